Background: an optimization exercise with open tools, aiming at small area and a short achievable clock period. Do not read the settings as production practice.
At most, simulation tests tie the RTL to the original design; equivalence was not proved.
The runs stand in the order in which they began. Some may have run side by side, so a run need not build on the results above it, and the first need not be the original design.
Some runs may be left out. An edit can pass the tests and still lose a function that they never use.
No functional check of the RTL was part of runs 3 to 7, 10 to 13, 19 to 22, 26 to 33, 35, 40 and 41.
In runs 7 to 35 and 37 to 41 the design's own scripts or RTL, not TritonCTS, make the clock network.
The flow treats the clock pin as an ideal source. Dropping or thinning the clock tree relies on that and would not hold on a real chip.
Power is estimated from default activity; no workload was simulated.

## flow/config.mk

```make
export PLATFORM = sky130hd
export DESIGN_NAME = fifo_module
export DESIGN_NICKNAME = fifo_module
export VERILOG_FILES = /design/flow/design.v
export SDC_FILE = /design/flow/constraint.sdc
export NUM_CORES = 4
export LEC_CHECK = 0
export CAP_MARGIN = 20
export CORE_MARGIN = 2
export CORE_UTILIZATION = 40
export SLEW_MARGIN = 20
```

## flow/constraint.sdc

```tcl
create_clock -name core_clock -period 4.0 [get_ports {clk}]
set_input_delay 0.8000 -clock core_clock [delete_from_list [all_inputs] [get_ports {clk}]]
set_output_delay 0.8000 -clock core_clock [all_outputs]
set_load 0.01 [all_outputs]
```

## flow/design.v

```verilog
module fifo_module #(
    parameter WIDTH = 8,
    parameter DEPTH = 16,
    parameter ADDR_WIDTH = 4
) (
    input clk,
    input rst,
    input [WIDTH-1:0] data_in,
    input write_enable,
    input read_enable,
    output reg [WIDTH-1:0] data_out,
    output wire full,
    output wire empty
);
reg [WIDTH-1:0] fifo_mem [0:DEPTH-1];
reg [ADDR_WIDTH-1:0] write_ptr;
reg [ADDR_WIDTH-1:0] read_ptr;
reg[ADDR_WIDTH:0] count;
always @(posedge clk ) begin
    if(rst) begin
        write_ptr <=0;
    end
    else if (write_enable && !full) begin
        fifo_mem[write_ptr]<=data_in;
        write_ptr <= write_ptr +1;
    end
end
always @(posedge clk) begin
    if(rst) begin
        read_ptr <=0;
    end
    else if (read_enable && !empty) begin
        data_out <= fifo_mem[read_ptr];
        read_ptr <= read_ptr +1;
    end
end
always @(posedge clk ) begin
    if(rst) begin 
        count<=0;
    end
    else begin
        case({write_enable && !full, read_enable && !empty})
        2'b10: count <= count+1;
        2'b01: count <= count-1;
        default: count <= count;
        endcase
    end
end
assign full = (count == DEPTH);
assign empty = (count == 0);
endmodule
```

## flow/run.sh

```bash
#!/bin/bash
# synth_recipe.tcl (not shown) runs the flow's synth.tcl, then flattens the netlist and writes it again
# the make line also repeats each setting of config.mk as NAME=value (left out here)
make -C /OpenROAD-flow-scripts/flow DESIGN_CONFIG=/design/flow/config.mk WORK_HOME=/design/flow/orfs CLKGATE_MAP_FILE= SYNTH_SCRIPT=/design/flow/synth_recipe.tcl finish
```

==> key figures, run 1 <==
Logic synthesis
  • Average size of a mapped cell: 18.4 um^2
  • Sequential share of the synthesized area: 73.6%
  • Yosys reg bits: 149
  • Ys Warns: 1
  • Net Count, Synth: 342
  • Unique masters post-synth: 33
  • Cell Area, Synth: around 6000 um^2
  • Gate Count Post-Synth: 320

CTS
  • CTS tree: done
  • Clock slew at reported path FFs: around 60 ps
  • Worst-case clock buffer depth: 2
  • Clock Latency Late Sink: between 400 and 500 ps
  • Post-CTS Setup Inserts: 0
  • H-Tree Depth: 4
  • Hold_buf cts: 0
  • Post-CTS sizing: 0
  • CTS root buf: clkbuf_16
  • TritonCTS buffer count: 17
  • Clk sinks: 149

Pwr
  • Pwr per Cell Area: roughly 600 nW/um^2
  • LEAKAGE: 2.31 nW
  • Maximum vdd drop: 294 uV

Die
  • Die Y: 125 um
  • Die width: between 100 and 150 um
  • Die Area: about 16,000 um^2
  • Std cell rows: 44
  • I/O pins: 22
  • Initial Util: 40.8%
  • Core area: ~14,000 um^2

Routing
  • Via count: 2,925
  • DR pass1 iterations: 5
  • Drt initial violations: 309
  • Final WL: roughly 11,000 um
  • ANT nets after route: 0
  • Wirelength per Cell: about 20 um
  • Via-per-instance ratio: approximately 5.3
  • DRC viols: 0

Setup path
  • WS Path Type: flop to flop
  • WP data required: 4310 ps
  • Crit. End Element: flop
  • R2R setup slack: about 810 ps
  • CP startpoint kind: flop
  • CP max FO: 7
  • CP arrival: 3490 ps
  • Crit path from: count[0]
  • FF-to-FF Start: count[0]

Timing
  • Fin. max-slew vios: 0
  • Final Skew: approximately 8 ps
  • Tcrit/Tclk final: 79.7%
  • Max Fclk: 314 MHz
  • Hold Slack: roughly 550 ps
  • Slew @ Worst Pin: 958 ps
  • Final period demand of the worst path: 3190 ps
  • RSZ-0062 raised after global routing: no
  • Max_slew headroom: a little over a third
  • Final hold violation count: 0
  • Setup_tns: 0 ps
  • Endpoints failing setup: 0

Layout
  • Final nets: ~380
  • Layout area overhead: 18.3%
  • Commonest non-fill, non-tap cell in the layout: edfxtp_1
  • Share of cells above drive strength 1: 20.6%
  • Antenna cells: 0
  • Commonest cells after routing, fill and taps aside: 136 x edfxtp_1, 40 x nor2_1, 32 x mux4_2, 21 x clkdlybuf4s50_1, 17 x clkbuf_16

Global route
  • GR Overflow Total: 0
  • Initial antenna violation count: 0
  • First-pass GRT wire length: ~18,000 um
  • Gr usage total: approximately 16%
  • Vias in the first global route: 3,098
  • Largest net degree at the start of global routing: 33

Outcome
  • Outcome: timing/DRC/antenna clean

Min path
  • Hold Path Origin: count[2]
  • Min-delay worst type: flop to flop

Placement
  • IO buf count: 21
  • Gpl congestion: 0.720
  • Post-DP HPWL: approximately 7300 um

Job
  • MaxCap Viol Count: 0
-- cells by family (layout without fill, tap and decap cells) --
family / Yosys count / in the layout / share of synthesized area (%)
fa+ha+maj: 10 / 10 / 2.25
mux: 37 / 37 / 13.1
compound gates: 26 / 26 / 3.24
buf+inv: 24 / 77 / 1.76
simple gates: 67 / 67 / 5.00
flops: 149 / 149 / 73.6
xor+xnor: 7 / 7 / 1.04
-- critical path, cell delays in order (launching register included) --
cell	delay, ps
dfxtp_1	340
or4_1	680
o21a_1	330
inv_1	90
ha_1	270
inv_1	110
fa_1	400
nand2b_1	160
a21oi_1	160
mux2i_1	210
mux2_2	340
-- synthesized netlist by cell type, drive strengths merged --
cell type	instances	area (um^2)
edfxtp	136	4080
nor2	40	150
mux4	32	721
a22oi	16	120
nand2	14	52.6
dfxtp	13	260
ha	9	113
buf	8	43.8
clkbuf	8	30.0
inv	8	30.0
xor2	6	52.6
a21oi	4	20.0
mux2i	3	30.0
nor2b	3	18.8
o211ai	3	27.5
mux2	2	22.5
nand2b	2	12.5
or3	2	12.5
a21o	1	7.51
and2	1	6.26
and3	1	6.26
fa	1	20.0
nand4	1	12.5
nor4	1	6.26
nor4bb	1	10.0
o21a	1	7.51
o21ai	1	8.76
or4	1	7.51
xnor2	1	8.76
-- through the flow --
stage	instances	util [%]	setup slack, ps	total power, mW	instance area (um^2)
2_1_floorplan	320	-	1070	2.45	5900
3_3_place_gp	526	44.3	761	2.67	6410
3_5_place_dp	526	44.3	664	2.68	6410
4_1_cts	557	48.2	793	4.23	6980
5_1_grt	557	48.2	596	4.38	6980
6_report	557	48.2	813	4.18	6980
-- flip-flops by register name, summed over array words and instances (netlist names) --
name,count
fifo_mem,128
read_ptr,4
write_ptr,4
count,5
data_out,8
-- cell type report --
type                            instances  area [um^2]
Inverter                                8         30.0
Sequential cell                       149         4350
Clock buffer                           19          433
Fill cell                            1216         7500
Tap cell                              184          230
Clock inverter                         12          136
Timing Repair Buffer                   38          350
Multi-Input combinational cell        147         1450
-- power breakdown --
group          switching, mW  internal [mW]
Sequential            0.0952           1.78
Combinational          0.350          0.403
Clock                  0.581          0.965
-- layer usage --
metal	track usage [%]	vias up	wire, um
met3	4.88	13	639
li1	-	1338	-
met2	23.8	67	5490
met5	0	-	0
met4	5.62	0	148
met1	22.1	1507	5050
-- final timing paths --
check | endpoint | depth (start not counted)
setup reg to reg | count[4] | 10
hold reg to reg | count[2] | 2
setup / recovery | count[4] | 10
hold / removal | count[2] | 2
==> inputs of run 2 (changes only) <==
==> flow/design.v (replaced) <==
module fifo_module #(
    parameter WIDTH = 8,
    parameter DEPTH = 16,
    parameter ADDR_WIDTH = 4
) (
    input clk,
    input rst,
    input [WIDTH-1:0] data_in,
    input write_enable,
    input read_enable,
    output reg [WIDTH-1:0] data_out,
    output wire full,
    output wire empty
);
reg [WIDTH-1:0] mem [0:DEPTH-1];
reg [ADDR_WIDTH:0] head;
assign empty = head[ADDR_WIDTH];
assign full  = ~head[ADDR_WIDTH] & (&head[ADDR_WIDTH-1:0]);
wire do_write = write_enable & ~full;
wire do_read  = read_enable & ~empty;
integer i;
always @(posedge clk) begin
    if (do_write) begin
        mem[0] <= data_in;
        for (i = 1; i < DEPTH; i = i + 1)
            mem[i] <= mem[i-1];
    end
end
always @(posedge clk) begin
    if (do_read && !rst)
        data_out <= mem[head[ADDR_WIDTH-1:0]];
end
always @(posedge clk) begin
    if (rst)
        head <= {(ADDR_WIDTH+1){1'b1}};
    else if (do_write && !do_read)
        head <= head + 1'b1;
    else if (do_read && !do_write)
        head <= head - 1'b1;
end
endmodule
==> run 2 against run 1 <==
  * Clock power fell by 5%
  * Final cell count increased by 1.4%
  * Synthesized area shrank 3.2%
  * Sequential power is 19% higher
  * Critical path depth fell by 7
  * Wire length shrank 2.4%
  * Utilization fell by 0.46 points
  * Sequential share of layout area is 0.67 points higher
  * Non-clock buffer count shrank 11
  * Via count grew 6.3%
  * Power up 17%
  * Final area is 4.7% lower
  * Critical path type is now flop to output pin
==> key figures, run 2 <==
Outcome
  • Outcome: timing/DRC/antenna clean (unchanged)

CTS
  • CTS tree: done (unchanged)
  • TritonCTS buffer count: 17 (unchanged)
  • Post-CTS Setup Inserts: 0 (unchanged)
  • Post-CTS sizing: 0 (unchanged)
  • Clock Latency Late Sink: 420 ps (about the same)
  • H-Tree Depth: 4 (unchanged)
  • Clk sinks: 141 (was 149)
  • Clock slew at reported path FFs: 50 ps (was 60 ps)
  • Worst-case clock buffer depth: 2 (unchanged)
  • Hold_buf cts: 0 (unchanged)
  • CTS root buf: clkbuf_16 (unchanged)

Job
  • MaxCap Viol Count: 0 (unchanged)

Timing
  • Tcrit/Tclk final: 73.6% (was 79.7%)
  • Final period demand of the worst path: 2940 ps (was 3190 ps)
  • Max_slew headroom: 35.6% (was 35.9%)
  • Endpoints failing setup: 0 (unchanged)
  • Slew @ Worst Pin: 962 ps (was 958 ps)
  • Hold Slack: 439 ps (was 553 ps)
  • Final setup margin: 1060 ps (was 813 ps)
  • Max Fclk: 340 MHz (was 314 MHz)
  • RSZ-0062 raised after global routing: no (unchanged)
  • Final Skew: 8.51 ps (was 7.97 ps)
  • Final hold violation count: 0 (unchanged)
  • Fin. max-slew vios: 0 (unchanged)

Setup path
  • Worst path max stage delay: 800 ps (was 680 ps)
  • Crit. End Element: output pin (was flop)
  • WP data required: 3200 ps (was 4310 ps)
  • Max stage delay cell, worst path: dfxtp_2 (was or4_1)
  • CP cell instances: nand2_4 > nor3_4 > clkdlybuf4s50_1 (was or4_1 > o21a_1 > inv_1 > ha_1 > inv_1 > fa_1 > nand2b_1 > a21oi_1 > mux2i_1 > mux2_2)
  • CP startpoint kind: flop (unchanged)
  • CP max FO: 39 (was 7)
  • CP arrival: 2140 ps (was 3490 ps)
  • WS Path Type: flop to output pin (was flop to flop)

Global route
  • Vias in the first global route: 3,022 (was 3,098)
  • First-pass GRT wire length: 17,200 um (was 18,100 um)
  • Largest net degree at the start of global routing: 129 (was 33)
  • Gr usage total: 15.8% (was 15.9%)
  • Initial antenna violation count: 0 (unchanged)
  • GR Overflow Total: 0 (unchanged)

Logic synthesis
  • Yosys top cell area share: 71.5% (was 69.2%)
  • Top FF cell, synth: edfxtp_1 (unchanged)
  • Mux contribution to synthesized area: 6.37% (was 13.1%)
  • Async SR Flop Fraction: 0% (unchanged)
  • EDFF count, synth: 136 (unchanged)
  • Compound-cell area share of the yosys netlist: 8.98% (was 3.24%)
  • Area contributors post-synth: edfxtp_1 71%, mux2_2 4.5%, a22oi_1 2.4% (was edfxtp_1 69%, mux4_2 12%, dfxtp_1 4.4%)
  • Yosys reg bits: 141 (was 149)
  • Unique masters post-synth: 52 (was 33)
  • Synth top cells by count: 136 x edfxtp_1, 23 x mux2_2, 18 x a22oi_1 (was 136 x edfxtp_1, 40 x nor2_1, 32 x mux4_2)
  • Post-synthesis adder-cell area fraction: 1.23% (was 2.25%)
  • Post-synth top area cell: edfxtp_1 (unchanged)
  • Largest family of logic cells by synthesized area: compound AO/OA/AOI/OAI gates (was multiplexers)
  • Synth Area in Simple Gates: 7.03% (was 5.00%)
  • Synth Area in XOR/XNOR: 0.460% (was 1.04%)
  • Most common cell in the netlist: edfxtp_1 (unchanged)
  • Cell Area, Synth: 5710 um^2 (was 5900 um^2)
  • Ys Warns: 2 (was 1)
  • Sequential share of the synthesized area: 73.2% (was 73.6%)
  • Average size of a mapped cell: 16.4 um^2 (was 18.4 um^2)
  • Gate Count Post-Synth: 348 (was 320)
  • Net Count, Synth: 365 (was 342)

Pwr
  • Power Total: 4.90 mW (was 4.18 mW)
  • Pwr per Cell Area: 737 nW/um^2 (was 598 nW/um^2)
  • Sequential cell fraction of total power: 45.6% (was 45.0%)
  • Comb pwr share: 24.5% (was 18.0%)
  • Switching share of power: 29.7% (was 24.6%)
  • P_int: 3.45 mW (was 3.15 mW)
  • LEAKAGE: 2.27 nW (was 2.31 nW)
  • Clock power share: 29.9% (was 37.0%)
  • Maximum vdd drop: 297 uV (was 294 uV)
  • P_sw: 1.46 mW (was 1.03 mW)

Routing
  • Wirelength per Cell: 19.6 um (was 20.3 um)
  • DRC viols: 0 (unchanged)
  • ANT nets after route: 0 (unchanged)
  • Top layer in use: met4 (unchanged)
  • Metal3 WL: 504 um (was 639 um)
  • Final WL: 11,100 um (was 11,300 um)
  • Via count: 3,110 (was 2,925)
  • DR pass1 iterations: 5 (unchanged)
  • Metal-1 WL: 5270 um (was 5050 um)
  • Met2 wire length: 4990 um (was 5490 um)
  • Via-per-instance ratio: 5.50 (was 5.25)
  • Drt initial violations: 317 (was 309)

Placement
  • Post-DP HPWL: 6360 um (was 7280 um)
  • DP Worst Slack: 1110 ps (was 664 ps)
  • IO buf count: 21 (unchanged)
  • Gpl congestion: 0.783 (was 0.720)

Layout
  • Layout area overhead: 16.4% (was 18.3%)
  • Top reg by flops: mem (was fifo_mem)
  • Commonest cells after routing, fill and taps aside: 136 x edfxtp_1, 23 x mux2_2, 21 x clkdlybuf4s50_1, 18 x a22oi_1, 17 x clkbuf_16 (was 136 x edfxtp_1, 40 x nor2_1, 32 x mux4_2, 21 x clkdlybuf4s50_1, 17 x clkbuf_16)
  • Antenna cells: 0 (unchanged)
  • Max FFs per register: 128 (unchanged)
  • Largest registers: mem x128, data_out x8, head x5 (was fifo_mem x128, data_out x8, count x5)
  • Final nets: 390 (was 383)
  • Commonest non-fill, non-tap cell in the layout: edfxtp_1 (unchanged)
  • Share of cells above drive strength 1: 18.4% (was 20.6%)

Min path
  • Min-delay worst type: flop to flop (unchanged)

Die
  • Initial Util: 41.0% (was 40.8%)
  • Std cell rows: 43 (was 44)
  • I/O pins: 22 (unchanged)
  • Die width: 124 um (was 125 um)
  • Core area: 13,900 um^2 (was 14,500 um^2)
  • Die Y: 124 um (was 125 um)
  • Die Area: 15,300 um^2 (was 15,700 um^2)
==> run 2: cell count changes in the layout (fill, tap and decap cells not counted), sizes merged, moves of 6 or more <==
cell | before | now
nand3 | 0 | 11
mux4 | 32 | 0
dfxtp | 13 | 5
mux2i | 3 | 9
nor2 | 40 | 16
nor2b | 3 | 12
o21ai | 1 | 9
buf | 17 | 6
mux2 | 2 | 24
a31oi | 0 | 7
==> run 2: power groups by stage <==
stage,Sequential [mW],Clock [mW],Combinational [mW]
after global routing,2.28,1.55,1.32
final,2.23,1.47,1.20
after floorplan,2.15,0,1.01
after CTS,2.24,1.50,1.21
after global placement,2.25,0,1.19
after detailed placement,2.26,0,1.21
==> run 2: path summary, 6_finish.rpt <==
path | slack [ps] | end | depth (start not counted) | from
worst max-delay path | 1060 | full | 3 | head[3]
worst min-delay path | 440 | mem[11][2] | 0 | mem[10][2]
worst max register to register | 1400 | head[4] | 10 | head[3]
worst min register to register | 440 | mem[11][2] | 0 | mem[10][2]
==> run 2: area by class of cell <==
cell class / instances / area [um^2]
Timing Repair Buffer: 27 / 268
Multi-Input combinational cell: 182 / 1420
Clock inverter: 10 / 98.8
Sequential cell: 141 / 4190
Fill cell: 1165 / 7280
Clock buffer: 21 / 440
Tap cell: 180 / 225
Inverter: 4 / 15.0
==> run 2: critical path: cells and delay by family, from the launching register on <==
kind	cells	cell delay, ps
flip-flops	1	800
AND/OR/NAND/NOR	2	330
buffers and inverters	1	580
==> run 2: cell families after synthesis <==
| logic type | after synthesis |
|---|---|
| DFF | 141 |
| adders and majority gates | 5 |
| AOI/OAI and AO/OA | 68 |
| buffers and inverters | 25 |
| xor gates and xnor gates | 3 |
| muxes | 33 |
| and+or+nand+nor | 73 |
==> run 2: per-stage QoR <==
step / cells / utilization [%] / instance area, um^2 / setup TNS, ps
floorplan: 348 / - / 5780 / -611
global placement: 534 / 43.9 / 6110 / 0
detailed placement: 534 / 43.9 / 6110 / 0
CTS: 565 / 47.7 / 6650 / 0
global route: 565 / 47.7 / 6650 / 0
finish: 565 / 47.7 / 6650 / 0
==> run 2: routing by layer <==
layer / vias to the layer above / track usage, %
met4: 0 / 8.45
li1: 1441 / -
met2: 93 / 22.1
met5: - / 0
met3: 22 / 4.29
met1: 1554 / 22.4
==> inputs of run 3 (changes only) <==
==> flow/design.v (replaced) <==
module fifo_module #(
    parameter WIDTH = 8,
    parameter DEPTH = 16,
    parameter ADDR_WIDTH = 4
) (
    input clk,
    input rst,
    input [WIDTH-1:0] data_in,
    input write_enable,
    input read_enable,
    output reg [WIDTH-1:0] data_out,
    output reg full,
    output reg empty
);
reg [WIDTH-1:0] mem [0:DEPTH-1];
reg [ADDR_WIDTH-1:0] head;
wire do_write = write_enable & ~full;
wire do_read  = read_enable & ~empty;
wire up = do_write & ~do_read;
wire dn = do_read & ~do_write;
wire [ADDR_WIDTH-1:0] head_inc = head + 1'b1;
wire [ADDR_WIDTH-1:0] head_dec = head - 1'b1;
wire head_lo = (head == 0);
wire head_hi = (head == DEPTH-2);
integer i;
always @(posedge clk) begin
    if (do_write) begin
        mem[0] <= data_in;
        for (i = 1; i < DEPTH; i = i + 1)
            mem[i] <= mem[i-1];
    end
end
always @(posedge clk) begin
    if (do_read && !rst)
        data_out <= mem[head];
end
always @(posedge clk) begin
    if (rst) begin
        head  <= {ADDR_WIDTH{1'b1}};
        empty <= 1'b1;
        full  <= 1'b0;
    end else begin
        if (up)
            head <= head_inc;
        else if (dn)
            head <= head_dec;
        if (empty)
            empty <= ~write_enable;
        else if (dn && head_lo)
            empty <= 1'b1;
        if (full)
            full <= ~read_enable;
        else if (up && head_hi)
            full <= 1'b1;
    end
end
endmodule
==> run 3 against run 2 <==
  * Worst hold slack better by 8.8 ps
  * Sequential power shrank 16%
  * Synthesized area shrank 2.2%
  * Maximum frequency grew 17%
  * Count of clock-buffer cells in the layout down 4
  * Die area is 2.2% lower
  * Largest cell class unchanged
  * Largest power group unchanged
  * Sequential share of layout area grew 0.67 points
  * Still clean on timing, DRC and antenna
  * Clock power up about 10%
==> key figures, run 3 <==
Die
  • Die Y: 122 um (was 124 um)
  • Die width: 122 um (was 124 um)
  • I/O pins: 22 (unchanged)
  • Initial Util: 40.6% (was 41.0%)
  • Std cell rows: 43 (unchanged)
  • Core area: 13,800 um^2 (was 13,900 um^2)
  • Die Area: 14,900 um^2 (was 15,300 um^2)

Logic synthesis
  • Top FF cell, synth: edfxtp_1 (unchanged)
  • Largest family of logic cells by synthesized area: compound AO/OA/AOI/OAI gates (unchanged)
  • Compound-cell area share of the yosys netlist: 11.1% (was 8.98%)
  • Most common cell in the netlist: edfxtp_1 (unchanged)
  • EDFF count, synth: 136 (unchanged)
  • Mux contribution to synthesized area: 1.97% (was 6.37%)
  • Ys Warns: 2 (unchanged)
  • Yosys reg bits: 142 (was 141)
  • Unique masters post-synth: 39 (was 52)
  • Average size of a mapped cell: 15.5 um^2 (was 16.4 um^2)
  • Post-synth top area cell: edfxtp_1 (unchanged)
  • Async SR Flop Fraction: 0% (unchanged)
  • Net Count, Synth: 380 (was 365)
  • Sequential share of the synthesized area: 75.3% (was 73.2%)
  • Yosys top cell area share: 73.1% (was 71.5%)
  • Synth Area in Simple Gates: 6.94% (was 7.03%)
  • Area contributors post-synth: edfxtp_1 73%, dfxtp_1 2.2%, a22oi_1 2.2% (was edfxtp_1 71%, mux2_2 4.5%, a22oi_1 2.4%)
  • Synth Area in XOR/XNOR: 0.470% (was 0.460%)
  • Gate Count Post-Synth: 361 (was 348)
  • Post-synthesis adder-cell area fraction: 1.57% (was 1.23%)
  • Synth top cells by count: 136 x edfxtp_1, 22 x nand2_1, 18 x a21oi_1 (was 136 x edfxtp_1, 23 x mux2_2, 18 x a22oi_1)
  • Cell Area, Synth: 5590 um^2 (was 5710 um^2)

CTS
  • Post-CTS sizing: 0 (unchanged)
  • Hold_buf cts: 0 (unchanged)
  • CTS tree: done (unchanged)
  • Post-CTS Setup Inserts: 0 (unchanged)
  • Clock slew at reported path FFs: 60 ps (was 50 ps)
  • CTS root buf: clkbuf_16 (unchanged)
  • Worst-case clock buffer depth: 2 (unchanged)
  • Clock Latency Late Sink: 420 ps (about the same)
  • TritonCTS buffer count: 17 (unchanged)
  • H-Tree Depth: 4 (unchanged)
  • Clk sinks: 142 (was 141)

Routing
  • DR pass1 iterations: 5 (unchanged)
  • DRC viols: 0 (unchanged)
  • Drt initial violations: 230 (was 317)
  • Via count: 3,224 (was 3,110)
  • ANT nets after route: 0 (unchanged)
  • Wirelength per Cell: 19.1 um (was 19.6 um)
  • Via-per-instance ratio: 5.56 (was 5.50)
  • Final WL: 11,100 um (about the same)

Timing
  • Final period demand of the worst path: 2510 ps (was 2940 ps)
  • Endpoints failing setup: 0 (unchanged)
  • Slew @ Worst Pin: 816 ps (was 962 ps)
  • Fin. max-slew vios: 0 (unchanged)
  • Final Skew: 7.37 ps (was 8.51 ps)
  • Final hold violation count: 0 (unchanged)
  • Max Fclk: 398 MHz (was 340 MHz)
  • Hold Slack: 448 ps (was 439 ps)
  • RSZ-0062 raised after global routing: no (unchanged)
  • Tcrit/Tclk final: 62.8% (was 73.6%)
  • Max_slew headroom: 45.4% (was 35.6%)
  • Final setup margin: 1490 ps (was 1060 ps)

Setup path
  • WS Path Type: flop to flop (was flop to output pin)
  • Worst path max stage delay: 450 ps (was 800 ps)
  • CP startpoint kind: flop (unchanged)
  • Max stage delay cell, worst path: dfxtp_1 (was dfxtp_2)
  • FF-to-FF Start: head[0] (was head[3])
  • Crit-path leading delay family: compound AO/OA/AOI/OAI gates (was flip-flops)
  • CP cell instances: inv_1 > ha_1 > buf_4 > a22o_1 > a211o_1 > a311oi_1 > a21oi_1 (was nand2_4 > nor3_4 > clkdlybuf4s50_1)
  • Reg2Reg Capture Point: data_out[7] (was head[4])
  • R2R setup slack: 1490 ps (was 1400 ps)
  • Reg2Reg Depth: 7 (was 10)
  • CP max FO: 19 (was 39)
  • WP data required: 4140 ps (was 3200 ps)
  • Crit. End Element: flop (was output pin)
  • Worst path bufs/invs: 2 (was 1)
  • CP arrival: 2650 ps (was 2140 ps)

Global route
  • First-pass GRT wire length: 17,700 um (was 17,200 um)
  • Initial antenna violation count: 0 (unchanged)
  • Vias in the first global route: 3,134 (was 3,022)
  • Largest net degree at the start of global routing: 129 (unchanged)
  • GR Overflow Total: 0 (unchanged)
  • Gr usage total: 15.9% (was 15.8%)

Placement
  • Gpl congestion: 0.770 (was 0.783)
  • IO buf count: 21 (unchanged)
  • Post-DP HPWL: 6550 um (was 6360 um)
  • Placed inst area: 6000 um^2 (was 6110 um^2)
  • DP Worst Slack: 1360 ps (was 1110 ps)
  • Cells after DPL: 548 (was 534)

Layout
  • Commonest non-fill, non-tap cell in the layout: edfxtp_1 (unchanged)
  • Layout area overhead: 18.3% (was 16.4%)
  • Final nets: 406 (was 390)
  • Max FFs per register: 128 (unchanged)
  • Share of cells above drive strength 1: 11.3% (was 18.4%)
  • Antenna cells: 0 (unchanged)
  • Final std cell area, no fill: 6610 um^2 (was 6650 um^2)
  • Filler cells: 1,224 (was 1,165)
  • Commonest cells after routing, fill and taps aside: 136 x edfxtp_1, 22 x nand2_1, 21 x clkdlybuf4s50_1, 18 x a21oi_1 (was 136 x edfxtp_1, 23 x mux2_2, 21 x clkdlybuf4s50_1, 18 x a22oi_1, 17 x clkbuf_16)
  • Top reg by flops: mem (unchanged)
  • Largest registers: mem x128, data_out x8, head x4 (was mem x128, data_out x8, head x5)
  • Final Non-Filler Cells: 580 (was 565)

Pwr
  • LEAKAGE: 2.28 nW (was 2.27 nW)
  • Pwr per Cell Area: 605 nW/um^2 (was 737 nW/um^2)
  • Maximum vdd drop: 314 uV (was 297 uV)

Job
  • MaxCap Viol Count: 0 (unchanged)

Min path
  • Min-delay worst type: flop to flop (unchanged)
  • Hold Path Origin: mem[3][2] (was mem[10][2])
  • Hold endpoint: mem[4][2] (was mem[11][2])
  • Hold path cells: 0 (unchanged)

Outcome
  • Outcome: timing/DRC/antenna clean (unchanged)
-- run 3: power by group --
part / internal [mW] / switching (mW) / total [mW]
combinational: 0.182 / 0.317 / 0.499
sequential: 1.80 / 0.0783 / 1.88
clock: 0.990 / 0.632 / 1.62
-- run 3: through the flow --
step           TNS [ps]  total power, mW  util [%]
3_5_place_dp          0             2.41      43.6
2_1_floorplan     -55.9             2.23         -
5_1_grt               0             4.14      48.0
3_3_place_gp          0             2.40      43.6
4_1_cts               0             4.03      48.0
6_report              0             4.00      48.0
-- run 3: worst register-to-register path: stages, from the launching register on --
cell	delay (ps)
dfxtp_1	450
inv_1	130
ha_1	440
buf_4	340
a22o_1	210
a211o_1	220
a311oi_1	320
a21oi_1	110
-- run 3: area by class of cell --
type | count | area [um^2] | share of cell area (%)
clock buffers | 17 | 425 | 6.44
well taps | 180 | 225 | 3.41
inverters | 6 | 26.3 | 0.398
multi-input cells | 190 | 1240 | 18.8
flip-flops and latches | 142 | 4200 | 63.6
clock inverters | 15 | 186 | 2.82
repair buffers | 30 | 303 | 4.58
-- run 3: worst max-delay path by stage --
| stage | start | endpoint | depth (start not counted) |
|---|---|---|---|
| global placement | write_enable | head[3] | 8 |
| global route | head[0] | data_out[7] | 7 |
| CTS | head[0] | data_out[7] | 7 |
| finish | head[0] | data_out[7] | 7 |
| detailed placement | write_enable | head[3] | 8 |
| floorplan | write_enable | head[3] | 7 |
-- run 3: cells by family after synthesis --
logic type,count (synthesis)
and+or+nand+nor,79
adders and majority gates,7
buffers and inverters,29
xor gates and xnor gates,3
AOI/OAI and AO/OA,90
DFF,142
muxes,11
-- run 3: metal layers --
layer,vias to the layer above,track usage [%],wire [um]
met5,-,0,0
met2,99,23.8,5250
met1,1627,22.3,5150
li1,1485,-,-
met3,13,3.75,509
met4,0,6.61,193
==> inputs of run 4 (changes only) <==
--- a/flow/config.mk
+++ b/flow/config.mk
@@ -9,3 +9,4 @@
 export CORE_MARGIN = 2
 export CORE_UTILIZATION = 40
+export SETUP_SLACK_MARGIN = 2.4
 export SLEW_MARGIN = 20
==> run 4 against run 3 <==
  * Non-clock buffer count is 33 higher
  * Wire length increased by 10%
  * Via count grew 5.7%
  * Critical path type unchanged
  * Largest cell class unchanged
==> key figures, run 4 <==
Layout
  • Commonest non-fill, non-tap cell in the layout: edfxtp_1 (unchanged)
  • Share of cells above drive strength 1: 26.3% (was 11.3%)
  • Max FFs per register: 128 (unchanged)
  • Top reg by flops: mem (unchanged)
  • Antenna cells: 0 (unchanged)
  • Final Util: 51.2% (was 48.0%)
  • Layout area overhead: 26.4% (was 18.3%)
  • Final nets: 439 (was 406)
  • Commonest cells after routing, fill and taps aside: 136 x edfxtp_1, 24 x buf_4, 19 x nand2_1, 19 x clkbuf_16, 18 x a21oi_1 (was 136 x edfxtp_1, 22 x nand2_1, 21 x clkdlybuf4s50_1, 18 x a21oi_1)
  • Largest registers: mem x128, data_out x8, head x4 (unchanged)

Routing
  • Via-per-instance ratio: 5.56 (about the same)
  • Wirelength per Cell: 19.9 um (was 19.1 um)
  • DRC viols: 0 (unchanged)
  • Metal-1 WL: 5360 um (was 5150 um)
  • Drt initial violations: 328 (was 230)
  • Via count: 3,407 (was 3,224)
  • ANT nets after route: 0 (unchanged)
  • Top layer in use: met5 (was met4)
  • Metal3 WL: 752 um (was 509 um)
  • Met2 wire length: 5910 um (was 5250 um)
  • DR pass1 iterations: 5 (unchanged)
  • Final WL: 12,200 um (was 11,100 um)

Logic synthesis
  • Average size of a mapped cell: 15.5 um^2 (unchanged)
  • Gate Count Post-Synth: 361 (unchanged)
  • Async SR Flop Fraction: 0% (unchanged)
  • Cell Area, Synth: 5590 um^2 (unchanged)
  • Yosys top cell area share: 73.1% (unchanged)
  • Yosys reg bits: 142 (unchanged)
  • Most common cell in the netlist: edfxtp_1 (unchanged)
  • Net Count, Synth: 380 (unchanged)
  • EDFF count, synth: 136 (unchanged)
  • Area contributors post-synth: edfxtp_1 73%, dfxtp_1 2.2%, a22oi_1 2.2% (unchanged)
  • Synth top cells by count: 136 x edfxtp_1, 22 x nand2_1, 18 x a21oi_1 (unchanged)
  • Ys Warns: 2 (unchanged)
  • Top FF cell, synth: edfxtp_1 (unchanged)
  • Unique masters post-synth: 39 (unchanged)
  • Sequential share of the synthesized area: 75.3% (unchanged)
  • Post-synth top area cell: edfxtp_1 (unchanged)

Pwr
  • P_sw: 1.03 mW (about the same)
  • Maximum vdd drop: 336 uV (was 314 uV)
  • Comb pwr share: 17.7% (was 12.5%)
  • LEAKAGE: 2.50 nW (was 2.28 nW)
  • Sequential cell fraction of total power: 47.2% (was 47.0%)
  • Pwr per Cell Area: 564 nW/um^2 (was 605 nW/um^2)
  • Power Total: 3.98 mW (was 4.00 mW)
  • Clock power share: 35.1% (was 40.5%)
  • Switching share of power: 25.9% (was 25.7%)
  • P_int: 2.95 mW (was 2.98 mW)

Die
  • Initial Util: 40.6% (unchanged)
  • I/O pins: 22 (unchanged)
  • Die width: 122 um (unchanged)
  • Std cell rows: 43 (unchanged)
  • Die Y: 122 um (unchanged)
  • Die Area: 14,900 um^2 (unchanged)
  • Core area: 13,800 um^2 (unchanged)

Setup path
  • FF-to-FF Start: head[1] (was head[0])
  • Crit path from: head[1] (was head[0])
  • CP startpoint kind: flop (unchanged)
  • CP arrival: 1980 ps (was 2650 ps)
  • WP data required: 4150 ps (was 4140 ps)
  • Worst path max stage delay: 370 ps (was 450 ps)
  • CP cell instances: inv_4 > buf_12 > ha_4 > buf_6 > a21oi_1 > a211oi_1 > a211oi_1 > a31oi_1 (was inv_1 > ha_1 > buf_4 > a22o_1 > a211o_1 > a311oi_1 > a21oi_1)
  • Max stage delay cell, worst path: dfxtp_4 (was dfxtp_1)
  • Crit. End Element: flop (unchanged)
  • WS Path Type: flop to flop (unchanged)
  • CP max FO: 10 (was 19)
  • CP most frequent cell: a211oi_1

CTS
  • TritonCTS buffer count: 17 (unchanged)
  • H-Tree Depth: 4 (unchanged)
  • CTS tree: done (unchanged)
  • Clk sinks: 142 (unchanged)
  • Clock slew at reported path FFs: 60 ps (about the same)
  • CTS root buf: clkbuf_16 (unchanged)
  • Hold_buf cts: 0 (unchanged)
  • Clock Latency Late Sink: 420 ps (about the same)
  • Worst-case clock buffer depth: 2 (unchanged)

Timing
  • Final period demand of the worst path: 1830 ps (was 2510 ps)
  • RSZ-0062 raised after global routing: yes (was no)
  • Fin. max-slew vios: 0 (unchanged)
  • Max Fclk: 545 MHz (was 398 MHz)
  • Slew @ Worst Pin: 482 ps (was 816 ps)
  • Final Skew: 8.31 ps (was 7.37 ps)
  • Endpoints failing setup: 0 (unchanged)
  • Final hold violation count: 0 (unchanged)
  • Tcrit/Tclk final: 45.9% (was 62.8%)
  • Max_slew headroom: 67.7% (was 45.4%)
  • Final setup margin: 2170 ps (was 1490 ps)

Global route
  • First-pass GRT wire length: 18,900 um (was 17,700 um)
  • Largest net degree at the start of global routing: 129 (unchanged)
  • Vias in the first global route: 3,389 (was 3,134)
  • Initial antenna violation count: 1 (was 0)
  • GR Overflow Total: 0 (unchanged)
  • Gr usage total: 17.2% (was 15.9%)

Placement
  • Gpl congestion: 0.798 (was 0.770)
  • DP Worst Slack: 1350 ps (was 1360 ps)
  • Post-DP HPWL: 6000 um (was 6550 um)
  • IO buf count: 21 (unchanged)

Min path
  • Hold Path Origin: mem[11][1] (was mem[3][2])
  • Min-delay worst type: flop to flop (unchanged)

Outcome
  • Outcome: timing/DRC/antenna clean (unchanged)

Job
  • MaxCap Viol Count: 0 (unchanged)
-- run 4: per-stage QoR --
stage	area (um^2)	hold WS, ps	TNS (ps)	instances
2_1_floorplan	5610	426	-55.7	361
3_3_place_gp	5970	430	0	545
3_5_place_dp	5970	433	0	545
4_1_cts	6890	446	0	606
5_1_grt	7060	451	0	613
6_report	7060	444	0	613
-- run 4: cells by family after synthesis --
kind of cell             Yosys count  synth area share, %
AND/OR/NAND/NOR                   79                 6.94
multiplexers                      11                 1.97
XOR/XNOR                           3                0.471
adder cells (fa/ha/maj)            7                 1.57
flip-flops                       142                 75.3
buffers and inverters             29                 2.67
AO/OA/AOI/OAI                     90                 11.1
-- run 4: cell type report --
class | instances | area, um^2
inverters | 6 | 31.3
repair buffers | 63 | 683
multi-input cells | 190 | 1390
flip-flops and latches | 142 | 4220
fillers | 1189 | 6720
well taps | 180 | 225
clock inverters | 12 | 77.6
clock buffers | 20 | 437
-- run 4: path summary, 6_finish.rpt --
check           endpoint  slack (ps)  depth (start not counted)
max reg2reg  data_out[2]        2170                          8
min reg2reg   mem[12][1]         440                          0
min           mem[12][1]         440                          0
max          data_out[2]        2170                          8
-- run 4: timing repair --
item / 4_1_cts / 5_1_grt
setup endpoints to repair: 160 / 129
hold endpoints to repair: 0 / 0
setup buffers: 29 / 5
resized for setup: 94 / 17
cloned: 0 / 2
pin swaps: 20 / 9
-- run 4: critical path, delay by kind of cell (launching register included) --
family / cells / cell delay [ps]
AO/OA/AOI/OAI: 4 / 690
adder cells (fa/ha/maj): 1 / 180
buffers and inverters: 3 / 330
flip-flops: 1 / 370
-- run 4: power by group through the flow --
stage	Sequential (mW)	Clock (mW)	Combinational, mW
2_1_floorplan	1.88	0	0.355
3_3_place_gp	1.90	0	0.494
3_5_place_dp	1.90	0	0.492
4_1_cts	1.88	1.41	0.632
5_1_grt	1.89	1.48	0.755
6_report	1.88	1.40	0.704
-- run 4: routing by layer --
| layer | global-route usage [%] | up-vias |
|---|---|---|
| li1 | - | 1548 |
| met1 | 24.0 | 1710 |
| met2 | 25.9 | 126 |
| met3 | 4.63 | 21 |
| met4 | 6.61 | 2 |
| met5 | 0 | - |
==> inputs of run 5 (changes only) <==
--- a/flow/config.mk
+++ b/flow/config.mk
@@ -9,4 +9,7 @@
 export CORE_MARGIN = 2
 export CORE_UTILIZATION = 40
-export SETUP_SLACK_MARGIN = 2.4
+export CTS_BUF_LIST = sky130_fd_sc_hd__clkbuf_8
+export CTS_CLUSTER_DIAMETER = 60
+export CTS_CLUSTER_SIZE = 24
+export SETUP_SLACK_MARGIN = 2.2
 export SLEW_MARGIN = 20
==> run 5 against run 4 <==
  * Maximum frequency grew 0.12%
  * Final cell count is 1.6% lower
  * Worst hold slack improved by 8.6 ps
  * Critical path type unchanged
  * Clock skew decreased by 0.89 ps
  * Still clean
  * Wire length shrank 2.3%
  * Synthesized area stayed put
  * Sequential power is essentially flat
  * Register-to-register slack about the same
  * First-iteration DRC count fell by 8.5%
  * Combinational power fell by 11%
  * Setup slack gained 2.2 ps
==> key figures, run 5 <==
Setup path
  • WS Path Type: flop to flop (unchanged)
  • Worst path max stage delay: 400 ps (was 370 ps)
  • Worst path bufs/invs: 2 (was 3)
  • Crit-path leading delay family: compound AO/OA/AOI/OAI gates (unchanged)
  • CP cell instances: inv_4 > ha_4 > buf_4 > a22o_1 > a211o_1 > a311oi_2 > a21oi_1 (was inv_4 > buf_12 > ha_4 > buf_6 > a21oi_1 > a211oi_1 > a211oi_1 > a31oi_1)
  • Crit. End Element: flop (unchanged)
  • CP arrival: 2010 ps (was 1980 ps)
  • CP startpoint kind: flop (unchanged)
  • CP max FO: 5 (was 10)
  • Max stage delay cell, worst path: dfxtp_4 (unchanged)
  • WP data required: 4180 ps (was 4150 ps)

Global route
  • Vias in the first global route: 3,383 (was 3,389)
  • First-pass GRT wire length: 18,800 um (was 18,900 um)
  • Largest net degree at the start of global routing: 129 (unchanged)
  • Initial antenna violation count: 0 (was 1)
  • Gr usage total: 17.1% (was 17.2%)
  • GR Overflow Total: 0 (unchanged)

Timing
  • RSZ-0062 raised after global routing: yes (unchanged)
  • Max Fclk: 546 MHz (was 545 MHz)
  • Final period demand of the worst path: 1830 ps (about the same)
  • Hold Slack: 453 ps (was 444 ps)
  • Final Skew: 7.42 ps (was 8.31 ps)
  • Fin. max-slew vios: 0 (unchanged)
  • Slew @ Worst Pin: 663 ps (was 482 ps)
  • Endpoints failing setup: 0 (unchanged)
  • Final hold violation count: 0 (unchanged)
  • Max_slew headroom: 55.8% (was 67.7%)
  • Tcrit/Tclk final: 45.8% (was 45.9%)

Routing
  • DRC viols: 0 (unchanged)
  • Via count: 3,283 (was 3,407)
  • ANT nets after route: 0 (unchanged)
  • DR pass1 iterations: 5 (unchanged)
  • Via-per-instance ratio: 5.44 (was 5.56)
  • Final WL: 12,000 um (was 12,200 um)
  • Wirelength per Cell: 19.8 um (was 19.9 um)
  • Drt initial violations: 300 (was 328)

Layout
  • Antenna cells: 0 (unchanged)
  • Max FFs per register: 128 (unchanged)
  • Largest registers: mem x128, data_out x8, head x4 (unchanged)
  • Share of cells above drive strength 1: 27.7% (was 26.3%)
  • Top reg by flops: mem (unchanged)
  • Commonest cells after routing, fill and taps aside: 136 x edfxtp_1, 20 x nand2_1, 20 x buf_4, 18 x a21oi_1, 17 x clkbuf_8 (was 136 x edfxtp_1, 24 x buf_4, 19 x nand2_1, 19 x clkbuf_16, 18 x a21oi_1)
  • Final std cell area, no fill: 6860 um^2 (was 7060 um^2)
  • Final nets: 429 (was 439)
  • Layout area overhead: 22.8% (was 26.4%)
  • Final Util: 49.8% (was 51.2%)
  • Commonest non-fill, non-tap cell in the layout: edfxtp_1 (unchanged)
  • Filler cells: 1,189 (unchanged)

Logic synthesis
  • Average size of a mapped cell: 15.5 um^2 (unchanged)
  • Sequential share of the synthesized area: 75.3% (unchanged)
  • Top FF cell, synth: edfxtp_1 (unchanged)
  • Cell Area, Synth: 5590 um^2 (unchanged)
  • Synth top cells by count: 136 x edfxtp_1, 22 x nand2_1, 18 x a21oi_1 (unchanged)
  • Async SR Flop Fraction: 0% (unchanged)
  • Yosys reg bits: 142 (unchanged)
  • Most common cell in the netlist: edfxtp_1 (unchanged)
  • Area contributors post-synth: edfxtp_1 73%, dfxtp_1 2.2%, a22oi_1 2.2% (unchanged)
  • Gate Count Post-Synth: 361 (unchanged)
  • Unique masters post-synth: 39 (unchanged)
  • Net Count, Synth: 380 (unchanged)
  • Post-synth top area cell: edfxtp_1 (unchanged)
  • Ys Warns: 2 (unchanged)
  • EDFF count, synth: 136 (unchanged)
  • Yosys top cell area share: 73.1% (unchanged)

CTS
  • TritonCTS buffer count: 17 (unchanged)
  • CTS tree: done (unchanged)
  • Hold_buf cts: 0 (unchanged)
  • Clock Latency Late Sink: 440 ps (was 420 ps)
  • CTS root buf: clkbuf_8 (was clkbuf_16)
  • Clock slew at reported path FFs: 80 ps (was 60 ps)
  • H-Tree Depth: 4 (unchanged)
  • Worst-case clock buffer depth: 2 (unchanged)
  • Clk sinks: 142 (unchanged)

Min path
  • Min-delay worst type: flop to flop (unchanged)

Pwr
  • Pwr per Cell Area: 546 nW/um^2 (was 564 nW/um^2)
  • LEAKAGE: 2.38 nW (was 2.50 nW)
  • Power Total: 3.75 mW (was 3.98 mW)
  • Maximum vdd drop: 341 uV (was 336 uV)

Placement
  • Placed inst area: 5990 um^2 (was 5970 um^2)
  • Gpl congestion: 0.813 (was 0.798)
  • IO buf count: 21 (unchanged)
  • Post-DP HPWL: 6510 um (was 6000 um)

Die
  • Std cell rows: 43 (unchanged)
  • Initial Util: 40.6% (unchanged)
  • Die Area: 14,900 um^2 (unchanged)
  • Die width: 122 um (unchanged)
  • I/O pins: 22 (unchanged)
  • Core area: 13,800 um^2 (unchanged)
  • Die Y: 122 um (unchanged)

Outcome
  • Outcome: timing/DRC/antenna clean (unchanged)

Job
  • MaxCap Viol Count: 0 (unchanged)
-- run 5: cell count changes in the layout (fill, tap and decap cells not counted), sizes merged, moves of 2 or more --
cell      change
buf          -10
clkinv        -5
clkbuf        -6
clkinvlp      +2
bufinv        +3
inv           +3
-- run 5: area by class of cell --
cell class                 count  area [um^2]  area share (%)
tap                          180          225            3.28
clock buffer                  17          234            3.41
clock inverter                15          196            2.86
inverter                       6         31.3           0.456
sequential                   142         4220            61.5
multi-input combinational    191         1460            21.3
timing repair buffer          52          487            7.10
-- run 5: power by group --
part | internal [mW] | leakage (nW) | switching, mW
clock | 0.677 | 0.219 | 0.545
sequential | 1.80 | 1.37 | 0.0914
combinational | 0.267 | 0.794 | 0.361
total | 2.75 | 2.38 | 0.998
-- run 5: worst paths after layout --
check / start / to / slack, ps / cells after the start
max: head[0] / data_out[7] / 2170 / 7
min: mem[1][0] / mem[2][0] / 450 / 0
max reg2reg: head[0] / data_out[7] / 2170 / 7
min reg2reg: mem[1][0] / mem[2][0] / 450 / 0
-- run 5: timing repair --
item / in CTS / in global routing
pin swaps: 13 / 15
cloned: 2 / 0
setup endpoints to repair: 157 / 121
gates resized for setup: 85 / 30
setup buffers: 19 / 2
-- run 5: routing by layer --
layer  track usage [%]  wire (um)
met5                 0          0
met4              7.40        192
met1              23.5       5480
met3              3.84        569
met2              26.3       5710
-- run 5: metrics by stage --
stage                     instances  setup TNS [ps]  worst slack [ps]
after floorplan                 361           -55.7             -55.7
after global placement          548               0              1380
after detailed placement        548               0              1350
after CTS                       601               0              2150
after global routing            603               0              2080
final                           603               0              2170
-- run 5: cells by family (layout without fill, tap and decap cells) --
group	count (synthesis)	in the layout	synth area share (%)
buf+inv	29	90	2.67
compound gates	90	90	11.1
mux	11	11	1.97
fa+ha+maj	7	7	1.57
simple gates	79	80	6.94
xor+xnor	3	3	0.471
flops	142	142	75.3
==> inputs of run 6 (changes only) <==
==> flow/flow/run.sh (new file) <==
#!/bin/bash
# Standard layout, with port buffers of a chosen cell and a clock tree without dummy loads.
set -euo pipefail
export BUFFER_PORTS_ARGS="-buffer_cell sky130_fd_sc_hd__buf_2"
export CTS_ARGS="-sink_clustering_enable -repair_clock_nets -dont_use_dummy_load -buf_list sky130_fd_sc_hd__clkbuf_8 -sink_clustering_size 24 -sink_clustering_max_diameter 60"
bash standard.sh > standard.log 2>&1
==> flow/standard.sh (new file) <==
#!/bin/bash
# synth_recipe.tcl (not shown) runs the flow's synth.tcl, then flattens the netlist and writes it again
# the make line also repeats each setting of config.mk as NAME=value (left out here)
make -C /OpenROAD-flow-scripts/flow DESIGN_CONFIG=/design/flow/config.mk WORK_HOME=/design/flow/orfs CLKGATE_MAP_FILE= SYNTH_SCRIPT=/design/flow/synth_recipe.tcl "${@:-finish}"
removed: flow/run.sh
==> run 6 against run 5 <==
  * Die area stayed put
  * Register-to-register slack hardly changed
  * Wire length is 2.4% lower
  * Sequential share of layout area is 4.7 points higher
  * Maximum frequency is 0.18% lower
  * Largest cell class unchanged
  * Critical endpoint is now data_out[1]
  * Final cell count is 3.6% lower
==> key figures, run 6 <==
Setup path
  • CP startpoint kind: flop (unchanged)
  • Reg2Reg Capture Point: data_out[1] (was data_out[7])
  • Max stage delay cell, worst path: dfxtp_4 (unchanged)
  • R2R setup slack: 2160 ps (was 2170 ps)
  • CP cell instances: inv_6 > ha_4 > buf_6 > a22o_1 > a211o_1 > a311oi_2 > a21oi_1 (was inv_4 > ha_4 > buf_4 > a22o_1 > a211o_1 > a311oi_2 > a21oi_1)
  • Crit. End Element: flop (unchanged)
  • CP arrival: 2020 ps (was 2010 ps)
  • CP max FO: 6 (was 5)
  • WS Path Type: flop to flop (unchanged)
  • WP data required: 4190 ps (was 4180 ps)
  • FF-to-FF Start: head[1] (was head[0])
  • Worst path max stage delay: 420 ps (was 400 ps)
  • Reg2Reg Depth: 7 (unchanged)

Layout
  • Largest registers: mem x128, data_out x8, head x4 (unchanged)
  • Top reg by flops: mem (unchanged)
  • Final nets: 422 (was 429)
  • Antenna cells: 0 (unchanged)
  • Filler cells: 1,230 (was 1,189)
  • Commonest cells after routing, fill and taps aside: 136 x edfxtp_1, 22 x buf_2, 20 x nand2_1, 18 x a21oi_1 (was 136 x edfxtp_1, 20 x nand2_1, 20 x buf_4, 18 x a21oi_1, 17 x clkbuf_8)
  • Layout area overhead: 14.0% (was 22.8%)
  • Commonest non-fill, non-tap cell in the layout: edfxtp_1 (unchanged)
  • Share of cells above drive strength 1: 21.7% (was 27.7%)
  • Sequential Area: 4220 um^2 (about the same)
  • Max FFs per register: 128 (unchanged)
  • Final Non-Filler Cells: 581 (was 603)
  • Multi-input logic area: 1330 um^2 (was 1460 um^2)

Die
  • Die Y: 122 um (unchanged)
  • Die width: 122 um (unchanged)
  • Std cell rows: 43 (unchanged)
  • Core area: 13,800 um^2 (unchanged)
  • Initial Util: 40.6% (unchanged)
  • Die Area: 14,900 um^2 (unchanged)
  • I/O pins: 22 (unchanged)

Routing
  • Final WL: 11,700 um (was 12,000 um)
  • Wirelength per Cell: 20.1 um (was 19.8 um)
  • Metal-1 WL: 5220 um (was 5480 um)
  • Top layer in use: met4 (unchanged)
  • DRC viols: 0 (unchanged)
  • Metal3 WL: 672 um (was 569 um)
  • Drt initial violations: 306 (was 300)
  • Met2 wire length: 5430 um (was 5710 um)
  • DR pass1 iterations: 5 (unchanged)
  • ANT nets after route: 0 (unchanged)
  • Via count: 3,264 (was 3,283)
  • Via-per-instance ratio: 5.62 (was 5.44)

Placement
  • Gpl congestion: 0.770 (was 0.813)
  • DP Worst Slack: 1570 ps (was 1350 ps)
  • Post-DP HPWL: 6620 um (was 6510 um)
  • IO buf count: 21 (unchanged)
  • Cells after DPL: 546 (was 548)

Job
  • MaxCap Viol Count: 0 (unchanged)

Logic synthesis
  • Gate Count Post-Synth: 361 (unchanged)
  • Cell Area, Synth: 5590 um^2 (unchanged)
  • EDFF count, synth: 136 (unchanged)
  • Synth Area in Simple Gates: 6.94% (unchanged)
  • Post-synthesis adder-cell area fraction: 1.57% (unchanged)
  • Most common cell in the netlist: edfxtp_1 (unchanged)
  • Post-synth top area cell: edfxtp_1 (unchanged)
  • Ys Warns: 2 (unchanged)
  • Yosys top cell area share: 73.1% (unchanged)
  • Synth top cells by count: 136 x edfxtp_1, 22 x nand2_1, 18 x a21oi_1 (unchanged)
  • Sequential share of the synthesized area: 75.3% (unchanged)
  • Synth Area in XOR/XNOR: 0.470% (unchanged)
  • Yosys reg bits: 142 (unchanged)
  • Top FF cell, synth: edfxtp_1 (unchanged)
  • Area contributors post-synth: edfxtp_1 73%, dfxtp_1 2.2%, a22oi_1 2.2% (unchanged)
  • Unique masters post-synth: 39 (unchanged)
  • Compound-cell area share of the yosys netlist: 11.1% (unchanged)
  • Net Count, Synth: 380 (unchanged)
  • Average size of a mapped cell: 15.5 um^2 (unchanged)
  • Largest family of logic cells by synthesized area: compound AO/OA/AOI/OAI gates (unchanged)
  • Async SR Flop Fraction: 0% (unchanged)
  • Mux contribution to synthesized area: 1.97% (unchanged)

Pwr
  • Pwr per Cell Area: 514 nW/um^2 (was 546 nW/um^2)
  • Maximum vdd drop: 229 uV (was 341 uV)
  • Power Total: 3.28 mW (was 3.75 mW)
  • LEAKAGE: 2.20 nW (was 2.38 nW)

Timing
  • Max Fclk: 545 MHz (was 546 MHz)
  • Fin. max-slew vios: 0 (unchanged)
  • Final hold violation count: 0 (unchanged)
  • Hold Slack: 447 ps (was 453 ps)
  • Final period demand of the worst path: 1840 ps (was 1830 ps)
  • Tcrit/Tclk final: 45.9% (was 45.8%)
  • Final setup margin: 2160 ps (was 2170 ps)
  • Endpoints failing setup: 0 (unchanged)
  • Final Skew: 12.3 ps (was 7.42 ps)
  • RSZ-0062 raised after global routing: yes (unchanged)
  • Max_slew headroom: 40.8% (was 55.8%)
  • Slew @ Worst Pin: 885 ps (was 663 ps)
  • Setup_tns: 0 ps (unchanged)

CTS
  • TritonCTS buffer count: 17 (unchanged)
  • Worst-case clock buffer depth: 2 (unchanged)
  • CTS tree: done (unchanged)
  • Clock Latency Late Sink: 440 ps (about the same)
  • CTS root buf: clkbuf_8 (unchanged)
  • Clock slew at reported path FFs: 70 ps (was 80 ps)
  • Hold_buf cts: 0 (unchanged)
  • H-Tree Depth: 4 (unchanged)
  • Clk sinks: 142 (unchanged)

Min path
  • Hold endpoint: mem[8][6] (was mem[2][0])
  • Hold Path Origin: mem[7][6] (was mem[1][0])
  • Min-delay worst type: flop to flop (unchanged)
  • Hold path cells: 0 (unchanged)

Outcome
  • Outcome: timing/DRC/antenna clean (unchanged)

Global route
  • GR Overflow Total: 0 (unchanged)
  • Initial antenna violation count: 0 (unchanged)
  • First-pass GRT wire length: 18,000 um (was 18,800 um)
  • Largest net degree at the start of global routing: 129 (unchanged)
  • Gr usage total: 16.6% (was 17.1%)
  • Vias in the first global route: 3,200 (was 3,383)
run 6: changes by cell type in the layout (fill, tap and decap cells not counted), sizes merged:
cell	change
dlygate4sd2	-1
buf	+5
clkinv	-6
clkdlybuf4s50	-9
bufinv	-4
clkinvlp	-2
inv	-3
bufbuf	-1
nand2	-1
run 6: stage by stage:
stage | area [um^2] | utilization (%)
global placement | 5870 | 42.6
finish | 6370 | 46.2
global route | 6370 | 46.2
CTS | 6310 | 45.8
detailed placement | 5870 | 42.6
floorplan | 5600 | -
run 6: kinds of logic after synthesis:
group,Yosys count
DFF,142
AOI/OAI and AO/OA,90
and+or+nand+nor,79
buffers and inverters,29
muxes,11
adders and majority gates,7
xor gates and xnor gates,3
run 6: what timing repair did:
item                       4_1_cts  5_1_grt
buffers inserted                15        3
resized for setup               25        9
setup endpoints to repair       17       18
pin swaps                       10        6
run 6: worst max-delay path by stage:
stage / from / end / cells after the start
6_report: head[1] / data_out[1] / 7
5_1_grt: head[1] / data_out[4] / 7
4_1_cts: data_out[7] / data_out[7] / 1
3_5_place_dp: head[0] / data_out[6] / 5
3_3_place_gp: head[0] / data_out[6] / 5
2_1_floorplan: write_enable / head[3] / 7
run 6: per-layer routing:
metal | track usage (%) | vias to the layer above
li1 | - | 1499
met1 | 22.6 | 1621
met2 | 25.1 | 115
met3 | 4.45 | 29
met4 | 7.61 | 0
met5 | 0 | -
run 6: critical path, delay by kind of cell, from the launching register on:
| kind | cells | cell delay (ps) |
|---|---|---|
| buf+inv | 2 | 180 |
| fa+ha+maj | 1 | 200 |
| compound gates | 4 | 800 |
| flops | 1 | 420 |
run 6: cell type report:
cell class                 count  area share (%)
clock buffer                  17            3.67
inverter                       6           0.491
tap                          180            3.54
multi-input combinational    190            20.8
sequential                   142            66.3
timing repair buffer          46            5.17
run 6: report_power, final:
group          internal, mW  switching (mW)
combinational         0.232           0.329
sequential             1.81          0.0933
clock                 0.373           0.442
==> inputs of run 7 (changes only) <==
==> flow/design.v (replaced) <==
module fifo_module #(
    parameter WIDTH = 8,
    parameter DEPTH = 16,
    parameter ADDR_WIDTH = 4
) (
    input clk,
    input rst,
    input [WIDTH-1:0] data_in,
    input write_enable,
    input read_enable,
    output reg [WIDTH-1:0] data_out,
    output reg full,
    output reg empty
);
reg [WIDTH-1:0] mem [0:DEPTH-1];
reg [ADDR_WIDTH-1:0] head;
wire [ADDR_WIDTH-1:0] head_d;
wire empty_d, full_d, mem_en, dout_en;
fm_ctrl u_ctrl (
    .we(write_enable), .re(read_enable), .rst(rst),
    .head(head), .empty(empty), .full(full),
    .head_d(head_d), .empty_d(empty_d), .full_d(full_d),
    .mem_en(mem_en), .dout_en(dout_en)
);
always @(posedge clk) begin
    head  <= head_d;
    empty <= empty_d;
    full  <= full_d;
end
integer i;
always @(posedge clk) begin
    if (mem_en) begin
        mem[0] <= data_in;
        for (i = 1; i < DEPTH; i = i + 1)
            mem[i] <= mem[i-1];
    end
end
wire [3:0] hn;
wire [3:0] nlo, nhi;
wire [DEPTH-1:0] sel;
genvar k, b;
generate
    for (k = 0; k < 4; k = k + 1) begin : g_inv
        fm_inv u_inv (.a(head[k]), .y(hn[k]));
    end
    for (k = 0; k < 4; k = k + 1) begin : g_pre
        fm_nand2 u_lo (.a(k[0] ? head[0] : hn[0]), .b(k[1] ? head[1] : hn[1]), .y(nlo[k]));
        fm_nand2 u_hi (.a(k[0] ? head[2] : hn[2]), .b(k[1] ? head[3] : hn[3]), .y(nhi[k]));
    end
    for (k = 0; k < DEPTH; k = k + 1) begin : g_sel
        fm_nor2 u_sel (.a(nlo[k % 4]), .b(nhi[k / 4]), .y(sel[k]));
    end
endgenerate
wire [WIDTH-1:0] oldest;
generate
    for (b = 0; b < WIDTH; b = b + 1) begin : g_rd
        wire [7:0] t;
        wire [1:0] z;
        for (k = 0; k < 8; k = k + 1) begin : g_t
            fm_a22oi u_t (.a1(sel[2*k]), .a2(mem[2*k][b]), .b1(sel[2*k+1]), .b2(mem[2*k+1][b]), .y(t[k]));
        end
        fm_nand4 u_z0 (.a(t[0]), .b(t[1]), .c(t[2]), .d(t[3]), .y(z[0]));
        fm_nand4 u_z1 (.a(t[4]), .b(t[5]), .c(t[6]), .d(t[7]), .y(z[1]));
        fm_or2 u_o (.a(z[0]), .b(z[1]), .y(oldest[b]));
    end
endgenerate
always @(posedge clk) begin
    if (dout_en)
        data_out <= oldest;
end
endmodule
module fm_ctrl (
    input we, input re, input rst,
    input [3:0] head, input empty, input full,
    output [3:0] head_d, output empty_d, output full_d,
    output mem_en, output dout_en
);
wire w  = we & ~full;
wire r  = re & ~empty;
wire up = w & ~r;
wire dn = r & ~w;
assign head_d  = rst ? 4'hf : up ? head + 1'b1 : dn ? head - 1'b1 : head;
assign empty_d = rst | (empty ? ~we : (head == 4'd0) & re & ~we);
assign full_d  = ~rst & (full ? ~re : (head == 4'd14) & we & ~re);
assign mem_en  = w;
assign dout_en = r & ~rst;
endmodule
module fm_inv (input a, output y);
assign y = ~a;
endmodule
module fm_nand2 (input a, input b, output y);
assign y = ~(a & b);
endmodule
module fm_nor2 (input a, input b, output y);
assign y = ~(a | b);
endmodule
module fm_or2 (input a, input b, output y);
assign y = a | b;
endmodule
module fm_nand4 (input a, input b, input c, input d, output y);
assign y = ~(a & b & c & d);
endmodule
module fm_a22oi (input a1, input a2, input b1, input b2, output y);
assign y = ~((a1 & a2) | (b1 & b2));
endmodule
==> flow/flow/run.sh (replaced) <==
#!/bin/bash
# The standard layout, with three changes: port buffers of a fixed small
# cell, every cell downsized after floorplanning (the repair steps size up
# what needs it), and a clock tree built by hand in place of the tool's.
set -euo pipefail
FLOW_DIR=$(cd "$(dirname "${BASH_SOURCE[0]}")" && pwd)
export BUFFER_PORTS_ARGS="-buffer_cell sky130_fd_sc_hd__buf_2"
export POST_FLOORPLAN_TCL=$FLOW_DIR/downsize.tcl
export PRE_CTS_TCL=$FLOW_DIR/cts_pre.tcl
bash standard.sh > standard.log 2>&1
==> flow/flow/cts_pre.tcl (new file) <==
# Build the clock tree by hand (see manual_cts.tcl) and skip the tool's own.
source [file join [file dirname [info script]] manual_cts.tcl]
fm_manual_cts 4 sky130_fd_sc_hd__clkbuf_16
proc clock_tree_synthesis {args} { puts "clock_tree_synthesis skipped: tree built by hand" }
==> flow/flow/downsize.tcl (new file) <==
# Give every cell its smallest drive strength; the later repair steps size up
# only what timing, slew and load need.
proc fm_downsize {} {
  set n 0
  foreach inst [get_cells *] {
    set cell [get_name [get_lib_cells -of_objects $inst]]
    if {![regexp {^(sky130_fd_sc_hd__[a-z0-9]+)_([0-9]+)$} $cell -> base drive]} { continue }
    set best $cell
    set best_area [get_property [get_lib_cells */$cell] area]
    foreach lc [get_lib_cells */${base}_*] {
      set name [get_name $lc]
      if {![regexp "^${base}_\[0-9\]+\$" $name]} { continue }
      if {[get_property $lc dont_use]} { continue }
      set a [get_property $lc area]
      if {$a < $best_area} { set best $name; set best_area $a }
    }
    if {$best ne $cell} {
      replace_cell $inst [get_lib_cells */$best]
      incr n
    }
  }
  puts "fm_downsize: $n cells downsized"
}
fm_downsize
==> flow/flow/manual_cts.tcl (new file) <==
# Clock tree built by hand: the clock port drives NBUF clock buffers, each
# driving the flip-flops of one region of the placement.
proc fm_split {pts k axis} {
  # split pts (list of {iterm x y}) into k groups of near-equal size,
  # alternating the sort axis
  if {$k <= 1} { return [list $pts] }
  set s [lsort -integer -index $axis $pts]
  set n [llength $s]
  set k1 [expr {$k / 2}]
  set n1 [expr {($n * $k1) / $k}]
  set nax [expr {$axis == 1 ? 2 : 1}]
  return [concat [fm_split [lrange $s 0 [expr {$n1 - 1}]] $k1 $nax] \
                 [fm_split [lrange $s $n1 end] [expr {$k - $k1}] $nax]]
}

proc fm_manual_cts {nbuf bufcell} {
  set block [ord::get_db_block]
  set clk [$block findNet clk]
  set pts {}
  foreach it [$clk getITerms] {
    set box [[$it getInst] getBBox]
    lappend pts [list $it [expr {([$box xMin] + [$box xMax]) / 2}] [expr {([$box yMin] + [$box yMax]) / 2}]]
  }
  set groups [fm_split $pts $nbuf 1]
  set master [[ord::get_db] findMaster $bufcell]
  set i 0
  foreach g $groups {
    set sx 0; set sy 0
    foreach p $g { incr sx [lindex $p 1]; incr sy [lindex $p 2] }
    set cx [expr {$sx / [llength $g]}]
    set cy [expr {$sy / [llength $g]}]
    set inst [odb::dbInst_create $block $master "clkbuf_fm_$i"]
    set net [odb::dbNet_create $block "clknet_fm_$i"]
    $net setSigType CLOCK
    foreach p $g {
      set it [lindex $p 0]
      $it disconnect
      $it connect $net
    }
    [$inst findITerm A] connect $clk
    [$inst findITerm X] connect $net
    $inst setLocation [expr {$cx - [$master getWidth] / 2}] [expr {$cy - [$master getHeight] / 2}]
    $inst setPlacementStatus PLACED
    puts "fm_manual_cts: clkbuf_fm_$i drives [llength $g] sinks"
    incr i
  }
  set_propagated_clock [all_clocks]
}
==> flow/config.mk (replaced) <==
export PLATFORM = sky130hd
export DESIGN_NAME = fifo_module
export DESIGN_NICKNAME = fifo_module
export VERILOG_FILES = /design/flow/design.v
export SDC_FILE = /design/flow/constraint.sdc
export NUM_CORES = 4
export LEC_CHECK = 0
export CAP_MARGIN = 20
export CORE_MARGIN = 2
export CORE_UTILIZATION = 60
export SETUP_SLACK_MARGIN = 2.4
export SLEW_MARGIN = 20
export SYNTH_HIERARCHICAL = 1
export SYNTH_MINIMUM_KEEP_SIZE = 0
==> run 7 against run 6 <==
  * Worst hold slack improved by 16 ps
  * Largest cell class unchanged
  * Final cell count is 23% lower
  * Largest power group unchanged
  * Critical endpoint is now head[0]
  * Via count is 15% lower
  * Utilization is 26 points higher
  * Critical path depth is 2 lower
  * Synthesized area is 1.3% lower
  * Register-to-register slack better by 250 ps
  * Synthesized cell count fell by 19%
==> key figures, run 7 <==
Outcome
  • Outcome: timing/DRC/antenna clean (unchanged)

Setup path
  • Worst path bufs/invs: 1 (was 2)
  • Reg2Reg Depth: 6 (was 7)
  • CP arrival: 1780 ps (was 2020 ps)
  • Worst path max stage delay: 370 ps (was 420 ps)
  • CP Depth: 5 (was 7)
  • R2R setup slack: 2410 ps (was 2160 ps)
  • WP data required: 4090 ps (was 4190 ps)
  • Crit path from: read_enable (was head[1])
  • Max stage delay cell, worst path: or3_4 (was dfxtp_4)
  • Reg2Reg Capture Point: data_out[2] (was data_out[1])
  • CP startpoint kind: input port (was flop)
  • Crit-path leading delay family: simple AND/OR/NAND/NOR gates (was compound AO/OA/AOI/OAI gates)
  • FF-to-FF Start: head[0] (was head[1])
  • CP max FO: 6 (unchanged)
  • CP cell instances: buf_2 > nand2b_2 > and2_4 > or3_4 > a21o_1 (was inv_6 > ha_4 > buf_6 > a22o_1 > a211o_1 > a311oi_2 > a21oi_1)
  • Crit. End Element: flop (unchanged)
  • WS Path Type: input port to flop (was flop to flop)
  • Crit path to: head[0] (was data_out[1])

Layout
  • Layout area overhead: 14.7% (was 14.0%)
  • Max FFs per register: 128 (unchanged)
  • Commonest cells after routing, fill and taps aside: 136 x edfxtp_1, 34 x a22oi_1, 32 x a22oi_2, 20 x buf_2 (was 136 x edfxtp_1, 22 x buf_2, 20 x nand2_1, 18 x a21oi_1)
  • Final nets: 355 (was 422)
  • Top reg by flops: mem (unchanged)
  • Commonest non-fill, non-tap cell in the layout: edfxtp_1 (unchanged)
  • Antenna cells: 0 (unchanged)
  • Share of cells above drive strength 1: 35.3% (was 21.7%)
  • Largest registers: mem x128, data_out x8, head x4 (unchanged)

Logic synthesis
  • Synth top cells by count: 136 x edfxtp_1, 64 x a22oi_2, 20 x nor2_1 (was 136 x edfxtp_1, 22 x nand2_1, 18 x a21oi_1)
  • Post-synth top area cell: edfxtp_1 (unchanged)
  • Yosys reg bits: 142 (unchanged)
  • Net Count, Synth: 307 (was 380)
  • Ys Warns: 9 (was 2)
  • Gate Count Post-Synth: 291 (was 361)
  • Yosys top cell area share: 74.1% (was 73.1%)
  • Top FF cell, synth: edfxtp_1 (unchanged)
  • Unique masters post-synth: 26 (was 39)
  • Async SR Flop Fraction: 0% (unchanged)
  • Average size of a mapped cell: 18.9 um^2 (was 15.5 um^2)
  • Sequential share of the synthesized area: 76.3% (was 75.3%)
  • Most common cell in the netlist: edfxtp_1 (unchanged)
  • EDFF count, synth: 136 (unchanged)
  • Area contributors post-synth: edfxtp_1 74%, a22oi_2 15%, dfxtp_1 2.2% (was edfxtp_1 73%, dfxtp_1 2.2%, a22oi_1 2.2%)
  • Cell Area, Synth: 5510 um^2 (was 5590 um^2)

Global route
  • Gr usage total: 18.9% (was 16.6%)
  • Largest net degree at the start of global routing: 65 (was 129)
  • Vias in the first global route: 2,664 (was 3,200)
  • Initial antenna violation count: 0 (unchanged)
  • First-pass GRT wire length: 14,700 um (was 18,000 um)
  • GR Overflow Total: 0 (unchanged)

CTS
  • Clock Latency Late Sink: 180 ps (was 440 ps)
  • Clock slew at reported path FFs: 120 ps (was 70 ps)
  • Hold_buf cts: 0 (unchanged)

Pwr
  • LEAKAGE: 2.08 nW (was 2.20 nW)
  • Pwr per Cell Area: 421 nW/um^2 (was 514 nW/um^2)
  • Maximum vdd drop: 371 uV (was 229 uV)
  • Clock power share: 19.4% (was 24.9%)
  • Comb pwr share: 12.5% (was 17.1%)
  • P_int: 2.08 mW (was 2.41 mW)
  • P_sw: 0.581 mW (was 0.864 mW)
  • Power Total: 2.66 mW (was 3.28 mW)
  • Switching share of power: 21.8% (was 26.4%)
  • Sequential cell fraction of total power: 68.1% (was 58.0%)

Die
  • Die Y: 99.8 um (was 122 um)
  • Initial Util: 62.6% (was 40.6%)
  • Die Area: 9970 um^2 (was 14,900 um^2)
  • Die width: 99.8 um (was 122 um)
  • I/O pins: 22 (unchanged)
  • Core area: 8810 um^2 (was 13,800 um^2)
  • Std cell rows: 34 (was 43)

Routing
  • Drt initial violations: 183 (was 306)
  • DR pass1 iterations: 4 (was 5)
  • Wirelength per Cell: 21.9 um (was 20.1 um)
  • Final WL: 9730 um (was 11,700 um)
  • DRC viols: 0 (unchanged)
  • Via-per-instance ratio: 6.24 (was 5.62)
  • ANT nets after route: 0 (unchanged)
  • Via count: 2,778 (was 3,264)

Timing
  • Endpoints failing setup: 0 (unchanged)
  • Max Fclk: 590 MHz (was 545 MHz)
  • Final hold violation count: 0 (unchanged)
  • Final Skew: 10.3 ps (was 12.3 ps)
  • Max_slew headroom: 68.3% (was 40.8%)
  • Tcrit/Tclk final: 42.4% (was 45.9%)
  • Hold Slack: 463 ps (was 447 ps)
  • Final period demand of the worst path: 1700 ps (was 1840 ps)
  • RSZ-0062 raised after global routing: yes (unchanged)
  • Slew @ Worst Pin: 475 ps (was 885 ps)
  • Setup_tns: 0 ps (unchanged)
  • Fin. max-slew vios: 0 (unchanged)

Placement
  • IO buf count: 21 (unchanged)
  • Post-DP HPWL: 5750 um (was 6620 um)
  • Gpl congestion: 0.740 (was 0.770)

Min path
  • Min-delay worst type: flop to flop (unchanged)
  • Hold path cells: 0 (unchanged)

Job
  • MaxCap Viol Count: 0 (unchanged)
## run 7: repair_timing
item                                    in CTS  in global routing
cloned                                       6                  2
resized for setup                           57                 63
endpoints found under the setup margin     147                131
pin swaps                                    2                 21
buffers inserted                            10                  3
## run 7: power groups by stage
stage	registers, mW	clock network, mW	logic [mW]
finish	1.82	0.515	0.333
global route	1.83	0.585	0.358
CTS	1.80	0.537	0.275
detailed placement	1.84	0	0.201
global placement	1.83	0	0.196
floorplan	1.84	0	0.167
## run 7: kinds of logic after synthesis
family / synth area share (%)
AO/OA/AOI/OAI: 15.5
adder cells (fa/ha/maj): 0.908
buffers and inverters: 0.477
flip-flops: 76.3
multiplexers: 0.568
AND/OR/NAND/NOR: 6.31
## run 7: layer usage
layer / global-route usage, % / vias to the layer above / share of wire [%]
met5: 0 / - / 0
met4: 2.74 / 0 / 1.6
met3: 1.53 / 7 / 3.5
met2: 30.8 / 64 / 49
met1: 29.3 / 1415 / 46
li1: - / 1292 / -
## run 7: worst min-delay path by stage
stage | start | end
after floorplan | mem[10][0] | mem[11][0]
final | mem[1][4] | mem[2][4]
after detailed placement | mem[12][3] | mem[13][3]
after global routing | mem[12][0] | mem[13][0]
after CTS | mem[12][3] | mem[13][3]
after global placement | mem[12][2] | mem[13][2]
## run 7: modules after synthesis (local to each module, per instance)
module       cell area (um^2)  cells inside
fifo_module              4200           142
fm_ctrl                   251            33
fm_a22oi                 12.5             1
fm_nand4                 6.26             1
fm_or2                   6.26             1
fm_inv                   3.75             1
fm_nand2                 3.75             1
fm_nor2                  3.75             1
## run 7: per-stage QoR
stage               setup WS (ps)  instance area, um^2  utilization, %  std cells
floorplan                     485                 5510               -        291
global placement             1990                 5440            61.7        420
detailed placement           1940                 5440            61.7        420
CTS                          2330                 5960            67.6        440
global route                 2310                 6320            71.8        445
finish                       2300                 6320            71.8        445
## run 7: cell type report
class                           count  area [um^2]
Sequential cell                   142         4220
Fill cell                         548         2480
Multi-Input combinational cell    142         1330
Timing Repair Buffer               43          499
Tap cell                          108          135
Buffer                              4          100
Inverter                            6         32.5
==> inputs of run 8 (changes only) <==
==> flow/design.v (replaced) <==
module fifo_module #(
    parameter WIDTH = 8,
    parameter DEPTH = 16,
    parameter ADDR_WIDTH = 4
) (
    input clk,
    input rst,
    input [WIDTH-1:0] data_in,
    input write_enable,
    input read_enable,
    output reg [WIDTH-1:0] data_out,
    output reg full,
    output reg empty
);
reg [WIDTH-1:0] mem_n [0:DEPTH-1];    
reg [ADDR_WIDTH-1:0] head;
wire [ADDR_WIDTH-1:0] head_d;
wire empty_d, full_d, dout_en;
wire [DEPTH-1:0] mem_en;
fm_ctrl u_ctrl (
    .we(write_enable), .re(read_enable), .rst(rst),
    .head(head), .empty(empty), .full(full),
    .head_d(head_d), .empty_d(empty_d), .full_d(full_d),
    .dout_en(dout_en)
);
always @(posedge clk) begin
    head  <= head_d;
    empty <= empty_d;
    full  <= full_d;
end
wire [WIDTH-1:0] din_n;
genvar k, b;
generate
    for (b = 0; b < WIDTH; b = b + 1) begin : g_din
        fm_inv u_inv (.a(data_in[b]), .y(din_n[b]));
    end
    for (k = 0; k < DEPTH; k = k + 1) begin : g_wen
        fm_nor2b u_en (.a(full), .b_n(write_enable), .y(mem_en[k]));
    end
endgenerate
always @(posedge clk) begin
    if (mem_en[0])
        mem_n[0] <= din_n;
end
generate
    for (k = 1; k < DEPTH; k = k + 1) begin : g_shift
        always @(posedge clk) begin
            if (mem_en[k])
                mem_n[k] <= mem_n[k-1];
        end
    end
endgenerate
wire [3:0] hn;
wire [3:0] nlo, nhi;
wire [DEPTH-1:0] sel;
generate
    for (k = 0; k < 4; k = k + 1) begin : g_inv
        fm_inv u_inv (.a(head[k]), .y(hn[k]));
    end
    for (k = 0; k < 4; k = k + 1) begin : g_pre
        fm_nand2 u_lo (.a(k[0] ? head[0] : hn[0]), .b(k[1] ? head[1] : hn[1]), .y(nlo[k]));
        fm_nand2 u_hi (.a(k[0] ? head[2] : hn[2]), .b(k[1] ? head[3] : hn[3]), .y(nhi[k]));
    end
    for (k = 0; k < DEPTH; k = k + 1) begin : g_sel
        fm_nor2 u_sel (.a(nlo[k % 4]), .b(nhi[k / 4]), .y(sel[k]));
    end
endgenerate
wire [WIDTH-1:0] oldest, dout_d;
generate
    for (b = 0; b < WIDTH; b = b + 1) begin : g_rd
        wire [7:0] t;
        wire [1:0] z;
        for (k = 0; k < 8; k = k + 1) begin : g_t
            fm_a22oi u_t (.a1(sel[2*k]), .a2(mem_n[2*k][b]), .b1(sel[2*k+1]), .b2(mem_n[2*k+1][b]), .y(t[k]));
        end
        fm_nand4 u_z0 (.a(t[0]), .b(t[1]), .c(t[2]), .d(t[3]), .y(z[0]));
        fm_nand4 u_z1 (.a(t[4]), .b(t[5]), .c(t[6]), .d(t[7]), .y(z[1]));
        fm_nor2 u_o (.a(z[0]), .b(z[1]), .y(oldest[b]));
        fm_mux2 u_h (.a0(data_out[b]), .a1(oldest[b]), .s(dout_en), .y(dout_d[b]));
    end
endgenerate
always @(posedge clk) begin
    data_out <= dout_d;
end
endmodule
module fm_ctrl (
    input we, input re, input rst,
    input [3:0] head, input empty, input full,
    output [3:0] head_d, output empty_d, output full_d,
    output dout_en
);
wire [3:0] nx_a, nx_b, nx_c;
wire e_rd, f_wr;
fm_ctrl_pre u_pre (.head(head), .empty(empty), .full(full),
                   .nx_a(nx_a), .nx_b(nx_b), .nx_c(nx_c), .e_rd(e_rd), .f_wr(f_wr));
wire d00, d01, d10, d11, rst_n;
fm_nor2  u_d00 (.a(we), .b(re), .y(d00));
fm_nor2b u_d01 (.a(we), .b_n(re), .y(d01));
fm_nor2b u_d10 (.a(re), .b_n(we), .y(d10));
fm_and2  u_d11 (.a(we), .b(re), .y(d11));
fm_inv   u_rst (.a(rst), .y(rst_n));
genvar i;
generate
    for (i = 0; i < 4; i = i + 1) begin : g_h
        wire t0, t1;
        fm_a22oi u_t0 (.a1(d00), .a2(head[i]), .b1(d01), .b2(nx_b[i]), .y(t0));
        fm_a22oi u_t1 (.a1(d10), .a2(nx_a[i]), .b1(d11), .b2(nx_c[i]), .y(t1));
        fm_nand3 u_o (.a(t0), .b(t1), .c(rst_n), .y(head_d[i]));
    end
endgenerate
wire te, tf;
fm_a22oi u_te (.a1(d00), .a2(empty), .b1(d01), .b2(e_rd), .y(te));
fm_nand2 u_e (.a(te), .b(rst_n), .y(empty_d));
fm_a22oi u_tf (.a1(d00), .a2(full), .b1(d10), .b2(f_wr), .y(tf));
fm_nor2  u_f (.a(tf), .b(rst), .y(full_d));
fm_nor3 u_den (.a(rst), .b(empty), .c(~re), .y(dout_en));
endmodule
module fm_ctrl_pre (
    input [3:0] head, input empty, input full,
    output [3:0] nx_a, output [3:0] nx_b, output [3:0] nx_c,
    output e_rd, output f_wr
);
wire [3:0] inc = head + 1'b1;
wire [3:0] dec = head - 1'b1;
assign nx_a = inc | {4{full}};
assign nx_b = dec | {4{empty}};
assign nx_c = {head[3:1], head[0] & ~full} & {4{~empty}};
assign e_rd = empty | (head == 4'd0);
assign f_wr = full | (head == 4'd14);
endmodule
module fm_inv (input a, output y);
assign y = ~a;
endmodule
module fm_nand2 (input a, input b, output y);
assign y = ~(a & b);
endmodule
module fm_and2 (input a, input b, output y);
assign y = a & b;
endmodule
module fm_nor2 (input a, input b, output y);
assign y = ~(a | b);
endmodule
module fm_nor2b (input a, input b_n, output y);
assign y = ~a & b_n;
endmodule
module fm_nand3 (input a, input b, input c, output y);
assign y = ~(a & b & c);
endmodule
module fm_nor3 (input a, input b, input c, output y);
assign y = ~(a | b | c);
endmodule
module fm_nand4 (input a, input b, input c, input d, output y);
assign y = ~(a & b & c & d);
endmodule
module fm_a22oi (input a1, input a2, input b1, input b2, output y);
assign y = ~((a1 & a2) | (b1 & b2));
endmodule
module fm_mux2 (input a0, input a1, input s, output y);
assign y = s ? a1 : a0;
endmodule
--- a/flow/config.mk
+++ b/flow/config.mk
@@ -9,5 +9,5 @@
 export CORE_MARGIN = 2
 export CORE_UTILIZATION = 60
-export SETUP_SLACK_MARGIN = 2.4
+export SETUP_SLACK_MARGIN = 2.25
 export SLEW_MARGIN = 20
 export SYNTH_HIERARCHICAL = 1
==> run 8 against run 7 <==
  * Wire length rose by 13%
  * Final cell count rose by 12%
  * Flip-flop and latch count did not move
  * Global-route usage rose by 1.6 points
  * First-iteration DRC count rose by 14%
  * Via count rose by 8.1%
  * Clock power barely moved
  * Register-to-register slack got worse by 80 ps
  * Synthesized cell count rose by 17%
  * Final area fell by 4.8%
  * Largest power group unchanged
==> key figures, run 8 <==
Logic synthesis
  • Yosys reg bits: 142 (unchanged)
  • Unique masters post-synth: 23 (was 26)
  • Average size of a mapped cell: 17.4 um^2 (was 18.9 um^2)
  • Gate Count Post-Synth: 340 (was 291)
  • Area contributors post-synth: edfxtp_1 65%, a22oi_2 16%, dfxtp_1 4.7% (was edfxtp_1 74%, a22oi_2 15%, dfxtp_1 2.2%)
  • Top FF cell, synth: edfxtp_1 (unchanged)
  • Most common cell in the netlist: edfxtp_1 (unchanged)
  • Cell Area, Synth: 5930 um^2 (was 5510 um^2)
  • Post-synth top area cell: edfxtp_1 (unchanged)
  • Net Count, Synth: 355 (was 307)
  • EDFF count, synth: 128 (was 136)
  • Yosys top cell area share: 64.8% (was 74.1%)
  • Synth top cells by count: 128 x edfxtp_1, 74 x a22oi_2, 30 x nor2_1 (was 136 x edfxtp_1, 64 x a22oi_2, 20 x nor2_1)
  • Ys Warns: 9 (unchanged)
  • Sequential share of the synthesized area: 69.5% (was 76.3%)
  • Async SR Flop Fraction: 0% (unchanged)

Global route
  • Gr usage total: 20.5% (was 18.9%)
  • Largest net degree at the start of global routing: 37 (was 65)
  • Vias in the first global route: 2,824 (was 2,664)
  • First-pass GRT wire length: 16,300 um (was 14,700 um)
  • GR Overflow Total: 0 (unchanged)
  • Initial antenna violation count: 0 (unchanged)

Layout
  • Antenna cells: 0 (unchanged)
  • Commonest cells after routing, fill and taps aside: 128 x edfxtp_1, 73 x a22oi_1, 21 x buf_2, 17 x nand4_1, 16 x nor2_4 (was 136 x edfxtp_1, 34 x a22oi_1, 32 x a22oi_2, 20 x buf_2)
  • Filler cells: 717 (was 548)
  • Sequential Area: 4140 um^2 (was 4220 um^2)
  • Largest registers: mem_n x128, data_out x8, head x4 (was mem x128, data_out x8, head x4)
  • Final std cell area, no fill: 6010 um^2 (was 6320 um^2)
  • Final nets: 383 (was 355)
  • Max FFs per register: 128 (unchanged)
  • Multi-input logic area: 1420 um^2 (was 1330 um^2)
  • Top reg by flops: mem_n (was mem)
  • Share of cells above drive strength 1: 21.3% (was 35.3%)
  • Layout area overhead: 1.41% (was 14.7%)
  • Commonest non-fill, non-tap cell in the layout: edfxtp_1 (unchanged)

Timing
  • Max_slew headroom: 72.2% (was 68.3%)
  • RSZ-0062 raised after global routing: yes (unchanged)
  • Setup_tns: 0 ps (unchanged)
  • Final period demand of the worst path: 1770 ps (was 1700 ps)
  • Fin. max-slew vios: 0 (unchanged)
  • Max Fclk: 566 MHz (was 590 MHz)
  • Tcrit/Tclk final: 44.2% (was 42.4%)
  • Slew @ Worst Pin: 416 ps (was 475 ps)
  • Final hold violation count: 0 (unchanged)
  • Endpoints failing setup: 0 (unchanged)
  • Final Skew: 6.86 ps (was 10.3 ps)

Routing
  • ANT nets after route: 0 (unchanged)
  • Final WL: 11,000 um (was 9730 um)
  • Via-per-instance ratio: 6.02 (was 6.24)
  • Via count: 3,002 (was 2,778)
  • DR pass1 iterations: 4 (unchanged)
  • DRC viols: 0 (unchanged)
  • Wirelength per Cell: 22.1 um (was 21.9 um)
  • Drt initial violations: 209 (was 183)

Die
  • Die Y: 103 um (was 99.8 um)
  • Die Area: 10,700 um^2 (was 9970 um^2)
  • Initial Util: 61.2% (was 62.6%)
  • Die width: 103 um (was 99.8 um)
  • I/O pins: 22 (unchanged)
  • Core area: 9680 um^2 (was 8810 um^2)
  • Std cell rows: 36 (was 34)

Pwr
  • Clock power share: 19.3% (was 19.4%)
  • Sequential cell fraction of total power: 69.0% (was 68.1%)
  • Pwr per Cell Area: 446 nW/um^2 (was 421 nW/um^2)
  • Comb pwr share: 11.7% (was 12.5%)
  • Switching share of power: 22.6% (was 21.8%)
  • P_int: 2.07 mW (was 2.08 mW)
  • Maximum vdd drop: 290 uV (was 371 uV)
  • LEAKAGE: 2.05 nW (was 2.08 nW)
  • P_sw: 0.606 mW (was 0.581 mW)

Setup path
  • WP data required: 3840 ps (was 4090 ps)
  • CP max FO: 20 (was 6)
  • CP arrival: 1610 ps (was 1780 ps)
  • CP startpoint kind: input port (unchanged)
  • Worst path max stage delay: 470 ps (was 370 ps)
  • Crit. End Element: flop (unchanged)
  • Max stage delay cell, worst path: nor2b_2 (was or3_4)
  • CP cell instances: buf_2 > nor2b_2 (was buf_2 > nand2b_2 > and2_4 > or3_4 > a21o_1)
  • Crit-path leading delay family: simple AND/OR/NAND/NOR gates (unchanged)
  • Worst path bufs/invs: 1 (unchanged)
  • WS Path Type: input port to flop (unchanged)

CTS
  • Clock Latency Late Sink: 180 ps (about the same)
  • Hold_buf cts: 0 (unchanged)
  • Clock slew at reported path FFs: 120 ps (about the same)

Outcome
  • Outcome: timing/DRC/antenna clean (unchanged)

Placement
  • Gpl congestion: 0.783 (was 0.740)
  • IO buf count: 21 (unchanged)
  • Placed inst area: 5660 um^2 (was 5440 um^2)
  • Post-DP HPWL: 8210 um (was 5750 um)

Job
  • MaxCap Viol Count: 0 (unchanged)

Min path
  • Min-delay worst type: flop to flop (unchanged)
-- run 8: power groups by stage --
stage / clock network, mW / registers [mW] / logic [mW]
global route: 0.575 / 1.86 / 0.347
global placement: 0 / 1.88 / 0.277
floorplan: 0 / 1.88 / 0.241
finish: 0.518 / 1.85 / 0.314
CTS: 0.529 / 1.85 / 0.310
detailed placement: 0 / 1.88 / 0.281
-- run 8: cell type report --
class	instances	share of cell area (%)
flip-flops and latches	142	68.9
multi-input cells	181	23.6
repair buffers	23	2.06
well taps	133	2.77
inverters	16	0.999
plain buffers	4	1.66
-- run 8: metrics by stage --
| step | cells | util, % | power (mW) | worst slack (ps) | hold slack [ps] |
|---|---|---|---|---|---|
| 5_1_grt | 499 | 62.1 | 2.79 | 2190 | 475 |
| 6_report | 499 | 62.1 | 2.68 | 2230 | 462 |
| 3_5_place_dp | 494 | 58.4 | 2.16 | 1820 | 434 |
| 4_1_cts | 498 | 61.5 | 2.69 | 2190 | 457 |
| 3_3_place_gp | 494 | 58.4 | 2.15 | 1860 | 433 |
| 2_1_floorplan | 340 | - | 2.12 | 2250 | 446 |
-- run 8: path summary, 6_finish.rpt --
check / from / to / slack, ps / depth (start not counted)
worst min-delay path: mem_n[5][2] / mem_n[6][2] / 460 / 0
worst min register to register: mem_n[5][2] / mem_n[6][2] / 460 / 0
worst max-delay path: write_enable / mem_n[10][7] / 2230 / 2
worst max register to register: head[2] / data_out[4] / 2330 / 7
-- run 8: worst register-to-register path: stages (launching register included) --
cell	delay (ps)
dfxtp_4	420
inv_1	170
nand2_4	120
nor2_4	190
a22oi_1	150
nand4_1	160
nor2_1	70
mux2_1	280
-- run 8: metal layers --
metal | vias to the layer above | GRT usage [%] | part of all wire (%)
li1 | 1398 | - | -
met1 | 1492 | 30.1 | 43
met2 | 95 | 34.4 | 49
met3 | 17 | 1.08 | 4.5
met4 | 0 | 4.35 | 2.7
met5 | - | 0 | 0
-- run 8: kinds of logic after synthesis --
group,synth area share (%)
xor gates and xnor gates,0.295
AOI/OAI and AO/OA,16.2
buffers and inverters,1.20
DFF,69.5
adders and majority gates,0.633
and+or+nand+nor,9.98
muxes,2.19
-- run 8: what timing repair did --
item | in CTS | in global routing
pin swaps | 0 | 6
setup endpoints to repair | 138 | 137
gates resized for setup | 65 | 13
buffers inserted | 0 | 1
-- run 8: modules after synthesis (local to each module, per instance), a selection --
module       area, um^2  copies in the design  flops+latches  cells
fifo_module        4120                     1            142    142
fm_ctrl_pre         193                     1              0     27
fm_mux2            15.0                     8              0      1
fm_nor2b           13.8                    18              0      1
fm_a22oi           12.5                    74              0      1
fm_nor3            10.0                     1              0      1
fm_and2            6.26                     1              0      1
fm_nand4           6.26                    16              0      1
fm_nand3           5.00                     4              0      1
fm_ctrl            3.75                     1              0      1
fm_nor2            3.75                    26              0      1
fm_inv             3.75                    13              0      1
==> inputs of run 9 (changes only) <==
--- a/flow/config.mk
+++ b/flow/config.mk
@@ -9,5 +9,5 @@
 export CORE_MARGIN = 2
 export CORE_UTILIZATION = 60
-export SETUP_SLACK_MARGIN = 2.25
+export SETUP_SLACK_MARGIN = 2.45
 export SLEW_MARGIN = 20
 export SYNTH_HIERARCHICAL = 1
==> run 9 against run 8 <==
  * Synthesized cell count is the same
  * Final area grew 8.0%
  * Setup slack gained 120 ps
  * Critical path depth grew 5
  * Register-to-register slack gained 30 ps
  * Largest cell class unchanged
  * Largest power group unchanged
==> key figures, run 9 <==
Outcome
  • Outcome: timing/DRC/antenna clean (unchanged)

Routing
  • DRC viols: 0 (unchanged)
  • ANT nets after route: 0 (unchanged)
  • Via-per-instance ratio: 6.01 (was 6.02)
  • Drt initial violations: 207 (was 209)
  • Via count: 3,106 (was 3,002)
  • Final WL: 11,700 um (was 11,000 um)
  • DR pass1 iterations: 5 (was 4)
  • Wirelength per Cell: 22.6 um (was 22.1 um)

Global route
  • Largest net degree at the start of global routing: 37 (unchanged)
  • Initial antenna violation count: 0 (unchanged)
  • Gr usage total: 22.5% (was 20.5%)
  • GR Overflow Total: 0 (unchanged)
  • Vias in the first global route: 3,094 (was 2,824)
  • First-pass GRT wire length: 17,800 um (was 16,300 um)

Die
  • Std cell rows: 36 (unchanged)
  • Core area: 9680 um^2 (unchanged)
  • I/O pins: 22 (unchanged)
  • Die Area: 10,700 um^2 (unchanged)
  • Initial Util: 61.2% (unchanged)
  • Die width: 103 um (unchanged)
  • Die Y: 103 um (unchanged)

Layout
  • Max FFs per register: 128 (unchanged)
  • Commonest cells after routing, fill and taps aside: 128 x edfxtp_1, 50 x a22oi_1, 24 x a22oi_2, 20 x buf_2, 17 x nand4_1 (was 128 x edfxtp_1, 73 x a22oi_1, 21 x buf_2, 17 x nand4_1, 16 x nor2_4)
  • Share of cells above drive strength 1: 35.9% (was 21.3%)
  • Final nets: 401 (was 383)
  • Final std cell area, no fill: 6490 um^2 (was 6010 um^2)
  • Commonest non-fill, non-tap cell in the layout: edfxtp_1 (unchanged)
  • Largest registers: mem_n x128, data_out x8, head x4 (unchanged)
  • Final Util: 67.1% (was 62.1%)
  • Filler cells: 671 (was 717)
  • Layout area overhead: 9.49% (was 1.41%)
  • Final Non-Filler Cells: 517 (was 499)
  • Top reg by flops: mem_n (unchanged)
  • Antenna cells: 0 (unchanged)

Placement
  • Gpl congestion: 0.858 (was 0.783)
  • IO buf count: 21 (unchanged)
  • DP Worst Slack: 1810 ps (was 1820 ps)
  • Placed inst area: 5660 um^2 (unchanged)
  • Cells after DPL: 494 (unchanged)
  • Post-DP HPWL: 8150 um (was 8210 um)

Timing
  • Final Skew: 14.1 ps (was 6.86 ps)
  • Final setup margin: 2360 ps (was 2230 ps)
  • Final hold violation count: 0 (unchanged)
  • Final period demand of the worst path: 1640 ps (was 1770 ps)
  • Slew @ Worst Pin: 432 ps (was 416 ps)
  • Setup_tns: 0 ps (unchanged)
  • Fin. max-slew vios: 0 (unchanged)
  • Hold Slack: 453 ps (was 462 ps)
  • Endpoints failing setup: 0 (unchanged)
  • Max Fclk: 609 MHz (was 566 MHz)
  • Max_slew headroom: 71.1% (was 72.2%)
  • Tcrit/Tclk final: 41.1% (was 44.2%)
  • RSZ-0062 raised after global routing: yes (unchanged)

Pwr
  • Power Total: 2.78 mW (was 2.68 mW)
  • Maximum vdd drop: 294 uV (was 290 uV)
  • LEAKAGE: 2.24 nW (was 2.05 nW)
  • Pwr per Cell Area: 429 nW/um^2 (was 446 nW/um^2)

Logic synthesis
  • Post-synth top area cell: edfxtp_1 (unchanged)
  • Sequential share of the synthesized area: 69.5% (unchanged)
  • Cell Area, Synth: 5930 um^2 (unchanged)
  • Most common cell in the netlist: edfxtp_1 (unchanged)
  • Ys Warns: 9 (unchanged)
  • Area contributors post-synth: edfxtp_1 65%, a22oi_2 16%, dfxtp_1 4.7% (unchanged)
  • Unique masters post-synth: 23 (unchanged)
  • Top FF cell, synth: edfxtp_1 (unchanged)
  • Async SR Flop Fraction: 0% (unchanged)
  • Gate Count Post-Synth: 340 (unchanged)
  • Synth top cells by count: 128 x edfxtp_1, 74 x a22oi_2, 30 x nor2_1 (unchanged)
  • EDFF count, synth: 128 (unchanged)
  • Average size of a mapped cell: 17.4 um^2 (unchanged)
  • Net Count, Synth: 355 (unchanged)
  • Yosys top cell area share: 64.8% (unchanged)
  • Yosys reg bits: 142 (unchanged)

Setup path
  • WP data required: 4140 ps (was 3840 ps)
  • CP max FO: 5 (was 20)
  • WS Path Type: flop to flop (was input port to flop)
  • CP arrival: 1780 ps (was 1610 ps)
  • Crit. End Element: flop (unchanged)
  • CP startpoint kind: flop (was input port)

Job
  • MaxCap Viol Count: 0 (unchanged)

CTS
  • Clock slew at reported path FFs: 120 ps (about the same)
  • Clock Latency Late Sink: 180 ps (about the same)

Min path
  • Min-delay worst type: flop to flop (unchanged)
==> run 9: cell counts after synthesis <==
No cell type changed its count.
==> run 9: final cells by class <==
class                   count  area (um^2)  share of cell area (%)
plain buffers               4          100                    1.54
inverters                  16         70.1                    1.08
multi-input cells         181         1710                    26.3
flip-flops and latches    142         4150                    63.9
well taps                 133          166                    2.56
repair buffers             41          302                    4.64
==> run 9: worst max-delay path: stages, from the launching register on <==
cell and delay, ps:
dfxtp_4 470, inv_6 70, nand2_8 120, nor2_4 60, a22oi_1 340, nand4_1 230, nor2_1 160, mux2_4 150
==> run 9: cells by family (layout without fill, tap and decap cells) <==
logic type | Yosys count | in the layout | share of synthesized area [%]
AO/OA/AOI/OAI | 78 | 78 | 16.2
flip-flops | 142 | 142 | 69.5
adder cells (fa/ha/maj) | 3 | 3 | 0.633
buffers and inverters | 17 | 61 | 1.20
XOR/XNOR | 2 | 2 | 0.295
AND/OR/NAND/NOR | 89 | 89 | 9.98
multiplexers | 9 | 9 | 2.19
==> run 9: timing repair <==
action | 4_1_cts | 5_1_grt
pin swaps | 45 | 16
endpoints found under the setup margin | 144 | 71
endpoints found under the hold margin | 0 | 0
hold buffers | 0 | 0
gates cloned | 0 | 0
resized for setup | 134 | 15
buffers inserted | 17 | 2
==> run 9: power breakdown <==
| group | switching, mW | internal, mW |
|---|---|---|
| clock network | 0.329 | 0.188 |
| logic | 0.225 | 0.192 |
| registers | 0.0902 | 1.76 |
| total | 0.644 | 2.14 |
==> run 9: worst paths after layout <==
kind / from / endpoint / slack [ps] / depth (start not counted)
worst min register to register: mem_n[6][7] / mem_n[7][7] / 450 / 0
worst max register to register: head[1] / data_out[2] / 2360 / 7
worst max-delay path: head[1] / data_out[2] / 2360 / 7
worst min-delay path: mem_n[6][7] / mem_n[7][7] / 450 / 0
==> run 9: modules after synthesis, one instance, submodules excluded <==
module	cell area, um^2	flops+latches
fm_nor2	3.75	0
fm_ctrl_pre	193	0
fm_nand3	5.00	0
fifo_module	4120	142
fm_mux2	15.0	0
fm_ctrl	3.75	0
fm_nand4	6.26	0
fm_inv	3.75	0
fm_nor3	10.0	0
fm_a22oi	12.5	0
fm_nand2	3.75	0
fm_and2	6.26	0
fm_nor2b	13.8	0
==> run 9: per-layer routing <==
layer	routed length [um]	vias up	GRT usage, %
met5	0	-	0
met4	390	0	7.59
met3	598	25	1.08
met2	5650	99	37.2
met1	5030	1538	32.5
li1	-	1444	-
==> inputs of run 10 (changes only) <==
==> flow/design.v (replaced) <==
module fifo_module #(
    parameter WIDTH = 8,
    parameter DEPTH = 16,
    parameter ADDR_WIDTH = 4
) (
    input clk,
    input rst,
    input [WIDTH-1:0] data_in,
    input write_enable,
    input read_enable,
    output reg [WIDTH-1:0] data_out,
    output reg full,
    output reg empty
);
reg [WIDTH-1:0] mem_n [0:DEPTH-1];    
reg [3:0] lo_n, hi_n;                 
reg full_q, empty_q;                  
wire [3:0] lo_d, hi_d;
wire empty_d, full_d, dout_en;
wire [DEPTH-1:0] mem_en;
fm_ctrl u_ctrl (
    .we(write_enable), .re(read_enable), .rst(rst),
    .lo_n(lo_n), .hi_n(hi_n), .empty(empty_q), .full(full_q),
    .lo_d(lo_d), .hi_d(hi_d), .empty_d(empty_d), .full_d(full_d),
    .dout_en(dout_en)
);
always @(posedge clk) begin
    lo_n    <= lo_d;
    hi_n    <= hi_d;
    empty_q <= empty_d;
    full_q  <= full_d;
    empty   <= empty_d;
    full    <= full_d;
end
wire [WIDTH-1:0] din_n;
genvar k, b;
generate
    for (b = 0; b < WIDTH; b = b + 1) begin : g_din
        fm_inv u_inv (.a(data_in[b]), .y(din_n[b]));
    end
    for (k = 0; k < DEPTH; k = k + 1) begin : g_wen
        wire en_n;
        fm_nand2b u_en_n (.a_n(full_q), .b(write_enable), .y(en_n));
        fm_inv u_en (.a(en_n), .y(mem_en[k]));
    end
endgenerate
always @(posedge clk) begin
    if (mem_en[0])
        mem_n[0] <= din_n;
end
generate
    for (k = 1; k < DEPTH; k = k + 1) begin : g_shift
        always @(posedge clk) begin
            if (mem_en[k])
                mem_n[k] <= mem_n[k-1];
        end
    end
endgenerate
wire [DEPTH-1:0] sel;
generate
    for (k = 0; k < DEPTH; k = k + 1) begin : g_sel
        fm_nor2 u_sel (.a(lo_n[k % 4]), .b(hi_n[k / 4]), .y(sel[k]));
    end
endgenerate
wire [WIDTH-1:0] oldest, dout_d;
generate
    for (b = 0; b < WIDTH; b = b + 1) begin : g_rd
        wire [7:0] t;
        wire [1:0] z;
        for (k = 0; k < 8; k = k + 1) begin : g_t
            fm_a22oi u_t (.a1(sel[2*k]), .a2(mem_n[2*k][b]), .b1(sel[2*k+1]), .b2(mem_n[2*k+1][b]), .y(t[k]));
        end
        fm_nand4 u_z0 (.a(t[0]), .b(t[1]), .c(t[2]), .d(t[3]), .y(z[0]));
        fm_nand4 u_z1 (.a(t[4]), .b(t[5]), .c(t[6]), .d(t[7]), .y(z[1]));
        fm_nor2 u_o (.a(z[0]), .b(z[1]), .y(oldest[b]));
        fm_mux2 u_h (.a0(data_out[b]), .a1(oldest[b]), .s(dout_en), .y(dout_d[b]));
    end
endgenerate
always @(posedge clk) begin
    data_out <= dout_d;
end
endmodule
module fm_ctrl (
    input we, input re, input rst,
    input [3:0] lo_n, input [3:0] hi_n, input empty, input full,
    output [3:0] lo_d, output [3:0] hi_d, output empty_d, output full_d,
    output dout_en
);
wire up, dn, hold, rst_n;
fm_updn u_updn (.we(we), .re(re), .empty(empty), .full(full), .up(up), .dn(dn), .hold(hold));
fm_inv u_rst (.a(rst), .y(rst_n));
wire [3:0] hi_inc, hi_dec;
genvar i;
generate
    for (i = 0; i < 4; i = i + 1) begin : g_hi
        fm_mux2 u_inc (.a0(hi_n[(i + 3) % 4]), .a1(hi_n[i]), .s(lo_n[3]), .y(hi_inc[i]));
        fm_mux2 u_dec (.a0(hi_n[(i + 1) % 4]), .a1(hi_n[i]), .s(lo_n[0]), .y(hi_dec[i]));
    end
endgenerate
wire [7:0] cur = {hi_n, lo_n};
wire [7:0] inc = {hi_inc, lo_n[2:0], lo_n[3]};
wire [7:0] dec = {hi_dec, lo_n[0], lo_n[3:1]};
wire [7:0] nxt;
generate
    for (i = 0; i < 8; i = i + 1) begin : g_h
        wire t0, t1;
        fm_a22oi u_t0 (.a1(up), .a2(inc[i]), .b1(dn), .b2(dec[i]), .y(t0));
        fm_nand2 u_t1 (.a(hold), .b(cur[i]), .y(t1));
        if (i % 4 == 3) begin : g_r0
            fm_a21oi u_o (.a1(t0), .a2(t1), .b1(rst), .y(nxt[i]));
        end else begin : g_r1
            fm_nand3 u_o (.a(t0), .b(t1), .c(rst_n), .y(nxt[i]));
        end
    end
endgenerate
assign lo_d = nxt[3:0];
assign hi_d = nxt[7:4];
wire h0, h14;
fm_nor2 u_h0 (.a(lo_n[0]), .b(hi_n[0]), .y(h0));
fm_nor2 u_h14 (.a(lo_n[2]), .b(hi_n[3]), .y(h14));
wire te, tf;
fm_a22oi u_te (.a1(empty), .a2(hold), .b1(dn), .b2(h0), .y(te));
fm_nand2 u_e (.a(te), .b(rst_n), .y(empty_d));
fm_a22oi u_tf (.a1(full), .a2(hold), .b1(up), .b2(h14), .y(tf));
fm_nor2  u_f (.a(tf), .b(rst), .y(full_d));
fm_nor3 u_den (.a(rst), .b(empty), .c(~re), .y(dout_en));
endmodule
module fm_updn (input we, input re, input empty, input full,
                output up, output dn, output hold);
wire w = we & ~full;
wire r = re & ~empty;
assign up = w & ~r;
assign dn = r & ~w;
assign hold = ~(up | dn);
endmodule
module fm_inv (input a, output y);
assign y = ~a;
endmodule
module fm_nand2 (input a, input b, output y);
assign y = ~(a & b);
endmodule
module fm_and2 (input a, input b, output y);
assign y = a & b;
endmodule
module fm_nor2 (input a, input b, output y);
assign y = ~(a | b);
endmodule
module fm_nor2b (input a, input b_n, output y);
assign y = ~a & b_n;
endmodule
module fm_nand2b (input a_n, input b, output y);
assign y = ~(~a_n & b);
endmodule
module fm_nand3 (input a, input b, input c, output y);
assign y = ~(a & b & c);
endmodule
module fm_nor3 (input a, input b, input c, output y);
assign y = ~(a | b | c);
endmodule
module fm_a21oi (input a1, input a2, input b1, output y);
assign y = ~((a1 & a2) | b1);
endmodule
module fm_nand4 (input a, input b, input c, input d, output y);
assign y = ~(a & b & c & d);
endmodule
module fm_a22oi (input a1, input a2, input b1, input b2, output y);
assign y = ~((a1 & a2) | (b1 & b2));
endmodule
module fm_mux2 (input a0, input a1, input s, output y);
assign y = s ? a1 : a0;
endmodule
==> flow/flow/cts_pre.tcl (replaced) <==
# Build the clock tree by hand (see manual_cts.tcl) and skip the tool's own:
# the clock port drives four inverters, each driving two inverters that
# drive the flip-flops.
source [file join [file dirname [info script]] manual_cts.tcl]
fm_manual_cts2 {{4 sky130_fd_sc_hd__inv_4} {8 sky130_fd_sc_hd__inv_8}}
proc clock_tree_synthesis {args} { puts "clock_tree_synthesis skipped: tree built by hand" }
# The tool would clone each clock inverter next to every flip-flop it drives.
proc repair_clock_inverters {args} { puts "repair_clock_inverters skipped: tree built by hand" }
==> flow/flow/manual_cts.tcl (replaced) <==
# Clock tree built by hand. The flip-flops are split by placement into
# groups of near-equal size, each driven by one leaf cell; with two levels,
# the leaves are split the same way under the cells the clock port drives.
# With inverters, two levels keep the clock's polarity.
proc fm_split {pts k axis} {
  # split pts (list of {object x y}) into k groups of near-equal size,
  # cutting across the longer spread first
  if {$k <= 1} { return [list $pts] }
  set xs [lsort -integer [lmap p $pts {lindex $p 1}]]
  set ys [lsort -integer [lmap p $pts {lindex $p 2}]]
  set axis [expr {([lindex $xs end] - [lindex $xs 0]) >= ([lindex $ys end] - [lindex $ys 0]) ? 1 : 2}]
  set s [lsort -integer -index $axis $pts]
  set n [llength $s]
  set k1 [expr {$k / 2}]
  set n1 [expr {($n * $k1) / $k}]
  return [concat [fm_split [lrange $s 0 [expr {$n1 - 1}]] $k1 $axis] \
                 [fm_split [lrange $s $n1 end] [expr {$k - $k1}] $axis]]
}

proc fm_drive {block groups master prefix src} {
  # one cell of master per group, its input on net src, its output driving
  # the group; returns {inst x y} for each new cell
  set out {}
  set i 0
  foreach g $groups {
    set sx 0; set sy 0
    foreach p $g { incr sx [lindex $p 1]; incr sy [lindex $p 2] }
    set cx [expr {$sx / [llength $g]}]
    set cy [expr {$sy / [llength $g]}]
    set inst [odb::dbInst_create $block $master "${prefix}_$i"]
    set net [odb::dbNet_create $block "${prefix}_net_$i"]
    $net setSigType CLOCK
    foreach p $g {
      set it [lindex $p 0]
      $it disconnect
      $it connect $net
    }
    set in_pin [lindex [lmap m [[$inst getMaster] getMTerms] {expr {[$m getIoType] eq "INPUT" && [$m getSigType] eq "SIGNAL" ? [$m getName] : [continue]}}] 0]
    set out_pin [lindex [lmap m [[$inst getMaster] getMTerms] {expr {[$m getIoType] eq "OUTPUT" ? [$m getName] : [continue]}}] 0]
    [$inst findITerm $in_pin] connect $src
    [$inst findITerm $out_pin] connect $net
    $inst setLocation [expr {$cx - [$master getWidth] / 2}] [expr {$cy - [$master getHeight] / 2}]
    $inst setPlacementStatus PLACED
    puts "fm_manual_cts: ${prefix}_$i ([$master getName]) drives [llength $g] pins"
    lappend out [list [$inst findITerm $in_pin] $cx $cy]
    incr i
  }
  return $out
}

# levels: list of {count cell}, from the clock port down to the leaves
proc fm_manual_cts2 {levels} {
  set block [ord::get_db_block]
  set db [ord::get_db]
  set clk [$block findNet clk]
  set pts {}
  foreach it [$clk getITerms] {
    set box [[$it getInst] getBBox]
    lappend pts [list $it [expr {([$box xMin] + [$box xMax]) / 2}] [expr {([$box yMin] + [$box yMax]) / 2}]]
  }
  # build from the leaves up: each level's cells are the sinks of the one above
  set lv [llength $levels]
  for {set l [expr {$lv - 1}]} {$l >= 0} {incr l -1} {
    lassign [lindex $levels $l] n cell
    set groups [fm_split $pts $n 1]
    set pts [fm_drive $block $groups [$db findMaster $cell] "clk_l${l}" $clk]
  }
  set_propagated_clock [all_clocks]
}
--- a/flow/config.mk
+++ b/flow/config.mk
@@ -9,5 +9,5 @@
 export CORE_MARGIN = 2
 export CORE_UTILIZATION = 60
-export SETUP_SLACK_MARGIN = 2.45
+export SETUP_SLACK_MARGIN = 2.55
 export SLEW_MARGIN = 20
 export SYNTH_HIERARCHICAL = 1
==> run 10 against run 9 <==
  * Die area down 0.33%
  * Largest power group unchanged
  * Critical endpoint is now empty_q
  * Utilization down 3.1 points
  * Flip-flop and latch count up 4
  * Synthesized area down 0.34%
  * Still clean on timing, DRC and antenna
  * Final area down 4.7%
==> key figures, run 10 <==
CTS
  • Clock Latency Late Sink: 140 ps (was 180 ps)
  • Clock slew at reported path FFs: 90 ps (was 120 ps)
  • Hold_buf cts: 0 (unchanged)

Die
  • Initial Util: 61.0% (was 61.2%)
  • Die width: 103 um (about the same)
  • Core area: 9680 um^2 (unchanged)
  • Std cell rows: 36 (unchanged)
  • Die Y: 103 um (about the same)
  • Die Area: 10,700 um^2 (about the same)
  • I/O pins: 22 (unchanged)

Placement
  • IO buf count: 21 (unchanged)
  • Gpl congestion: 0.777 (was 0.858)
  • Placed inst area: 5750 um^2 (was 5660 um^2)
  • DP Worst Slack: 1990 ps (was 1810 ps)
  • Post-DP HPWL: 7490 um (was 8150 um)
  • Cells after DPL: 500 (was 494)

Pwr
  • Switching share of power: 28.0% (was 23.1%)
  • Power Total: 2.97 mW (was 2.78 mW)
  • Pwr per Cell Area: 481 nW/um^2 (was 429 nW/um^2)
  • P_int: 2.14 mW (about the same)
  • LEAKAGE: 2.13 nW (was 2.24 nW)
  • Comb pwr share: 14.6% (was 15.0%)
  • P_sw: 0.832 mW (was 0.644 mW)
  • Sequential cell fraction of total power: 66.1% (was 66.5%)
  • Clock power share: 19.3% (was 18.5%)
  • Maximum vdd drop: 249 uV (was 294 uV)

Layout
  • Final Util: 63.9% (was 67.1%)
  • Antenna cells: 0 (unchanged)
  • Filler cells: 724 (was 671)
  • Max FFs per register: 128 (unchanged)
  • Commonest cells after routing, fill and taps aside: 128 x edfxtp_1, 67 x a22oi_1, 18 x nand2b_1, 17 x buf_2, 16 x nand4_1 (was 128 x edfxtp_1, 50 x a22oi_1, 24 x a22oi_2, 20 x buf_2, 17 x nand4_1)
  • Top reg by flops: mem_n (unchanged)
  • Final nets: 399 (was 401)
  • Layout area overhead: 4.72% (was 9.49%)
  • Largest registers: mem_n x128, data_out x8 (was mem_n x128, data_out x8, head x4)
  • Share of cells above drive strength 1: 25.6% (was 35.9%)
  • Final std cell area, no fill: 6190 um^2 (was 6490 um^2)
  • Commonest non-fill, non-tap cell in the layout: edfxtp_1 (unchanged)
  • Final Non-Filler Cells: 516 (was 517)

Global route
  • Busiest layer in global routing: met2 (unchanged)
  • Largest net degree at the start of global routing: 20 (was 37)
  • First-pass GRT wire length: 16,200 um (was 17,800 um)
  • Gr usage total: 19.7% (was 22.5%)
  • Grt met1 use: 27.8% (was 32.5%)
  • Met2 layer usage reported by global route: 34.6% (was 37.2%)
  • GR Overflow Total: 0 (unchanged)
  • Initial antenna violation count: 0 (unchanged)
  • Vias in the first global route: 3,059 (was 3,094)
  • Global-route met3 utilization: 1.55% (was 1.08%)

Logic synthesis
  • Area contributors post-synth: edfxtp_1 65%, a22oi_2 16%, dfxtp_1 6.1% (was edfxtp_1 65%, a22oi_2 16%, dfxtp_1 4.7%)
  • Post-synth top area cell: edfxtp_1 (unchanged)
  • Ys Warns: 9 (unchanged)
  • Cell Area, Synth: 5910 um^2 (was 5930 um^2)
  • Gate Count Post-Synth: 345 (was 340)
  • Most common cell in the netlist: edfxtp_1 (unchanged)
  • Async SR Flop Fraction: 0% (unchanged)
  • Unique masters post-synth: 14 (was 23)
  • Average size of a mapped cell: 17.1 um^2 (was 17.4 um^2)
  • Top FF cell, synth: edfxtp_1 (unchanged)
  • Synth top cells by count: 128 x edfxtp_1, 74 x a22oi_2, 27 x nor2_1 (was 128 x edfxtp_1, 74 x a22oi_2, 30 x nor2_1)
  • Yosys top cell area share: 65.0% (was 64.8%)
  • Yosys reg bits: 146 (was 142)
  • Sequential share of the synthesized area: 71.1% (was 69.5%)
  • EDFF count, synth: 128 (unchanged)
  • Net Count, Synth: 359 (was 355)

Routing
  • Final WL: 10,400 um (was 11,700 um)
  • Via-per-instance ratio: 5.83 (was 6.01)
  • Drt initial violations: 190 (was 207)
  • DR pass1 iterations: 4 (was 5)
  • Via count: 3,010 (was 3,106)
  • Wirelength per Cell: 20.1 um (was 22.6 um)
  • ANT nets after route: 0 (unchanged)
  • DRC viols: 0 (unchanged)

Job
  • MaxCap Viol Count: 0 (unchanged)

Timing
  • Setup_tns: 0 ps (unchanged)
  • Max_slew headroom: 76.6% (was 71.1%)
  • Slew @ Worst Pin: 351 ps (was 432 ps)
  • Final hold violation count: 0 (unchanged)
  • Tcrit/Tclk final: 38.2% (was 41.1%)
  • Final setup margin: 2470 ps (was 2360 ps)
  • Max Fclk: 655 MHz (was 609 MHz)
  • Fin. max-slew vios: 0 (unchanged)
  • Hold Slack: 450 ps (was 453 ps)
  • Endpoints failing setup: 0 (unchanged)
  • Final period demand of the worst path: 1530 ps (was 1640 ps)
  • RSZ-0062 raised after global routing: yes (unchanged)
  • Final Skew: 11.5 ps (was 14.1 ps)

Min path
  • Min-delay worst type: flop to flop (unchanged)

Setup path
  • CP startpoint kind: input port (was flop)
  • Crit. End Element: flop (unchanged)
  • Worst path max stage delay: 240 ps (was 470 ps)
  • WS Path Type: input port to flop (was flop to flop)
  • WP data required: 4040 ps (was 4140 ps)
  • CP max FO: 18 (was 5)
  • CP arrival: 1560 ps (was 1780 ps)
  • CP cell instances: buf_12 > nor2b_4 > ha_4 > a22oi_2 > nand2_1 (was inv_6 > nand2_8 > nor2_4 > a22oi_1 > nand4_1 > nor2_1 > mux2_4)
  • Max stage delay cell, worst path: ha_4 (was dfxtp_4)

Outcome
  • Outcome: timing/DRC/antenna clean (unchanged)
[run 10: cell types whose count changed after synthesis, sizes merged, moves of 2 or more]
| cell | change |
|---|---|
| inv | +10 |
| nand3 | +2 |
| xnor2 | -2 |
| dfxtp | +4 |
| nand2b | +13 |
| nor2 | -3 |
| nor2b | -18 |
| a31o | -2 |
| a21o | -2 |
| mux2 | +8 |
| a21oi | +2 |
[run 10: cell families after synthesis]
logic type	after synthesis	share of synthesized area, %
flip-flops	146	71.1
AND/OR/NAND/NOR	79	6.77
multiplexers	16	4.06
adder cells (fa/ha/maj)	2	0.423
AO/OA/AOI/OAI	76	16.0
buffers and inverters	26	1.65
[run 10: area by class of cell]
type	count	area (um^2)	area share, %
multi-input cells	173	1380	22.3
flip-flops and latches	146	4240	68.4
well taps	133	166	2.69
repair buffers	26	188	3.03
inverters	38	220	3.56
[run 10: critical path: cells and delay by family]
kind	cells	cell delay, ps
adder cells (fa/ha/maj)	1	240
buffers and inverters	1	120
AND/OR/NAND/NOR	2	220
AO/OA/AOI/OAI	1	180
[run 10: worst paths after layout]
| kind | slack [ps] | end | depth (start not counted) | start |
|---|---|---|---|---|
| setup / recovery | 2470 | empty_q | 5 | write_enable |
| setup reg to reg | 2550 | data_out[2] | 5 | hi_n[2] |
| hold reg to reg | 450 | mem_n[12][5] | 0 | mem_n[11][5] |
| hold / removal | 450 | mem_n[12][5] | 0 | mem_n[11][5] |
[run 10: modules after synthesis (local to each module, per instance), excerpt]
module	area (um^2)	flip-flops and latches	times used
fifo_module	4200	146	1
fm_nand2	3.75	0	9
fm_a22oi	12.5	0	74
fm_mux2	15.0	0	16
fm_a21oi	8.76	0	2
fm_updn	50.0	0	1
fm_ctrl	3.75	0	1
fm_nor2	3.75	0	27
fm_inv	3.75	0	25
[run 10: layer usage]
metal  part of all wire (%)  wire length, um
met1                     43             4420
met2                     51             5330
met5                      0                0
met4                    1.6              162
met3                    4.3              444
[run 10: what timing repair did]
| action | 4_1_cts | 5_1_grt |
|---|---|---|
| hold endpoints to repair | 0 | 0 |
| pin swaps | 1 | 2 |
| buffers inserted | 3 | 1 |
| gates resized for setup | 63 | 31 |
| setup endpoints to repair | 149 | 87 |
[run 10: power groups by stage]
stage               Sequential (mW)  Clock, mW  Combinational [mW]
detailed placement             1.97          0               0.360
CTS                            1.96      0.599               0.417
global placement               1.96          0               0.353
global route                   1.99      0.655               0.478
floorplan                      1.98          0               0.325
finish                         1.97      0.575               0.433
==> inputs of run 11 (changes only) <==
--- a/flow/config.mk
+++ b/flow/config.mk
@@ -9,5 +9,5 @@
 export CORE_MARGIN = 2
 export CORE_UTILIZATION = 60
-export SETUP_SLACK_MARGIN = 2.55
+export SETUP_SLACK_MARGIN = 2.7
 export SLEW_MARGIN = 20
 export SYNTH_HIERARCHICAL = 1
==> run 11 against run 10 <==
  * Via count increased by 5.1%
  * Global-route usage increased by 0.48 points
  * Still clean
  * Combinational power increased by 29%
==> key figures, run 11 <==
Outcome
  • Outcome: timing/DRC/antenna clean (unchanged)

Logic synthesis
  • Post-synth top area cell: edfxtp_1 (unchanged)
  • Area contributors post-synth: edfxtp_1 65%, a22oi_2 16%, dfxtp_1 6.1% (unchanged)
  • Cell Area, Synth: 5910 um^2 (unchanged)
  • Sequential share of the synthesized area: 71.1% (unchanged)
  • Ys Warns: 9 (unchanged)
  • Async SR Flop Fraction: 0% (unchanged)
  • Unique masters post-synth: 14 (unchanged)
  • Top FF cell, synth: edfxtp_1 (unchanged)
  • Synth top cells by count: 128 x edfxtp_1, 74 x a22oi_2, 27 x nor2_1 (unchanged)
  • Gate Count Post-Synth: 345 (unchanged)
  • Most common cell in the netlist: edfxtp_1 (unchanged)
  • EDFF count, synth: 128 (unchanged)
  • Average size of a mapped cell: 17.1 um^2 (unchanged)
  • Net Count, Synth: 359 (unchanged)
  • Yosys top cell area share: 65.0% (unchanged)
  • Yosys reg bits: 146 (unchanged)

Layout
  • Commonest non-fill, non-tap cell in the layout: edfxtp_1 (unchanged)
  • Max FFs per register: 128 (unchanged)
  • Multi-input logic area: 1510 um^2 (was 1380 um^2)
  • Filler cells: 634 (was 724)
  • Largest registers: mem_n x128, data_out x8 (unchanged)
  • Sequential Area: 4240 um^2 (about the same)
  • Share of cells above drive strength 1: 35.9% (was 25.6%)
  • Top reg by flops: mem_n (unchanged)
  • Final nets: 417 (was 399)
  • Commonest cells after routing, fill and taps aside: 128 x edfxtp_1, 66 x a22oi_1, 16 x nand4_1, 16 x buf_6, 15 x inv_8 (was 128 x edfxtp_1, 67 x a22oi_1, 18 x nand2b_1, 17 x buf_2, 16 x nand4_1)
  • Antenna cells: 0 (unchanged)
  • Layout area overhead: 12.5% (was 4.72%)

Timing
  • Max_slew headroom: 76.9% (was 76.6%)
  • Fin. max-slew vios: 0 (unchanged)
  • Final hold violation count: 0 (unchanged)
  • Max Fclk: 632 MHz (was 655 MHz)
  • Tcrit/Tclk final: 39.5% (was 38.2%)
  • Final setup margin: 2420 ps (was 2470 ps)
  • Setup_tns: 0 ps (unchanged)
  • Slew @ Worst Pin: 346 ps (was 351 ps)
  • RSZ-0062 raised after global routing: yes (unchanged)
  • Final period demand of the worst path: 1580 ps (was 1530 ps)
  • Final Skew: 15.4 ps (was 11.5 ps)
  • Endpoints failing setup: 0 (unchanged)

Global route
  • Vias in the first global route: 3,081 (was 3,059)
  • First-pass GRT wire length: 16,500 um (was 16,200 um)
  • Largest net degree at the start of global routing: 20 (unchanged)
  • Gr usage total: 20.2% (was 19.7%)
  • GR Overflow Total: 0 (unchanged)
  • Initial antenna violation count: 0 (unchanged)

Routing
  • Via count: 3,163 (was 3,010)
  • Final WL: 11,000 um (was 10,400 um)
  • ANT nets after route: 0 (unchanged)
  • Via-per-instance ratio: 5.92 (was 5.83)
  • DR pass1 iterations: 4 (unchanged)
  • DRC viols: 0 (unchanged)
  • Wirelength per Cell: 20.6 um (was 20.1 um)
  • Drt initial violations: 139 (was 190)

Placement
  • Gpl congestion: 0.756 (was 0.777)
  • Post-DP HPWL: 7460 um (was 7490 um)
  • IO buf count: 21 (unchanged)
  • DP Worst Slack: 1990 ps (about the same)

Pwr
  • Clock power share: 18.7% (was 19.3%)
  • P_sw: 0.877 mW (was 0.832 mW)
  • Comb pwr share: 17.9% (was 14.6%)
  • P_int: 2.24 mW (was 2.14 mW)
  • Switching share of power: 28.1% (was 28.0%)
  • Sequential cell fraction of total power: 63.5% (was 66.1%)
  • LEAKAGE: 2.30 nW (was 2.13 nW)
  • Power Total: 3.12 mW (was 2.97 mW)
  • Pwr per Cell Area: 469 nW/um^2 (was 481 nW/um^2)
  • Maximum vdd drop: 271 uV (was 249 uV)

Setup path
  • FF-to-FF Start: lo_n[2] (was hi_n[2])
  • Reg2Reg Depth: 5 (unchanged)
  • CP max FO: 5 (was 18)
  • R2R setup slack: 2550 ps (about the same)
  • Crit. End Element: flop (unchanged)
  • CP arrival: 1620 ps (was 1560 ps)
  • WS Path Type: input port to flop (unchanged)
  • WP data required: 4040 ps (about the same)
  • Reg2Reg Capture Point: data_out[2] (unchanged)
  • CP startpoint kind: input port (unchanged)

Job
  • MaxCap Viol Count: 0 (unchanged)

Min path
  • Hold endpoint: mem_n[5][5] (was mem_n[12][5])
  • Hold path cells: 0 (unchanged)
  • Min-delay worst type: flop to flop (unchanged)
  • Hold Path Origin: mem_n[4][5] (was mem_n[11][5])

CTS
  • Clock Latency Late Sink: 140 ps (about the same)
  • Clock slew at reported path FFs: 100 ps (was 90 ps)
  • Hold_buf cts: 0 (unchanged)

Die
  • Die width: 103 um (unchanged)
  • Die Y: 103 um (unchanged)
  • Core area: 9680 um^2 (unchanged)
  • Die Area: 10,700 um^2 (unchanged)
  • Std cell rows: 36 (unchanged)
  • I/O pins: 22 (unchanged)
  • Initial Util: 61.0% (unchanged)
run 11: cell counts after synthesis:
No cell type changed its count.
run 11: logic make-up after synthesis:
logic type / Yosys count / synth area share (%)
DFF: 146 / 71.1
and+or+nand+nor: 79 / 6.77
adders and majority gates: 2 / 0.423
AOI/OAI and AO/OA: 76 / 16.0
buffers and inverters: 26 / 1.65
muxes: 16 / 4.06
run 11: critical path, stage by stage:
cell and delay, ps:
buf_16 110, nor2b_4 120, ha_4 180, buf_12 130, a22oi_2 190, a21oi_2 80
run 11: how the worst max path moves through the flow:
stage               depth (start not counted)         start          end
floorplan                                   2           rst  data_out[0]
global placement                            5  write_enable      empty_q
detailed placement                          5  write_enable      empty_q
CTS                                         5   read_enable  data_out[3]
global route                                6  write_enable      hi_n[1]
finish                                      6  write_enable      hi_n[3]
run 11: stage by stage:
stage          std cells  hold slack [ps]  cell area (um^2)  util (%)
3_3_place_gp         500              429              5750      59.3
6_report             534              451              6650      68.7
5_1_grt              534              463              6650      68.7
2_1_floorplan        345              446              5960         -
3_5_place_dp         500              435              5750      59.3
4_1_cts              516              450              6250      64.5
run 11: per-layer routing:
layer	track usage (%)	routed length (um)	up-vias
met5	0	0	-
met4	2.33	127	0
met3	1.34	442	9
met2	35.7	5740	81
met1	28.8	4680	1597
li1	-	-	1476
run 11: power groups by stage:
stage / registers [mW] / logic [mW] / clock network, mW
2_1_floorplan: 1.98 / 0.328 / 0
3_3_place_gp: 1.96 / 0.358 / 0
3_5_place_dp: 1.97 / 0.363 / 0
4_1_cts: 1.97 / 0.491 / 0.604
5_1_grt: 2.00 / 0.603 / 0.666
6_report: 1.98 / 0.557 / 0.582
run 11: Yosys stat by module (local to each module, per instance), excerpt:
module | flops+latches | cells
fm_a21oi | 0 | 1
fm_nand2 | 0 | 1
fifo_module | 146 | 146
fm_nand3 | 0 | 1
fm_nor2 | 0 | 1
fm_inv | 0 | 1
fm_nand4 | 0 | 1
fm_nand2b | 0 | 1
fm_updn | 0 | 6
run 11: final cells by class:
cell class                 count  share of cell area [%]
inverter                      38                    4.40
sequential                   146                    63.8
tap                          133                    2.50
timing repair buffer          44                    6.62
multi-input combinational    173                    22.7
run 11: what timing repair did:
item                                    4_1_cts  5_1_grt
resized for setup                            98       64
endpoints found under the setup margin      156      124
cloned                                        0        1
pin swaps                                     2        8
setup buffers                                 4       17
==> inputs of run 12 (changes only) <==
--- a/flow/design.v
+++ b/flow/design.v
@@ -17,11 +17,10 @@
 reg full_q, empty_q;                  
 wire [3:0] lo_d, hi_d;
-wire empty_d, full_d, dout_en;
+wire empty_d, full_d;
 wire [DEPTH-1:0] mem_en;
 fm_ctrl u_ctrl (
     .we(write_enable), .re(read_enable), .rst(rst),
     .lo_n(lo_n), .hi_n(hi_n), .empty(empty_q), .full(full_q),
-    .lo_d(lo_d), .hi_d(hi_d), .empty_d(empty_d), .full_d(full_d),
-    .dout_en(dout_en)
+    .lo_d(lo_d), .hi_d(hi_d), .empty_d(empty_d), .full_d(full_d)
 );
 always @(posedge clk) begin
@@ -74,5 +73,7 @@
         fm_nand4 u_z1 (.a(t[4]), .b(t[5]), .c(t[6]), .d(t[7]), .y(z[1]));
         fm_nor2 u_o (.a(z[0]), .b(z[1]), .y(oldest[b]));
-        fm_mux2 u_h (.a0(data_out[b]), .a1(oldest[b]), .s(dout_en), .y(dout_d[b]));
+        wire den;
+        fm_nor3b u_den (.a(rst), .b(empty_q), .c_n(read_enable), .y(den));
+        fm_mux2 u_h (.a0(data_out[b]), .a1(oldest[b]), .s(den), .y(dout_d[b]));
     end
 endgenerate
@@ -84,9 +85,13 @@
     input we, input re, input rst,
     input [3:0] lo_n, input [3:0] hi_n, input empty, input full,
-    output [3:0] lo_d, output [3:0] hi_d, output empty_d, output full_d,
-    output dout_en
+    output [3:0] lo_d, output [3:0] hi_d, output empty_d, output full_d
 );
-wire up, dn, hold, rst_n;
-fm_updn u_updn (.we(we), .re(re), .empty(empty), .full(full), .up(up), .dn(dn), .hold(hold));
+wire w, r, up, dn, up_n, dn_n, rst_n;
+fm_nor2b  u_w  (.a(full), .b_n(we), .y(w));
+fm_nor2b  u_r  (.a(empty), .b_n(re), .y(r));
+fm_nor2b  u_up (.a(r), .b_n(w), .y(up));
+fm_nor2b  u_dn (.a(w), .b_n(r), .y(dn));
+fm_nand2b u_upn (.a_n(r), .b(w), .y(up_n));
+fm_nand2b u_dnn (.a_n(w), .b(r), .y(dn_n));
 fm_inv u_rst (.a(rst), .y(rst_n));
 wire [3:0] hi_inc, hi_dec;
@@ -106,5 +111,5 @@
         wire t0, t1;
         fm_a22oi u_t0 (.a1(up), .a2(inc[i]), .b1(dn), .b2(dec[i]), .y(t0));
-        fm_nand2 u_t1 (.a(hold), .b(cur[i]), .y(t1));
+        fm_nand3 u_t1 (.a(up_n), .b(dn_n), .c(cur[i]), .y(t1));
         if (i % 4 == 3) begin : g_r0
             fm_a21oi u_o (.a1(t0), .a2(t1), .b1(rst), .y(nxt[i]));
@@ -120,17 +125,8 @@
 fm_nor2 u_h14 (.a(lo_n[2]), .b(hi_n[3]), .y(h14));
 wire te, tf;
-fm_a22oi u_te (.a1(empty), .a2(hold), .b1(dn), .b2(h0), .y(te));
+fm_a22oi u_te (.a1(empty), .a2(up_n), .b1(dn), .b2(h0), .y(te));
 fm_nand2 u_e (.a(te), .b(rst_n), .y(empty_d));
-fm_a22oi u_tf (.a1(full), .a2(hold), .b1(up), .b2(h14), .y(tf));
+fm_a22oi u_tf (.a1(full), .a2(dn_n), .b1(up), .b2(h14), .y(tf));
 fm_nor2  u_f (.a(tf), .b(rst), .y(full_d));
-fm_nor3 u_den (.a(rst), .b(empty), .c(~re), .y(dout_en));
-endmodule
-module fm_updn (input we, input re, input empty, input full,
-                output up, output dn, output hold);
-wire w = we & ~full;
-wire r = re & ~empty;
-assign up = w & ~r;
-assign dn = r & ~w;
-assign hold = ~(up | dn);
 endmodule
 module fm_inv (input a, output y);
@@ -155,9 +151,9 @@
 assign y = ~(a & b & c);
 endmodule
-module fm_nor3 (input a, input b, input c, output y);
-assign y = ~(a | b | c);
-endmodule
 module fm_a21oi (input a1, input a2, input b1, output y);
 assign y = ~((a1 & a2) | b1);
+endmodule
+module fm_nor3b (input a, input b, input c_n, output y);
+assign y = ~a & ~b & c_n;
 endmodule
 module fm_nand4 (input a, input b, input c, input d, output y);
--- a/flow/config.mk
+++ b/flow/config.mk
@@ -9,5 +9,5 @@
 export CORE_MARGIN = 2
 export CORE_UTILIZATION = 60
-export SETUP_SLACK_MARGIN = 2.7
+export SETUP_SLACK_MARGIN = 2.6
 export SLEW_MARGIN = 20
 export SYNTH_HIERARCHICAL = 1
==> run 12 against run 11 <==
  * Wire length increased by 9.3%
  * Sequential share of layout area shrank 0.76 points
  * First-iteration DRC count up 68%
  * Global-route usage rose by 1.4 points
  * Critical path depth is the same
  * Setup slack lost 61 ps
  * Clock skew down 2.9 ps
==> key figures, run 12 <==
Die
  • I/O pins: 22 (unchanged)
  • Die Area: 10,900 um^2 (was 10,700 um^2)
  • Die width: 104 um (was 103 um)
  • Initial Util: 61.6% (was 61.0%)
  • Core area: 9770 um^2 (was 9680 um^2)
  • Die Y: 104 um (was 103 um)
  • Std cell rows: 36 (unchanged)

Pwr
  • P_int: 2.20 mW (was 2.24 mW)
  • P_sw: 0.865 mW (was 0.877 mW)
  • Comb pwr share: 16.7% (was 17.9%)
  • Switching share of power: 28.2% (was 28.1%)
  • Maximum vdd drop: 228 uV (was 271 uV)
  • LEAKAGE: 2.34 nW (was 2.30 nW)
  • Clock power share: 18.9% (was 18.7%)
  • Pwr per Cell Area: 455 nW/um^2 (was 469 nW/um^2)
  • Sequential cell fraction of total power: 64.4% (was 63.5%)

Timing
  • Final setup margin: 2360 ps (was 2420 ps)
  • Setup_tns: 0 ps (unchanged)
  • Max_slew headroom: 76.2% (was 76.9%)
  • Final hold violation count: 0 (unchanged)
  • RSZ-0062 raised after global routing: yes (unchanged)
  • Tcrit/Tclk final: 41.1% (was 39.5%)
  • Max Fclk: 609 MHz (was 632 MHz)
  • Slew @ Worst Pin: 357 ps (was 346 ps)
  • Final period demand of the worst path: 1640 ps (was 1580 ps)
  • Hold Slack: 452 ps (was 451 ps)
  • Fin. max-slew vios: 0 (unchanged)
  • Final Skew: 12.5 ps (was 15.4 ps)
  • Endpoints failing setup: 0 (unchanged)

Routing
  • Via count: 3,280 (was 3,163)
  • ANT nets after route: 0 (unchanged)
  • DR pass1 iterations: 5 (was 4)
  • Final WL: 12,000 um (was 11,000 um)
  • Via-per-instance ratio: 6.02 (was 5.92)
  • DRC viols: 0 (unchanged)
  • Wirelength per Cell: 22.1 um (was 20.6 um)
  • Drt initial violations: 234 (was 139)

Logic synthesis
  • Cell Area, Synth: 6020 um^2 (was 5910 um^2)
  • Sequential share of the synthesized area: 69.8% (was 71.1%)
  • EDFF count, synth: 128 (unchanged)
  • Yosys top cell area share: 63.8% (was 65.0%)
  • Yosys reg bits: 146 (unchanged)
  • Average size of a mapped cell: 17.2 um^2 (was 17.1 um^2)
  • Top FF cell, synth: edfxtp_1 (unchanged)
  • Area contributors post-synth: edfxtp_1 64%, a22oi_2 15%, dfxtp_1 6.0% (was edfxtp_1 65%, a22oi_2 16%, dfxtp_1 6.1%)
  • Ys Warns: 9 (unchanged)
  • Gate Count Post-Synth: 351 (was 345)
  • Net Count, Synth: 363 (was 359)
  • Post-synth top area cell: edfxtp_1 (unchanged)
  • Unique masters post-synth: 13 (was 14)
  • Async SR Flop Fraction: 0% (unchanged)
  • Synth top cells by count: 128 x edfxtp_1, 74 x a22oi_2, 27 x nor2_1 (unchanged)
  • Most common cell in the netlist: edfxtp_1 (unchanged)

CTS
  • Hold_buf cts: 0 (unchanged)
  • Clock Latency Late Sink: 140 ps (about the same)
  • Clock slew at reported path FFs: 100 ps (about the same)

Setup path
  • WS Path Type: input port to flop (unchanged)
  • Crit path from: write_enable (unchanged)
  • CP startpoint kind: input port (unchanged)
  • CP max FO: 7 (was 5)
  • Reg2Reg Depth: 5 (unchanged)
  • R2R setup slack: 2530 ps (was 2550 ps)
  • FF-to-FF Start: hi_n[1] (was lo_n[2])
  • Crit. End Element: flop (unchanged)
  • CP arrival: 1710 ps (was 1620 ps)
  • Crit path to: hi_n[3] (unchanged)
  • Reg2Reg Capture Point: data_out[3] (was data_out[2])
  • WP data required: 4070 ps (was 4040 ps)

Layout
  • Antenna cells: 0 (unchanged)
  • Layout area overhead: 12.0% (was 12.5%)
  • Filler cells: 672 (was 634)
  • Top reg by flops: mem_n (unchanged)
  • Largest registers: mem_n x128, data_out x8 (unchanged)
  • Commonest non-fill, non-tap cell in the layout: edfxtp_1 (unchanged)
  • Final std cell area, no fill: 6750 um^2 (was 6650 um^2)
  • Final nets: 426 (was 417)
  • Max FFs per register: 128 (unchanged)
  • Share of cells above drive strength 1: 34.7% (was 35.9%)
  • Commonest cells after routing, fill and taps aside: 128 x edfxtp_1, 63 x a22oi_1, 17 x inv_4, 17 x buf_4 (was 128 x edfxtp_1, 66 x a22oi_1, 16 x nand4_1, 16 x buf_6, 15 x inv_8)
  • Final Non-Filler Cells: 545 (was 534)

Global route
  • Initial antenna violation count: 0 (unchanged)
  • Vias in the first global route: 3,331 (was 3,081)
  • Met2 layer usage reported by global route: 37.7% (was 35.7%)
  • Gr usage total: 21.5% (was 20.2%)
  • Grt met1 use: 29.5% (was 28.8%)
  • Largest net degree at the start of global routing: 20 (unchanged)
  • Busiest layer in global routing: met2 (unchanged)
  • GR Overflow Total: 0 (unchanged)
  • Global-route met3 utilization: 1.94% (was 1.34%)
  • First-pass GRT wire length: 18,400 um (was 16,500 um)

Placement
  • Post-DP HPWL: 7770 um (was 7460 um)
  • Cells after DPL: 505 (was 500)
  • Gpl congestion: 0.810 (was 0.756)
  • IO buf count: 21 (unchanged)
  • Placed inst area: 5790 um^2 (was 5750 um^2)
  • DP Worst Slack: 1640 ps (was 1990 ps)

Job
  • MaxCap Viol Count: 0 (unchanged)

Min path
  • Min-delay worst type: flop to flop (unchanged)

Outcome
  • Outcome: timing/DRC/antenna clean (unchanged)
==> run 12: changes by cell type after synthesis, sizes merged <==
cell | previous run | this run
nand2 | 9 | 1
inv | 26 | 25
nor3 | 1 | 0
ha | 2 | 0
nand3 | 6 | 14
nor2b | 2 | 4
nor3b | 0 | 8
==> run 12: cells by family after synthesis <==
group                  count (synthesis)  share of synthesized area [%]
AO/OA/AOI/OAI                         76                           15.7
buffers and inverters                 25                           1.56
AND/OR/NAND/NOR                       88                           9.01
multiplexers                          16                           3.99
flip-flops                           146                           69.8
==> run 12: power groups by stage <==
stage / logic [mW] / clock network, mW / registers (mW)
detailed placement: 0.338 / 0 / 1.97
global route: 0.552 / 0.654 / 1.99
floorplan: 0.304 / 0 / 2.00
finish: 0.513 / 0.580 / 1.97
global placement: 0.331 / 0 / 1.96
CTS: 0.447 / 0.598 / 1.96
==> run 12: modules after synthesis (local to each module, per instance), a selection <==
module / cells inside / copies in the design / area, um^2
fifo_module: 146 / 1 / 4200
fm_a21oi: 1 / 2 / 8.76
fm_a22oi: 1 / 74 / 12.5
fm_inv: 1 / 25 / 3.75
fm_mux2: 1 / 16 / 15.0
fm_nand3: 1 / 14 / 5.00
fm_nand4: 1 / 16 / 6.26
fm_nor2: 1 / 27 / 3.75
fm_nor2b: 1 / 4 / 13.8
fm_nor3b: 1 / 8 / 12.5
==> run 12: layout make-up <==
| type | instances | area [um^2] | share of cell area [%] |
|---|---|---|---|
| inverters | 37 | 241 | 3.58 |
| multi-input cells | 184 | 1600 | 23.7 |
| flip-flops and latches | 146 | 4250 | 63.0 |
| repair buffers | 45 | 488 | 7.23 |
| well taps | 133 | 166 | 2.47 |
==> run 12: worst max-delay path, cell delays in order <==
cell	delay, ps
buf_16	120
nor2b_4	140
buf_12	140
nor2b_4	240
a22oi_1	100
a21oi_1	170
==> run 12: worst min-delay path by stage <==
| stage | from | end | depth (start not counted) |
|---|---|---|---|
| global placement | mem_n[12][4] | mem_n[13][4] | 0 |
| floorplan | mem_n[10][0] | mem_n[11][0] | 0 |
| CTS | mem_n[6][4] | mem_n[7][4] | 0 |
| finish | mem_n[6][4] | mem_n[7][4] | 0 |
| detailed placement | mem_n[6][4] | mem_n[7][4] | 0 |
| global route | mem_n[5][3] | mem_n[6][3] | 0 |
==> run 12: metal layers <==
metal	part of all wire, %	vias to the layer above
met3	4.9	19
met5	0	-
met1	42	1641
met2	51	94
li1	-	1526
met4	1.7	0
==> run 12: stage by stage <==
step	total power, mW	utilization, %
2_1_floorplan	2.30	-
3_3_place_gp	2.30	59.2
3_5_place_dp	2.31	59.2
4_1_cts	3.01	66.8
5_1_grt	3.20	69.0
6_report	3.07	69.0
==> run 12: what timing repair did <==
action / 4_1_cts / 5_1_grt
resized for setup: 129 / 32
cloned: 5 / 2
setup endpoints to repair: 152 / 113
pin swaps: 8 / 7
setup buffers: 15 / 6
==> inputs of run 13 (changes only) <==
--- a/flow/config.mk
+++ b/flow/config.mk
@@ -9,5 +9,5 @@
 export CORE_MARGIN = 2
 export CORE_UTILIZATION = 60
-export SETUP_SLACK_MARGIN = 2.6
+export SETUP_SLACK_MARGIN = 2.5
 export SLEW_MARGIN = 20
 export SYNTH_HIERARCHICAL = 1
==> run 13 against run 12 <==
  * Synthesized cell count unchanged
  * Synthesized area unchanged
  * Global-route usage down 1.6 points
  * Critical path type unchanged
  * Wire length down 6.5%
  * Still clean
  * Clock power about the same
  * Die area unchanged
==> key figures, run 13 <==
Outcome
  • Outcome: timing/DRC/antenna clean (unchanged)

Timing
  • Setup_tns: 0 ps (unchanged)
  • Max_slew headroom: 71.6% (was 76.2%)
  • Max Fclk: 615 MHz (was 609 MHz)
  • Final hold violation count: 0 (unchanged)
  • Fin. max-slew vios: 0 (unchanged)
  • Tcrit/Tclk final: 40.7% (was 41.1%)
  • Slew @ Worst Pin: 426 ps (was 357 ps)
  • Endpoints failing setup: 0 (unchanged)
  • Final Skew: 21.9 ps (was 12.5 ps)
  • Final period demand of the worst path: 1630 ps (was 1640 ps)
  • RSZ-0062 raised after global routing: yes (unchanged)

Setup path
  • WS Path Type: input port to flop (unchanged)
  • Reg2Reg Depth: 5 (unchanged)
  • Max stage delay cell, worst path: a22oi_1 (was nor2b_4)
  • Crit path from: write_enable (unchanged)
  • CP max FO: 6 (was 7)
  • WP data required: 4040 ps (was 4070 ps)
  • CP arrival: 1670 ps (was 1710 ps)
  • Crit. End Element: flop (unchanged)
  • Worst path max stage delay: 160 ps (was 240 ps)
  • FF-to-FF Start: lo_n[3] (was hi_n[1])
  • CP cell instances: buf_12 > nor2b_4 > buf_12 > buf_6 > nor2b_4 > a22oi_1 > nand3_1 (was buf_16 > nor2b_4 > buf_12 > nor2b_4 > a22oi_1 > a21oi_1)
  • CP startpoint kind: input port (unchanged)

CTS
  • Clock slew at reported path FFs: 100 ps (about the same)
  • Hold_buf cts: 0 (unchanged)
  • Clock Latency Late Sink: 150 ps (was 140 ps)

Min path
  • Hold path cells: 0 (unchanged)
  • Min-delay worst type: flop to flop (unchanged)
  • Hold Path Origin: mem_n[13][7] (was mem_n[6][4])

Placement
  • Gpl congestion: 0.780 (was 0.810)
  • IO buf count: 21 (unchanged)
  • Post-DP HPWL: 7700 um (was 7770 um)

Logic synthesis
  • Yosys top cell area share: 63.8% (unchanged)
  • Gate Count Post-Synth: 351 (unchanged)
  • Most common cell in the netlist: edfxtp_1 (unchanged)
  • Top FF cell, synth: edfxtp_1 (unchanged)
  • Compound-cell area share of the yosys netlist: 15.7% (unchanged)
  • Area contributors post-synth: edfxtp_1 64%, a22oi_2 15%, dfxtp_1 6.0% (unchanged)
  • Unique masters post-synth: 13 (unchanged)
  • Synth Area in Simple Gates: 9.01% (unchanged)
  • Post-synthesis adder-cell area fraction: 0% (unchanged)
  • Yosys reg bits: 146 (unchanged)
  • Ys Warns: 9 (unchanged)
  • Sequential share of the synthesized area: 69.8% (unchanged)
  • Largest family of logic cells by synthesized area: compound AO/OA/AOI/OAI gates (unchanged)
  • Average size of a mapped cell: 17.2 um^2 (unchanged)
  • Post-synth top area cell: edfxtp_1 (unchanged)
  • Async SR Flop Fraction: 0% (unchanged)
  • EDFF count, synth: 128 (unchanged)
  • Synth top cells by count: 128 x edfxtp_1, 74 x a22oi_2, 27 x nor2_1 (unchanged)
  • Synth Area in XOR/XNOR: 0% (unchanged)
  • Net Count, Synth: 363 (unchanged)
  • Mux contribution to synthesized area: 3.99% (unchanged)
  • Cell Area, Synth: 6020 um^2 (unchanged)

Layout
  • Top reg by flops: mem_n (unchanged)
  • Filler cells: 721 (was 672)
  • Max FFs per register: 128 (unchanged)
  • Final Util: 65.8% (was 69.0%)
  • Largest registers: mem_n x128, data_out x8 (unchanged)
  • Commonest cells after routing, fill and taps aside: 128 x edfxtp_1, 69 x a22oi_1, 18 x buf_2, 16 x nand4_1, 16 x nor2_4 (was 128 x edfxtp_1, 63 x a22oi_1, 17 x inv_4, 17 x buf_4)
  • Antenna cells: 0 (unchanged)
  • Layout area overhead: 6.77% (was 12.0%)
  • Share of cells above drive strength 1: 27.6% (was 34.7%)
  • Final nets: 416 (was 426)
  • Commonest non-fill, non-tap cell in the layout: edfxtp_1 (unchanged)

Global route
  • First-pass GRT wire length: 17,300 um (was 18,400 um)
  • Vias in the first global route: 3,180 (was 3,331)
  • Gr usage total: 20.0% (was 21.5%)
  • Largest net degree at the start of global routing: 20 (unchanged)
  • Initial antenna violation count: 0 (unchanged)
  • GR Overflow Total: 0 (unchanged)

Pwr
  • Pwr per Cell Area: 459 nW/um^2 (was 455 nW/um^2)
  • LEAKAGE: 2.22 nW (was 2.34 nW)
  • Maximum vdd drop: 274 uV (was 228 uV)

Die
  • Initial Util: 61.6% (unchanged)
  • Die width: 104 um (unchanged)
  • Die Y: 104 um (unchanged)
  • Std cell rows: 36 (unchanged)
  • Core area: 9770 um^2 (unchanged)
  • I/O pins: 22 (unchanged)
  • Die Area: 10,900 um^2 (unchanged)

Routing
  • Top layer in use: met4 (unchanged)
  • DRC viols: 0 (unchanged)
  • Met2 wire length: 5690 um (was 6170 um)
  • Metal3 WL: 249 um (was 589 um)
  • Drt initial violations: 171 (was 234)
  • Via-per-instance ratio: 5.96 (was 6.02)
  • Final WL: 11,200 um (was 12,000 um)
  • Metal-1 WL: 5100 um (was 5050 um)
  • DR pass1 iterations: 4 (was 5)
  • Via count: 3,190 (was 3,280)
  • Wirelength per Cell: 21.0 um (was 22.1 um)
  • ANT nets after route: 0 (unchanged)

Job
  • MaxCap Viol Count: 0 (unchanged)
run 13: cell counts after synthesis:
No cell type changed its count.
run 13: repair_timing:
item	4_1_cts	5_1_grt
setup buffers	9	6
gates resized for setup	93	15
endpoints found under the setup margin	148	34
pin swaps	7	8
gates cloned	2	1
run 13: path summary, 6_finish.rpt:
kind | to | slack [ps]
hold reg to reg | mem_n[14][7] | 450
hold / removal | mem_n[14][7] | 450
setup reg to reg | data_out[6] | 2520
setup / recovery | hi_n[0] | 2370
run 13: cells by family after synthesis:
kind of cell    after synthesis
compound gates               76
flops                       146
simple gates                 88
mux                          16
buf+inv                      25
run 13: layer usage:
| layer | global-route usage, % | vias up |
|---|---|---|
| li1 | - | 1504 |
| met1 | 28.7 | 1623 |
| met2 | 34.8 | 50 |
| met3 | 1.19 | 13 |
| met4 | 3.19 | 0 |
| met5 | 0 | - |
run 13: worst max-delay path: cells and delay by family:
| family | cells | cell delay [ps] |
|---|---|---|
| buffers and inverters | 3 | 360 |
| AOI/OAI and AO/OA | 1 | 160 |
| and+or+nand+nor | 3 | 350 |
run 13: report_power, final:
| part | leakage (nW) | switching (mW) | internal (mW) | total (mW) |
|---|---|---|---|---|
| registers | 1.40 | 0.121 | 1.84 | 1.96 |
| clock network | 0.0663 | 0.487 | 0.0955 | 0.582 |
| logic | 0.760 | 0.226 | 0.185 | 0.411 |
run 13: Yosys stat by module (local to each module, per instance), excerpt:
module / cells / copies in the design / flops+latches
fm_nor2b: 1 / 4 / 0
fm_a22oi: 1 / 74 / 0
fm_a21oi: 1 / 2 / 0
fm_inv: 1 / 25 / 0
fifo_module: 146 / 1 / 146
fm_nand2b: 1 / 18 / 0
fm_mux2: 1 / 16 / 0
fm_nor3b: 1 / 8 / 0
fm_nand4: 1 / 16 / 0
fm_nor2: 1 / 27 / 0
fm_nand2: 1 / 1 / 0
fm_nand3: 1 / 14 / 0
run 13: layout make-up:
type | instances | area [um^2] | area share [%]
inverter | 37 | 216 | 3.37
sequential | 146 | 4230 | 65.7
multi-input combinational | 183 | 1520 | 23.6
timing repair buffer | 36 | 305 | 4.75
tap | 133 | 166 | 2.59
run 13: stage by stage:
| stage | hold slack [ps] | setup slack (ps) | area, um^2 | cells | power (mW) |
|---|---|---|---|---|---|
| after floorplan | 446 | 2420 | 6040 | 351 | 2.28 |
| after global placement | 428 | 1780 | 5790 | 505 | 2.29 |
| after detailed placement | 433 | 1660 | 5790 | 505 | 2.31 |
| after CTS | 454 | 2410 | 6300 | 528 | 2.94 |
| after global routing | 461 | 2350 | 6430 | 535 | 3.09 |
| final | 449 | 2370 | 6430 | 535 | 2.95 |
==> inputs of run 14 (changes only) <==
--- a/flow/design.v
+++ b/flow/design.v
@@ -17,10 +17,11 @@
 reg full_q, empty_q;                  
 wire [3:0] lo_d, hi_d;
-wire empty_d, full_d;
+wire empty_d, full_d, dout_en;
 wire [DEPTH-1:0] mem_en;
 fm_ctrl u_ctrl (
     .we(write_enable), .re(read_enable), .rst(rst),
     .lo_n(lo_n), .hi_n(hi_n), .empty(empty_q), .full(full_q),
-    .lo_d(lo_d), .hi_d(hi_d), .empty_d(empty_d), .full_d(full_d)
+    .lo_d(lo_d), .hi_d(hi_d), .empty_d(empty_d), .full_d(full_d),
+    .dout_en(dout_en)
 );
 always @(posedge clk) begin
@@ -39,7 +40,5 @@
     end
     for (k = 0; k < DEPTH; k = k + 1) begin : g_wen
-        wire en_n;
-        fm_nand2b u_en_n (.a_n(full_q), .b(write_enable), .y(en_n));
-        fm_inv u_en (.a(en_n), .y(mem_en[k]));
+        fm_nor2b u_en (.a(full_q), .b_n(write_enable), .y(mem_en[k]));
     end
 endgenerate
@@ -73,7 +72,5 @@
         fm_nand4 u_z1 (.a(t[4]), .b(t[5]), .c(t[6]), .d(t[7]), .y(z[1]));
         fm_nor2 u_o (.a(z[0]), .b(z[1]), .y(oldest[b]));
-        wire den;
-        fm_nor3b u_den (.a(rst), .b(empty_q), .c_n(read_enable), .y(den));
-        fm_mux2 u_h (.a0(data_out[b]), .a1(oldest[b]), .s(den), .y(dout_d[b]));
+        fm_mux2 u_h (.a0(data_out[b]), .a1(oldest[b]), .s(dout_en), .y(dout_d[b]));
     end
 endgenerate
@@ -85,13 +82,9 @@
     input we, input re, input rst,
     input [3:0] lo_n, input [3:0] hi_n, input empty, input full,
-    output [3:0] lo_d, output [3:0] hi_d, output empty_d, output full_d
+    output [3:0] lo_d, output [3:0] hi_d, output empty_d, output full_d,
+    output dout_en
 );
-wire w, r, up, dn, up_n, dn_n, rst_n;
-fm_nor2b  u_w  (.a(full), .b_n(we), .y(w));
-fm_nor2b  u_r  (.a(empty), .b_n(re), .y(r));
-fm_nor2b  u_up (.a(r), .b_n(w), .y(up));
-fm_nor2b  u_dn (.a(w), .b_n(r), .y(dn));
-fm_nand2b u_upn (.a_n(r), .b(w), .y(up_n));
-fm_nand2b u_dnn (.a_n(w), .b(r), .y(dn_n));
+wire up, dn, hold, rst_n;
+fm_updn u_updn (.we(we), .re(re), .empty(empty), .full(full), .up(up), .dn(dn), .hold(hold));
 fm_inv u_rst (.a(rst), .y(rst_n));
 wire [3:0] hi_inc, hi_dec;
@@ -111,5 +104,5 @@
         wire t0, t1;
         fm_a22oi u_t0 (.a1(up), .a2(inc[i]), .b1(dn), .b2(dec[i]), .y(t0));
-        fm_nand3 u_t1 (.a(up_n), .b(dn_n), .c(cur[i]), .y(t1));
+        fm_nand2 u_t1 (.a(hold), .b(cur[i]), .y(t1));
         if (i % 4 == 3) begin : g_r0
             fm_a21oi u_o (.a1(t0), .a2(t1), .b1(rst), .y(nxt[i]));
@@ -125,8 +118,17 @@
 fm_nor2 u_h14 (.a(lo_n[2]), .b(hi_n[3]), .y(h14));
 wire te, tf;
-fm_a22oi u_te (.a1(empty), .a2(up_n), .b1(dn), .b2(h0), .y(te));
+fm_a22oi u_te (.a1(empty), .a2(hold), .b1(dn), .b2(h0), .y(te));
 fm_nand2 u_e (.a(te), .b(rst_n), .y(empty_d));
-fm_a22oi u_tf (.a1(full), .a2(dn_n), .b1(up), .b2(h14), .y(tf));
+fm_a22oi u_tf (.a1(full), .a2(hold), .b1(up), .b2(h14), .y(tf));
 fm_nor2  u_f (.a(tf), .b(rst), .y(full_d));
+fm_nor3 u_den (.a(rst), .b(empty), .c(~re), .y(dout_en));
+endmodule
+module fm_updn (input we, input re, input empty, input full,
+                output up, output dn, output hold);
+wire w = we & ~full;
+wire r = re & ~empty;
+assign up = w & ~r;
+assign dn = r & ~w;
+assign hold = ~(up | dn);
 endmodule
 module fm_inv (input a, output y);
@@ -145,15 +147,12 @@
 assign y = ~a & b_n;
 endmodule
-module fm_nand2b (input a_n, input b, output y);
-assign y = ~(~a_n & b);
-endmodule
 module fm_nand3 (input a, input b, input c, output y);
 assign y = ~(a & b & c);
 endmodule
+module fm_nor3 (input a, input b, input c, output y);
+assign y = ~(a | b | c);
+endmodule
 module fm_a21oi (input a1, input a2, input b1, output y);
 assign y = ~((a1 & a2) | b1);
-endmodule
-module fm_nor3b (input a, input b, input c_n, output y);
-assign y = ~a & ~b & c_n;
 endmodule
 module fm_nand4 (input a, input b, input c, input d, output y);
==> flow/flow/cts_pre.tcl (replaced) <==
# Build the clock tree by hand (see manual_cts.tcl) and skip the tool's own.
source [file join [file dirname [info script]] manual_cts.tcl]
fm_manual_cts 4 sky130_fd_sc_hd__clkbuf_16
proc clock_tree_synthesis {args} { puts "clock_tree_synthesis skipped: tree built by hand" }
==> flow/flow/manual_cts.tcl (replaced) <==
# Clock tree built by hand: the clock port drives NBUF clock buffers, each
# driving the flip-flops of one region of the placement.
proc fm_split {pts k axis} {
  # split pts (list of {iterm x y}) into k groups of near-equal size,
  # alternating the sort axis
  if {$k <= 1} { return [list $pts] }
  set s [lsort -integer -index $axis $pts]
  set n [llength $s]
  set k1 [expr {$k / 2}]
  set n1 [expr {($n * $k1) / $k}]
  set nax [expr {$axis == 1 ? 2 : 1}]
  return [concat [fm_split [lrange $s 0 [expr {$n1 - 1}]] $k1 $nax] \
                 [fm_split [lrange $s $n1 end] [expr {$k - $k1}] $nax]]
}

proc fm_manual_cts {nbuf bufcell} {
  set block [ord::get_db_block]
  set clk [$block findNet clk]
  set pts {}
  foreach it [$clk getITerms] {
    set box [[$it getInst] getBBox]
    lappend pts [list $it [expr {([$box xMin] + [$box xMax]) / 2}] [expr {([$box yMin] + [$box yMax]) / 2}]]
  }
  set groups [fm_split $pts $nbuf 1]
  set master [[ord::get_db] findMaster $bufcell]
  set i 0
  foreach g $groups {
    set sx 0; set sy 0
    foreach p $g { incr sx [lindex $p 1]; incr sy [lindex $p 2] }
    set cx [expr {$sx / [llength $g]}]
    set cy [expr {$sy / [llength $g]}]
    set inst [odb::dbInst_create $block $master "clkbuf_fm_$i"]
    set net [odb::dbNet_create $block "clknet_fm_$i"]
    $net setSigType CLOCK
    foreach p $g {
      set it [lindex $p 0]
      $it disconnect
      $it connect $net
    }
    [$inst findITerm A] connect $clk
    [$inst findITerm X] connect $net
    $inst setLocation [expr {$cx - [$master getWidth] / 2}] [expr {$cy - [$master getHeight] / 2}]
    $inst setPlacementStatus PLACED
    puts "fm_manual_cts: clkbuf_fm_$i drives [llength $g] sinks"
    incr i
  }
  set_propagated_clock [all_clocks]
}
--- a/flow/config.mk
+++ b/flow/config.mk
@@ -9,5 +9,5 @@
 export CORE_MARGIN = 2
 export CORE_UTILIZATION = 60
-export SETUP_SLACK_MARGIN = 2.5
+export SETUP_SLACK_MARGIN = 2.45
 export SLEW_MARGIN = 20
 export SYNTH_HIERARCHICAL = 1
==> run 14 against run 13 <==
  * Sequential power hardly changed
  * Critical path depth is 6 lower
  * Wire length is 2.8% lower
  * Final cell count is 8.4% lower
  * Via count is 8.1% lower
  * Combinational power hardly changed
  * Sequential share of layout area is 4.0 points higher
  * Clock power is 9.1% lower
  * Maximum frequency is 6.7% higher
  * Clock skew is 10 ps lower
  * Global-route usage hardly changed
  * Worst hold slack better by 15 ps
  * Largest cell class unchanged
==> key figures, run 14 <==
Timing
  • Final hold violation count: 0 (unchanged)
  • Slew @ Worst Pin: 438 ps (was 426 ps)
  • Max_slew headroom: 70.6% (was 71.6%)
  • Endpoints failing setup: 0 (unchanged)
  • Final period demand of the worst path: 1530 ps (was 1630 ps)
  • Fin. max-slew vios: 0 (unchanged)
  • Final Skew: 11.8 ps (was 21.9 ps)
  • RSZ-0062 raised after global routing: yes (unchanged)
  • Setup_tns: 0 ps (unchanged)
  • Max Fclk: 656 MHz (was 615 MHz)
  • Tcrit/Tclk final: 38.1% (was 40.7%)

Logic synthesis
  • Gate Count Post-Synth: 329 (was 351)
  • Top FF cell, synth: edfxtp_1 (unchanged)
  • Area contributors post-synth: edfxtp_1 64%, a22oi_2 16%, dfxtp_1 6.0% (was edfxtp_1 64%, a22oi_2 15%, dfxtp_1 6.0%)
  • Yosys top cell area share: 64.4% (was 63.8%)
  • Unique masters post-synth: 15 (was 13)
  • Average size of a mapped cell: 18.1 um^2 (was 17.2 um^2)
  • Cell Area, Synth: 5970 um^2 (was 6020 um^2)
  • Ys Warns: 9 (unchanged)
  • Post-synth top area cell: edfxtp_1 (unchanged)
  • Yosys reg bits: 146 (unchanged)
  • EDFF count, synth: 128 (unchanged)
  • Net Count, Synth: 343 (was 363)
  • Synth top cells by count: 128 x edfxtp_1, 74 x a22oi_2, 27 x nor2_1 (unchanged)
  • Sequential share of the synthesized area: 70.4% (was 69.8%)
  • Async SR Flop Fraction: 0% (unchanged)
  • Most common cell in the netlist: edfxtp_1 (unchanged)

Setup path
  • WP data required: 3200 ps (was 4040 ps)
  • CP cell instances: buf_2 (was buf_12 > nor2b_4 > buf_12 > buf_6 > nor2b_4 > a22oi_1 > nand3_1)
  • WS Path Type: flop to output pin (was input port to flop)
  • R2R setup slack: 2490 ps (was 2520 ps)
  • Crit-path leading delay family: flip-flops (was buffers and inverters)
  • Worst path max stage delay: 390 ps (was 160 ps)
  • CP max FO: 2 (was 6)
  • Reg2Reg Capture Point: data_out[4] (was data_out[6])
  • CP startpoint kind: flop (was input port)
  • FF-to-FF Start: hi_n[0] (was lo_n[3])
  • CP arrival: 730 ps (was 1670 ps)
  • Max stage delay cell, worst path: dfxtp_1 (was a22oi_1)
  • Worst path bufs/invs: 1 (was 3)
  • Crit. End Element: output pin (was flop)
  • Reg2Reg Depth: 5 (unchanged)

Pwr
  • Sequential cell fraction of total power: 67.7% (was 66.4%)
  • Clock power share: 18.1% (was 19.7%)
  • Power Total: 2.91 mW (was 2.95 mW)
  • Switching share of power: 24.0% (was 28.2%)
  • Maximum vdd drop: 337 uV (was 274 uV)
  • LEAKAGE: 2.03 nW (was 2.22 nW)
  • Pwr per Cell Area: 480 nW/um^2 (was 459 nW/um^2)
  • P_int: 2.21 mW (was 2.12 mW)
  • P_sw: 0.700 mW (was 0.834 mW)
  • Comb pwr share: 14.1% (was 13.9%)

Layout
  • Commonest cells after routing, fill and taps aside: 128 x edfxtp_1, 74 x a22oi_1, 19 x buf_2, 16 x nand4_1, 16 x nor2b_2 (was 128 x edfxtp_1, 69 x a22oi_1, 18 x buf_2, 16 x nand4_1, 16 x nor2_4)
  • Layout area overhead: 1.59% (was 6.77%)
  • Share of cells above drive strength 1: 23.0% (was 27.6%)
  • Antenna cells: 0 (unchanged)
  • Top reg by flops: mem_n (unchanged)
  • Commonest non-fill, non-tap cell in the layout: edfxtp_1 (unchanged)
  • Max FFs per register: 128 (unchanged)
  • Final nets: 373 (was 416)
  • Largest registers: mem_n x128, data_out x8 (unchanged)

Global route
  • Grt met1 use: 28.9% (was 28.7%)
  • Vias in the first global route: 2,793 (was 3,180)
  • Gr usage total: 20.0% (about the same)
  • Largest net degree at the start of global routing: 38 (was 20)
  • Global-route met3 utilization: 1.38% (was 1.19%)
  • Busiest layer in global routing: met2 (unchanged)
  • GR Overflow Total: 0 (unchanged)
  • Initial antenna violation count: 0 (unchanged)
  • First-pass GRT wire length: 16,600 um (was 17,300 um)
  • Met2 layer usage reported by global route: 34.4% (was 34.8%)

Die
  • Die Y: 104 um (about the same)
  • I/O pins: 22 (unchanged)
  • Die width: 104 um (about the same)
  • Core area: 9730 um^2 (was 9770 um^2)
  • Std cell rows: 36 (unchanged)
  • Initial Util: 61.4% (was 61.6%)
  • Die Area: 10,800 um^2 (was 10,900 um^2)

Routing
  • DRC viols: 0 (unchanged)
  • Via count: 2,933 (was 3,190)
  • ANT nets after route: 0 (unchanged)
  • DR pass1 iterations: 5 (was 4)
  • Wirelength per Cell: 22.3 um (was 21.0 um)
  • Via-per-instance ratio: 5.99 (was 5.96)
  • Drt initial violations: 239 (was 171)
  • Final WL: 10,900 um (was 11,200 um)

Min path
  • Min-delay worst type: flop to flop (unchanged)
  • Hold Path Origin: mem_n[7][1] (was mem_n[13][7])
  • Hold endpoint: mem_n[8][1] (was mem_n[14][7])
  • Hold path cells: 0 (unchanged)

Placement
  • IO buf count: 21 (unchanged)
  • Gpl congestion: 0.773 (was 0.780)
  • Post-DP HPWL: 7950 um (was 7700 um)

Job
  • MaxCap Viol Count: 0 (unchanged)

Outcome
  • Outcome: timing/DRC/antenna clean (unchanged)

CTS
  • Clock Latency Late Sink: 180 ps (was 150 ps)
  • Clock slew at reported path FFs: 120 ps (was 100 ps)
## run 14: repair_timing
item	4_1_cts	5_1_grt
resized for setup	61	22
hold buffers	0	0
buffers inserted	2	0
pin swaps	0	1
setup endpoints to repair	147	40
## run 14: cells by family after synthesis
family / share of synthesized area, %
flip-flops: 70.4
AO/OA/AOI/OAI: 15.8
AND/OR/NAND/NOR: 8.72
buffers and inverters: 0.629
adder cells (fa/ha/maj): 0.419
multiplexers: 4.02
## run 14: how the worst max path moves through the flow
| stage | start | slack, ps | cells after the start | endpoint |
|---|---|---|---|---|
| global placement | write_enable | 1910 | 2 | mem_n[13][6] |
| floorplan | rst | 2340 | 2 | data_out[0] |
| global route | data_out[7] | 2440 | 1 | data_out[7] |
| CTS | empty_q | 2450 | 1 | empty |
| finish | data_out[7] | 2470 | 1 | data_out[7] |
| detailed placement | write_enable | 1830 | 2 | mem_n[12][2] |
## run 14: routing by layer
metal	part of all wire [%]	vias to the layer above
li1	-	1377
met1	43	1448
met2	51	91
met3	3.9	17
met4	2.1	0
met5	0	-
## run 14: cell type report
class                      instances  area [um^2]
sequential                       146         4230
fill                             761         3660
timing repair buffer              24          156
tap                              133          166
buffer                             4          100
multi-input combinational        173         1370
inverter                          10         40.0
## run 14: per-stage QoR
stage          hold WS (ps)  instance area [um^2]  cells  worst slack [ps]  utilization (%)
2_1_floorplan           446                  6000    329              2340                -
3_3_place_gp            436                  5690    484              1910             58.4
3_5_place_dp            436                  5690    484              1830             58.4
4_1_cts                 464                  5990    490              2450             61.5
5_1_grt                 480                  6070    490              2440             62.3
6_report                464                  6070    490              2470             62.3
## run 14: worst reg2reg max path: stages, from the launching register on
cell and delay [ps]:
dfxtp_2 520, nor2_4 110, a22oi_1 330, nand4_1 210
nor2_1 140, mux2_4 150
## run 14: modules after synthesis, one instance, submodules excluded, excerpt
module | area, um^2 | times used | flip-flops and latches | cells inside
fm_ctrl | 3.75 | 1 | 0 | 1
fm_inv | 3.75 | 9 | 0 | 1
fm_mux2 | 15.0 | 16 | 0 | 1
fm_nand2 | 3.75 | 9 | 0 | 1
fm_nand4 | 6.26 | 16 | 0 | 1
fm_nor2b | 13.8 | 16 | 0 | 1
fm_updn | 50.0 | 1 | 0 | 6
## run 14: power groups by stage
stage          sequential, mW  clock [mW]  combinational, mW
6_report                 1.97       0.529              0.412
4_1_cts                  1.97       0.542              0.379
5_1_grt                  1.99       0.590              0.447
2_1_floorplan            1.98           0              0.330
3_3_place_gp             1.99           0              0.349
3_5_place_dp             1.99           0              0.355
==> inputs of run 15 (changes only) <==
==> flow/flow/cts_pre.tcl (replaced) <==
# Build the clock tree by hand (see manual_cts.tcl) and skip the tool's own:
# the clock port drives four inverters, each driving one inverter that
# drive the flip-flops.
source [file join [file dirname [info script]] manual_cts.tcl]
fm_manual_cts2 {{4 sky130_fd_sc_hd__inv_4} {4 sky130_fd_sc_hd__inv_16}}
proc clock_tree_synthesis {args} { puts "clock_tree_synthesis skipped: tree built by hand" }
# The tool would clone each clock inverter next to every flip-flop it drives.
proc repair_clock_inverters {args} { puts "repair_clock_inverters skipped: tree built by hand" }
==> flow/flow/manual_cts.tcl: back to that of run 10 <==
==> run 15 against run 14 <==
  * Sequential share of layout area fell by 0.56 points
  * Maximum frequency decreased by 2.2%
  * Setup slack got worse by 35 ps
  * Global-route usage up 0.43 points
  * Wire length is 2.5% higher
  * Flip-flop and latch count stayed put
  * Register-to-register slack improved by 30 ps
  * Sequential power barely moved
  * Critical path depth grew 3
  * Still clean on timing, DRC and antenna
  * Synthesized area unchanged
  * Synthesized cell count did not move
==> key figures, run 15 <==
Layout
  • Top reg by flops: mem_n (unchanged)
  • Largest registers: mem_n x128, data_out x8 (unchanged)
  • Max FFs per register: 128 (unchanged)
  • Filler cells: 746 (was 761)
  • Commonest cells after routing, fill and taps aside: 128 x edfxtp_1, 72 x a22oi_1, 19 x buf_2, 16 x nand4_1, 13 x nor2_4 (was 128 x edfxtp_1, 74 x a22oi_1, 19 x buf_2, 16 x nand4_1, 16 x nor2b_2)
  • Share of cells above drive strength 1: 24.7% (was 23.0%)
  • Final Util: 62.8% (was 62.3%)
  • Layout area overhead: 2.35% (was 1.59%)
  • Antenna cells: 0 (unchanged)
  • Final nets: 377 (was 373)
  • Commonest non-fill, non-tap cell in the layout: edfxtp_1 (unchanged)

Timing
  • Final period demand of the worst path: 1560 ps (was 1530 ps)
  • Max Fclk: 641 MHz (was 656 MHz)
  • Final Skew: 9.76 ps (was 11.8 ps)
  • Slew @ Worst Pin: 432 ps (was 438 ps)
  • Max_slew headroom: 71.1% (was 70.6%)
  • Tcrit/Tclk final: 39.0% (was 38.1%)
  • Final setup margin: 2440 ps (was 2470 ps)
  • Endpoints failing setup: 0 (unchanged)
  • RSZ-0062 raised after global routing: yes (unchanged)
  • Setup_tns: 0 ps (unchanged)
  • Final hold violation count: 0 (unchanged)
  • Fin. max-slew vios: 0 (unchanged)

Logic synthesis
  • Synth Area in XOR/XNOR: 0% (unchanged)
  • Area contributors post-synth: edfxtp_1 64%, a22oi_2 16%, dfxtp_1 6.0% (unchanged)
  • Async SR Flop Fraction: 0% (unchanged)
  • Cell Area, Synth: 5970 um^2 (unchanged)
  • Most common cell in the netlist: edfxtp_1 (unchanged)
  • Post-synthesis adder-cell area fraction: 0.419% (unchanged)
  • Post-synth top area cell: edfxtp_1 (unchanged)
  • EDFF count, synth: 128 (unchanged)
  • Yosys reg bits: 146 (unchanged)
  • Mux contribution to synthesized area: 4.02% (unchanged)
  • Net Count, Synth: 343 (unchanged)
  • Ys Warns: 9 (unchanged)
  • Synth Area in Simple Gates: 8.72% (unchanged)
  • Sequential share of the synthesized area: 70.4% (unchanged)
  • Synth top cells by count: 128 x edfxtp_1, 74 x a22oi_2, 27 x nor2_1 (unchanged)
  • Yosys top cell area share: 64.4% (unchanged)
  • Gate Count Post-Synth: 329 (unchanged)
  • Compound-cell area share of the yosys netlist: 15.8% (unchanged)
  • Largest family of logic cells by synthesized area: compound AO/OA/AOI/OAI gates (unchanged)
  • Average size of a mapped cell: 18.1 um^2 (unchanged)
  • Top FF cell, synth: edfxtp_1 (unchanged)
  • Unique masters post-synth: 15 (unchanged)

Setup path
  • WP data required: 4040 ps (was 3200 ps)
  • CP max FO: 8 (was 2)
  • WS Path Type: input port to flop (was flop to output pin)
  • Crit. End Element: flop (was output pin)
  • CP startpoint kind: input port (was flop)
  • CP arrival: 1600 ps (was 730 ps)

Die
  • Die width: 104 um (unchanged)
  • Std cell rows: 36 (unchanged)
  • Die Y: 104 um (unchanged)
  • Initial Util: 61.4% (unchanged)
  • Die Area: 10,800 um^2 (unchanged)
  • I/O pins: 22 (unchanged)
  • Core area: 9730 um^2 (unchanged)

Global route
  • Gr usage total: 20.4% (was 20.0%)
  • Vias in the first global route: 2,866 (was 2,793)
  • GR Overflow Total: 0 (unchanged)
  • Initial antenna violation count: 0 (unchanged)
  • Largest net degree at the start of global routing: 38 (unchanged)
  • First-pass GRT wire length: 16,800 um (was 16,600 um)

Placement
  • Gpl congestion: 0.773 (unchanged)
  • IO buf count: 21 (unchanged)
  • Post-DP HPWL: 7950 um (unchanged)
  • DP Worst Slack: 1830 ps (unchanged)

Routing
  • Drt initial violations: 242 (was 239)
  • Final WL: 11,200 um (was 10,900 um)
  • Metal3 WL: 406 um (was 424 um)
  • Via-per-instance ratio: 6.02 (was 5.99)
  • ANT nets after route: 0 (unchanged)
  • Top layer in use: met4 (unchanged)
  • Via count: 2,973 (was 2,933)
  • Wirelength per Cell: 22.7 um (was 22.3 um)
  • Metal-1 WL: 4830 um (was 4700 um)
  • DR pass1 iterations: 5 (unchanged)
  • Met2 wire length: 5660 um (was 5570 um)
  • DRC viols: 0 (unchanged)

CTS
  • Hold_buf cts: 0 (unchanged)
  • Clock Latency Late Sink: 150 ps (was 180 ps)
  • Clock slew at reported path FFs: 100 ps (was 120 ps)

Outcome
  • Outcome: timing/DRC/antenna clean (unchanged)

Pwr
  • Maximum vdd drop: 271 uV (was 337 uV)
  • Pwr per Cell Area: 483 nW/um^2 (was 480 nW/um^2)
  • LEAKAGE: 2.07 nW (was 2.03 nW)

Min path
  • Min-delay worst type: flop to flop (unchanged)

Job
  • MaxCap Viol Count: 0 (unchanged)
run 15: timing repair:
action	CTS	global route
buffers inserted	2	0
gates cloned	0	0
resized for setup	63	27
setup endpoints to repair	147	45
pin swaps	1	1
run 15: cell families (layout without fill, tap and decap cells):
family | Yosys count | after routing
AO/OA/AOI/OAI | 76 | 76
adder cells (fa/ha/maj) | 2 | 2
buffers and inverters | 10 | 42
flip-flops | 146 | 146
multiplexers | 16 | 16
AND/OR/NAND/NOR | 79 | 79
run 15: final timing paths:
check | start | endpoint | slack [ps] | cells after the start
setup / recovery | rst | data_out[7] | 2440 | 4
hold reg to reg | mem_n[6][5] | mem_n[7][5] | 460 | 0
setup reg to reg | hi_n[0] | data_out[4] | 2520 | 5
hold / removal | mem_n[6][5] | mem_n[7][5] | 460 | 0
run 15: per-stage QoR:
step / cell area (um^2) / power [mW] / hold slack (ps) / instances
floorplan: 6000 / 2.31 / 446 / 329
global placement: 5690 / 2.34 / 436 / 484
detailed placement: 5690 / 2.34 / 436 / 484
CTS: 6000 / 2.92 / 456 / 494
global route: 6110 / 3.08 / 472 / 494
finish: 6110 / 2.95 / 457 / 494
run 15: critical path, cell delays in order:
cell and delay [ps]:
buf_4 140, nor3_4 160, buf_6 190, mux2_4 310
run 15: layer usage:
metal / up-vias / GRT usage [%]
li1: 1392 / -
met1: 1476 / 29.4
met2: 87 / 34.7
met3: 18 / 1.51
met4: 0 / 4.83
met5: - / 0
run 15: area by class of cell:
cell class	instances	area (um^2)	area share [%]
repair buffers	24	153	2.50
well taps	133	166	2.72
flip-flops and latches	146	4230	69.2
inverters	18	143	2.33
multi-input cells	173	1420	23.2
run 15: power by group:
part | switching [mW] | internal, mW | total (mW) | leakage (nW)
clock | 0.460 | 0.0940 | 0.554 | 0.0570
sequential | 0.137 | 1.84 | 1.97 | 1.40
combinational | 0.226 | 0.197 | 0.423 | 0.610
total | 0.823 | 2.13 | 2.95 | 2.07
run 15: modules after synthesis, one instance, submodules excluded, a selection:
module       area [um^2]  flops+latches  times used  cells
fifo_module         4200            146           1    146
fm_updn             50.0              0           1      6
fm_nor3             10.0              0           1      1
fm_a21oi            8.76              0           2      1
fm_nand3            5.00              0           6      1
fm_nor2             3.75              0          27      1
fm_inv              3.75              0           9      1
==> inputs of run 16 (changes only) <==
==> flow/flow/run.sh (replaced) <==
#!/bin/bash
# The standard layout, with four changes: port buffers of a fixed small
# cell, every cell downsized after floorplanning (the repair steps size up
# what needs it), a clock tree built by hand in place of the tool's, and
# a final downsizing of cells with slack to spare.
set -euo pipefail
FLOW_DIR=$(cd "$(dirname "${BASH_SOURCE[0]}")" && pwd)
export BUFFER_PORTS_ARGS="-buffer_cell sky130_fd_sc_hd__buf_2"
export POST_FLOORPLAN_TCL=$FLOW_DIR/downsize.tcl
export PRE_CTS_TCL=$FLOW_DIR/cts_pre.tcl
export PRE_GLOBAL_ROUTE_TCL=$FLOW_DIR/grt_pre.tcl
bash standard.sh > standard.log 2>&1
==> flow/flow/cts_pre.tcl (replaced) <==
# Build the clock tree by hand (see manual_cts.tcl) and skip the tool's own.
source [file join [file dirname [info script]] manual_cts.tcl]
fm_manual_cts 4 sky130_fd_sc_hd__clkbuf_16
proc clock_tree_synthesis {args} { puts "clock_tree_synthesis skipped: tree built by hand" }
==> flow/flow/grt_pre.tcl (new file) <==
# After the timing repair of global routing, downsize the cells whose paths
# have slack to spare, keeping the same setup margin the repair aimed for.
proc recover_power_helper { } {
  set args [list -recover_power 100 -verbose]
  if { [env_var_exists_and_non_empty SETUP_SLACK_MARGIN] } {
    lappend args -setup_margin $::env(SETUP_SLACK_MARGIN)
  }
  report_wns
  log_cmd repair_timing {*}$args
  report_wns
}
==> flow/flow/manual_cts.tcl (replaced) <==
# Clock tree built by hand: the clock port drives NBUF clock buffers, each
# driving the flip-flops of one region of the placement.
proc fm_split {pts k axis} {
  # split pts (list of {iterm x y}) into k groups of near-equal size,
  # alternating the sort axis
  if {$k <= 1} { return [list $pts] }
  set s [lsort -integer -index $axis $pts]
  set n [llength $s]
  set k1 [expr {$k / 2}]
  set n1 [expr {($n * $k1) / $k}]
  set nax [expr {$axis == 1 ? 2 : 1}]
  return [concat [fm_split [lrange $s 0 [expr {$n1 - 1}]] $k1 $nax] \
                 [fm_split [lrange $s $n1 end] [expr {$k - $k1}] $nax]]
}

proc fm_manual_cts {nbuf bufcell} {
  set block [ord::get_db_block]
  set clk [$block findNet clk]
  set pts {}
  foreach it [$clk getITerms] {
    set box [[$it getInst] getBBox]
    lappend pts [list $it [expr {([$box xMin] + [$box xMax]) / 2}] [expr {([$box yMin] + [$box yMax]) / 2}]]
  }
  set groups [fm_split $pts $nbuf 1]
  set master [[ord::get_db] findMaster $bufcell]
  set i 0
  foreach g $groups {
    set sx 0; set sy 0
    foreach p $g { incr sx [lindex $p 1]; incr sy [lindex $p 2] }
    set cx [expr {$sx / [llength $g]}]
    set cy [expr {$sy / [llength $g]}]
    set inst [odb::dbInst_create $block $master "clkbuf_fm_$i"]
    set net [odb::dbNet_create $block "clknet_fm_$i"]
    $net setSigType CLOCK
    foreach p $g {
      set it [lindex $p 0]
      $it disconnect
      $it connect $net
    }
    [$inst findITerm A] connect $clk
    [$inst findITerm X] connect $net
    $inst setLocation [expr {$cx - [$master getWidth] / 2}] [expr {$cy - [$master getHeight] / 2}]
    $inst setPlacementStatus PLACED
    puts "fm_manual_cts: clkbuf_fm_$i drives [llength $g] sinks"
    incr i
  }
  set_propagated_clock [all_clocks]
}
==> run 16 against run 15 <==
  * Final area decreased by 2.9%
  * Power fell by 3.2%
  * First-iteration DRC count shrank 3.7%
  * Combinational power decreased by 15%
  * Utilization decreased by 1.8 points
  * Maximum frequency decreased by 32%
  * Sequential power hardly changed
  * Sequential share of layout area rose by 2.0 points
  * Global-route usage down 0.43 points
  * Clock power decreased by 5.1%
  * Critical endpoint is now mem_n[3][2]
  * Largest power group unchanged
==> key figures, run 16 <==
Pwr
  • Pwr per Cell Area: 481 nW/um^2 (was 483 nW/um^2)
  • P_int: 2.17 mW (was 2.13 mW)
  • Maximum vdd drop: 365 uV (was 271 uV)
  • Switching share of power: 24.1% (was 27.9%)
  • P_sw: 0.688 mW (was 0.823 mW)
  • Clock power share: 18.4% (was 18.8%)
  • LEAKAGE: 1.95 nW (was 2.07 nW)
  • Sequential cell fraction of total power: 69.0% (was 66.9%)
  • Comb pwr share: 12.6% (was 14.3%)

Placement
  • Post-DP HPWL: 7950 um (unchanged)
  • IO buf count: 21 (unchanged)
  • Gpl congestion: 0.773 (unchanged)
  • DP Worst Slack: 1830 ps (unchanged)

Die
  • Die Y: 104 um (unchanged)
  • Die Area: 10,800 um^2 (unchanged)
  • Std cell rows: 36 (unchanged)
  • I/O pins: 22 (unchanged)
  • Core area: 9730 um^2 (unchanged)
  • Die width: 104 um (unchanged)
  • Initial Util: 61.4% (unchanged)

Logic synthesis
  • Cell Area, Synth: 5970 um^2 (unchanged)
  • Most common cell in the netlist: edfxtp_1 (unchanged)
  • Top FF cell, synth: edfxtp_1 (unchanged)
  • EDFF count, synth: 128 (unchanged)
  • Sequential share of the synthesized area: 70.4% (unchanged)
  • Post-synth top area cell: edfxtp_1 (unchanged)
  • Net Count, Synth: 343 (unchanged)
  • Yosys top cell area share: 64.4% (unchanged)
  • Unique masters post-synth: 15 (unchanged)
  • Gate Count Post-Synth: 329 (unchanged)
  • Synth Area in XOR/XNOR: 0% (unchanged)
  • Async SR Flop Fraction: 0% (unchanged)
  • Average size of a mapped cell: 18.1 um^2 (unchanged)
  • Largest family of logic cells by synthesized area: compound AO/OA/AOI/OAI gates (unchanged)
  • Mux contribution to synthesized area: 4.02% (unchanged)
  • Ys Warns: 9 (unchanged)
  • Synth top cells by count: 128 x edfxtp_1, 74 x a22oi_2, 27 x nor2_1 (unchanged)
  • Area contributors post-synth: edfxtp_1 64%, a22oi_2 16%, dfxtp_1 6.0% (unchanged)
  • Compound-cell area share of the yosys netlist: 15.8% (unchanged)
  • Synth Area in Simple Gates: 8.72% (unchanged)
  • Post-synthesis adder-cell area fraction: 0.419% (unchanged)
  • Yosys reg bits: 146 (unchanged)

Timing
  • Setup_tns: 0 ps (unchanged)
  • Final setup margin: 1700 ps (was 2440 ps)
  • Max Fclk: 435 MHz (was 641 MHz)
  • Max_slew headroom: 41.0% (was 71.1%)
  • Tcrit/Tclk final: 57.5% (was 39.0%)
  • Endpoints failing setup: 0 (unchanged)
  • Slew @ Worst Pin: 885 ps (was 432 ps)
  • Final Skew: 6.69 ps (was 9.76 ps)
  • Final period demand of the worst path: 2300 ps (was 1560 ps)
  • RSZ-0062 raised after global routing: yes (unchanged)
  • Fin. max-slew vios: 0 (unchanged)
  • Final hold violation count: 0 (unchanged)

Routing
  • Via-per-instance ratio: 5.97 (was 6.02)
  • ANT nets after route: 0 (unchanged)
  • Via count: 2,925 (was 2,973)
  • Wirelength per Cell: 22.2 um (was 22.7 um)
  • DR pass1 iterations: 5 (unchanged)
  • Final WL: 10,900 um (was 11,200 um)
  • DRC viols: 0 (unchanged)
  • Drt initial violations: 233 (was 242)

Layout
  • Largest registers: mem_n x128, data_out x8 (unchanged)
  • Max FFs per register: 128 (unchanged)
  • Sequential Area: 4230 um^2 (about the same)
  • Top reg by flops: mem_n (unchanged)
  • Multi-input logic area: 1280 um^2 (was 1420 um^2)
  • Filler cells: 780 (was 746)
  • Commonest non-fill, non-tap cell in the layout: edfxtp_1 (unchanged)
  • Antenna cells: 0 (unchanged)
  • Commonest cells after routing, fill and taps aside: 128 x edfxtp_1, 74 x a22oi_1, 17 x nor2b_1, 16 x nand4_1, 15 x mux2_1 (was 128 x edfxtp_1, 72 x a22oi_1, 19 x buf_2, 16 x nand4_1, 13 x nor2_4)
  • Final nets: 373 (was 377)
  • Layout area overhead: -0.587% (was 2.35%)
  • Share of cells above drive strength 1: 12.9% (was 24.7%)

CTS
  • Clock slew at reported path FFs: 120 ps (was 100 ps)
  • Clock Latency Late Sink: 180 ps (was 150 ps)

Global route
  • Largest net degree at the start of global routing: 38 (unchanged)
  • Initial antenna violation count: 0 (unchanged)
  • Vias in the first global route: 2,793 (was 2,866)
  • Gr usage total: 20.0% (was 20.4%)
  • GR Overflow Total: 0 (unchanged)
  • First-pass GRT wire length: 16,600 um (was 16,800 um)

Setup path
  • Crit. End Element: flop (unchanged)
  • WS Path Type: input port to flop (unchanged)
  • Worst path max stage delay: 670 ps (was 310 ps)
  • CP startpoint kind: input port (unchanged)
  • Crit-path leading delay family: simple AND/OR/NAND/NOR gates (was buffers and inverters)
  • Worst path bufs/invs: 1 (was 2)
  • CP cell instances: clkbuf_1 > nor2b_1 (was buf_4 > nor3_4 > buf_6 > mux2_4)
  • CP max FO: 18 (was 8)
  • CP arrival: 2120 ps (was 1600 ps)
  • WP data required: 3820 ps (was 4040 ps)
  • Max stage delay cell, worst path: nor2b_1 (was mux2_4)

Min path
  • Min-delay worst type: flop to flop (unchanged)

Job
  • MaxCap Viol Count: 0 (unchanged)

Outcome
  • Outcome: timing/DRC/antenna clean (unchanged)
run 16: timing repair:
item	CTS	global route
endpoints found under the setup margin	147	40
resized for setup	61	22
pin swaps	0	1
hold buffers	0	0
setup buffers	2	0
run 16: through the flow:
step | utilization (%) | instance area, um^2 | hold slack [ps] | cells | total power [mW]
6_report | 61.0 | 5940 | 463 | 490 | 2.86
5_1_grt | 61.0 | 5940 | 480 | 490 | 2.98
4_1_cts | 61.5 | 5990 | 464 | 490 | 2.89
3_5_place_dp | 58.4 | 5690 | 436 | 484 | 2.34
3_3_place_gp | 58.4 | 5690 | 436 | 484 | 2.34
2_1_floorplan | - | 6000 | 446 | 329 | 2.31
run 16: area by class of cell:
type	instances	area share [%]
Buffer	4	1.69
Tap cell	133	2.80
Timing Repair Buffer	24	2.04
Multi-Input combinational cell	173	21.6
Sequential cell	146	71.2
Inverter	10	0.675
run 16: path summary, 6_finish.rpt:
check | end | depth (start not counted) | slack, ps | from
min | mem_n[6][2] | 0 | 460 | mem_n[5][2]
min reg2reg | mem_n[6][2] | 0 | 460 | mem_n[5][2]
max | mem_n[3][2] | 2 | 1700 | write_enable
max reg2reg | mem_n[2][7] | 3 | 2390 | full_q
run 16: cell families (layout without fill, tap and decap cells):
family                   count (synthesis)  count (layout)
AND/OR/NAND/NOR                         79              79
adder cells (fa/ha/maj)                  2               2
multiplexers                            16              16
AO/OA/AOI/OAI                           76              76
flip-flops                             146             146
buffers and inverters                   10              38
run 16: power groups by stage:
| stage | clock network [mW] | logic [mW] | registers (mW) |
|---|---|---|---|
| 6_report | 0.526 | 0.361 | 1.97 |
| 5_1_grt | 0.590 | 0.396 | 1.99 |
| 4_1_cts | 0.542 | 0.379 | 1.97 |
| 3_5_place_dp | 0 | 0.355 | 1.99 |
| 3_3_place_gp | 0 | 0.349 | 1.99 |
| 2_1_floorplan | 0 | 0.330 | 1.98 |
run 16: per-layer routing:
layer	share of wire [%]	global-route usage, %	wire length (um)
met1	43	28.9	4670
met2	51	34.4	5520
met3	4.3	1.38	465
met4	1.9	3.67	210
met5	0	0	0
run 16: Yosys stat by module, one instance, submodules excluded, excerpt:
| module | copies in the design | area (um^2) | flops+latches | cells |
|---|---|---|---|---|
| fm_a21oi | 2 | 8.76 | 0 | 1 |
| fm_inv | 9 | 3.75 | 0 | 1 |
| fm_ctrl | 1 | 3.75 | 0 | 1 |
| fm_nand3 | 6 | 5.00 | 0 | 1 |
| fm_nand4 | 16 | 6.26 | 0 | 1 |
| fm_nor2b | 16 | 13.8 | 0 | 1 |
| fm_a22oi | 74 | 12.5 | 0 | 1 |
| fm_mux2 | 16 | 15.0 | 0 | 1 |
==> inputs of run 17 (changes only) <==
==> flow/flow/run.sh (replaced) <==
#!/bin/bash
# The standard layout, with three changes: port buffers of a fixed small
# cell, every cell downsized after floorplanning (the repair steps size up
# what needs it), and a clock tree built by hand in place of the tool's.
set -euo pipefail
FLOW_DIR=$(cd "$(dirname "${BASH_SOURCE[0]}")" && pwd)
export BUFFER_PORTS_ARGS="-buffer_cell sky130_fd_sc_hd__buf_2"
export POST_FLOORPLAN_TCL=$FLOW_DIR/downsize.tcl
export PRE_CTS_TCL=$FLOW_DIR/cts_pre.tcl
export SETUP_MOVE_SEQUENCE=unbuffer,sizeup,swap
bash standard.sh > standard.log 2>&1
==> flow/flow/cts_pre.tcl (replaced) <==
# Build the clock tree by hand (see manual_cts.tcl) and skip the tool's own:
# the clock port drives four inverters, each driving one inverter that
# drive the flip-flops.
source [file join [file dirname [info script]] manual_cts.tcl]
fm_manual_cts2 {{4 sky130_fd_sc_hd__inv_4} {4 sky130_fd_sc_hd__inv_16}}
proc clock_tree_synthesis {args} { puts "clock_tree_synthesis skipped: tree built by hand" }
# The tool would clone each clock inverter next to every flip-flop it drives.
proc repair_clock_inverters {args} { puts "repair_clock_inverters skipped: tree built by hand" }
==> flow/flow/manual_cts.tcl: back to that of run 10 <==
--- a/flow/config.mk
+++ b/flow/config.mk
@@ -9,5 +9,5 @@
 export CORE_MARGIN = 2
 export CORE_UTILIZATION = 60
-export SETUP_SLACK_MARGIN = 2.45
+export SETUP_SLACK_MARGIN = 2.5
 export SLEW_MARGIN = 20
 export SYNTH_HIERARCHICAL = 1
removed: flow/flow/grt_pre.tcl
==> run 17 against run 16 <==
  * Largest cell class unchanged
  * Still clean
  * Power up 3.3%
  * Maximum frequency is 35% higher
  * Critical path type is now flop to output pin
  * Utilization is 1.5 points higher
  * Setup slack improved by 600 ps
  * Wire length increased by 0.78%
  * Final area is 2.5% higher
  * Clock power is 5.3% higher
  * Clock skew rose by 2.7 ps
  * Combinational power is 15% higher
  * Sequential share of layout area is 1.5 points lower
  * Register-to-register slack better by 120 ps
  * Largest power group unchanged
==> key figures, run 17 <==
Routing
  • Drt initial violations: 234 (was 233)
  • Wirelength per Cell: 22.3 um (was 22.2 um)
  • DR pass1 iterations: 5 (unchanged)
  • Via-per-instance ratio: 6.06 (was 5.97)
  • DRC viols: 0 (unchanged)
  • Final WL: 10,900 um (about the same)
  • ANT nets after route: 0 (unchanged)
  • Via count: 2,982 (was 2,925)

Timing
  • Max Fclk: 588 MHz (was 435 MHz)
  • RSZ-0062 raised after global routing: yes (unchanged)
  • Final period demand of the worst path: 1700 ps (was 2300 ps)
  • Final Skew: 9.42 ps (was 6.69 ps)
  • Max_slew headroom: 71.5% (was 41.0%)
  • Final hold violation count: 0 (unchanged)
  • Slew @ Worst Pin: 426 ps (was 885 ps)
  • Fin. max-slew vios: 0 (unchanged)
  • Endpoints failing setup: 0 (unchanged)
  • Tcrit/Tclk final: 42.5% (was 57.5%)
  • Final setup margin: 2300 ps (was 1700 ps)
  • Hold Slack: 459 ps (was 463 ps)
  • Setup_tns: 0 ps (unchanged)

Global route
  • Busiest layer in global routing: met2 (unchanged)
  • Gr usage total: 20.4% (was 20.0%)
  • GR Overflow Total: 0 (unchanged)
  • Largest net degree at the start of global routing: 38 (unchanged)
  • Initial antenna violation count: 0 (unchanged)
  • Global-route met3 utilization: 1.32% (was 1.38%)
  • Vias in the first global route: 2,963 (was 2,793)
  • Met2 layer usage reported by global route: 35.1% (was 34.4%)
  • Grt met1 use: 29.0% (was 28.9%)
  • First-pass GRT wire length: 17,000 um (was 16,600 um)

Setup path
  • CP arrival: 900 ps (was 2120 ps)
  • Crit. End Element: output pin (was flop)
  • Max stage delay cell, worst path: dfxtp_4 (was nor2b_1)
  • R2R setup slack: 2510 ps (was 2390 ps)
  • CP startpoint kind: flop (was input port)
  • Worst path max stage delay: 600 ps (was 670 ps)
  • Worst path bufs/invs: 1 (unchanged)
  • CP max FO: 20 (was 18)
  • CP cell instances: buf_6 (was clkbuf_1 > nor2b_1)
  • Crit-path leading delay family: flip-flops (was simple AND/OR/NAND/NOR gates)
  • WS Path Type: flop to output pin (was input port to flop)
  • WP data required: 3200 ps (was 3820 ps)

Min path
  • Min-delay worst type: flop to flop (unchanged)

Layout
  • Final nets: 375 (was 373)
  • Top reg by flops: mem_n (unchanged)
  • Commonest non-fill, non-tap cell in the layout: edfxtp_1 (unchanged)
  • Share of cells above drive strength 1: 26.5% (was 12.9%)
  • Layout area overhead: 1.91% (was -0.587%)
  • Max FFs per register: 128 (unchanged)
  • Antenna cells: 0 (unchanged)
  • Largest registers: mem_n x128, data_out x8 (unchanged)
  • Commonest cells after routing, fill and taps aside: 128 x edfxtp_1, 67 x a22oi_1, 16 x nand4_1, 16 x nor2b_2, 16 x buf_2 (was 128 x edfxtp_1, 74 x a22oi_1, 17 x nor2b_1, 16 x nand4_1, 15 x mux2_1)

Pwr
  • Comb pwr share: 14.1% (was 12.6%)
  • LEAKAGE: 2.03 nW (was 1.95 nW)
  • Switching share of power: 27.8% (was 24.1%)
  • P_int: 2.13 mW (was 2.17 mW)
  • Maximum vdd drop: 323 uV (was 365 uV)
  • Pwr per Cell Area: 485 nW/um^2 (was 481 nW/um^2)
  • Sequential cell fraction of total power: 67.2% (was 69.0%)
  • P_sw: 0.820 mW (was 0.688 mW)
  • Clock power share: 18.8% (was 18.4%)

Outcome
  • Outcome: timing/DRC/antenna clean (unchanged)

Die
  • Die Area: 10,800 um^2 (unchanged)
  • Core area: 9730 um^2 (unchanged)
  • I/O pins: 22 (unchanged)
  • Die Y: 104 um (unchanged)
  • Initial Util: 61.4% (unchanged)
  • Die width: 104 um (unchanged)
  • Std cell rows: 36 (unchanged)

Logic synthesis
  • Unique masters post-synth: 15 (unchanged)
  • Cell Area, Synth: 5970 um^2 (unchanged)
  • Yosys reg bits: 146 (unchanged)
  • Async SR Flop Fraction: 0% (unchanged)
  • EDFF count, synth: 128 (unchanged)
  • Yosys top cell area share: 64.4% (unchanged)
  • Post-synth top area cell: edfxtp_1 (unchanged)
  • Gate Count Post-Synth: 329 (unchanged)
  • Average size of a mapped cell: 18.1 um^2 (unchanged)
  • Synth top cells by count: 128 x edfxtp_1, 74 x a22oi_2, 27 x nor2_1 (unchanged)
  • Area contributors post-synth: edfxtp_1 64%, a22oi_2 16%, dfxtp_1 6.0% (unchanged)
  • Net Count, Synth: 343 (unchanged)
  • Most common cell in the netlist: edfxtp_1 (unchanged)
  • Sequential share of the synthesized area: 70.4% (unchanged)
  • Top FF cell, synth: edfxtp_1 (unchanged)
  • Ys Warns: 9 (unchanged)

Job
  • MaxCap Viol Count: 0 (unchanged)

CTS
  • Clock slew at reported path FFs: 100 ps (was 120 ps)
  • Clock Latency Late Sink: 150 ps (was 180 ps)

Placement
  • Gpl congestion: 0.781 (was 0.773)
  • Post-DP HPWL: 7950 um (about the same)
  • IO buf count: 21 (unchanged)
  • DP Worst Slack: 1890 ps (was 1830 ps)
==> run 17: path summary, 6_finish.rpt <==
path,start,end,depth (start not counted)
max,full_q,full,1
min,mem_n[1][5],mem_n[2][5],0
max reg2reg,lo_n[0],data_out[3],5
min reg2reg,mem_n[1][5],mem_n[2][5],0
==> run 17: Yosys stat by module (local to each module, per instance), excerpt <==
module	flip-flops and latches	copies in the design	area (um^2)	cells
fifo_module	146	1	4200	146
fm_mux2	0	16	15.0	1
fm_nor2b	0	16	13.8	1
fm_a22oi	0	74	12.5	1
fm_nor3	0	1	10.0	1
fm_nor2	0	27	3.75	1
fm_inv	0	9	3.75	1
fm_ctrl	0	1	3.75	1
==> run 17: kinds of logic (layout without fill, tap and decap cells) <==
kind of cell / count (synthesis) / count (layout) / share of synthesized area [%]
fa+ha+maj: 2 / 2 / 0.419
simple gates: 79 / 79 / 8.72
flops: 146 / 146 / 70.4
buf+inv: 10 / 40 / 0.629
compound gates: 76 / 76 / 15.8
mux: 16 / 16 / 4.02
==> run 17: layout make-up <==
type	instances	area, um^2
fillers	732	3640
inverters	18	143
multi-input cells	173	1380
flip-flops and latches	146	4240
well taps	133	166
repair buffers	22	151
==> run 17: power by group through the flow <==
stage | registers (mW) | clock network [mW] | logic, mW
floorplan | 1.98 | 0 | 0.332
global placement | 1.99 | 0 | 0.347
detailed placement | 1.99 | 0 | 0.351
CTS | 1.98 | 0.574 | 0.403
global route | 2.01 | 0.626 | 0.455
finish | 1.98 | 0.554 | 0.416
==> run 17: per-stage QoR <==
| step | power (mW) | std cells | utilization (%) | cell area [um^2] |
|---|---|---|---|---|
| after floorplan | 2.32 | 329 | - | 6020 |
| after global placement | 2.34 | 484 | 58.4 | 5690 |
| after detailed placement | 2.34 | 484 | 58.4 | 5690 |
| after CTS | 2.95 | 492 | 61.6 | 6000 |
| after global routing | 3.09 | 492 | 62.5 | 6080 |
| final | 2.95 | 492 | 62.5 | 6080 |
==> run 17: what timing repair did <==
action                     4_1_cts  5_1_grt
cloned                           0        0
hold buffers                     0        0
setup endpoints to repair      147      152
buffers inserted                 0        0
pin swaps                        1        1
gates resized for setup         68       24
==> run 17: metal layers <==
| metal | up-vias | share of wire [%] |
|---|---|---|
| met5 | - | 0 |
| met3 | 18 | 4.1 |
| li1 | 1383 | - |
| met2 | 84 | 52 |
| met1 | 1497 | 42 |
| met4 | 0 | 2.6 |
==> run 17: worst reg2reg max path, delay by kind of cell, from the launching register on <==
family / cells / cell delay [ps]
mux: 1 / 250
simple gates: 3 / 560
flops: 1 / 430
compound gates: 1 / 150
==> inputs of run 18 (changes only) <==
--- a/flow/flow/run.sh
+++ b/flow/flow/run.sh
@@ -8,4 +8,3 @@
 export POST_FLOORPLAN_TCL=$FLOW_DIR/downsize.tcl
 export PRE_CTS_TCL=$FLOW_DIR/cts_pre.tcl
-export SETUP_MOVE_SEQUENCE=unbuffer,sizeup,swap
 bash standard.sh > standard.log 2>&1
==> run 18 against run 17 <==
  * Still clean
  * Sequential share of layout area shrank 0.79 points
  * Register-to-register slack is essentially flat
  * Power grew 0.62%
  * Combinational power grew 4%
  * Global-route usage grew 0.33 points
  * Sequential power is essentially flat
  * Final area grew 1.1%
  * Die area is the same
  * Setup slack gained 110 ps
  * Worst hold slack is essentially flat
  * Largest cell class unchanged
==> key figures, run 18 <==
Outcome
  • Outcome: timing/DRC/antenna clean (unchanged)

Timing
  • Fin. max-slew vios: 0 (unchanged)
  • Max_slew headroom: 71.9% (was 71.5%)
  • Final period demand of the worst path: 1590 ps (was 1700 ps)
  • RSZ-0062 raised after global routing: yes (unchanged)
  • Endpoints failing setup: 0 (unchanged)
  • Setup_tns: 0 ps (unchanged)
  • Final hold violation count: 0 (unchanged)
  • Max Fclk: 629 MHz (was 588 MHz)
  • Tcrit/Tclk final: 39.7% (was 42.5%)
  • Final Skew: 11.2 ps (was 9.42 ps)
  • Slew @ Worst Pin: 420 ps (was 426 ps)

Setup path
  • Reg2Reg Capture Point: data_out[3] (unchanged)
  • Max stage delay cell, worst path: a22oi_2 (was dfxtp_4)
  • CP max FO: 18 (was 20)
  • CP Depth: 5 (was 1)
  • Crit. End Element: flop (was output pin)
  • CP cell instances: buf_12 > nor2b_4 > ha_4 > a22oi_2 > nand3_1 (was buf_6)
  • FF-to-FF Start: lo_n[0] (unchanged)
  • CP startpoint kind: input port (was flop)
  • R2R setup slack: 2520 ps (was 2510 ps)
  • WS Path Type: input port to flop (was flop to output pin)
  • Reg2Reg Depth: 5 (unchanged)
  • WP data required: 4020 ps (was 3200 ps)
  • Worst path bufs/invs: 1 (unchanged)
  • Crit-path leading delay family: simple AND/OR/NAND/NOR gates (was flip-flops)
  • Crit path to: lo_n[1] (was full)
  • CP arrival: 1610 ps (was 900 ps)
  • Crit path from: write_enable (was full_q)
  • Worst path max stage delay: 220 ps (was 600 ps)

Logic synthesis
  • Post-synth top area cell: edfxtp_1 (unchanged)
  • Synth Area in Simple Gates: 8.72% (unchanged)
  • Unique masters post-synth: 15 (unchanged)
  • Sequential share of the synthesized area: 70.4% (unchanged)
  • Mux contribution to synthesized area: 4.02% (unchanged)
  • Cell Area, Synth: 5970 um^2 (unchanged)
  • EDFF count, synth: 128 (unchanged)
  • Yosys top cell area share: 64.4% (unchanged)
  • Post-synthesis adder-cell area fraction: 0.419% (unchanged)
  • Average size of a mapped cell: 18.1 um^2 (unchanged)
  • Compound-cell area share of the yosys netlist: 15.8% (unchanged)
  • Synth Area in XOR/XNOR: 0% (unchanged)
  • Ys Warns: 9 (unchanged)
  • Gate Count Post-Synth: 329 (unchanged)
  • Area contributors post-synth: edfxtp_1 64%, a22oi_2 16%, dfxtp_1 6.0% (unchanged)
  • Top FF cell, synth: edfxtp_1 (unchanged)
  • Net Count, Synth: 343 (unchanged)
  • Most common cell in the netlist: edfxtp_1 (unchanged)
  • Synth top cells by count: 128 x edfxtp_1, 74 x a22oi_2, 27 x nor2_1 (unchanged)
  • Largest family of logic cells by synthesized area: compound AO/OA/AOI/OAI gates (unchanged)
  • Async SR Flop Fraction: 0% (unchanged)
  • Yosys reg bits: 146 (unchanged)

Die
  • Std cell rows: 36 (unchanged)
  • Die width: 104 um (unchanged)
  • Initial Util: 61.4% (unchanged)
  • Die Y: 104 um (unchanged)
  • Core area: 9730 um^2 (unchanged)
  • I/O pins: 22 (unchanged)
  • Die Area: 10,800 um^2 (unchanged)

Global route
  • Initial antenna violation count: 0 (unchanged)
  • Gr usage total: 20.7% (was 20.4%)
  • Largest net degree at the start of global routing: 38 (unchanged)
  • First-pass GRT wire length: 17,300 um (was 17,000 um)
  • Vias in the first global route: 2,992 (was 2,963)
  • GR Overflow Total: 0 (unchanged)

Layout
  • Filler cells: 723 (was 732)
  • Top reg by flops: mem_n (unchanged)
  • Commonest non-fill, non-tap cell in the layout: edfxtp_1 (unchanged)
  • Final nets: 381 (was 375)
  • Layout area overhead: 3.02% (was 1.91%)
  • Share of cells above drive strength 1: 27.1% (was 26.5%)
  • Commonest cells after routing, fill and taps aside: 128 x edfxtp_1, 70 x a22oi_1, 19 x buf_2, 16 x nand4_1, 12 x nor2b_2 (was 128 x edfxtp_1, 67 x a22oi_1, 16 x nand4_1, 16 x nor2b_2, 16 x buf_2)
  • Antenna cells: 0 (unchanged)
  • Max FFs per register: 128 (unchanged)
  • Largest registers: mem_n x128, data_out x8 (unchanged)

Pwr
  • Power Total: 2.97 mW (was 2.95 mW)
  • Pwr per Cell Area: 483 nW/um^2 (was 485 nW/um^2)
  • LEAKAGE: 2.08 nW (was 2.03 nW)
  • Maximum vdd drop: 325 uV (was 323 uV)

Placement
  • Gpl congestion: 0.781 (unchanged)
  • Post-DP HPWL: 7950 um (unchanged)
  • IO buf count: 21 (unchanged)

Min path
  • Hold Path Origin: mem_n[1][5] (unchanged)
  • Min-delay worst type: flop to flop (unchanged)

Routing
  • DRC viols: 0 (unchanged)
  • Via-per-instance ratio: 6.05 (was 6.06)
  • Wirelength per Cell: 22.5 um (was 22.3 um)
  • Via count: 3,014 (was 2,982)
  • ANT nets after route: 0 (unchanged)
  • Drt initial violations: 220 (was 234)
  • Final WL: 11,200 um (was 10,900 um)
  • DR pass1 iterations: 4 (was 5)

CTS
  • Clock Latency Late Sink: 150 ps (about the same)
  • Clock slew at reported path FFs: 100 ps (about the same)

Job
  • MaxCap Viol Count: 0 (unchanged)
run 18: report_power, final:
group          switching (mW)  total, mW  internal, mW
registers               0.137       1.98          1.84
logic                   0.229      0.433         0.205
clock network           0.465      0.559        0.0944
total                   0.830       2.97          2.14
run 18: repair_timing:
item,4_1_cts,5_1_grt
buffers inserted,2,4
pin swaps,1,0
hold buffers,0,0
gates resized for setup,69,26
setup endpoints to repair,147,143
run 18: per-layer routing:
metal  share of wire [%]  track usage, %  vias to the layer above
met2                  51            35.6                       86
li1                    -               -                     1394
met5                   0               0                        -
met4                 3.3            5.69                        0
met3                 3.9            1.70                       24
met1                  42            28.8                     1510
run 18: area by class of cell:
type	count	area (um^2)	share of cell area, %
multi-input combinational	173	1410	22.9
sequential	146	4240	68.9
timing repair buffer	28	190	3.09
tap	133	166	2.71
inverter	18	145	2.36
run 18: stage by stage:
step           util, %  area, um^2  worst slack, ps  hold WS [ps]  cells
6_report          63.2        6150             2410           459    498
5_1_grt           63.2        6150             2410           468    498
4_1_cts           61.8        6020             2470           462    494
3_5_place_dp      58.4        5690             1890           435    484
3_3_place_gp      58.4        5690             1920           432    484
2_1_floorplan        -        6020             2340           446    329
run 18: worst reg2reg max path, delay by kind of cell, from the launching register on:
family | cells | cell delay [ps]
AOI/OAI and AO/OA | 1 | 150
DFF | 1 | 430
muxes | 1 | 250
and+or+nand+nor | 3 | 540
run 18: cells by family after synthesis:
logic type      count (synthesis)
mux                            16
compound gates                 76
buf+inv                        10
fa+ha+maj                       2
simple gates                   79
flops                         146
run 18: how the worst min path moves through the flow:
stage	depth (start not counted)	to
detailed placement	0	mem_n[10][5]
floorplan	0	mem_n[11][0]
global route	0	mem_n[10][5]
global placement	0	mem_n[10][2]
CTS	0	mem_n[10][5]
finish	0	mem_n[2][5]
run 18: per-module statistics from Yosys (local to each module, per instance):
module,flops+latches,copies in the design
fm_inv,0,9
fm_nand3,0,6
fm_updn,0,1
fm_nand2,0,9
fm_nor2,0,27
fifo_module,146,1
fm_a22oi,0,74
fm_nor3,0,1
fm_ctrl,0,1
fm_a21oi,0,2
fm_mux2,0,16
fm_nor2b,0,16
fm_nand4,0,16
==> inputs of run 19 (changes only) <==
--- a/flow/design.v
+++ b/flow/design.v
@@ -17,11 +17,10 @@
 reg full_q, empty_q;                  
 wire [3:0] lo_d, hi_d;
-wire empty_d, full_d, dout_en;
+wire empty_d, full_d;
 wire [DEPTH-1:0] mem_en;
 fm_ctrl u_ctrl (
     .we(write_enable), .re(read_enable), .rst(rst),
     .lo_n(lo_n), .hi_n(hi_n), .empty(empty_q), .full(full_q),
-    .lo_d(lo_d), .hi_d(hi_d), .empty_d(empty_d), .full_d(full_d),
-    .dout_en(dout_en)
+    .lo_d(lo_d), .hi_d(hi_d), .empty_d(empty_d), .full_d(full_d)
 );
 always @(posedge clk) begin
@@ -40,5 +39,7 @@
     end
     for (k = 0; k < DEPTH; k = k + 1) begin : g_wen
-        fm_nor2b u_en (.a(full_q), .b_n(write_enable), .y(mem_en[k]));
+        wire en_n;
+        fm_nand2b u_en_n (.a_n(full_q), .b(write_enable), .y(en_n));
+        fm_inv u_en (.a(en_n), .y(mem_en[k]));
     end
 endgenerate
@@ -61,4 +62,7 @@
     end
 endgenerate
+wire den, den_n;
+fm_nor3b u_den (.a(rst), .b(empty_q), .c_n(read_enable), .y(den));
+fm_or3b u_den_n (.a(rst), .b(empty_q), .c_n(read_enable), .y(den_n));
 wire [WIDTH-1:0] oldest, dout_d;
 generate
@@ -72,5 +76,8 @@
         fm_nand4 u_z1 (.a(t[4]), .b(t[5]), .c(t[6]), .d(t[7]), .y(z[1]));
         fm_nor2 u_o (.a(z[0]), .b(z[1]), .y(oldest[b]));
-        fm_mux2 u_h (.a0(data_out[b]), .a1(oldest[b]), .s(dout_en), .y(dout_d[b]));
+        wire n0, n1;
+        fm_nand2 u_n0 (.a(den), .b(oldest[b]), .y(n0));
+        fm_nand2 u_n1 (.a(den_n), .b(data_out[b]), .y(n1));
+        fm_nand2 u_d (.a(n0), .b(n1), .y(dout_d[b]));
     end
 endgenerate
@@ -82,9 +89,19 @@
     input we, input re, input rst,
     input [3:0] lo_n, input [3:0] hi_n, input empty, input full,
-    output [3:0] lo_d, output [3:0] hi_d, output empty_d, output full_d,
-    output dout_en
+    output [3:0] lo_d, output [3:0] hi_d, output empty_d, output full_d
 );
-wire up, dn, hold, rst_n;
-fm_updn u_updn (.we(we), .re(re), .empty(empty), .full(full), .up(up), .dn(dn), .hold(hold));
+wire w, r, rst_n;
+wire [2:0] up, dn, up_n, dn_n;
+fm_nor2b  u_w  (.a(full), .b_n(we), .y(w));
+fm_nor2b  u_r  (.a(empty), .b_n(re), .y(r));
+genvar g;
+generate
+    for (g = 0; g < 3; g = g + 1) begin : g_ud
+        fm_nor2b  u_up (.a(r), .b_n(w), .y(up[g]));
+        fm_nor2b  u_dn (.a(w), .b_n(r), .y(dn[g]));
+        fm_nand2b u_upn (.a_n(r), .b(w), .y(up_n[g]));
+        fm_nand2b u_dnn (.a_n(w), .b(r), .y(dn_n[g]));
+    end
+endgenerate
 fm_inv u_rst (.a(rst), .y(rst_n));
 wire [3:0] hi_inc, hi_dec;
@@ -103,6 +120,6 @@
     for (i = 0; i < 8; i = i + 1) begin : g_h
         wire t0, t1;
-        fm_a22oi u_t0 (.a1(up), .a2(inc[i]), .b1(dn), .b2(dec[i]), .y(t0));
-        fm_nand2 u_t1 (.a(hold), .b(cur[i]), .y(t1));
+        fm_a22oi u_t0 (.a1(up[i / 4]), .a2(inc[i]), .b1(dn[i / 4]), .b2(dec[i]), .y(t0));
+        fm_nand3 u_t1 (.a(up_n[i / 4]), .b(dn_n[i / 4]), .c(cur[i]), .y(t1));
         if (i % 4 == 3) begin : g_r0
             fm_a21oi u_o (.a1(t0), .a2(t1), .b1(rst), .y(nxt[i]));
@@ -118,17 +135,8 @@
 fm_nor2 u_h14 (.a(lo_n[2]), .b(hi_n[3]), .y(h14));
 wire te, tf;
-fm_a22oi u_te (.a1(empty), .a2(hold), .b1(dn), .b2(h0), .y(te));
+fm_a22oi u_te (.a1(empty), .a2(up_n[2]), .b1(dn[2]), .b2(h0), .y(te));
 fm_nand2 u_e (.a(te), .b(rst_n), .y(empty_d));
-fm_a22oi u_tf (.a1(full), .a2(hold), .b1(up), .b2(h14), .y(tf));
+fm_a22oi u_tf (.a1(full), .a2(dn_n[2]), .b1(up[2]), .b2(h14), .y(tf));
 fm_nor2  u_f (.a(tf), .b(rst), .y(full_d));
-fm_nor3 u_den (.a(rst), .b(empty), .c(~re), .y(dout_en));
-endmodule
-module fm_updn (input we, input re, input empty, input full,
-                output up, output dn, output hold);
-wire w = we & ~full;
-wire r = re & ~empty;
-assign up = w & ~r;
-assign dn = r & ~w;
-assign hold = ~(up | dn);
 endmodule
 module fm_inv (input a, output y);
@@ -147,12 +155,18 @@
 assign y = ~a & b_n;
 endmodule
+module fm_nand2b (input a_n, input b, output y);
+assign y = ~(~a_n & b);
+endmodule
 module fm_nand3 (input a, input b, input c, output y);
 assign y = ~(a & b & c);
 endmodule
-module fm_nor3 (input a, input b, input c, output y);
-assign y = ~(a | b | c);
-endmodule
 module fm_a21oi (input a1, input a2, input b1, output y);
 assign y = ~((a1 & a2) | b1);
+endmodule
+module fm_nor3b (input a, input b, input c_n, output y);
+assign y = ~a & ~b & c_n;
+endmodule
+module fm_or3b (input a, input b, input c_n, output y);
+assign y = a | b | ~c_n;
 endmodule
 module fm_nand4 (input a, input b, input c, input d, output y);
==> flow/flow/cts_pre.tcl (replaced) <==
# Build the clock tree by hand (see manual_cts.tcl) and skip the tool's own:
# the clock port drives four inverters, each driving two inverters that
# drive the flip-flops.
source [file join [file dirname [info script]] manual_cts.tcl]
fm_manual_cts2 {{4 sky130_fd_sc_hd__clkinv_2} {8 sky130_fd_sc_hd__clkinv_4}}
proc clock_tree_synthesis {args} { puts "clock_tree_synthesis skipped: tree built by hand" }
# The tool would clone each clock inverter next to every flip-flop it drives.
proc repair_clock_inverters {args} { puts "repair_clock_inverters skipped: tree built by hand" }
--- a/flow/config.mk
+++ b/flow/config.mk
@@ -9,5 +9,5 @@
 export CORE_MARGIN = 2
 export CORE_UTILIZATION = 60
-export SETUP_SLACK_MARGIN = 2.5
+export SETUP_SLACK_MARGIN = 2.45
 export SLEW_MARGIN = 20
 export SYNTH_HIERARCHICAL = 1
==> run 19 against run 18 <==
  * Clock skew grew 11 ps
  * Synthesized area increased by 0.42%
  * Utilization grew 0.18 points
  * Wire length shrank 1.7%
  * Largest power group unchanged
  * Combinational power is 15% lower
  * Via count up 7.2%
  * Sequential power is 3% lower
  * Power fell by 6.1%
  * Register-to-register slack is essentially flat
  * Setup slack better by 53 ps
  * Final area increased by 0.28%
==> key figures, run 19 <==
Setup path
  • CP max FO: 7 (was 18)
  • WP data required: 4120 ps (was 4020 ps)
  • WS Path Type: input port to flop (unchanged)
  • R2R setup slack: 2520 ps (about the same)
  • Reg2Reg Capture Point: data_out[5] (was data_out[3])
  • CP startpoint kind: input port (unchanged)
  • Crit. End Element: flop (unchanged)
  • Reg2Reg Depth: 6 (was 5)
  • CP arrival: 1650 ps (was 1610 ps)
  • FF-to-FF Start: hi_n[1] (was lo_n[0])

Pwr
  • Power Total: 2.79 mW (was 2.97 mW)
  • LEAKAGE: 2.19 nW (was 2.08 nW)
  • Maximum vdd drop: 255 uV (was 325 uV)
  • Pwr per Cell Area: 452 nW/um^2 (was 483 nW/um^2)

Logic synthesis
  • Unique masters post-synth: 14 (was 15)
  • EDFF count, synth: 128 (unchanged)
  • Ys Warns: 9 (unchanged)
  • Yosys reg bits: 146 (unchanged)
  • Async SR Flop Fraction: 0% (unchanged)
  • Net Count, Synth: 381 (was 343)
  • Most common cell in the netlist: edfxtp_1 (unchanged)
  • Sequential share of the synthesized area: 70.1% (was 70.4%)
  • Area contributors post-synth: edfxtp_1 64%, a22oi_2 15%, dfxtp_1 6.0% (was edfxtp_1 64%, a22oi_2 16%, dfxtp_1 6.0%)
  • Post-synth top area cell: edfxtp_1 (unchanged)
  • Gate Count Post-Synth: 369 (was 329)
  • Cell Area, Synth: 6000 um^2 (was 5970 um^2)
  • Synth top cells by count: 128 x edfxtp_1, 74 x a22oi_2, 27 x nor2_1 (unchanged)
  • Average size of a mapped cell: 16.2 um^2 (was 18.1 um^2)
  • Yosys top cell area share: 64.1% (was 64.4%)
  • Top FF cell, synth: edfxtp_1 (unchanged)

Layout
  • Final nets: 425 (was 381)
  • Layout area overhead: 2.88% (was 3.02%)
  • Filler cells: 736 (was 723)
  • Commonest non-fill, non-tap cell in the layout: edfxtp_1 (unchanged)
  • Max FFs per register: 128 (unchanged)
  • Share of cells above drive strength 1: 20.7% (was 27.1%)
  • Antenna cells: 0 (unchanged)
  • Largest registers: mem_n x128, data_out x8 (unchanged)
  • Top reg by flops: mem_n (unchanged)
  • Commonest cells after routing, fill and taps aside: 128 x edfxtp_1, 71 x a22oi_1, 25 x inv_1, 25 x nand2_1, 20 x nand2b_1 (was 128 x edfxtp_1, 70 x a22oi_1, 19 x buf_2, 16 x nand4_1, 12 x nor2b_2)

CTS
  • Clock slew at reported path FFs: 120 ps (was 100 ps)
  • Hold_buf cts: 0 (unchanged)
  • Clock Latency Late Sink: 230 ps (was 150 ps)

Die
  • Std cell rows: 36 (unchanged)
  • Core area: 9730 um^2 (unchanged)
  • Die Y: 104 um (about the same)
  • Die width: 104 um (about the same)
  • Initial Util: 61.6% (was 61.4%)
  • I/O pins: 22 (unchanged)
  • Die Area: 10,800 um^2 (about the same)

Timing
  • Endpoints failing setup: 0 (unchanged)
  • RSZ-0062 raised after global routing: yes (unchanged)
  • Final period demand of the worst path: 1540 ps (was 1590 ps)
  • Max Fclk: 651 MHz (was 629 MHz)
  • Setup_tns: 0 ps (unchanged)
  • Final hold violation count: 0 (unchanged)
  • Slew @ Worst Pin: 540 ps (was 420 ps)
  • Final Skew: 22.6 ps (was 11.2 ps)
  • Tcrit/Tclk final: 38.4% (was 39.7%)
  • Fin. max-slew vios: 0 (unchanged)
  • Max_slew headroom: 63.8% (was 71.9%)

Min path
  • Hold path cells: 0 (unchanged)
  • Min-delay worst type: flop to flop (unchanged)
  • Hold Path Origin: mem_n[0][2] (was mem_n[1][5])
  • Hold endpoint: mem_n[1][2] (was mem_n[2][5])

Global route
  • Gr usage total: 20.1% (was 20.7%)
  • Vias in the first global route: 3,160 (was 2,992)
  • First-pass GRT wire length: 17,300 um (about the same)
  • Largest net degree at the start of global routing: 20 (was 38)
  • Initial antenna violation count: 0 (unchanged)
  • GR Overflow Total: 0 (unchanged)

Placement
  • Post-DP HPWL: 7780 um (was 7950 um)
  • IO buf count: 21 (unchanged)
  • Gpl congestion: 0.831 (was 0.781)

Routing
  • ANT nets after route: 0 (unchanged)
  • Via count: 3,230 (was 3,014)
  • Final WL: 11,000 um (was 11,200 um)
  • DRC viols: 0 (unchanged)
  • Wirelength per Cell: 20.3 um (was 22.5 um)
  • Drt initial violations: 247 (was 220)
  • Via-per-instance ratio: 5.94 (was 6.05)
  • DR pass1 iterations: 5 (was 4)

Job
  • MaxCap Viol Count: 0 (unchanged)

Outcome
  • Outcome: timing/DRC/antenna clean (unchanged)
run 19: report_power, final:
part	internal (mW)	total, mW	switching [mW]
combinational	0.147	0.368	0.222
sequential	1.83	1.93	0.102
clock	0.0569	0.491	0.434
total	2.03	2.79	0.758
run 19: metrics by stage:
step | hold slack (ps) | area, um^2 | worst slack [ps] | util, % | cells
floorplan | 446 | 6000 | 2370 | - | 369
global placement | 421 | 5790 | 1720 | 59.6 | 523
detailed placement | 428 | 5790 | 1590 | 59.6 | 523
CTS | 445 | 5950 | 2330 | 61.2 | 538
global route | 459 | 6170 | 2400 | 63.4 | 544
finish | 441 | 6170 | 2460 | 63.4 | 544
run 19: area by class of cell:
type	count	area, um^2	share of cell area, %
inverters	37	184	2.98
multi-input cells	199	1360	22.0
flip-flops and latches	146	4240	68.7
well taps	133	166	2.70
repair buffers	29	226	3.67
run 19: worst max-delay path by stage:
stage                 start           to  cells past startpoint  slack (ps)
6_report       write_enable      hi_n[2]                      6        2460
5_1_grt             hi_n[3]  data_out[5]                      6        2400
4_1_cts                 rst  data_out[2]                      4        2330
3_5_place_dp   write_enable      lo_n[3]                      5        1590
2_1_floorplan  write_enable      lo_n[3]                      4        2370
3_3_place_gp   write_enable      lo_n[3]                      5        1720
run 19: logic make-up (layout without fill, tap and decap cells):
logic type      Yosys count  in the layout  synth area share (%)
flops                   146            146                  70.1
simple gates            114            115                  10.6
compound gates           76             76                  15.7
buf+inv                  25             66                  1.57
mux                       8              8                  2.00
run 19: critical path, stage by stage:
cell	delay (ps)
buf_16	100
nor2b_4	260
buf_6	140
nor2b_4	40
a22oi_1	210
nand3_1	100
run 19: timing repair:
| action | CTS | global route |
|---|---|---|
| setup endpoints to repair | 92 | 25 |
| buffers inserted | 3 | 5 |
| resized for setup | 20 | 44 |
| pin swaps | 1 | 1 |
| gates cloned | 0 | 1 |
run 19: modules after synthesis, one instance, submodules excluded, a selection:
| module | cells | times used |
|---|---|---|
| fm_nand2 | 1 | 25 |
| fm_nor2b | 1 | 8 |
| fm_a22oi | 1 | 74 |
| fm_mux2 | 1 | 8 |
| fm_or3b | 1 | 1 |
| fm_inv | 1 | 25 |
run 19: metal layers:
layer	share of wire, %	up-vias	GRT usage [%]
met5	0	-	0
met4	3.1	0	5.21
met3	4.4	24	1.38
met2	48	106	32.2
met1	45	1583	30.5
li1	-	1517	-
==> inputs of run 20 (changes only) <==
--- a/flow/config.mk
+++ b/flow/config.mk
@@ -9,5 +9,5 @@
 export CORE_MARGIN = 2
 export CORE_UTILIZATION = 60
-export SETUP_SLACK_MARGIN = 2.45
+export SETUP_SLACK_MARGIN = 2.55
 export SLEW_MARGIN = 20
 export SYNTH_HIERARCHICAL = 1
==> run 20 against run 19 <==
  * Setup slack gained 15 ps
  * Worst hold slack better by 7.0 ps
  * Synthesized cell count unchanged
  * Critical path type is now flop to output pin
  * Utilization up 1.7 points
  * Highest routed layer unchanged
==> key figures, run 20 <==
Outcome
  • Outcome: timing/DRC/antenna clean (unchanged)

Timing
  • Max_slew headroom: 74.4% (was 63.8%)
  • RSZ-0062 raised after global routing: yes (unchanged)
  • Final period demand of the worst path: 1520 ps (was 1540 ps)
  • Tcrit/Tclk final: 38.0% (was 38.4%)
  • Final setup margin: 2480 ps (was 2460 ps)
  • Final Skew: 25.0 ps (was 22.6 ps)
  • Endpoints failing setup: 0 (unchanged)
  • Max Fclk: 657 MHz (was 651 MHz)
  • Fin. max-slew vios: 0 (unchanged)
  • Slew @ Worst Pin: 383 ps (was 540 ps)
  • Final hold violation count: 0 (unchanged)
  • Setup_tns: 0 ps (unchanged)

Pwr
  • Clock power share: 17.3% (was 17.6%)
  • Sequential cell fraction of total power: 68.1% (was 69.2%)
  • LEAKAGE: 2.24 nW (was 2.19 nW)
  • Pwr per Cell Area: 450 nW/um^2 (was 452 nW/um^2)
  • Power Total: 2.85 mW (was 2.79 mW)
  • P_int: 2.08 mW (was 2.03 mW)
  • Switching share of power: 27.0% (was 27.2%)
  • P_sw: 0.770 mW (was 0.758 mW)
  • Comb pwr share: 14.6% (was 13.2%)
  • Maximum vdd drop: 275 uV (was 255 uV)

Logic synthesis
  • Average size of a mapped cell: 16.2 um^2 (unchanged)
  • Synth top cells by count: 128 x edfxtp_1, 74 x a22oi_2, 27 x nor2_1 (unchanged)
  • Gate Count Post-Synth: 369 (unchanged)
  • Post-synth top area cell: edfxtp_1 (unchanged)
  • Cell Area, Synth: 6000 um^2 (unchanged)
  • Yosys reg bits: 146 (unchanged)
  • Async SR Flop Fraction: 0% (unchanged)
  • Sequential share of the synthesized area: 70.1% (unchanged)
  • Unique masters post-synth: 14 (unchanged)
  • Ys Warns: 9 (unchanged)
  • Top FF cell, synth: edfxtp_1 (unchanged)
  • Net Count, Synth: 381 (unchanged)
  • Yosys top cell area share: 64.1% (unchanged)
  • Area contributors post-synth: edfxtp_1 64%, a22oi_2 15%, dfxtp_1 6.0% (unchanged)
  • Most common cell in the netlist: edfxtp_1 (unchanged)
  • EDFF count, synth: 128 (unchanged)

Die
  • Die Area: 10,800 um^2 (unchanged)
  • I/O pins: 22 (unchanged)
  • Die Y: 104 um (unchanged)
  • Std cell rows: 36 (unchanged)
  • Die width: 104 um (unchanged)
  • Initial Util: 61.6% (unchanged)
  • Core area: 9730 um^2 (unchanged)

CTS
  • Clock Latency Late Sink: 230 ps (about the same)
  • Clock slew at reported path FFs: 120 ps (about the same)

Setup path
  • Worst path max stage delay: 380 ps (was 260 ps)
  • Crit. End Element: output pin (was flop)
  • Crit-path leading delay family: flip-flops (was simple AND/OR/NAND/NOR gates)
  • Worst path bufs/invs: 1 (was 2)
  • CP max FO: 2 (was 7)
  • CP Depth: 1 (was 6)
  • WS Path Type: flop to output pin (was input port to flop)
  • Reg2Reg Depth: 6 (unchanged)
  • Max stage delay cell, worst path: dfxtp_4 (was nor2b_4)
  • WP data required: 3200 ps (was 4120 ps)
  • CP startpoint kind: flop (was input port)
  • CP cell instances: buf_6 (was buf_16 > nor2b_4 > buf_6 > nor2b_4 > a22oi_1 > nand3_1)
  • CP arrival: 720 ps (was 1650 ps)

Routing
  • ANT nets after route: 0 (unchanged)
  • Via count: 3,227 (was 3,230)
  • Via-per-instance ratio: 5.87 (was 5.94)
  • Drt initial violations: 224 (was 247)
  • Wirelength per Cell: 20.1 um (was 20.3 um)
  • Top layer in use: met4 (unchanged)
  • Metal-1 WL: 4830 um (was 4930 um)
  • DR pass1 iterations: 5 (unchanged)
  • Met2 wire length: 5480 um (was 5270 um)
  • Final WL: 11,000 um (about the same)
  • Metal3 WL: 537 um (was 487 um)
  • DRC viols: 0 (unchanged)

Placement
  • DP Worst Slack: 1600 ps (was 1590 ps)
  • Gpl congestion: 0.816 (was 0.831)
  • Post-DP HPWL: 7600 um (was 7780 um)
  • IO buf count: 21 (unchanged)

Layout
  • Largest registers: mem_n x128, data_out x8 (unchanged)
  • Top reg by flops: mem_n (unchanged)
  • Commonest cells after routing, fill and taps aside: 128 x edfxtp_1, 68 x a22oi_1, 25 x nand2_1, 24 x inv_1, 20 x nand2b_1 (was 128 x edfxtp_1, 71 x a22oi_1, 25 x inv_1, 25 x nand2_1, 20 x nand2b_1)
  • Max FFs per register: 128 (unchanged)
  • Final Util: 65.1% (was 63.4%)
  • Commonest non-fill, non-tap cell in the layout: edfxtp_1 (unchanged)
  • Layout area overhead: 5.72% (was 2.88%)
  • Share of cells above drive strength 1: 23.7% (was 20.7%)
  • Final nets: 431 (was 425)
  • Antenna cells: 0 (unchanged)

Min path
  • Min-delay worst type: flop to flop (unchanged)
  • Hold path cells: 2 (was 0)

Global route
  • GR Overflow Total: 0 (unchanged)
  • Gr usage total: 19.8% (was 20.1%)
  • Largest net degree at the start of global routing: 20 (unchanged)
  • First-pass GRT wire length: 16,900 um (was 17,300 um)
  • Vias in the first global route: 3,095 (was 3,160)
  • Initial antenna violation count: 0 (unchanged)

Job
  • MaxCap Viol Count: 0 (unchanged)
[run 20: changes by cell type in the layout (fill, tap and decap cells not counted), moves of 2 or more]
| cell | before | now |
|---|---|---|
| a21oi_1 | 0 | 2 |
| nor2_4 | 0 | 5 |
| buf_2 | 17 | 9 |
| nor2_1 | 13 | 11 |
| nor2_2 | 14 | 11 |
| buf_6 | 5 | 12 |
| buf_4 | 5 | 11 |
| dfxtp_1 | 3 | 0 |
| a22oi_1 | 71 | 68 |
| a21oi_2 | 2 | 0 |
| dfxtp_4 | 5 | 9 |
| a22oi_2 | 3 | 6 |
[run 20: stage by stage]
| step | hold WS (ps) | cell area, um^2 | cells |
|---|---|---|---|
| after floorplan | 446 | 6000 | 369 |
| after global placement | 424 | 5790 | 523 |
| after detailed placement | 425 | 5790 | 523 |
| after CTS | 452 | 6090 | 539 |
| after global routing | 468 | 6340 | 550 |
| final | 448 | 6340 | 550 |
[run 20: what timing repair did]
item	4_1_cts	5_1_grt
hold buffers	0	0
setup buffers	4	9
pin swaps	0	4
endpoints found under the hold margin	0	0
gates resized for setup	58	32
gates cloned	0	2
setup endpoints to repair	156	34
[run 20: kinds of logic (layout without fill, tap and decap cells)]
group           count (synthesis)  after routing  synth area share [%]
buf+inv                        25             72                  1.57
compound gates                 76             76                  15.7
simple gates                  114            115                  10.6
mux                             8              8                  2.00
flops                         146            146                  70.1
[run 20: worst paths after layout]
check,start,end,slack (ps)
max,full_q,full,2480
min reg2reg,data_out[6],data_out[6],450
min,data_out[6],data_out[6],450
max reg2reg,lo_n[2],data_out[3],2570
[run 20: final cells by class]
| type | count | area [um^2] |
|---|---|---|
| flip-flops and latches | 146 | 4250 |
| fillers | 737 | 3390 |
| multi-input cells | 199 | 1410 |
| repair buffers | 35 | 328 |
| inverters | 37 | 188 |
| well taps | 133 | 166 |
[run 20: tightest hold or removal path, delay by kind of cell, from the launching register on]
family | cells | cell delay (ps)
AND/OR/NAND/NOR | 2 | 90
flip-flops | 1 | 340
[run 20: per-layer routing]
layer  up-vias  global-route usage (%)
met5         -                       0
met4         0                    2.90
met3        16                    1.82
met2        87                    33.3
met1      1599                    29.3
li1       1525                       -
[run 20: Yosys stat by module, one instance, submodules excluded, excerpt]
module / cell area [um^2] / cells / flops+latches / copies in the design
fifo_module: 4200 / 146 / 146 / 1
fm_nor3b: 12.5 / 1 / 0 / 1
fm_or3b: 8.76 / 1 / 0 / 1
fm_a21oi: 8.76 / 1 / 0 / 2
fm_nand4: 6.26 / 1 / 0 / 16
fm_nand3: 5.00 / 1 / 0 / 14
fm_nor2: 3.75 / 1 / 0 / 27
[run 20: power groups by stage]
| stage | Combinational, mW | Clock (mW) | Sequential, mW |
|---|---|---|---|
| final | 0.417 | 0.494 | 1.94 |
| after global routing | 0.454 | 0.584 | 1.96 |
| after CTS | 0.367 | 0.513 | 1.94 |
| after detailed placement | 0.318 | 0 | 1.95 |
| after global placement | 0.312 | 0 | 1.95 |
| after floorplan | 0.267 | 0 | 1.95 |
==> inputs of run 21 (changes only) <==
--- a/flow/design.v
+++ b/flow/design.v
@@ -17,10 +17,11 @@
 reg full_q, empty_q;                  
 wire [3:0] lo_d, hi_d;
-wire empty_d, full_d;
+wire empty_d, full_d, empty_o_d, full_o_d;
 wire [DEPTH-1:0] mem_en;
 fm_ctrl u_ctrl (
     .we(write_enable), .re(read_enable), .rst(rst),
     .lo_n(lo_n), .hi_n(hi_n), .empty(empty_q), .full(full_q),
-    .lo_d(lo_d), .hi_d(hi_d), .empty_d(empty_d), .full_d(full_d)
+    .lo_d(lo_d), .hi_d(hi_d), .empty_d(empty_d), .full_d(full_d),
+    .empty_o_d(empty_o_d), .full_o_d(full_o_d)
 );
 always @(posedge clk) begin
@@ -29,6 +30,6 @@
     empty_q <= empty_d;
     full_q  <= full_d;
-    empty   <= empty_d;
-    full    <= full_d;
+    empty   <= empty_o_d;
+    full    <= full_o_d;
 end
 wire [WIDTH-1:0] din_n;
@@ -89,5 +90,6 @@
     input we, input re, input rst,
     input [3:0] lo_n, input [3:0] hi_n, input empty, input full,
-    output [3:0] lo_d, output [3:0] hi_d, output empty_d, output full_d
+    output [3:0] lo_d, output [3:0] hi_d, output empty_d, output full_d,
+    output empty_o_d, output full_o_d
 );
 wire w, r, rst_n;
@@ -137,6 +139,8 @@
 fm_a22oi u_te (.a1(empty), .a2(up_n[2]), .b1(dn[2]), .b2(h0), .y(te));
 fm_nand2 u_e (.a(te), .b(rst_n), .y(empty_d));
+fm_nand2 u_eo (.a(te), .b(rst_n), .y(empty_o_d));
 fm_a22oi u_tf (.a1(full), .a2(dn_n[2]), .b1(up[2]), .b2(h14), .y(tf));
 fm_nor2  u_f (.a(tf), .b(rst), .y(full_d));
+fm_nor2  u_fo (.a(tf), .b(rst), .y(full_o_d));
 endmodule
 module fm_inv (input a, output y);
==> run 21 against run 20 <==
  * Flip-flop and latch count is 2 higher
  * Still clean on timing, DRC and antenna
  * Setup slack better by 15 ps
  * Final cell count stayed put
  * Highest routed layer unchanged
  * Sequential power hardly changed
  * Largest power group unchanged
==> key figures, run 21 <==
Die
  • Core area: 9770 um^2 (was 9730 um^2)
  • I/O pins: 22 (unchanged)
  • Die Y: 104 um (about the same)
  • Initial Util: 61.8% (was 61.6%)
  • Std cell rows: 36 (unchanged)
  • Die Area: 10,900 um^2 (was 10,800 um^2)
  • Die width: 104 um (about the same)

Logic synthesis
  • Top FF cell, synth: edfxtp_1 (unchanged)
  • Synth top cells by count: 128 x edfxtp_1, 74 x a22oi_2, 28 x nor2_1 (was 128 x edfxtp_1, 74 x a22oi_2, 27 x nor2_1)
  • Async SR Flop Fraction: 0% (unchanged)
  • EDFF count, synth: 128 (unchanged)
  • Yosys reg bits: 148 (was 146)
  • Average size of a mapped cell: 16.2 um^2 (about the same)
  • Ys Warns: 9 (unchanged)
  • Most common cell in the netlist: edfxtp_1 (unchanged)
  • Post-synth top area cell: edfxtp_1 (unchanged)
  • Gate Count Post-Synth: 373 (was 369)
  • Sequential share of the synthesized area: 70.2% (was 70.1%)
  • Net Count, Synth: 385 (was 381)
  • Yosys top cell area share: 63.6% (was 64.1%)
  • Area contributors post-synth: edfxtp_1 64%, a22oi_2 15%, dfxtp_1 6.6% (was edfxtp_1 64%, a22oi_2 15%, dfxtp_1 6.0%)
  • Cell Area, Synth: 6040 um^2 (was 6000 um^2)
  • Unique masters post-synth: 14 (unchanged)

CTS
  • Clock slew at reported path FFs: 110 ps (was 120 ps)
  • Clock Latency Late Sink: 230 ps (about the same)

Layout
  • Max FFs per register: 128 (unchanged)
  • Final Non-Filler Cells: 550 (unchanged)
  • Antenna cells: 0 (unchanged)
  • Layout area overhead: 5.82% (was 5.72%)
  • Final Util: 65.4% (was 65.1%)
  • Commonest cells after routing, fill and taps aside: 128 x edfxtp_1, 62 x a22oi_1, 25 x nand2_1, 23 x inv_1, 17 x nand2b_1 (was 128 x edfxtp_1, 68 x a22oi_1, 25 x nand2_1, 24 x inv_1, 20 x nand2b_1)
  • Final nets: 431 (unchanged)
  • Largest registers: mem_n x128, data_out x8 (unchanged)
  • Share of cells above drive strength 1: 25.9% (was 23.7%)
  • Final std cell area, no fill: 6390 um^2 (was 6340 um^2)
  • Top reg by flops: mem_n (unchanged)
  • Commonest non-fill, non-tap cell in the layout: edfxtp_1 (unchanged)

Timing
  • Final Skew: 19.7 ps (was 25.0 ps)
  • Max_slew headroom: 75.1% (was 74.4%)
  • Slew @ Worst Pin: 373 ps (was 383 ps)
  • Max Fclk: 664 MHz (was 657 MHz)
  • RSZ-0062 raised after global routing: yes (unchanged)
  • Tcrit/Tclk final: 37.7% (was 38.0%)
  • Setup_tns: 0 ps (unchanged)
  • Hold Slack: 446 ps (was 448 ps)
  • Final setup margin: 2490 ps (was 2480 ps)
  • Endpoints failing setup: 0 (unchanged)
  • Fin. max-slew vios: 0 (unchanged)
  • Final period demand of the worst path: 1510 ps (was 1520 ps)
  • Final hold violation count: 0 (unchanged)

Routing
  • DRC viols: 0 (unchanged)
  • Drt initial violations: 246 (was 224)
  • DR pass1 iterations: 5 (unchanged)
  • Via count: 3,262 (was 3,227)
  • Final WL: 11,200 um (was 11,000 um)
  • Wirelength per Cell: 20.4 um (was 20.1 um)
  • Via-per-instance ratio: 5.93 (was 5.87)
  • ANT nets after route: 0 (unchanged)

Min path
  • Min-delay worst type: flop to flop (unchanged)

Placement
  • Cells after DPL: 527 (was 523)
  • DP Worst Slack: 1650 ps (was 1600 ps)
  • Placed inst area: 5840 um^2 (was 5790 um^2)
  • Gpl congestion: 0.793 (was 0.816)
  • Post-DP HPWL: 7880 um (was 7600 um)
  • IO buf count: 21 (unchanged)

Global route
  • Largest net degree at the start of global routing: 20 (unchanged)
  • Vias in the first global route: 3,391 (was 3,095)
  • Initial antenna violation count: 0 (unchanged)
  • Gr usage total: 20.7% (was 19.8%)
  • First-pass GRT wire length: 18,100 um (was 16,900 um)
  • GR Overflow Total: 0 (unchanged)

Setup path
  • Crit-path leading delay family: simple AND/OR/NAND/NOR gates (was flip-flops)
  • CP arrival: 1660 ps (was 720 ps)
  • Max stage delay cell, worst path: nor2b_4 (was dfxtp_4)
  • CP startpoint kind: input port (was flop)
  • Worst path bufs/invs: 1 (unchanged)
  • WS Path Type: input port to flop (was flop to output pin)
  • CP max FO: 6 (was 2)
  • CP most frequent cell: nor2b_4
  • Crit. End Element: flop (was output pin)
  • Worst path max stage delay: 260 ps (was 380 ps)
  • WP data required: 4160 ps (was 3200 ps)
  • CP cell instances: buf_12 > nor2b_4 > nor2b_4 > a22oi_2 > a21oi_2 (was buf_6)

Pwr
  • LEAKAGE: 2.25 nW (was 2.24 nW)
  • Pwr per Cell Area: 450 nW/um^2 (about the same)
  • Power Total: 2.88 mW (was 2.85 mW)
  • Maximum vdd drop: 318 uV (was 275 uV)

Outcome
  • Outcome: timing/DRC/antenna clean (unchanged)

Job
  • MaxCap Viol Count: 0 (unchanged)
==> run 21: changes by cell type after synthesis, sizes merged <==
cell	delta
dfxtp	+2
nand2	+1
nor2	+1
==> run 21: final timing paths <==
kind,startpoint,endpoint,slack [ps],cells past startpoint
setup reg to reg,lo_n[2],data_out[5],2590,6
setup / recovery,write_enable,lo_n[3],2490,5
hold / removal,mem_n[1][1],mem_n[2][1],450,0
hold reg to reg,mem_n[1][1],mem_n[2][1],450,0
==> run 21: cell families after synthesis <==
logic type | count (synthesis) | share of synthesized area, %
simple gates | 116 | 10.6
compound gates | 76 | 15.6
buf+inv | 25 | 1.55
flops | 148 | 70.2
mux | 8 | 1.99
==> run 21: report_power, final <==
group	switching, mW	leakage, nW	internal, mW
Combinational	0.226	0.785	0.185
Sequential	0.116	1.42	1.85
Clock	0.442	0.0486	0.0568
Total	0.784	2.25	2.10
==> run 21: modules after synthesis, one instance, submodules excluded, excerpt <==
module	area, um^2	copies in the design
fm_a22oi	12.5	74
fm_mux2	15.0	8
fm_nand3	5.00	14
fm_a21oi	8.76	2
fm_or3b	8.76	1
fm_nor2	3.75	28
fm_nand2b	6.26	22
fm_nor3b	12.5	1
fm_nand4	6.26	16
fm_inv	3.75	25
fifo_module	4240	1
fm_nor2b	13.8	8
fm_nand2	3.75	26
==> run 21: area by class of cell <==
| type | instances | area [um^2] |
|---|---|---|
| well taps | 133 | 166 |
| inverters | 37 | 184 |
| fillers | 721 | 3380 |
| multi-input cells | 202 | 1490 |
| flip-flops and latches | 148 | 4290 |
| repair buffers | 30 | 270 |
==> run 21: repair_timing <==
| item | in CTS | in global routing |
|---|---|---|
| setup buffers | 3 | 6 |
| resized for setup | 63 | 42 |
| cloned | 2 | 0 |
| pin swaps | 2 | 7 |
| hold buffers | 0 | 0 |
| setup endpoints to repair | 158 | 114 |
==> run 21: per-layer routing <==
metal,up-vias,GRT usage [%],routed length (um)
li1,1533,-,-
met1,1623,28.7,4600
met2,92,36.6,5840
met3,14,1.82,565
met4,0,3.57,210
met5,-,0,0
==> inputs of run 22 (changes only) <==
==> flow/flow/cts_pre.tcl (replaced) <==
# Build the clock tree by hand (see manual_cts.tcl) and skip the tool's own:
# the clock port drives four inverters, each driving one inverter that
# drive the flip-flops.
source [file join [file dirname [info script]] manual_cts.tcl]
fm_manual_cts2 {{4 sky130_fd_sc_hd__inv_4} {4 sky130_fd_sc_hd__inv_16}}
proc clock_tree_synthesis {args} { puts "clock_tree_synthesis skipped: tree built by hand" }
# The tool would clone each clock inverter next to every flip-flop it drives.
proc repair_clock_inverters {args} { puts "repair_clock_inverters skipped: tree built by hand" }
==> run 22 against run 21 <==
  * Power increased by 1.8%
  * Clock skew fell by 12 ps
  * Sequential power is essentially flat
  * Critical path depth unchanged
  * Clock power grew 12%
  * Register-to-register slack worse by 30 ps
  * Setup slack worse by 71 ps
  * Worst hold slack better by 9.7 ps
  * Global-route usage about the same
  * Final area rose by 0.39%
  * Synthesized cell count did not move
==> key figures, run 22 <==
Pwr
  • Pwr per Cell Area: 457 nW/um^2 (was 450 nW/um^2)
  • Power Total: 2.93 mW (was 2.88 mW)
  • LEAKAGE: 2.27 nW (was 2.25 nW)
  • Maximum vdd drop: 288 uV (was 318 uV)

Setup path
  • Crit. End Element: flop (unchanged)
  • WP data required: 4080 ps (was 4160 ps)
  • Reg2Reg Capture Point: data_out[5] (unchanged)
  • CP arrival: 1660 ps (about the same)
  • R2R setup slack: 2560 ps (was 2590 ps)
  • Reg2Reg Depth: 6 (unchanged)
  • FF-to-FF Start: hi_n[1] (was lo_n[2])
  • WS Path Type: input port to flop (unchanged)
  • Crit path from: write_enable (unchanged)
  • Crit path to: lo_n[3] (unchanged)
  • CP startpoint kind: input port (unchanged)
  • CP max FO: 7 (was 6)

Routing
  • Via-per-instance ratio: 6.05 (was 5.93)
  • DRC viols: 0 (unchanged)
  • Drt initial violations: 247 (was 246)
  • Via count: 3,323 (was 3,262)
  • DR pass1 iterations: 5 (unchanged)
  • Final WL: 11,400 um (was 11,200 um)
  • Wirelength per Cell: 20.7 um (was 20.4 um)
  • ANT nets after route: 0 (unchanged)

Logic synthesis
  • Ys Warns: 9 (unchanged)
  • Unique masters post-synth: 14 (unchanged)
  • Async SR Flop Fraction: 0% (unchanged)
  • Area contributors post-synth: edfxtp_1 64%, a22oi_2 15%, dfxtp_1 6.6% (unchanged)
  • Most common cell in the netlist: edfxtp_1 (unchanged)
  • Top FF cell, synth: edfxtp_1 (unchanged)
  • Sequential share of the synthesized area: 70.2% (unchanged)
  • Average size of a mapped cell: 16.2 um^2 (unchanged)
  • Net Count, Synth: 385 (unchanged)
  • Synth top cells by count: 128 x edfxtp_1, 74 x a22oi_2, 28 x nor2_1 (unchanged)
  • Cell Area, Synth: 6040 um^2 (unchanged)
  • Yosys reg bits: 148 (unchanged)
  • Post-synth top area cell: edfxtp_1 (unchanged)
  • Gate Count Post-Synth: 373 (unchanged)
  • Yosys top cell area share: 63.6% (unchanged)
  • EDFF count, synth: 128 (unchanged)

Job
  • MaxCap Viol Count: 0 (unchanged)

Die
  • Core area: 9770 um^2 (unchanged)
  • Die Area: 10,900 um^2 (unchanged)
  • Std cell rows: 36 (unchanged)
  • I/O pins: 22 (unchanged)
  • Die width: 104 um (unchanged)
  • Initial Util: 61.8% (unchanged)
  • Die Y: 104 um (unchanged)

Min path
  • Hold path cells: 2 (was 0)
  • Min-delay worst type: flop to flop (unchanged)

Placement
  • IO buf count: 21 (unchanged)
  • Post-DP HPWL: 7880 um (unchanged)
  • DP Worst Slack: 1650 ps (unchanged)
  • Gpl congestion: 0.793 (unchanged)

Outcome
  • Outcome: timing/DRC/antenna clean (unchanged)

CTS
  • Clock Latency Late Sink: 150 ps (was 230 ps)
  • Clock slew at reported path FFs: 110 ps (about the same)
  • Hold_buf cts: 0 (unchanged)

Layout
  • Antenna cells: 0 (unchanged)
  • Max FFs per register: 128 (unchanged)
  • Layout area overhead: 6.23% (was 5.82%)
  • Largest registers: mem_n x128, data_out x8 (unchanged)
  • Commonest non-fill, non-tap cell in the layout: edfxtp_1 (unchanged)
  • Share of cells above drive strength 1: 27.9% (was 25.9%)
  • Final Util: 65.7% (was 65.4%)
  • Top reg by flops: mem_n (unchanged)
  • Final nets: 430 (was 431)
  • Commonest cells after routing, fill and taps aside: 128 x edfxtp_1, 63 x a22oi_1, 23 x nand2_1, 18 x nand2b_1, 16 x nand4_1 (was 128 x edfxtp_1, 62 x a22oi_1, 25 x nand2_1, 23 x inv_1, 17 x nand2b_1)

Timing
  • Endpoints failing setup: 0 (unchanged)
  • Slew @ Worst Pin: 383 ps (was 373 ps)
  • Final Skew: 8.13 ps (was 19.7 ps)
  • Final hold violation count: 0 (unchanged)
  • Fin. max-slew vios: 0 (unchanged)
  • Setup_tns: 0 ps (unchanged)
  • RSZ-0062 raised after global routing: yes (unchanged)
  • Final period demand of the worst path: 1580 ps (was 1510 ps)
  • Max Fclk: 634 MHz (was 664 MHz)
  • Tcrit/Tclk final: 39.4% (was 37.7%)
  • Final setup margin: 2420 ps (was 2490 ps)
  • Max_slew headroom: 74.4% (was 75.1%)

Global route
  • Vias in the first global route: 3,326 (was 3,391)
  • GR Overflow Total: 0 (unchanged)
  • Largest net degree at the start of global routing: 38 (was 20)
  • Initial antenna violation count: 0 (unchanged)
  • First-pass GRT wire length: 18,000 um (was 18,100 um)
  • Gr usage total: 20.7% (about the same)
-- run 22: cells by family after synthesis --
group	share of synthesized area [%]
flops	70.2
mux	1.99
compound gates	15.6
simple gates	10.6
buf+inv	1.55
-- run 22: worst max-delay path, stage by stage --
cell     delay, ps
buf_12         100
nor2b_4        250
nor2b_4        250
a22oi_1        120
a21oi_1        130
-- run 22: how the worst min path moves through the flow --
stage / from / to
after floorplan: mem_n[10][0] / mem_n[11][0]
after global placement: data_out[5] / data_out[5]
after detailed placement: data_out[4] / data_out[4]
after CTS: data_out[0] / data_out[0]
after global routing: mem_n[3][7] / mem_n[4][7]
final: data_out[5] / data_out[5]
-- run 22: metrics by stage --
stage / hold slack (ps) / instances / instance area (um^2)
detailed placement: 431 / 527 / 5840
CTS: 452 / 543 / 6190
finish: 456 / 549 / 6420
global placement: 422 / 527 / 5840
global route: 468 / 549 / 6420
floorplan: 446 / 373 / 6050
-- run 22: layout make-up --
cell class	count	area [um^2]
Sequential cell	148	4280
Fill cell	716	3350
Multi-Input combinational cell	202	1470
Timing Repair Buffer	33	303
Inverter	33	199
Tap cell	133	166
-- run 22: what timing repair did --
action,in CTS,in global routing
resized for setup,64,42
setup endpoints to repair,149,34
pin swaps,5,16
gates cloned,3,0
buffers inserted,5,6
-- run 22: Yosys stat by module (local to each module, per instance), a selection --
module	flip-flops and latches	cells inside	times used	cell area, um^2
fifo_module	148	148	1	4240
fm_nand2b	0	1	22	6.26
fm_a21oi	0	1	2	8.76
fm_nor2	0	1	28	3.75
fm_nor2b	0	1	8	13.8
fm_nor3b	0	1	1	12.5
fm_mux2	0	1	8	15.0
fm_inv	0	1	25	3.75
fm_nand4	0	1	16	6.26
fm_nand2	0	1	26	3.75
-- run 22: layer usage --
layer  track usage, %  wire length (um)
met1             29.2              4750
met2             36.4              5900
met4             3.28               197
met3             1.50               527
met5                0                 0
-- run 22: report_power, final --
part | leakage [nW] | internal (mW) | switching [mW]
logic | 0.801 | 0.178 | 0.229
clock network | 0.0570 | 0.0947 | 0.464
registers | 1.42 | 1.85 | 0.114
total | 2.27 | 2.13 | 0.807
==> inputs of run 23 (changes only) <==
==> flow/design.v: back to that of run 14 <==
==> flow/flow/cts_pre.tcl (replaced) <==
# Build the clock tree by hand (see manual_cts.tcl) and skip the tool's own:
# the clock port drives four inverters, each driving two inverters that
# drive the flip-flops.
source [file join [file dirname [info script]] manual_cts.tcl]
fm_manual_cts2 {{4 sky130_fd_sc_hd__clkinv_2} {8 sky130_fd_sc_hd__clkinv_4}}
proc clock_tree_synthesis {args} { puts "clock_tree_synthesis skipped: tree built by hand" }
# The tool would clone each clock inverter next to every flip-flop it drives.
proc repair_clock_inverters {args} { puts "repair_clock_inverters skipped: tree built by hand" }
--- a/flow/config.mk
+++ b/flow/config.mk
@@ -9,5 +9,5 @@
 export CORE_MARGIN = 2
 export CORE_UTILIZATION = 60
-export SETUP_SLACK_MARGIN = 2.55
+export SETUP_SLACK_MARGIN = 2.45
 export SLEW_MARGIN = 20
 export SYNTH_HIERARCHICAL = 1
==> run 23 against run 22 <==
  * Still clean
  * Combinational power shrank 4%
  * Register-to-register slack lost 60 ps
  * First-iteration DRC count shrank 14%
  * Wire length shrank 2.2%
  * Clock skew grew 13 ps
  * Maximum frequency grew 3.8%
==> key figures, run 23 <==
Logic synthesis
  • Top FF cell, synth: edfxtp_1 (unchanged)
  • Sequential share of the synthesized area: 70.4% (was 70.2%)
  • Ys Warns: 9 (unchanged)
  • Cell Area, Synth: 5970 um^2 (was 6040 um^2)
  • Unique masters post-synth: 15 (was 14)
  • Async SR Flop Fraction: 0% (unchanged)
  • Net Count, Synth: 343 (was 385)
  • Synth top cells by count: 128 x edfxtp_1, 74 x a22oi_2, 27 x nor2_1 (was 128 x edfxtp_1, 74 x a22oi_2, 28 x nor2_1)
  • Yosys top cell area share: 64.4% (was 63.6%)
  • Average size of a mapped cell: 18.1 um^2 (was 16.2 um^2)
  • EDFF count, synth: 128 (unchanged)
  • Yosys reg bits: 146 (was 148)
  • Area contributors post-synth: edfxtp_1 64%, a22oi_2 16%, dfxtp_1 6.0% (was edfxtp_1 64%, a22oi_2 15%, dfxtp_1 6.6%)
  • Most common cell in the netlist: edfxtp_1 (unchanged)
  • Gate Count Post-Synth: 329 (was 373)
  • Post-synth top area cell: edfxtp_1 (unchanged)

Layout
  • Commonest non-fill, non-tap cell in the layout: edfxtp_1 (unchanged)
  • Largest registers: mem_n x128, data_out x8 (unchanged)
  • Commonest cells after routing, fill and taps aside: 128 x edfxtp_1, 72 x a22oi_1, 19 x buf_2, 16 x mux2_1, 16 x nand4_1 (was 128 x edfxtp_1, 63 x a22oi_1, 23 x nand2_1, 18 x nand2b_1, 16 x nand4_1)
  • Final nets: 381 (was 430)
  • Sequential Area: 4240 um^2 (was 4280 um^2)
  • Antenna cells: 0 (unchanged)
  • Multi-input logic area: 1370 um^2 (was 1470 um^2)
  • Layout area overhead: 1.49% (was 6.23%)
  • Max FFs per register: 128 (unchanged)
  • Filler cells: 756 (was 716)
  • Share of cells above drive strength 1: 24.4% (was 27.9%)
  • Final std cell area, no fill: 6060 um^2 (was 6420 um^2)
  • Top reg by flops: mem_n (unchanged)

Routing
  • DR pass1 iterations: 5 (unchanged)
  • DRC viols: 0 (unchanged)
  • Metal3 WL: 526 um (was 527 um)
  • Wirelength per Cell: 22.3 um (was 20.7 um)
  • Drt initial violations: 213 (was 247)
  • Final WL: 11,100 um (was 11,400 um)
  • Metal-1 WL: 4730 um (was 4750 um)
  • Via count: 2,985 (was 3,323)
  • Met2 wire length: 5620 um (was 5900 um)
  • Via-per-instance ratio: 5.99 (was 6.05)
  • ANT nets after route: 0 (unchanged)
  • Top layer in use: met4 (unchanged)

Timing
  • Fin. max-slew vios: 0 (unchanged)
  • Slew @ Worst Pin: 418 ps (was 383 ps)
  • Max Fclk: 658 MHz (was 634 MHz)
  • RSZ-0062 raised after global routing: yes (unchanged)
  • Max_slew headroom: 72.0% (was 74.4%)
  • Setup_tns: 0 ps (unchanged)
  • Endpoints failing setup: 0 (unchanged)
  • Final period demand of the worst path: 1520 ps (was 1580 ps)
  • Final Skew: 20.9 ps (was 8.13 ps)
  • Final hold violation count: 0 (unchanged)
  • Hold Slack: 455 ps (was 456 ps)
  • Tcrit/Tclk final: 38.0% (was 39.4%)

Setup path
  • WP data required: 4100 ps (was 4080 ps)
  • CP arrival: 1620 ps (was 1660 ps)
  • CP startpoint kind: input port (unchanged)
  • WS Path Type: input port to flop (unchanged)
  • Crit. End Element: flop (unchanged)
  • CP max FO: 18 (was 7)

Global route
  • Initial antenna violation count: 0 (unchanged)
  • Largest net degree at the start of global routing: 20 (was 38)
  • First-pass GRT wire length: 16,900 um (was 18,000 um)
  • Gr usage total: 20.5% (was 20.7%)
  • GR Overflow Total: 0 (unchanged)
  • Vias in the first global route: 2,890 (was 3,326)

CTS
  • Clock slew at reported path FFs: 110 ps (about the same)
  • Clock Latency Late Sink: 220 ps (was 150 ps)

Die
  • I/O pins: 22 (unchanged)
  • Std cell rows: 36 (unchanged)
  • Core area: 9730 um^2 (was 9770 um^2)
  • Initial Util: 61.4% (was 61.8%)
  • Die width: 104 um (about the same)
  • Die Y: 104 um (about the same)
  • Die Area: 10,800 um^2 (was 10,900 um^2)

Placement
  • IO buf count: 21 (unchanged)
  • Post-DP HPWL: 7950 um (was 7880 um)
  • Placed inst area: 5690 um^2 (was 5840 um^2)
  • Gpl congestion: 0.773 (was 0.793)

Pwr
  • Pwr per Cell Area: 471 nW/um^2 (was 457 nW/um^2)
  • LEAKAGE: 2.03 nW (was 2.27 nW)
  • Maximum vdd drop: 224 uV (was 288 uV)
  • Power Total: 2.86 mW (was 2.93 mW)

Outcome
  • Outcome: timing/DRC/antenna clean (unchanged)

Job
  • MaxCap Viol Count: 0 (unchanged)

Min path
  • Min-delay worst type: flop to flop (unchanged)
run 23: stage by stage:
stage	instances	worst slack, ps	util (%)
after floorplan	329	2340	-
after global placement	484	1910	58.4
after detailed placement	484	1830	58.4
after CTS	498	2440	61.6
after global routing	498	2450	62.3
final	498	2480	62.3
run 23: per-layer routing:
metal  vias to the layer above  track usage [%]
li1                       1398                -
met1                      1462             29.8
met2                       109             34.3
met3                        16             1.51
met4                         0             5.02
met5                         -                0
run 23: where the power goes:
part	total, mW	switching [mW]	internal [mW]
Combinational	0.391	0.221	0.170
Clock	0.487	0.430	0.0570
Sequential	1.98	0.135	1.84
Total	2.86	0.786	2.07
run 23: logic make-up after synthesis:
family	after synthesis	share of synthesized area (%)
and+or+nand+nor	79	8.72
muxes	16	4.02
adders and majority gates	2	0.419
DFF	146	70.4
buffers and inverters	10	0.629
AOI/OAI and AO/OA	76	15.8
run 23: final cells by class:
cell class,instances,area share (%)
Multi-Input combinational cell,173,22.7
Timing Repair Buffer,24,2.56
Inverter,22,2.11
Sequential cell,146,69.9
Tap cell,133,2.75
run 23: worst paths after layout:
check	start	cells past startpoint	slack [ps]	to
min	mem_n[7][1]	0	460	mem_n[8][1]
max reg2reg	hi_n[3]	5	2500	data_out[6]
max	write_enable	5	2480	empty_q
min reg2reg	mem_n[7][1]	0	460	mem_n[8][1]
run 23: what timing repair did:
item	CTS	global route
gates resized for setup	65	18
hold endpoints to repair	0	0
setup endpoints to repair	150	17
setup buffers	2	0
hold buffers	0	0
run 23: critical path, stage by stage:
cell and delay [ps]:
buf_8 150, nor2b_4 180, ha_4 230, a22oi_1 180, nand2_1 70
run 23: Yosys stat by module (local to each module, per instance):
module | cells inside | copies in the design | flip-flops and latches | area [um^2]
fm_a22oi | 1 | 74 | 0 | 12.5
fm_ctrl | 1 | 1 | 0 | 3.75
fm_nand4 | 1 | 16 | 0 | 6.26
fm_inv | 1 | 9 | 0 | 3.75
fm_nand2 | 1 | 9 | 0 | 3.75
fm_nor2b | 1 | 16 | 0 | 13.8
fm_updn | 6 | 1 | 0 | 50.0
fifo_module | 146 | 1 | 146 | 4200
fm_mux2 | 1 | 16 | 0 | 15.0
fm_a21oi | 1 | 2 | 0 | 8.76
fm_nor2 | 1 | 27 | 0 | 3.75
fm_nor3 | 1 | 1 | 0 | 10.0
fm_nand3 | 1 | 6 | 0 | 5.00
==> inputs of run 24 (changes only) <==
--- a/flow/config.mk
+++ b/flow/config.mk
@@ -8,5 +8,5 @@
 export CAP_MARGIN = 20
 export CORE_MARGIN = 2
-export CORE_UTILIZATION = 60
+export CORE_UTILIZATION = 70
 export SETUP_SLACK_MARGIN = 2.45
 export SLEW_MARGIN = 20
==> run 24 against run 23 <==
  * Utilization rose by 10 points
  * Critical endpoint is now mem_n[12][2]
  * Clock skew fell by 13 ps
  * Die area fell by 14%
  * Still clean
  * Setup slack improved by 1.0 ps
  * Critical path depth fell by 3
==> key figures, run 24 <==
Setup path
  • CP startpoint kind: input port (unchanged)
  • Crit. End Element: flop (unchanged)
  • Worst path max stage delay: 440 ps (was 230 ps)
  • CP cell instances: buf_6 > nor2b_2 (was buf_8 > nor2b_4 > ha_4 > a22oi_1 > nand2_1)
  • Reg2Reg Capture Point: data_out[2] (was data_out[6])
  • CP arrival: 1400 ps (was 1620 ps)
  • Max stage delay cell, worst path: nor2b_2 (was ha_4)
  • R2R setup slack: 2500 ps (about the same)
  • Worst path bufs/invs: 1 (unchanged)
  • WS Path Type: input port to flop (unchanged)
  • Crit-path leading delay family: simple AND/OR/NAND/NOR gates (unchanged)
  • CP max FO: 18 (unchanged)
  • Reg2Reg Depth: 5 (unchanged)
  • WP data required: 3880 ps (was 4100 ps)
  • FF-to-FF Start: hi_n[3] (unchanged)

Logic synthesis
  • Synth top cells by count: 128 x edfxtp_1, 74 x a22oi_2, 27 x nor2_1 (unchanged)
  • Yosys reg bits: 146 (unchanged)
  • Async SR Flop Fraction: 0% (unchanged)
  • Cell Area, Synth: 5970 um^2 (unchanged)
  • Most common cell in the netlist: edfxtp_1 (unchanged)
  • Unique masters post-synth: 15 (unchanged)
  • Gate Count Post-Synth: 329 (unchanged)
  • EDFF count, synth: 128 (unchanged)
  • Area contributors post-synth: edfxtp_1 64%, a22oi_2 16%, dfxtp_1 6.0% (unchanged)
  • Average size of a mapped cell: 18.1 um^2 (unchanged)
  • Sequential share of the synthesized area: 70.4% (unchanged)
  • Ys Warns: 9 (unchanged)
  • Top FF cell, synth: edfxtp_1 (unchanged)
  • Net Count, Synth: 343 (unchanged)
  • Yosys top cell area share: 64.4% (unchanged)
  • Post-synth top area cell: edfxtp_1 (unchanged)

Routing
  • Via-per-instance ratio: 6.38 (was 5.99)
  • DRC viols: 0 (unchanged)
  • Metal-1 WL: 4360 um (was 4730 um)
  • Met2 wire length: 5060 um (was 5620 um)
  • ANT nets after route: 0 (unchanged)
  • Final WL: 10,300 um (was 11,100 um)
  • Via count: 3,003 (was 2,985)
  • Wirelength per Cell: 22.0 um (was 22.3 um)
  • Top layer in use: met4 (unchanged)
  • DR pass1 iterations: 5 (unchanged)
  • Metal3 WL: 703 um (was 526 um)
  • Drt initial violations: 180 (was 213)

Die
  • Die Y: 96.4 um (was 104 um)
  • Initial Util: 72.3% (was 61.4%)
  • Die width: 96.4 um (was 104 um)
  • Std cell rows: 33 (was 36)
  • I/O pins: 22 (unchanged)
  • Die Area: 9280 um^2 (was 10,800 um^2)
  • Core area: 8260 um^2 (was 9730 um^2)

Placement
  • IO buf count: 21 (unchanged)
  • Post-DP HPWL: 7270 um (was 7950 um)
  • DP Worst Slack: 1690 ps (was 1830 ps)
  • Gpl congestion: 0.770 (was 0.773)

Pwr
  • LEAKAGE: 2.02 nW (was 2.03 nW)
  • Power Total: 2.84 mW (was 2.86 mW)
  • Pwr per Cell Area: 474 nW/um^2 (was 471 nW/um^2)
  • Maximum vdd drop: 329 uV (was 224 uV)

Global route
  • Largest net degree at the start of global routing: 20 (unchanged)
  • Gr usage total: 22.8% (was 20.5%)
  • GR Overflow Total: 0 (unchanged)
  • Vias in the first global route: 2,916 (was 2,890)
  • First-pass GRT wire length: 15,700 um (was 16,900 um)
  • Initial antenna violation count: 0 (unchanged)

Job
  • MaxCap Viol Count: 0 (unchanged)

CTS
  • Clock slew at reported path FFs: 110 ps (about the same)
  • Hold_buf cts: 0 (unchanged)
  • Clock Latency Late Sink: 220 ps (about the same)

Min path
  • Hold Path Origin: mem_n[2][2] (was mem_n[7][1])
  • Hold endpoint: mem_n[3][2] (was mem_n[8][1])
  • Min-delay worst type: flop to flop (unchanged)
  • Hold path cells: 0 (unchanged)

Timing
  • RSZ-0062 raised after global routing: yes (unchanged)
  • Max Fclk: 658 MHz (about the same)
  • Slew @ Worst Pin: 462 ps (was 418 ps)
  • Tcrit/Tclk final: 38.0% (about the same)
  • Max_slew headroom: 69.0% (was 72.0%)
  • Setup_tns: 0 ps (unchanged)
  • Final hold violation count: 0 (unchanged)
  • Final setup margin: 2480 ps (about the same)
  • Endpoints failing setup: 0 (unchanged)
  • Fin. max-slew vios: 0 (unchanged)
  • Final period demand of the worst path: 1520 ps (about the same)
  • Final Skew: 8.02 ps (was 20.9 ps)

Layout
  • Final nets: 382 (was 381)
  • Commonest non-fill, non-tap cell in the layout: edfxtp_1 (unchanged)
  • Top reg by flops: mem_n (unchanged)
  • Share of cells above drive strength 1: 24.3% (was 24.4%)
  • Antenna cells: 0 (unchanged)
  • Final Util: 72.7% (was 62.3%)
  • Max FFs per register: 128 (unchanged)
  • Layout area overhead: 0.587% (was 1.49%)
  • Filler cells: 537 (was 756)
  • Largest registers: mem_n x128, data_out x8 (unchanged)
  • Commonest cells after routing, fill and taps aside: 128 x edfxtp_1, 74 x a22oi_1, 19 x buf_2 (was 128 x edfxtp_1, 72 x a22oi_1, 19 x buf_2, 16 x mux2_1, 16 x nand4_1)

Outcome
  • Outcome: timing/DRC/antenna clean (unchanged)
## run 24: modules after synthesis, one instance, submodules excluded, excerpt
module	times used	cells	flip-flops and latches	cell area [um^2]
fifo_module	1	146	146	4200
fm_ctrl	1	1	0	3.75
fm_mux2	16	1	0	15.0
fm_nand4	16	1	0	6.26
fm_nor2b	16	1	0	13.8
fm_a22oi	74	1	0	12.5
fm_a21oi	2	1	0	8.76
fm_updn	1	6	0	50.0
fm_nand3	6	1	0	5.00
fm_nor2	27	1	0	3.75
fm_nor3	1	1	0	10.0
fm_nand2	9	1	0	3.75
## run 24: layout make-up
class | instances | area (um^2) | area share [%]
Sequential cell | 146 | 4240 | 70.6
Multi-Input combinational cell | 173 | 1350 | 22.4
Timing Repair Buffer | 25 | 164 | 2.73
Tap cell | 105 | 131 | 2.19
Inverter | 22 | 128 | 2.12
## run 24: where the power goes
| group | total [mW] | leakage (nW) | switching [mW] | internal, mW |
|---|---|---|---|---|
| clock network | 0.490 | 0.0486 | 0.433 | 0.0568 |
| logic | 0.387 | 0.576 | 0.222 | 0.164 |
| registers | 1.97 | 1.40 | 0.127 | 1.84 |
## run 24: what timing repair did
| item | in CTS | in global routing |
|---|---|---|
| pin swaps | 1 | 0 |
| gates resized for setup | 63 | 13 |
| buffers inserted | 3 | 1 |
| setup endpoints to repair | 148 | 23 |
## run 24: layer usage
metal	up-vias	GRT usage, %
li1	1396	-
met1	1464	32.7
met2	126	38.1
met3	17	2.74
met4	0	5.40
met5	-	0
## run 24: worst max path at each step
| stage | start | endpoint | cells after the start |
|---|---|---|---|
| 2_1_floorplan | rst | data_out[0] | 2 |
| 3_3_place_gp | rst | data_out[5] | 3 |
| 3_5_place_dp | rst | data_out[6] | 3 |
| 4_1_cts | lo_n[0] | data_out[3] | 5 |
| 5_1_grt | lo_n[0] | data_out[3] | 5 |
| 6_report | write_enable | mem_n[12][2] | 2 |
## run 24: cells by family (layout without fill, tap and decap cells)
family / Yosys count / after routing / share of synthesized area (%)
compound gates: 76 / 76 / 15.8
fa+ha+maj: 2 / 2 / 0.419
buf+inv: 10 / 47 / 0.629
flops: 146 / 146 / 70.4
mux: 16 / 16 / 4.02
simple gates: 79 / 79 / 8.72
## run 24: per-stage QoR
step	hold WS [ps]	area [um^2]	cells
floorplan	446	6000	329
global placement	428	5640	455
detailed placement	434	5640	455
CTS	458	5970	470
global route	462	6010	471
finish	457	6010	471
==> inputs of run 25 (changes only) <==
==> flow/flow/run.sh (replaced) <==
#!/bin/bash
# The standard layout, with four changes: port buffers of a fixed small
# cell, every cell downsized after floorplanning (the repair steps size up
# what needs it), a clock tree built by hand in place of the tool's, and an
# area recovery after the timing repair of global routing.
set -euo pipefail
FLOW_DIR=$(cd "$(dirname "${BASH_SOURCE[0]}")" && pwd)
export BUFFER_PORTS_ARGS="-buffer_cell sky130_fd_sc_hd__buf_2"
export POST_FLOORPLAN_TCL=$FLOW_DIR/downsize.tcl
export PRE_CTS_TCL=$FLOW_DIR/cts_pre.tcl
export PRE_GLOBAL_ROUTE_TCL=$FLOW_DIR/grt_pre.tcl
bash standard.sh > standard.log 2>&1
==> flow/flow/grt_pre.tcl (new file) <==
# After the timing repair of global routing, give back area: the step that
# would recover power runs the area recovery of recover.tcl instead.
source [file join [file dirname [info script]] recover.tcl]
proc recover_power_helper { } {
  fm_recover_area
}
==> flow/flow/recover.tcl (new file) <==
# Area recovery: try each cell at a smaller drive strength, biggest saving
# first, and keep the change when the worst setup slack stays at or above
# what it was and no max-slew or max-capacitance violation appears.
proc fm_family_sizes {cell} {
  # cells of the same function as cell, smallest area first
  if {![regexp {^(sky130_fd_sc_hd__[a-z0-9]+)_([0-9]+)$} $cell -> base drive]} { return {} }
  set sizes {}
  foreach lc [get_lib_cells */${base}_*] {
    set name [get_name $lc]
    if {![regexp "^${base}_\[0-9\]+\$" $name]} { continue }
    if {[get_property $lc dont_use]} { continue }
    lappend sizes [list $name [get_property $lc area]]
  }
  return [lsort -real -index 1 $sizes]
}

proc fm_recover_area {} {
  set target [expr {[sta::worst_slack -max] - 0.002}]
  set slew0 [sta::max_slew_violation_count]
  set cap0 [sta::max_capacitance_violation_count]
  set cands {}
  foreach inst [get_cells *] {
    set name [get_name $inst]
    # leave the hand-built clock tree alone
    if {[string match clk_l* $name]} { continue }
    set lc [get_lib_cells -quiet -of_objects $inst]
    if {$lc eq "" || $lc eq "NULL"} { continue }
    set cell [get_name $lc]
    set area [get_property $lc area]
    set smaller {}
    foreach s [fm_family_sizes $cell] {
      if {[lindex $s 1] < $area} { lappend smaller $s }
    }
    if {[llength $smaller] == 0} { continue }
    lappend cands [list $inst $cell [expr {$area - [lindex $smaller 0 1]}] $smaller]
  }
  set saved 0.0
  set n 0
  foreach c [lsort -real -decreasing -index 2 $cands] {
    lassign $c inst cell gain smaller
    set area [get_property [get_lib_cells */$cell] area]
    foreach s $smaller {
      replace_cell $inst [get_lib_cells */[lindex $s 0]]
      if {[sta::worst_slack -max] >= $target
          && [sta::max_slew_violation_count] <= $slew0
          && [sta::max_capacitance_violation_count] <= $cap0} {
        set saved [expr {$saved + $area - [lindex $s 1]}]
        incr n
        break
      }
      replace_cell $inst [get_lib_cells */$cell]
    }
  }
  puts [format "fm_recover_area: %d cells downsized, %.1f um2 saved, worst slack %.3f (target %.3f)" \
    $n $saved [sta::worst_slack -max] $target]
}
--- a/flow/config.mk
+++ b/flow/config.mk
@@ -8,5 +8,5 @@
 export CAP_MARGIN = 20
 export CORE_MARGIN = 2
-export CORE_UTILIZATION = 70
+export CORE_UTILIZATION = 60
 export SETUP_SLACK_MARGIN = 2.45
 export SLEW_MARGIN = 20
==> run 25 against run 24 <==
  * Still clean
  * Setup slack worse by 76 ps
  * Die area grew 16%
  * Register-to-register slack worse by 90 ps
  * Largest power group unchanged
  * Utilization is 12 points lower
  * Maximum frequency shrank 4.8%
  * Largest cell class unchanged
  * Sequential share of layout area rose by 0.64 points
  * Flip-flop and latch count did not move
  * Final cell count rose by 5.7%
  * Critical path type unchanged
  * Worst hold slack worse by 3.1 ps
  * Combinational power down 5.9%
==> key figures, run 25 <==
Setup path
  • Worst path bufs/invs: 1 (unchanged)
  • WP data required: 4100 ps (was 3880 ps)
  • CP startpoint kind: input port (unchanged)
  • WS Path Type: input port to flop (unchanged)
  • CP cell instances: buf_8 > nor2b_1 > ha_4 > a22oi_1 > nand2_1 (was buf_6 > nor2b_2)
  • CP arrival: 1700 ps (was 1400 ps)
  • Crit-path leading delay family: simple AND/OR/NAND/NOR gates (unchanged)
  • Max stage delay cell, worst path: ha_4 (was nor2b_2)
  • Crit. End Element: flop (unchanged)
  • CP max FO: 18 (unchanged)
  • Worst path max stage delay: 260 ps (was 440 ps)
  • Reg2Reg Depth: 5 (unchanged)
  • R2R setup slack: 2410 ps (was 2500 ps)
  • CP Depth: 5 (was 2)

Layout
  • Final Non-Filler Cells: 498 (was 471)
  • Sequential Area: 4230 um^2 (was 4240 um^2)
  • Antenna cells: 0 (unchanged)
  • Layout area overhead: -0.608% (was 0.587%)
  • Largest registers: mem_n x128, data_out x8 (unchanged)
  • Final std cell area, no fill: 5930 um^2 (was 6010 um^2)
  • Share of cells above drive strength 1: 17.3% (was 24.3%)
  • Commonest cells after routing, fill and taps aside: 128 x edfxtp_1, 74 x a22oi_1, 19 x buf_1 (was 128 x edfxtp_1, 74 x a22oi_1, 19 x buf_2)
  • Top reg by flops: mem_n (unchanged)
  • Filler cells: 778 (was 537)
  • Commonest non-fill, non-tap cell in the layout: edfxtp_1 (unchanged)
  • Final nets: 381 (was 382)
  • Multi-input logic area: 1300 um^2 (was 1350 um^2)
  • Max FFs per register: 128 (unchanged)

Die
  • Die width: 104 um (was 96.4 um)
  • Core area: 9730 um^2 (was 8260 um^2)
  • Die Y: 104 um (was 96.4 um)
  • Std cell rows: 36 (was 33)
  • Initial Util: 61.4% (was 72.3%)
  • I/O pins: 22 (unchanged)
  • Die Area: 10,800 um^2 (was 9280 um^2)

Timing
  • Tcrit/Tclk final: 39.9% (was 38.0%)
  • Slew @ Worst Pin: 452 ps (was 462 ps)
  • Max Fclk: 627 MHz (was 658 MHz)
  • Fin. max-slew vios: 0 (unchanged)
  • Setup_tns: 0 ps (unchanged)
  • Final period demand of the worst path: 1600 ps (was 1520 ps)
  • Final setup margin: 2400 ps (was 2480 ps)
  • Endpoints failing setup: 0 (unchanged)
  • Max_slew headroom: 69.8% (was 69.0%)
  • RSZ-0062 raised after global routing: yes (unchanged)
  • Final Skew: 24.9 ps (was 8.02 ps)
  • Final hold violation count: 0 (unchanged)

Routing
  • DR pass1 iterations: 5 (unchanged)
  • ANT nets after route: 0 (unchanged)
  • Drt initial violations: 252 (was 180)
  • DRC viols: 0 (unchanged)
  • Via-per-instance ratio: 5.92 (was 6.38)
  • Final WL: 11,100 um (was 10,300 um)
  • Via count: 2,949 (was 3,003)
  • Wirelength per Cell: 22.4 um (was 22.0 um)

Placement
  • IO buf count: 21 (unchanged)
  • Placed inst area: 5690 um^2 (was 5640 um^2)
  • Post-DP HPWL: 7950 um (was 7270 um)
  • Gpl congestion: 0.773 (was 0.770)
  • DP Worst Slack: 1830 ps (was 1690 ps)
  • Cells after DPL: 484 (was 455)

CTS
  • Hold_buf cts: 0 (unchanged)
  • Clock slew at reported path FFs: 110 ps (about the same)
  • Clock Latency Late Sink: 220 ps (about the same)

Pwr
  • LEAKAGE: 1.94 nW (was 2.02 nW)
  • Maximum vdd drop: 225 uV (was 329 uV)
  • Pwr per Cell Area: 476 nW/um^2 (was 474 nW/um^2)

Logic synthesis
  • Gate Count Post-Synth: 329 (unchanged)
  • Average size of a mapped cell: 18.1 um^2 (unchanged)
  • Area contributors post-synth: edfxtp_1 64%, a22oi_2 16%, dfxtp_1 6.0% (unchanged)
  • Yosys top cell area share: 64.4% (unchanged)
  • Largest family of logic cells by synthesized area: compound AO/OA/AOI/OAI gates (unchanged)
  • Sequential share of the synthesized area: 70.4% (unchanged)
  • Compound-cell area share of the yosys netlist: 15.8% (unchanged)
  • Unique masters post-synth: 15 (unchanged)
  • Yosys reg bits: 146 (unchanged)
  • Net Count, Synth: 343 (unchanged)
  • Post-synthesis adder-cell area fraction: 0.419% (unchanged)
  • Mux contribution to synthesized area: 4.02% (unchanged)
  • Cell Area, Synth: 5970 um^2 (unchanged)
  • Synth Area in Simple Gates: 8.72% (unchanged)
  • Post-synth top area cell: edfxtp_1 (unchanged)
  • Synth Area in XOR/XNOR: 0% (unchanged)
  • EDFF count, synth: 128 (unchanged)
  • Most common cell in the netlist: edfxtp_1 (unchanged)
  • Async SR Flop Fraction: 0% (unchanged)
  • Synth top cells by count: 128 x edfxtp_1, 74 x a22oi_2, 27 x nor2_1 (unchanged)
  • Ys Warns: 9 (unchanged)
  • Top FF cell, synth: edfxtp_1 (unchanged)

Outcome
  • Outcome: timing/DRC/antenna clean (unchanged)

Global route
  • First-pass GRT wire length: 16,900 um (was 15,700 um)
  • GR Overflow Total: 0 (unchanged)
  • Vias in the first global route: 2,890 (was 2,916)
  • Gr usage total: 20.5% (was 22.8%)
  • Initial antenna violation count: 0 (unchanged)
  • Largest net degree at the start of global routing: 20 (unchanged)

Min path
  • Min-delay worst type: flop to flop (unchanged)
  • Hold path cells: 0 (unchanged)

Job
  • MaxCap Viol Count: 0 (unchanged)
[run 25: cell count changes in the layout (fill, tap and decap cells not counted), sizes merged]
cell,delta
buf,-1
[run 25: path summary, 6_finish.rpt]
check,start,endpoint
min,mem_n[7][1],mem_n[8][1]
max reg2reg,lo_n[1],data_out[6]
max,write_enable,empty_q
min reg2reg,mem_n[7][1],mem_n[8][1]
[run 25: logic make-up (layout without fill, tap and decap cells)]
logic type / count (synthesis) / in the layout
muxes: 16 / 16
buffers and inverters: 10 / 46
DFF: 146 / 146
and+or+nand+nor: 79 / 79
AOI/OAI and AO/OA: 76 / 76
adders and majority gates: 2 / 2
[run 25: per-module statistics from Yosys, one instance, submodules excluded, a selection]
module	cells inside	cell area [um^2]	flip-flops and latches	copies in the design
fm_a22oi	1	12.5	0	74
fm_inv	1	3.75	0	9
fm_updn	6	50.0	0	1
fm_mux2	1	15.0	0	16
fm_nor2b	1	13.8	0	16
fm_nor3	1	10.0	0	1
[run 25: metrics by stage]
stage	hold slack (ps)	total power, mW	utilization, %
3_5_place_dp	436	2.34	58.4
4_1_cts	461	2.85	61.6
2_1_floorplan	446	2.31	-
5_1_grt	472	2.95	61.0
3_3_place_gp	436	2.34	58.4
6_report	454	2.82	61.0
[run 25: power breakdown]
part / switching, mW / total, mW / internal (mW)
Combinational: 0.219 / 0.364 / 0.145
Sequential: 0.129 / 1.97 / 1.84
Clock: 0.430 / 0.488 / 0.0572
Total: 0.779 / 2.82 / 2.04
[run 25: layout make-up]
type,count,share of cell area [%]
repair buffers,24,1.92
flip-flops and latches,146,71.2
well taps,133,2.80
inverters,22,2.15
multi-input cells,173,21.9
[run 25: metal layers]
layer	track usage [%]	wire [um]	vias to the layer above
li1	-	-	1396
met1	29.8	4880	1449
met2	34.3	5590	90
met3	1.51	444	14
met4	5.02	233	0
met5	0	0	-
[run 25: repair_timing]
action | 4_1_cts | 5_1_grt
buffers inserted | 2 | 0
endpoints found under the setup margin | 150 | 17
gates resized for setup | 65 | 18
==> inputs of run 26 (changes only) <==
--- a/flow/design.v
+++ b/flow/design.v
@@ -17,5 +17,5 @@
 reg full_q, empty_q;                  
 wire [3:0] lo_d, hi_d;
-wire empty_d, full_d, dout_en;
+wire empty_d, full_d, empty_o_d, full_o_d;
 wire [DEPTH-1:0] mem_en;
 fm_ctrl u_ctrl (
@@ -23,5 +23,5 @@
     .lo_n(lo_n), .hi_n(hi_n), .empty(empty_q), .full(full_q),
     .lo_d(lo_d), .hi_d(hi_d), .empty_d(empty_d), .full_d(full_d),
-    .dout_en(dout_en)
+    .empty_o_d(empty_o_d), .full_o_d(full_o_d)
 );
 always @(posedge clk) begin
@@ -30,6 +30,6 @@
     empty_q <= empty_d;
     full_q  <= full_d;
-    empty   <= empty_d;
-    full    <= full_d;
+    empty   <= empty_o_d;
+    full    <= full_o_d;
 end
 wire [WIDTH-1:0] din_n;
@@ -40,5 +40,7 @@
     end
     for (k = 0; k < DEPTH; k = k + 1) begin : g_wen
-        fm_nor2b u_en (.a(full_q), .b_n(write_enable), .y(mem_en[k]));
+        wire en_n;
+        fm_nand2b u_en_n (.a_n(full_q), .b(write_enable), .y(en_n));
+        fm_inv u_en (.a(en_n), .y(mem_en[k]));
     end
 endgenerate
@@ -61,4 +63,7 @@
     end
 endgenerate
+wire den, den_n;
+fm_nor3b u_den (.a(rst), .b(empty_q), .c_n(read_enable), .y(den));
+fm_or3b u_den_n (.a(rst), .b(empty_q), .c_n(read_enable), .y(den_n));
 wire [WIDTH-1:0] oldest, dout_d;
 generate
@@ -72,5 +77,8 @@
         fm_nand4 u_z1 (.a(t[4]), .b(t[5]), .c(t[6]), .d(t[7]), .y(z[1]));
         fm_nor2 u_o (.a(z[0]), .b(z[1]), .y(oldest[b]));
-        fm_mux2 u_h (.a0(data_out[b]), .a1(oldest[b]), .s(dout_en), .y(dout_d[b]));
+        wire n0, n1;
+        fm_nand2 u_n0 (.a(den), .b(oldest[b]), .y(n0));
+        fm_nand2 u_n1 (.a(den_n), .b(data_out[b]), .y(n1));
+        fm_nand2 u_d (.a(n0), .b(n1), .y(dout_d[b]));
     end
 endgenerate
@@ -83,26 +91,29 @@
     input [3:0] lo_n, input [3:0] hi_n, input empty, input full,
     output [3:0] lo_d, output [3:0] hi_d, output empty_d, output full_d,
-    output dout_en
+    output empty_o_d, output full_o_d
 );
-wire up, dn, hold, rst_n;
-fm_updn u_updn (.we(we), .re(re), .empty(empty), .full(full), .up(up), .dn(dn), .hold(hold));
-fm_inv u_rst (.a(rst), .y(rst_n));
-wire [3:0] hi_inc, hi_dec;
-genvar i;
+wire [7:0] nx_a, nx_b, nx_c;
+wire e_rd, f_wr;
+fm_ctrl_pre u_pre (.lo_n(lo_n), .hi_n(hi_n), .empty(empty), .full(full),
+                   .nx_a(nx_a), .nx_b(nx_b), .nx_c(nx_c), .e_rd(e_rd), .f_wr(f_wr));
+wire [1:0] d00, d01, d10, d11;
+wire rst_n;
+genvar g, i;
 generate
-    for (i = 0; i < 4; i = i + 1) begin : g_hi
-        fm_mux2 u_inc (.a0(hi_n[(i + 3) % 4]), .a1(hi_n[i]), .s(lo_n[3]), .y(hi_inc[i]));
-        fm_mux2 u_dec (.a0(hi_n[(i + 1) % 4]), .a1(hi_n[i]), .s(lo_n[0]), .y(hi_dec[i]));
+    for (g = 0; g < 2; g = g + 1) begin : g_dec
+        fm_nor2  u_d00 (.a(we), .b(re), .y(d00[g]));
+        fm_nor2b u_d01 (.a(we), .b_n(re), .y(d01[g]));
+        fm_nor2b u_d10 (.a(re), .b_n(we), .y(d10[g]));
+        fm_and2  u_d11 (.a(we), .b(re), .y(d11[g]));
     end
 endgenerate
+fm_inv u_rst (.a(rst), .y(rst_n));
 wire [7:0] cur = {hi_n, lo_n};
-wire [7:0] inc = {hi_inc, lo_n[2:0], lo_n[3]};
-wire [7:0] dec = {hi_dec, lo_n[0], lo_n[3:1]};
 wire [7:0] nxt;
 generate
     for (i = 0; i < 8; i = i + 1) begin : g_h
         wire t0, t1;
-        fm_a22oi u_t0 (.a1(up), .a2(inc[i]), .b1(dn), .b2(dec[i]), .y(t0));
-        fm_nand2 u_t1 (.a(hold), .b(cur[i]), .y(t1));
+        fm_a22oi u_t0 (.a1(d00[i / 4]), .a2(cur[i]), .b1(d01[i / 4]), .b2(nx_b[i]), .y(t0));
+        fm_a22oi u_t1 (.a1(d10[i / 4]), .a2(nx_a[i]), .b1(d11[i / 4]), .b2(nx_c[i]), .y(t1));
         if (i % 4 == 3) begin : g_r0
             fm_a21oi u_o (.a1(t0), .a2(t1), .b1(rst), .y(nxt[i]));
@@ -114,21 +125,30 @@
 assign lo_d = nxt[3:0];
 assign hi_d = nxt[7:4];
-wire h0, h14;
-fm_nor2 u_h0 (.a(lo_n[0]), .b(hi_n[0]), .y(h0));
-fm_nor2 u_h14 (.a(lo_n[2]), .b(hi_n[3]), .y(h14));
 wire te, tf;
-fm_a22oi u_te (.a1(empty), .a2(hold), .b1(dn), .b2(h0), .y(te));
+fm_a22oi u_te (.a1(d00[0]), .a2(empty), .b1(d01[0]), .b2(e_rd), .y(te));
 fm_nand2 u_e (.a(te), .b(rst_n), .y(empty_d));
-fm_a22oi u_tf (.a1(full), .a2(hold), .b1(up), .b2(h14), .y(tf));
+fm_nand2 u_eo (.a(te), .b(rst_n), .y(empty_o_d));
+fm_a22oi u_tf (.a1(d00[0]), .a2(full), .b1(d10[0]), .b2(f_wr), .y(tf));
 fm_nor2  u_f (.a(tf), .b(rst), .y(full_d));
-fm_nor3 u_den (.a(rst), .b(empty), .c(~re), .y(dout_en));
+fm_nor2  u_fo (.a(tf), .b(rst), .y(full_o_d));
 endmodule
-module fm_updn (input we, input re, input empty, input full,
-                output up, output dn, output hold);
-wire w = we & ~full;
-wire r = re & ~empty;
-assign up = w & ~r;
-assign dn = r & ~w;
-assign hold = ~(up | dn);
+module fm_ctrl_pre (
+    input [3:0] lo_n, input [3:0] hi_n, input empty, input full,
+    output [7:0] nx_a, output [7:0] nx_b, output [7:0] nx_c,
+    output e_rd, output f_wr
+);
+wire [3:0] hi_inc = lo_n[3] ? hi_n : {hi_n[2:0], hi_n[3]};
+wire [3:0] hi_dec = lo_n[0] ? hi_n : {hi_n[0], hi_n[3:1]};
+wire [7:0] cur = {hi_n, lo_n};
+wire [7:0] inc = {hi_inc, lo_n[2:0], lo_n[3]};
+wire [7:0] dec = {hi_dec, lo_n[0], lo_n[3:1]};
+localparam [7:0] H15 = 8'b0111_0111;
+localparam [7:0] H0  = 8'b1110_1110;
+localparam [7:0] H14 = 8'b0111_1011;
+assign nx_a = full ? H15 : inc;
+assign nx_b = empty ? H15 : dec;
+assign nx_c = empty ? H0 : full ? H14 : cur;
+assign e_rd = empty | ~(lo_n[0] | hi_n[0]);
+assign f_wr = full | ~(lo_n[2] | hi_n[3]);
 endmodule
 module fm_inv (input a, output y);
@@ -147,12 +167,18 @@
 assign y = ~a & b_n;
 endmodule
+module fm_nand2b (input a_n, input b, output y);
+assign y = ~(~a_n & b);
+endmodule
 module fm_nand3 (input a, input b, input c, output y);
 assign y = ~(a & b & c);
 endmodule
-module fm_nor3 (input a, input b, input c, output y);
-assign y = ~(a | b | c);
-endmodule
 module fm_a21oi (input a1, input a2, input b1, output y);
 assign y = ~((a1 & a2) | b1);
+endmodule
+module fm_nor3b (input a, input b, input c_n, output y);
+assign y = ~a & ~b & c_n;
+endmodule
+module fm_or3b (input a, input b, input c_n, output y);
+assign y = a | b | ~c_n;
 endmodule
 module fm_nand4 (input a, input b, input c, input d, output y);
==> flow/flow/run.sh (replaced) <==
#!/bin/bash
# The standard layout, with three changes: port buffers of a fixed small
# cell, every cell downsized after floorplanning (the repair steps size up
# what needs it), and a clock tree built by hand in place of the tool's.
set -euo pipefail
FLOW_DIR=$(cd "$(dirname "${BASH_SOURCE[0]}")" && pwd)
export BUFFER_PORTS_ARGS="-buffer_cell sky130_fd_sc_hd__buf_2"
export POST_FLOORPLAN_TCL=$FLOW_DIR/downsize.tcl
export PRE_CTS_TCL=$FLOW_DIR/cts_pre.tcl
bash standard.sh > standard.log 2>&1
removed: flow/flow/grt_pre.tcl
removed: flow/flow/recover.tcl
==> run 26 against run 25 <==
  * Clock skew increased by 12 ps
  * Sequential share of layout area decreased by 1.7 points
  * Via count increased by 12%
  * Flip-flop and latch count increased by 2
  * Clock power increased by 2%
  * Still clean on timing, DRC and antenna
  * Register-to-register slack improved by 120 ps
  * Synthesized area increased by 3.4%
  * Setup slack improved by 89 ps
  * Critical path depth decreased by 2
  * Sequential power decreased by 4%
  * Critical endpoint is now mem_n[5][1]
  * Global-route usage decreased by 0.41 points
==> key figures, run 26 <==
Pwr
  • LEAKAGE: 2.15 nW (was 1.94 nW)
  • Pwr per Cell Area: 436 nW/um^2 (was 476 nW/um^2)
  • Maximum vdd drop: 224 uV (was 225 uV)

Logic synthesis
  • Ys Warns: 9 (unchanged)
  • Net Count, Synth: 409 (was 343)
  • Async SR Flop Fraction: 0% (unchanged)
  • Most common cell in the netlist: edfxtp_1 (unchanged)
  • Area contributors post-synth: edfxtp_1 62%, a22oi_2 17%, dfxtp_1 6.5% (was edfxtp_1 64%, a22oi_2 16%, dfxtp_1 6.0%)
  • Yosys reg bits: 148 (was 146)
  • Cell Area, Synth: 6170 um^2 (was 5970 um^2)
  • Post-synth top area cell: edfxtp_1 (unchanged)
  • Yosys top cell area share: 62.2% (was 64.4%)
  • Sequential share of the synthesized area: 68.7% (was 70.4%)
  • Gate Count Post-Synth: 397 (was 329)
  • Top FF cell, synth: edfxtp_1 (unchanged)
  • EDFF count, synth: 128 (unchanged)
  • Unique masters post-synth: 27 (was 15)
  • Synth top cells by count: 128 x edfxtp_1, 82 x a22oi_2, 32 x nor2_1 (was 128 x edfxtp_1, 74 x a22oi_2, 27 x nor2_1)
  • Average size of a mapped cell: 15.6 um^2 (was 18.1 um^2)

Timing
  • Max Fclk: 664 MHz (was 627 MHz)
  • Final setup margin: 2490 ps (was 2400 ps)
  • Final Skew: 37.0 ps (was 24.9 ps)
  • Endpoints failing setup: 0 (unchanged)
  • Fin. max-slew vios: 0 (unchanged)
  • RSZ-0062 raised after global routing: yes (unchanged)
  • Max_slew headroom: 59.8% (was 69.8%)
  • Final period demand of the worst path: 1510 ps (was 1600 ps)
  • Tcrit/Tclk final: 37.7% (was 39.9%)
  • Slew @ Worst Pin: 602 ps (was 452 ps)
  • Final hold violation count: 0 (unchanged)
  • Setup_tns: 0 ps (unchanged)

Placement
  • IO buf count: 21 (unchanged)
  • Gpl congestion: 0.776 (was 0.773)
  • Post-DP HPWL: 7950 um (about the same)
  • Placed inst area: 5970 um^2 (was 5690 um^2)
  • DP Worst Slack: 2040 ps (was 1830 ps)

Die
  • I/O pins: 22 (unchanged)
  • Core area: 10,100 um^2 (was 9730 um^2)
  • Die width: 105 um (was 104 um)
  • Std cell rows: 37 (was 36)
  • Initial Util: 60.9% (was 61.4%)
  • Die Y: 105 um (was 104 um)
  • Die Area: 11,100 um^2 (was 10,800 um^2)

Routing
  • Via count: 3,294 (was 2,949)
  • Wirelength per Cell: 19.7 um (was 22.4 um)
  • ANT nets after route: 0 (unchanged)
  • DR pass1 iterations: 4 (was 5)
  • Final WL: 11,100 um (about the same)
  • Via-per-instance ratio: 5.84 (was 5.92)
  • Drt initial violations: 236 (was 252)
  • DRC viols: 0 (unchanged)

Setup path
  • Crit-path leading delay family: buffers and inverters (was simple AND/OR/NAND/NOR gates)
  • Worst path max stage delay: 250 ps (was 260 ps)
  • Max stage delay cell, worst path: buf_4 (was ha_4)
  • CP arrival: 1390 ps (was 1700 ps)
  • WP data required: 3890 ps (was 4100 ps)
  • CP cell instances: buf_4 > nand2b_1 > inv_1 (was buf_8 > nor2b_1 > ha_4 > a22oi_1 > nand2_1)
  • CP startpoint kind: input port (unchanged)
  • WS Path Type: input port to flop (unchanged)
  • Crit. End Element: flop (unchanged)
  • Crit path from: write_enable (unchanged)
  • CP max FO: 24 (was 18)
  • FF-to-FF Start: lo_n[3] (was lo_n[1])
  • Worst path bufs/invs: 2 (was 1)

Job
  • MaxCap Viol Count: 0 (unchanged)

Layout
  • Final std cell area, no fill: 6130 um^2 (was 5930 um^2)
  • Antenna cells: 0 (unchanged)
  • Final nets: 442 (was 381)
  • Commonest non-fill, non-tap cell in the layout: edfxtp_1 (unchanged)
  • Layout area overhead: -0.709% (was -0.608%)
  • Top reg by flops: mem_n (unchanged)
  • Share of cells above drive strength 1: 17.3% (about the same)
  • Commonest cells after routing, fill and taps aside: 128 x edfxtp_1, 82 x a22oi_1, 29 x nand2_1, 20 x buf_2, 17 x nor2_1 (was 128 x edfxtp_1, 74 x a22oi_1, 19 x buf_1)
  • Max FFs per register: 128 (unchanged)
  • Largest registers: mem_n x128, data_out x8 (unchanged)

Global route
  • Initial antenna violation count: 0 (unchanged)
  • GR Overflow Total: 0 (unchanged)
  • Largest net degree at the start of global routing: 29 (was 20)
  • Gr usage total: 20.1% (was 20.5%)
  • First-pass GRT wire length: 17,600 um (was 16,900 um)
  • Vias in the first global route: 3,273 (was 2,890)

Min path
  • Hold Path Origin: mem_n[3][4] (was mem_n[7][1])
  • Min-delay worst type: flop to flop (unchanged)

Outcome
  • Outcome: timing/DRC/antenna clean (unchanged)

CTS
  • Clock slew at reported path FFs: 120 ps (was 110 ps)
  • Clock Latency Late Sink: 240 ps (was 220 ps)
  • Hold_buf cts: 0 (unchanged)
==> run 26: cell count changes after synthesis, moves of 6 or more <==
cell,delta
inv_1,+15
nand2b_1,+14
nor2b_4,-11
nand2_1,+20
a22oi_2,+8
mux2_4,-16
or2_1,+6
==> run 26: cell type report <==
type / instances / area, um^2
inverter: 38 / 191
sequential: 148 / 4260
multi-input combinational: 219 / 1380
fill: 803 / 4010
timing repair buffer: 23 / 123
tap: 136 / 170
==> run 26: final timing paths <==
kind	end	slack (ps)	depth (start not counted)
setup reg to reg	data_out[4]	2530	6
hold / removal	mem_n[4][4]	430	0
hold reg to reg	mem_n[4][4]	430	0
setup / recovery	mem_n[5][1]	2490	3
==> run 26: timing repair <==
| item | in CTS | in global routing |
|---|---|---|
| gates resized for setup | 16 | 25 |
| pin swaps | 0 | 0 |
| endpoints found under the setup margin | 148 | 80 |
| setup buffers | 0 | 1 |
==> run 26: power breakdown <==
| group | internal (mW) | switching (mW) | total (mW) |
|---|---|---|---|
| clock network | 0.0570 | 0.442 | 0.499 |
| logic | 0.106 | 0.167 | 0.273 |
| registers | 1.81 | 0.0878 | 1.90 |
| total | 1.98 | 0.696 | 2.67 |
==> run 26: stage by stage <==
stage | utilization (%) | std cells | total power, mW | hold WS (ps)
after global routing | 60.5 | 564 | 2.80 | 446
final | 60.5 | 564 | 2.67 | 432
after global placement | 58.8 | 551 | 2.19 | 417
after floorplan | - | 397 | 2.14 | 446
after CTS | 60.0 | 563 | 2.69 | 438
after detailed placement | 58.8 | 551 | 2.20 | 424
==> run 26: cells by family after synthesis <==
logic type	after synthesis	share of synthesized area, %
multiplexers	5	0.811
AND/OR/NAND/NOR	124	10.8
AO/OA/AOI/OAI	90	17.6
buffers and inverters	30	2.05
flip-flops	148	68.7
==> run 26: worst reg2reg max path: cells and delay by family (launching register included) <==
kind / cells / cell delay [ps]
simple gates: 5 / 770
compound gates: 1 / 170
flops: 1 / 430
==> run 26: routing by layer <==
layer  vias up  GRT usage [%]  share of wire (%)  wire length (um)
met1      1614           29.8                 46              5070
li1       1596              -                  -                 -
met4         0           2.95                1.3               145
met2        73           33.7                 49              5480
met5         -              0                  0                 0
met3        11           1.48                3.9               436
==> run 26: Yosys stat by module (local to each module, per instance), a selection <==
module,cells,copies in the design,area (um^2)
fm_and2,1,2,6.26
fm_nand3,1,6,5.00
fm_a22oi,1,82,12.5
fm_nor3b,1,1,12.5
fifo_module,148,1,4240
fm_or3b,1,1,8.76
fm_nand2b,1,16,6.26
fm_inv,1,25,3.75
fm_nor2b,1,4,13.8
==> inputs of run 27 (changes only) <==
--- a/flow/config.mk
+++ b/flow/config.mk
@@ -9,5 +9,5 @@
 export CORE_MARGIN = 2
 export CORE_UTILIZATION = 60
-export SETUP_SLACK_MARGIN = 2.45
+export SETUP_SLACK_MARGIN = 2.55
 export SLEW_MARGIN = 20
 export SYNTH_HIERARCHICAL = 1
==> run 27 against run 26 <==
  * Sequential share of layout area fell by 1.4 points
  * Clock power hardly changed
  * First-iteration DRC count increased by 16%
  * Power rose by 1.9%
  * Maximum frequency up 1.1%
  * Critical path depth fell by 2
  * Critical endpoint is now data_out[6]
  * Synthesized cell count did not move
  * Sequential power is essentially flat
  * Still clean
  * Final cell count grew 0.89%
  * Clock skew grew 0.97 ps
  * Highest routed layer unchanged
  * Synthesized area is the same
==> key figures, run 27 <==
Outcome
  • Outcome: timing/DRC/antenna clean (unchanged)

Logic synthesis
  • Yosys top cell area share: 62.2% (unchanged)
  • Area contributors post-synth: edfxtp_1 62%, a22oi_2 17%, dfxtp_1 6.5% (unchanged)
  • Synth top cells by count: 128 x edfxtp_1, 82 x a22oi_2, 32 x nor2_1 (unchanged)
  • Async SR Flop Fraction: 0% (unchanged)
  • Compound-cell area share of the yosys netlist: 17.6% (unchanged)
  • Synth Area in Simple Gates: 10.8% (unchanged)
  • EDFF count, synth: 128 (unchanged)
  • Most common cell in the netlist: edfxtp_1 (unchanged)
  • Average size of a mapped cell: 15.6 um^2 (unchanged)
  • Unique masters post-synth: 27 (unchanged)
  • Post-synthesis adder-cell area fraction: 0% (unchanged)
  • Post-synth top area cell: edfxtp_1 (unchanged)
  • Ys Warns: 9 (unchanged)
  • Net Count, Synth: 409 (unchanged)
  • Synth Area in XOR/XNOR: 0% (unchanged)
  • Top FF cell, synth: edfxtp_1 (unchanged)
  • Mux contribution to synthesized area: 0.811% (unchanged)
  • Cell Area, Synth: 6170 um^2 (unchanged)
  • Gate Count Post-Synth: 397 (unchanged)
  • Largest family of logic cells by synthesized area: compound AO/OA/AOI/OAI gates (unchanged)
  • Yosys reg bits: 148 (unchanged)
  • Sequential share of the synthesized area: 68.7% (unchanged)

Layout
  • Final nets: 447 (was 442)
  • Commonest cells after routing, fill and taps aside: 128 x edfxtp_1, 81 x a22oi_1, 28 x nand2_1, 17 x inv_2 (was 128 x edfxtp_1, 82 x a22oi_1, 29 x nand2_1, 20 x buf_2, 17 x nor2_1)
  • Top reg by flops: mem_n (unchanged)
  • Largest registers: mem_n x128, data_out x8 (unchanged)
  • Final std cell area, no fill: 6290 um^2 (was 6130 um^2)
  • Layout area overhead: 1.93% (was -0.709%)
  • Share of cells above drive strength 1: 23.1% (was 17.3%)
  • Antenna cells: 0 (unchanged)
  • Max FFs per register: 128 (unchanged)
  • Commonest non-fill, non-tap cell in the layout: edfxtp_1 (unchanged)

Routing
  • ANT nets after route: 0 (unchanged)
  • DRC viols: 0 (unchanged)
  • Via-per-instance ratio: 5.86 (was 5.84)
  • DR pass1 iterations: 5 (was 4)
  • Drt initial violations: 274 (was 236)
  • Via count: 3,333 (was 3,294)
  • Final WL: 11,200 um (was 11,100 um)
  • Wirelength per Cell: 19.7 um (about the same)

Timing
  • Endpoints failing setup: 0 (unchanged)
  • Slew @ Worst Pin: 364 ps (was 602 ps)
  • Max_slew headroom: 75.7% (was 59.8%)
  • RSZ-0062 raised after global routing: yes (unchanged)
  • Fin. max-slew vios: 0 (unchanged)
  • Setup_tns: 0 ps (unchanged)
  • Final period demand of the worst path: 1490 ps (was 1510 ps)
  • Max Fclk: 671 MHz (was 664 MHz)
  • Tcrit/Tclk final: 37.2% (was 37.7%)
  • Final hold violation count: 0 (unchanged)
  • Final Skew: 37.9 ps (was 37.0 ps)
  • Final setup margin: 2510 ps (was 2490 ps)

Placement
  • Post-DP HPWL: 7950 um (unchanged)
  • Placed inst area: 5970 um^2 (unchanged)
  • Gpl congestion: 0.776 (unchanged)
  • DP Worst Slack: 2040 ps (unchanged)
  • IO buf count: 21 (unchanged)

Global route
  • Largest net degree at the start of global routing: 29 (unchanged)
  • Gr usage total: 20.2% (was 20.1%)
  • Vias in the first global route: 3,283 (was 3,273)
  • First-pass GRT wire length: 17,700 um (was 17,600 um)
  • GR Overflow Total: 0 (unchanged)
  • Initial antenna violation count: 0 (unchanged)

CTS
  • Clock slew at reported path FFs: 120 ps (about the same)
  • Hold_buf cts: 0 (unchanged)
  • Clock Latency Late Sink: 240 ps (about the same)

Setup path
  • WP data required: 3200 ps (was 3890 ps)
  • Worst path max stage delay: 340 ps (was 250 ps)
  • CP arrival: 690 ps (was 1390 ps)
  • CP startpoint kind: flop (was input port)
  • CP cell instances: buf_6 (was buf_4 > nand2b_1 > inv_1)
  • CP max FO: 2 (was 24)
  • Worst path bufs/invs: 1 (was 2)
  • WS Path Type: flop to output pin (was input port to flop)
  • Crit. End Element: output pin (was flop)
  • Crit-path leading delay family: flip-flops (was buffers and inverters)
  • Max stage delay cell, worst path: dfxtp_2 (was buf_4)

Pwr
  • LEAKAGE: 2.21 nW (was 2.15 nW)
  • Maximum vdd drop: 226 uV (was 224 uV)
  • Pwr per Cell Area: 433 nW/um^2 (was 436 nW/um^2)

Die
  • Die Area: 11,100 um^2 (unchanged)
  • Die Y: 105 um (unchanged)
  • I/O pins: 22 (unchanged)
  • Initial Util: 60.9% (unchanged)
  • Std cell rows: 37 (unchanged)
  • Core area: 10,100 um^2 (unchanged)
  • Die width: 105 um (unchanged)

Job
  • MaxCap Viol Count: 0 (unchanged)

Min path
  • Min-delay worst type: flop to flop (unchanged)
run 27: final timing paths:
check | slack [ps] | cells past startpoint | from | end
setup / recovery | 2510 | 1 | data_out[6] | data_out[6]
hold / removal | 430 | 0 | mem_n[3][4] | mem_n[4][4]
setup reg to reg | 2600 | 6 | lo_n[1] | data_out[7]
hold reg to reg | 430 | 0 | mem_n[3][4] | mem_n[4][4]
run 27: logic make-up after synthesis:
family,Yosys count
buffers and inverters,30
and+or+nand+nor,124
AOI/OAI and AO/OA,90
DFF,148
muxes,5
run 27: metal layers:
layer / GRT usage [%] / part of all wire [%] / wire (um) / vias to the layer above
met1: 29.9 / 46 / 5150 / 1631
met2: 34.0 / 49 / 5500 / 82
met3: 1.48 / 4.0 / 443 / 9
li1: - / - / - / 1611
met5: 0 / 0 / 0 / -
met4: 2.95 / 1.1 / 118 / 0
run 27: worst register-to-register path, stage by stage, from the launching register on:
cell and delay, ps:
dfxtp_2 470, nor2_2 130, a22oi_1 250, nand4_1 220
nor2_1 150, nand2_1 60, nand2_1 50
run 27: what timing repair did:
action | in CTS | in global routing
endpoints found under the setup margin | 158 | 75
resized for setup | 65 | 18
setup buffers | 1 | 5
run 27: area by class of cell:
type | instances | area (um^2)
flip-flops and latches | 148 | 4290
fillers | 786 | 3840
multi-input cells | 219 | 1420
repair buffers | 28 | 226
inverters | 38 | 188
well taps | 136 | 170
run 27: per-module statistics from Yosys, one instance, submodules excluded, a selection:
module,cell area (um^2),flops+latches,times used
fm_or3b,8.76,0,1
fm_nor3b,12.5,0,1
fm_a22oi,12.5,0,82
fm_nand2,3.75,0,26
fm_nand2b,6.26,0,16
fifo_module,4240,148,1
fm_a21oi,8.76,0,2
fm_and2,6.26,0,2
fm_inv,3.75,0,25
fm_nand3,5.00,0,6
fm_nand4,6.26,0,16
fm_nor2b,13.8,0,4
fm_ctrl_pre,272,0,1
run 27: power breakdown:
part	internal, mW	switching, mW
combinational	0.141	0.172
sequential	1.82	0.0945
clock	0.0570	0.442
total	2.02	0.709
run 27: stage by stage:
stage / utilization, % / power [mW] / std cells / hold slack, ps
after floorplan: - / 2.14 / 397 / 446
after global placement: 58.8 / 2.19 / 551 / 417
after detailed placement: 58.8 / 2.20 / 551 / 424
after CTS: 61.1 / 2.73 / 564 / 438
after global routing: 62.1 / 2.85 / 569 / 446
final: 62.1 / 2.72 / 569 / 429
==> inputs of run 28 (changes only) <==
--- a/flow/design.v
+++ b/flow/design.v
@@ -63,7 +63,6 @@
     end
 endgenerate
-wire den, den_n;
+wire den;
 fm_nor3b u_den (.a(rst), .b(empty_q), .c_n(read_enable), .y(den));
-fm_or3b u_den_n (.a(rst), .b(empty_q), .c_n(read_enable), .y(den_n));
 wire [WIDTH-1:0] oldest, dout_d;
 generate
@@ -79,5 +78,5 @@
         wire n0, n1;
         fm_nand2 u_n0 (.a(den), .b(oldest[b]), .y(n0));
-        fm_nand2 u_n1 (.a(den_n), .b(data_out[b]), .y(n1));
+        fm_nand2b u_n1 (.a_n(den), .b(data_out[b]), .y(n1));
         fm_nand2 u_d (.a(n0), .b(n1), .y(dout_d[b]));
     end
@@ -179,7 +178,4 @@
 assign y = ~a & ~b & c_n;
 endmodule
-module fm_or3b (input a, input b, input c_n, output y);
-assign y = a | b | ~c_n;
-endmodule
 module fm_nand4 (input a, input b, input c, input d, output y);
 assign y = ~(a & b & c & d);
--- a/flow/flow/cts_pre.tcl
+++ b/flow/flow/cts_pre.tcl
@@ -3,5 +3,5 @@
 # drive the flip-flops.
 source [file join [file dirname [info script]] manual_cts.tcl]
-fm_manual_cts2 {{4 sky130_fd_sc_hd__clkinv_2} {8 sky130_fd_sc_hd__clkinv_4}}
+fm_manual_cts2 {{4 sky130_fd_sc_hd__inv_4} {8 sky130_fd_sc_hd__inv_8}}
 proc clock_tree_synthesis {args} { puts "clock_tree_synthesis skipped: tree built by hand" }
 # The tool would clone each clock inverter next to every flip-flop it drives.
==> run 28 against run 27 <==
  * Still clean on timing, DRC and antenna
  * Wire length rose by 0.43%
  * Maximum frequency grew 1.7%
  * Setup slack improved by 24 ps
  * Global-route usage is 0.092 points lower
  * Critical endpoint is now data_out[7]
  * Largest cell class unchanged
==> key figures, run 28 <==
Global route
  • Initial antenna violation count: 0 (unchanged)
  • Vias in the first global route: 3,364 (was 3,283)
  • Largest net degree at the start of global routing: 29 (unchanged)
  • GR Overflow Total: 0 (unchanged)
  • First-pass GRT wire length: 17,900 um (was 17,700 um)
  • Gr usage total: 20.1% (was 20.2%)

Pwr
  • Clock power share: 20.7% (was 18.3%)
  • Sequential cell fraction of total power: 67.9% (was 70.2%)
  • Switching share of power: 27.1% (was 26.0%)
  • Maximum vdd drop: 219 uV (was 226 uV)
  • P_sw: 0.760 mW (was 0.709 mW)
  • Pwr per Cell Area: 436 nW/um^2 (was 433 nW/um^2)
  • P_int: 2.04 mW (was 2.02 mW)
  • LEAKAGE: 2.28 nW (was 2.21 nW)
  • Comb pwr share: 11.3% (was 11.5%)

Min path
  • Min-delay worst type: flop to flop (unchanged)
  • Hold Path Origin: mem_n[2][5] (was mem_n[3][4])

Placement
  • Post-DP HPWL: 7830 um (was 7950 um)
  • Cells after DPL: 549 (was 551)
  • Placed inst area: 5970 um^2 (about the same)
  • IO buf count: 21 (unchanged)
  • Gpl congestion: 0.793 (was 0.776)

Setup path
  • CP max FO: 8 (was 2)
  • CP startpoint kind: input port (was flop)
  • Worst path max stage delay: 240 ps (was 340 ps)
  • CP cell instances: buf_8 > nor3b_4 > buf_6 > buf_16 > nand2_4 > nand2_2 (was buf_6)
  • WP data required: 4080 ps (was 3200 ps)
  • FF-to-FF Start: empty_q (was lo_n[1])
  • Crit path from: rst (was data_out[6])
  • Worst path bufs/invs: 3 (was 1)
  • Crit. End Element: flop (was output pin)
  • Max stage delay cell, worst path: nor3b_4 (was dfxtp_2)
  • CP arrival: 1550 ps (was 690 ps)
  • Crit-path leading delay family: buffers and inverters (was flip-flops)
  • WS Path Type: input port to flop (was flop to output pin)

Die
  • Initial Util: 60.7% (was 60.9%)
  • Std cell rows: 37 (unchanged)
  • Die Area: 11,100 um^2 (about the same)
  • I/O pins: 22 (unchanged)
  • Die Y: 106 um (was 105 um)
  • Die width: 106 um (was 105 um)
  • Core area: 10,200 um^2 (was 10,100 um^2)

Logic synthesis
  • Post-synth top area cell: edfxtp_1 (unchanged)
  • Cell Area, Synth: 6190 um^2 (was 6170 um^2)
  • Most common cell in the netlist: edfxtp_1 (unchanged)
  • Ys Warns: 9 (unchanged)
  • Yosys top cell area share: 62.1% (was 62.2%)
  • Gate Count Post-Synth: 396 (was 397)
  • Top FF cell, synth: edfxtp_1 (unchanged)
  • Average size of a mapped cell: 15.6 um^2 (about the same)
  • EDFF count, synth: 128 (unchanged)
  • Yosys reg bits: 148 (unchanged)
  • Net Count, Synth: 408 (was 409)
  • Async SR Flop Fraction: 0% (unchanged)
  • Synth top cells by count: 128 x edfxtp_1, 82 x a22oi_2, 32 x nor2_1 (unchanged)
  • Area contributors post-synth: edfxtp_1 62%, a22oi_2 17%, dfxtp_1 6.5% (unchanged)
  • Sequential share of the synthesized area: 68.6% (was 68.7%)
  • Unique masters post-synth: 26 (was 27)

Timing
  • Max_slew headroom: 55.7% (was 75.7%)
  • Tcrit/Tclk final: 36.6% (was 37.2%)
  • Max Fclk: 682 MHz (was 671 MHz)
  • Fin. max-slew vios: 0 (unchanged)
  • RSZ-0062 raised after global routing: yes (unchanged)
  • Hold Slack: 444 ps (was 429 ps)
  • Final Skew: 16.4 ps (was 37.9 ps)
  • Endpoints failing setup: 0 (unchanged)
  • Final period demand of the worst path: 1470 ps (was 1490 ps)
  • Setup_tns: 0 ps (unchanged)
  • Final hold violation count: 0 (unchanged)
  • Slew @ Worst Pin: 664 ps (was 364 ps)

CTS
  • Clock slew at reported path FFs: 90 ps (was 120 ps)
  • Clock Latency Late Sink: 140 ps (was 240 ps)
  • Hold_buf cts: 0 (unchanged)

Routing
  • ANT nets after route: 0 (unchanged)
  • DR pass1 iterations: 5 (unchanged)
  • DRC viols: 0 (unchanged)
  • Via count: 3,391 (was 3,333)
  • Drt initial violations: 243 (was 274)
  • Wirelength per Cell: 19.6 um (was 19.7 um)
  • Final WL: 11,300 um (was 11,200 um)
  • Via-per-instance ratio: 5.92 (was 5.86)

Layout
  • Filler cells: 787 (was 786)
  • Antenna cells: 0 (unchanged)
  • Final Non-Filler Cells: 573 (was 569)
  • Max FFs per register: 128 (unchanged)
  • Share of cells above drive strength 1: 25.9% (was 23.1%)
  • Final nets: 451 (was 447)
  • Top reg by flops: mem_n (unchanged)
  • Final std cell area, no fill: 6430 um^2 (was 6290 um^2)
  • Commonest non-fill, non-tap cell in the layout: edfxtp_1 (unchanged)
  • Commonest cells after routing, fill and taps aside: 128 x edfxtp_1, 79 x a22oi_1, 24 x nand2b_1, 18 x nor2_2, 18 x buf_2 (was 128 x edfxtp_1, 81 x a22oi_1, 28 x nand2_1, 17 x inv_2)
  • Final Util: 63.1% (was 62.1%)
  • Largest registers: mem_n x128, data_out x8 (unchanged)
  • Layout area overhead: 3.94% (was 1.93%)

Job
  • MaxCap Viol Count: 0 (unchanged)

Outcome
  • Outcome: timing/DRC/antenna clean (unchanged)
-- run 28: area by class of cell --
class                           instances  area [um^2]  area share (%)
Sequential cell                       148         4280            66.5
Multi-Input combinational cell        218         1480            23.1
Timing Repair Buffer                   33          280            4.36
Inverter                               38          220            3.42
Tap cell                              136          170            2.65
-- run 28: path summary, 6_finish.rpt --
kind            endpoint  cells after the start  slack, ps
min          mem_n[3][5]                      0        440
min reg2reg  mem_n[3][5]                      0        440
max reg2reg  data_out[7]                      5       2590
max          data_out[7]                      6       2530
-- run 28: layer usage --
layer  GRT usage [%]  routed length (um)  vias up
met4            3.76                 208        0
met2            33.4                5420       86
met3            2.10                 438       14
li1                -                   -     1614
met1            29.4                5190     1677
met5               0                   0        -
-- run 28: per-module statistics from Yosys, one instance, submodules excluded, a selection --
module	times used	flops+latches	cell area, um^2
fm_a22oi	82	0	12.5
fm_inv	25	0	3.75
fm_nand4	16	0	6.26
fm_nor2	28	0	3.75
fm_and2	2	0	6.26
fm_nor2b	4	0	13.8
fm_nand3	6	0	5.00
fm_nor3b	1	0	12.5
fm_nand2	18	0	3.75
fm_a21oi	2	0	8.76
fm_ctrl_pre	1	0	272
fifo_module	1	148	4240
fm_nand2b	24	0	6.26
-- run 28: what timing repair did --
item,in CTS,in global routing
buffers inserted,3,7
gates cloned,1,1
resized for setup,65,26
setup endpoints to repair,149,36
pin swaps,12,5
-- run 28: kinds of logic (layout without fill, tap and decap cells) --
family / after synthesis / after routing / synth area share [%]
compound gates: 90 / 90 / 17.6
buf+inv: 30 / 71 / 2.04
flops: 148 / 148 / 68.6
mux: 5 / 5 / 0.809
simple gates: 123 / 123 / 10.9
-- run 28: through the flow --
step	power [mW]	setup slack (ps)
after CTS	2.80	2490
after floorplan	2.15	2550
after global placement	2.19	1940
after detailed placement	2.20	1880
final	2.80	2530
after global routing	2.93	2510
-- run 28: power groups by stage --
| stage | sequential [mW] | combinational [mW] | clock, mW |
|---|---|---|---|
| 2_1_floorplan | 1.92 | 0.224 | 0 |
| 3_3_place_gp | 1.93 | 0.262 | 0 |
| 3_5_place_dp | 1.93 | 0.269 | 0 |
| 4_1_cts | 1.90 | 0.290 | 0.608 |
| 5_1_grt | 1.92 | 0.349 | 0.666 |
| 6_report | 1.90 | 0.318 | 0.581 |
-- run 28: worst reg2reg max path, cell delays in order (launching register included) --
cell	delay, ps
dfxtp_1	750
nor3b_4	130
buf_6	170
buf_16	150
nand2_4	70
nand2_2	40
==> inputs of run 29 (changes only) <==
--- a/flow/config.mk
+++ b/flow/config.mk
@@ -9,5 +9,5 @@
 export CORE_MARGIN = 2
 export CORE_UTILIZATION = 60
-export SETUP_SLACK_MARGIN = 2.55
+export SETUP_SLACK_MARGIN = 2.62
 export SLEW_MARGIN = 20
 export SYNTH_HIERARCHICAL = 1
==> run 29 against run 28 <==
  * Still clean
  * Combinational power increased by 8.8%
  * Setup slack worse by 33 ps
  * Synthesized cell count unchanged
  * Via count is 1.4% lower
  * Power is 1.3% higher
  * Utilization is 0.61 points higher
  * Highest routed layer unchanged
==> key figures, run 29 <==
Die
  • Std cell rows: 37 (unchanged)
  • Die Y: 106 um (unchanged)
  • Die width: 106 um (unchanged)
  • Initial Util: 60.7% (unchanged)
  • Core area: 10,200 um^2 (unchanged)
  • Die Area: 11,100 um^2 (unchanged)
  • I/O pins: 22 (unchanged)

Placement
  • Gpl congestion: 0.793 (unchanged)
  • Post-DP HPWL: 7830 um (unchanged)
  • IO buf count: 21 (unchanged)

Logic synthesis
  • Async SR Flop Fraction: 0% (unchanged)
  • EDFF count, synth: 128 (unchanged)
  • Ys Warns: 9 (unchanged)
  • Post-synth top area cell: edfxtp_1 (unchanged)
  • Net Count, Synth: 408 (unchanged)
  • Top FF cell, synth: edfxtp_1 (unchanged)
  • Yosys reg bits: 148 (unchanged)
  • Gate Count Post-Synth: 396 (unchanged)
  • Synth top cells by count: 128 x edfxtp_1, 82 x a22oi_2, 32 x nor2_1 (unchanged)
  • Sequential share of the synthesized area: 68.6% (unchanged)
  • Cell Area, Synth: 6190 um^2 (unchanged)
  • Yosys top cell area share: 62.1% (unchanged)
  • Average size of a mapped cell: 15.6 um^2 (unchanged)
  • Unique masters post-synth: 26 (unchanged)
  • Most common cell in the netlist: edfxtp_1 (unchanged)
  • Area contributors post-synth: edfxtp_1 62%, a22oi_2 17%, dfxtp_1 6.5% (unchanged)

Global route
  • Initial antenna violation count: 0 (unchanged)
  • Largest net degree at the start of global routing: 29 (unchanged)
  • Gr usage total: 19.8% (was 20.1%)
  • GR Overflow Total: 0 (unchanged)
  • Vias in the first global route: 3,365 (was 3,364)
  • First-pass GRT wire length: 17,700 um (was 17,900 um)

Routing
  • Met2 wire length: 5540 um (was 5420 um)
  • DRC viols: 0 (unchanged)
  • Top layer in use: met4 (unchanged)
  • Final WL: 11,100 um (was 11,300 um)
  • Drt initial violations: 235 (was 243)
  • Via-per-instance ratio: 5.82 (was 5.92)
  • Wirelength per Cell: 19.4 um (was 19.6 um)
  • DR pass1 iterations: 4 (was 5)
  • ANT nets after route: 0 (unchanged)
  • Via count: 3,343 (was 3,391)
  • Metal-1 WL: 5070 um (was 5190 um)
  • Metal3 WL: 353 um (was 438 um)

Setup path
  • Worst path max stage delay: 210 ps (was 240 ps)
  • CP arrival: 1530 ps (was 1550 ps)
  • WP data required: 4040 ps (was 4080 ps)
  • CP most frequent cell: buf_12
  • CP cell instances: buf_12 > nor3b_4 > buf_4 > buf_12 > nand2b_1 > nand2_1 (was buf_8 > nor3b_4 > buf_6 > buf_16 > nand2_4 > nand2_2)
  • Crit. End Element: flop (unchanged)
  • WS Path Type: input port to flop (unchanged)
  • Max stage delay cell, worst path: nor3b_4 (unchanged)
  • CP startpoint kind: input port (unchanged)
  • CP max FO: 8 (unchanged)

Timing
  • Final period demand of the worst path: 1500 ps (was 1470 ps)
  • Fin. max-slew vios: 0 (unchanged)
  • RSZ-0062 raised after global routing: yes (unchanged)
  • Endpoints failing setup: 0 (unchanged)
  • Slew @ Worst Pin: 393 ps (was 664 ps)
  • Max Fclk: 667 MHz (was 682 MHz)
  • Final hold violation count: 0 (unchanged)
  • Tcrit/Tclk final: 37.5% (was 36.6%)
  • Max_slew headroom: 73.8% (was 55.7%)
  • Final Skew: 16.0 ps (was 16.4 ps)
  • Setup_tns: 0 ps (unchanged)

Pwr
  • P_sw: 0.762 mW (was 0.760 mW)
  • Pwr per Cell Area: 437 nW/um^2 (was 436 nW/um^2)
  • Maximum vdd drop: 231 uV (was 219 uV)
  • Power Total: 2.84 mW (was 2.80 mW)
  • Sequential cell fraction of total power: 67.4% (was 67.9%)
  • Switching share of power: 26.8% (was 27.1%)
  • P_int: 2.08 mW (was 2.04 mW)
  • LEAKAGE: 2.29 nW (was 2.28 nW)
  • Comb pwr share: 12.2% (was 11.3%)
  • Clock power share: 20.4% (was 20.7%)

Layout
  • Top reg by flops: mem_n (unchanged)
  • Layout area overhead: 4.96% (was 3.94%)
  • Commonest non-fill, non-tap cell in the layout: edfxtp_1 (unchanged)
  • Final nets: 452 (was 451)
  • Largest registers: mem_n x128, data_out x8 (unchanged)
  • Commonest cells after routing, fill and taps aside: 128 x edfxtp_1, 78 x a22oi_1, 21 x nand2b_1, 19 x nand2_1, 19 x nor2_2 (was 128 x edfxtp_1, 79 x a22oi_1, 24 x nand2b_1, 18 x nor2_2, 18 x buf_2)
  • Share of cells above drive strength 1: 26.3% (was 25.9%)
  • Antenna cells: 0 (unchanged)
  • Max FFs per register: 128 (unchanged)

CTS
  • Hold_buf cts: 0 (unchanged)
  • Clock Latency Late Sink: 140 ps (about the same)
  • Clock slew at reported path FFs: 90 ps (about the same)

Min path
  • Min-delay worst type: flop to flop (unchanged)

Job
  • MaxCap Viol Count: 0 (unchanged)

Outcome
  • Outcome: timing/DRC/antenna clean (unchanged)
## run 29: through the flow
stage	utilization (%)	setup slack, ps	hold slack, ps	area (um^2)	instances
2_1_floorplan	-	2550	446	6200	396
3_3_place_gp	58.7	1940	428	5970	549
3_5_place_dp	58.7	1880	433	5970	549
4_1_cts	61.6	2530	442	6270	563
5_1_grt	63.7	2500	458	6490	574
6_report	63.7	2500	444	6490	574
## run 29: cell families after synthesis
group	after synthesis	synth area share, %
buffers and inverters	30	2.04
AOI/OAI and AO/OA	90	17.6
DFF	148	68.6
muxes	5	0.809
and+or+nand+nor	123	10.9
## run 29: layout make-up
class                           count  area [um^2]
Fill cell                         775         3690
Inverter                           38          225
Multi-Input combinational cell    218         1480
Sequential cell                   148         4280
Tap cell                          136          170
Timing Repair Buffer               34          332
## run 29: power by group through the flow
stage	Sequential (mW)	Clock, mW	Combinational (mW)
3_3_place_gp	1.93	0	0.262
3_5_place_dp	1.93	0	0.269
6_report	1.91	0.579	0.346
4_1_cts	1.91	0.608	0.307
5_1_grt	1.93	0.665	0.378
2_1_floorplan	1.92	0	0.225
## run 29: per-module statistics from Yosys (local to each module, per instance), a selection
module | flip-flops and latches | cells | times used
fm_nand4 | 0 | 1 | 16
fm_nand2 | 0 | 1 | 18
fm_nor3b | 0 | 1 | 1
fifo_module | 148 | 148 | 1
fm_nor2b | 0 | 1 | 4
fm_inv | 0 | 1 | 25
fm_a22oi | 0 | 1 | 82
fm_nor2 | 0 | 1 | 28
fm_ctrl_pre | 0 | 40 | 1
fm_nand3 | 0 | 1 | 6
fm_and2 | 0 | 1 | 2
fm_nand2b | 0 | 1 | 24
fm_a21oi | 0 | 1 | 2
## run 29: worst paths after layout
path               startpoint          end  slack [ps]  cells after the start
hold / removal    mem_n[2][5]  mem_n[3][5]         440                      0
hold reg to reg   mem_n[2][5]  mem_n[3][5]         440                      0
setup / recovery          rst  data_out[2]        2500                      6
setup reg to reg      hi_n[3]  data_out[4]        2600                      6
## run 29: what timing repair did
| action | 4_1_cts | 5_1_grt |
|---|---|---|
| buffers inserted | 2 | 10 |
| endpoints found under the setup margin | 158 | 131 |
| resized for setup | 69 | 36 |
| cloned | 0 | 1 |
| pin swaps | 0 | 1 |
## run 29: metal layers
metal  up-vias  track usage [%]
met4         0             3.10
met5         -                0
met1      1654             28.8
li1       1612                -
met2        69             33.6
met3         8             1.67
## run 29: worst max-delay path, delay by kind of cell
family | cells | cell delay (ps)
AND/OR/NAND/NOR | 3 | 360
buffers and inverters | 3 | 370
==> inputs of run 30 (changes only) <==
--- a/flow/design.v
+++ b/flow/design.v
@@ -39,8 +39,9 @@
         fm_inv u_inv (.a(data_in[b]), .y(din_n[b]));
     end
-    for (k = 0; k < DEPTH; k = k + 1) begin : g_wen
+    for (k = 0; k < DEPTH / 2; k = k + 1) begin : g_wen
         wire en_n;
         fm_nand2b u_en_n (.a_n(full_q), .b(write_enable), .y(en_n));
-        fm_inv u_en (.a(en_n), .y(mem_en[k]));
+        fm_inv u_en (.a(en_n), .y(mem_en[2*k]));
+        assign mem_en[2*k+1] = mem_en[2*k];
     end
 endgenerate
@@ -63,6 +64,10 @@
     end
 endgenerate
-wire den;
-fm_nor3b u_den (.a(rst), .b(empty_q), .c_n(read_enable), .y(den));
+wire [WIDTH/2-1:0] den;
+generate
+    for (b = 0; b < WIDTH / 2; b = b + 1) begin : g_den
+        fm_nor3b u_den (.a(rst), .b(empty_q), .c_n(read_enable), .y(den[b]));
+    end
+endgenerate
 wire [WIDTH-1:0] oldest, dout_d;
 generate
@@ -77,6 +82,6 @@
         fm_nor2 u_o (.a(z[0]), .b(z[1]), .y(oldest[b]));
         wire n0, n1;
-        fm_nand2 u_n0 (.a(den), .b(oldest[b]), .y(n0));
-        fm_nand2b u_n1 (.a_n(den), .b(data_out[b]), .y(n1));
+        fm_nand2 u_n0 (.a(den[b / 2]), .b(oldest[b]), .y(n0));
+        fm_nand2b u_n1 (.a_n(den[b / 2]), .b(data_out[b]), .y(n1));
         fm_nand2 u_d (.a(n0), .b(n1), .y(dout_d[b]));
     end
--- a/flow/config.mk
+++ b/flow/config.mk
@@ -9,5 +9,5 @@
 export CORE_MARGIN = 2
 export CORE_UTILIZATION = 60
-export SETUP_SLACK_MARGIN = 2.62
+export SETUP_SLACK_MARGIN = 2.55
 export SLEW_MARGIN = 20
 export SYNTH_HIERARCHICAL = 1
==> run 30 against run 29 <==
  * Still clean on timing, DRC and antenna
  * Utilization rose by 2.4 points
  * Sequential share of layout area fell by 0.37 points
  * Worst hold slack got worse by 12 ps
  * First-iteration DRC count fell by 6.8%
==> key figures, run 30 <==
Outcome
  • Outcome: timing/DRC/antenna clean (unchanged)

Min path
  • Hold endpoint: mem_n[4][4] (was mem_n[3][5])
  • Hold Path Origin: mem_n[3][4] (was mem_n[2][5])
  • Hold path cells: 0 (unchanged)
  • Min-delay worst type: flop to flop (unchanged)

Global route
  • GR Overflow Total: 0 (unchanged)
  • Initial antenna violation count: 0 (unchanged)
  • Gr usage total: 19.8% (about the same)
  • First-pass GRT wire length: 17,300 um (was 17,700 um)
  • Grt met1 use: 27.9% (was 28.8%)
  • Vias in the first global route: 3,250 (was 3,365)
  • Largest net degree at the start of global routing: 23 (was 29)
  • Global-route met3 utilization: 2.56% (was 1.67%)
  • Busiest layer in global routing: met2 (unchanged)
  • Met2 layer usage reported by global route: 32.6% (was 33.6%)

Placement
  • Gpl congestion: 0.796 (was 0.793)
  • IO buf count: 21 (unchanged)
  • Cells after DPL: 533 (was 549)
  • Placed inst area: 5920 um^2 (was 5970 um^2)
  • Post-DP HPWL: 7670 um (was 7830 um)
  • DP Worst Slack: 1790 ps (was 1880 ps)

Layout
  • Final nets: 447 (was 452)
  • Max FFs per register: 128 (unchanged)
  • Commonest non-fill, non-tap cell in the layout: edfxtp_1 (unchanged)
  • Commonest cells after routing, fill and taps aside: 128 x edfxtp_1, 78 x a22oi_1, 20 x nand2_1, 16 x nand4_1, 16 x buf_2 (was 128 x edfxtp_1, 78 x a22oi_1, 21 x nand2b_1, 19 x nand2_1, 19 x nor2_2)
  • Layout area overhead: 6.27% (was 4.96%)
  • Sequential Area: 4280 um^2 (unchanged)
  • Final std cell area, no fill: 6530 um^2 (was 6490 um^2)
  • Largest registers: mem_n x128, data_out x8 (unchanged)
  • Top reg by flops: mem_n (unchanged)
  • Share of cells above drive strength 1: 25.4% (was 26.3%)
  • Antenna cells: 0 (unchanged)
  • Filler cells: 707 (was 775)
  • Final Non-Filler Cells: 566 (was 574)
  • Multi-input logic area: 1450 um^2 (was 1480 um^2)

Setup path
  • Max stage delay cell, worst path: dfxtp_4 (was nor3b_4)
  • CP startpoint kind: flop (was input port)
  • R2R setup slack: 2610 ps (was 2600 ps)
  • CP arrival: 650 ps (was 1530 ps)
  • Worst path max stage delay: 380 ps (was 210 ps)
  • Crit. End Element: output pin (was flop)
  • Worst path bufs/invs: 1 (was 3)
  • WS Path Type: flop to output pin (was input port to flop)
  • WP data required: 3200 ps (was 4040 ps)
  • FF-to-FF Start: lo_n[1] (was hi_n[3])
  • Reg2Reg Capture Point: data_out[2] (was data_out[4])
  • Reg2Reg Depth: 6 (unchanged)
  • CP max FO: 2 (was 8)
  • Crit-path leading delay family: flip-flops (was buffers and inverters)
  • CP cell instances: buf_6 (was buf_12 > nor3b_4 > buf_4 > buf_12 > nand2b_1 > nand2_1)

Logic synthesis
  • Yosys top cell area share: 62.6% (was 62.1%)
  • Area contributors post-synth: edfxtp_1 63%, a22oi_2 17%, dfxtp_1 6.5% (was edfxtp_1 62%, a22oi_2 17%, dfxtp_1 6.5%)
  • Cell Area, Synth: 6140 um^2 (was 6190 um^2)
  • Unique masters post-synth: 26 (unchanged)
  • Most common cell in the netlist: edfxtp_1 (unchanged)
  • Async SR Flop Fraction: 0% (unchanged)
  • Net Count, Synth: 395 (was 408)
  • Ys Warns: 9 (unchanged)
  • Average size of a mapped cell: 16.0 um^2 (was 15.6 um^2)
  • EDFF count, synth: 128 (unchanged)
  • Yosys reg bits: 148 (unchanged)
  • Sequential share of the synthesized area: 69.1% (was 68.6%)
  • Top FF cell, synth: edfxtp_1 (unchanged)
  • Post-synth top area cell: edfxtp_1 (unchanged)
  • Synth top cells by count: 128 x edfxtp_1, 82 x a22oi_2, 32 x nor2_1 (unchanged)
  • Gate Count Post-Synth: 383 (was 396)

Timing
  • Slew @ Worst Pin: 449 ps (was 393 ps)
  • Fin. max-slew vios: 0 (unchanged)
  • Setup_tns: 0 ps (unchanged)
  • Max_slew headroom: 70.1% (was 73.8%)
  • Tcrit/Tclk final: 36.2% (was 37.5%)
  • Final setup margin: 2550 ps (was 2500 ps)
  • Final Skew: 20.7 ps (was 16.0 ps)
  • Max Fclk: 691 MHz (was 667 MHz)
  • Endpoints failing setup: 0 (unchanged)
  • Final period demand of the worst path: 1450 ps (was 1500 ps)
  • Final hold violation count: 0 (unchanged)
  • RSZ-0062 raised after global routing: yes (unchanged)

Pwr
  • Maximum vdd drop: 309 uV (was 231 uV)
  • Power Total: 2.83 mW (was 2.84 mW)
  • Pwr per Cell Area: 434 nW/um^2 (was 437 nW/um^2)
  • LEAKAGE: 2.24 nW (was 2.29 nW)

Die
  • Std cell rows: 36 (was 37)
  • Die Area: 11,100 um^2 (about the same)
  • Die Y: 105 um (was 106 um)
  • Initial Util: 62.3% (was 60.7%)
  • Core area: 9860 um^2 (was 10,200 um^2)
  • I/O pins: 22 (unchanged)
  • Die width: 105 um (was 106 um)

Routing
  • Via count: 3,368 (was 3,343)
  • Via-per-instance ratio: 5.95 (was 5.82)
  • Wirelength per Cell: 19.7 um (was 19.4 um)
  • ANT nets after route: 0 (unchanged)
  • DRC viols: 0 (unchanged)
  • DR pass1 iterations: 4 (unchanged)
  • Final WL: 11,100 um (about the same)
  • Drt initial violations: 219 (was 235)

CTS
  • Clock Latency Late Sink: 150 ps (was 140 ps)
  • Clock slew at reported path FFs: 100 ps (was 90 ps)

Job
  • MaxCap Viol Count: 0 (unchanged)
-- run 30: power by group --
part / internal [mW] / total, mW / switching, mW / leakage, nW
logic: 0.153 / 0.335 / 0.183 / 0.755
clock network: 0.0958 / 0.579 / 0.483 / 0.0663
registers: 1.82 / 1.92 / 0.0992 / 1.42
total: 2.07 / 2.83 / 0.765 / 2.24
-- run 30: through the flow --
stage               utilization (%)  hold slack (ps)
global placement               60.0              429
CTS                            64.8              437
global route                   66.2              451
detailed placement             60.0              433
finish                         66.2              432
floorplan                         -              446
-- run 30: how the worst max path moves through the flow --
stage | startpoint | cells past startpoint | to
2_1_floorplan | write_enable | 2 | mem_n[2][0]
3_3_place_gp | write_enable | 3 | mem_n[10][2]
3_5_place_dp | write_enable | 3 | mem_n[9][2]
4_1_cts | rst | 4 | data_out[3]
5_1_grt | write_enable | 4 | mem_n[1][1]
6_report | data_out[5] | 1 | data_out[5]
-- run 30: cell type report --
class | count | share of cell area (%)
flip-flops and latches | 148 | 65.6
multi-input cells | 213 | 22.2
repair buffers | 42 | 6.36
inverters | 30 | 3.26
well taps | 133 | 2.55
-- run 30: repair_timing --
| item | 4_1_cts | 5_1_grt |
|---|---|---|
| setup buffers | 13 | 8 |
| resized for setup | 56 | 24 |
| pin swaps | 1 | 1 |
| hold buffers | 0 | 0 |
| endpoints found under the setup margin | 150 | 67 |
-- run 30: layer usage --
metal  up-vias  wire, um
li1       1601         -
met1      1659      4940
met2        90      5370
met3        18       486
met4         0       330
met5         -         0
-- run 30: per-module statistics from Yosys (local to each module, per instance), excerpt --
module,flops+latches,copies in the design,cells
fifo_module,148,1,148
fm_a21oi,0,2,1
fm_a22oi,0,82,1
fm_and2,0,2,1
fm_ctrl_pre,0,1,40
fm_inv,0,17,1
fm_nand2,0,18,1
fm_nand2b,0,16,1
fm_nand3,0,6,1
fm_nand4,0,16,1
fm_nor2,0,28,1
fm_nor2b,0,4,1
fm_nor3b,0,4,1
-- run 30: logic make-up (layout without fill, tap and decap cells) --
logic type             count (synthesis)  after routing  synth area share [%]
AO/OA/AOI/OAI                         90             90                  17.7
flip-flops                           148            148                  69.1
multiplexers                           5              5                 0.815
buffers and inverters                 22             72                  1.57
AND/OR/NAND/NOR                      118            118                  10.8
==> inputs of run 31 (changes only) <==
--- a/flow/config.mk
+++ b/flow/config.mk
@@ -9,5 +9,5 @@
 export CORE_MARGIN = 2
 export CORE_UTILIZATION = 60
-export SETUP_SLACK_MARGIN = 2.55
+export SETUP_SLACK_MARGIN = 2.45
 export SLEW_MARGIN = 20
 export SYNTH_HIERARCHICAL = 1
==> run 31 against run 30 <==
  * Combinational power down 8.4%
  * Register-to-register slack worse by 100 ps
  * Critical path depth increased by 3
==> key figures, run 31 <==
Logic synthesis
  • Top FF cell, synth: edfxtp_1 (unchanged)
  • Net Count, Synth: 395 (unchanged)
  • Gate Count Post-Synth: 383 (unchanged)
  • Ys Warns: 9 (unchanged)
  • Cell Area, Synth: 6140 um^2 (unchanged)
  • Area contributors post-synth: edfxtp_1 63%, a22oi_2 17%, dfxtp_1 6.5% (unchanged)
  • EDFF count, synth: 128 (unchanged)
  • Synth top cells by count: 128 x edfxtp_1, 82 x a22oi_2, 32 x nor2_1 (unchanged)
  • Post-synth top area cell: edfxtp_1 (unchanged)
  • Yosys top cell area share: 62.6% (unchanged)
  • Async SR Flop Fraction: 0% (unchanged)
  • Average size of a mapped cell: 16.0 um^2 (unchanged)
  • Yosys reg bits: 148 (unchanged)
  • Unique masters post-synth: 26 (unchanged)
  • Most common cell in the netlist: edfxtp_1 (unchanged)
  • Sequential share of the synthesized area: 69.1% (unchanged)

Setup path
  • R2R setup slack: 2510 ps (was 2610 ps)
  • CP max FO: 12 (was 2)
  • FF-to-FF Start: lo_n[2] (was lo_n[1])
  • Reg2Reg Depth: 6 (unchanged)
  • WP data required: 4080 ps (was 3200 ps)
  • Crit. End Element: flop (was output pin)
  • CP arrival: 1610 ps (was 650 ps)
  • Reg2Reg Capture Point: data_out[4] (was data_out[2])
  • CP startpoint kind: input port (was flop)
  • WS Path Type: input port to flop (was flop to output pin)

Pwr
  • Comb pwr share: 11.0% (was 11.8%)
  • Switching share of power: 27.1% (was 27.0%)
  • P_sw: 0.759 mW (was 0.765 mW)
  • Sequential cell fraction of total power: 68.2% (was 67.7%)
  • P_int: 2.04 mW (was 2.07 mW)
  • LEAKAGE: 2.21 nW (was 2.24 nW)
  • Clock power share: 20.9% (was 20.4%)
  • Maximum vdd drop: 289 uV (was 309 uV)
  • Pwr per Cell Area: 437 nW/um^2 (was 434 nW/um^2)

Min path
  • Hold endpoint: mem_n[4][0] (was mem_n[4][4])
  • Hold Path Origin: mem_n[3][0] (was mem_n[3][4])
  • Hold path cells: 0 (unchanged)
  • Min-delay worst type: flop to flop (unchanged)

Die
  • Initial Util: 62.3% (unchanged)
  • Die Area: 11,100 um^2 (unchanged)
  • Core area: 9860 um^2 (unchanged)
  • Die width: 105 um (unchanged)
  • I/O pins: 22 (unchanged)
  • Die Y: 105 um (unchanged)
  • Std cell rows: 36 (unchanged)

Global route
  • GR Overflow Total: 0 (unchanged)
  • Gr usage total: 20.2% (was 19.8%)
  • First-pass GRT wire length: 17,600 um (was 17,300 um)
  • Largest net degree at the start of global routing: 23 (unchanged)
  • Initial antenna violation count: 0 (unchanged)
  • Vias in the first global route: 3,288 (was 3,250)

Timing
  • Final period demand of the worst path: 1520 ps (was 1450 ps)
  • Hold Slack: 435 ps (was 432 ps)
  • Max Fclk: 656 MHz (was 691 MHz)
  • Slew @ Worst Pin: 799 ps (was 449 ps)
  • Endpoints failing setup: 0 (unchanged)
  • Tcrit/Tclk final: 38.1% (was 36.2%)
  • Final hold violation count: 0 (unchanged)
  • Fin. max-slew vios: 0 (unchanged)
  • Final Skew: 21.1 ps (was 20.7 ps)
  • Max_slew headroom: 46.7% (was 70.1%)
  • Setup_tns: 0 ps (unchanged)
  • RSZ-0062 raised after global routing: no (was yes)

Layout
  • Commonest cells after routing, fill and taps aside: 128 x edfxtp_1, 82 x a22oi_1, 21 x nand2_1, 19 x buf_2 (was 128 x edfxtp_1, 78 x a22oi_1, 20 x nand2_1, 16 x nand4_1, 16 x buf_2)
  • Commonest non-fill, non-tap cell in the layout: edfxtp_1 (unchanged)
  • Antenna cells: 0 (unchanged)
  • Share of cells above drive strength 1: 21.2% (was 25.4%)
  • Largest registers: mem_n x128, data_out x8 (unchanged)
  • Final nets: 444 (was 447)
  • Layout area overhead: 4.38% (was 6.27%)
  • Top reg by flops: mem_n (unchanged)
  • Max FFs per register: 128 (unchanged)

Routing
  • ANT nets after route: 0 (unchanged)
  • Via-per-instance ratio: 5.88 (was 5.95)
  • DRC viols: 0 (unchanged)
  • Wirelength per Cell: 19.7 um (about the same)
  • Final WL: 11,100 um (about the same)
  • Via count: 3,309 (was 3,368)
  • Drt initial violations: 273 (was 219)
  • DR pass1 iterations: 5 (was 4)

Placement
  • IO buf count: 21 (unchanged)
  • Post-DP HPWL: 7740 um (was 7670 um)
  • Gpl congestion: 0.856 (was 0.796)

CTS
  • Clock Latency Late Sink: 150 ps (about the same)
  • Clock slew at reported path FFs: 100 ps (about the same)

Job
  • MaxCap Viol Count: 0 (unchanged)

Outcome
  • Outcome: timing/DRC/antenna clean (unchanged)
## run 31: cell counts after synthesis
Identical to the previous run, type by type.
## run 31: per-layer routing
metal | routed length (um) | track usage [%] | vias up | share of wire [%]
li1 | - | - | 1589 | -
met1 | 4850 | 29.8 | 1630 | 44
met2 | 5590 | 33.9 | 74 | 50
met3 | 429 | 2.00 | 16 | 3.9
met4 | 201 | 2.86 | 0 | 1.8
met5 | 0 | 0 | - | 0
## run 31: through the flow
step / setup WS, ps / util (%) / std cells / cell area, um^2 / total power [mW]
4_1_cts: 2450 / 64.5 / 563 / 6360 / 2.82
6_report: 2480 / 65.0 / 563 / 6410 / 2.80
3_5_place_dp: 1970 / 59.9 / 533 / 5910 / 2.20
2_1_floorplan: 2460 / - / 383 / 6140 / 2.14
5_1_grt: 2450 / 65.0 / 563 / 6410 / 2.94
3_3_place_gp: 2010 / 59.9 / 533 / 5910 / 2.19
## run 31: kinds of logic after synthesis
family	after synthesis	synth area share, %
mux	5	0.815
flops	148	69.1
compound gates	90	17.7
buf+inv	22	1.57
simple gates	118	10.8
## run 31: worst max-delay path by stage
stage | startpoint | endpoint | slack (ps) | cells after the start
finish | read_enable | hi_n[3] | 2480 | 4
global route | read_enable | hi_n[3] | 2450 | 4
CTS | hi_n[2] | data_out[6] | 2450 | 6
detailed placement | write_enable | mem_n[11][4] | 1970 | 3
global placement | write_enable | mem_n[0][3] | 2010 | 3
floorplan | read_enable | lo_n[3] | 2460 | 3
## run 31: per-module statistics from Yosys, one instance, submodules excluded, a selection
module       copies in the design  cells inside
fifo_module                     1           148
fm_a21oi                        2             1
fm_inv                         17             1
fm_nand2                       18             1
fm_nand3                        6             1
fm_nor2                        28             1
fm_nor3b                        4             1
## run 31: worst max-delay path, cell delays in order
cell and delay [ps]:
clkbuf_4 190, nor2b_1 330, a22oi_1 120, a21oi_1 160
## run 31: layout make-up
cell class / count / area, um^2
tap: 133 / 166
timing repair buffer: 39 / 374
fill: 708 / 3450
inverter: 30 / 213
multi-input combinational: 213 / 1390
sequential: 148 / 4270
## run 31: power groups by stage
stage	Combinational [mW]	Clock, mW	Sequential [mW]
after CTS	0.305	0.613	1.90
final	0.307	0.585	1.91
after floorplan	0.222	0	1.92
after global routing	0.339	0.675	1.93
after global placement	0.259	0	1.93
after detailed placement	0.263	0	1.94
## run 31: what timing repair did
action,CTS,global route
gates resized for setup,25,22
endpoints found under the setup margin,146,26
hold buffers,0,0
setup buffers,18,0
hold endpoints to repair,0,0
==> inputs of run 32 (changes only) <==
==> flow/design.v (replaced) <==
module fifo_module #(
    parameter WIDTH = 8,
    parameter DEPTH = 16,
    parameter ADDR_WIDTH = 4
) (
    input clk,
    input rst,
    input [WIDTH-1:0] data_in,
    input write_enable,
    input read_enable,
    output reg [WIDTH-1:0] data_out,
    output reg full,
    output reg empty
);
reg [WIDTH-1:0] mem_n [0:DEPTH-1];    
reg [3:0] lo_n, hi_n;                 
reg full_q, empty_q;                  
wire [3:0] lo_d, hi_d;
wire empty_d, full_d, empty_o_d, full_o_d, dout_en;
wire [DEPTH-1:0] mem_en;
fm_ctrl u_ctrl (
    .we(write_enable), .re(read_enable), .rst(rst),
    .lo_n(lo_n), .hi_n(hi_n), .empty(empty_q), .full(full_q),
    .lo_d(lo_d), .hi_d(hi_d), .empty_d(empty_d), .full_d(full_d),
    .empty_o_d(empty_o_d), .full_o_d(full_o_d),
    .dout_en(dout_en)
);
always @(posedge clk) begin
    lo_n    <= lo_d;
    hi_n    <= hi_d;
    empty_q <= empty_d;
    full_q  <= full_d;
    empty   <= empty_o_d;
    full    <= full_o_d;
end
wire [WIDTH-1:0] din_n;
genvar k, b;
generate
    for (b = 0; b < WIDTH; b = b + 1) begin : g_din
        fm_inv u_inv (.a(data_in[b]), .y(din_n[b]));
    end
    for (k = 0; k < DEPTH; k = k + 1) begin : g_wen
        wire en_n;
        fm_nand2b u_en_n (.a_n(full_q), .b(write_enable), .y(en_n));
        fm_inv u_en (.a(en_n), .y(mem_en[k]));
    end
endgenerate
always @(posedge clk) begin
    if (mem_en[0])
        mem_n[0] <= din_n;
end
generate
    for (k = 1; k < DEPTH; k = k + 1) begin : g_shift
        always @(posedge clk) begin
            if (mem_en[k])
                mem_n[k] <= mem_n[k-1];
        end
    end
endgenerate
wire [DEPTH-1:0] sel;
generate
    for (k = 0; k < DEPTH; k = k + 1) begin : g_sel
        fm_nor2 u_sel (.a(lo_n[k % 4]), .b(hi_n[k / 4]), .y(sel[k]));
    end
endgenerate
wire [WIDTH-1:0] oldest, dout_d;
generate
    for (b = 0; b < WIDTH; b = b + 1) begin : g_rd
        wire [7:0] t;
        wire [1:0] z;
        for (k = 0; k < 8; k = k + 1) begin : g_t
            fm_a22oi u_t (.a1(sel[2*k]), .a2(mem_n[2*k][b]), .b1(sel[2*k+1]), .b2(mem_n[2*k+1][b]), .y(t[k]));
        end
        fm_nand4 u_z0 (.a(t[0]), .b(t[1]), .c(t[2]), .d(t[3]), .y(z[0]));
        fm_nand4 u_z1 (.a(t[4]), .b(t[5]), .c(t[6]), .d(t[7]), .y(z[1]));
        fm_nor2 u_o (.a(z[0]), .b(z[1]), .y(oldest[b]));
        fm_mux2 u_h (.a0(data_out[b]), .a1(oldest[b]), .s(dout_en), .y(dout_d[b]));
    end
endgenerate
always @(posedge clk) begin
    data_out <= dout_d;
end
endmodule
module fm_ctrl (
    input we, input re, input rst,
    input [3:0] lo_n, input [3:0] hi_n, input empty, input full,
    output [3:0] lo_d, output [3:0] hi_d, output empty_d, output full_d,
    output empty_o_d, output full_o_d,
    output dout_en
);
wire up, dn, hold, rst_n;
fm_updn u_updn (.we(we), .re(re), .empty(empty), .full(full), .up(up), .dn(dn), .hold(hold));
fm_inv u_rst (.a(rst), .y(rst_n));
wire [3:0] hi_inc, hi_dec;
genvar i;
generate
    for (i = 0; i < 4; i = i + 1) begin : g_hi
        fm_mux2 u_inc (.a0(hi_n[(i + 3) % 4]), .a1(hi_n[i]), .s(lo_n[3]), .y(hi_inc[i]));
        fm_mux2 u_dec (.a0(hi_n[(i + 1) % 4]), .a1(hi_n[i]), .s(lo_n[0]), .y(hi_dec[i]));
    end
endgenerate
wire [7:0] cur = {hi_n, lo_n};
wire [7:0] inc = {hi_inc, lo_n[2:0], lo_n[3]};
wire [7:0] dec = {hi_dec, lo_n[0], lo_n[3:1]};
wire [7:0] nxt;
generate
    for (i = 0; i < 8; i = i + 1) begin : g_h
        wire t0, t1;
        fm_a22oi u_t0 (.a1(up), .a2(inc[i]), .b1(dn), .b2(dec[i]), .y(t0));
        fm_nand2 u_t1 (.a(hold), .b(cur[i]), .y(t1));
        if (i % 4 == 3) begin : g_r0
            fm_a21oi u_o (.a1(t0), .a2(t1), .b1(rst), .y(nxt[i]));
        end else begin : g_r1
            fm_nand3 u_o (.a(t0), .b(t1), .c(rst_n), .y(nxt[i]));
        end
    end
endgenerate
assign lo_d = nxt[3:0];
assign hi_d = nxt[7:4];
wire h0, h14;
fm_nor2 u_h0 (.a(lo_n[0]), .b(hi_n[0]), .y(h0));
fm_nor2 u_h14 (.a(lo_n[2]), .b(hi_n[3]), .y(h14));
wire te, tf;
fm_a22oi u_te (.a1(empty), .a2(hold), .b1(dn), .b2(h0), .y(te));
fm_nand2 u_e (.a(te), .b(rst_n), .y(empty_d));
fm_nand2 u_eo (.a(te), .b(rst_n), .y(empty_o_d));
fm_a22oi u_tf (.a1(full), .a2(hold), .b1(up), .b2(h14), .y(tf));
fm_nor2  u_f (.a(tf), .b(rst), .y(full_d));
fm_nor2  u_fo (.a(tf), .b(rst), .y(full_o_d));
fm_nor3 u_den (.a(rst), .b(empty), .c(~re), .y(dout_en));
endmodule
module fm_updn (input we, input re, input empty, input full,
                output up, output dn, output hold);
wire w = we & ~full;
wire r = re & ~empty;
assign up = w & ~r;
assign dn = r & ~w;
assign hold = ~(up | dn);
endmodule
module fm_inv (input a, output y);
assign y = ~a;
endmodule
module fm_nand2 (input a, input b, output y);
assign y = ~(a & b);
endmodule
module fm_and2 (input a, input b, output y);
assign y = a & b;
endmodule
module fm_nor2 (input a, input b, output y);
assign y = ~(a | b);
endmodule
module fm_nor2b (input a, input b_n, output y);
assign y = ~a & b_n;
endmodule
module fm_nand2b (input a_n, input b, output y);
assign y = ~(~a_n & b);
endmodule
module fm_nand3 (input a, input b, input c, output y);
assign y = ~(a & b & c);
endmodule
module fm_nor3 (input a, input b, input c, output y);
assign y = ~(a | b | c);
endmodule
module fm_a21oi (input a1, input a2, input b1, output y);
assign y = ~((a1 & a2) | b1);
endmodule
module fm_nand4 (input a, input b, input c, input d, output y);
assign y = ~(a & b & c & d);
endmodule
module fm_a22oi (input a1, input a2, input b1, input b2, output y);
assign y = ~((a1 & a2) | (b1 & b2));
endmodule
module fm_mux2 (input a0, input a1, input s, output y);
assign y = s ? a1 : a0;
endmodule
--- a/flow/flow/cts_pre.tcl
+++ b/flow/flow/cts_pre.tcl
@@ -3,5 +3,5 @@
 # drive the flip-flops.
 source [file join [file dirname [info script]] manual_cts.tcl]
-fm_manual_cts2 {{4 sky130_fd_sc_hd__inv_4} {8 sky130_fd_sc_hd__inv_8}}
+fm_manual_cts2 {{4 sky130_fd_sc_hd__clkinv_2} {8 sky130_fd_sc_hd__clkinv_4}}
 proc clock_tree_synthesis {args} { puts "clock_tree_synthesis skipped: tree built by hand" }
 # The tool would clone each clock inverter next to every flip-flop it drives.
==> run 32 against run 31 <==
  * Still clean on timing, DRC and antenna
  * Utilization shrank 2.0 points
  * Largest power group unchanged
  * Global-route usage shrank 0.72 points
  * Critical path depth shrank 3
  * Combinational power grew 27%
  * Final cell count shrank 8.2%
  * Wire length shrank 5.0%
==> key figures, run 32 <==
Routing
  • Drt initial violations: 160 (was 273)
  • DRC viols: 0 (unchanged)
  • Via-per-instance ratio: 5.85 (was 5.88)
  • Wirelength per Cell: 20.3 um (was 19.7 um)
  • Via count: 3,026 (was 3,309)
  • DR pass1 iterations: 5 (unchanged)
  • Final WL: 10,500 um (was 11,100 um)
  • ANT nets after route: 0 (unchanged)

Job
  • MaxCap Viol Count: 0 (unchanged)

Pwr
  • Switching share of power: 27.7% (was 27.1%)
  • Power Total: 2.88 mW (was 2.80 mW)
  • Pwr per Cell Area: 471 nW/um^2 (was 437 nW/um^2)
  • Comb pwr share: 13.5% (was 11.0%)
  • Sequential cell fraction of total power: 69.3% (was 68.2%)
  • Clock power share: 17.1% (was 20.9%)
  • Maximum vdd drop: 255 uV (was 289 uV)
  • LEAKAGE: 2.12 nW (was 2.21 nW)
  • P_int: 2.08 mW (was 2.04 mW)
  • P_sw: 0.795 mW (was 0.759 mW)

Layout
  • Largest registers: mem_n x128, data_out x8 (unchanged)
  • Final std cell area, no fill: 6100 um^2 (was 6410 um^2)
  • Antenna cells: 0 (unchanged)
  • Layout area overhead: 2.41% (was 4.38%)
  • Final nets: 400 (was 444)
  • Share of cells above drive strength 1: 18.0% (was 21.2%)
  • Commonest non-fill, non-tap cell in the layout: edfxtp_1 (unchanged)
  • Max FFs per register: 128 (unchanged)
  • Top reg by flops: mem_n (unchanged)
  • Commonest cells after routing, fill and taps aside: 128 x edfxtp_1, 72 x a22oi_1, 25 x inv_1, 20 x buf_2, 18 x nand2b_1 (was 128 x edfxtp_1, 82 x a22oi_1, 21 x nand2_1, 19 x buf_2)

Die
  • I/O pins: 22 (unchanged)
  • Die width: 104 um (was 105 um)
  • Die Area: 10,700 um^2 (was 11,100 um^2)
  • Die Y: 104 um (was 105 um)
  • Initial Util: 61.5% (was 62.3%)
  • Core area: 9680 um^2 (was 9860 um^2)
  • Std cell rows: 36 (unchanged)

Logic synthesis
  • Most common cell in the netlist: edfxtp_1 (unchanged)
  • Gate Count Post-Synth: 349 (was 383)
  • Average size of a mapped cell: 17.1 um^2 (was 16.0 um^2)
  • Sequential share of the synthesized area: 71.2% (was 69.1%)
  • Top FF cell, synth: edfxtp_1 (unchanged)
  • Yosys top cell area share: 64.5% (was 62.6%)
  • Post-synth top area cell: edfxtp_1 (unchanged)
  • Yosys reg bits: 148 (unchanged)
  • Synth top cells by count: 128 x edfxtp_1, 74 x a22oi_2, 28 x nor2_1 (was 128 x edfxtp_1, 82 x a22oi_2, 32 x nor2_1)
  • Async SR Flop Fraction: 0% (unchanged)
  • EDFF count, synth: 128 (unchanged)
  • Area contributors post-synth: edfxtp_1 65%, a22oi_2 16%, dfxtp_1 6.7% (was edfxtp_1 63%, a22oi_2 17%, dfxtp_1 6.5%)
  • Cell Area, Synth: 5960 um^2 (was 6140 um^2)
  • Net Count, Synth: 363 (was 395)
  • Unique masters post-synth: 14 (was 26)
  • Ys Warns: 9 (unchanged)

Timing
  • Max Fclk: 659 MHz (was 656 MHz)
  • Endpoints failing setup: 0 (unchanged)
  • Final period demand of the worst path: 1520 ps (about the same)
  • Setup_tns: 0 ps (unchanged)
  • Final Skew: 16.1 ps (was 21.1 ps)
  • RSZ-0062 raised after global routing: yes (was no)
  • Slew @ Worst Pin: 351 ps (was 799 ps)
  • Fin. max-slew vios: 0 (unchanged)
  • Tcrit/Tclk final: 37.9% (was 38.1%)
  • Final hold violation count: 0 (unchanged)
  • Max_slew headroom: 76.6% (was 46.7%)

Placement
  • Post-DP HPWL: 7470 um (was 7740 um)
  • Placed inst area: 5790 um^2 (was 5910 um^2)
  • IO buf count: 21 (unchanged)
  • Gpl congestion: 0.812 (was 0.856)

Global route
  • Largest net degree at the start of global routing: 20 (was 23)
  • Initial antenna violation count: 0 (unchanged)
  • Vias in the first global route: 3,148 (was 3,288)
  • First-pass GRT wire length: 16,600 um (was 17,600 um)
  • Gr usage total: 19.5% (was 20.2%)
  • GR Overflow Total: 0 (unchanged)

CTS
  • Clock Latency Late Sink: 220 ps (was 150 ps)
  • Hold_buf cts: 0 (unchanged)
  • Clock slew at reported path FFs: 120 ps (was 100 ps)

Setup path
  • Crit. End Element: output pin (was flop)
  • CP arrival: 720 ps (was 1610 ps)
  • Max stage delay cell, worst path: dfxtp_1 (was nor2b_1)
  • WP data required: 3200 ps (was 4080 ps)
  • CP startpoint kind: flop (was input port)
  • CP cell instances: buf_2 (was clkbuf_4 > nor2b_1 > a22oi_1 > a21oi_1)
  • Crit-path leading delay family: flip-flops (was simple AND/OR/NAND/NOR gates)
  • Worst path bufs/invs: 1 (unchanged)
  • CP max FO: 2 (was 12)
  • WS Path Type: flop to output pin (was input port to flop)
  • Worst path max stage delay: 360 ps (was 330 ps)

Min path
  • Min-delay worst type: flop to flop (unchanged)

Outcome
  • Outcome: timing/DRC/antenna clean (unchanged)
[run 32: cell types whose count changed after synthesis, moves of 4 or more]
cell,change
nor2_1,-4
nand2_1,-11
mux2_4,+16
inv_1,+9
a22oi_2,-8
or2_1,-6
or3_1,-4
nor3b_2,-4
mux2i_1,-5
nor2b_4,-5
[run 32: power groups by stage]
stage | Combinational, mW | Clock, mW | Sequential (mW)
5_1_grt | 0.423 | 0.570 | 2.01
6_report | 0.389 | 0.492 | 1.99
3_3_place_gp | 0.356 | 0 | 1.99
4_1_cts | 0.379 | 0.518 | 1.98
3_5_place_dp | 0.362 | 0 | 2.00
2_1_floorplan | 0.324 | 0 | 2.00
[run 32: through the flow]
step                instances  hold WS (ps)  utilization (%)  setup WS [ps]
detailed placement        503           433             59.8           1640
finish                    517           457             63.0           2480
global route              517           459             63.0           2450
global placement          503           429             59.8           1740
floorplan                 349           446                -           2340
CTS                       516           448             62.3           2450
[run 32: repair_timing]
item,4_1_cts,5_1_grt
setup endpoints to repair,140,23
resized for setup,43,17
buffers inserted,1,1
pin swaps,1,0
[run 32: cell families (layout without fill, tap and decap cells)]
logic type                 Yosys count  after routing  share of synthesized area, %
muxes                               16             16                          4.03
adders and majority gates            2              2                         0.420
AOI/OAI and AO/OA                   76             76                          15.8
and+or+nand+nor                     81             81                          6.85
DFF                                148            148                          71.2
buffers and inverters               26             61                          1.64
[run 32: path summary, 6_finish.rpt]
check,end,depth (start not counted),startpoint,slack [ps]
min,mem_n[3][3],0,mem_n[2][3],460
max reg2reg,data_out[5],5,lo_n[1],2490
min reg2reg,mem_n[3][3],0,mem_n[2][3],460
max,data_out[7],1,data_out[7],2480
[run 32: layer usage]
metal	track usage, %	up-vias	share of wire (%)
li1	-	1445	-
met1	26.7	1501	43
met2	33.6	65	50
met3	2.45	15	4.3
met4	5.02	0	2.7
met5	0	-	0
[run 32: cell type report]
| cell class | instances | area [um^2] |
|---|---|---|
| multi-input combinational | 175 | 1330 |
| timing repair buffer | 23 | 143 |
| sequential | 148 | 4270 |
| inverter | 38 | 188 |
| fill | 709 | 3580 |
| tap | 133 | 166 |
[run 32: per-module statistics from Yosys (local to each module, per instance)]
module       cells  times used  area, um^2  flops+latches
fm_inv           1          25        3.75              0
fm_nand2         1          10        3.75              0
fm_nand2b        1          16        6.26              0
fm_nand3         1           6        5.00              0
fm_ctrl          1           1        3.75              0
fm_a22oi         1          74        12.5              0
fm_nor2          1          28        3.75              0
fm_updn          6           1        50.0              0
fm_mux2          1          16        15.0              0
fm_a21oi         1           2        8.76              0
fm_nor3          1           1        10.0              0
fifo_module    148           1        4240            148
fm_nand4         1          16        6.26              0
==> inputs of run 33 (changes only) <==
--- a/flow/config.mk
+++ b/flow/config.mk
@@ -9,5 +9,5 @@
 export CORE_MARGIN = 2
 export CORE_UTILIZATION = 60
-export SETUP_SLACK_MARGIN = 2.45
+export SETUP_SLACK_MARGIN = 2.5
 export SLEW_MARGIN = 20
 export SYNTH_HIERARCHICAL = 1
==> run 33 against run 32 <==
  * Setup slack gained 14 ps
  * Global-route usage grew 0.35 points
  * Final cell count grew 0.58%
  * Combinational power grew 19%
  * First-iteration DRC count grew 28%
  * Power grew 3.1%
  * Flip-flop and latch count is the same
  * Wire length grew 2.0%
  * Critical endpoint is now data_out[3]
  * Largest cell class unchanged
==> key figures, run 33 <==
Outcome
  • Outcome: timing/DRC/antenna clean (unchanged)

Layout
  • Top reg by flops: mem_n (unchanged)
  • Commonest cells after routing, fill and taps aside: 128 x edfxtp_1, 68 x a22oi_1, 25 x inv_1, 18 x nand2b_1 (was 128 x edfxtp_1, 72 x a22oi_1, 25 x inv_1, 20 x buf_2, 18 x nand2b_1)
  • Multi-input logic area: 1380 um^2 (was 1330 um^2)
  • Filler cells: 701 (was 709)
  • Sequential Area: 4290 um^2 (was 4270 um^2)
  • Layout area overhead: 4.60% (was 2.41%)
  • Largest registers: mem_n x128, data_out x8 (unchanged)
  • Antenna cells: 0 (unchanged)
  • Final Non-Filler Cells: 520 (was 517)
  • Max FFs per register: 128 (unchanged)
  • Share of cells above drive strength 1: 21.7% (was 18.0%)
  • Commonest non-fill, non-tap cell in the layout: edfxtp_1 (unchanged)
  • Final nets: 403 (was 400)

Job
  • MaxCap Viol Count: 0 (unchanged)

Die
  • I/O pins: 22 (unchanged)
  • Initial Util: 61.5% (unchanged)
  • Die width: 104 um (unchanged)
  • Die Area: 10,700 um^2 (unchanged)
  • Die Y: 104 um (unchanged)
  • Std cell rows: 36 (unchanged)
  • Core area: 9680 um^2 (unchanged)

Global route
  • Gr usage total: 19.9% (was 19.5%)
  • First-pass GRT wire length: 17,000 um (was 16,600 um)
  • Vias in the first global route: 3,196 (was 3,148)
  • Largest net degree at the start of global routing: 20 (unchanged)
  • GR Overflow Total: 0 (unchanged)
  • Initial antenna violation count: 0 (unchanged)

Timing
  • Final Skew: 17.1 ps (was 16.1 ps)
  • Max Fclk: 665 MHz (was 659 MHz)
  • Endpoints failing setup: 0 (unchanged)
  • Final period demand of the worst path: 1500 ps (was 1520 ps)
  • Tcrit/Tclk final: 37.6% (was 37.9%)
  • Final hold violation count: 0 (unchanged)
  • Setup_tns: 0 ps (unchanged)
  • Slew @ Worst Pin: 362 ps (was 351 ps)
  • Fin. max-slew vios: 0 (unchanged)
  • Final setup margin: 2500 ps (was 2480 ps)
  • Max_slew headroom: 75.8% (was 76.6%)
  • RSZ-0062 raised after global routing: yes (unchanged)

Placement
  • Gpl congestion: 0.785 (was 0.812)
  • Cells after DPL: 503 (unchanged)
  • DP Worst Slack: 1670 ps (was 1640 ps)
  • IO buf count: 21 (unchanged)
  • Post-DP HPWL: 7630 um (was 7470 um)

Logic synthesis
  • Async SR Flop Fraction: 0% (unchanged)
  • Most common cell in the netlist: edfxtp_1 (unchanged)
  • Cell Area, Synth: 5960 um^2 (unchanged)
  • Synth top cells by count: 128 x edfxtp_1, 74 x a22oi_2, 28 x nor2_1 (unchanged)
  • Area contributors post-synth: edfxtp_1 65%, a22oi_2 16%, dfxtp_1 6.7% (unchanged)
  • Net Count, Synth: 363 (unchanged)
  • Post-synth top area cell: edfxtp_1 (unchanged)
  • Average size of a mapped cell: 17.1 um^2 (unchanged)
  • Sequential share of the synthesized area: 71.2% (unchanged)
  • EDFF count, synth: 128 (unchanged)
  • Ys Warns: 9 (unchanged)
  • Gate Count Post-Synth: 349 (unchanged)
  • Yosys reg bits: 148 (unchanged)
  • Yosys top cell area share: 64.5% (unchanged)
  • Top FF cell, synth: edfxtp_1 (unchanged)
  • Unique masters post-synth: 14 (unchanged)

Min path
  • Min-delay worst type: flop to flop (unchanged)
  • Hold path cells: 0 (unchanged)

Setup path
  • CP arrival: 1610 ps (was 720 ps)
  • CP startpoint kind: input port (was flop)
  • CP max FO: 8 (was 2)
  • Crit. End Element: flop (was output pin)
  • Reg2Reg Depth: 5 (unchanged)
  • WP data required: 4100 ps (was 3200 ps)
  • WS Path Type: input port to flop (was flop to output pin)

Pwr
  • Maximum vdd drop: 243 uV (was 255 uV)
  • LEAKAGE: 2.15 nW (was 2.12 nW)
  • Pwr per Cell Area: 476 nW/um^2 (was 471 nW/um^2)

Routing
  • Drt initial violations: 205 (was 160)
  • DRC viols: 0 (unchanged)
  • ANT nets after route: 0 (unchanged)
  • Via-per-instance ratio: 5.88 (was 5.85)
  • Via count: 3,060 (was 3,026)
  • Wirelength per Cell: 20.6 um (was 20.3 um)
  • Final WL: 10,700 um (was 10,500 um)
  • DR pass1 iterations: 5 (unchanged)

CTS
  • Clock slew at reported path FFs: 120 ps (about the same)
  • Clock Latency Late Sink: 220 ps (about the same)
run 33: cell counts after synthesis:
Identical to the previous run, type by type.
run 33: metrics by stage:
step	area, um^2	util (%)	hold WS, ps	power (mW)
6_report	6230	64.4	450	2.96
5_1_grt	6230	64.4	468	3.11
4_1_cts	6120	63.2	450	2.93
3_5_place_dp	5790	59.8	434	2.36
3_3_place_gp	5790	59.8	428	2.35
2_1_floorplan	6000	-	446	2.33
run 33: cell type report:
type / count / area share, %
inverters: 38 / 3.01
multi-input cells: 175 / 22.1
flip-flops and latches: 148 / 68.8
well taps: 133 / 2.67
repair buffers: 26 / 3.49
run 33: kinds of logic (layout without fill, tap and decap cells):
kind of cell,after synthesis,in the layout,share of synthesized area [%]
flip-flops,148,148,71.2
multiplexers,16,16,4.03
buffers and inverters,26,64,1.64
AO/OA/AOI/OAI,76,76,15.8
adder cells (fa/ha/maj),2,2,0.420
AND/OR/NAND/NOR,81,81,6.85
run 33: power by group:
group | internal [mW] | switching [mW]
registers | 1.87 | 0.142
clock network | 0.0571 | 0.435
logic | 0.227 | 0.234
total | 2.15 | 0.812
run 33: final timing paths:
| kind | end | slack (ps) | start |
|---|---|---|---|
| hold reg to reg | mem_n[4][4] | 450 | mem_n[3][4] |
| setup / recovery | data_out[3] | 2500 | read_enable |
| setup reg to reg | hi_n[1] | 2520 | lo_n[0] |
| hold / removal | mem_n[4][4] | 450 | mem_n[3][4] |
run 33: metal layers:
| metal | wire (um) | share of wire (%) | GRT usage, % |
|---|---|---|---|
| met5 | 0 | 0 | 0 |
| met4 | 219 | 2.0 | 4.54 |
| met3 | 519 | 4.8 | 3.15 |
| met2 | 5470 | 51 | 34.5 |
| met1 | 4510 | 42 | 26.8 |
run 33: modules after synthesis, one instance, submodules excluded, a selection:
module | flip-flops and latches | times used
fifo_module | 148 | 1
fm_nand2 | 0 | 10
fm_ctrl | 0 | 1
fm_a22oi | 0 | 74
fm_nor2 | 0 | 28
fm_nand3 | 0 | 6
fm_updn | 0 | 1
fm_nor3 | 0 | 1
fm_a21oi | 0 | 2
run 33: timing repair:
| item | 4_1_cts | 5_1_grt |
|---|---|---|
| gates resized for setup | 64 | 21 |
| hold buffers | 0 | 0 |
| pin swaps | 1 | 12 |
| buffers inserted | 2 | 3 |
| setup endpoints to repair | 155 | 19 |
| hold endpoints to repair | 0 | 0 |
run 33: critical path: stages:
cell	delay (ps)
buf_2	110
inv_2	40
nor3_4	190
buf_12	150
mux2_1	320
==> inputs of run 34 (changes only) <==
--- a/flow/design.v
+++ b/flow/design.v
@@ -17,5 +17,5 @@
 reg full_q, empty_q;                  
 wire [3:0] lo_d, hi_d;
-wire empty_d, full_d, empty_o_d, full_o_d, dout_en;
+wire empty_d, full_d, dout_en;
 wire [DEPTH-1:0] mem_en;
 fm_ctrl u_ctrl (
@@ -23,5 +23,4 @@
     .lo_n(lo_n), .hi_n(hi_n), .empty(empty_q), .full(full_q),
     .lo_d(lo_d), .hi_d(hi_d), .empty_d(empty_d), .full_d(full_d),
-    .empty_o_d(empty_o_d), .full_o_d(full_o_d),
     .dout_en(dout_en)
 );
@@ -31,6 +30,6 @@
     empty_q <= empty_d;
     full_q  <= full_d;
-    empty   <= empty_o_d;
-    full    <= full_o_d;
+    empty   <= empty_d;
+    full    <= full_d;
 end
 wire [WIDTH-1:0] din_n;
@@ -41,7 +40,5 @@
     end
     for (k = 0; k < DEPTH; k = k + 1) begin : g_wen
-        wire en_n;
-        fm_nand2b u_en_n (.a_n(full_q), .b(write_enable), .y(en_n));
-        fm_inv u_en (.a(en_n), .y(mem_en[k]));
+        fm_nor2b u_en (.a(full_q), .b_n(write_enable), .y(mem_en[k]));
     end
 endgenerate
@@ -86,5 +83,4 @@
     input [3:0] lo_n, input [3:0] hi_n, input empty, input full,
     output [3:0] lo_d, output [3:0] hi_d, output empty_d, output full_d,
-    output empty_o_d, output full_o_d,
     output dout_en
 );
@@ -124,8 +120,6 @@
 fm_a22oi u_te (.a1(empty), .a2(hold), .b1(dn), .b2(h0), .y(te));
 fm_nand2 u_e (.a(te), .b(rst_n), .y(empty_d));
-fm_nand2 u_eo (.a(te), .b(rst_n), .y(empty_o_d));
 fm_a22oi u_tf (.a1(full), .a2(hold), .b1(up), .b2(h14), .y(tf));
 fm_nor2  u_f (.a(tf), .b(rst), .y(full_d));
-fm_nor2  u_fo (.a(tf), .b(rst), .y(full_o_d));
 fm_nor3 u_den (.a(rst), .b(empty), .c(~re), .y(dout_en));
 endmodule
@@ -153,7 +147,4 @@
 assign y = ~a & b_n;
 endmodule
-module fm_nand2b (input a_n, input b, output y);
-assign y = ~(~a_n & b);
-endmodule
 module fm_nand3 (input a, input b, input c, output y);
 assign y = ~(a & b & c);
--- a/flow/config.mk
+++ b/flow/config.mk
@@ -9,5 +9,6 @@
 export CORE_MARGIN = 2
 export CORE_UTILIZATION = 60
-export SETUP_SLACK_MARGIN = 2.5
+export PLACE_DENSITY = 0.8
+export SETUP_SLACK_MARGIN = 2.45
 export SLEW_MARGIN = 20
 export SYNTH_HIERARCHICAL = 1
==> run 34 against run 33 <==
  * Setup slack lost 12 ps
  * Synthesized cell count fell by 5.7%
  * Utilization decreased by 2.2 points
  * Critical path depth down 4
  * Wire length grew 3.5%
  * First-iteration DRC count is 51% higher
  * Register-to-register slack worse by 30 ps
  * Clock power decreased by 4%
  * Critical path type is now flop to output pin
  * Largest power group unchanged
==> key figures, run 34 <==
Logic synthesis
  • Sequential share of the synthesized area: 70.4% (was 71.2%)
  • Area contributors post-synth: edfxtp_1 64%, a22oi_2 16%, dfxtp_1 6.0% (was edfxtp_1 65%, a22oi_2 16%, dfxtp_1 6.7%)
  • Synth top cells by count: 128 x edfxtp_1, 74 x a22oi_2, 27 x nor2_1 (was 128 x edfxtp_1, 74 x a22oi_2, 28 x nor2_1)
  • EDFF count, synth: 128 (unchanged)
  • Top FF cell, synth: edfxtp_1 (unchanged)
  • Cell Area, Synth: 5970 um^2 (was 5960 um^2)
  • Async SR Flop Fraction: 0% (unchanged)
  • Gate Count Post-Synth: 329 (was 349)
  • Average size of a mapped cell: 18.1 um^2 (was 17.1 um^2)
  • Unique masters post-synth: 15 (was 14)
  • Most common cell in the netlist: edfxtp_1 (unchanged)
  • Ys Warns: 9 (unchanged)
  • Post-synth top area cell: edfxtp_1 (unchanged)
  • Net Count, Synth: 343 (was 363)
  • Yosys reg bits: 146 (was 148)
  • Yosys top cell area share: 64.4% (was 64.5%)

Die
  • Die width: 104 um (about the same)
  • Core area: 9730 um^2 (was 9680 um^2)
  • Die Area: 10,800 um^2 (was 10,700 um^2)
  • Initial Util: 61.4% (was 61.5%)
  • Die Y: 104 um (about the same)
  • I/O pins: 22 (unchanged)
  • Std cell rows: 36 (unchanged)

Timing
  • Setup_tns: 0 ps (unchanged)
  • Fin. max-slew vios: 0 (unchanged)
  • Slew @ Worst Pin: 439 ps (was 362 ps)
  • Final Skew: 17.1 ps (about the same)
  • Final hold violation count: 0 (unchanged)
  • RSZ-0062 raised after global routing: yes (unchanged)
  • Final period demand of the worst path: 1520 ps (was 1500 ps)
  • Tcrit/Tclk final: 37.9% (was 37.6%)
  • Endpoints failing setup: 0 (unchanged)
  • Max_slew headroom: 70.6% (was 75.8%)
  • Final setup margin: 2480 ps (was 2500 ps)
  • Max Fclk: 660 MHz (was 665 MHz)

Global route
  • First-pass GRT wire length: 16,800 um (was 17,000 um)
  • Gr usage total: 19.9% (about the same)
  • Initial antenna violation count: 0 (unchanged)
  • GR Overflow Total: 0 (unchanged)
  • Largest net degree at the start of global routing: 20 (unchanged)
  • Vias in the first global route: 3,023 (was 3,196)

Layout
  • Top reg by flops: mem_n (unchanged)
  • Final Non-Filler Cells: 499 (was 520)
  • Share of cells above drive strength 1: 23.2% (was 21.7%)
  • Commonest non-fill, non-tap cell in the layout: edfxtp_1 (unchanged)
  • Layout area overhead: 1.26% (was 4.60%)
  • Max FFs per register: 128 (unchanged)
  • Antenna cells: 0 (unchanged)
  • Final nets: 382 (was 403)
  • Largest registers: mem_n x128, data_out x8 (unchanged)
  • Commonest cells after routing, fill and taps aside: 128 x edfxtp_1, 74 x a22oi_1, 18 x buf_2 (was 128 x edfxtp_1, 68 x a22oi_1, 25 x inv_1, 18 x nand2b_1)

CTS
  • Clock slew at reported path FFs: 120 ps (about the same)
  • Clock Latency Late Sink: 220 ps (about the same)
  • Hold_buf cts: 0 (unchanged)

Routing
  • ANT nets after route: 0 (unchanged)
  • DR pass1 iterations: 4 (was 5)
  • Via count: 3,131 (was 3,060)
  • Wirelength per Cell: 22.3 um (was 20.6 um)
  • Final WL: 11,100 um (was 10,700 um)
  • DRC viols: 0 (unchanged)
  • Drt initial violations: 309 (was 205)
  • Via-per-instance ratio: 6.27 (was 5.88)

Placement
  • Cells after DPL: 484 (was 503)
  • IO buf count: 21 (unchanged)
  • DP Worst Slack: 1880 ps (was 1670 ps)
  • Gpl congestion: 0.974 (was 0.785)
  • Post-DP HPWL: 7880 um (was 7630 um)

Setup path
  • CP arrival: 720 ps (was 1610 ps)
  • Worst path max stage delay: 380 ps (was 320 ps)
  • CP startpoint kind: flop (was input port)
  • Crit-path leading delay family: flip-flops (was multiplexers)
  • WP data required: 3200 ps (was 4100 ps)
  • CP max FO: 2 (was 8)
  • Max stage delay cell, worst path: dfxtp_4 (was mux2_1)
  • Crit. End Element: output pin (was flop)
  • WS Path Type: flop to output pin (was input port to flop)
  • Worst path bufs/invs: 1 (was 3)
  • CP cell instances: buf_6 (was buf_2 > inv_2 > nor3_4 > buf_12 > mux2_1)

Pwr
  • LEAKAGE: 2.02 nW (was 2.15 nW)
  • Pwr per Cell Area: 469 nW/um^2 (was 476 nW/um^2)
  • Maximum vdd drop: 252 uV (was 243 uV)
  • Power Total: 2.83 mW (was 2.96 mW)

Outcome
  • Outcome: timing/DRC/antenna clean (unchanged)

Job
  • MaxCap Viol Count: 0 (unchanged)

Min path
  • Min-delay worst type: flop to flop (unchanged)
run 34: metal layers:
layer / track usage [%] / wire, um
met5: 0 / 0
met4: 4.63 / 297
met1: 26.9 / 4440
met2: 34.9 / 5620
met3: 2.45 / 748
run 34: Yosys stat by module, one instance, submodules excluded:
module,copies in the design,flip-flops and latches,cells
fm_nor2b,16,0,1
fm_nor2,27,0,1
fm_nand3,6,0,1
fm_inv,9,0,1
fm_a21oi,2,0,1
fm_mux2,16,0,1
fm_updn,1,0,6
fm_nand2,9,0,1
fm_nor3,1,0,1
fm_nand4,16,0,1
fifo_module,1,146,146
fm_a22oi,74,0,1
fm_ctrl,1,0,1
run 34: final timing paths:
| path | startpoint | to | slack [ps] | depth (start not counted) |
|---|---|---|---|---|
| max | full_q | full | 2480 | 1 |
| min reg2reg | mem_n[1][1] | mem_n[2][1] | 460 | 0 |
| max reg2reg | full_q | mem_n[6][2] | 2490 | 3 |
| min | mem_n[1][1] | mem_n[2][1] | 460 | 0 |
run 34: worst register-to-register path: stages (launching register included):
cell     delay (ps)
dfxtp_4         380
buf_4           210
buf_6           190
nor2b_2         390
run 34: area by class of cell:
class	instances	area, um^2
Sequential cell	146	4240
Fill cell	711	3680
Multi-Input combinational cell	173	1350
Tap cell	133	166
Timing Repair Buffer	25	165
Inverter	22	128
run 34: what timing repair did:
| action | 4_1_cts | 5_1_grt |
|---|---|---|
| buffers inserted | 2 | 1 |
| endpoints found under the hold margin | 0 | 0 |
| setup endpoints to repair | 148 | 14 |
| resized for setup | 58 | 20 |
run 34: cell families (layout without fill, tap and decap cells):
logic type,Yosys count,after routing,share of synthesized area (%)
flops,146,146,70.4
simple gates,79,79,8.72
compound gates,76,76,15.8
mux,16,16,4.02
buf+inv,10,47,0.629
fa+ha+maj,2,2,0.419
run 34: power breakdown:
| part | leakage, nW | switching [mW] | total, mW | internal, mW |
|---|---|---|---|---|
| Sequential | 1.40 | 0.134 | 1.97 | 1.84 |
| Combinational | 0.573 | 0.220 | 0.385 | 0.165 |
| Clock | 0.0486 | 0.418 | 0.475 | 0.0567 |
run 34: metrics by stage:
step,cell area [um^2],utilization (%),hold WS (ps)
CTS,5960,61.3,453
finish,6050,62.1,455
floorplan,6000,-,446
global placement,5690,58.4,433
global route,6050,62.1,462
detailed placement,5690,58.4,434
==> inputs of run 35 (changes only) <==
--- a/flow/design.v
+++ b/flow/design.v
@@ -17,5 +17,5 @@
 reg full_q, empty_q;                  
 wire [3:0] lo_d, hi_d;
-wire empty_d, full_d, dout_en;
+wire empty_d, full_d, empty_o_d, full_o_d, dout_en;
 wire [DEPTH-1:0] mem_en;
 fm_ctrl u_ctrl (
@@ -23,4 +23,5 @@
     .lo_n(lo_n), .hi_n(hi_n), .empty(empty_q), .full(full_q),
     .lo_d(lo_d), .hi_d(hi_d), .empty_d(empty_d), .full_d(full_d),
+    .empty_o_d(empty_o_d), .full_o_d(full_o_d),
     .dout_en(dout_en)
 );
@@ -30,6 +31,6 @@
     empty_q <= empty_d;
     full_q  <= full_d;
-    empty   <= empty_d;
-    full    <= full_d;
+    empty   <= empty_o_d;
+    full    <= full_o_d;
 end
 wire [WIDTH-1:0] din_n;
@@ -40,5 +41,7 @@
     end
     for (k = 0; k < DEPTH; k = k + 1) begin : g_wen
-        fm_nor2b u_en (.a(full_q), .b_n(write_enable), .y(mem_en[k]));
+        wire en_n;
+        fm_nand2b u_en_n (.a_n(full_q), .b(write_enable), .y(en_n));
+        fm_inv u_en (.a(en_n), .y(mem_en[k]));
     end
 endgenerate
@@ -83,4 +86,5 @@
     input [3:0] lo_n, input [3:0] hi_n, input empty, input full,
     output [3:0] lo_d, output [3:0] hi_d, output empty_d, output full_d,
+    output empty_o_d, output full_o_d,
     output dout_en
 );
@@ -120,6 +124,8 @@
 fm_a22oi u_te (.a1(empty), .a2(hold), .b1(dn), .b2(h0), .y(te));
 fm_nand2 u_e (.a(te), .b(rst_n), .y(empty_d));
+fm_nand2 u_eo (.a(te), .b(rst_n), .y(empty_o_d));
 fm_a22oi u_tf (.a1(full), .a2(hold), .b1(up), .b2(h14), .y(tf));
 fm_nor2  u_f (.a(tf), .b(rst), .y(full_d));
+fm_nor2  u_fo (.a(tf), .b(rst), .y(full_o_d));
 fm_nor3 u_den (.a(rst), .b(empty), .c(~re), .y(dout_en));
 endmodule
@@ -147,4 +153,7 @@
 assign y = ~a & b_n;
 endmodule
+module fm_nand2b (input a_n, input b, output y);
+assign y = ~(~a_n & b);
+endmodule
 module fm_nand3 (input a, input b, input c, output y);
 assign y = ~(a & b & c);
--- a/flow/config.mk
+++ b/flow/config.mk
@@ -9,6 +9,5 @@
 export CORE_MARGIN = 2
 export CORE_UTILIZATION = 60
-export PLACE_DENSITY = 0.8
-export SETUP_SLACK_MARGIN = 2.45
+export SETUP_SLACK_MARGIN = 2.48
 export SLEW_MARGIN = 20
 export SYNTH_HIERARCHICAL = 1
==> run 35 against run 34 <==
  * Clock power up 4%
  * Final cell count grew 4.4%
  * Global-route usage hardly changed
  * Sequential power barely moved
  * Final area rose by 2.7%
  * Utilization grew 2.0 points
  * First-iteration DRC count decreased by 39%
  * Wire length fell by 3.6%
  * Largest cell class unchanged
==> key figures, run 35 <==
Timing
  • RSZ-0062 raised after global routing: yes (unchanged)
  • Endpoints failing setup: 0 (unchanged)
  • Final setup margin: 2480 ps (about the same)
  • Max Fclk: 656 MHz (was 660 MHz)
  • Max_slew headroom: 75.8% (was 70.6%)
  • Tcrit/Tclk final: 38.1% (was 37.9%)
  • Final hold violation count: 0 (unchanged)
  • Final period demand of the worst path: 1520 ps (about the same)
  • Fin. max-slew vios: 0 (unchanged)
  • Slew @ Worst Pin: 363 ps (was 439 ps)
  • Final Skew: 15.7 ps (was 17.1 ps)
  • Setup_tns: 0 ps (unchanged)

Logic synthesis
  • Yosys top cell area share: 64.5% (was 64.4%)
  • EDFF count, synth: 128 (unchanged)
  • Sequential share of the synthesized area: 71.2% (was 70.4%)
  • Gate Count Post-Synth: 349 (was 329)
  • Top FF cell, synth: edfxtp_1 (unchanged)
  • Async SR Flop Fraction: 0% (unchanged)
  • Net Count, Synth: 363 (was 343)
  • Cell Area, Synth: 5960 um^2 (was 5970 um^2)
  • Most common cell in the netlist: edfxtp_1 (unchanged)
  • Ys Warns: 9 (unchanged)
  • Yosys reg bits: 148 (was 146)
  • Synth top cells by count: 128 x edfxtp_1, 74 x a22oi_2, 28 x nor2_1 (was 128 x edfxtp_1, 74 x a22oi_2, 27 x nor2_1)
  • Post-synth top area cell: edfxtp_1 (unchanged)
  • Unique masters post-synth: 14 (was 15)
  • Average size of a mapped cell: 17.1 um^2 (was 18.1 um^2)
  • Area contributors post-synth: edfxtp_1 65%, a22oi_2 16%, dfxtp_1 6.7% (was edfxtp_1 64%, a22oi_2 16%, dfxtp_1 6.0%)

Setup path
  • R2R setup slack: 2480 ps (was 2490 ps)
  • Worst path max stage delay: 420 ps (was 380 ps)
  • Crit-path leading delay family: simple AND/OR/NAND/NOR gates (was flip-flops)
  • Max stage delay cell, worst path: dfxtp_4 (unchanged)
  • Crit. End Element: flop (was output pin)
  • Worst path bufs/invs: 1 (unchanged)
  • CP max FO: 8 (was 2)
  • WS Path Type: flop to flop (was flop to output pin)
  • CP startpoint kind: flop (unchanged)
  • Reg2Reg Depth: 6 (was 3)
  • FF-to-FF Start: lo_n[0] (was full_q)
  • CP arrival: 1630 ps (was 720 ps)
  • Reg2Reg Capture Point: data_out[2] (was mem_n[6][2])
  • CP cell instances: buf_6 > nor2_4 > a22oi_1 > nand4_1 > nor2_1 > mux2_1 (was buf_6)
  • WP data required: 4110 ps (was 3200 ps)

Routing
  • Via count: 3,031 (was 3,131)
  • Final WL: 10,700 um (was 11,100 um)
  • ANT nets after route: 0 (unchanged)
  • Drt initial violations: 188 (was 309)
  • DR pass1 iterations: 5 (was 4)
  • DRC viols: 0 (unchanged)
  • Via-per-instance ratio: 5.82 (was 6.27)
  • Wirelength per Cell: 20.6 um (was 22.3 um)

Layout
  • Filler cells: 700 (was 711)
  • Max FFs per register: 128 (unchanged)
  • Commonest cells after routing, fill and taps aside: 128 x edfxtp_1, 67 x a22oi_1, 25 x inv_1, 18 x nand2b_1 (was 128 x edfxtp_1, 74 x a22oi_1, 18 x buf_2)
  • Top reg by flops: mem_n (unchanged)
  • Commonest non-fill, non-tap cell in the layout: edfxtp_1 (unchanged)
  • Antenna cells: 0 (unchanged)
  • Sequential Area: 4280 um^2 (was 4240 um^2)
  • Multi-input logic area: 1370 um^2 (was 1350 um^2)
  • Largest registers: mem_n x128, data_out x8 (unchanged)
  • Share of cells above drive strength 1: 21.9% (was 23.2%)
  • Final nets: 404 (was 382)
  • Layout area overhead: 4.24% (was 1.26%)

Die
  • Core area: 9680 um^2 (was 9730 um^2)
  • Initial Util: 61.5% (was 61.4%)
  • Std cell rows: 36 (unchanged)
  • Die Area: 10,700 um^2 (was 10,800 um^2)
  • Die Y: 104 um (about the same)
  • Die width: 104 um (about the same)
  • I/O pins: 22 (unchanged)

Pwr
  • Maximum vdd drop: 244 uV (was 252 uV)
  • LEAKAGE: 2.15 nW (was 2.02 nW)
  • Pwr per Cell Area: 474 nW/um^2 (was 469 nW/um^2)

Min path
  • Hold endpoint: mem_n[4][4] (was mem_n[2][1])
  • Hold path cells: 0 (unchanged)
  • Hold Path Origin: mem_n[3][4] (was mem_n[1][1])
  • Min-delay worst type: flop to flop (unchanged)

Global route
  • Vias in the first global route: 3,179 (was 3,023)
  • Initial antenna violation count: 0 (unchanged)
  • GR Overflow Total: 0 (unchanged)
  • Gr usage total: 19.8% (was 19.9%)
  • Largest net degree at the start of global routing: 20 (unchanged)
  • First-pass GRT wire length: 17,000 um (was 16,800 um)

Placement
  • Post-DP HPWL: 7630 um (was 7880 um)
  • Gpl congestion: 0.785 (was 0.974)
  • DP Worst Slack: 1670 ps (was 1880 ps)
  • IO buf count: 21 (unchanged)

Outcome
  • Outcome: timing/DRC/antenna clean (unchanged)

CTS
  • Hold_buf cts: 0 (unchanged)
  • Clock Latency Late Sink: 220 ps (about the same)
  • Clock slew at reported path FFs: 120 ps (about the same)

Job
  • MaxCap Viol Count: 0 (unchanged)
run 35: cell types whose count changed after synthesis:
| cell | change |
|---|---|
| nor2b_4 | -16 |
| nand2_1 | +1 |
| nor2_1 | +1 |
| inv_1 | +16 |
| nand2b_1 | +16 |
| dfxtp_1 | +2 |
run 35: worst register-to-register path: stages, from the launching register on:
cell and delay [ps]:
dfxtp_4 420, buf_6 140, nor2_4 200, a22oi_1 130, nand4_1 170, nor2_1 80, mux2_1 290
run 35: report_power, final:
| group | leakage [nW] | switching (mW) | internal [mW] |
|---|---|---|---|
| Combinational | 0.684 | 0.236 | 0.212 |
| Sequential | 1.42 | 0.137 | 1.87 |
| Clock | 0.0486 | 0.435 | 0.0571 |
| Total | 2.15 | 0.809 | 2.14 |
run 35: cell families (layout without fill, tap and decap cells):
logic type / count (synthesis) / in the layout / synth area share, %
and+or+nand+nor: 81 / 81 / 6.85
DFF: 148 / 148 / 71.2
muxes: 16 / 16 / 4.03
buffers and inverters: 26 / 65 / 1.64
adders and majority gates: 2 / 2 / 0.420
AOI/OAI and AO/OA: 76 / 76 / 15.8
run 35: final cells by class:
| class | count | area share (%) |
|---|---|---|
| multi-input combinational | 175 | 22.1 |
| tap | 133 | 2.68 |
| inverter | 38 | 3.02 |
| timing repair buffer | 27 | 3.30 |
| sequential | 148 | 68.9 |
run 35: worst max path at each step:
stage / depth (start not counted) / slack, ps / start / end
after floorplan: 2 / 2340 / rst / data_out[0]
after global placement: 3 / 1740 / rst / data_out[0]
after detailed placement: 3 / 1670 / rst / data_out[1]
after CTS: 1 / 2480 / data_out[7] / data_out[7]
after global routing: 5 / 2460 / lo_n[0] / data_out[0]
final: 6 / 2480 / lo_n[0] / data_out[2]
run 35: repair_timing:
item | 4_1_cts | 5_1_grt
endpoints found under the setup margin | 152 | 18
hold endpoints to repair | 0 | 0
buffers inserted | 1 | 5
pin swaps | 1 | 8
resized for setup | 55 | 25
run 35: metrics by stage:
stage	hold slack [ps]	total power [mW]	utilization (%)	area (um^2)	instances
2_1_floorplan	446	2.32	-	5990	349
3_3_place_gp	428	2.35	59.8	5790	503
3_5_place_dp	434	2.36	59.8	5790	503
4_1_cts	450	2.90	62.7	6070	516
5_1_grt	468	3.08	64.1	6210	521
6_report	451	2.94	64.1	6210	521
run 35: layer usage:
layer | GRT usage (%) | vias to the layer above | wire [um]
met5 | 0 | - | 0
met3 | 3.15 | 15 | 503
met1 | 26.8 | 1498 | 4570
met4 | 4.54 | 0 | 221
li1 | - | 1450 | -
met2 | 34.2 | 68 | 5420
run 35: modules after synthesis (local to each module, per instance), a selection:
module	cell area, um^2	cells inside
fm_updn	50.0	6
fm_nor3	10.0	1
fm_nand2	3.75	1
fm_inv	3.75	1
fm_nand3	5.00	1
fifo_module	4240	148
==> inputs of run 36 (changes only) <==
--- a/flow/design.v
+++ b/flow/design.v
@@ -17,5 +17,5 @@
 reg full_q, empty_q;                  
 wire [3:0] lo_d, hi_d;
-wire empty_d, full_d, empty_o_d, full_o_d, dout_en;
+wire empty_d, full_d, dout_en;
 wire [DEPTH-1:0] mem_en;
 fm_ctrl u_ctrl (
@@ -23,5 +23,4 @@
     .lo_n(lo_n), .hi_n(hi_n), .empty(empty_q), .full(full_q),
     .lo_d(lo_d), .hi_d(hi_d), .empty_d(empty_d), .full_d(full_d),
-    .empty_o_d(empty_o_d), .full_o_d(full_o_d),
     .dout_en(dout_en)
 );
@@ -31,6 +30,6 @@
     empty_q <= empty_d;
     full_q  <= full_d;
-    empty   <= empty_o_d;
-    full    <= full_o_d;
+    empty   <= empty_d;
+    full    <= full_d;
 end
 wire [WIDTH-1:0] din_n;
@@ -41,7 +40,5 @@
     end
     for (k = 0; k < DEPTH; k = k + 1) begin : g_wen
-        wire en_n;
-        fm_nand2b u_en_n (.a_n(full_q), .b(write_enable), .y(en_n));
-        fm_inv u_en (.a(en_n), .y(mem_en[k]));
+        fm_nor2b u_en (.a(full_q), .b_n(write_enable), .y(mem_en[k]));
     end
 endgenerate
@@ -86,5 +83,4 @@
     input [3:0] lo_n, input [3:0] hi_n, input empty, input full,
     output [3:0] lo_d, output [3:0] hi_d, output empty_d, output full_d,
-    output empty_o_d, output full_o_d,
     output dout_en
 );
@@ -124,8 +120,6 @@
 fm_a22oi u_te (.a1(empty), .a2(hold), .b1(dn), .b2(h0), .y(te));
 fm_nand2 u_e (.a(te), .b(rst_n), .y(empty_d));
-fm_nand2 u_eo (.a(te), .b(rst_n), .y(empty_o_d));
 fm_a22oi u_tf (.a1(full), .a2(hold), .b1(up), .b2(h14), .y(tf));
 fm_nor2  u_f (.a(tf), .b(rst), .y(full_d));
-fm_nor2  u_fo (.a(tf), .b(rst), .y(full_o_d));
 fm_nor3 u_den (.a(rst), .b(empty), .c(~re), .y(dout_en));
 endmodule
@@ -153,7 +147,4 @@
 assign y = ~a & b_n;
 endmodule
-module fm_nand2b (input a_n, input b, output y);
-assign y = ~(~a_n & b);
-endmodule
 module fm_nand3 (input a, input b, input c, output y);
 assign y = ~(a & b & c);
==> flow/flow/run.sh (replaced) <==
#!/bin/bash
# The standard layout, with four changes: port buffers of a fixed small
# cell, every cell downsized after floorplanning (the repair steps size up
# what needs it), a clock tree built by hand in place of the tool's, and an
# area recovery after the timing repair of global routing.
set -euo pipefail
FLOW_DIR=$(cd "$(dirname "${BASH_SOURCE[0]}")" && pwd)
export BUFFER_PORTS_ARGS="-buffer_cell sky130_fd_sc_hd__buf_2"
export POST_FLOORPLAN_TCL=$FLOW_DIR/downsize.tcl
export PRE_CTS_TCL=$FLOW_DIR/cts_pre.tcl
export PRE_GLOBAL_ROUTE_TCL=$FLOW_DIR/grt_pre.tcl
bash standard.sh > standard.log 2>&1
==> flow/flow/grt_pre.tcl (new file) <==
# After the timing repair of global routing, give back area: the step that
# would recover power runs the area recovery of recover.tcl instead.
source [file join [file dirname [info script]] recover.tcl]
proc recover_power_helper { } {
  fm_recover_area
}
==> flow/flow/recover.tcl (new file) <==
# Area recovery: try each cell at a smaller drive strength, biggest saving
# first, and keep the change when the worst setup slack stays at or above
# what it was, the paths through the cell keep a guard band of slack above
# that (routing changes the parasitics a little) and no max-slew or
# max-capacitance violation appears.
set fm_recover_guard 0.1
proc fm_family_sizes {cell} {
  # cells of the same function as cell, smallest area first
  if {![regexp {^(sky130_fd_sc_hd__[a-z0-9]+)_([0-9]+)$} $cell -> base drive]} { return {} }
  set sizes {}
  foreach lc [get_lib_cells */${base}_*] {
    set name [get_name $lc]
    if {![regexp "^${base}_\[0-9\]+\$" $name]} { continue }
    if {[get_property $lc dont_use]} { continue }
    lappend sizes [list $name [get_property $lc area]]
  }
  return [lsort -real -index 1 $sizes]
}

proc fm_inst_slack {inst} {
  set w 1e9
  foreach pin [get_pins -of_objects $inst] {
    foreach s [get_property $pin slack_max] {
      if {$s ne "" && $s ne "INF" && $s < $w} { set w $s }
    }
  }
  return $w
}

proc fm_recover_area {} {
  global fm_recover_guard
  set target [expr {[sta::worst_slack -max] - 0.002}]
  set slew0 [sta::max_slew_violation_count]
  set cap0 [sta::max_capacitance_violation_count]
  set cands {}
  foreach inst [get_cells *] {
    set name [get_name $inst]
    # leave the hand-built clock tree alone
    if {[string match clk_l* $name]} { continue }
    set lc [get_lib_cells -quiet -of_objects $inst]
    if {$lc eq "" || $lc eq "NULL"} { continue }
    set cell [get_name $lc]
    set area [get_property $lc area]
    set smaller {}
    foreach s [fm_family_sizes $cell] {
      if {[lindex $s 1] < $area} { lappend smaller $s }
    }
    if {[llength $smaller] == 0} { continue }
    lappend cands [list $inst $cell [expr {$area - [lindex $smaller 0 1]}] $smaller]
  }
  set saved 0.0
  set n 0
  foreach c [lsort -real -decreasing -index 2 $cands] {
    lassign $c inst cell gain smaller
    set area [get_property [get_lib_cells */$cell] area]
    foreach s $smaller {
      replace_cell $inst [get_lib_cells */[lindex $s 0]]
      if {[sta::worst_slack -max] >= $target
          && [fm_inst_slack $inst] >= $target + $fm_recover_guard
          && [sta::max_slew_violation_count] <= $slew0
          && [sta::max_capacitance_violation_count] <= $cap0} {
        set saved [expr {$saved + $area - [lindex $s 1]}]
        incr n
        break
      }
      replace_cell $inst [get_lib_cells */$cell]
    }
  }
  puts [format "fm_recover_area: %d cells downsized, %.1f um2 saved, worst slack %.3f (target %.3f)" \
    $n $saved [sta::worst_slack -max] $target]
}
--- a/flow/config.mk
+++ b/flow/config.mk
@@ -9,5 +9,5 @@
 export CORE_MARGIN = 2
 export CORE_UTILIZATION = 60
-export SETUP_SLACK_MARGIN = 2.48
+export SETUP_SLACK_MARGIN = 2.45
 export SLEW_MARGIN = 20
 export SYNTH_HIERARCHICAL = 1
==> run 36 against run 35 <==
  * The flow now stops in global routing
  * Synthesized area is 0.21% higher
  * Synthesized cell count is 5.7% lower
==> key figures, run 36 <==
Die
  • Initial Util: 61.4% (was 61.5%)
  • Std cell rows: 36 (unchanged)
  • Die Y: 104 um (about the same)
  • I/O pins: 22 (unchanged)
  • Die width: 104 um (about the same)

Logic synthesis
  • Area contributors post-synth: edfxtp_1 64%, a22oi_2 16%, dfxtp_1 6.0% (was edfxtp_1 65%, a22oi_2 16%, dfxtp_1 6.7%)
  • Post-synth top area cell: edfxtp_1 (unchanged)
  • Sequential share of the synthesized area: 70.4% (was 71.2%)
  • Unique masters post-synth: 15 (was 14)
  • Most common cell in the netlist: edfxtp_1 (unchanged)
  • Yosys top cell area share: 64.4% (was 64.5%)
  • Cell Area, Synth: 5970 um^2 (was 5960 um^2)
  • Synth top cells by count: 128 x edfxtp_1, 74 x a22oi_2, 27 x nor2_1 (was 128 x edfxtp_1, 74 x a22oi_2, 28 x nor2_1)
  • Average size of a mapped cell: 18.1 um^2 (was 17.1 um^2)
  • Yosys reg bits: 146 (was 148)
  • Ys Warns: 9 (unchanged)
  • Top FF cell, synth: edfxtp_1 (unchanged)
  • Net Count, Synth: 343 (was 363)
  • Gate Count Post-Synth: 329 (was 349)
  • Async SR Flop Fraction: 0% (unchanged)
  • EDFF count, synth: 128 (unchanged)

Placement
  • Post-DP HPWL: 7950 um (was 7630 um)
  • Placed inst area: 5690 um^2 (was 5790 um^2)
  • Gpl congestion: 0.773 (was 0.785)
  • DP Worst Slack: 1830 ps (was 1670 ps)
  • IO buf count: 21 (unchanged)
  • Cells after DPL: 484 (was 503)

Outcome
  • Exit stage: global routing
  • Error: Error: global_route.tcl, 121 can't read "fm_recover_guard": no such variable
  • Outcome: aborted with a tool error (was timing/DRC/antenna clean)

Global route
  • Largest net degree at the start of global routing: 20
run 36: cells by family after synthesis:
kind of cell	Yosys count	share of synthesized area [%]
adders and majority gates	2	0.419
and+or+nand+nor	79	8.72
DFF	146	70.4
buffers and inverters	10	0.629
muxes	16	4.02
AOI/OAI and AO/OA	76	15.8
run 36: power by group through the flow:
| stage | logic (mW) | registers (mW) | clock network (mW) |
|---|---|---|---|
| detailed placement | 0.355 | 1.99 | 0 |
| global placement | 0.349 | 1.99 | 0 |
| floorplan | 0.330 | 1.98 | 0 |
| CTS | 0.383 | 1.97 | 0.501 |
run 36: modules after synthesis, one instance, submodules excluded, excerpt:
module       flops+latches  cell area [um^2]
fm_nor2                  0              3.75
fm_mux2                  0              15.0
fm_nand3                 0              5.00
fm_a22oi                 0              12.5
fifo_module            146              4200
fm_a21oi                 0              8.76
fm_inv                   0              3.75
fm_nand4                 0              6.26
fm_ctrl                  0              3.75
fm_nor3                  0              10.0
run 36: worst max-delay path by stage:
| stage | start | end | slack (ps) | cells past startpoint |
|---|---|---|---|---|
| after CTS | hi_n[2] | data_out[1] | 2440 | 5 |
| after global placement | write_enable | mem_n[13][6] | 1910 | 2 |
| after floorplan | rst | data_out[0] | 2340 | 2 |
| after detailed placement | write_enable | mem_n[12][2] | 1830 | 2 |
run 36: what timing repair did:
item | 4_1_cts
endpoints found under the setup margin | 150
hold buffers | 0
pin swaps | 0
buffers inserted | 2
endpoints found under the hold margin | 0
resized for setup | 65
==> inputs of run 37 (changes only) <==
==> flow/flow/run.sh (replaced) <==
#!/bin/bash
# The standard layout, with three changes: port buffers of a fixed small
# cell, every cell downsized after floorplanning (the repair steps size up
# what needs it), and a clock tree built by hand in place of the tool's.
set -euo pipefail
FLOW_DIR=$(cd "$(dirname "${BASH_SOURCE[0]}")" && pwd)
export BUFFER_PORTS_ARGS="-buffer_cell sky130_fd_sc_hd__buf_2"
export POST_FLOORPLAN_TCL=$FLOW_DIR/downsize.tcl
export PRE_CTS_TCL=$FLOW_DIR/cts_pre.tcl
bash standard.sh > standard.log 2>&1
--- a/flow/config.mk
+++ b/flow/config.mk
@@ -13,2 +13,3 @@
 export SYNTH_HIERARCHICAL = 1
 export SYNTH_MINIMUM_KEEP_SIZE = 0
+export TNS_END_PERCENT = 30
removed: flow/flow/grt_pre.tcl
removed: flow/flow/recover.tcl
==> run 37 against run 36 <==
  * The run now finishes clean
  * Synthesized area unchanged
  * Synthesized cell count did not move
==> key figures, run 37 <==
Outcome
  • Outcome: timing/DRC/antenna clean (was aborted with a tool error)

Die
  • Core area: 9730 um^2
  • I/O pins: 22 (unchanged)
  • Die Area: between 10,000 and 15,000 um^2
  • Initial Util: 61.4% (unchanged)
  • Std cell rows: 36 (unchanged)
  • Die width: 104 um (unchanged)
  • Die Y: 104 um (unchanged)

Logic synthesis
  • Yosys reg bits: 146 (unchanged)
  • Net Count, Synth: 343 (unchanged)
  • Top FF cell, synth: edfxtp_1 (unchanged)
  • Yosys top cell area share: 64.4% (unchanged)
  • Synth top cells by count: 128 x edfxtp_1, 74 x a22oi_2, 27 x nor2_1 (unchanged)
  • Average size of a mapped cell: 18.1 um^2 (unchanged)
  • Sequential share of the synthesized area: 70.4% (unchanged)
  • Async SR Flop Fraction: 0% (unchanged)
  • Ys Warns: 9 (unchanged)
  • Cell Area, Synth: 5970 um^2 (unchanged)
  • EDFF count, synth: 128 (unchanged)
  • Unique masters post-synth: 15 (unchanged)
  • Area contributors post-synth: edfxtp_1 64%, a22oi_2 16%, dfxtp_1 6.0% (unchanged)
  • Post-synth top area cell: edfxtp_1 (unchanged)
  • Most common cell in the netlist: edfxtp_1 (unchanged)
  • Gate Count Post-Synth: 329 (unchanged)

Layout
  • Final nets: roughly 380
  • Largest registers: mem_n x128, data_out x8
  • Max FFs per register: 128
  • Top reg by flops: mem_n
  • Commonest cells after routing, fill and taps aside: 128 x edfxtp_1, 72 x a22oi_1, 20 x buf_2, 16 x mux2_1, 16 x nand4_1
  • Final std cell area, no fill: 6050 um^2
  • Antenna cells: 0
  • Layout area overhead: 1.26%
  • Share of cells above drive strength 1: 23.8%
  • Commonest non-fill, non-tap cell in the layout: edfxtp_1

Routing
  • ANT nets after route: 0
  • Metal-1 WL: approximately 4800 um
  • DRC viols: 0
  • Top layer in use: met4
  • Via count: 3,008
  • Via-per-instance ratio: 6.04
  • DR pass1 iterations: 5
  • Wirelength per Cell: 22.3 um
  • Metal3 WL: around 500 um
  • Met2 wire length: approximately 5600 um
  • Drt initial violations: 230
  • Final WL: 11,100 um

Timing
  • Setup_tns: 0 ps
  • Final setup margin: between 2000 and 2500 ps
  • Final period demand of the worst path: 1560 ps
  • Hold Slack: about 460 ps
  • Tcrit/Tclk final: 39.0%
  • RSZ-0062 raised after global routing: yes
  • Max Fclk: 641 MHz
  • Endpoints failing setup: 0
  • Final Skew: 18.4 ps
  • Final hold violation count: 0
  • Slew @ Worst Pin: approximately 410 ps
  • Fin. max-slew vios: 0
  • Max_slew headroom: just over 70%

Pwr
  • LEAKAGE: 2.02 nW
  • Pwr per Cell Area: roughly 470 nW/um^2
  • Maximum vdd drop: 224 uV

Setup path
  • Crit path from: write_enable
  • WS Path Type: input port to flop
  • CP startpoint kind: input port
  • Crit. End Element: flop
  • WP data required: between 4000 and 5000 ps
  • CP max FO: 18
  • FF-to-FF Start: hi_n[3]
  • CP arrival: approximately 1700 ps

Placement
  • Post-DP HPWL: 7950 um (unchanged)
  • DP Worst Slack: 1830 ps (unchanged)
  • Gpl congestion: 0.773 (unchanged)
  • Placed inst area: 5690 um^2 (unchanged)
  • IO buf count: 21 (unchanged)

Global route
  • Largest net degree at the start of global routing: 20
  • GR Overflow Total: 0
  • First-pass GRT wire length: 16,900 um
  • Vias in the first global route: about 2,900
  • Gr usage total: between 20% and 30%
  • Initial antenna violation count: 0

Min path
  • Hold Path Origin: mem_n[7][1]
  • Min-delay worst type: flop to flop

Job
  • MaxCap Viol Count: 0

CTS
  • Clock Latency Late Sink: 220 ps
  • Hold_buf cts: 0 (unchanged)
  • Clock slew at reported path FFs: 110 ps
run 37: repair_timing:
action | CTS | global route
gates resized for setup | 56 | 23
endpoints found under the hold margin | 0 | 0
endpoints found under the setup margin | 150 | 21
buffers inserted | 2 | 0
run 37: per-module statistics from Yosys, one instance, submodules excluded:
module	area, um^2	copies in the design	flip-flops and latches
fifo_module	4200	1	146
fm_a21oi	8.76	2	0
fm_a22oi	12.5	74	0
fm_ctrl	3.75	1	0
fm_inv	3.75	9	0
fm_mux2	15.0	16	0
fm_nand2	3.75	9	0
fm_nand3	5.00	6	0
fm_nand4	6.26	16	0
fm_nor2	3.75	27	0
fm_nor2b	13.8	16	0
fm_nor3	10.0	1	0
fm_updn	50.0	1	0
run 37: cell type report:
class,count,area [um^2]
timing repair buffer,24,149
sequential,146,4230
inverter,22,128
tap,133,166
fill,758,3680
multi-input combinational,173,1370
run 37: cells by family (layout without fill, tap and decap cells):
family                     count (synthesis)  count (layout)  share of synthesized area [%]
muxes                                     16              16                           4.02
buffers and inverters                     10              46                          0.629
DFF                                      146             146                           70.4
and+or+nand+nor                           79              79                           8.72
adders and majority gates                  2               2                          0.419
AOI/OAI and AO/OA                         76              76                           15.8
run 37: power breakdown:
| group | internal, mW | switching (mW) | leakage [nW] | total, mW |
|---|---|---|---|---|
| clock network | 0.0570 | 0.427 | 0.0486 | 0.484 |
| registers | 1.84 | 0.134 | 1.40 | 1.97 |
| logic | 0.164 | 0.221 | 0.576 | 0.385 |
run 37: path summary, 6_finish.rpt:
check	to	slack, ps	cells after the start
setup / recovery	empty_q	2440	5
hold / removal	mem_n[8][1]	460	0
setup reg to reg	data_out[6]	2520	5
hold reg to reg	mem_n[8][1]	460	0
run 37: critical path, stage by stage:
cell	delay, ps
buf_8	150
nor2b_2	200
ha_4	250
a22oi_1	180
nand2_1	70
run 37: through the flow:
step	total power, mW	instances	utilization (%)
final	2.84	498	62.1
after global routing	2.97	498	62.1
after CTS	2.84	498	61.3
after detailed placement	2.34	484	58.4
after global placement	2.34	484	58.4
after floorplan	2.31	329	-
run 37: routing by layer:
layer  global-route usage, %  up-vias
li1                        -     1400
met3                    1.51       16
met4                    5.12        0
met1                    29.8     1483
met5                       0        -
met2                    34.2      109
==> inputs of run 38 (changes only) <==
==> flow/flow/run.sh (replaced) <==
#!/bin/bash
# The standard layout, with four changes: port buffers of a fixed small
# cell, every cell downsized after floorplanning (the repair steps size up
# what needs it), a clock tree built by hand in place of the tool's, and an
# area recovery after the timing repair of global routing.
set -euo pipefail
FLOW_DIR=$(cd "$(dirname "${BASH_SOURCE[0]}")" && pwd)
export BUFFER_PORTS_ARGS="-buffer_cell sky130_fd_sc_hd__buf_2"
export POST_FLOORPLAN_TCL=$FLOW_DIR/downsize.tcl
export PRE_CTS_TCL=$FLOW_DIR/cts_pre.tcl
export PRE_GLOBAL_ROUTE_TCL=$FLOW_DIR/grt_pre.tcl
bash standard.sh > standard.log 2>&1
==> flow/flow/grt_pre.tcl (new file) <==
# After the timing repair of global routing, give back area: the step that
# would recover power runs the area recovery of recover.tcl instead.
source [file join [file dirname [info script]] recover.tcl]
proc recover_power_helper { } {
  fm_recover_area
}
==> flow/flow/recover.tcl (new file) <==
# Area recovery: try each cell at a smaller drive strength, biggest saving
# first, and keep the change when the worst setup slack stays at or above
# what it was, the paths through the cell keep a guard band of slack above
# that (routing changes the parasitics a little) and no max-slew or
# max-capacitance violation appears.
set ::fm_recover_guard 0.1
proc fm_family_sizes {cell} {
  # cells of the same function as cell, smallest area first
  if {![regexp {^(sky130_fd_sc_hd__[a-z0-9]+)_([0-9]+)$} $cell -> base drive]} { return {} }
  set sizes {}
  foreach lc [get_lib_cells */${base}_*] {
    set name [get_name $lc]
    if {![regexp "^${base}_\[0-9\]+\$" $name]} { continue }
    if {[get_property $lc dont_use]} { continue }
    lappend sizes [list $name [get_property $lc area]]
  }
  return [lsort -real -index 1 $sizes]
}

proc fm_inst_slack {inst} {
  set w 1e9
  foreach pin [get_pins -of_objects $inst] {
    foreach s [get_property $pin slack_max] {
      if {$s ne "" && $s ne "INF" && $s < $w} { set w $s }
    }
  }
  return $w
}

proc fm_recover_area {} {
  global fm_recover_guard
  set target [expr {[sta::worst_slack -max] - 0.002}]
  set slew0 [sta::max_slew_violation_count]
  set cap0 [sta::max_capacitance_violation_count]
  set cands {}
  foreach inst [get_cells *] {
    set name [get_name $inst]
    # leave the hand-built clock tree alone
    if {[string match clk_l* $name]} { continue }
    set lc [get_lib_cells -quiet -of_objects $inst]
    if {$lc eq "" || $lc eq "NULL"} { continue }
    set cell [get_name $lc]
    set area [get_property $lc area]
    set smaller {}
    foreach s [fm_family_sizes $cell] {
      if {[lindex $s 1] < $area} { lappend smaller $s }
    }
    if {[llength $smaller] == 0} { continue }
    lappend cands [list $inst $cell [expr {$area - [lindex $smaller 0 1]}] $smaller]
  }
  set saved 0.0
  set n 0
  foreach c [lsort -real -decreasing -index 2 $cands] {
    lassign $c inst cell gain smaller
    set area [get_property [get_lib_cells */$cell] area]
    foreach s $smaller {
      replace_cell $inst [get_lib_cells */[lindex $s 0]]
      if {[sta::worst_slack -max] >= $target
          && [fm_inst_slack $inst] >= $target + $fm_recover_guard
          && [sta::max_slew_violation_count] <= $slew0
          && [sta::max_capacitance_violation_count] <= $cap0} {
        set saved [expr {$saved + $area - [lindex $s 1]}]
        incr n
        break
      }
      replace_cell $inst [get_lib_cells */$cell]
    }
  }
  puts [format "fm_recover_area: %d cells downsized, %.1f um2 saved, worst slack %.3f (target %.3f)" \
    $n $saved [sta::worst_slack -max] $target]
}
--- a/flow/config.mk
+++ b/flow/config.mk
@@ -13,3 +13,2 @@
 export SYNTH_HIERARCHICAL = 1
 export SYNTH_MINIMUM_KEEP_SIZE = 0
-export TNS_END_PERCENT = 30
==> run 38 against run 37 <==
  * Still clean on timing, DRC and antenna
  * Worst hold slack better by 0.53 ps
  * Critical path depth unchanged
  * Die area unchanged
  * Power grew 0.15%
  * Sequential power about the same
  * Combinational power about the same
  * First-iteration DRC count is 3.9% higher
  * Utilization is 0.21 points lower
  * Synthesized cell count unchanged
==> key figures, run 38 <==
Layout
  • Commonest non-fill, non-tap cell in the layout: edfxtp_1 (unchanged)
  • Final Util: 61.9% (was 62.1%)
  • Sequential Area: 4230 um^2 (unchanged)
  • Final nets: 381 (unchanged)
  • Multi-input logic area: 1350 um^2 (was 1370 um^2)
  • Top reg by flops: mem_n (unchanged)
  • Max FFs per register: 128 (unchanged)
  • Largest registers: mem_n x128, data_out x8 (unchanged)
  • Commonest cells after routing, fill and taps aside: 128 x edfxtp_1, 73 x a22oi_1, 16 x mux2_1, 16 x nand4_1, 16 x nor2b_2 (was 128 x edfxtp_1, 72 x a22oi_1, 20 x buf_2, 16 x mux2_1, 16 x nand4_1)
  • Antenna cells: 0 (unchanged)
  • Filler cells: 763 (was 758)
  • Layout area overhead: 0.922% (was 1.26%)
  • Share of cells above drive strength 1: 21.6% (was 23.8%)

Global route
  • Initial antenna violation count: 0 (unchanged)
  • Met2 layer usage reported by global route: 34.3% (was 34.2%)
  • Grt met1 use: 29.8% (about the same)
  • Largest net degree at the start of global routing: 20 (unchanged)
  • GR Overflow Total: 0 (unchanged)
  • Global-route met3 utilization: 1.51% (unchanged)
  • First-pass GRT wire length: 16,900 um (about the same)
  • Vias in the first global route: 2,890 (was 2,888)
  • Gr usage total: 20.5% (about the same)
  • Busiest layer in global routing: met2 (unchanged)

Pwr
  • Maximum vdd drop: 225 uV (was 224 uV)
  • P_int: 2.07 mW (was 2.06 mW)
  • Clock power share: 17.0% (about the same)
  • Pwr per Cell Area: 473 nW/um^2 (was 470 nW/um^2)
  • Switching share of power: 27.5% (about the same)
  • P_sw: 0.782 mW (was 0.783 mW)
  • Sequential cell fraction of total power: 69.4% (about the same)
  • LEAKAGE: 1.99 nW (was 2.02 nW)
  • Comb pwr share: 13.5% (was 13.6%)

Routing
  • Drt initial violations: 239 (was 230)
  • ANT nets after route: 0 (unchanged)
  • DR pass1 iterations: 4 (was 5)
  • Wirelength per Cell: 22.3 um (about the same)
  • Via count: 2,973 (was 3,008)
  • Via-per-instance ratio: 5.97 (was 6.04)
  • DRC viols: 0 (unchanged)
  • Final WL: 11,100 um (about the same)

Die
  • Std cell rows: 36 (unchanged)
  • I/O pins: 22 (unchanged)
  • Die width: 104 um (unchanged)
  • Die Area: 10,800 um^2 (unchanged)
  • Core area: 9730 um^2 (unchanged)
  • Initial Util: 61.4% (unchanged)
  • Die Y: 104 um (unchanged)

Job
  • MaxCap Viol Count: 0 (unchanged)

Logic synthesis
  • Sequential share of the synthesized area: 70.4% (unchanged)
  • Net Count, Synth: 343 (unchanged)
  • Area contributors post-synth: edfxtp_1 64%, a22oi_2 16%, dfxtp_1 6.0% (unchanged)
  • Unique masters post-synth: 15 (unchanged)
  • Synth top cells by count: 128 x edfxtp_1, 74 x a22oi_2, 27 x nor2_1 (unchanged)
  • Most common cell in the netlist: edfxtp_1 (unchanged)
  • Top FF cell, synth: edfxtp_1 (unchanged)
  • EDFF count, synth: 128 (unchanged)
  • Gate Count Post-Synth: 329 (unchanged)
  • Cell Area, Synth: 5970 um^2 (unchanged)
  • Yosys reg bits: 146 (unchanged)
  • Post-synth top area cell: edfxtp_1 (unchanged)
  • Async SR Flop Fraction: 0% (unchanged)
  • Average size of a mapped cell: 18.1 um^2 (unchanged)
  • Yosys top cell area share: 64.4% (unchanged)
  • Ys Warns: 9 (unchanged)

Timing
  • Final period demand of the worst path: 1520 ps (was 1560 ps)
  • Fin. max-slew vios: 0 (unchanged)
  • Tcrit/Tclk final: 38.0% (was 39.0%)
  • Endpoints failing setup: 0 (unchanged)
  • Setup_tns: 0 ps (unchanged)
  • Final Skew: 18.6 ps (was 18.4 ps)
  • Max Fclk: 658 MHz (was 641 MHz)
  • RSZ-0062 raised after global routing: yes (unchanged)
  • Max_slew headroom: 71.7% (was 72.3%)
  • Final hold violation count: 0 (unchanged)
  • Slew @ Worst Pin: 423 ps (was 414 ps)

Setup path
  • CP Depth: 5 (unchanged)
  • CP cell instances: buf_8 > nor2b_4 > ha_4 > a22oi_1 > nand2_1 (was buf_8 > nor2b_2 > ha_4 > a22oi_1 > nand2_1)
  • CP max FO: 18 (unchanged)
  • Worst path max stage delay: 230 ps (was 250 ps)
  • Reg2Reg Depth: 5 (unchanged)
  • WS Path Type: input port to flop (unchanged)
  • Worst path bufs/invs: 1 (unchanged)
  • CP arrival: 1620 ps (was 1660 ps)
  • Crit-path leading delay family: simple AND/OR/NAND/NOR gates (unchanged)
  • Crit. End Element: flop (unchanged)
  • CP startpoint kind: input port (unchanged)
  • Max stage delay cell, worst path: ha_4 (unchanged)
  • WP data required: 4100 ps (about the same)

Outcome
  • Outcome: timing/DRC/antenna clean (unchanged)

Placement
  • IO buf count: 21 (unchanged)
  • Post-DP HPWL: 7950 um (unchanged)
  • Gpl congestion: 0.773 (unchanged)

CTS
  • Clock Latency Late Sink: 220 ps (about the same)
  • Clock slew at reported path FFs: 110 ps (about the same)

Min path
  • Min-delay worst type: flop to flop (unchanged)
  • Hold path cells: 0 (unchanged)
## run 38: cell counts after synthesis
Identical to the previous run, type by type.
## run 38: metrics by stage
step                      instance area (um^2)  total power, mW  setup slack [ps]  std cells  hold slack, ps
after floorplan                           6000             2.31              2340        329             446
final                                     6030             2.85              2480        498             456
after global placement                    5690             2.34              1910        484             436
after CTS                                 5990             2.85              2440        498             461
after global routing                      6030             2.98              2450        498             472
after detailed placement                  5690             2.34              1830        484             436
## run 38: logic make-up after synthesis
logic type               synth area share [%]
AO/OA/AOI/OAI                            15.8
flip-flops                               70.4
multiplexers                             4.02
AND/OR/NAND/NOR                          8.72
buffers and inverters                   0.629
adder cells (fa/ha/maj)                 0.419
## run 38: power groups by stage
stage | Combinational (mW) | Clock (mW) | Sequential [mW]
2_1_floorplan | 0.330 | 0 | 1.98
3_3_place_gp | 0.349 | 0 | 1.99
3_5_place_dp | 0.355 | 0 | 1.99
4_1_cts | 0.383 | 0.501 | 1.97
5_1_grt | 0.421 | 0.560 | 2.00
6_report | 0.385 | 0.485 | 1.98
## run 38: Yosys stat by module (local to each module, per instance)
module / flip-flops and latches / cells inside / cell area [um^2]
fm_updn: 0 / 6 / 50.0
fm_nor3: 0 / 1 / 10.0
fm_mux2: 0 / 1 / 15.0
fm_a21oi: 0 / 1 / 8.76
fm_inv: 0 / 1 / 3.75
fm_nand2: 0 / 1 / 3.75
fm_nand4: 0 / 1 / 6.26
fm_a22oi: 0 / 1 / 12.5
fm_ctrl: 0 / 1 / 3.75
fm_nand3: 0 / 1 / 5.00
fifo_module: 146 / 146 / 4200
fm_nor2b: 0 / 1 / 13.8
fm_nor2: 0 / 1 / 3.75
## run 38: metal layers
layer | wire, um | share of wire [%] | vias up
met2 | 5640 | 51 | 87
met5 | 0 | 0 | -
met1 | 4780 | 43 | 1474
li1 | - | - | 1398
met3 | 443 | 4.0 | 14
met4 | 238 | 2.1 | 0
## run 38: worst paths after layout
kind,startpoint,to,slack [ps]
max,write_enable,empty_q,2480
min,mem_n[7][1],mem_n[8][1],460
max reg2reg,hi_n[3],data_out[2],2530
min reg2reg,mem_n[7][1],mem_n[8][1],460
## run 38: layout make-up
class / instances / share of cell area [%]
Timing Repair Buffer: 24 / 2.39
Inverter: 22 / 2.12
Sequential cell: 146 / 70.3
Tap cell: 133 / 2.76
Multi-Input combinational cell: 173 / 22.5
## run 38: what timing repair did
action                                  CTS  global route
resized for setup                        65            18
endpoints found under the setup margin  150            17
hold buffers                              0             0
hold endpoints to repair                  0             0
setup buffers                             2             0
==> inputs of run 39 (changes only) <==
--- a/flow/config.mk
+++ b/flow/config.mk
@@ -9,5 +9,5 @@
 export CORE_MARGIN = 2
 export CORE_UTILIZATION = 60
-export SETUP_SLACK_MARGIN = 2.45
+export SETUP_SLACK_MARGIN = 2.55
 export SLEW_MARGIN = 20
 export SYNTH_HIERARCHICAL = 1
==> run 39 against run 38 <==
  * First-iteration DRC count grew 5.4%
  * Final area increased by 2.3%
  * Largest cell class unchanged
  * Combinational power is 18% higher
  * Register-to-register slack lost 80 ps
  * Critical endpoint is now data_out[0]
  * Synthesized cell count unchanged
  * Power increased by 3.0%
  * Wire length increased by 3.1%
==> key figures, run 39 <==
Routing
  • DRC viols: 0 (unchanged)
  • Wirelength per Cell: 22.8 um (was 22.3 um)
  • Final WL: 11,400 um (was 11,100 um)
  • Via-per-instance ratio: 6.07 (was 5.97)
  • Via count: 3,048 (was 2,973)
  • ANT nets after route: 0 (unchanged)
  • DR pass1 iterations: 4 (unchanged)
  • Drt initial violations: 252 (was 239)

Layout
  • Filler cells: 762 (was 763)
  • Antenna cells: 0 (unchanged)
  • Final std cell area, no fill: 6170 um^2 (was 6030 um^2)
  • Share of cells above drive strength 1: 23.0% (was 21.6%)
  • Commonest cells after routing, fill and taps aside: 128 x edfxtp_1, 74 x a22oi_1, 16 x nand4_1, 16 x nor2_4, 14 x mux2_1 (was 128 x edfxtp_1, 73 x a22oi_1, 16 x mux2_1, 16 x nand4_1, 16 x nor2b_2)
  • Top reg by flops: mem_n (unchanged)
  • Layout area overhead: 3.27% (was 0.922%)
  • Largest registers: mem_n x128, data_out x8 (unchanged)
  • Final nets: 385 (was 381)
  • Max FFs per register: 128 (unchanged)
  • Commonest non-fill, non-tap cell in the layout: edfxtp_1 (unchanged)
  • Final Util: 63.4% (was 61.9%)

Timing
  • Endpoints failing setup: 0 (unchanged)
  • RSZ-0062 raised after global routing: yes (unchanged)
  • Max_slew headroom: 72.1% (was 71.7%)
  • Final period demand of the worst path: 1550 ps (was 1520 ps)
  • Setup_tns: 0 ps (unchanged)
  • Tcrit/Tclk final: 38.8% (was 38.0%)
  • Final hold violation count: 0 (unchanged)
  • Slew @ Worst Pin: 416 ps (was 423 ps)
  • Final setup margin: 2450 ps (was 2480 ps)
  • Max Fclk: 644 MHz (was 658 MHz)
  • Fin. max-slew vios: 0 (unchanged)
  • Final Skew: 26.4 ps (was 18.6 ps)

Die
  • I/O pins: 22 (unchanged)
  • Initial Util: 61.4% (unchanged)
  • Std cell rows: 36 (unchanged)
  • Die width: 104 um (unchanged)
  • Core area: 9730 um^2 (unchanged)
  • Die Y: 104 um (unchanged)
  • Die Area: 10,800 um^2 (unchanged)

Placement
  • DP Worst Slack: 1840 ps (was 1830 ps)
  • Placed inst area: 5690 um^2 (unchanged)
  • Post-DP HPWL: 8190 um (was 7950 um)
  • IO buf count: 21 (unchanged)
  • Gpl congestion: 0.825 (was 0.773)

Logic synthesis
  • Yosys reg bits: 146 (unchanged)
  • Ys Warns: 9 (unchanged)
  • Top FF cell, synth: edfxtp_1 (unchanged)
  • Most common cell in the netlist: edfxtp_1 (unchanged)
  • Unique masters post-synth: 15 (unchanged)
  • Synth top cells by count: 128 x edfxtp_1, 74 x a22oi_2, 27 x nor2_1 (unchanged)
  • Area contributors post-synth: edfxtp_1 64%, a22oi_2 16%, dfxtp_1 6.0% (unchanged)
  • Cell Area, Synth: 5970 um^2 (unchanged)
  • EDFF count, synth: 128 (unchanged)
  • Post-synth top area cell: edfxtp_1 (unchanged)
  • Async SR Flop Fraction: 0% (unchanged)
  • Average size of a mapped cell: 18.1 um^2 (unchanged)
  • Net Count, Synth: 343 (unchanged)
  • Yosys top cell area share: 64.4% (unchanged)
  • Sequential share of the synthesized area: 70.4% (unchanged)
  • Gate Count Post-Synth: 329 (unchanged)

Setup path
  • CP arrival: 1710 ps (was 1620 ps)
  • Reg2Reg Depth: 5 (unchanged)
  • Reg2Reg Capture Point: data_out[0] (was data_out[2])
  • FF-to-FF Start: lo_n[2] (was hi_n[3])
  • WS Path Type: flop to flop (was input port to flop)
  • R2R setup slack: 2450 ps (was 2530 ps)
  • WP data required: 4150 ps (was 4100 ps)
  • CP max FO: 8 (was 18)
  • CP startpoint kind: flop (was input port)
  • Crit. End Element: flop (unchanged)

Global route
  • GR Overflow Total: 0 (unchanged)
  • Initial antenna violation count: 0 (unchanged)
  • Vias in the first global route: 3,002 (was 2,890)
  • Gr usage total: 21.2% (was 20.5%)
  • First-pass GRT wire length: 17,400 um (was 16,900 um)
  • Largest net degree at the start of global routing: 20 (unchanged)

CTS
  • Hold_buf cts: 0 (unchanged)
  • Clock slew at reported path FFs: 120 ps (was 110 ps)
  • Clock Latency Late Sink: 230 ps (was 220 ps)

Min path
  • Hold path cells: 0 (unchanged)
  • Hold Path Origin: mem_n[14][2] (was mem_n[7][1])
  • Min-delay worst type: flop to flop (unchanged)
  • Hold endpoint: mem_n[15][2] (was mem_n[8][1])

Pwr
  • Maximum vdd drop: 238 uV (was 225 uV)
  • Pwr per Cell Area: 476 nW/um^2 (was 473 nW/um^2)
  • Power Total: 2.93 mW (was 2.85 mW)
  • LEAKAGE: 2.06 nW (was 1.99 nW)

Outcome
  • Outcome: timing/DRC/antenna clean (unchanged)

Job
  • MaxCap Viol Count: 0 (unchanged)
## run 39: cell counts after synthesis
Identical to the previous run, type by type.
## run 39: repair_timing
| action | 4_1_cts | 5_1_grt |
|---|---|---|
| setup buffers | 3 | 3 |
| setup endpoints to repair | 156 | 121 |
| pin swaps | 1 | 1 |
| resized for setup | 95 | 23 |
## run 39: power breakdown
part	switching, mW	leakage, nW	internal (mW)	total, mW
clock	0.427	0.0486	0.0570	0.484
combinational	0.231	0.607	0.225	0.456
sequential	0.146	1.40	1.85	1.99
## run 39: area by class of cell
cell class	instances	area [um^2]	share of cell area (%)
inverter	22	128	2.07
multi-input combinational	173	1400	22.7
sequential	146	4240	68.8
tap	133	166	2.70
timing repair buffer	28	233	3.77
## run 39: metrics by stage
stage / hold WS, ps / instances
after floorplan: 446 / 329
after global placement: 433 / 484
after detailed placement: 436 / 484
after CTS: 456 / 499
after global routing: 463 / 502
final: 446 / 502
## run 39: worst max-delay path by stage
stage                            start           end  cells after the start
final                          lo_n[2]   data_out[0]                      5
after global routing            full_q  mem_n[11][7]                      3
after CTS                       full_q          full                      1
after detailed placement  write_enable  mem_n[10][5]                      2
after global placement    write_enable   mem_n[9][4]                      2
after floorplan                    rst   data_out[0]                      2
## run 39: per-module statistics from Yosys, one instance, submodules excluded, excerpt
module       flip-flops and latches  area, um^2  cells inside  copies in the design
fifo_module                     146        4200           146                     1
fm_updn                           0        50.0             6                     1
fm_mux2                           0        15.0             1                    16
fm_a22oi                          0        12.5             1                    74
fm_nor3                           0        10.0             1                     1
fm_a21oi                          0        8.76             1                     2
fm_nand4                          0        6.26             1                    16
fm_nand3                          0        5.00             1                     6
fm_inv                            0        3.75             1                     9
fm_nand2                          0        3.75             1                     9
fm_ctrl                           0        3.75             1                     1
fm_nor2                           0        3.75             1                    27
## run 39: routing by layer
layer | vias up | part of all wire [%] | track usage (%)
met3 | 18 | 7.0 | 2.83
met1 | 1510 | 43 | 31.7
met4 | 0 | 2.5 | 5.12
met5 | - | 0 | 0
met2 | 115 | 48 | 33.7
li1 | 1405 | - | -
## run 39: kinds of logic (layout without fill, tap and decap cells)
logic type	after synthesis	after routing	share of synthesized area (%)
compound gates	76	76	15.8
buf+inv	10	50	0.629
fa+ha+maj	2	2	0.419
flops	146	146	70.4
simple gates	79	79	8.72
mux	16	16	4.02
## run 39: worst max-delay path, stage by stage, from the launching register on
cell,delay [ps]
dfxtp_2,610
nor2_4,110
a22oi_1,300
nand4_1,170
nor2_1,140
mux2_4,160
==> inputs of run 40 (changes only) <==
==> flow/design.v: back to that of run 28 <==
==> run 40 against run 39 <==
  * Sequential power down 4%
  * Clock power increased by 2%
  * Power fell by 7.5%
  * Maximum frequency grew 2.7%
  * Via count rose by 7.9%
  * Highest routed layer unchanged
  * Critical path depth increased by 1
==> key figures, run 40 <==
Global route
  • First-pass GRT wire length: 17,600 um (was 17,400 um)
  • Gr usage total: 19.7% (was 21.2%)
  • GR Overflow Total: 0 (unchanged)
  • Vias in the first global route: 3,323 (was 3,002)
  • Initial antenna violation count: 0 (unchanged)
  • Largest net degree at the start of global routing: 29 (was 20)

Layout
  • Filler cells: 810 (was 762)
  • Commonest non-fill, non-tap cell in the layout: edfxtp_1 (unchanged)
  • Layout area overhead: 0.607% (was 3.27%)
  • Max FFs per register: 128 (unchanged)
  • Top reg by flops: mem_n (unchanged)
  • Share of cells above drive strength 1: 18.5% (was 23.0%)
  • Commonest cells after routing, fill and taps aside: 128 x edfxtp_1, 82 x a22oi_1, 24 x nand2b_1, 21 x nand2_1 (was 128 x edfxtp_1, 74 x a22oi_1, 16 x nand4_1, 16 x nor2_4, 14 x mux2_1)
  • Final nets: 447 (was 385)
  • Antenna cells: 0 (unchanged)
  • Largest registers: mem_n x128, data_out x8 (unchanged)

Logic synthesis
  • Post-synth top area cell: edfxtp_1 (unchanged)
  • Area contributors post-synth: edfxtp_1 62%, a22oi_2 17%, dfxtp_1 6.5% (was edfxtp_1 64%, a22oi_2 16%, dfxtp_1 6.0%)
  • Sequential share of the synthesized area: 68.6% (was 70.4%)
  • Yosys top cell area share: 62.1% (was 64.4%)
  • Yosys reg bits: 148 (was 146)
  • EDFF count, synth: 128 (unchanged)
  • Gate Count Post-Synth: 396 (was 329)
  • Top FF cell, synth: edfxtp_1 (unchanged)
  • Average size of a mapped cell: 15.6 um^2 (was 18.1 um^2)
  • Cell Area, Synth: 6190 um^2 (was 5970 um^2)
  • Ys Warns: 9 (unchanged)
  • Unique masters post-synth: 26 (was 15)
  • Most common cell in the netlist: edfxtp_1 (unchanged)
  • Synth top cells by count: 128 x edfxtp_1, 82 x a22oi_2, 32 x nor2_1 (was 128 x edfxtp_1, 74 x a22oi_2, 27 x nor2_1)
  • Net Count, Synth: 408 (was 343)
  • Async SR Flop Fraction: 0% (unchanged)

Die
  • I/O pins: 22 (unchanged)
  • Die width: 106 um (was 104 um)
  • Die Y: 106 um (was 104 um)
  • Die Area: 11,100 um^2 (was 10,800 um^2)
  • Std cell rows: 37 (was 36)
  • Core area: 10,200 um^2 (was 9730 um^2)
  • Initial Util: 60.7% (was 61.4%)

Job
  • MaxCap Viol Count: 0 (unchanged)

Routing
  • Top layer in use: met4 (unchanged)
  • ANT nets after route: 0 (unchanged)
  • DRC viols: 0 (unchanged)
  • Met2 wire length: 5290 um (was 5460 um)
  • Wirelength per Cell: 19.2 um (was 22.8 um)
  • Via-per-instance ratio: 5.78 (was 6.07)
  • Drt initial violations: 291 (was 252)
  • Via count: 3,290 (was 3,048)
  • Final WL: 10,900 um (was 11,400 um)
  • DR pass1 iterations: 4 (unchanged)
  • Metal-1 WL: 5100 um (was 4900 um)
  • Metal3 WL: 360 um (was 797 um)

Setup path
  • CP startpoint kind: flop (unchanged)
  • Reg2Reg Depth: 6 (was 5)
  • FF-to-FF Start: hi_n[0] (was lo_n[2])
  • WP data required: 4160 ps (was 4150 ps)
  • Crit. End Element: flop (unchanged)
  • WS Path Type: flop to flop (unchanged)
  • R2R setup slack: 2490 ps (was 2450 ps)
  • CP max FO: 11 (was 8)
  • CP arrival: 1670 ps (was 1710 ps)
  • Reg2Reg Capture Point: data_out[2] (was data_out[0])

Timing
  • Slew @ Worst Pin: 595 ps (was 416 ps)
  • Max Fclk: 662 MHz (was 644 MHz)
  • Tcrit/Tclk final: 37.8% (was 38.8%)
  • Final Skew: 28.8 ps (was 26.4 ps)
  • Final period demand of the worst path: 1510 ps (was 1550 ps)
  • Hold Slack: 438 ps (was 446 ps)
  • Max_slew headroom: 60.3% (was 72.1%)
  • Final hold violation count: 0 (unchanged)
  • Endpoints failing setup: 0 (unchanged)
  • Setup_tns: 0 ps (unchanged)
  • RSZ-0062 raised after global routing: yes (unchanged)
  • Fin. max-slew vios: 0 (unchanged)

Outcome
  • Outcome: timing/DRC/antenna clean (unchanged)

Min path
  • Min-delay worst type: flop to flop (unchanged)
  • Hold path cells: 0 (unchanged)
  • Hold Path Origin: mem_n[2][5] (was mem_n[14][2])
  • Hold endpoint: mem_n[3][5] (was mem_n[15][2])

CTS
  • Clock slew at reported path FFs: 110 ps (was 120 ps)
  • Hold_buf cts: 0 (unchanged)
  • Clock Latency Late Sink: 230 ps (about the same)

Pwr
  • Maximum vdd drop: 213 uV (was 238 uV)
  • LEAKAGE: 2.15 nW (was 2.06 nW)
  • Pwr per Cell Area: 436 nW/um^2 (was 476 nW/um^2)

Placement
  • IO buf count: 21 (unchanged)
  • Post-DP HPWL: 7830 um (was 8190 um)
  • Gpl congestion: 0.793 (was 0.825)
==> run 40: routing by layer <==
metal / vias up / track usage [%]
met5: - / 0
met4: 0 / 3.01
met3: 8 / 1.67
met2: 60 / 33.2
met1: 1621 / 28.9
li1: 1601 / -
==> run 40: metrics by stage <==
stage / setup WS [ps] / std cells / area [um^2] / power, mW / utilization (%)
5_1_grt: 2340 / 569 / 6220 / 2.84 / 61.1
3_3_place_gp: 1940 / 549 / 5970 / 2.19 / 58.7
2_1_floorplan: 2550 / 396 / 6190 / 2.15 / -
4_1_cts: 2470 / 563 / 6220 / 2.74 / 61.1
6_report: 2490 / 569 / 6220 / 2.71 / 61.1
3_5_place_dp: 1880 / 549 / 5970 / 2.20 / 58.7
==> run 40: how the worst max path moves through the flow <==
| stage | from | end | slack, ps | depth (start not counted) |
|---|---|---|---|---|
| 3_5_place_dp | read_enable | data_out[2] | 1880 | 4 |
| 2_1_floorplan | read_enable | data_out[0] | 2550 | 3 |
| 6_report | hi_n[0] | data_out[2] | 2490 | 6 |
| 3_3_place_gp | read_enable | data_out[5] | 1940 | 4 |
| 4_1_cts | data_out[3] | data_out[3] | 2470 | 1 |
| 5_1_grt | hi_n[0] | data_out[2] | 2340 | 6 |
==> run 40: worst max-delay path, cell delays in order, from the launching register on <==
cell and delay (ps):
dfxtp_2 490, nor2_1 190, a22oi_1 250, nand4_1 140, nor2_1 200, nand2_1 90
nand2_1 80
==> run 40: area by class of cell <==
cell class | count | area (um^2) | area share [%]
multi-input combinational | 218 | 1420 | 22.7
timing repair buffer | 29 | 185 | 2.98
sequential | 148 | 4270 | 68.5
tap | 136 | 170 | 2.73
inverter | 38 | 188 | 3.02
==> run 40: modules after synthesis, one instance, submodules excluded, a selection <==
module / cells / flops+latches
fm_and2: 1 / 0
fm_nand3: 1 / 0
fm_a22oi: 1 / 0
fm_nor2b: 1 / 0
fm_nand2: 1 / 0
fm_nor3b: 1 / 0
fm_ctrl_pre: 40 / 0
fifo_module: 148 / 148
fm_nand4: 1 / 0
fm_inv: 1 / 0
fm_a21oi: 1 / 0
fm_nand2b: 1 / 0
fm_nor2: 1 / 0
==> run 40: cell families (layout without fill, tap and decap cells) <==
kind of cell    after synthesis  in the layout  share of synthesized area [%]
compound gates               90             90                           17.6
buf+inv                      30             67                           2.04
flops                       148            148                           68.6
mux                           5              5                          0.809
simple gates                123            123                           10.9
==> run 40: timing repair <==
item,in CTS,in global routing
gates cloned,0,0
buffers inserted,2,6
resized for setup,63,19
setup endpoints to repair,158,38
==> run 40: power by group <==
part / total, mW / switching (mW) / internal, mW
sequential: 1.91 / 0.0913 / 1.82
clock: 0.496 / 0.438 / 0.0574
combinational: 0.307 / 0.174 / 0.133
total: 2.71 / 0.704 / 2.01
==> inputs of run 41 (changes only) <==
--- a/flow/config.mk
+++ b/flow/config.mk
@@ -9,5 +9,5 @@
 export CORE_MARGIN = 2
 export CORE_UTILIZATION = 60
-export SETUP_SLACK_MARGIN = 2.55
+export SETUP_SLACK_MARGIN = 2.5
 export SLEW_MARGIN = 20
 export SYNTH_HIERARCHICAL = 1
==> run 41 against run 40 <==
  * Still clean
  * Synthesized area stayed put
  * Flip-flop and latch count stayed put
  * Via count is 0.88% higher
  * Setup slack worse by 140 ps
  * Final area hardly changed
==> key figures, run 41 <==
Timing
  • Max Fclk: 607 MHz (was 662 MHz)
  • RSZ-0062 raised after global routing: yes (unchanged)
  • Slew @ Worst Pin: 586 ps (was 595 ps)
  • Fin. max-slew vios: 0 (unchanged)
  • Final setup margin: 2350 ps (was 2490 ps)
  • Final Skew: 29.5 ps (was 28.8 ps)
  • Max_slew headroom: 60.9% (was 60.3%)
  • Setup_tns: 0 ps (unchanged)
  • Final hold violation count: 0 (unchanged)
  • Final period demand of the worst path: 1650 ps (was 1510 ps)
  • Tcrit/Tclk final: 41.2% (was 37.8%)
  • Hold Slack: 437 ps (was 438 ps)
  • Endpoints failing setup: 0 (unchanged)

Pwr
  • LEAKAGE: 2.14 nW (was 2.15 nW)
  • Pwr per Cell Area: 436 nW/um^2 (about the same)
  • Power Total: 2.71 mW (about the same)
  • Maximum vdd drop: 214 uV (was 213 uV)

Routing
  • Final WL: 10,900 um (about the same)
  • ANT nets after route: 0 (unchanged)
  • DR pass1 iterations: 4 (unchanged)
  • Drt initial violations: 259 (was 291)
  • Wirelength per Cell: 19.1 um (was 19.2 um)
  • DRC viols: 0 (unchanged)
  • Via-per-instance ratio: 5.82 (was 5.78)
  • Via count: 3,319 (was 3,290)

Placement
  • Post-DP HPWL: 7830 um (unchanged)
  • Placed inst area: 5970 um^2 (unchanged)
  • Gpl congestion: 0.793 (unchanged)
  • IO buf count: 21 (unchanged)
  • Cells after DPL: 549 (unchanged)
  • DP Worst Slack: 1880 ps (unchanged)

Setup path
  • CP max FO: 8 (was 11)
  • Crit. End Element: flop (unchanged)
  • FF-to-FF Start: lo_n[1] (was hi_n[0])
  • WP data required: 4160 ps (about the same)
  • Crit path from: lo_n[1] (was hi_n[0])
  • Worst path max stage delay: 570 ps (was 490 ps)
  • CP cell instances: nor2_1 > a22oi_1 > nand4_1 > nor2_1 > nand2_1 > nand2_1 (unchanged)
  • CP arrival: 1800 ps (was 1670 ps)
  • CP startpoint kind: flop (unchanged)
  • Max stage delay cell, worst path: dfxtp_1 (was dfxtp_2)
  • WS Path Type: flop to flop (unchanged)

Die
  • Die Area: 11,100 um^2 (unchanged)
  • Core area: 10,200 um^2 (unchanged)
  • I/O pins: 22 (unchanged)
  • Initial Util: 60.7% (unchanged)
  • Die Y: 106 um (unchanged)
  • Die width: 106 um (unchanged)
  • Std cell rows: 37 (unchanged)

Logic synthesis
  • Cell Area, Synth: 6190 um^2 (unchanged)
  • Async SR Flop Fraction: 0% (unchanged)
  • Yosys top cell area share: 62.1% (unchanged)
  • Net Count, Synth: 408 (unchanged)
  • Top FF cell, synth: edfxtp_1 (unchanged)
  • Unique masters post-synth: 26 (unchanged)
  • Synth top cells by count: 128 x edfxtp_1, 82 x a22oi_2, 32 x nor2_1 (unchanged)
  • Sequential share of the synthesized area: 68.6% (unchanged)
  • Ys Warns: 9 (unchanged)
  • EDFF count, synth: 128 (unchanged)
  • Most common cell in the netlist: edfxtp_1 (unchanged)
  • Gate Count Post-Synth: 396 (unchanged)
  • Area contributors post-synth: edfxtp_1 62%, a22oi_2 17%, dfxtp_1 6.5% (unchanged)
  • Post-synth top area cell: edfxtp_1 (unchanged)
  • Average size of a mapped cell: 15.6 um^2 (unchanged)
  • Yosys reg bits: 148 (unchanged)

Layout
  • Max FFs per register: 128 (unchanged)
  • Commonest non-fill, non-tap cell in the layout: edfxtp_1 (unchanged)
  • Filler cells: 810 (unchanged)
  • Final Util: 61.1% (about the same)
  • Top reg by flops: mem_n (unchanged)
  • Multi-input logic area: 1400 um^2 (was 1420 um^2)
  • Largest registers: mem_n x128, data_out x8 (unchanged)
  • Commonest cells after routing, fill and taps aside: 128 x edfxtp_1, 81 x a22oi_1, 24 x nand2b_1, 21 x nand2_1 (was 128 x edfxtp_1, 82 x a22oi_1, 24 x nand2b_1, 21 x nand2_1)
  • Sequential Area: 4280 um^2 (was 4270 um^2)
  • Share of cells above drive strength 1: 17.3% (was 18.5%)
  • Layout area overhead: 0.587% (was 0.607%)
  • Final Non-Filler Cells: 570 (was 569)
  • Antenna cells: 0 (unchanged)
  • Final std cell area, no fill: 6220 um^2 (about the same)
  • Final nets: 448 (was 447)

Global route
  • Initial antenna violation count: 0 (unchanged)
  • Vias in the first global route: 3,317 (was 3,323)
  • Gr usage total: 19.7% (about the same)
  • Largest net degree at the start of global routing: 29 (unchanged)
  • First-pass GRT wire length: 17,600 um (about the same)
  • GR Overflow Total: 0 (unchanged)

Min path
  • Min-delay worst type: flop to flop (unchanged)
  • Hold Path Origin: mem_n[2][5] (unchanged)

CTS
  • Hold_buf cts: 0 (unchanged)
  • Clock Latency Late Sink: 230 ps (about the same)
  • Clock slew at reported path FFs: 110 ps (about the same)

Outcome
  • Outcome: timing/DRC/antenna clean (unchanged)

Job
  • MaxCap Viol Count: 0 (unchanged)
[run 41: cell types whose count changed in the layout (fill, tap and decap cells not counted), sizes merged]
cell,previous run,this run
buf,28,30
clkbuf,1,0
[run 41: worst paths after layout]
path / to / slack [ps] / depth (start not counted)
hold reg to reg: mem_n[3][5] / 440 / 0
setup reg to reg: data_out[2] / 2350 / 6
setup / recovery: data_out[2] / 2350 / 6
hold / removal: mem_n[3][5] / 440 / 0
[run 41: cells by family (layout without fill, tap and decap cells)]
| family | Yosys count | after routing | synth area share (%) |
|---|---|---|---|
| flip-flops | 148 | 148 | 68.6 |
| multiplexers | 5 | 5 | 0.809 |
| AND/OR/NAND/NOR | 123 | 123 | 10.9 |
| AO/OA/AOI/OAI | 90 | 90 | 17.6 |
| buffers and inverters | 30 | 68 | 2.04 |
[run 41: what timing repair did]
item                                    CTS  global route
pin swaps                                 0             0
resized for setup                        31            39
endpoints found under the setup margin  154           124
buffers inserted                          2             7
[run 41: critical path, delay by kind of cell (launching register included)]
family / cells / cell delay [ps]
and+or+nand+nor: 5 / 740
DFF: 1 / 570
AOI/OAI and AO/OA: 1 / 270
[run 41: layer usage]
metal,vias to the layer above,GRT usage (%),routed length [um]
met1,1638,28.8,5060
met2,69,33.1,5320
met5,-,0,0
met3,8,2.10,358
li1,1604,-,-
met4,0,3.29,161
[run 41: where the power goes]
group,switching [mW],internal (mW),total (mW),leakage [nW]
Sequential,0.0903,1.82,1.91,1.42
Clock,0.440,0.0575,0.497,0.0486
Combinational,0.174,0.132,0.306,0.677
Total,0.704,2.01,2.71,2.14
[run 41: layout make-up]
type / instances / area share, %
repair buffers: 30 / 3.02
well taps: 136 / 2.73
inverters: 38 / 3.02
multi-input cells: 218 / 22.5
flip-flops and latches: 148 / 68.7
[run 41: modules after synthesis (local to each module, per instance), a selection]
module / times used / area [um^2] / cells inside
fifo_module: 1 / 4240 / 148
fm_a22oi: 82 / 12.5 / 1
fm_and2: 2 / 6.26 / 1
fm_ctrl_pre: 1 / 272 / 40
fm_inv: 25 / 3.75 / 1
fm_nand2: 18 / 3.75 / 1
fm_nand2b: 24 / 6.26 / 1
fm_nand3: 6 / 5.00 / 1
fm_nor2: 28 / 3.75 / 1
fm_nor2b: 4 / 13.8 / 1

[port drivers added, routing unchanged]
The flow's constraints put no driver on any port. The routed layouts listed below were extracted and timed again, unchanged, in two steps.
Step 1 (the two cells are an assumption about what drives the block):
set clk [get_ports {clk}]
set_driving_cell -lib_cell sky130_fd_sc_hd__clkbuf_16 $clk
set_driving_cell -lib_cell sky130_fd_sc_hd__buf_2 [delete_from_list [all_inputs] $clk]
Step 2 times the ports against the registers' clock, not the clock port: input delays grow and output delays shrink by t, the midpoint of the rising clock arrivals with the driver on.
Slacks: ideal ports / drivers / drivers and shift; pairs: ideal ports / drivers.
run	t (ns)	setup slack, ns	hold slack, ns
run 1	0.456	0.813 / 0.813 / 0.687	0.553 / 0.553 / 0.553
run 2	0.458	1.057 / 1.018 / 1.100	0.439 / 0.439 / 0.439
run 3	0.451	1.489 / 1.489 / 1.342	0.448 / 0.448 / 0.448
run 4	0.451	2.165 / 2.165 / 1.832	0.444 / 0.444 / 0.444
run 5	0.471	2.167 / 2.142 / 1.746	0.453 / 0.453 / 0.453
run 6	0.466	2.164 / 2.160 / 1.787	0.447 / 0.447 / 0.447
run 7	0.253	2.304 / 2.339 / 2.087	0.463 / 0.463 / 0.463
run 8	0.252	2.233 / 2.200 / 2.037	0.462 / 0.462 / 0.462
run 9	0.258	2.357 / 2.357 / 2.274	0.453 / 0.453 / 0.453
run 10	0.222	2.473 / 2.415 / 2.270	0.450 / 0.450 / 0.450
run 11	0.225	2.419 / 2.373 / 2.184	0.451 / 0.451 / 0.451
run 12	0.228	2.358 / 2.337 / 2.109	0.452 / 0.452 / 0.452
run 13	0.228	2.373 / 2.414 / 2.186	0.449 / 0.449 / 0.449
run 14	0.261	2.475 / 2.392 / 2.243	0.464 / 0.464 / 0.464
run 15	0.235	2.440 / 2.404 / 2.236	0.457 / 0.458 / 0.458
run 16	0.261	1.699 / 1.754 / 1.494	0.463 / 0.463 / 0.463
run 17	0.234	2.299 / 2.207 / 2.140	0.459 / 0.459 / 0.459
run 18	0.236	2.410 / 2.444 / 2.219	0.459 / 0.459 / 0.459
run 19	0.288	2.463 / 2.396 / 2.152	0.441 / 0.441 / 0.441
run 20	0.284	2.478 / 2.407 / 2.191	0.448 / 0.448 / 0.448
run 21	0.295	2.494 / 2.431 / 2.213	0.446 / 0.446 / 0.446
run 22	0.237	2.422 / 2.396 / 2.159	0.456 / 0.456 / 0.456
run 23	0.285	2.480 / 2.410 / 2.217	0.455 / 0.455 / 0.455
run 24	0.285	2.481 / 2.422 / 2.232	0.457 / 0.457 / 0.457
run 25	0.283	2.405 / 2.382 / 2.145	0.454 / 0.454 / 0.454
run 26	0.289	2.494 / 2.426 / 2.254	0.432 / 0.432 / 0.432
run 27	0.290	2.510 / 2.437 / 2.316	0.429 / 0.428 / 0.428
run 28	0.227	2.535 / 2.501 / 2.290	0.444 / 0.444 / 0.444
run 29	0.226	2.502 / 2.492 / 2.303	0.444 / 0.443 / 0.443
run 30	0.232	2.553 / 2.459 / 2.372	0.432 / 0.432 / 0.432
run 31	0.234	2.477 / 2.397 / 2.312	0.435 / 0.435 / 0.435
run 32	0.284	2.483 / 2.408 / 2.246	0.457 / 0.457 / 0.457
run 33	0.290	2.497 / 2.441 / 2.262	0.450 / 0.450 / 0.450
run 34	0.279	2.484 / 2.415 / 2.235	0.455 / 0.455 / 0.455
run 35	0.289	2.475 / 2.434 / 2.251	0.451 / 0.451 / 0.451
run 37	0.284	2.439 / 2.384 / 2.177	0.455 / 0.455 / 0.455
run 38	0.284	2.480 / 2.410 / 2.219	0.456 / 0.456 / 0.456
run 39	0.289	2.448 / 2.436 / 2.222	0.446 / 0.446 / 0.446
run 40	0.286	2.489 / 2.438 / 2.283	0.438 / 0.438 / 0.438
run 41	0.285	2.353 / 2.353 / 2.208	0.437 / 0.437 / 0.437
After both steps every run listed still meets setup and hold. For run 5, which loses most, drivers alone change the setup slack by -0.025 ns; drivers and shift together by -0.421 ns.
